Context: an optimization exercise on an open-source flow, tuned for small area and a short achievable clock period. The choices shown serve that exercise and are no tape-out recipe. At most, simulation tests tie the RTL to the original design; equivalence was not proved. The runs stand in the order in which they began. Some may have run side by side, so a run need not build on the results above it, and the first need not be the original design. Some runs may be left out. An edit can pass the tests and still lose a function that they never use. Function not checked in runs 4, 8 to 14, 27 to 30 and 33: the RTL went through the layout flow alone.

==> flow/design.v <==
module user_logic
(
  Bus2IP_Clk,                      
  Bus2IP_Reset,                    
  Bus2IP_Data,                     
  Bus2IP_BE,                       
  Bus2IP_RdCE,                     
  Bus2IP_WrCE,                     
  IP2Bus_Data,                     
  IP2Bus_RdAck,                    
  IP2Bus_WrAck,                    
  IP2Bus_Error                     
);  
parameter C_SLV_DWIDTH                   = 32;
parameter C_NUM_REG                      = 3;
input                                     Bus2IP_Clk;
input                                     Bus2IP_Reset;
input      [0 : C_SLV_DWIDTH-1]           Bus2IP_Data;
input      [0 : C_SLV_DWIDTH/8-1]         Bus2IP_BE;
input      [0 : C_NUM_REG-1]              Bus2IP_RdCE;
input      [0 : C_NUM_REG-1]              Bus2IP_WrCE;
output     [0 : C_SLV_DWIDTH-1]           IP2Bus_Data;
output                                    IP2Bus_RdAck;
output                                    IP2Bus_WrAck;
output                                    IP2Bus_Error;
  reg        [0 : C_SLV_DWIDTH-1]           slv_reg0;
  reg        [0 : C_SLV_DWIDTH-1]           slv_reg1;
  reg        [0 : C_SLV_DWIDTH-1]           slv_reg2;
  wire       [0 : 2]                        slv_reg_write_sel;
  wire       [0 : 2]                        slv_reg_read_sel;
  reg        [0 : C_SLV_DWIDTH-1]           slv_ip2bus_data;
  wire                                      slv_read_ack;
  wire                                      slv_write_ack;
  integer                                   byte_index, bit_index;
	reg [0 : C_SLV_DWIDTH-1] tmp_reg;
	always @(posedge Bus2IP_Clk)
	  begin
	    if(Bus2IP_Reset == 1)
	      begin
		slv_reg2 <= 0;
		tmp_reg <= 0;
	      end
	    else
	      begin
		tmp_reg <= slv_reg0 * slv_reg1;
		slv_reg2 <= tmp_reg;
	      end
	  end
  assign
    slv_reg_write_sel = Bus2IP_WrCE[0:2],
    slv_reg_read_sel  = Bus2IP_RdCE[0:2],
    slv_write_ack     = Bus2IP_WrCE[0] || Bus2IP_WrCE[1] || Bus2IP_WrCE[2],
    slv_read_ack      = Bus2IP_RdCE[0] || Bus2IP_RdCE[1] || Bus2IP_RdCE[2];
  always @( posedge Bus2IP_Clk )
    begin: SLAVE_REG_WRITE_PROC
      if ( Bus2IP_Reset == 1 )
        begin
          slv_reg0 <= 0;
          slv_reg1 <= 0;
        end
      else
        case ( slv_reg_write_sel )
          3'b100 :
            for ( byte_index = 0; byte_index <= (C_SLV_DWIDTH/8)-1; byte_index = byte_index+1 )
              if ( Bus2IP_BE[byte_index] == 1 )
                for ( bit_index = byte_index*8; bit_index <= byte_index*8+7; bit_index = bit_index+1 )
                  slv_reg0[bit_index] <= Bus2IP_Data[bit_index];
          3'b010 :
            for ( byte_index = 0; byte_index <= (C_SLV_DWIDTH/8)-1; byte_index = byte_index+1 )
              if ( Bus2IP_BE[byte_index] == 1 )
                for ( bit_index = byte_index*8; bit_index <= byte_index*8+7; bit_index = bit_index+1 )
                  slv_reg1[bit_index] <= Bus2IP_Data[bit_index];
          default : ;
        endcase
    end  
  always @( slv_reg_read_sel or slv_reg0 or slv_reg1 or slv_reg2 )
    begin: SLAVE_REG_READ_PROC
      case ( slv_reg_read_sel )
        3'b100 : slv_ip2bus_data <= slv_reg0;
        3'b010 : slv_ip2bus_data <= slv_reg1;
        3'b001 : slv_ip2bus_data <= slv_reg2;
        default : slv_ip2bus_data <= 0;
      endcase
    end  
  assign IP2Bus_Data    = slv_ip2bus_data;
  assign IP2Bus_WrAck   = slv_write_ack;
  assign IP2Bus_RdAck   = slv_read_ack;
  assign IP2Bus_Error   = 0;
endmodule
==> flow/run.sh <==
#!/bin/bash
# synth_recipe.tcl (not shown) runs the flow's synth.tcl, then flattens the netlist and writes it again
# the make line also repeats each setting of config.mk as NAME=value (left out here)
make -C /OpenROAD-flow-scripts/flow DESIGN_CONFIG=/design/flow/config.mk WORK_HOME=/design/flow/orfs CLKGATE_MAP_FILE= SYNTH_SCRIPT=/design/flow/synth_recipe.tcl finish
==> flow/config.mk <==
export PLATFORM = sky130hd
export DESIGN_NAME = user_logic
export DESIGN_NICKNAME = user_logic
export VERILOG_FILES = /design/flow/design.v
export SDC_FILE = /design/flow/constraint.sdc
export NUM_CORES = 4
export LEC_CHECK = 0
export CAP_MARGIN = 20
export CORE_MARGIN = 2
export CORE_UTILIZATION = 40
export SLEW_MARGIN = 20
==> flow/constraint.sdc <==
create_clock -name core_clock -period 8.0 [get_ports {Bus2IP_Clk}]
set_input_delay 1.6000 -clock core_clock [delete_from_list [all_inputs] [get_ports {Bus2IP_Clk}]]
set_output_delay 1.6000 -clock core_clock [all_outputs]
set_load 0.01 [all_outputs]
==> summary.txt, run 1 <==
Run status
  • Status: complete, no violations

GRT
  • First-pass GRT wire length: approximately 100 mm
  • Total Routing Usage GR: 24.91%
  • Largest net degree at the start of global routing: 102
  • Global route overflow: 0
  • Antenna violations before repair: 2
  • Vias in the first global route: between 15000 and 20000

Drt
  • Post-route ant nets: 0
  • WL/cell: 20.76 microns
  • Drc violations: 0
  • DR iter-0 viols: roughly 1200
  • Via Count: between 15000 and 20000
  • Vias/cell: between 5 and 6
  • Drt pass-1 iters: 6
  • DRT Wirelength: roughly 63 mm

Yosys
  • Distinct cell type count of the synthesized netlist: 53
  • Ys flop type: dfxtp_1
  • EDFF count, synth: 0
  • Top cells by area, synth: fa_1 40%, dfxtp_1 13%, nand2_1 8.1%
  • Biggest area consumer among synthesized cells: fa_1
  • Sequential area share after synthesis: between 10% and 20%
  • Cells after synthesis: 2312
  • Post-synthesis mux area share: 0.5063%
  • Post-Synth Simple-Gate Area: 19.32%
  • Largest family of logic cells by synthesized area: adder cells
  • Synth warnings: 1
  • Synthesized cell area: 20260 sq um
  • FFs w/ async S/R, synth: 0%
  • Syn_area_per_cell: 8.765 sq um
  • Seq cells post-synth: 128
  • Syn Nets: 2887
  • Yosys top cell area share: 40.31%
  • XOR/XNOR share of the synthesized area: 3.606%
  • Compound-Gate Fraction of Synth Area: around 5.7%
  • Synthesized-area fraction occupied by adder cells: 47.90%

Floorplanning
  • # IOs: 79
  • Core Region: 50070 sq um
  • Die Ht: 229.1 microns
  • Core Rows: between 80 and 90
  • Die ar.: between 50000 and 60000 sq um
  • Die width: 229.1 microns
  • Starting Density: between 40% and 50%

STA
  • Max Clock Freq: 129.7 MHz
  • Final Hold Vio Count: 0
  • Final Skew: between 0.007 and 0.008 ns
  • Post-layout min period: ~7.7 ns
  • Setup Total Neg Slack: 0 ns
  • Unrepaired setup endpoints after global routing: false
  • Setup WS post-layout: 0.2922 ns
  • Setup violations, final: 0
  • Final Max Tran Viols: 0
  • Final worst path period share: 96.35%
  • Slew HR: 25.80%
  • Final hold slack: 0.4361 ns
  • Worst-margin pin slew: 1.113 ns

Place
  • Pre-CTS setup slack: 0.3938 ns
  • Final Wtd Congestion: between 1 and 1.5
  • IO buf count: 77
  • DP HPWL: 49.47 mm

Finish
  • Area of the multi-input gates: 15630 sq um
  • Nets: 2917
  • Filler cell count: 4964
  • Diode count: 0
  • Area growth syn-to-layout: 11.40%
  • Register area: 2564 sq um
  • Share of post-route cells with drive strength above 1: 4.968%
  • Final Core Density: 45.09%

CTS
  • CTS tree: yes
  • Hold_buf cts: 0
  • CTS H-tree lvls: 4
  • Setup Fix Bufs, Post-CTS: 0
  • CTS buffer count: 17
  • Clock slew at reported path FFs: roughly 0.070 ns
  • Sink Count: 128
  • Root Buffer: clkbuf_16
  • Max clock buf depth: 2
  • Later-pin clock latency in the skew report: around 0.44 ns

Setup path
  • CP Launch Type: register
  • WS Path Type: reg2reg
  • Critical Path End Type: register
  • Required @ worst endpoint: 8.35 ns
  • Critical path arrival: 8.06 ns
  • Crit-path max FO: 13

Job
  • Max Cap Viol: 0

Hold path
  • Worst min path class: reg2reg
==> logic make-up after synthesis <==
kind of cell / count (synthesis)
AOI/OAI and AO/OA: 194
xor gates and xnor gates: 81
adders and majority gates: 531
buffers and inverters: 547
DFF: 128
muxes: 10
other: 1
and+or+nand+nor: 820
==> area by class of cell <==
cell class / instances / area share, %
clock inverter: 15 / 1.025
multi-input combinational: 1637 / 69.25
clock buffer: 17 / 1.884
sequential: 128 / 11.36
tap: 672 / 3.724
timing repair buffer: 152 / 6.008
inverter: 406 / 6.751
==> metrics by stage <==
step,instance area [sq um],instances
3_5_place_dp,21920,2995
3_3_place_gp,21920,2995
2_1_floorplan,20260,2312
5_1_grt,22580,3027
6_report,22580,3027
4_1_cts,22570,3027
==> cells in the mapped netlist, types with 2 or more instances <==
cell type    n
nand2_1    438
fa_1       408
inv_1      406
and2_1     259
clkbuf_1   133
dfxtp_1    128
ha_1       123
a21oi_1     81
xnor2_1     56
nor2_1      43
nor2b_1     43
o21ai_0     41
a22oi_1     32
xor2_1      23
a21o_1      11
mux2i_1      8
nand3_1      8
nor3_1       8
and3_1       5
buf_2        5
o211ai_1     4
o31ai_1      4
a211oi_1     3
nand4_1      3
o21bai_1     3
or3_1        3
a2111oi_0    2
a21boi_0     2
mux2_1       2
nand2b_1     2
nor3b_1      2
nor4_1       2
==> what timing repair did <==
| action | 4_1_cts | 5_1_grt |
|---|---|---|
| endpoints found under the hold margin | 0 | 0 |
| endpoints found under the setup margin | 0 | 1 |
| resized for setup | 0 | 1 |
==> worst max-delay path, stage by stage (launching register included) <==
cell,delay (ns)
dfxtp_1,0.89
buf_4,0.29
nand2_1,0.08
fa_1,0.43
inv_1,0.08
fa_1,0.43
fa_1,0.52
inv_1,0.05
fa_1,0.48
inv_1,0.06
fa_1,0.50
inv_1,0.05
fa_1,0.56
inv_1,0.06
fa_1,0.50
fa_1,0.45
ha_1,0.40
nand3_1,0.19
nor3_1,0.27
and4_1,0.29
nor2_2,0.09
o211a_1,0.26
or4_1,0.51
a21oi_1,0.15
==> metal layers <==
metal  global-route usage [%]  vias up  part of all wire (%)  routed length (microns)
met5                        0        -                     0                        0
met4                    8.726        0                   3.2                     2017
met3                    3.723      111                   7.7                     4819
met2                    39.93      610                    45                    28570
met1                    34.41     7963                    44                    27420
li1                         -     6917                     -                        -
==> cells in the final DEF (no fill, tap or decap), types with 3 or more instances in the layout <==
cell / n
ha_1: 123
o21bai_1: 3
inv_6: 4
a211oi_1: 3
nand2_1: 438
o31ai_1: 4
fa_1: 408
clkbuf_16: 17
o211ai_1: 4
inv_1: 406
a22oi_1: 32
and3_1: 5
bufinv_16: 5
and2_1: 259
mux2i_1: 8
nor2_1: 43
dfxtp_1: 127
nor2b_1: 41
a21oi_1: 81
nand4_1: 3
a21o_1: 11
clkinv_4: 3
nor3_1: 8
xor2_1: 23
xnor2_1: 56
o21ai_0: 41
buf_4: 74
or3_1: 3
nand3_1: 8
clkdlybuf4s50_1: 76
==> worst paths after layout <==
path                                   start           end  slack [ns]  depth (start not counted)
worst max-delay path            slv_reg0[23]    tmp_reg[0]        0.29                         23
worst max register to register  slv_reg0[23]    tmp_reg[0]        0.29                         23
worst min register to register   tmp_reg[16]  slv_reg2[16]        0.44                          1
worst min-delay path             tmp_reg[16]  slv_reg2[16]        0.44                          1
Power of run 1 is not shown: the default activity estimate is doubtful for this run.
==> inputs of run 2 (changes only) <==
==> flow/design.v (replaced) <==
module user_logic
(
  Bus2IP_Clk,                      
  Bus2IP_Reset,                    
  Bus2IP_Data,                     
  Bus2IP_BE,                       
  Bus2IP_RdCE,                     
  Bus2IP_WrCE,                     
  IP2Bus_Data,                     
  IP2Bus_RdAck,                    
  IP2Bus_WrAck,                    
  IP2Bus_Error                     
);
parameter C_SLV_DWIDTH                   = 32;
parameter C_NUM_REG                      = 3;
input                                     Bus2IP_Clk;
input                                     Bus2IP_Reset;
input      [0 : C_SLV_DWIDTH-1]           Bus2IP_Data;
input      [0 : C_SLV_DWIDTH/8-1]         Bus2IP_BE;
input      [0 : C_NUM_REG-1]              Bus2IP_RdCE;
input      [0 : C_NUM_REG-1]              Bus2IP_WrCE;
output     [0 : C_SLV_DWIDTH-1]           IP2Bus_Data;
output                                    IP2Bus_RdAck;
output                                    IP2Bus_WrAck;
output                                    IP2Bus_Error;
  reg  [0:31] slv_reg0;    
  reg  [0:31] slv_reg1;    
  reg  [0:31] slv_reg2;    
  reg         rst_d;       
  reg  [31:0] p_s;         
  integer     byte_index;
  wire n1 = slv_reg1[31];
  wire n2 = slv_reg1[30] & ~slv_reg1[31];
  wire n3 = n1 & slv_reg0[31];
  wire n4 = slv_reg1[30] & ~(n1 & slv_reg0[31]);
  wire n5 = ((n1 & slv_reg0[30]) | (n2 & slv_reg0[31])) ^ slv_reg1[30];
  wire n6 = ((n1 & slv_reg0[29]) | (n2 & slv_reg0[30])) ^ slv_reg1[30];
  wire n7 = ((n1 & slv_reg0[28]) | (n2 & slv_reg0[29])) ^ slv_reg1[30];
  wire n8 = ((n1 & slv_reg0[27]) | (n2 & slv_reg0[28])) ^ slv_reg1[30];
  wire n9 = ((n1 & slv_reg0[26]) | (n2 & slv_reg0[27])) ^ slv_reg1[30];
  wire n10 = ((n1 & slv_reg0[25]) | (n2 & slv_reg0[26])) ^ slv_reg1[30];
  wire n11 = ((n1 & slv_reg0[24]) | (n2 & slv_reg0[25])) ^ slv_reg1[30];
  wire n12 = ((n1 & slv_reg0[23]) | (n2 & slv_reg0[24])) ^ slv_reg1[30];
  wire n13 = ((n1 & slv_reg0[22]) | (n2 & slv_reg0[23])) ^ slv_reg1[30];
  wire n14 = ((n1 & slv_reg0[21]) | (n2 & slv_reg0[22])) ^ slv_reg1[30];
  wire n15 = ((n1 & slv_reg0[20]) | (n2 & slv_reg0[21])) ^ slv_reg1[30];
  wire n16 = ((n1 & slv_reg0[19]) | (n2 & slv_reg0[20])) ^ slv_reg1[30];
  wire n17 = ((n1 & slv_reg0[18]) | (n2 & slv_reg0[19])) ^ slv_reg1[30];
  wire n18 = ((n1 & slv_reg0[17]) | (n2 & slv_reg0[18])) ^ slv_reg1[30];
  wire n19 = ((n1 & slv_reg0[16]) | (n2 & slv_reg0[17])) ^ slv_reg1[30];
  wire n20 = ((n1 & slv_reg0[15]) | (n2 & slv_reg0[16])) ^ slv_reg1[30];
  wire n21 = ((n1 & slv_reg0[14]) | (n2 & slv_reg0[15])) ^ slv_reg1[30];
  wire n22 = ((n1 & slv_reg0[13]) | (n2 & slv_reg0[14])) ^ slv_reg1[30];
  wire n23 = ((n1 & slv_reg0[12]) | (n2 & slv_reg0[13])) ^ slv_reg1[30];
  wire n24 = ((n1 & slv_reg0[11]) | (n2 & slv_reg0[12])) ^ slv_reg1[30];
  wire n25 = ((n1 & slv_reg0[10]) | (n2 & slv_reg0[11])) ^ slv_reg1[30];
  wire n26 = ((n1 & slv_reg0[9]) | (n2 & slv_reg0[10])) ^ slv_reg1[30];
  wire n27 = ((n1 & slv_reg0[8]) | (n2 & slv_reg0[9])) ^ slv_reg1[30];
  wire n28 = ((n1 & slv_reg0[7]) | (n2 & slv_reg0[8])) ^ slv_reg1[30];
  wire n29 = ((n1 & slv_reg0[6]) | (n2 & slv_reg0[7])) ^ slv_reg1[30];
  wire n30 = ((n1 & slv_reg0[5]) | (n2 & slv_reg0[6])) ^ slv_reg1[30];
  wire n31 = ((n1 & slv_reg0[4]) | (n2 & slv_reg0[5])) ^ slv_reg1[30];
  wire n32 = ((n1 & slv_reg0[3]) | (n2 & slv_reg0[4])) ^ slv_reg1[30];
  wire n33 = ((n1 & slv_reg0[2]) | (n2 & slv_reg0[3])) ^ slv_reg1[30];
  wire n34 = ((n1 & slv_reg0[1]) | (n2 & slv_reg0[2])) ^ slv_reg1[30];
  wire n35 = ((n1 & slv_reg0[0]) | (n2 & slv_reg0[1])) ^ slv_reg1[30];
  wire n36 = slv_reg1[29] ^ slv_reg1[30];
  wire n37 = (slv_reg1[28] & ~slv_reg1[29] & ~slv_reg1[30]) | (~slv_reg1[28] & slv_reg1[29] & slv_reg1[30]);
  wire n38 = n36 & slv_reg0[31];
  wire n39 = slv_reg1[28] & ~(n36 & slv_reg0[31]);
  wire n40 = ((n36 & slv_reg0[30]) | (n37 & slv_reg0[31])) ^ slv_reg1[28];
  wire n41 = ((n36 & slv_reg0[29]) | (n37 & slv_reg0[30])) ^ slv_reg1[28];
  wire n42 = ((n36 & slv_reg0[28]) | (n37 & slv_reg0[29])) ^ slv_reg1[28];
  wire n43 = ((n36 & slv_reg0[27]) | (n37 & slv_reg0[28])) ^ slv_reg1[28];
  wire n44 = ((n36 & slv_reg0[26]) | (n37 & slv_reg0[27])) ^ slv_reg1[28];
  wire n45 = ((n36 & slv_reg0[25]) | (n37 & slv_reg0[26])) ^ slv_reg1[28];
  wire n46 = ((n36 & slv_reg0[24]) | (n37 & slv_reg0[25])) ^ slv_reg1[28];
  wire n47 = ((n36 & slv_reg0[23]) | (n37 & slv_reg0[24])) ^ slv_reg1[28];
  wire n48 = ((n36 & slv_reg0[22]) | (n37 & slv_reg0[23])) ^ slv_reg1[28];
  wire n49 = ((n36 & slv_reg0[21]) | (n37 & slv_reg0[22])) ^ slv_reg1[28];
  wire n50 = ((n36 & slv_reg0[20]) | (n37 & slv_reg0[21])) ^ slv_reg1[28];
  wire n51 = ((n36 & slv_reg0[19]) | (n37 & slv_reg0[20])) ^ slv_reg1[28];
  wire n52 = ((n36 & slv_reg0[18]) | (n37 & slv_reg0[19])) ^ slv_reg1[28];
  wire n53 = ((n36 & slv_reg0[17]) | (n37 & slv_reg0[18])) ^ slv_reg1[28];
  wire n54 = ((n36 & slv_reg0[16]) | (n37 & slv_reg0[17])) ^ slv_reg1[28];
  wire n55 = ((n36 & slv_reg0[15]) | (n37 & slv_reg0[16])) ^ slv_reg1[28];
  wire n56 = ((n36 & slv_reg0[14]) | (n37 & slv_reg0[15])) ^ slv_reg1[28];
  wire n57 = ((n36 & slv_reg0[13]) | (n37 & slv_reg0[14])) ^ slv_reg1[28];
  wire n58 = ((n36 & slv_reg0[12]) | (n37 & slv_reg0[13])) ^ slv_reg1[28];
  wire n59 = ((n36 & slv_reg0[11]) | (n37 & slv_reg0[12])) ^ slv_reg1[28];
  wire n60 = ((n36 & slv_reg0[10]) | (n37 & slv_reg0[11])) ^ slv_reg1[28];
  wire n61 = ((n36 & slv_reg0[9]) | (n37 & slv_reg0[10])) ^ slv_reg1[28];
  wire n62 = ((n36 & slv_reg0[8]) | (n37 & slv_reg0[9])) ^ slv_reg1[28];
  wire n63 = ((n36 & slv_reg0[7]) | (n37 & slv_reg0[8])) ^ slv_reg1[28];
  wire n64 = ((n36 & slv_reg0[6]) | (n37 & slv_reg0[7])) ^ slv_reg1[28];
  wire n65 = ((n36 & slv_reg0[5]) | (n37 & slv_reg0[6])) ^ slv_reg1[28];
  wire n66 = ((n36 & slv_reg0[4]) | (n37 & slv_reg0[5])) ^ slv_reg1[28];
  wire n67 = ((n36 & slv_reg0[3]) | (n37 & slv_reg0[4])) ^ slv_reg1[28];
  wire n68 = ((n36 & slv_reg0[2]) | (n37 & slv_reg0[3])) ^ slv_reg1[28];
  wire n69 = slv_reg1[27] ^ slv_reg1[28];
  wire n70 = (slv_reg1[26] & ~slv_reg1[27] & ~slv_reg1[28]) | (~slv_reg1[26] & slv_reg1[27] & slv_reg1[28]);
  wire n71 = n69 & slv_reg0[31];
  wire n72 = slv_reg1[26] & ~(n69 & slv_reg0[31]);
  wire n73 = ((n69 & slv_reg0[30]) | (n70 & slv_reg0[31])) ^ slv_reg1[26];
  wire n74 = ((n69 & slv_reg0[29]) | (n70 & slv_reg0[30])) ^ slv_reg1[26];
  wire n75 = ((n69 & slv_reg0[28]) | (n70 & slv_reg0[29])) ^ slv_reg1[26];
  wire n76 = ((n69 & slv_reg0[27]) | (n70 & slv_reg0[28])) ^ slv_reg1[26];
  wire n77 = ((n69 & slv_reg0[26]) | (n70 & slv_reg0[27])) ^ slv_reg1[26];
  wire n78 = ((n69 & slv_reg0[25]) | (n70 & slv_reg0[26])) ^ slv_reg1[26];
  wire n79 = ((n69 & slv_reg0[24]) | (n70 & slv_reg0[25])) ^ slv_reg1[26];
  wire n80 = ((n69 & slv_reg0[23]) | (n70 & slv_reg0[24])) ^ slv_reg1[26];
  wire n81 = ((n69 & slv_reg0[22]) | (n70 & slv_reg0[23])) ^ slv_reg1[26];
  wire n82 = ((n69 & slv_reg0[21]) | (n70 & slv_reg0[22])) ^ slv_reg1[26];
  wire n83 = ((n69 & slv_reg0[20]) | (n70 & slv_reg0[21])) ^ slv_reg1[26];
  wire n84 = ((n69 & slv_reg0[19]) | (n70 & slv_reg0[20])) ^ slv_reg1[26];
  wire n85 = ((n69 & slv_reg0[18]) | (n70 & slv_reg0[19])) ^ slv_reg1[26];
  wire n86 = ((n69 & slv_reg0[17]) | (n70 & slv_reg0[18])) ^ slv_reg1[26];
  wire n87 = ((n69 & slv_reg0[16]) | (n70 & slv_reg0[17])) ^ slv_reg1[26];
  wire n88 = ((n69 & slv_reg0[15]) | (n70 & slv_reg0[16])) ^ slv_reg1[26];
  wire n89 = ((n69 & slv_reg0[14]) | (n70 & slv_reg0[15])) ^ slv_reg1[26];
  wire n90 = ((n69 & slv_reg0[13]) | (n70 & slv_reg0[14])) ^ slv_reg1[26];
  wire n91 = ((n69 & slv_reg0[12]) | (n70 & slv_reg0[13])) ^ slv_reg1[26];
  wire n92 = ((n69 & slv_reg0[11]) | (n70 & slv_reg0[12])) ^ slv_reg1[26];
  wire n93 = ((n69 & slv_reg0[10]) | (n70 & slv_reg0[11])) ^ slv_reg1[26];
  wire n94 = ((n69 & slv_reg0[9]) | (n70 & slv_reg0[10])) ^ slv_reg1[26];
  wire n95 = ((n69 & slv_reg0[8]) | (n70 & slv_reg0[9])) ^ slv_reg1[26];
  wire n96 = ((n69 & slv_reg0[7]) | (n70 & slv_reg0[8])) ^ slv_reg1[26];
  wire n97 = ((n69 & slv_reg0[6]) | (n70 & slv_reg0[7])) ^ slv_reg1[26];
  wire n98 = ((n69 & slv_reg0[5]) | (n70 & slv_reg0[6])) ^ slv_reg1[26];
  wire n99 = ((n69 & slv_reg0[4]) | (n70 & slv_reg0[5])) ^ slv_reg1[26];
  wire n100 = slv_reg1[25] ^ slv_reg1[26];
  wire n101 = (slv_reg1[24] & ~slv_reg1[25] & ~slv_reg1[26]) | (~slv_reg1[24] & slv_reg1[25] & slv_reg1[26]);
  wire n102 = n100 & slv_reg0[31];
  wire n103 = slv_reg1[24] & ~(n100 & slv_reg0[31]);
  wire n104 = ((n100 & slv_reg0[30]) | (n101 & slv_reg0[31])) ^ slv_reg1[24];
  wire n105 = ((n100 & slv_reg0[29]) | (n101 & slv_reg0[30])) ^ slv_reg1[24];
  wire n106 = ((n100 & slv_reg0[28]) | (n101 & slv_reg0[29])) ^ slv_reg1[24];
  wire n107 = ((n100 & slv_reg0[27]) | (n101 & slv_reg0[28])) ^ slv_reg1[24];
  wire n108 = ((n100 & slv_reg0[26]) | (n101 & slv_reg0[27])) ^ slv_reg1[24];
  wire n109 = ((n100 & slv_reg0[25]) | (n101 & slv_reg0[26])) ^ slv_reg1[24];
  wire n110 = ((n100 & slv_reg0[24]) | (n101 & slv_reg0[25])) ^ slv_reg1[24];
  wire n111 = ((n100 & slv_reg0[23]) | (n101 & slv_reg0[24])) ^ slv_reg1[24];
  wire n112 = ((n100 & slv_reg0[22]) | (n101 & slv_reg0[23])) ^ slv_reg1[24];
  wire n113 = ((n100 & slv_reg0[21]) | (n101 & slv_reg0[22])) ^ slv_reg1[24];
  wire n114 = ((n100 & slv_reg0[20]) | (n101 & slv_reg0[21])) ^ slv_reg1[24];
  wire n115 = ((n100 & slv_reg0[19]) | (n101 & slv_reg0[20])) ^ slv_reg1[24];
  wire n116 = ((n100 & slv_reg0[18]) | (n101 & slv_reg0[19])) ^ slv_reg1[24];
  wire n117 = ((n100 & slv_reg0[17]) | (n101 & slv_reg0[18])) ^ slv_reg1[24];
  wire n118 = ((n100 & slv_reg0[16]) | (n101 & slv_reg0[17])) ^ slv_reg1[24];
  wire n119 = ((n100 & slv_reg0[15]) | (n101 & slv_reg0[16])) ^ slv_reg1[24];
  wire n120 = ((n100 & slv_reg0[14]) | (n101 & slv_reg0[15])) ^ slv_reg1[24];
  wire n121 = ((n100 & slv_reg0[13]) | (n101 & slv_reg0[14])) ^ slv_reg1[24];
  wire n122 = ((n100 & slv_reg0[12]) | (n101 & slv_reg0[13])) ^ slv_reg1[24];
  wire n123 = ((n100 & slv_reg0[11]) | (n101 & slv_reg0[12])) ^ slv_reg1[24];
  wire n124 = ((n100 & slv_reg0[10]) | (n101 & slv_reg0[11])) ^ slv_reg1[24];
  wire n125 = ((n100 & slv_reg0[9]) | (n101 & slv_reg0[10])) ^ slv_reg1[24];
  wire n126 = ((n100 & slv_reg0[8]) | (n101 & slv_reg0[9])) ^ slv_reg1[24];
  wire n127 = ((n100 & slv_reg0[7]) | (n101 & slv_reg0[8])) ^ slv_reg1[24];
  wire n128 = ((n100 & slv_reg0[6]) | (n101 & slv_reg0[7])) ^ slv_reg1[24];
  wire n129 = slv_reg1[23] ^ slv_reg1[24];
  wire n130 = (slv_reg1[22] & ~slv_reg1[23] & ~slv_reg1[24]) | (~slv_reg1[22] & slv_reg1[23] & slv_reg1[24]);
  wire n131 = n129 & slv_reg0[31];
  wire n132 = slv_reg1[22] & ~(n129 & slv_reg0[31]);
  wire n133 = ((n129 & slv_reg0[30]) | (n130 & slv_reg0[31])) ^ slv_reg1[22];
  wire n134 = ((n129 & slv_reg0[29]) | (n130 & slv_reg0[30])) ^ slv_reg1[22];
  wire n135 = ((n129 & slv_reg0[28]) | (n130 & slv_reg0[29])) ^ slv_reg1[22];
  wire n136 = ((n129 & slv_reg0[27]) | (n130 & slv_reg0[28])) ^ slv_reg1[22];
  wire n137 = ((n129 & slv_reg0[26]) | (n130 & slv_reg0[27])) ^ slv_reg1[22];
  wire n138 = ((n129 & slv_reg0[25]) | (n130 & slv_reg0[26])) ^ slv_reg1[22];
  wire n139 = ((n129 & slv_reg0[24]) | (n130 & slv_reg0[25])) ^ slv_reg1[22];
  wire n140 = ((n129 & slv_reg0[23]) | (n130 & slv_reg0[24])) ^ slv_reg1[22];
  wire n141 = ((n129 & slv_reg0[22]) | (n130 & slv_reg0[23])) ^ slv_reg1[22];
  wire n142 = ((n129 & slv_reg0[21]) | (n130 & slv_reg0[22])) ^ slv_reg1[22];
  wire n143 = ((n129 & slv_reg0[20]) | (n130 & slv_reg0[21])) ^ slv_reg1[22];
  wire n144 = ((n129 & slv_reg0[19]) | (n130 & slv_reg0[20])) ^ slv_reg1[22];
  wire n145 = ((n129 & slv_reg0[18]) | (n130 & slv_reg0[19])) ^ slv_reg1[22];
  wire n146 = ((n129 & slv_reg0[17]) | (n130 & slv_reg0[18])) ^ slv_reg1[22];
  wire n147 = ((n129 & slv_reg0[16]) | (n130 & slv_reg0[17])) ^ slv_reg1[22];
  wire n148 = ((n129 & slv_reg0[15]) | (n130 & slv_reg0[16])) ^ slv_reg1[22];
  wire n149 = ((n129 & slv_reg0[14]) | (n130 & slv_reg0[15])) ^ slv_reg1[22];
  wire n150 = ((n129 & slv_reg0[13]) | (n130 & slv_reg0[14])) ^ slv_reg1[22];
  wire n151 = ((n129 & slv_reg0[12]) | (n130 & slv_reg0[13])) ^ slv_reg1[22];
  wire n152 = ((n129 & slv_reg0[11]) | (n130 & slv_reg0[12])) ^ slv_reg1[22];
  wire n153 = ((n129 & slv_reg0[10]) | (n130 & slv_reg0[11])) ^ slv_reg1[22];
  wire n154 = ((n129 & slv_reg0[9]) | (n130 & slv_reg0[10])) ^ slv_reg1[22];
  wire n155 = ((n129 & slv_reg0[8]) | (n130 & slv_reg0[9])) ^ slv_reg1[22];
  wire n156 = slv_reg1[21] ^ slv_reg1[22];
  wire n157 = (slv_reg1[20] & ~slv_reg1[21] & ~slv_reg1[22]) | (~slv_reg1[20] & slv_reg1[21] & slv_reg1[22]);
  wire n158 = n156 & slv_reg0[31];
  wire n159 = slv_reg1[20] & ~(n156 & slv_reg0[31]);
  wire n160 = ((n156 & slv_reg0[30]) | (n157 & slv_reg0[31])) ^ slv_reg1[20];
  wire n161 = ((n156 & slv_reg0[29]) | (n157 & slv_reg0[30])) ^ slv_reg1[20];
  wire n162 = ((n156 & slv_reg0[28]) | (n157 & slv_reg0[29])) ^ slv_reg1[20];
  wire n163 = ((n156 & slv_reg0[27]) | (n157 & slv_reg0[28])) ^ slv_reg1[20];
  wire n164 = ((n156 & slv_reg0[26]) | (n157 & slv_reg0[27])) ^ slv_reg1[20];
  wire n165 = ((n156 & slv_reg0[25]) | (n157 & slv_reg0[26])) ^ slv_reg1[20];
  wire n166 = ((n156 & slv_reg0[24]) | (n157 & slv_reg0[25])) ^ slv_reg1[20];
  wire n167 = ((n156 & slv_reg0[23]) | (n157 & slv_reg0[24])) ^ slv_reg1[20];
  wire n168 = ((n156 & slv_reg0[22]) | (n157 & slv_reg0[23])) ^ slv_reg1[20];
  wire n169 = ((n156 & slv_reg0[21]) | (n157 & slv_reg0[22])) ^ slv_reg1[20];
  wire n170 = ((n156 & slv_reg0[20]) | (n157 & slv_reg0[21])) ^ slv_reg1[20];
  wire n171 = ((n156 & slv_reg0[19]) | (n157 & slv_reg0[20])) ^ slv_reg1[20];
  wire n172 = ((n156 & slv_reg0[18]) | (n157 & slv_reg0[19])) ^ slv_reg1[20];
  wire n173 = ((n156 & slv_reg0[17]) | (n157 & slv_reg0[18])) ^ slv_reg1[20];
  wire n174 = ((n156 & slv_reg0[16]) | (n157 & slv_reg0[17])) ^ slv_reg1[20];
  wire n175 = ((n156 & slv_reg0[15]) | (n157 & slv_reg0[16])) ^ slv_reg1[20];
  wire n176 = ((n156 & slv_reg0[14]) | (n157 & slv_reg0[15])) ^ slv_reg1[20];
  wire n177 = ((n156 & slv_reg0[13]) | (n157 & slv_reg0[14])) ^ slv_reg1[20];
  wire n178 = ((n156 & slv_reg0[12]) | (n157 & slv_reg0[13])) ^ slv_reg1[20];
  wire n179 = ((n156 & slv_reg0[11]) | (n157 & slv_reg0[12])) ^ slv_reg1[20];
  wire n180 = ((n156 & slv_reg0[10]) | (n157 & slv_reg0[11])) ^ slv_reg1[20];
  wire n181 = slv_reg1[19] ^ slv_reg1[20];
  wire n182 = (slv_reg1[18] & ~slv_reg1[19] & ~slv_reg1[20]) | (~slv_reg1[18] & slv_reg1[19] & slv_reg1[20]);
  wire n183 = n181 & slv_reg0[31];
  wire n184 = slv_reg1[18] & ~(n181 & slv_reg0[31]);
  wire n185 = ((n181 & slv_reg0[30]) | (n182 & slv_reg0[31])) ^ slv_reg1[18];
  wire n186 = ((n181 & slv_reg0[29]) | (n182 & slv_reg0[30])) ^ slv_reg1[18];
  wire n187 = ((n181 & slv_reg0[28]) | (n182 & slv_reg0[29])) ^ slv_reg1[18];
  wire n188 = ((n181 & slv_reg0[27]) | (n182 & slv_reg0[28])) ^ slv_reg1[18];
  wire n189 = ((n181 & slv_reg0[26]) | (n182 & slv_reg0[27])) ^ slv_reg1[18];
  wire n190 = ((n181 & slv_reg0[25]) | (n182 & slv_reg0[26])) ^ slv_reg1[18];
  wire n191 = ((n181 & slv_reg0[24]) | (n182 & slv_reg0[25])) ^ slv_reg1[18];
  wire n192 = ((n181 & slv_reg0[23]) | (n182 & slv_reg0[24])) ^ slv_reg1[18];
  wire n193 = ((n181 & slv_reg0[22]) | (n182 & slv_reg0[23])) ^ slv_reg1[18];
  wire n194 = ((n181 & slv_reg0[21]) | (n182 & slv_reg0[22])) ^ slv_reg1[18];
  wire n195 = ((n181 & slv_reg0[20]) | (n182 & slv_reg0[21])) ^ slv_reg1[18];
  wire n196 = ((n181 & slv_reg0[19]) | (n182 & slv_reg0[20])) ^ slv_reg1[18];
  wire n197 = ((n181 & slv_reg0[18]) | (n182 & slv_reg0[19])) ^ slv_reg1[18];
  wire n198 = ((n181 & slv_reg0[17]) | (n182 & slv_reg0[18])) ^ slv_reg1[18];
  wire n199 = ((n181 & slv_reg0[16]) | (n182 & slv_reg0[17])) ^ slv_reg1[18];
  wire n200 = ((n181 & slv_reg0[15]) | (n182 & slv_reg0[16])) ^ slv_reg1[18];
  wire n201 = ((n181 & slv_reg0[14]) | (n182 & slv_reg0[15])) ^ slv_reg1[18];
  wire n202 = ((n181 & slv_reg0[13]) | (n182 & slv_reg0[14])) ^ slv_reg1[18];
  wire n203 = ((n181 & slv_reg0[12]) | (n182 & slv_reg0[13])) ^ slv_reg1[18];
  wire n204 = slv_reg1[17] ^ slv_reg1[18];
  wire n205 = (slv_reg1[16] & ~slv_reg1[17] & ~slv_reg1[18]) | (~slv_reg1[16] & slv_reg1[17] & slv_reg1[18]);
  wire n206 = n204 & slv_reg0[31];
  wire n207 = slv_reg1[16] & ~(n204 & slv_reg0[31]);
  wire n208 = ((n204 & slv_reg0[30]) | (n205 & slv_reg0[31])) ^ slv_reg1[16];
  wire n209 = ((n204 & slv_reg0[29]) | (n205 & slv_reg0[30])) ^ slv_reg1[16];
  wire n210 = ((n204 & slv_reg0[28]) | (n205 & slv_reg0[29])) ^ slv_reg1[16];
  wire n211 = ((n204 & slv_reg0[27]) | (n205 & slv_reg0[28])) ^ slv_reg1[16];
  wire n212 = ((n204 & slv_reg0[26]) | (n205 & slv_reg0[27])) ^ slv_reg1[16];
  wire n213 = ((n204 & slv_reg0[25]) | (n205 & slv_reg0[26])) ^ slv_reg1[16];
  wire n214 = ((n204 & slv_reg0[24]) | (n205 & slv_reg0[25])) ^ slv_reg1[16];
  wire n215 = ((n204 & slv_reg0[23]) | (n205 & slv_reg0[24])) ^ slv_reg1[16];
  wire n216 = ((n204 & slv_reg0[22]) | (n205 & slv_reg0[23])) ^ slv_reg1[16];
  wire n217 = ((n204 & slv_reg0[21]) | (n205 & slv_reg0[22])) ^ slv_reg1[16];
  wire n218 = ((n204 & slv_reg0[20]) | (n205 & slv_reg0[21])) ^ slv_reg1[16];
  wire n219 = ((n204 & slv_reg0[19]) | (n205 & slv_reg0[20])) ^ slv_reg1[16];
  wire n220 = ((n204 & slv_reg0[18]) | (n205 & slv_reg0[19])) ^ slv_reg1[16];
  wire n221 = ((n204 & slv_reg0[17]) | (n205 & slv_reg0[18])) ^ slv_reg1[16];
  wire n222 = ((n204 & slv_reg0[16]) | (n205 & slv_reg0[17])) ^ slv_reg1[16];
  wire n223 = ((n204 & slv_reg0[15]) | (n205 & slv_reg0[16])) ^ slv_reg1[16];
  wire n224 = ((n204 & slv_reg0[14]) | (n205 & slv_reg0[15])) ^ slv_reg1[16];
  wire n225 = slv_reg1[15] ^ slv_reg1[16];
  wire n226 = (slv_reg1[14] & ~slv_reg1[15] & ~slv_reg1[16]) | (~slv_reg1[14] & slv_reg1[15] & slv_reg1[16]);
  wire n227 = n225 & slv_reg0[31];
  wire n228 = slv_reg1[14] & ~(n225 & slv_reg0[31]);
  wire n229 = ((n225 & slv_reg0[30]) | (n226 & slv_reg0[31])) ^ slv_reg1[14];
  wire n230 = ((n225 & slv_reg0[29]) | (n226 & slv_reg0[30])) ^ slv_reg1[14];
  wire n231 = ((n225 & slv_reg0[28]) | (n226 & slv_reg0[29])) ^ slv_reg1[14];
  wire n232 = ((n225 & slv_reg0[27]) | (n226 & slv_reg0[28])) ^ slv_reg1[14];
  wire n233 = ((n225 & slv_reg0[26]) | (n226 & slv_reg0[27])) ^ slv_reg1[14];
  wire n234 = ((n225 & slv_reg0[25]) | (n226 & slv_reg0[26])) ^ slv_reg1[14];
  wire n235 = ((n225 & slv_reg0[24]) | (n226 & slv_reg0[25])) ^ slv_reg1[14];
  wire n236 = ((n225 & slv_reg0[23]) | (n226 & slv_reg0[24])) ^ slv_reg1[14];
  wire n237 = ((n225 & slv_reg0[22]) | (n226 & slv_reg0[23])) ^ slv_reg1[14];
  wire n238 = ((n225 & slv_reg0[21]) | (n226 & slv_reg0[22])) ^ slv_reg1[14];
  wire n239 = ((n225 & slv_reg0[20]) | (n226 & slv_reg0[21])) ^ slv_reg1[14];
  wire n240 = ((n225 & slv_reg0[19]) | (n226 & slv_reg0[20])) ^ slv_reg1[14];
  wire n241 = ((n225 & slv_reg0[18]) | (n226 & slv_reg0[19])) ^ slv_reg1[14];
  wire n242 = ((n225 & slv_reg0[17]) | (n226 & slv_reg0[18])) ^ slv_reg1[14];
  wire n243 = ((n225 & slv_reg0[16]) | (n226 & slv_reg0[17])) ^ slv_reg1[14];
  wire n244 = slv_reg1[13] ^ slv_reg1[14];
  wire n245 = (slv_reg1[12] & ~slv_reg1[13] & ~slv_reg1[14]) | (~slv_reg1[12] & slv_reg1[13] & slv_reg1[14]);
  wire n246 = n244 & slv_reg0[31];
  wire n247 = slv_reg1[12] & ~(n244 & slv_reg0[31]);
  wire n248 = ((n244 & slv_reg0[30]) | (n245 & slv_reg0[31])) ^ slv_reg1[12];
  wire n249 = ((n244 & slv_reg0[29]) | (n245 & slv_reg0[30])) ^ slv_reg1[12];
  wire n250 = ((n244 & slv_reg0[28]) | (n245 & slv_reg0[29])) ^ slv_reg1[12];
  wire n251 = ((n244 & slv_reg0[27]) | (n245 & slv_reg0[28])) ^ slv_reg1[12];
  wire n252 = ((n244 & slv_reg0[26]) | (n245 & slv_reg0[27])) ^ slv_reg1[12];
  wire n253 = ((n244 & slv_reg0[25]) | (n245 & slv_reg0[26])) ^ slv_reg1[12];
  wire n254 = ((n244 & slv_reg0[24]) | (n245 & slv_reg0[25])) ^ slv_reg1[12];
  wire n255 = ((n244 & slv_reg0[23]) | (n245 & slv_reg0[24])) ^ slv_reg1[12];
  wire n256 = ((n244 & slv_reg0[22]) | (n245 & slv_reg0[23])) ^ slv_reg1[12];
  wire n257 = ((n244 & slv_reg0[21]) | (n245 & slv_reg0[22])) ^ slv_reg1[12];
  wire n258 = ((n244 & slv_reg0[20]) | (n245 & slv_reg0[21])) ^ slv_reg1[12];
  wire n259 = ((n244 & slv_reg0[19]) | (n245 & slv_reg0[20])) ^ slv_reg1[12];
  wire n260 = ((n244 & slv_reg0[18]) | (n245 & slv_reg0[19])) ^ slv_reg1[12];
  wire n261 = slv_reg1[11] ^ slv_reg1[12];
  wire n262 = (slv_reg1[10] & ~slv_reg1[11] & ~slv_reg1[12]) | (~slv_reg1[10] & slv_reg1[11] & slv_reg1[12]);
  wire n263 = n261 & slv_reg0[31];
  wire n264 = slv_reg1[10] & ~(n261 & slv_reg0[31]);
  wire n265 = ((n261 & slv_reg0[30]) | (n262 & slv_reg0[31])) ^ slv_reg1[10];
  wire n266 = ((n261 & slv_reg0[29]) | (n262 & slv_reg0[30])) ^ slv_reg1[10];
  wire n267 = ((n261 & slv_reg0[28]) | (n262 & slv_reg0[29])) ^ slv_reg1[10];
  wire n268 = ((n261 & slv_reg0[27]) | (n262 & slv_reg0[28])) ^ slv_reg1[10];
  wire n269 = ((n261 & slv_reg0[26]) | (n262 & slv_reg0[27])) ^ slv_reg1[10];
  wire n270 = ((n261 & slv_reg0[25]) | (n262 & slv_reg0[26])) ^ slv_reg1[10];
  wire n271 = ((n261 & slv_reg0[24]) | (n262 & slv_reg0[25])) ^ slv_reg1[10];
  wire n272 = ((n261 & slv_reg0[23]) | (n262 & slv_reg0[24])) ^ slv_reg1[10];
  wire n273 = ((n261 & slv_reg0[22]) | (n262 & slv_reg0[23])) ^ slv_reg1[10];
  wire n274 = ((n261 & slv_reg0[21]) | (n262 & slv_reg0[22])) ^ slv_reg1[10];
  wire n275 = ((n261 & slv_reg0[20]) | (n262 & slv_reg0[21])) ^ slv_reg1[10];
  wire n276 = slv_reg1[9] ^ slv_reg1[10];
  wire n277 = (slv_reg1[8] & ~slv_reg1[9] & ~slv_reg1[10]) | (~slv_reg1[8] & slv_reg1[9] & slv_reg1[10]);
  wire n278 = n276 & slv_reg0[31];
  wire n279 = slv_reg1[8] & ~(n276 & slv_reg0[31]);
  wire n280 = ((n276 & slv_reg0[30]) | (n277 & slv_reg0[31])) ^ slv_reg1[8];
  wire n281 = ((n276 & slv_reg0[29]) | (n277 & slv_reg0[30])) ^ slv_reg1[8];
  wire n282 = ((n276 & slv_reg0[28]) | (n277 & slv_reg0[29])) ^ slv_reg1[8];
  wire n283 = ((n276 & slv_reg0[27]) | (n277 & slv_reg0[28])) ^ slv_reg1[8];
  wire n284 = ((n276 & slv_reg0[26]) | (n277 & slv_reg0[27])) ^ slv_reg1[8];
  wire n285 = ((n276 & slv_reg0[25]) | (n277 & slv_reg0[26])) ^ slv_reg1[8];
  wire n286 = ((n276 & slv_reg0[24]) | (n277 & slv_reg0[25])) ^ slv_reg1[8];
  wire n287 = ((n276 & slv_reg0[23]) | (n277 & slv_reg0[24])) ^ slv_reg1[8];
  wire n288 = ((n276 & slv_reg0[22]) | (n277 & slv_reg0[23])) ^ slv_reg1[8];
  wire n289 = slv_reg1[7] ^ slv_reg1[8];
  wire n290 = (slv_reg1[6] & ~slv_reg1[7] & ~slv_reg1[8]) | (~slv_reg1[6] & slv_reg1[7] & slv_reg1[8]);
  wire n291 = n289 & slv_reg0[31];
  wire n292 = slv_reg1[6] & ~(n289 & slv_reg0[31]);
  wire n293 = ((n289 & slv_reg0[30]) | (n290 & slv_reg0[31])) ^ slv_reg1[6];
  wire n294 = ((n289 & slv_reg0[29]) | (n290 & slv_reg0[30])) ^ slv_reg1[6];
  wire n295 = ((n289 & slv_reg0[28]) | (n290 & slv_reg0[29])) ^ slv_reg1[6];
  wire n296 = ((n289 & slv_reg0[27]) | (n290 & slv_reg0[28])) ^ slv_reg1[6];
  wire n297 = ((n289 & slv_reg0[26]) | (n290 & slv_reg0[27])) ^ slv_reg1[6];
  wire n298 = ((n289 & slv_reg0[25]) | (n290 & slv_reg0[26])) ^ slv_reg1[6];
  wire n299 = ((n289 & slv_reg0[24]) | (n290 & slv_reg0[25])) ^ slv_reg1[6];
  wire n300 = slv_reg1[5] ^ slv_reg1[6];
  wire n301 = (slv_reg1[4] & ~slv_reg1[5] & ~slv_reg1[6]) | (~slv_reg1[4] & slv_reg1[5] & slv_reg1[6]);
  wire n302 = n300 & slv_reg0[31];
  wire n303 = slv_reg1[4] & ~(n300 & slv_reg0[31]);
  wire n304 = ((n300 & slv_reg0[30]) | (n301 & slv_reg0[31])) ^ slv_reg1[4];
  wire n305 = ((n300 & slv_reg0[29]) | (n301 & slv_reg0[30])) ^ slv_reg1[4];
  wire n306 = ((n300 & slv_reg0[28]) | (n301 & slv_reg0[29])) ^ slv_reg1[4];
  wire n307 = ((n300 & slv_reg0[27]) | (n301 & slv_reg0[28])) ^ slv_reg1[4];
  wire n308 = ((n300 & slv_reg0[26]) | (n301 & slv_reg0[27])) ^ slv_reg1[4];
  wire n309 = slv_reg1[3] ^ slv_reg1[4];
  wire n310 = (slv_reg1[2] & ~slv_reg1[3] & ~slv_reg1[4]) | (~slv_reg1[2] & slv_reg1[3] & slv_reg1[4]);
  wire n311 = n309 & slv_reg0[31];
  wire n312 = slv_reg1[2] & ~(n309 & slv_reg0[31]);
  wire n313 = ((n309 & slv_reg0[30]) | (n310 & slv_reg0[31])) ^ slv_reg1[2];
  wire n314 = ((n309 & slv_reg0[29]) | (n310 & slv_reg0[30])) ^ slv_reg1[2];
  wire n315 = ((n309 & slv_reg0[28]) | (n310 & slv_reg0[29])) ^ slv_reg1[2];
  wire n316 = slv_reg1[1] ^ slv_reg1[2];
  wire n317 = (slv_reg1[0] & ~slv_reg1[1] & ~slv_reg1[2]) | (~slv_reg1[0] & slv_reg1[1] & slv_reg1[2]);
  wire n318 = n316 & slv_reg0[31];
  wire n319 = slv_reg1[0] & ~(n316 & slv_reg0[31]);
  wire n320 = ((n316 & slv_reg0[30]) | (n317 & slv_reg0[31])) ^ slv_reg1[0];
  wire n321, n322;
  mul_ha u_n321 (.a(n4), .b(n5), .s(n321), .co(n322));
  wire n323, n324;
  mul_fa u_n323 (.a(n38), .b(n6), .c(n322), .s(n323), .co(n324));
  wire n325, n326;
  mul_fa u_n325 (.a(n39), .b(n40), .c(n7), .s(n325), .co(n326));
  wire n327, n328;
  mul_ha u_n327 (.a(n324), .b(n325), .s(n327), .co(n328));
  wire n329, n330;
  mul_fa u_n329 (.a(n71), .b(n41), .c(n8), .s(n329), .co(n330));
  wire n331, n332;
  mul_fa u_n331 (.a(n326), .b(n329), .c(n328), .s(n331), .co(n332));
  wire n333, n334;
  mul_fa u_n333 (.a(n42), .b(n72), .c(n73), .s(n333), .co(n334));
  wire n335, n336;
  mul_fa u_n335 (.a(n9), .b(n330), .c(n333), .s(n335), .co(n336));
  wire n337, n338;
  mul_ha u_n337 (.a(n332), .b(n335), .s(n337), .co(n338));
  wire n339, n340;
  mul_fa u_n339 (.a(n102), .b(n10), .c(n43), .s(n339), .co(n340));
  wire n341, n342;
  mul_fa u_n341 (.a(n74), .b(n334), .c(n339), .s(n341), .co(n342));
  wire n343, n344;
  mul_fa u_n343 (.a(n336), .b(n341), .c(n338), .s(n343), .co(n344));
  wire n345, n346;
  mul_fa u_n345 (.a(n103), .b(n104), .c(n11), .s(n345), .co(n346));
  wire n347, n348;
  mul_fa u_n347 (.a(n44), .b(n75), .c(n340), .s(n347), .co(n348));
  wire n349, n350;
  mul_fa u_n349 (.a(n345), .b(n342), .c(n347), .s(n349), .co(n350));
  wire n351, n352;
  mul_fa u_n351 (.a(n131), .b(n105), .c(n12), .s(n351), .co(n352));
  wire n353, n354;
  mul_fa u_n353 (.a(n45), .b(n76), .c(n346), .s(n353), .co(n354));
  wire n355, n356;
  mul_fa u_n355 (.a(n351), .b(n348), .c(n353), .s(n355), .co(n356));
  wire n357, n358;
  mul_fa u_n357 (.a(n106), .b(n13), .c(n132), .s(n357), .co(n358));
  wire n359, n360;
  mul_fa u_n359 (.a(n133), .b(n46), .c(n77), .s(n359), .co(n360));
  wire n361, n362;
  mul_fa u_n361 (.a(n352), .b(n357), .c(n359), .s(n361), .co(n362));
  wire n363, n364;
  mul_fa u_n363 (.a(n354), .b(n361), .c(n356), .s(n363), .co(n364));
  wire n365, n366;
  mul_fa u_n365 (.a(n158), .b(n107), .c(n134), .s(n365), .co(n366));
  wire n367, n368;
  mul_fa u_n367 (.a(n14), .b(n47), .c(n78), .s(n367), .co(n368));
  wire n369, n370;
  mul_fa u_n369 (.a(n358), .b(n360), .c(n365), .s(n369), .co(n370));
  wire n371, n372;
  mul_fa u_n371 (.a(n367), .b(n362), .c(n369), .s(n371), .co(n372));
  wire n373, n374;
  mul_fa u_n373 (.a(n108), .b(n135), .c(n15), .s(n373), .co(n374));
  wire n375, n376;
  mul_fa u_n375 (.a(n159), .b(n160), .c(n48), .s(n375), .co(n376));
  wire n377, n378;
  mul_fa u_n377 (.a(n79), .b(n366), .c(n368), .s(n377), .co(n378));
  wire n379, n380;
  mul_fa u_n379 (.a(n373), .b(n375), .c(n370), .s(n379), .co(n380));
  wire n381, n382;
  mul_fa u_n381 (.a(n377), .b(n372), .c(n379), .s(n381), .co(n382));
  wire n383, n384;
  mul_fa u_n383 (.a(n183), .b(n109), .c(n136), .s(n383), .co(n384));
  wire n385, n386;
  mul_fa u_n385 (.a(n16), .b(n161), .c(n49), .s(n385), .co(n386));
  wire n387, n388;
  mul_fa u_n387 (.a(n80), .b(n374), .c(n376), .s(n387), .co(n388));
  wire n389, n390;
  mul_fa u_n389 (.a(n383), .b(n385), .c(n378), .s(n389), .co(n390));
  wire n391, n392;
  mul_fa u_n391 (.a(n387), .b(n380), .c(n389), .s(n391), .co(n392));
  wire n393, n394;
  mul_fa u_n393 (.a(n110), .b(n137), .c(n162), .s(n393), .co(n394));
  wire n395, n396;
  mul_fa u_n395 (.a(n17), .b(n184), .c(n185), .s(n395), .co(n396));
  wire n397, n398;
  mul_fa u_n397 (.a(n50), .b(n81), .c(n384), .s(n397), .co(n398));
  wire n399, n400;
  mul_fa u_n399 (.a(n386), .b(n393), .c(n395), .s(n399), .co(n400));
  wire n401, n402;
  mul_fa u_n401 (.a(n388), .b(n397), .c(n399), .s(n401), .co(n402));
  wire n403, n404;
  mul_fa u_n403 (.a(n390), .b(n401), .c(n392), .s(n403), .co(n404));
  wire n405, n406;
  mul_fa u_n405 (.a(n206), .b(n111), .c(n138), .s(n405), .co(n406));
  wire n407, n408;
  mul_fa u_n407 (.a(n163), .b(n18), .c(n186), .s(n407), .co(n408));
  wire n409, n410;
  mul_fa u_n409 (.a(n51), .b(n82), .c(n394), .s(n409), .co(n410));
  wire n411, n412;
  mul_fa u_n411 (.a(n396), .b(n405), .c(n407), .s(n411), .co(n412));
  wire n413, n414;
  mul_fa u_n413 (.a(n398), .b(n400), .c(n409), .s(n413), .co(n414));
  wire n415, n416;
  mul_fa u_n415 (.a(n411), .b(n402), .c(n413), .s(n415), .co(n416));
  wire n417, n418;
  mul_fa u_n417 (.a(n112), .b(n139), .c(n164), .s(n417), .co(n418));
  wire n419, n420;
  mul_fa u_n419 (.a(n187), .b(n19), .c(n207), .s(n419), .co(n420));
  wire n421, n422;
  mul_fa u_n421 (.a(n208), .b(n52), .c(n83), .s(n421), .co(n422));
  wire n423, n424;
  mul_fa u_n423 (.a(n406), .b(n408), .c(n417), .s(n423), .co(n424));
  wire n425, n426;
  mul_fa u_n425 (.a(n419), .b(n421), .c(n410), .s(n425), .co(n426));
  wire n427, n428;
  mul_fa u_n427 (.a(n412), .b(n423), .c(n414), .s(n427), .co(n428));
  wire n429, n430;
  mul_fa u_n429 (.a(n425), .b(n416), .c(n427), .s(n429), .co(n430));
  wire n431, n432;
  mul_fa u_n431 (.a(n227), .b(n113), .c(n140), .s(n431), .co(n432));
  wire n433, n434;
  mul_fa u_n433 (.a(n165), .b(n188), .c(n20), .s(n433), .co(n434));
  wire n435, n436;
  mul_fa u_n435 (.a(n209), .b(n53), .c(n84), .s(n435), .co(n436));
  wire n437, n438;
  mul_fa u_n437 (.a(n418), .b(n420), .c(n422), .s(n437), .co(n438));
  wire n439, n440;
  mul_fa u_n439 (.a(n431), .b(n433), .c(n435), .s(n439), .co(n440));
  wire n441, n442;
  mul_fa u_n441 (.a(n424), .b(n437), .c(n439), .s(n441), .co(n442));
  wire n443, n444;
  mul_fa u_n443 (.a(n426), .b(n441), .c(n428), .s(n443), .co(n444));
  wire n445, n446;
  mul_fa u_n445 (.a(n114), .b(n141), .c(n166), .s(n445), .co(n446));
  wire n447, n448;
  mul_fa u_n447 (.a(n189), .b(n21), .c(n210), .s(n447), .co(n448));
  wire n449, n450;
  mul_fa u_n449 (.a(n228), .b(n229), .c(n54), .s(n449), .co(n450));
  wire n451, n452;
  mul_fa u_n451 (.a(n85), .b(n432), .c(n434), .s(n451), .co(n452));
  wire n453, n454;
  mul_fa u_n453 (.a(n436), .b(n445), .c(n447), .s(n453), .co(n454));
  wire n455, n456;
  mul_fa u_n455 (.a(n449), .b(n438), .c(n440), .s(n455), .co(n456));
  wire n457, n458;
  mul_fa u_n457 (.a(n451), .b(n453), .c(n442), .s(n457), .co(n458));
  wire n459, n460;
  mul_fa u_n459 (.a(n455), .b(n457), .c(n444), .s(n459), .co(n460));
  wire n461, n462;
  mul_fa u_n461 (.a(n246), .b(n115), .c(n142), .s(n461), .co(n462));
  wire n463, n464;
  mul_fa u_n463 (.a(n167), .b(n190), .c(n211), .s(n463), .co(n464));
  wire n465, n466;
  mul_fa u_n465 (.a(n22), .b(n230), .c(n55), .s(n465), .co(n466));
  wire n467, n468;
  mul_fa u_n467 (.a(n86), .b(n446), .c(n448), .s(n467), .co(n468));
  wire n469, n470;
  mul_fa u_n469 (.a(n450), .b(n461), .c(n463), .s(n469), .co(n470));
  wire n471, n472;
  mul_fa u_n471 (.a(n465), .b(n452), .c(n454), .s(n471), .co(n472));
  wire n473, n474;
  mul_fa u_n473 (.a(n467), .b(n469), .c(n456), .s(n473), .co(n474));
  wire n475, n476;
  mul_fa u_n475 (.a(n471), .b(n458), .c(n473), .s(n475), .co(n476));
  wire n477, n478;
  mul_fa u_n477 (.a(n116), .b(n143), .c(n168), .s(n477), .co(n478));
  wire n479, n480;
  mul_fa u_n479 (.a(n191), .b(n212), .c(n23), .s(n479), .co(n480));
  wire n481, n482;
  mul_fa u_n481 (.a(n231), .b(n247), .c(n248), .s(n481), .co(n482));
  wire n483, n484;
  mul_fa u_n483 (.a(n56), .b(n87), .c(n462), .s(n483), .co(n484));
  wire n485, n486;
  mul_fa u_n485 (.a(n464), .b(n466), .c(n477), .s(n485), .co(n486));
  wire n487, n488;
  mul_fa u_n487 (.a(n479), .b(n481), .c(n468), .s(n487), .co(n488));
  wire n489, n490;
  mul_fa u_n489 (.a(n470), .b(n483), .c(n485), .s(n489), .co(n490));
  wire n491, n492;
  mul_fa u_n491 (.a(n472), .b(n487), .c(n489), .s(n491), .co(n492));
  wire n493, n494;
  mul_fa u_n493 (.a(n474), .b(n491), .c(n476), .s(n493), .co(n494));
  wire n495, n496;
  mul_fa u_n495 (.a(n263), .b(n117), .c(n144), .s(n495), .co(n496));
  wire n497, n498;
  mul_fa u_n497 (.a(n169), .b(n192), .c(n213), .s(n497), .co(n498));
  wire n499, n500;
  mul_fa u_n499 (.a(n232), .b(n24), .c(n249), .s(n499), .co(n500));
  wire n501, n502;
  mul_fa u_n501 (.a(n57), .b(n88), .c(n478), .s(n501), .co(n502));
  wire n503, n504;
  mul_fa u_n503 (.a(n480), .b(n482), .c(n495), .s(n503), .co(n504));
  wire n505, n506;
  mul_fa u_n505 (.a(n497), .b(n499), .c(n484), .s(n505), .co(n506));
  wire n507, n508;
  mul_fa u_n507 (.a(n486), .b(n501), .c(n503), .s(n507), .co(n508));
  wire n509, n510;
  mul_fa u_n509 (.a(n488), .b(n505), .c(n490), .s(n509), .co(n510));
  wire n511, n512;
  mul_fa u_n511 (.a(n507), .b(n492), .c(n509), .s(n511), .co(n512));
  wire n513, n514;
  mul_fa u_n513 (.a(n118), .b(n145), .c(n170), .s(n513), .co(n514));
  wire n515, n516;
  mul_fa u_n515 (.a(n193), .b(n214), .c(n233), .s(n515), .co(n516));
  wire n517, n518;
  mul_fa u_n517 (.a(n25), .b(n250), .c(n264), .s(n517), .co(n518));
  wire n519, n520;
  mul_fa u_n519 (.a(n265), .b(n58), .c(n89), .s(n519), .co(n520));
  wire n521, n522;
  mul_fa u_n521 (.a(n496), .b(n498), .c(n500), .s(n521), .co(n522));
  wire n523, n524;
  mul_fa u_n523 (.a(n513), .b(n515), .c(n517), .s(n523), .co(n524));
  wire n525, n526;
  mul_fa u_n525 (.a(n519), .b(n502), .c(n504), .s(n525), .co(n526));
  wire n527, n528;
  mul_fa u_n527 (.a(n521), .b(n523), .c(n506), .s(n527), .co(n528));
  wire n529, n530;
  mul_fa u_n529 (.a(n508), .b(n525), .c(n527), .s(n529), .co(n530));
  wire n531, n532;
  mul_fa u_n531 (.a(n510), .b(n529), .c(n512), .s(n531), .co(n532));
  wire n533, n534;
  mul_fa u_n533 (.a(n278), .b(n119), .c(n146), .s(n533), .co(n534));
  wire n535, n536;
  mul_fa u_n535 (.a(n171), .b(n194), .c(n215), .s(n535), .co(n536));
  wire n537, n538;
  mul_fa u_n537 (.a(n234), .b(n251), .c(n26), .s(n537), .co(n538));
  wire n539, n540;
  mul_fa u_n539 (.a(n266), .b(n59), .c(n90), .s(n539), .co(n540));
  wire n541, n542;
  mul_fa u_n541 (.a(n514), .b(n516), .c(n518), .s(n541), .co(n542));
  wire n543, n544;
  mul_fa u_n543 (.a(n520), .b(n533), .c(n535), .s(n543), .co(n544));
  wire n545, n546;
  mul_fa u_n545 (.a(n537), .b(n539), .c(n522), .s(n545), .co(n546));
  wire n547, n548;
  mul_fa u_n547 (.a(n524), .b(n541), .c(n543), .s(n547), .co(n548));
  wire n549, n550;
  mul_fa u_n549 (.a(n526), .b(n545), .c(n547), .s(n549), .co(n550));
  wire n551, n552;
  mul_fa u_n551 (.a(n528), .b(n549), .c(n530), .s(n551), .co(n552));
  wire n553, n554;
  mul_fa u_n553 (.a(n120), .b(n147), .c(n172), .s(n553), .co(n554));
  wire n555, n556;
  mul_fa u_n555 (.a(n195), .b(n216), .c(n235), .s(n555), .co(n556));
  wire n557, n558;
  mul_fa u_n557 (.a(n252), .b(n267), .c(n27), .s(n557), .co(n558));
  wire n559, n560;
  mul_fa u_n559 (.a(n279), .b(n280), .c(n60), .s(n559), .co(n560));
  wire n561, n562;
  mul_fa u_n561 (.a(n91), .b(n534), .c(n536), .s(n561), .co(n562));
  wire n563, n564;
  mul_fa u_n563 (.a(n538), .b(n540), .c(n553), .s(n563), .co(n564));
  wire n565, n566;
  mul_fa u_n565 (.a(n555), .b(n557), .c(n559), .s(n565), .co(n566));
  wire n567, n568;
  mul_fa u_n567 (.a(n542), .b(n544), .c(n561), .s(n567), .co(n568));
  wire n569, n570;
  mul_fa u_n569 (.a(n563), .b(n565), .c(n546), .s(n569), .co(n570));
  wire n571, n572;
  mul_fa u_n571 (.a(n548), .b(n567), .c(n569), .s(n571), .co(n572));
  wire n573, n574;
  mul_fa u_n573 (.a(n550), .b(n571), .c(n552), .s(n573), .co(n574));
  wire n575, n576;
  mul_fa u_n575 (.a(n291), .b(n121), .c(n148), .s(n575), .co(n576));
  wire n577, n578;
  mul_fa u_n577 (.a(n173), .b(n196), .c(n217), .s(n577), .co(n578));
  wire n579, n580;
  mul_fa u_n579 (.a(n236), .b(n253), .c(n268), .s(n579), .co(n580));
  wire n581, n582;
  mul_fa u_n581 (.a(n28), .b(n281), .c(n61), .s(n581), .co(n582));
  wire n583, n584;
  mul_fa u_n583 (.a(n92), .b(n554), .c(n556), .s(n583), .co(n584));
  wire n585, n586;
  mul_fa u_n585 (.a(n558), .b(n560), .c(n575), .s(n585), .co(n586));
  wire n587, n588;
  mul_fa u_n587 (.a(n577), .b(n579), .c(n581), .s(n587), .co(n588));
  wire n589, n590;
  mul_fa u_n589 (.a(n562), .b(n564), .c(n566), .s(n589), .co(n590));
  wire n591, n592;
  mul_fa u_n591 (.a(n583), .b(n585), .c(n587), .s(n591), .co(n592));
  wire n593, n594;
  mul_fa u_n593 (.a(n568), .b(n589), .c(n591), .s(n593), .co(n594));
  wire n595, n596;
  mul_fa u_n595 (.a(n570), .b(n593), .c(n572), .s(n595), .co(n596));
  wire n597, n598;
  mul_fa u_n597 (.a(n122), .b(n149), .c(n174), .s(n597), .co(n598));
  wire n599, n600;
  mul_fa u_n599 (.a(n197), .b(n218), .c(n237), .s(n599), .co(n600));
  wire n601, n602;
  mul_fa u_n601 (.a(n254), .b(n269), .c(n282), .s(n601), .co(n602));
  wire n603, n604;
  mul_fa u_n603 (.a(n29), .b(n292), .c(n293), .s(n603), .co(n604));
  wire n605, n606;
  mul_fa u_n605 (.a(n62), .b(n93), .c(n576), .s(n605), .co(n606));
  wire n607, n608;
  mul_fa u_n607 (.a(n578), .b(n580), .c(n582), .s(n607), .co(n608));
  wire n609, n610;
  mul_fa u_n609 (.a(n597), .b(n599), .c(n601), .s(n609), .co(n610));
  wire n611, n612;
  mul_fa u_n611 (.a(n603), .b(n584), .c(n586), .s(n611), .co(n612));
  wire n613, n614;
  mul_fa u_n613 (.a(n588), .b(n605), .c(n607), .s(n613), .co(n614));
  wire n615, n616;
  mul_fa u_n615 (.a(n609), .b(n590), .c(n592), .s(n615), .co(n616));
  wire n617, n618;
  mul_fa u_n617 (.a(n611), .b(n613), .c(n594), .s(n617), .co(n618));
  wire n619, n620;
  mul_fa u_n619 (.a(n615), .b(n617), .c(n596), .s(n619), .co(n620));
  wire n621, n622;
  mul_fa u_n621 (.a(n302), .b(n123), .c(n150), .s(n621), .co(n622));
  wire n623, n624;
  mul_fa u_n623 (.a(n175), .b(n198), .c(n219), .s(n623), .co(n624));
  wire n625, n626;
  mul_fa u_n625 (.a(n238), .b(n255), .c(n270), .s(n625), .co(n626));
  wire n627, n628;
  mul_fa u_n627 (.a(n283), .b(n294), .c(n30), .s(n627), .co(n628));
  wire n629, n630;
  mul_fa u_n629 (.a(n63), .b(n94), .c(n598), .s(n629), .co(n630));
  wire n631, n632;
  mul_fa u_n631 (.a(n600), .b(n602), .c(n604), .s(n631), .co(n632));
  wire n633, n634;
  mul_fa u_n633 (.a(n621), .b(n623), .c(n625), .s(n633), .co(n634));
  wire n635, n636;
  mul_fa u_n635 (.a(n627), .b(n606), .c(n608), .s(n635), .co(n636));
  wire n637, n638;
  mul_fa u_n637 (.a(n610), .b(n629), .c(n631), .s(n637), .co(n638));
  wire n639, n640;
  mul_fa u_n639 (.a(n633), .b(n612), .c(n614), .s(n639), .co(n640));
  wire n641, n642;
  mul_fa u_n641 (.a(n635), .b(n637), .c(n616), .s(n641), .co(n642));
  wire n643, n644;
  mul_fa u_n643 (.a(n639), .b(n618), .c(n641), .s(n643), .co(n644));
  wire n645, n646;
  mul_fa u_n645 (.a(n124), .b(n151), .c(n176), .s(n645), .co(n646));
  wire n647, n648;
  mul_fa u_n647 (.a(n199), .b(n220), .c(n239), .s(n647), .co(n648));
  wire n649, n650;
  mul_fa u_n649 (.a(n256), .b(n271), .c(n284), .s(n649), .co(n650));
  wire n651, n652;
  mul_fa u_n651 (.a(n295), .b(n303), .c(n304), .s(n651), .co(n652));
  wire n653, n654;
  mul_fa u_n653 (.a(n31), .b(n64), .c(n95), .s(n653), .co(n654));
  wire n655, n656;
  mul_fa u_n655 (.a(n622), .b(n624), .c(n626), .s(n655), .co(n656));
  wire n657, n658;
  mul_fa u_n657 (.a(n628), .b(n645), .c(n647), .s(n657), .co(n658));
  wire n659, n660;
  mul_fa u_n659 (.a(n649), .b(n651), .c(n653), .s(n659), .co(n660));
  wire n661, n662;
  mul_fa u_n661 (.a(n630), .b(n632), .c(n634), .s(n661), .co(n662));
  wire n663, n664;
  mul_fa u_n663 (.a(n655), .b(n657), .c(n659), .s(n663), .co(n664));
  wire n665, n666;
  mul_fa u_n665 (.a(n636), .b(n638), .c(n661), .s(n665), .co(n666));
  wire n667, n668;
  mul_fa u_n667 (.a(n663), .b(n640), .c(n665), .s(n667), .co(n668));
  wire n669, n670;
  mul_fa u_n669 (.a(n642), .b(n667), .c(n644), .s(n669), .co(n670));
  wire n671, n672;
  mul_fa u_n671 (.a(n311), .b(n125), .c(n152), .s(n671), .co(n672));
  wire n673, n674;
  mul_fa u_n673 (.a(n177), .b(n200), .c(n221), .s(n673), .co(n674));
  wire n675, n676;
  mul_fa u_n675 (.a(n240), .b(n257), .c(n272), .s(n675), .co(n676));
  wire n677, n678;
  mul_fa u_n677 (.a(n285), .b(n296), .c(n305), .s(n677), .co(n678));
  wire n679, n680;
  mul_fa u_n679 (.a(n32), .b(n65), .c(n96), .s(n679), .co(n680));
  wire n681, n682;
  mul_fa u_n681 (.a(n646), .b(n648), .c(n650), .s(n681), .co(n682));
  wire n683, n684;
  mul_fa u_n683 (.a(n652), .b(n654), .c(n671), .s(n683), .co(n684));
  wire n685, n686;
  mul_fa u_n685 (.a(n673), .b(n675), .c(n677), .s(n685), .co(n686));
  wire n687, n688;
  mul_fa u_n687 (.a(n679), .b(n656), .c(n658), .s(n687), .co(n688));
  wire n689, n690;
  mul_fa u_n689 (.a(n660), .b(n681), .c(n683), .s(n689), .co(n690));
  wire n691, n692;
  mul_fa u_n691 (.a(n685), .b(n662), .c(n664), .s(n691), .co(n692));
  wire n693, n694;
  mul_fa u_n693 (.a(n687), .b(n689), .c(n666), .s(n693), .co(n694));
  wire n695, n696;
  mul_fa u_n695 (.a(n691), .b(n668), .c(n693), .s(n695), .co(n696));
  wire n697, n698;
  mul_fa u_n697 (.a(n126), .b(n153), .c(n178), .s(n697), .co(n698));
  wire n699, n700;
  mul_fa u_n699 (.a(n201), .b(n222), .c(n241), .s(n699), .co(n700));
  wire n701, n702;
  mul_fa u_n701 (.a(n258), .b(n273), .c(n286), .s(n701), .co(n702));
  wire n703, n704;
  mul_fa u_n703 (.a(n297), .b(n306), .c(n312), .s(n703), .co(n704));
  wire n705, n706;
  mul_fa u_n705 (.a(n313), .b(n33), .c(n66), .s(n705), .co(n706));
  wire n707, n708;
  mul_fa u_n707 (.a(n97), .b(n672), .c(n674), .s(n707), .co(n708));
  wire n709, n710;
  mul_fa u_n709 (.a(n676), .b(n678), .c(n680), .s(n709), .co(n710));
  wire n711, n712;
  mul_fa u_n711 (.a(n697), .b(n699), .c(n701), .s(n711), .co(n712));
  wire n713, n714;
  mul_fa u_n713 (.a(n703), .b(n705), .c(n682), .s(n713), .co(n714));
  wire n715, n716;
  mul_fa u_n715 (.a(n684), .b(n686), .c(n707), .s(n715), .co(n716));
  wire n717, n718;
  mul_fa u_n717 (.a(n709), .b(n711), .c(n688), .s(n717), .co(n718));
  wire n719, n720;
  mul_fa u_n719 (.a(n713), .b(n690), .c(n715), .s(n719), .co(n720));
  wire n721, n722;
  mul_fa u_n721 (.a(n692), .b(n717), .c(n719), .s(n721), .co(n722));
  wire n723, n724;
  mul_fa u_n723 (.a(n694), .b(n721), .c(n696), .s(n723), .co(n724));
  wire n725, n726;
  mul_fa u_n725 (.a(n318), .b(n127), .c(n154), .s(n725), .co(n726));
  wire n727, n728;
  mul_fa u_n727 (.a(n179), .b(n202), .c(n223), .s(n727), .co(n728));
  wire n729, n730;
  mul_fa u_n729 (.a(n242), .b(n259), .c(n274), .s(n729), .co(n730));
  wire n731, n732;
  mul_fa u_n731 (.a(n287), .b(n298), .c(n307), .s(n731), .co(n732));
  wire n733, n734;
  mul_fa u_n733 (.a(n314), .b(n34), .c(n67), .s(n733), .co(n734));
  wire n735, n736;
  mul_fa u_n735 (.a(n98), .b(n698), .c(n700), .s(n735), .co(n736));
  wire n737, n738;
  mul_fa u_n737 (.a(n702), .b(n704), .c(n706), .s(n737), .co(n738));
  wire n739, n740;
  mul_fa u_n739 (.a(n725), .b(n727), .c(n729), .s(n739), .co(n740));
  wire n741, n742;
  mul_fa u_n741 (.a(n731), .b(n733), .c(n708), .s(n741), .co(n742));
  wire n743, n744;
  mul_fa u_n743 (.a(n710), .b(n712), .c(n735), .s(n743), .co(n744));
  wire n745, n746;
  mul_fa u_n745 (.a(n737), .b(n739), .c(n714), .s(n745), .co(n746));
  wire n747, n748;
  mul_fa u_n747 (.a(n716), .b(n741), .c(n743), .s(n747), .co(n748));
  wire n749, n750;
  mul_fa u_n749 (.a(n718), .b(n745), .c(n720), .s(n749), .co(n750));
  wire n751, n752;
  mul_fa u_n751 (.a(n747), .b(n722), .c(n749), .s(n751), .co(n752));
  wire n753 = n128 ^ n155;
  wire n754 = n180 ^ n203;
  wire n755 = n224 ^ n243;
  wire n756 = n260 ^ n275;
  wire n757 = n288 ^ n299;
  wire n758 = n308 ^ n315;
  wire n759 = n319 ^ n320;
  wire n760 = n35 ^ n68;
  wire n761 = n99 ^ n753;
  wire n762 = n754 ^ n755;
  wire n763 = n756 ^ n757;
  wire n764 = n758 ^ n759;
  wire n765 = n760 ^ n726;
  wire n766 = n728 ^ n730;
  wire n767 = n732 ^ n734;
  wire n768 = n761 ^ n762;
  wire n769 = n763 ^ n764;
  wire n770 = n765 ^ n766;
  wire n771 = n767 ^ n768;
  wire n772 = n769 ^ n736;
  wire n773 = n738 ^ n770;
  wire n774 = n740 ^ n771;
  wire n775 = n772 ^ n773;
  wire n776 = n774 ^ n742;
  wire n777 = n744 ^ n775;
  wire n778 = n776 ^ n777;
  wire n779 = n746 ^ n748;
  wire n780 = n778 ^ n779;
  wire n781 = n750 ^ n780;
  wire n782 = n781 ^ n752;
  wire [31:0] cs_s = {n782, n751, n723, n695, n669, n643, n619, n595, n573, n551, n531, n511, n493, n475, n459, n430, n429, n415, n403, n382, n381, n371, n363, n350, n349, n343, n337, n331, n327, n323, n321, n3};
  wire [31:0] cs_c = {1'b0, n724, 1'b0, n670, 1'b0, n620, 1'b0, n574, 1'b0, n532, 1'b0, n494, 1'b0, n460, 1'b0, n443, 1'b0, n404, 1'b0, n391, 1'b0, n364, 1'b0, n355, n344, 1'b0, 1'b0, 1'b0, 1'b0, 1'b0, 1'b0, 1'b0};
  reg         p_c7;
  reg         p_c8;
  reg         p_c10;
  reg         p_c12;
  reg         p_c14;
  reg         p_c16;
  reg         p_c18;
  reg         p_c20;
  reg         p_c22;
  reg         p_c24;
  reg         p_c26;
  reg         p_c28;
  reg         p_c30;
  always @(posedge Bus2IP_Clk) begin
    rst_d <= Bus2IP_Reset;
    p_s[0] <= cs_s[0];
    p_s[1] <= cs_s[1];
    p_s[2] <= cs_s[2];
    p_s[3] <= cs_s[3];
    p_s[4] <= cs_s[4];
    p_s[5] <= cs_s[5];
    p_s[6] <= cs_s[6];
    p_s[7] <= cs_s[7];
    p_c7 <= cs_c[7];
    p_s[8] <= cs_s[8];
    p_c8 <= cs_c[8];
    p_s[9] <= cs_s[9];
    p_s[10] <= cs_s[10];
    p_c10 <= cs_c[10];
    p_s[11] <= cs_s[11];
    p_s[12] <= cs_s[12];
    p_c12 <= cs_c[12];
    p_s[13] <= cs_s[13];
    p_s[14] <= cs_s[14];
    p_c14 <= cs_c[14];
    p_s[15] <= cs_s[15];
    p_s[16] <= cs_s[16];
    p_c16 <= cs_c[16];
    p_s[17] <= cs_s[17];
    p_s[18] <= cs_s[18];
    p_c18 <= cs_c[18];
    p_s[19] <= cs_s[19];
    p_s[20] <= cs_s[20];
    p_c20 <= cs_c[20];
    p_s[21] <= cs_s[21];
    p_s[22] <= cs_s[22];
    p_c22 <= cs_c[22];
    p_s[23] <= cs_s[23];
    p_s[24] <= cs_s[24];
    p_c24 <= cs_c[24];
    p_s[25] <= cs_s[25];
    p_s[26] <= cs_s[26];
    p_c26 <= cs_c[26];
    p_s[27] <= cs_s[27];
    p_s[28] <= cs_s[28];
    p_c28 <= cs_c[28];
    p_s[29] <= cs_s[29];
    p_s[30] <= cs_s[30];
    p_c30 <= cs_c[30];
    p_s[31] <= cs_s[31];
  end
  wire [31:0] prod = p_s + {1'b0, p_c30, 1'b0, p_c28, 1'b0, p_c26, 1'b0, p_c24, 1'b0, p_c22, 1'b0, p_c20, 1'b0, p_c18, 1'b0, p_c16, 1'b0, p_c14, 1'b0, p_c12, 1'b0, p_c10, 1'b0, p_c8, p_c7, 1'b0, 1'b0, 1'b0, 1'b0, 1'b0, 1'b0, 1'b0};
  always @(posedge Bus2IP_Clk) begin
    if (Bus2IP_Reset | rst_d)
      slv_reg2 <= 0;
    else
      slv_reg2 <= {prod[31], prod[30], prod[29], prod[28], prod[27], prod[26], prod[25], prod[24], prod[23], prod[22], prod[21], prod[20], prod[19], prod[18], prod[17], prod[16], prod[15], prod[14], prod[13], prod[12], prod[11], prod[10], prod[9], prod[8], prod[7], prod[6], prod[5], prod[4], prod[3], prod[2], prod[1], prod[0]};
  end
  always @(posedge Bus2IP_Clk) begin
    if (Bus2IP_Reset == 1) begin
      slv_reg0 <= 0;
      slv_reg1 <= 0;
    end else
      case (Bus2IP_WrCE)
        3'b100 :
          for (byte_index = 0; byte_index <= 3; byte_index = byte_index + 1)
            if (Bus2IP_BE[byte_index] == 1)
              slv_reg0[byte_index*8 +: 8] <= Bus2IP_Data[byte_index*8 +: 8];
        3'b010 :
          for (byte_index = 0; byte_index <= 3; byte_index = byte_index + 1)
            if (Bus2IP_BE[byte_index] == 1)
              slv_reg1[byte_index*8 +: 8] <= Bus2IP_Data[byte_index*8 +: 8];
        default : ;
      endcase
  end
  reg [0:31] slv_ip2bus_data;
  always @(*)
    case (Bus2IP_RdCE)
      3'b100  : slv_ip2bus_data = slv_reg0;
      3'b010  : slv_ip2bus_data = slv_reg1;
      3'b001  : slv_ip2bus_data = slv_reg2;
      default : slv_ip2bus_data = 0;
    endcase
  assign IP2Bus_Data  = slv_ip2bus_data;
  assign IP2Bus_WrAck = Bus2IP_WrCE[0] | Bus2IP_WrCE[1] | Bus2IP_WrCE[2];
  assign IP2Bus_RdAck = Bus2IP_RdCE[0] | Bus2IP_RdCE[1] | Bus2IP_RdCE[2];
  assign IP2Bus_Error = 1'b0;
endmodule
module mul_fa (input a, input b, input c, output s, output co);
  assign s  = a ^ b ^ c;
  assign co = (a & b) | (a & c) | (b & c);
endmodule
module mul_ha (input a, input b, output s, output co);
  assign s  = a ^ b;
  assign co = a & b;
endmodule
--- a/flow/config.mk
+++ b/flow/config.mk
@@ -5,7 +5,10 @@
 export SDC_FILE = /design/flow/constraint.sdc
 export NUM_CORES = 4
 export LEC_CHECK = 0
+export ABC_AREA = 1
 export CAP_MARGIN = 20
 export CORE_MARGIN = 2
 export CORE_UTILIZATION = 40
 export SLEW_MARGIN = 20
+export SYNTH_HIERARCHICAL = 1
+export SYNTH_MINIMUM_KEEP_SIZE = 0
==> run 2 against run 1 <==
Effect of this change: critical path type unchanged; largest cell class unchanged; still clean; synthesized cell count is 21% lower; die area is 24% lower; routed wire length shrank 12%; register-to-register slack better by 1.6 ns; synthesized area fell by 24%.
==> summary.txt, run 2 <==
Run status
  • Status: complete, no violations

STA
  • Setup violations, final: 0
  • Final Hold Vio Count: 0
  • Unrepaired setup endpoints after global routing: false
  • Final worst path period share: 76.25%
  • Final Skew: 0.01540 ns
  • Post-layout min period: 6.100 ns
  • Setup Total Neg Slack: 0 ns
  • Final Max Tran Viols: 0
  • Slew HR: 25.80%
  • Worst-margin pin slew: roughly 1.1 ns
  • Max Clock Freq: 163.9 MHz

Drt
  • Drc violations: 0
  • Vias/cell: 5.899
  • Drt pass-1 iters: 5
  • DRT Wirelength: 55.05 mm
  • WL/cell: between 20 and 25 microns
  • Via Count: 13793
  • DR iter-0 viols: 1545
  • Post-route ant nets: 0

Floorplanning
  • Core Region: 37840 sq um
  • # IOs: 79
  • Die width: 200.3 microns
  • Die ar.: 40120 sq um
  • Core Rows: ~70
  • Starting Density: 40.73%
  • Die Ht: 200.3 microns

Finish
  • Diode count: 0
  • Register area: 2848 sq um
  • Share of post-route cells with drive strength above 1: under 10%
  • Nets: approximately 2100
  • Area growth syn-to-layout: 10.38%
  • Area of the multi-input gates: 11340 sq um
  • Filler cell count: roughly 3800
  • Most common cell after layout, fill and taps aside: xor2_1
  • Commonest non-fill, non-tap cells in the layout: 247 x xor2_1, 242 x o22ai_1, 239 x nand2_1

Yosys
  • EDFF count, synth: 0
  • Distinct cell type count of the synthesized netlist: between 40 and 50
  • Sequential area share after synthesis: 18.44%
  • Top cells by area, synth: fa_1 28%, dfxtp_1 18%, xor2_1 14%
  • Synthesized cell area: 15410 sq um
  • Cells after synthesis: 1836
  • Most frequent cell after synthesis: xor2_1
  • Seq cells post-synth: 142
  • Synth warnings: 7
  • Most common library cells after synthesis: 247 x xor2_1, 242 x o22ai_1, 239 x nand2_1
  • FFs w/ async S/R, synth: 0%
  • Ys flop type: dfxtp_1
  • Yosys top cell area share: 27.79%
  • Biggest area consumer among synthesized cells: fa_1
  • Syn_area_per_cell: ~8.4 sq um
  • Syn Nets: 2110

Place
  • Final Wtd Congestion: 0.9677
  • IO buf count: 77
  • DP HPWL: 40.09 mm

CTS
  • Gates resized, CTS repair: 0
  • Sink Count: 142
  • Root Buffer: clkbuf_16
  • CTS tree: yes
  • Hold_buf cts: 0
  • Later-pin clock latency in the skew report: 0.46 ns
  • CTS H-tree lvls: 4
  • Max clock buf depth: 2
  • Clock slew at reported path FFs: 0.07 ns
  • Setup Fix Bufs, Post-CTS: 0
  • CTS buffer count: 17

GRT
  • Total Routing Usage GR: between 20% and 30%
  • First-pass GRT wire length: 83.64 mm
  • Vias in the first global route: 13662
  • Global route overflow: 0
  • Antenna violations before repair: 0
  • Largest net degree at the start of global routing: 65

Hold path
  • HP Start: p_s[3]
  • WHS Path Cells: 2
  • Worst min path class: reg2reg
  • Hold Path End: slv_reg2[28]

Setup path
  • Reg2reg path depth: 20
  • WP buf/inv: 3
  • Crit-path max FO: 24
  • Crit-path slowest cell: nand2_1
  • WS Path Type: reg2reg
  • R2R setup slack: roughly 1.9 ns
  • CP Launch Type: register
  • Most frequent cell on the critical path: nand2_1
  • Worst reg2reg endpoint: p_s[31]
  • Required @ worst endpoint: 8.35 ns
  • Critical path arrival: 6.45 ns
  • CP max stage delay: 0.82 ns
  • Critical Path End Type: register
  • Crit-path cells: buf_4 -> nand2_1 -> nand2_1 -> o22ai_1 -> xor2_1 -> fa_1 -> fa_1 -> fa_1 -> fa_1 -> fa_1 -> fa_1 -> xnor2_1 -> inv_1 -> or2_1 -> nand2_1 -> nand2_1 -> nand2_1 -> inv_1 -> nand2_1 -> nand2_1
  • Critical path's top delay family: adder cells
  • Worst reg2reg startpoint: slv_reg1[24]

Job
  • Max Cap Viol: 0
## run 2: cell type report
cell class | instances | share of cell area, %
sequential | 142 | 16.74
multi-input combinational | 1387 | 66.67
inverter | 158 | 3.493
clock buffer | 18 | 2.522
timing repair buffer | 108 | 5.897
clock inverter | 14 | 0.9265
tap | 511 | 3.758
## run 2: worst register-to-register path, delay by kind of cell, from the launching register on
family / cells / cell delay [ns]
flip-flops: 1 / 0.66
AO/OA/AOI/OAI: 1 / 0.21
XOR/XNOR: 2 / 0.36
AND/OR/NAND/NOR: 8 / 1.48
adder cells (fa/ha/maj): 6 / 2.76
buffers and inverters: 3 / 0.52
## run 2: modules after synthesis (local to each module, per instance)
| module | times used | cells |
|---|---|---|
| mul_fa | 213 | 1 |
| user_logic | 1 | 1620 |
| mul_ha | 3 | 1 |
## run 2: layer usage
layer	share of wire (%)	global-route usage [%]	vias up
met2	45	42.81	804
met4	4.3	11.98	0
li1	-	-	6088
met3	10	7.240	163
met5	0	0	-
met1	40	35.93	6738
## run 2: metrics by stage
step           worst slack [ns]  cell area [sq um]  hold WS [ns]  utilization, %  cells
6_report                  1.900              17020        0.4133           44.96   2338
3_5_place_dp              2.016              16430        0.3998           43.41   2306
2_1_floorplan             3.218              15410        0.3936               -   1836
4_1_cts                   1.971              17020        0.4111           44.96   2338
5_1_grt                   1.605              17020        0.4343           44.96   2338
3_3_place_gp              1.951              16430        0.3948           43.41   2306
## run 2: how the worst max path moves through the flow
stage          slack [ns]      end    startpoint  cells past startpoint
6_report             1.90  p_s[31]  slv_reg1[24]                     20
5_1_grt              1.61  p_s[31]  slv_reg1[24]                     20
4_1_cts              1.97  p_s[31]  slv_reg1[24]                     20
3_5_place_dp         2.02  p_s[31]  slv_reg1[24]                     20
3_3_place_gp         1.95  p_s[31]  slv_reg1[24]                     20
2_1_floorplan        3.22  p_s[31]  slv_reg1[12]                     20
## run 2: logic make-up (layout without fill, tap and decap cells)
group / after synthesis / count (layout) / share of synthesized area (%)
buf+inv: 307 / 298 / 8.003
xor+xnor: 257 / 257 / 14.60
other cells: 1 / 1 / 0.02433
flops: 142 / 142 / 18.44
fa+ha+maj: 230 / 230 / 29.09
simple gates: 415 / 415 / 11.19
compound gates: 484 / 484 / 18.64
Power of run 2 is not shown: the default activity estimate is doubtful for this run.
==> inputs of run 3 (changes only) <==
--- a/flow/config.mk
+++ b/flow/config.mk
@@ -9,6 +9,7 @@
 export CAP_MARGIN = 20
 export CORE_MARGIN = 2
 export CORE_UTILIZATION = 40
+export SETUP_SLACK_MARGIN = 3.5
 export SLEW_MARGIN = 20
 export SYNTH_HIERARCHICAL = 1
 export SYNTH_MINIMUM_KEEP_SIZE = 0
==> run 3 against run 2 <==
Effect of this change: still clean; first-iteration DRC count shrank 8.7%; synthesized cell count stayed put; die area is the same; setup slack improved by 1.3 ns; routed wire length up 9.2%; largest cell class unchanged; highest routed layer is now met5.
==> summary.txt, run 3 <==
Run status
  • Status: complete, no violations

CTS
  • Hold_buf cts: 0
  • Max clock buf depth: 2
  • Root Buffer: clkbuf_16
  • Later-pin clock latency in the skew report: 0.46 ns
  • CTS H-tree lvls: 4
  • CTS buffer count: 17
  • Clock slew at reported path FFs: 0.07 ns
  • CTS tree: yes
  • Sink Count: 142

Floorplanning
  • Core Rows: 71
  • Starting Density: 40.73%
  • Core Region: approximately 38000 sq um
  • Die Ht: ~200 microns
  • Die ar.: 40120 sq um
  • Die width: 200.3 microns
  • # IOs: 79

STA
  • Max Clock Freq: 209.2 MHz
  • Final Hold Vio Count: 0
  • Final Skew: 0.01340 ns
  • Setup violations, final: 0
  • Post-layout min period: 4.780 ns
  • Final worst path period share: 59.74%
  • Unrepaired setup endpoints after global routing: true
  • Final Max Tran Viols: 0
  • Slew HR: 41.87%
  • Setup Total Neg Slack: 0 ns
  • Worst-margin pin slew: 0.8710 ns

Finish
  • Area growth syn-to-layout: 24.07%
  • Diode count: 0
  • Area of the multi-input gates: 12130 sq um
  • Nets: 2191
  • Register area: 2915 sq um
  • Commonest non-fill, non-tap cells in the layout: 236 x xor2_1, 213 x nand2_1, 209 x o22ai_1
  • Most common cell after layout, fill and taps aside: xor2_1
  • Filler cell count: ~3600
  • Share of post-route cells with drive strength above 1: 21.25%

Yosys
  • Yosys top cell area share: 27.79%
  • Most common library cells after synthesis: 247 x xor2_1, 242 x o22ai_1, 239 x nand2_1
  • Synth warnings: 7
  • Synthesized cell area: 15410 sq um
  • EDFF count, synth: 0
  • Seq cells post-synth: 142
  • Distinct cell type count of the synthesized netlist: 42
  • Syn_area_per_cell: 8.396 sq um
  • Cells after synthesis: roughly 1800
  • Top cells by area, synth: fa_1 28%, dfxtp_1 18%, xor2_1 14%
  • Syn Nets: 2110
  • Sequential area share after synthesis: 18.44%
  • Most frequent cell after synthesis: xor2_1
  • Biggest area consumer among synthesized cells: fa_1
  • FFs w/ async S/R, synth: 0%
  • Ys flop type: dfxtp_1

Setup path
  • CP max stage delay: between 0.6 and 0.7 ns
  • Crit-path max FO: 13
  • Critical Path End Type: register
  • Most frequent cell on the critical path: fa_2
  • WS Path Type: reg2reg
  • CP Launch Type: register
  • Required @ worst endpoint: 8.36 ns
  • Critical path arrival: 5.14 ns
  • Crit-path slowest cell: inv_1
  • Crit-path cells: inv_1 -> o22ai_2 -> xor2_2 -> fa_2 -> fa_2 -> fa_2 -> fa_2 -> fa_2 -> fa_2 -> xnor2_1 -> inv_1 -> or2_1 -> nand2_1 -> nand2_1 -> nand2_1 -> inv_1 -> nand2_1 -> nand2_1

Drt
  • Drt pass-1 iters: 8
  • Post-route ant nets: 0
  • WL/cell: 24.64 microns
  • Vias/cell: 5.960
  • Via Count: 14543
  • Drc violations: 0
  • DRT Wirelength: 60.13 mm
  • DR iter-0 viols: 1410

GRT
  • Vias in the first global route: 14832
  • First-pass GRT wire length: 89.82 mm
  • Largest net degree at the start of global routing: 65
  • Antenna violations before repair: 2
  • Total Routing Usage GR: a little under 30%
  • Global route overflow: 0

Job
  • Max Cap Viol: 0

Place
  • Final Wtd Congestion: 0.9103
  • IO buf count: 77
  • DP HPWL: 39.24 mm

Hold path
  • Worst min path class: reg2reg
-- run 3: stage by stage --
stage	util [%]	instance area, sq um	std cells	setup WS (ns)	hold slack (ns)
finish	50.54	19120	2440	3.221	0.4152
floorplan	-	15550	1836	3.491	0.3936
detailed placement	43.56	16490	2304	1.956	0.4027
global route	50.54	19120	2440	3.067	0.4347
CTS	49.29	18650	2427	3.267	0.4135
global placement	43.56	16490	2304	2.050	0.3957
-- run 3: cell families after synthesis --
kind of cell    after synthesis  synth area share, %
compound gates              484                18.64
flops                       142                18.44
buf+inv                     307                8.003
simple gates                415                11.19
xor+xnor                    257                14.60
other cells                   1              0.02433
fa+ha+maj                   230                29.09
-- run 3: layout make-up --
class / instances / area share (%)
well taps: 511 / 3.343
repair buffers: 203 / 11.07
multi-input cells: 1389 / 63.40
flip-flops and latches: 142 / 15.24
inverters: 158 / 3.598
repair inverters: 6 / 0.2355
clock buffers: 18 / 2.244
clock inverters: 13 / 0.8636
-- run 3: per-module statistics from Yosys (local to each module, per instance) --
module	cell area, sq um	copies in the design	flops+latches	cells inside
mul_ha	12.51	3	0	1
user_logic	11110	1	142	1620
mul_fa	20.02	213	0	1
-- run 3: worst paths after layout --
kind,endpoint,slack [ns],cells past startpoint,start
hold / removal,slv_reg2[30],0.42,2,p_s[1]
hold reg to reg,slv_reg2[30],0.42,2,p_s[1]
setup / recovery,p_s[31],3.22,18,slv_reg0[11]
setup reg to reg,p_s[31],3.22,18,slv_reg0[11]
-- run 3: routing by layer --
metal,vias up,share of wire [%],track usage (%)
met3,210,11,9.567
li1,6305,-,-
met2,909,46,48.03
met1,7117,38,36.04
met4,2,4.7,14.18
met5,-,0.022,0
-- run 3: critical path, delay by kind of cell (launching register included) --
family | cells | cell delay [ns]
buffers and inverters | 3 | 0.71
AOI/OAI and AO/OA | 1 | 0.21
adders and majority gates | 6 | 2.56
xor gates and xnor gates | 2 | 0.35
and+or+nand+nor | 6 | 0.50
DFF | 1 | 0.32
-- run 3: repair_timing --
item,CTS,global route
pin swaps,51,54
gates cloned,16,1
setup endpoints to repair,63,49
gates resized for setup,247,139
buffers inserted,76,12
Power of run 3 is not shown: the default activity estimate is doubtful for this run.
## Run 4: large edit since run 3, in outline
flow/design.v: 921 -> 1249 lines; modules unchanged: 2
  user_logic: edited, 913 -> 1235 lines, shown in part
  mul_bs: new, 3 lines
  mul_x2: new, 3 lines
==> module user_logic, changes in run 4, first 41 of 1140 lines <==
@@ -27,328 +27,607 @@
   reg  [0:31] slv_reg1;    
   reg  [0:31] slv_reg2;    
   reg         rst_d;       
-  reg  [31:0] p_s;         
   integer     byte_index;
+  reg [0:31] a_next, b_next;
+  always @(*) begin
+    a_next = slv_reg0;
+    b_next = slv_reg1;
+    if (Bus2IP_Reset == 1) begin
+      a_next = 0;
+      b_next = 0;
+    end else
+      case (Bus2IP_WrCE)
+        3'b100 :
+          for (byte_index = 0; byte_index <= 3; byte_index = byte_index + 1)
+            if (Bus2IP_BE[byte_index] == 1)
+              a_next[byte_index*8 +: 8] = Bus2IP_Data[byte_index*8 +: 8];
+        3'b010 :
+          for (byte_index = 0; byte_index <= 3; byte_index = byte_index + 1)
+            if (Bus2IP_BE[byte_index] == 1)
+              b_next[byte_index*8 +: 8] = Bus2IP_Data[byte_index*8 +: 8];
+        default : ;
+      endcase
+  end
+  always @(posedge Bus2IP_Clk) begin
+    slv_reg0 <= a_next;
+    slv_reg1 <= b_next;
+  end
   wire n1 = slv_reg1[31];
   wire n2 = slv_reg1[30] & ~slv_reg1[31];
   wire n3 = n1 & slv_reg0[31];
   wire n4 = slv_reg1[30] & ~(n1 & slv_reg0[31]);
-  wire n5 = ((n1 & slv_reg0[30]) | (n2 & slv_reg0[31])) ^ slv_reg1[30];
-  wire n6 = ((n1 & slv_reg0[29]) | (n2 & slv_reg0[30])) ^ slv_reg1[30];
-  wire n7 = ((n1 & slv_reg0[28]) | (n2 & slv_reg0[29])) ^ slv_reg1[30];
-  wire n8 = ((n1 & slv_reg0[27]) | (n2 & slv_reg0[28])) ^ slv_reg1[30];
-  wire n9 = ((n1 & slv_reg0[26]) | (n2 & slv_reg0[27])) ^ slv_reg1[30];
-  wire n10 = ((n1 & slv_reg0[25]) | (n2 & slv_reg0[26])) ^ slv_reg1[30];
-  wire n11 = ((n1 & slv_reg0[24]) | (n2 & slv_reg0[25])) ^ slv_reg1[30];
==> module mul_bs as of run 4 <==
module mul_bs (input one, input two, input neg, input x1, input x0, output pp);
  assign pp = ((one & x1) | (two & x0)) ^ neg;
endmodule
==> module mul_x2 as of run 4 <==
module mul_x2 (input a, input b, output y);
  assign y = a ^ b;
endmodule
--- a/flow/config.mk
+++ b/flow/config.mk
@@ -5,7 +5,7 @@
 export SDC_FILE = /design/flow/constraint.sdc
 export NUM_CORES = 4
 export LEC_CHECK = 0
-export ABC_AREA = 1
+export ABC_AREA = 0
 export CAP_MARGIN = 20
 export CORE_MARGIN = 2
 export CORE_UTILIZATION = 40
==> run 4 against run 3 <==
Effect of this change: still clean; hold slack improved by 0.013 ns; core utilization rose by 1.2 points; synthesized cell count fell by 15%; global-route usage grew 0.22 points; cell count fell by 4.8%; register-to-register slack improved by 0.19 ns; sequential cell count unchanged; sequential share of layout area decreased by 1.3 points; die area increased by 6.5%; setup slack improved by 0.19 ns; highest routed layer unchanged.
==> summary.txt, run 4 <==
Run status
  • Status: complete, no violations

CTS
  • Clock slew at reported path FFs: 0.07 ns
  • Sink Count: 142
  • Later-pin clock latency in the skew report: 0.46 ns
  • CTS buffer count: 17
  • CTS H-tree lvls: 4
  • Max clock buf depth: 2
  • Root Buffer: clkbuf_16
  • CTS tree: yes

Yosys
  • Yosys top cell area share: 26.07%
  • Synth warnings: 7
  • Sequential area share after synthesis: 17.30%
  • Most frequent cell after synthesis: xnor2_1
  • Top cells by area, synth: fa_1 26%, a22oi_2 19%, dfxtp_1 17%
  • EDFF count, synth: 0
  • Cells after synthesis: 1564
  • FFs w/ async S/R, synth: 0%
  • Ys flop type: dfxtp_1
  • Synthesized cell area: 16440 sq um
  • Most common library cells after synthesis: 262 x xnor2_1, 256 x a22oi_2, 215 x nand2_1
  • Distinct cell type count of the synthesized netlist: between 50 and 60
  • Syn_area_per_cell: 10.51 sq um
  • Biggest area consumer among synthesized cells: fa_1
  • Syn Nets: 1838
  • Seq cells post-synth: ~140

Drt
  • Post-route ant nets: 0
  • DRT Wirelength: between 60 and 70 mm
  • Drc violations: 0
  • Via Count: 14025
  • Met1 wire length: roughly 25 mm
  • Vias/cell: 6.035
  • WL/cell: 26.93 microns
  • DR iter-0 viols: roughly 1200
  • Max layer used: met5
  • Routed wl met3: 5.591 mm
  • Drt pass-1 iters: 8
  • Met2 WL post-DR: between 20 and 30 mm

Setup path
  • Reg2reg path depth: 12
  • Worst reg2reg startpoint: slv_reg1[19]
  • Worst reg2reg endpoint: p29_0
  • Crit-path cells: nand2_1 -> o21ai_4 -> buf_12 -> a22oi_2 -> xnor2_1 -> fa_1 -> fa_1 -> fa_1 -> fa_1 -> fa_2 -> fa_2 -> fa_2
  • Critical Path End Type: register
  • Most frequent cell on the critical path: fa_1
  • Critical path's top delay family: adder cells
  • Crit-path slowest cell: fa_2
  • WP buf/inv: 1
  • CP Launch Type: register
  • Critical path arrival: 4.97 ns
  • CP max stage delay: around 0.57 ns
  • Required @ worst endpoint: 8.38 ns
  • WS Path Type: reg2reg
  • Crit-path max FO: 5
  • R2R setup slack: 3.41 ns

Finish
  • Non-Filler Instances: 2324
  • Commonest non-fill, non-tap cells in the layout: 256 x a22oi_2, 239 x xnor2_1, 214 x nand2_1
  • Biggest regs: slv_reg0 (32), slv_reg1 (32), slv_reg2 (32)
  • Final Core Density: 51.76%
  • Share of post-route cells with drive strength above 1: 36.52%
  • Area of the multi-input gates: 14080 sq um
  • Most common cell after layout, fill and taps aside: a22oi_2
  • Nets: 2049
  • Area growth syn-to-layout: 28.30%
  • Register area: 2945 sq um
  • Filler cell count: between 3000 and 4000

Place
  • Final Wtd Congestion: 0.9212
  • DP HPWL: 40.43 mm
  • Dpl cells: 2159
  • IO buf count: 77

GRT
  • Largest net degree at the start of global routing: 73
  • First-pass GRT wire length: just over 90 mm
  • Antenna violations before repair: 2
  • Global route overflow: 0
  • Total Routing Usage GR: 29.97%
  • Vias in the first global route: 14664

Hold path
  • HP Start: p2_0
  • Hold Path End: slv_reg2[29]
  • WHS Path Cells: 1
  • Worst min path class: reg2reg

STA
  • Setup violations, final: 0
  • Unrepaired setup endpoints after global routing: true
  • Setup Total Neg Slack: 0 ns
  • Max Clock Freq: about 220 MHz
  • Slew HR: a little over a third
  • Final Hold Vio Count: 0
  • Final Skew: roughly 0.019 ns
  • Final worst path period share: 57.34%
  • Worst-margin pin slew: around 0.98 ns
  • Final Max Tran Viols: 0
  • Post-layout min period: 4.587 ns

Floorplanning
  • Core Region: 40740 sq um
  • Die ar.: 42730 sq um
  • Die width: 206.7 microns
  • Die Ht: approximately 210 microns
  • Starting Density: 40.34%
  • Core Rows: 74
  • # IOs: 79

Job
  • Max Cap Viol: 0
## run 4: stage by stage
| stage | hold slack (ns) | worst slack [ns] | instance area [sq um] |
|---|---|---|---|
| floorplan | 0.4057 | 3.069 | 16960 |
| global placement | 0.4098 | 2.095 | 18430 |
| detailed placement | 0.4127 | 2.057 | 18430 |
| CTS | 0.4302 | 3.481 | 20720 |
| global route | 0.4470 | 3.361 | 21080 |
| finish | 0.4286 | 3.413 | 21090 |
## run 4: layout make-up
cell class | count | area share, %
multi-input cells | 1359 | 66.76
flip-flops and latches | 142 | 13.97
repair buffers | 247 | 13.13
well taps | 532 | 3.157
clock buffers | 18 | 2.136
clock inverters | 14 | 0.6645
inverters | 8 | 0.1424
diodes | 4 | 0.04747
## run 4: cells by family (layout without fill, tap and decap cells)
logic type | Yosys count | count (layout) | synth area share, %
buffers and inverters | 63 | 287 | 1.492
DFF | 142 | 142 | 17.30
other | 1 | 5 | 0.02282
and+or+nand+nor | 356 | 356 | 10.07
adders and majority gates | 230 | 230 | 27.28
muxes | 7 | 7 | 0.4339
AOI/OAI and AO/OA | 452 | 452 | 26.72
xor gates and xnor gates | 313 | 313 | 16.68
## run 4: routing by layer
metal,vias up,track usage [%]
met5,-,0
met4,2,13.93
met3,187,7.786
met2,762,48.10
met1,7107,37.87
li1,5967,-
## run 4: how the worst max path moves through the flow
stage	startpoint	endpoint	slack (ns)	cells after the start
after detailed placement	Bus2IP_RdCE[1]	IP2Bus_Data[15]	2.06	7
after global routing	slv_reg1[12]	p27_0	3.36	12
after global placement	Bus2IP_RdCE[1]	IP2Bus_Data[16]	2.10	7
after floorplan	slv_reg1[26]	p27_0	3.07	11
final	slv_reg1[19]	p29_0	3.41	12
after CTS	Bus2IP_RdCE[2]	IP2Bus_Data[8]	3.48	6
## run 4: timing repair
| item | in CTS | in global routing |
|---|---|---|
| setup buffers | 106 | 17 |
| gates cloned | 4 | 2 |
| gates resized for setup | 187 | 62 |
| setup endpoints to repair | 61 | 41 |
| hold buffers | 0 | 0 |
| pin swaps | 31 | 20 |
## run 4: modules after synthesis, one instance, submodules excluded
module / flip-flops and latches / area (sq um)
mul_x2: 0 / 8.758
mul_bs: 0 / 21.27
user_logic: 142 / 6426
mul_ha: 0 / 12.51
mul_fa: 0 / 20.02
Power of run 4 is not shown: the default activity estimate is doubtful for this run.
## Run 5: large edit since run 4, in outline
flow/design.v: 1249 -> 1013 lines; modules unchanged: 2
  user_logic: edited, 1235 -> 1005 lines, shown in part
  removed: mul_bs, mul_x2
==> module user_logic as of run 5, first 47 of 1005 lines <==
module user_logic
(
  Bus2IP_Clk,                      
  Bus2IP_Reset,                    
  Bus2IP_Data,                     
  Bus2IP_BE,                       
  Bus2IP_RdCE,                     
  Bus2IP_WrCE,                     
  IP2Bus_Data,                     
  IP2Bus_RdAck,                    
  IP2Bus_WrAck,                    
  IP2Bus_Error                     
);
parameter C_SLV_DWIDTH                   = 32;
parameter C_NUM_REG                      = 3;
input                                     Bus2IP_Clk;
input                                     Bus2IP_Reset;
input      [0 : C_SLV_DWIDTH-1]           Bus2IP_Data;
input      [0 : C_SLV_DWIDTH/8-1]         Bus2IP_BE;
input      [0 : C_NUM_REG-1]              Bus2IP_RdCE;
input      [0 : C_NUM_REG-1]              Bus2IP_WrCE;
output     [0 : C_SLV_DWIDTH-1]           IP2Bus_Data;
output                                    IP2Bus_RdAck;
output                                    IP2Bus_WrAck;
output                                    IP2Bus_Error;
  reg  [0:31] slv_reg0;    
  reg  [0:31] slv_reg1;    
  reg  [0:31] slv_reg2;    
  reg         rst_d;       
  integer     byte_index;
  reg [0:31] a_next, b_next;
  always @(*) begin
    a_next = slv_reg0;
    b_next = slv_reg1;
    if (Bus2IP_Reset == 1) begin
      a_next = 0;
      b_next = 0;
    end else
      case (Bus2IP_WrCE)
        3'b100 :
          for (byte_index = 0; byte_index <= 3; byte_index = byte_index + 1)
            if (Bus2IP_BE[byte_index] == 1)
              a_next[byte_index*8 +: 8] = Bus2IP_Data[byte_index*8 +: 8];
        3'b010 :
          for (byte_index = 0; byte_index <= 3; byte_index = byte_index + 1)
            if (Bus2IP_BE[byte_index] == 1)
              b_next[byte_index*8 +: 8] = Bus2IP_Data[byte_index*8 +: 8];
--- a/flow/config.mk
+++ b/flow/config.mk
@@ -5,7 +5,7 @@
 export SDC_FILE = /design/flow/constraint.sdc
 export NUM_CORES = 4
 export LEC_CHECK = 0
-export ABC_AREA = 0
+export ABC_AREA = 1
 export CAP_MARGIN = 20
 export CORE_MARGIN = 2
 export CORE_UTILIZATION = 40
==> run 5 against run 4 <==
Effect of this change: non-clock buffer count fell by 125; count of clock-buffer cells in the layout fell by 1; final area fell by 15%; register-to-register slack improved by 0.30 ns; sequential share of layout area rose by 5.2 points.
==> summary.txt, run 5 <==
Yosys
  • Synthesized cell area: 16090 sq um
  • Yosys top cell area share: 26.62%
  • Compound-Gate Fraction of Synth Area: 16.82%
  • EDFF count, synth: 0
  • Distinct cell type count of the synthesized netlist: 44
  • FFs w/ async S/R, synth: 0%
  • Synthesized-area fraction occupied by adder cells: 27.87%
  • Most common library cells after synthesis: 294 x nand2_1, 246 x xor2_1, 239 x o22ai_1
  • Seq cells post-synth: 170
  • Most frequent cell after synthesis: nand2_1
  • Post-synthesis mux area share: 0%
  • Synth warnings: 7
  • XOR/XNOR share of the synthesized area: 13.76%
  • Syn_area_per_cell: 8.501 sq um
  • Top cells by area, synth: fa_1 27%, dfxtp_1 21%, xor2_1 13%
  • Biggest area consumer among synthesized cells: fa_1
  • Largest family of logic cells by synthesized area: adder cells
  • Sequential area share after synthesis: 21.15%
  • Cells after synthesis: 1893
  • Ys flop type: dfxtp_1
  • Post-Synth Simple-Gate Area: 12.64%
  • Syn Nets: 2167

STA
  • Final Max Tran Viols: 0
  • Max Clock Freq: 225.2 MHz
  • Final Skew: 0.01691 ns
  • Setup Total Neg Slack: 0 ns
  • Final hold slack: around 0.41 ns
  • Worst-margin pin slew: 1.147 ns
  • Final worst path period share: 55.51%
  • Slew HR: 23.45%
  • Unrepaired setup endpoints after global routing: false
  • Setup violations, final: 0
  • Post-layout min period: roughly 4.4 ns
  • Final Hold Vio Count: 0

Floorplanning
  • Die Ht: 204.6 microns
  • Core Rows: 73
  • Core Region: 39730 sq um
  • Die width: around 200 microns
  • # IOs: 79
  • Die ar.: 41850 sq um
  • Starting Density: between 40% and 50%

Setup path
  • WS Path Type: in2out
  • Required @ worst endpoint: 6.40 ns
  • Worst reg2reg startpoint: slv_reg1[28]
  • Critical Path End Type: output pin
  • CP Launch Type: input port
  • Reg2reg path depth: 21
  • Critical path arrival: ~2.8 ns
  • Worst reg2reg endpoint: p31_0
  • R2R setup slack: 3.71 ns
  • Crit-path max FO: 5

Finish
  • Area growth syn-to-layout: 11.38%
  • Diode count: 0
  • Filler cell count: roughly 3900
  • Final Core Density: 45.11%
  • Share of post-route cells with drive strength above 1: between 8 and 9%
  • Most common cell after layout, fill and taps aside: nand2_1
  • Nets: 2165
  • Biggest regs: slv_reg0 (32), slv_reg1 (32), slv_reg2 (32)
  • Commonest non-fill, non-tap cells in the layout: 290 x nand2_1, 246 x xor2_1, 239 x o22ai_1
  • Non-Filler Instances: 2429
  • Register area: 3427 sq um
  • Area of the multi-input gates: 11510 sq um

Drt
  • Via Count: between 10000 and 15000
  • DRT Wirelength: 58.62 mm
  • Drc violations: 0
  • Vias/cell: ~6
  • Post-route ant nets: 0
  • Drt pass-1 iters: 5
  • DR iter-0 viols: 1615
  • WL/cell: 24.13 microns

CTS
  • Clock slew at reported path FFs: approximately 0.070 ns
  • Max clock buf depth: 2
  • CTS H-tree lvls: 4
  • Root Buffer: clkbuf_16
  • CTS buffer count: 17
  • Later-pin clock latency in the skew report: 0.47 ns
  • CTS tree: yes
  • Hold_buf cts: 0
  • Sink Count: 170

Hold path
  • HP Start: p4_0
  • Hold Path End: slv_reg2[27]
  • Worst min path class: reg2reg
  • WHS Path Cells: 2

Run status
  • Status: complete, no violations

GRT
  • Vias in the first global route: between 10000 and 15000
  • Largest net degree at the start of global routing: 67
  • Global route overflow: 0
  • First-pass GRT wire length: 87.77 mm
  • Antenna violations before repair: 0
  • Total Routing Usage GR: 28.16%

Place
  • IO buf count: 77
  • Dpl cells: between 2000 and 2500
  • Final Wtd Congestion: 0.8645
  • DP HPWL: 39.13 mm

Job
  • Max Cap Viol: 0
-- run 5: cell types whose count changed after synthesis, moves of 42 or more --
cell,change
xnor2_1,-257
o22ai_1,+238
xor2_1,+195
a22oi_2,-256
a211oi_1,+54
a21oi_1,-42
inv_1,+137
clkbuf_1,+61
nor2_1,+95
nand2_1,+79
-- run 5: cell families after synthesis --
kind of cell,Yosys count
AOI/OAI and AO/OA,430
xor gates and xnor gates,252
adders and majority gates,230
buffers and inverters,308
DFF,170
other,1
and+or+nand+nor,502
-- run 5: Yosys stat by module, one instance, submodules excluded --
| module | cell area, sq um | flip-flops and latches |
|---|---|---|
| mul_fa | 20.02 | 0 |
| user_logic | 11790 | 170 |
| mul_ha | 12.51 | 0 |
-- run 5: stage by stage --
step                setup WS (ns)  area, sq um
floorplan                   3.947        16090
global placement            2.465        17090
detailed placement          2.376        17090
CTS                         3.527        17780
global route                3.496        17920
finish                      3.559        17920
-- run 5: worst max-delay path by stage --
stage | from | endpoint | slack [ns] | depth (start not counted)
2_1_floorplan | Bus2IP_RdCE[2] | IP2Bus_Data[30] | 3.95 | 4
4_1_cts | slv_reg1[26] | p31_0 | 3.53 | 27
6_report | Bus2IP_WrCE[1] | IP2Bus_WrAck | 3.56 | 4
5_1_grt | slv_reg1[20] | p31_0 | 3.50 | 26
3_3_place_gp | Bus2IP_RdCE[2] | IP2Bus_Data[1] | 2.46 | 5
3_5_place_dp | Bus2IP_RdCE[2] | IP2Bus_Data[16] | 2.38 | 5
-- run 5: critical path: stages --
cell and delay [ns]:
clkdlybuf4s50_1 0.47, nor2_4 0.21, nand2_1 0.08, clkdlybuf4s50_1 0.48
-- run 5: layout make-up --
cell class / count / share of cell area [%]
Inverter: 162 / 3.504
Timing Repair Buffer: 122 / 6.213
Tap cell: 525 / 3.665
Timing Repair inverter: 2 / 0.05585
Clock buffer: 17 / 2.373
Sequential cell: 170 / 19.12
Multi-Input combinational cell: 1416 / 64.22
Clock inverter: 15 / 0.8447
-- run 5: timing repair --
item / 4_1_cts / 5_1_grt
buffers inserted: 9 / 3
cloned: 4 / 4
resized for setup: 162 / 26
pin swaps: 2 / 1
hold endpoints to repair: 0 / 0
setup endpoints to repair: 73 / 5
-- run 5: per-layer routing --
metal,wire (microns),track usage [%],part of all wire [%]
met5,0,0,0
met4,4288,18.04,7.3
met3,5214,5.218,8.9
met2,25940,43.61,44
met1,23170,36.20,40
Power of run 5 is not shown: the default activity estimate is doubtful for this run.
==> inputs of run 6 (changes only) <==
--- a/flow/config.mk
+++ b/flow/config.mk
@@ -9,7 +9,7 @@
 export CAP_MARGIN = 20
 export CORE_MARGIN = 2
 export CORE_UTILIZATION = 40
-export SETUP_SLACK_MARGIN = 3.5
+export SETUP_SLACK_MARGIN = 4.5
 export SLEW_MARGIN = 20
 export SYNTH_HIERARCHICAL = 1
 export SYNTH_MINIMUM_KEEP_SIZE = 0
==> run 6 against run 5 <==
Effect of this change: still clean on timing, DRC and antenna; non-clock buffer count increased by 130; setup slack gained 0.15 ns; global-route usage rose by 1.6 points; first-iteration DRC count grew 17%; critical path depth is 4 higher; cell count increased by 5.8%; critical path type unchanged.
==> summary.txt, run 6 <==
Run status
  • Status: complete, no violations

Finish
  • Area growth syn-to-layout: 27.21%
  • Diode count: 0
  • Biggest regs: slv_reg0 (32), slv_reg1 (32), slv_reg2 (32)
  • Filler cell count: around 3500
  • Commonest non-fill, non-tap cells in the layout: 247 x nand2_1, 233 x xor2_1, 204 x o22ai_1
  • Share of post-route cells with drive strength above 1: 24.69%
  • Nets: 2306
  • Most common cell after layout, fill and taps aside: nand2_1

Drt
  • DR iter-0 viols: 1882
  • DRT Wirelength: around 65 mm
  • WL/cell: 25.39 microns
  • Vias/cell: 6.086
  • Drt pass-1 iters: 6
  • Drc violations: 0
  • Via Count: 15642
  • Post-route ant nets: 0

Yosys
  • Ys flop type: dfxtp_1
  • Most frequent cell after synthesis: nand2_1
  • Seq cells post-synth: 170
  • Distinct cell type count of the synthesized netlist: 44
  • FFs w/ async S/R, synth: 0%
  • Top cells by area, synth: fa_1 27%, dfxtp_1 21%, xor2_1 13%
  • Most common library cells after synthesis: 294 x nand2_1, 246 x xor2_1, 239 x o22ai_1
  • Synth warnings: 7
  • Syn Nets: 2167
  • EDFF count, synth: 0
  • Synthesized cell area: 16090 sq um
  • Biggest area consumer among synthesized cells: fa_1
  • Yosys top cell area share: 26.62%
  • Sequential area share after synthesis: 21.15%
  • Syn_area_per_cell: 8.501 sq um
  • Cells after synthesis: 1893

GRT
  • Largest net degree at the start of global routing: 67
  • Antenna violations before repair: 0
  • First-pass GRT wire length: 92.26 mm
  • Global route overflow: 0
  • Vias in the first global route: approximately 15000
  • Total Routing Usage GR: just under 30%

CTS
  • CTS H-tree lvls: 4
  • CTS tree: yes
  • Sink Count: 170
  • Root Buffer: clkbuf_16
  • Clock slew at reported path FFs: about 0.07 ns
  • Later-pin clock latency in the skew report: ~0.46 ns
  • Max clock buf depth: 2
  • CTS buffer count: 17
  • Hold_buf cts: 0

STA
  • Setup WS post-layout: between 3 and 4 ns
  • Final Hold Vio Count: 0
  • Final Max Tran Viols: 0
  • Setup violations, final: 0
  • Final hold slack: 0.4149 ns
  • Setup Total Neg Slack: 0 ns
  • Max Clock Freq: about 230 MHz
  • Unrepaired setup endpoints after global routing: true
  • Post-layout min period: 4.289 ns
  • Worst-margin pin slew: between 0.7 and 0.8 ns
  • Slew HR: 48.00%
  • Final Skew: around 0.018 ns
  • Final worst path period share: 53.62%

Hold path
  • WHS Path Cells: 2
  • Worst min path class: reg2reg

Floorplanning
  • Starting Density: just over 40%
  • Die Ht: just over 200 microns
  • Die width: 204.6 microns
  • Core Rows: 73
  • # IOs: between 70 and 80
  • Die ar.: around 42000 sq um
  • Core Region: about 40000 sq um

Place
  • DP HPWL: 39.17 mm
  • Pre-CTS setup slack: 2.539 ns
  • Final Wtd Congestion: 0.8959
  • IO buf count: 77

Setup path
  • Required @ worst endpoint: approximately 6.4 ns
  • Critical Path End Type: output pin
  • Reg2reg path depth: 24
  • Critical path arrival: 2.69 ns
  • CP Launch Type: input port
  • Crit-path max FO: 6
  • R2R setup slack: around 4.3 ns
  • WS Path Type: in2out

Job
  • Max Cap Viol: 0
run 6: per-layer routing:
| layer | vias to the layer above | global-route usage, % | wire length (microns) |
|---|---|---|---|
| li1 | 6583 | - | - |
| met1 | 7590 | 38.09 | 24020 |
| met2 | 1150 | 45.42 | 28090 |
| met3 | 319 | 6.347 | 7416 |
| met4 | 0 | 19.46 | 5739 |
| met5 | - | 0 | 0 |
run 6: timing repair:
item	CTS	global route
endpoints found under the setup margin	104	72
pin swaps	40	66
resized for setup	339	206
setup buffers	76	59
cloned	17	9
run 6: area by class of cell:
type / instances / area, sq um / area share (%)
multi-input cells: 1418 / 12320 / 60.19
inverters: 162 / 748.2 / 3.655
repair inverters: 11 / 81.33 / 0.3973
clock buffers: 17 / 425.4 / 2.078
well taps: 525 / 656.9 / 3.209
repair buffers: 252 / 2589 / 12.65
clock inverters: 15 / 183.9 / 0.8985
flip-flops and latches: 170 / 3465 / 16.92
run 6: kinds of logic (layout without fill, tap and decap cells):
logic type	count (synthesis)	in the layout	share of synthesized area [%]
AO/OA/AOI/OAI	430	430	16.82
other	1	1	0.02330
flip-flops	170	170	21.15
AND/OR/NAND/NOR	502	505	12.64
XOR/XNOR	252	252	13.76
adder cells (fa/ha/maj)	230	230	27.87
buffers and inverters	308	457	7.744
run 6: Yosys stat by module, one instance, submodules excluded:
module	flops+latches	area, sq um
mul_fa	0	20.02
mul_ha	0	12.51
user_logic	170	11790
run 6: through the flow:
| step | std cells | utilization, % | instance area [sq um] |
|---|---|---|---|
| after floorplan | 1893 | - | 16200 |
| after global placement | 2376 | 43.10 | 17130 |
| after detailed placement | 2377 | 43.17 | 17150 |
| after CTS | 2502 | 48.00 | 19070 |
| after global routing | 2570 | 51.52 | 20470 |
| final | 2570 | 51.52 | 20470 |
run 6: critical path: stages:
cell and delay (ns):
buf_12 0.11, nor3_4 0.20, buf_12 0.15, buf_16 0.14, buf_8 0.14, nand2_1 0.05, o211ai_1 0.10, buf_2 0.18
run 6: path summary, 6_finish.rpt:
check | from | end
worst max-delay path | Bus2IP_RdCE[2] | IP2Bus_Data[14]
worst min-delay path | p6_0 | slv_reg2[25]
worst max register to register | slv_reg0[12] | p31_0
worst min register to register | p6_0 | slv_reg2[25]
Power of run 6 is not shown: the default activity estimate is doubtful for this run.
==> inputs of run 7 (changes only) <==
--- a/flow/config.mk
+++ b/flow/config.mk
@@ -9,7 +9,7 @@
 export CAP_MARGIN = 20
 export CORE_MARGIN = 2
 export CORE_UTILIZATION = 40
-export SETUP_SLACK_MARGIN = 4.5
+export SETUP_SLACK_MARGIN = 4.0
 export SLEW_MARGIN = 20
 export SYNTH_HIERARCHICAL = 1
 export SYNTH_MINIMUM_KEEP_SIZE = 0
==> run 7 against run 6 <==
Effect of this change: clock skew is 0.0027 ns lower; sequential cell count unchanged; register-to-register slack got worse by 0.37 ns; synthesized area is the same; fmax increased by 0.80%; synthesized cell count stayed put; global-route usage fell by 1.4 points; largest cell class unchanged; highest routed layer unchanged.
==> summary.txt, run 7 <==
CTS
  • Later-pin clock latency in the skew report: 0.46 ns
  • Sink Count: 170
  • CTS H-tree lvls: 4
  • Root Buffer: clkbuf_16
  • CTS buffer count: 17
  • Clock slew at reported path FFs: about 0.070 ns
  • Max clock buf depth: 2
  • Hold_buf cts: 0
  • CTS tree: yes

Drt
  • Drt pass-1 iters: 6
  • Via Count: 14713
  • Post-route ant nets: 0
  • Vias/cell: 5.998
  • DR iter-0 viols: 1570
  • WL/cell: 24.47 microns
  • Drc violations: 0
  • DRT Wirelength: ~60 mm

Hold path
  • WHS Path Cells: 2
  • Worst min path class: reg2reg

Finish
  • Most common cell after layout, fill and taps aside: nand2_1
  • Commonest non-fill, non-tap cells in the layout: 269 x nand2_1, 245 x xor2_1, 239 x o22ai_1
  • Cell area after layout: roughly 18000 sq um
  • Diode count: 0
  • Share of post-route cells with drive strength above 1: 11.26%
  • Nets: 2189
  • Biggest regs: slv_reg0 (32), slv_reg1 (32), slv_reg2 (32)
  • Area growth syn-to-layout: 14.17%

Floorplanning
  • Die Ht: slightly above 200 microns
  • # IOs: 79
  • Die width: between 200 and 250 microns
  • Die ar.: 41850 sq um
  • Core Rows: 73
  • Core Region: 39730 sq um
  • Starting Density: 40.50%

Yosys
  • Synth warnings: 7
  • Sequential area share after synthesis: 21.15%
  • Most common library cells after synthesis: 294 x nand2_1, 246 x xor2_1, 239 x o22ai_1
  • Syn Nets: between 2000 and 2500
  • EDFF count, synth: 0
  • Syn_area_per_cell: 8.501 sq um
  • Top cells by area, synth: fa_1 27%, dfxtp_1 21%, xor2_1 13%
  • Seq cells post-synth: 170
  • Cells after synthesis: 1893
  • Biggest area consumer among synthesized cells: fa_1
  • Yosys top cell area share: around a quarter
  • FFs w/ async S/R, synth: 0%
  • Ys flop type: dfxtp_1
  • Distinct cell type count of the synthesized netlist: 44
  • Synthesized cell area: between 15000 and 20000 sq um
  • Most frequent cell after synthesis: nand2_1

STA
  • Final hold slack: 0.4122 ns
  • Setup WS post-layout: 3.745 ns
  • Max Clock Freq: 235.0 MHz
  • Final Hold Vio Count: 0
  • Final worst path period share: 53.19%
  • Final Skew: 0.01511 ns
  • Setup violations, final: 0
  • Setup Total Neg Slack: 0 ns
  • Slew HR: 24.27%
  • Final Max Tran Viols: 0
  • Unrepaired setup endpoints after global routing: true
  • Post-layout min period: between 4 and 5 ns
  • Worst-margin pin slew: 1.135 ns

Job
  • Max Cap Viol: 0

GRT
  • Largest net degree at the start of global routing: 67
  • Met1 Use GR: 36.62%
  • M2 GR Usage: a little over two fifths
  • Total Routing Usage GR: between 20 and 30%
  • GR Util met3: 5.011%
  • Vias in the first global route: 14701
  • First-pass GRT wire length: 88.88 mm
  • Busiest grt layer: met2
  • Antenna violations before repair: 0
  • Global route overflow: 0

Place
  • DP HPWL: 39.13 mm
  • Final Wtd Congestion: 0.8645
  • Placed cell area: 17090 sq um
  • Pre-CTS setup slack: 2.376 ns
  • IO buf count: a little under 80

Setup path
  • Crit-path max FO: 8
  • Required @ worst endpoint: 6.40 ns
  • CP Launch Type: input port
  • WS Path Type: in2out
  • Critical Path End Type: output pin
  • Reg2reg path depth: 18
  • Critical path arrival: 2.66 ns
  • R2R setup slack: 3.97 ns

Run status
  • Status: complete, no violations
-- run 7: cell counts after synthesis --
No cell type changed its count.
-- run 7: timing repair --
item,CTS,global route
pin swaps,14,16
endpoints found under the setup margin,98,52
buffers inserted,18,14
cloned,6,6
gates resized for setup,225,44
-- run 7: worst paths after layout --
check | from | endpoint
worst min-delay path | p4_0 | slv_reg2[27]
worst max-delay path | Bus2IP_RdCE[0] | IP2Bus_Data[25]
worst max register to register | slv_reg1[10] | p31_0
worst min register to register | p4_0 | slv_reg2[27]
-- run 7: area by class of cell --
type                    instances  area, sq um
fillers                      3856        21360
multi-input cells            1417        11650
flip-flops and latches        170         3438
repair buffers                144         1360
inverters                     162        669.4
well taps                     525        656.9
clock buffers                  17        425.4
clock inverters                15        151.4
repair inverters                3        22.52
-- run 7: routing by layer --
| layer | wire length (microns) | share of wire (%) | up-vias |
|---|---|---|---|
| met5 | 0 | 0 | - |
| met4 | 4418 | 7.4 | 0 |
| met3 | 5853 | 9.8 | 177 |
| met2 | 26260 | 44 | 988 |
| met1 | 23500 | 39 | 7202 |
| li1 | - | - | 6346 |
-- run 7: worst max-delay path: stages --
cell	delay (ns)
buf_12	0.10
nor3_4	0.21
buf_6	0.16
buf_12	0.11
buf_16	0.15
nand2_2	0.05
o211ai_1	0.10
buf_2	0.17
-- run 7: cells by family after synthesis --
kind of cell / count (synthesis) / share of synthesized area (%)
other: 1 / 0.02330
and+or+nand+nor: 502 / 12.64
xor gates and xnor gates: 252 / 13.76
buffers and inverters: 308 / 7.744
DFF: 170 / 21.15
AOI/OAI and AO/OA: 430 / 16.82
adders and majority gates: 230 / 27.87
-- run 7: modules after synthesis (local to each module, per instance) --
module / cell area, sq um / cells inside
mul_ha: 12.51 / 1
user_logic: 11790 / 1677
mul_fa: 20.02 / 1
-- run 7: per-stage QoR --
step                      utilization (%)  cells
after CTS                           45.27   2432
after global routing                46.24   2453
after global placement              43.02   2376
final                               46.24   2453
after floorplan                         -   1893
after detailed placement            43.02   2376
Power of run 7 is not shown: the default activity estimate is doubtful for this run.
--- run 8: outline of the changes from run 7 ---
flow/design.v: 1013 -> 1561 lines; modules unchanged: 2
  user_logic: edited, 1005 -> 1544 lines, shown in part
  mul_ao22: new, 3 lines
  mul_x2: new, 3 lines
  mul_omux: new, 3 lines
==> module user_logic as of run 8, first 41 of 1544 lines <==
module user_logic
(
  Bus2IP_Clk,                      
  Bus2IP_Reset,                    
  Bus2IP_Data,                     
  Bus2IP_BE,                       
  Bus2IP_RdCE,                     
  Bus2IP_WrCE,                     
  IP2Bus_Data,                     
  IP2Bus_RdAck,                    
  IP2Bus_WrAck,                    
  IP2Bus_Error                     
);
parameter C_SLV_DWIDTH                   = 32;
parameter C_NUM_REG                      = 3;
input                                     Bus2IP_Clk;
input                                     Bus2IP_Reset;
input      [0 : C_SLV_DWIDTH-1]           Bus2IP_Data;
input      [0 : C_SLV_DWIDTH/8-1]         Bus2IP_BE;
input      [0 : C_NUM_REG-1]              Bus2IP_RdCE;
input      [0 : C_NUM_REG-1]              Bus2IP_WrCE;
output     [0 : C_SLV_DWIDTH-1]           IP2Bus_Data;
output                                    IP2Bus_RdAck;
output                                    IP2Bus_WrAck;
output                                    IP2Bus_Error;
  reg  [0:31] slv_reg0;    
  reg  [0:31] slv_reg1;    
  reg  [0:31] slv_reg2;    
  reg         rst_d;       
  integer     byte_index;
  reg [0:31] a_next, b_next;
  always @(*) begin
    a_next = slv_reg0;
    b_next = slv_reg1;
    if (Bus2IP_Reset == 1) begin
      a_next = 0;
      b_next = 0;
    end else
      case (Bus2IP_WrCE)
        3'b100 :
          for (byte_index = 0; byte_index <= 3; byte_index = byte_index + 1)
==> module mul_ao22 as of run 8 <==
module mul_ao22 (input a, input b, input c, input d, output y);
  assign y = (a & b) | (c & d);
endmodule
==> module mul_x2 as of run 8 <==
module mul_x2 (input a, input b, output y);
  assign y = a ^ b;
endmodule
==> module mul_omux as of run 8 <==
module mul_omux (input bad, input s0, input s1, input s2, input d0, input d1, input d2, output y);
  assign y = ~bad & ((s0 & d0) | (s1 & d1) | (s2 & d2));
endmodule
--- a/flow/config.mk
+++ b/flow/config.mk
@@ -5,7 +5,7 @@
 export SDC_FILE = /design/flow/constraint.sdc
 export NUM_CORES = 4
 export LEC_CHECK = 0
-export ABC_AREA = 1
+export ABC_AREA = 0
 export CAP_MARGIN = 20
 export CORE_MARGIN = 2
 export CORE_UTILIZATION = 40
==> run 8 against run 7 <==
Effect of this change: synthesized cell count decreased by 19%; hold slack improved by 0.017 ns; sequential share of layout area down 0.42 points; via count down 9.4%; largest cell class unchanged; core utilization up 2.1 points.
==> summary.txt, run 8 <==
Drt
  • Via Count: 13335
  • DRT Wirelength: 58.06 mm
  • Drt pass-1 iters: 7
  • Post-route ant nets: 0
  • Drc violations: 0
  • Vias/cell: between 6 and 7
  • WL/cell: about 26 microns
  • DR iter-0 viols: between 1500 and 2000

CTS
  • Hold_buf cts: 0
  • Sink Count: 170
  • Max clock buf depth: 2
  • Clock slew at reported path FFs: 0.07 ns
  • CTS H-tree lvls: 4
  • Later-pin clock latency in the skew report: 0.45 ns
  • Root Buffer: clkbuf_16
  • CTS tree: yes
  • CTS buffer count: 17

STA
  • Worst-margin pin slew: roughly 1.1 ns
  • Setup Total Neg Slack: 0 ns
  • Post-layout min period: 4.364 ns
  • Slew HR: 24.40%
  • Unrepaired setup endpoints after global routing: true
  • Final Max Tran Viols: 0
  • Setup violations, final: 0
  • Final Skew: roughly 0.018 ns
  • Max Clock Freq: roughly 230 MHz
  • Final Hold Vio Count: 0
  • Final worst path period share: 54.55%

Hold path
  • Worst min path class: reg2reg
  • WHS Path Cells: 1
  • HP Start: p0_0

Setup path
  • Crit-path cells: buf_8 -> buf_12 -> xor2_4 -> o21ai_4 -> buf_6 -> buf_12 -> buf_16 -> nor2_1 -> buf_2
  • CP max stage delay: 0.19 ns
  • Reg2reg path depth: 8
  • Crit-path max FO: 5
  • Crit-path slowest cell: o21ai_4
  • CP startpoint: Bus2IP_RdCE[0]
  • Required @ worst endpoint: 6.40 ns
  • WS Path Type: in2out
  • Worst reg2reg startpoint: slv_reg1[30]
  • Most frequent cell on the critical path: buf_12
  • Critical path arrival: 2.76 ns
  • Critical Path End Type: output pin
  • CP Launch Type: input port

Yosys
  • Syn Nets: between 1500 and 2000
  • Distinct cell type count of the synthesized netlist: 53
  • Sequential area share after synthesis: 21.57%
  • Top cells by area, synth: fa_1 27%, dfxtp_1 22%, xor2_1 17%
  • Syn_area_per_cell: 10.33 sq um
  • EDFF count, synth: 0
  • Biggest area consumer among synthesized cells: fa_1
  • Most frequent cell after synthesis: xor2_1
  • FFs w/ async S/R, synth: 0%
  • Ys flop type: dfxtp_1
  • Most common library cells after synthesis: 303 x xor2_1, 257 x a22o_1, 214 x fa_1
  • Seq cells post-synth: 170
  • Yosys top cell area share: 27.15%
  • Synth warnings: 7
  • Cells after synthesis: around 1500
  • Synthesized cell area: 15780 sq um

Place
  • IO buf count: 77
  • DP HPWL: 37.02 mm
  • Final Wtd Congestion: 0.8908

Finish
  • Filler cell count: 3553
  • Commonest non-fill, non-tap cells in the layout: 294 x xor2_1, 257 x a22o_1, 214 x fa_1
  • Area growth syn-to-layout: 18.95%
  • Share of post-route cells with drive strength above 1: 12.93%
  • Nets: 1947
  • Most common cell after layout, fill and taps aside: xor2_1
  • Biggest regs: slv_reg0 (32), slv_reg1 (32), slv_reg2 (32)

GRT
  • Largest net degree at the start of global routing: 69
  • Vias in the first global route: 13672
  • Total Routing Usage GR: 28.34%
  • Global route overflow: 0
  • Antenna violations before repair: 0
  • First-pass GRT wire length: 86.22 mm

Floorplanning
  • Die Ht: 202.6 microns
  • # IOs: 79
  • Starting Density: 40.64%
  • Core Rows: 72
  • Die ar.: 41050 sq um
  • Die width: 202.6 microns
  • Core Region: roughly 39000 sq um

Job
  • Max Cap Viol: 0

Run status
  • Status: complete, no violations
## run 8: per-stage QoR
step / cells / hold WS, ns / cell area [sq um] / worst slack [ns] / util [%]
finish: 2205 / 0.4291 / 18770 / 3.636 / 48.34
global route: 2204 / 0.4448 / 18770 / 3.620 / 48.34
CTS: 2193 / 0.4314 / 18520 / 3.631 / 47.71
detailed placement: 2136 / 0.4135 / 17540 / 2.360 / 45.16
global placement: 2136 / 0.4099 / 17530 / 2.426 / 45.15
floorplan: 1527 / 0.4057 / 15890 / 3.970 / -
## run 8: cell families (layout without fill, tap and decap cells)
kind of cell | Yosys count | count (layout) | share of synthesized area (%)
adder cells (fa/ha/maj) | 230 | 230 | 28.42
flip-flops | 170 | 170 | 21.57
XOR/XNOR | 313 | 313 | 17.37
other | 1 | 2 | 0.02376
AND/OR/NAND/NOR | 346 | 347 | 9.903
AO/OA/AOI/OAI | 430 | 431 | 21.65
multiplexers | 3 | 3 | 0.1982
buffers and inverters | 34 | 191 | 0.8643
## run 8: final cells by class
cell class                 count  area, sq um  share of cell area [%]
inverter                       7        26.28                  0.1400
clock buffer                  18        439.2                   2.340
sequential                   170         3433                   18.29
clock inverter                14        126.4                  0.6732
timing repair buffer         152         1560                   8.312
antenna                        1        2.502                 0.01333
multi-input combinational   1325        12530                   66.78
tap                          518        648.1                   3.453
## run 8: Yosys stat by module (local to each module, per instance)
module | cell area, sq um | times used | flops+latches
mul_ao22 | 8.758 | 256 | 0
mul_fa | 20.02 | 213 | 0
mul_ha | 12.51 | 3 | 0
mul_x2 | 8.758 | 286 | 0
user_logic | 6291 | 1 | 170
mul_omux | 13.76 | 32 | 0
## run 8: critical path: cells and delay by family
family                 cells  cell delay [ns]
AND/OR/NAND/NOR            1             0.05
buffers and inverters      6             0.76
XOR/XNOR                   1             0.15
AO/OA/AOI/OAI              1             0.19
## run 8: repair_timing
item                       4_1_cts  5_1_grt
setup endpoints to repair       79       50
pin swaps                       13       14
cloned                           8        1
hold endpoints to repair         0        0
resized for setup              207       29
buffers inserted                17       10
## run 8: layer usage
metal  track usage, %  share of wire (%)
met5            2.143               0.21
met4            11.05                3.5
met3            9.053                 13
met2            43.24                 44
met1            37.23                 40
## run 8: worst paths after layout
path / slack [ns] / to
setup / recovery: 3.64 / IP2Bus_Data[15]
hold / removal: 0.43 / slv_reg2[31]
setup reg to reg: 4.10 / p29_2
hold reg to reg: 0.43 / slv_reg2[31]
Power of run 8 is not shown: the default activity estimate is doubtful for this run.
==> inputs of run 9 (changes only) <==
--- a/flow/design.v
+++ b/flow/design.v
@@ -1532,10 +1532,15 @@
     else
       slv_reg2 <= {prod[31], prod[30], prod[29], prod[28], prod[27], prod[26], prod[25], prod[24], prod[23], prod[22], prod[21], prod[20], prod[19], prod[18], prod[17], prod[16], prod[15], prod[14], prod[13], prod[12], prod[11], prod[10], prod[9], prod[8], prod[7], prod[6], prod[5], prod[4], prod[3], prod[2], prod[1], prod[0]};
   end
-  wire rd_bad = ~((Bus2IP_RdCE == 3'b100) | (Bus2IP_RdCE == 3'b010) | (Bus2IP_RdCE == 3'b001));
   genvar gi;
   generate for (gi = 0; gi < 32; gi = gi + 1) begin : g_rd
-    mul_omux u_omux (.bad(rd_bad), .s0(Bus2IP_RdCE[0]), .s1(Bus2IP_RdCE[1]), .s2(Bus2IP_RdCE[2]),
+    wire many;
+    if (gi % 8 == 0) begin : g_dec
+      mul_maj3 u_many (.a(Bus2IP_RdCE[0]), .b(Bus2IP_RdCE[1]), .c(Bus2IP_RdCE[2]), .y(many));
+    end else begin : g_use
+      assign many = g_rd[gi - gi % 8].many;
+    end
+    mul_omux u_omux (.many(many), .s0(Bus2IP_RdCE[0]), .s1(Bus2IP_RdCE[1]), .s2(Bus2IP_RdCE[2]),
                      .d0(slv_reg0[gi]), .d1(slv_reg1[gi]), .d2(slv_reg2[gi]), .y(IP2Bus_Data[gi]));
   end endgenerate
   assign IP2Bus_WrAck = Bus2IP_WrCE[0] | Bus2IP_WrCE[1] | Bus2IP_WrCE[2];
@@ -1556,6 +1561,9 @@
 module mul_x2 (input a, input b, output y);
   assign y = a ^ b;
 endmodule
-module mul_omux (input bad, input s0, input s1, input s2, input d0, input d1, input d2, output y);
-  assign y = ~bad & ((s0 & d0) | (s1 & d1) | (s2 & d2));
+module mul_maj3 (input a, input b, input c, output y);
+  assign y = (a & b) | (a & c) | (b & c);
+endmodule
+module mul_omux (input many, input s0, input s1, input s2, input d0, input d1, input d2, output y);
+  assign y = ~many & ((s0 & d0) | (s1 & d1) | (s2 & d2));
 endmodule
==> run 9 against run 8 <==
Effect of this change: synthesized cell count shrank 1.1%; critical endpoint unchanged; final area fell by 0.39%; clock skew down 0.0033 ns; largest cell class unchanged; sequential cell count unchanged; still clean on timing, DRC and antenna; critical path depth down 3; fmax up 3.6%; routed wire length decreased by 2.1%.
==> summary.txt, run 9 <==
Yosys
  • Biggest area consumer among synthesized cells: fa_1
  • Syn Nets: 1784
  • Synthesized cell area: ~16000 sq um
  • Seq cells post-synth: 170
  • Ys flop type: dfxtp_1
  • Cells after synthesis: 1510
  • FFs w/ async S/R, synth: 0%
  • Distinct cell type count of the synthesized netlist: 54
  • Most common library cells after synthesis: 309 x xor2_1, 256 x a22o_1, 214 x fa_1
  • Yosys top cell area share: 27.26%
  • Top cells by area, synth: fa_1 27%, dfxtp_1 22%, xor2_1 17%
  • Syn_area_per_cell: 10.41 sq um
  • EDFF count, synth: 0
  • Most frequent cell after synthesis: xor2_1
  • Sequential area share after synthesis: 21.65%
  • Synth warnings: 7

Floorplanning
  • Core Region: 38740 sq um
  • Die Ht: 202.2 microns
  • Starting Density: 40.57%
  • # IOs: 79
  • Die ar.: 40900 sq um
  • Core Rows: 72
  • Die width: 202.2 microns

Drt
  • WL/cell: 25.92 microns
  • Post-route ant nets: 0
  • Met1 wire length: 22.70 mm
  • Met2 WL post-DR: between 20 and 30 mm
  • Vias/cell: 6.086
  • Drt pass-1 iters: 9
  • DRT Wirelength: about 57 mm
  • Routed wl met3: 5.800 mm
  • Via Count: 13341
  • Drc violations: 0
  • DR iter-0 viols: 1439
  • Max layer used: met4

GRT
  • Total Routing Usage GR: 27.85%
  • Antenna violations before repair: 0
  • Largest net degree at the start of global routing: just over 70
  • Global route overflow: 0
  • First-pass GRT wire length: between 80 and 90 mm
  • Vias in the first global route: 13691

Finish
  • Area growth syn-to-layout: 18.96%
  • Most common cell after layout, fill and taps aside: xor2_1
  • Biggest regs: slv_reg0 (32), slv_reg1 (32), slv_reg2 (32)
  • Nets: just under 2000
  • Share of post-route cells with drive strength above 1: 12.31%
  • Cell area after layout: 18700 sq um
  • Commonest non-fill, non-tap cells in the layout: 300 x xor2_1, 256 x a22o_1, 214 x fa_1

CTS
  • CTS H-tree lvls: 4
  • Later-pin clock latency in the skew report: about 0.45 ns
  • Sink Count: 170
  • CTS tree: yes
  • Max clock buf depth: 2
  • Root Buffer: clkbuf_16
  • Clock slew at reported path FFs: 0.07 ns
  • CTS buffer count: 17

Place
  • Final Wtd Congestion: between 0.8 and 0.9
  • Placed cell area: 17460 sq um
  • DP HPWL: 37.20 mm
  • Pre-CTS setup slack: ~2.5 ns
  • IO buf count: just under 80

Setup path
  • Critical path arrival: 2.61 ns
  • Critical Path End Type: output pin
  • Worst reg2reg endpoint: p31_1
  • Worst reg2reg startpoint: slv_reg1[24]
  • Required @ worst endpoint: roughly 6.4 ns
  • Reg2reg path depth: 11
  • R2R setup slack: roughly 4.1 ns
  • CP startpoint: Bus2IP_RdCE[1]
  • Setup crit end: IP2Bus_Data[15]
  • Crit-path max FO: 8
  • CP Launch Type: input port
  • WS Path Type: in2out

STA
  • Final Max Tran Viols: 0
  • Max Clock Freq: 237.4 MHz
  • Slew HR: 23.30%
  • Setup Total Neg Slack: 0 ns
  • Setup violations, final: 0
  • Setup WS post-layout: 3.788 ns
  • Final hold slack: 0.4270 ns
  • Unrepaired setup endpoints after global routing: true
  • Final Skew: 0.01433 ns
  • Final worst path period share: 52.65%
  • Worst-margin pin slew: about 1.1 ns
  • Post-layout min period: approximately 4.2 ns
  • Final Hold Vio Count: 0

Job
  • Max Cap Viol: 0

Run status
  • Status: complete, no violations

Hold path
  • HP Start: p2_0
  • Worst min path class: reg2reg
==> run 9: cell count changes in the layout (fill, tap and decap cells not counted), moves of 5 or more <==
cell	change
a21oi_1	-6
o21ai_4	-5
xor2_1	+6
buf_4	-5
nor3_1	-5
==> run 9: worst min-delay path by stage <==
stage                         to  slack, ns  depth (start not counted)
finish              slv_reg2[29]       0.43                          1
global route        slv_reg2[27]       0.45                          1
CTS                 slv_reg2[29]       0.43                          1
detailed placement  slv_reg2[29]       0.41                          1
global placement    slv_reg2[29]       0.41                          1
floorplan           slv_reg2[25]       0.41                          1
==> run 9: layout make-up <==
cell class / instances / area, sq um
diodes: 1 / 2.502
clock buffers: 20 / 446.7
clock inverters: 12 / 102.6
fillers: 3661 / 20040
inverters: 6 / 22.52
multi-input cells: 1313 / 12470
flip-flops and latches: 170 / 3432
well taps: 518 / 648.1
repair buffers: 152 / 1573
==> run 9: Yosys stat by module, one instance, submodules excluded <==
module      cells  copies in the design  flops+latches
mul_ha          1                     3              0
mul_ao22        1                   256              0
mul_omux        2                    32              0
mul_fa          1                   213              0
mul_x2          1                   286              0
user_logic    684                     1            170
mul_maj3        1                     4              0
==> run 9: cell families after synthesis <==
kind of cell | after synthesis | share of synthesized area, %
and+or+nand+nor | 335 | 9.553
AOI/OAI and AO/OA | 423 | 21.43
buffers and inverters | 28 | 0.7085
xor gates and xnor gates | 315 | 17.55
other | 1 | 0.02386
muxes | 4 | 0.2627
DFF | 170 | 21.65
adders and majority gates | 234 | 28.82
==> run 9: critical path, cell delays in order <==
cell,delay [ns]
buf_12,0.11
buf_12,0.14
maj3_4,0.37
buf_12,0.15
nor2_2,0.08
buf_2,0.15
==> run 9: stage by stage <==
stage / cells / utilization [%]
after floorplan: 1510 / -
after global placement: 2120 / 45.05
after detailed placement: 2120 / 45.06
after CTS: 2183 / 47.80
after global routing: 2191 / 48.26
final: 2192 / 48.27
==> run 9: repair_timing <==
action / CTS / global route
hold buffers: 0 / 0
cloned: 7 / 0
gates resized for setup: 226 / 16
endpoints found under the setup margin: 72 / 43
pin swaps: 49 / 18
buffers inserted: 24 / 8
==> run 9: metal layers <==
metal / vias to the layer above / track usage [%]
met5: - / 0
met4: 0 / 13.22
met3: 149 / 6.998
met1: 6698 / 35.91
li1: 5722 / -
met2: 772 / 43.90
Power of run 9 is not shown: the default activity estimate is doubtful for this run.
==> inputs of run 10 (changes only) <==
--- a/flow/design.v
+++ b/flow/design.v
@@ -907,419 +907,377 @@
   wire n597, n598;
   mul_fa u_n597 (.a(n78), .b(n590), .c(n595), .s(n597), .co(n598));
   wire n599, n600;
-  mul_fa u_n599 (.a(n592), .b(n597), .c(n594), .s(n599), .co(n600));
+  mul_fa u_n599 (.a(n138), .b(n18), .c(n190), .s(n599), .co(n600));
   wire n601, n602;
-  mul_fa u_n601 (.a(n138), .b(n18), .c(n190), .s(n601), .co(n602));
+  mul_fa u_n601 (.a(n192), .b(n80), .c(n596), .s(n601), .co(n602));
   wire n603, n604;
-  mul_fa u_n603 (.a(n192), .b(n80), .c(n596), .s(n603), .co(n604));
+  mul_fa u_n603 (.a(n599), .b(n598), .c(n601), .s(n603), .co(n604));
   wire n605, n606;
-  mul_fa u_n605 (.a(n601), .b(n598), .c(n603), .s(n605), .co(n606));
+  mul_fa u_n605 (.a(n243), .b(n140), .c(n194), .s(n605), .co(n606));
   wire n607, n608;
-  mul_fa u_n607 (.a(n243), .b(n140), .c(n194), .s(n607), .co(n608));
+  mul_fa u_n607 (.a(n20), .b(n82), .c(n600), .s(n607), .co(n608));
   wire n609, n610;
-  mul_fa u_n609 (.a(n20), .b(n82), .c(n602), .s(n609), .co(n610));
+  mul_fa u_n609 (.a(n605), .b(n602), .c(n607), .s(n609), .co(n610));
   wire n611, n612;
-  mul_fa u_n611 (.a(n607), .b(n604), .c(n609), .s(n611), .co(n612));
+  mul_fa u_n611 (.a(n142), .b(n196), .c(n22), .s(n611), .co(n612));
   wire n613, n614;
-  mul_fa u_n613 (.a(n142), .b(n196), .c(n22), .s(n613), .co(n614));
+  mul_fa u_n613 (.a(n244), .b(n246), .c(n84), .s(n613), .co(n614));
   wire n615, n616;
-  mul_fa u_n615 (.a(n244), .b(n246), .c(n84), .s(n615), .co(n616));
+  mul_fa u_n615 (.a(n606), .b(n611), .c(n613), .s(n615), .co(n616));
   wire n617, n618;
-  mul_fa u_n617 (.a(n608), .b(n613), .c(n615), .s(n617), .co(n618));
+  mul_fa u_n617 (.a(n293), .b(n144), .c(n198), .s(n617), .co(n618));
   wire n619, n620;
-  mul_fa u_n619 (.a(n610), .b(n617), .c(n612), .s(n619), .co(n620));
+  mul_fa u_n619 (.a(n24), .b(n248), .c(n86), .s(n619), .co(n620));
   wire n621, n622;
-  mul_fa u_n621 (.a(n293), .b(n144), .c(n198), .s(n621), .co(n622));
+  mul_fa u_n621 (.a(n612), .b(n614), .c(n617), .s(n621), .co(n622));
   wire n623, n624;
-  mul_fa u_n623 (.a(n24), .b(n248), .c(n86), .s(n623), .co(n624));
+  mul_fa u_n623 (.a(n619), .b(n616), .c(n621), .s(n623), .co(n624));
   wire n625, n626;
-  mul_fa u_n625 (.a(n614), .b(n616), .c(n621), .s(n625), .co(n626));
+  mul_fa u_n625 (.a(n146), .b(n200), .c(n250), .s(n625), .co(n626));
   wire n627, n628;
-  mul_fa u_n627 (.a(n623), .b(n618), .c(n625), .s(n627), .co(n628));
+  mul_fa u_n627 (.a(n26), .b(n294), .c(n296), .s(n627), .co(n628));
   wire n629, n630;
-  mul_fa u_n629 (.a(n146), .b(n200), .c(n250), .s(n629), .co(n630));
+  mul_fa u_n629 (.a(n88), .b(n618), .c(n620), .s(n629), .co(n630));
   wire n631, n632;
-  mul_fa u_n631 (.a(n26), .b(n294), .c(n296), .s(n631), .co(n632));
+  mul_fa u_n631 (.a(n625), .b(n627), .c(n622), .s(n631), .co(n632));
   wire n633, n634;
-  mul_fa u_n633 (.a(n88), .b(n622), .c(n624), .s(n633), .co(n634));
+  mul_fa u_n633 (.a(n339), .b(n148), .c(n202), .s(n633), .co(n634));
   wire n635, n636;
-  mul_fa u_n635 (.a(n629), .b(n631), .c(n626), .s(n635), .co(n636));
+  mul_fa u_n635 (.a(n252), .b(n28), .c(n298), .s(n635), .co(n636));
   wire n637, n638;
-  mul_fa u_n637 (.a(n633), .b(n628), .c(n635), .s(n637), .co(n638));
+  mul_fa u_n637 (.a(n90), .b(n626), .c(n628), .s(n637), .co(n638));
   wire n639, n640;
-  mul_fa u_n639 (.a(n339), .b(n148), .c(n202), .s(n639), .co(n640));
+  mul_fa u_n639 (.a(n633), .b(n635), .c(n630), .s(n639), .co(n640));
   wire n641, n642;
-  mul_fa u_n641 (.a(n252), .b(n28), .c(n298), .s(n641), .co(n642));
+  mul_fa u_n641 (.a(n150), .b(n204), .c(n254), .s(n641), .co(n642));
   wire n643, n644;
-  mul_fa u_n643 (.a(n90), .b(n630), .c(n632), .s(n643), .co(n644));
+  mul_fa u_n643 (.a(n30), .b(n300), .c(n340), .s(n643), .co(n644));
   wire n645, n646;
-  mul_fa u_n645 (.a(n639), .b(n641), .c(n634), .s(n645), .co(n646));
+  mul_fa u_n645 (.a(n342), .b(n92), .c(n634), .s(n645), .co(n646));
   wire n647, n648;
-  mul_fa u_n647 (.a(n643), .b(n636), .c(n645), .s(n647), .co(n648));
+  mul_fa u_n647 (.a(n636), .b(n641), .c(n643), .s(n647), .co(n648));
   wire n649, n650;
-  mul_fa u_n649 (.a(n150), .b(n204), .c(n254), .s(n649), .co(n650));
+  mul_fa u_n649 (.a(n638), .b(n645), .c(n647), .s(n649), .co(n650));
   wire n651, n652;
-  mul_fa u_n651 (.a(n30), .b(n300), .c(n340), .s(n651), .co(n652));
+  mul_fa u_n651 (.a(n381), .b(n152), .c(n206), .s(n651), .co(n652));
   wire n653, n654;
-  mul_fa u_n653 (.a(n342), .b(n92), .c(n640), .s(n653), .co(n654));
+  mul_fa u_n653 (.a(n256), .b(n302), .c(n32), .s(n653), .co(n654));
   wire n655, n656;
-  mul_fa u_n655 (.a(n642), .b(n649), .c(n651), .s(n655), .co(n656));
+  mul_fa u_n655 (.a(n344), .b(n94), .c(n642), .s(n655), .co(n656));
   wire n657, n658;
-  mul_fa u_n657 (.a(n644), .b(n653), .c(n655), .s(n657), .co(n658));
+  mul_fa u_n657 (.a(n644), .b(n651), .c(n653), .s(n657), .co(n658));
   wire n659, n660;
-  mul_fa u_n659 (.a(n381), .b(n152), .c(n206), .s(n659), .co(n660));
+  mul_fa u_n659 (.a(n646), .b(n648), .c(n655), .s(n659), .co(n660));
   wire n661, n662;
-  mul_fa u_n661 (.a(n256), .b(n302), .c(n32), .s(n661), .co(n662));
+  mul_fa u_n661 (.a(n154), .b(n208), .c(n258), .s(n661), .co(n662));
   wire n663, n664;
-  mul_fa u_n663 (.a(n344), .b(n94), .c(n650), .s(n663), .co(n664));
+  mul_fa u_n663 (.a(n304), .b(n34), .c(n346), .s(n663), .co(n664));
   wire n665, n666;
-  mul_fa u_n665 (.a(n652), .b(n659), .c(n661), .s(n665), .co(n666));
+  mul_fa u_n665 (.a(n382), .b(n384), .c(n96), .s(n665), .co(n666));
   wire n667, n668;
-  mul_fa u_n667 (.a(n654), .b(n656), .c(n663), .s(n667), .co(n668));
+  mul_fa u_n667 (.a(n652), .b(n654), .c(n661), .s(n667), .co(n668));
   wire n669, n670;
-  mul_fa u_n669 (.a(n665), .b(n658), .c(n667), .s(n669), .co(n670));
+  mul_fa u_n669 (.a(n663), .b(n665), .c(n656), .s(n669), .co(n670));
   wire n671, n672;
-  mul_fa u_n671 (.a(n154), .b(n208), .c(n258), .s(n671), .co(n672));
+  mul_fa u_n671 (.a(n419), .b(n156), .c(n210), .s(n671), .co(n672));
   wire n673, n674;
-  mul_fa u_n673 (.a(n304), .b(n34), .c(n346), .s(n673), .co(n674));
+  mul_fa u_n673 (.a(n260), .b(n306), .c(n348), .s(n673), .co(n674));
   wire n675, n676;
-  mul_fa u_n675 (.a(n382), .b(n384), .c(n96), .s(n675), .co(n676));
+  mul_fa u_n675 (.a(n36), .b(n386), .c(n98), .s(n675), .co(n676));
   wire n677, n678;
-  mul_fa u_n677 (.a(n660), .b(n662), .c(n671), .s(n677), .co(n678));
+  mul_fa u_n677 (.a(n662), .b(n664), .c(n666), .s(n677), .co(n678));
   wire n679, n680;
-  mul_fa u_n679 (.a(n673), .b(n675), .c(n664), .s(n679), .co(n680));
+  mul_fa u_n679 (.a(n671), .b(n673), .c(n675), .s(n679), .co(n680));
   wire n681, n682;
-  mul_fa u_n681 (.a(n666), .b(n677), .c(n668), .s(n681), .co(n682));
+  mul_fa u_n681 (.a(n668), .b(n677), .c(n679), .s(n681), .co(n682));
   wire n683, n684;
-  mul_fa u_n683 (.a(n419), .b(n156), .c(n210), .s(n683), .co(n684));
+  mul_fa u_n683 (.a(n100), .b(n158), .c(n212), .s(n683), .co(n684));
   wire n685, n686;
-  mul_fa u_n685 (.a(n260), .b(n306), .c(n348), .s(n685), .co(n686));
+  mul_fa u_n685 (.a(n262), .b(n308), .c(n350), .s(n685), .co(n686));
   wire n687, n688;
-  mul_fa u_n687 (.a(n36), .b(n386), .c(n98), .s(n687), .co(n688));
+  mul_fa u_n687 (.a(n38), .b(n388), .c(n420), .s(n687), .co(n688));
   wire n689, n690;
-  mul_fa u_n689 (.a(n672), .b(n674), .c(n676), .s(n689), .co(n690));
+  mul_fa u_n689 (.a(n422), .b(n672), .c(n674), .s(n689), .co(n690));
   wire n691, n692;
-  mul_fa u_n691 (.a(n683), .b(n685), .c(n687), .s(n691), .co(n692));
+  mul_fa u_n691 (.a(n676), .b(n683), .c(n685), .s(n691), .co(n692));
   wire n693, n694;
-  mul_fa u_n693 (.a(n678), .b(n689), .c(n691), .s(n693), .co(n694));
+  mul_fa u_n693 (.a(n687), .b(n678), .c(n680), .s(n693), .co(n694));
   wire n695, n696;
-  mul_fa u_n695 (.a(n100), .b(n158), .c(n212), .s(n695), .co(n696));
+  mul_fa u_n695 (.a(n453), .b(n102), .c(n160), .s(n695), .co(n696));
   wire n697, n698;
-  mul_fa u_n697 (.a(n262), .b(n308), .c(n350), .s(n697), .co(n698));
+  mul_fa u_n697 (.a(n214), .b(n264), .c(n310), .s(n697), .co(n698));
   wire n699, n700;
-  mul_fa u_n699 (.a(n38), .b(n388), .c(n420), .s(n699), .co(n700));
+  mul_fa u_n699 (.a(n352), .b(n390), .c(n40), .s(n699), .co(n700));
   wire n701, n702;
-  mul_fa u_n701 (.a(n422), .b(n684), .c(n686), .s(n701), .co(n702));
+  mul_fa u_n701 (.a(n424), .b(n684), .c(n686), .s(n701), .co(n702));
   wire n703, n704;
   mul_fa u_n703 (.a(n688), .b(n695), .c(n697), .s(n703), .co(n704));
   wire n705, n706;
   mul_fa u_n705 (.a(n699), .b(n690), .c(n692), .s(n705), .co(n706));
   wire n707, n708;
-  mul_fa u_n707 (.a(n701), .b(n703), .c(n694), .s(n707), .co(n708));
+  mul_fa u_n707 (.a(n104), .b(n162), .c(n216), .s(n707), .co(n708));
   wire n709, n710;
-  mul_fa u_n709 (.a(n453), .b(n102), .c(n160), .s(n709), .co(n710));
+  mul_fa u_n709 (.a(n266), .b(n312), .c(n354), .s(n709), .co(n710));
   wire n711, n712;
-  mul_fa u_n711 (.a(n214), .b(n264), .c(n310), .s(n711), .co(n712));
+  mul_fa u_n711 (.a(n392), .b(n42), .c(n426), .s(n711), .co(n712));
   wire n713, n714;
-  mul_fa u_n713 (.a(n352), .b(n390), .c(n40), .s(n713), .co(n714));
+  mul_fa u_n713 (.a(n454), .b(n456), .c(n696), .s(n713), .co(n714));
   wire n715, n716;
-  mul_fa u_n715 (.a(n424), .b(n696), .c(n698), .s(n715), .co(n716));
+  mul_fa u_n715 (.a(n698), .b(n700), .c(n707), .s(n715), .co(n716));
   wire n717, n718;
-  mul_fa u_n717 (.a(n700), .b(n709), .c(n711), .s(n717), .co(n718));
+  mul_fa u_n717 (.a(n709), .b(n711), .c(n702), .s(n717), .co(n718));
   wire n719, n720;
-  mul_fa u_n719 (.a(n713), .b(n702), .c(n704), .s(n719), .co(n720));
+  mul_fa u_n719 (.a(n704), .b(n713), .c(n715), .s(n719), .co(n720));
   wire n721, n722;
-  mul_fa u_n721 (.a(n715), .b(n717), .c(n706), .s(n721), .co(n722));
+  mul_fa u_n721 (.a(n483), .b(n106), .c(n164), .s(n721), .co(n722));
   wire n723, n724;
-  mul_fa u_n723 (.a(n104), .b(n162), .c(n216), .s(n723), .co(n724));
+  mul_fa u_n723 (.a(n218), .b(n268), .c(n314), .s(n723), .co(n724));
   wire n725, n726;
-  mul_fa u_n725 (.a(n266), .b(n312), .c(n354), .s(n725), .co(n726));
+  mul_fa u_n725 (.a(n356), .b(n394), .c(n428), .s(n725), .co(n726));
   wire n727, n728;
-  mul_fa u_n727 (.a(n392), .b(n42), .c(n426), .s(n727), .co(n728));
+  mul_fa u_n727 (.a(n44), .b(n458), .c(n708), .s(n727), .co(n728));
   wire n729, n730;
-  mul_fa u_n729 (.a(n454), .b(n456), .c(n710), .s(n729), .co(n730));
+  mul_fa u_n729 (.a(n710), .b(n712), .c(n721), .s(n729), .co(n730));
   wire n731, n732;
-  mul_fa u_n731 (.a(n712), .b(n714), .c(n723), .s(n731), .co(n732));
+  mul_fa u_n731 (.a(n723), .b(n725), .c(n714), .s(n731), .co(n732));
   wire n733, n734;
-  mul_fa u_n733 (.a(n725), .b(n727), .c(n716), .s(n733), .co(n734));
+  mul_fa u_n733 (.a(n716), .b(n727), .c(n729), .s(n733), .co(n734));
   wire n735, n736;
-  mul_fa u_n735 (.a(n718), .b(n729), .c(n731), .s(n735), .co(n736));
+  mul_fa u_n735 (.a(n108), .b(n166), .c(n220), .s(n735), .co(n736));
   wire n737, n738;
-  mul_fa u_n737 (.a(n720), .b(n733), .c(n735), .s(n737), .co(n738));
+  mul_fa u_n737 (.a(n270), .b(n316), .c(n358), .s(n737), .co(n738));
   wire n739, n740;
-  mul_fa u_n739 (.a(n483), .b(n106), .c(n164), .s(n739), .co(n740));
+  mul_fa u_n739 (.a(n396), .b(n430), .c(n46), .s(n739), .co(n740));
   wire n741, n742;
-  mul_fa u_n741 (.a(n218), .b(n268), .c(n314), .s(n741), .co(n742));
+  mul_fa u_n741 (.a(n460), .b(n484), .c(n486), .s(n741), .co(n742));
   wire n743, n744;
-  mul_fa u_n743 (.a(n356), .b(n394), .c(n428), .s(n743), .co(n744));
+  mul_fa u_n743 (.a(n722), .b(n724), .c(n726), .s(n743), .co(n744));
   wire n745, n746;
-  mul_fa u_n745 (.a(n44), .b(n458), .c(n724), .s(n745), .co(n746));
+  mul_fa u_n745 (.a(n735), .b(n737), .c(n739), .s(n745), .co(n746));
   wire n747, n748;
-  mul_fa u_n747 (.a(n726), .b(n728), .c(n739), .s(n747), .co(n748));
+  mul_fa u_n747 (.a(n741), .b(n728), .c(n730), .s(n747), .co(n748));
   wire n749, n750;
-  mul_fa u_n749 (.a(n741), .b(n743), .c(n730), .s(n749), .co(n750));
+  mul_fa u_n749 (.a(n743), .b(n745), .c(n732), .s(n749), .co(n750));
   wire n751, n752;
-  mul_fa u_n751 (.a(n732), .b(n745), .c(n747), .s(n751), .co(n752));
+  mul_fa u_n751 (.a(n509), .b(n110), .c(n168), .s(n751), .co(n752));
   wire n753, n754;
-  mul_fa u_n753 (.a(n734), .b(n749), .c(n736), .s(n753), .co(n754));
+  mul_fa u_n753 (.a(n222), .b(n272), .c(n318), .s(n753), .co(n754));
   wire n755, n756;
-  mul_fa u_n755 (.a(n108), .b(n166), .c(n220), .s(n755), .co(n756));
+  mul_fa u_n755 (.a(n360), .b(n398), .c(n432), .s(n755), .co(n756));
   wire n757, n758;
-  mul_fa u_n757 (.a(n270), .b(n316), .c(n358), .s(n757), .co(n758));
+  mul_fa u_n757 (.a(n462), .b(n48), .c(n488), .s(n757), .co(n758));
   wire n759, n760;
-  mul_fa u_n759 (.a(n396), .b(n430), .c(n46), .s(n759), .co(n760));
+  mul_fa u_n759 (.a(n736), .b(n738), .c(n740), .s(n759), .co(n760));
   wire n761, n762;
-  mul_fa u_n761 (.a(n460), .b(n484), .c(n486), .s(n761), .co(n762));
+  mul_fa u_n761 (.a(n742), .b(n751), .c(n753), .s(n761), .co(n762));
   wire n763, n764;
-  mul_fa u_n763 (.a(n740), .b(n742), .c(n744), .s(n763), .co(n764));
+  mul_fa u_n763 (.a(n755), .b(n757), .c(n744), .s(n763), .co(n764));
   wire n765, n766;
-  mul_fa u_n765 (.a(n755), .b(n757), .c(n759), .s(n765), .co(n766));
+  mul_fa u_n765 (.a(n746), .b(n759), .c(n761), .s(n765), .co(n766));
   wire n767, n768;
-  mul_fa u_n767 (.a(n761), .b(n746), .c(n748), .s(n767), .co(n768));
+  mul_fa u_n767 (.a(n112), .b(n170), .c(n224), .s(n767), .co(n768));
   wire n769, n770;
-  mul_fa u_n769 (.a(n763), .b(n765), .c(n750), .s(n769), .co(n770));
+  mul_fa u_n769 (.a(n274), .b(n320), .c(n362), .s(n769), .co(n770));
   wire n771, n772;
-  mul_fa u_n771 (.a(n509), .b(n110), .c(n168), .s(n771), .co(n772));
+  mul_fa u_n771 (.a(n400), .b(n434), .c(n464), .s(n771), .co(n772));
   wire n773, n774;
-  mul_fa u_n773 (.a(n222), .b(n272), .c(n318), .s(n773), .co(n774));
+  mul_fa u_n773 (.a(n490), .b(n50), .c(n510), .s(n773), .co(n774));
   wire n775, n776;
-  mul_fa u_n775 (.a(n360), .b(n398), .c(n432), .s(n775), .co(n776));
+  mul_fa u_n775 (.a(n512), .b(n752), .c(n754), .s(n775), .co(n776));
   wire n777, n778;
-  mul_fa u_n777 (.a(n462), .b(n48), .c(n488), .s(n777), .co(n778));
+  mul_fa u_n777 (.a(n756), .b(n758), .c(n767), .s(n777), .co(n778));
   wire n779, n780;
-  mul_fa u_n779 (.a(n756), .b(n758), .c(n760), .s(n779), .co(n780));
+  mul_fa u_n779 (.a(n769), .b(n771), .c(n773), .s(n779), .co(n780));
   wire n781, n782;
-  mul_fa u_n781 (.a(n762), .b(n771), .c(n773), .s(n781), .co(n782));
+  mul_fa u_n781 (.a(n760), .b(n762), .c(n775), .s(n781), .co(n782));
   wire n783, n784;
-  mul_fa u_n783 (.a(n775), .b(n777), .c(n764), .s(n783), .co(n784));
+  mul_fa u_n783 (.a(n777), .b(n779), .c(n764), .s(n783), .co(n784));
   wire n785, n786;
-  mul_fa u_n785 (.a(n766), .b(n779), .c(n781), .s(n785), .co(n786));
+  mul_fa u_n785 (.a(n531), .b(n114), .c(n172), .s(n785), .co(n786));
   wire n787, n788;
-  mul_fa u_n787 (.a(n768), .b(n783), .c(n785), .s(n787), .co(n788));
+  mul_fa u_n787 (.a(n226), .b(n276), .c(n322), .s(n787), .co(n788));
   wire n789, n790;
-  mul_fa u_n789 (.a(n112), .b(n170), .c(n224), .s(n789), .co(n790));
+  mul_fa u_n789 (.a(n364), .b(n402), .c(n436), .s(n789), .co(n790));
   wire n791, n792;
-  mul_fa u_n791 (.a(n274), .b(n320), .c(n362), .s(n791), .co(n792));
+  mul_fa u_n791 (.a(n466), .b(n492), .c(n514), .s(n791), .co(n792));
   wire n793, n794;
-  mul_fa u_n793 (.a(n400), .b(n434), .c(n464), .s(n793), .co(n794));
+  mul_fa u_n793 (.a(n52), .b(n768), .c(n770), .s(n793), .co(n794));
   wire n795, n796;
-  mul_fa u_n795 (.a(n490), .b(n50), .c(n510), .s(n795), .co(n796));
+  mul_fa u_n795 (.a(n772), .b(n774), .c(n785), .s(n795), .co(n796));
   wire n797, n798;
-  mul_fa u_n797 (.a(n512), .b(n772), .c(n774), .s(n797), .co(n798));
+  mul_fa u_n797 (.a(n787), .b(n789), .c(n791), .s(n797), .co(n798));
   wire n799, n800;
-  mul_fa u_n799 (.a(n776), .b(n778), .c(n789), .s(n799), .co(n800));
+  mul_fa u_n799 (.a(n776), .b(n778), .c(n780), .s(n799), .co(n800));
   wire n801, n802;
-  mul_fa u_n801 (.a(n791), .b(n793), .c(n795), .s(n801), .co(n802));
+  mul_fa u_n801 (.a(n793), .b(n795), .c(n797), .s(n801), .co(n802));
   wire n803, n804;
-  mul_fa u_n803 (.a(n780), .b(n782), .c(n797), .s(n803), .co(n804));
+  mul_fa u_n803 (.a(n116), .b(n174), .c(n228), .s(n803), .co(n804));
   wire n805, n806;
-  mul_fa u_n805 (.a(n799), .b(n801), .c(n784), .s(n805), .co(n806));
+  mul_fa u_n805 (.a(n278), .b(n324), .c(n366), .s(n805), .co(n806));
   wire n807, n808;
-  mul_fa u_n807 (.a(n531), .b(n114), .c(n172), .s(n807), .co(n808));
+  mul_fa u_n807 (.a(n404), .b(n438), .c(n468), .s(n807), .co(n808));
   wire n809, n810;
-  mul_fa u_n809 (.a(n226), .b(n276), .c(n322), .s(n809), .co(n810));
+  mul_fa u_n809 (.a(n494), .b(n516), .c(n532), .s(n809), .co(n810));
   wire n811, n812;
-  mul_fa u_n811 (.a(n364), .b(n402), .c(n436), .s(n811), .co(n812));
+  mul_fa u_n811 (.a(n534), .b(n54), .c(n786), .s(n811), .co(n812));
   wire n813, n814;
-  mul_fa u_n813 (.a(n466), .b(n492), .c(n514), .s(n813), .co(n814));
+  mul_fa u_n813 (.a(n788), .b(n790), .c(n792), .s(n813), .co(n814));
   wire n815, n816;
-  mul_fa u_n815 (.a(n52), .b(n790), .c(n792), .s(n815), .co(n816));
+  mul_fa u_n815 (.a(n803), .b(n805), .c(n807), .s(n815), .co(n816));
   wire n817, n818;
-  mul_fa u_n817 (.a(n794), .b(n796), .c(n807), .s(n817), .co(n818));
+  mul_fa u_n817 (.a(n809), .b(n794), .c(n796), .s(n817), .co(n818));
   wire n819, n820;
-  mul_fa u_n819 (.a(n809), .b(n811), .c(n813), .s(n819), .co(n820));
+  mul_fa u_n819 (.a(n798), .b(n811), .c(n813), .s(n819), .co(n820));
   wire n821, n822;
-  mul_fa u_n821 (.a(n798), .b(n800), .c(n802), .s(n821), .co(n822));
+  mul_fa u_n821 (.a(n549), .b(n118), .c(n176), .s(n821), .co(n822));
   wire n823, n824;
-  mul_fa u_n823 (.a(n815), .b(n817), .c(n819), .s(n823), .co(n824));
+  mul_fa u_n823 (.a(n230), .b(n280), .c(n326), .s(n823), .co(n824));
   wire n825, n826;
-  mul_fa u_n825 (.a(n804), .b(n821), .c(n823), .s(n825), .co(n826));
+  mul_fa u_n825 (.a(n368), .b(n406), .c(n440), .s(n825), .co(n826));
   wire n827, n828;
-  mul_fa u_n827 (.a(n116), .b(n174), .c(n228), .s(n827), .co(n828));
+  mul_fa u_n827 (.a(n470), .b(n496), .c(n518), .s(n827), .co(n828));
   wire n829, n830;
-  mul_fa u_n829 (.a(n278), .b(n324), .c(n366), .s(n829), .co(n830));
+  mul_fa u_n829 (.a(n536), .b(n56), .c(n804), .s(n829), .co(n830));
   wire n831, n832;
-  mul_fa u_n831 (.a(n404), .b(n438), .c(n468), .s(n831), .co(n832));
+  mul_fa u_n831 (.a(n806), .b(n808), .c(n810), .s(n831), .co(n832));
   wire n833, n834;
-  mul_fa u_n833 (.a(n494), .b(n516), .c(n532), .s(n833), .co(n834));
+  mul_fa u_n833 (.a(n821), .b(n823), .c(n825), .s(n833), .co(n834));
   wire n835, n836;
-  mul_fa u_n835 (.a(n534), .b(n54), .c(n808), .s(n835), .co(n836));
+  mul_fa u_n835 (.a(n827), .b(n812), .c(n814), .s(n835), .co(n836));
   wire n837, n838;
-  mul_fa u_n837 (.a(n810), .b(n812), .c(n814), .s(n837), .co(n838));
+  mul_fa u_n837 (.a(n816), .b(n829), .c(n831), .s(n837), .co(n838));
   wire n839, n840;
-  mul_fa u_n839 (.a(n827), .b(n829), .c(n831), .s(n839), .co(n840));
+  mul_fa u_n839 (.a(n120), .b(n178), .c(n232), .s(n839), .co(n840));
   wire n841, n842;
-  mul_fa u_n841 (.a(n833), .b(n816), .c(n818), .s(n841), .co(n842));
+  mul_fa u_n841 (.a(n282), .b(n328), .c(n370), .s(n841), .co(n842));
   wire n843, n844;
-  mul_fa u_n843 (.a(n820), .b(n835), .c(n837), .s(n843), .co(n844));
+  mul_fa u_n843 (.a(n408), .b(n442), .c(n472), .s(n843), .co(n844));
   wire n845, n846;
-  mul_fa u_n845 (.a(n839), .b(n822), .c(n824), .s(n845), .co(n846));
+  mul_fa u_n845 (.a(n498), .b(n520), .c(n538), .s(n845), .co(n846));
   wire n847, n848;
-  mul_fa u_n847 (.a(n549), .b(n118), .c(n176), .s(n847), .co(n848));
+  mul_fa u_n847 (.a(n550), .b(n552), .c(n58), .s(n847), .co(n848));
   wire n849, n850;
-  mul_fa u_n849 (.a(n230), .b(n280), .c(n326), .s(n849), .co(n850));
+  mul_fa u_n849 (.a(n822), .b(n824), .c(n826), .s(n849), .co(n850));
   wire n851, n852;
-  mul_fa u_n851 (.a(n368), .b(n406), .c(n440), .s(n851), .co(n852));
+  mul_fa u_n851 (.a(n828), .b(n839), .c(n841), .s(n851), .co(n852));
   wire n853, n854;
-  mul_fa u_n853 (.a(n470), .b(n496), .c(n518), .s(n853), .co(n854));
+  mul_fa u_n853 (.a(n843), .b(n845), .c(n847), .s(n853), .co(n854));
   wire n855, n856;
-  mul_fa u_n855 (.a(n536), .b(n56), .c(n828), .s(n855), .co(n856));
+  mul_fa u_n855 (.a(n830), .b(n832), .c(n834), .s(n855), .co(n856));
   wire n857, n858;
-  mul_fa u_n857 (.a(n830), .b(n832), .c(n834), .s(n857), .co(n858));
+  mul_fa u_n857 (.a(n849), .b(n851), .c(n853), .s(n857), .co(n858));
   wire n859, n860;
-  mul_fa u_n859 (.a(n847), .b(n849), .c(n851), .s(n859), .co(n860));
+  mul_fa u_n859 (.a(n563), .b(n122), .c(n180), .s(n859), .co(n860));
   wire n861, n862;
-  mul_fa u_n861 (.a(n853), .b(n836), .c(n838), .s(n861), .co(n862));
+  mul_fa u_n861 (.a(n234), .b(n284), .c(n330), .s(n861), .co(n862));
   wire n863, n864;
-  mul_fa u_n863 (.a(n840), .b(n855), .c(n857), .s(n863), .co(n864));
+  mul_fa u_n863 (.a(n372), .b(n410), .c(n444), .s(n863), .co(n864));
   wire n865, n866;
-  mul_fa u_n865 (.a(n859), .b(n842), .c(n844), .s(n865), .co(n866));
+  mul_fa u_n865 (.a(n474), .b(n500), .c(n522), .s(n865), .co(n866));
   wire n867, n868;
-  mul_fa u_n867 (.a(n120), .b(n178), .c(n232), .s(n867), .co(n868));
+  mul_fa u_n867 (.a(n540), .b(n554), .c(n60), .s(n867), .co(n868));
   wire n869, n870;
-  mul_fa u_n869 (.a(n282), .b(n328), .c(n370), .s(n869), .co(n870));
+  mul_fa u_n869 (.a(n840), .b(n842), .c(n844), .s(n869), .co(n870));
   wire n871, n872;
-  mul_fa u_n871 (.a(n408), .b(n442), .c(n472), .s(n871), .co(n872));
+  mul_fa u_n871 (.a(n846), .b(n848), .c(n859), .s(n871), .co(n872));
   wire n873, n874;
-  mul_fa u_n873 (.a(n498), .b(n520), .c(n538), .s(n873), .co(n874));
+  mul_fa u_n873 (.a(n861), .b(n863), .c(n865), .s(n873), .co(n874));
   wire n875, n876;
-  mul_fa u_n875 (.a(n550), .b(n552), .c(n58), .s(n875), .co(n876));
+  mul_fa u_n875 (.a(n867), .b(n850), .c(n852), .s(n875), .co(n876));
   wire n877, n878;
-  mul_fa u_n877 (.a(n848), .b(n850), .c(n852), .s(n877), .co(n878));
+  mul_fa u_n877 (.a(n854), .b(n869), .c(n871), .s(n877), .co(n878));
   wire n879, n880;
-  mul_fa u_n879 (.a(n854), .b(n867), .c(n869), .s(n879), .co(n880));
+  mul_fa u_n879 (.a(n124), .b(n182), .c(n236), .s(n879), .co(n880));
   wire n881, n882;
-  mul_fa u_n881 (.a(n871), .b(n873), .c(n875), .s(n881), .co(n882));
+  mul_fa u_n881 (.a(n286), .b(n332), .c(n374), .s(n881), .co(n882));
   wire n883, n884;
-  mul_fa u_n883 (.a(n856), .b(n858), .c(n860), .s(n883), .co(n884));
+  mul_fa u_n883 (.a(n412), .b(n446), .c(n476), .s(n883), .co(n884));
   wire n885, n886;
-  mul_fa u_n885 (.a(n877), .b(n879), .c(n881), .s(n885), .co(n886));
+  mul_fa u_n885 (.a(n502), .b(n524), .c(n542), .s(n885), .co(n886));
   wire n887, n888;
-  mul_fa u_n887 (.a(n862), .b(n864), .c(n883), .s(n887), .co(n888));
+  mul_fa u_n887 (.a(n556), .b(n564), .c(n566), .s(n887), .co(n888));
   wire n889, n890;
-  mul_fa u_n889 (.a(n563), .b(n122), .c(n180), .s(n889), .co(n890));
+  mul_fa u_n889 (.a(n62), .b(n860), .c(n862), .s(n889), .co(n890));
   wire n891, n892;
-  mul_fa u_n891 (.a(n234), .b(n284), .c(n330), .s(n891), .co(n892));
+  mul_fa u_n891 (.a(n864), .b(n866), .c(n868), .s(n891), .co(n892));
   wire n893, n894;
-  mul_fa u_n893 (.a(n372), .b(n410), .c(n444), .s(n893), .co(n894));
+  mul_fa u_n893 (.a(n879), .b(n881), .c(n883), .s(n893), .co(n894));
   wire n895, n896;
-  mul_fa u_n895 (.a(n474), .b(n500), .c(n522), .s(n895), .co(n896));
+  mul_fa u_n895 (.a(n885), .b(n887), .c(n870), .s(n895), .co(n896));
   wire n897, n898;
-  mul_fa u_n897 (.a(n540), .b(n554), .c(n60), .s(n897), .co(n898));
+  mul_fa u_n897 (.a(n872), .b(n874), .c(n889), .s(n897), .co(n898));
   wire n899, n900;
-  mul_fa u_n899 (.a(n868), .b(n870), .c(n872), .s(n899), .co(n900));
+  mul_fa u_n899 (.a(n573), .b(n126), .c(n184), .s(n899), .co(n900));
   wire n901, n902;
-  mul_fa u_n901 (.a(n874), .b(n876), .c(n889), .s(n901), .co(n902));
+  mul_fa u_n901 (.a(n238), .b(n288), .c(n334), .s(n901), .co(n902));
   wire n903, n904;
-  mul_fa u_n903 (.a(n891), .b(n893), .c(n895), .s(n903), .co(n904));
+  mul_fa u_n903 (.a(n376), .b(n414), .c(n448), .s(n903), .co(n904));
   wire n905, n906;
-  mul_fa u_n905 (.a(n897), .b(n878), .c(n880), .s(n905), .co(n906));
+  mul_fa u_n905 (.a(n478), .b(n504), .c(n526), .s(n905), .co(n906));
   wire n907, n908;
-  mul_fa u_n907 (.a(n882), .b(n899), .c(n901), .s(n907), .co(n908));
+  mul_fa u_n907 (.a(n544), .b(n558), .c(n568), .s(n907), .co(n908));
   wire n909, n910;
-  mul_fa u_n909 (.a(n903), .b(n884), .c(n886), .s(n909), .co(n910));
+  mul_fa u_n909 (.a(n64), .b(n880), .c(n882), .s(n909), .co(n910));
   wire n911, n912;
-  mul_fa u_n911 (.a(n124), .b(n182), .c(n236), .s(n911), .co(n912));
+  mul_fa u_n911 (.a(n884), .b(n886), .c(n888), .s(n911), .co(n912));
   wire n913, n914;
-  mul_fa u_n913 (.a(n286), .b(n332), .c(n374), .s(n913), .co(n914));
+  mul_fa u_n913 (.a(n899), .b(n901), .c(n903), .s(n913), .co(n914));
   wire n915, n916;
-  mul_fa u_n915 (.a(n412), .b(n446), .c(n476), .s(n915), .co(n916));
+  mul_fa u_n915 (.a(n905), .b(n907), .c(n890), .s(n915), .co(n916));
   wire n917, n918;
-  mul_fa u_n917 (.a(n502), .b(n524), .c(n542), .s(n917), .co(n918));
+  mul_fa u_n917 (.a(n892), .b(n894), .c(n909), .s(n917), .co(n918));
   wire n919, n920;
-  mul_fa u_n919 (.a(n556), .b(n564), .c(n566), .s(n919), .co(n920));
-  wire n921, n922;
-  mul_fa u_n921 (.a(n62), .b(n890), .c(n892), .s(n921), .co(n922));
-  wire n923, n924;
-  mul_fa u_n923 (.a(n894), .b(n896), .c(n898), .s(n923), .co(n924));
-  wire n925, n926;
-  mul_fa u_n925 (.a(n911), .b(n913), .c(n915), .s(n925), .co(n926));
-  wire n927, n928;
-  mul_fa u_n927 (.a(n917), .b(n919), .c(n900), .s(n927), .co(n928));
-  wire n929, n930;
-  mul_fa u_n929 (.a(n902), .b(n904), .c(n921), .s(n929), .co(n930));
-  wire n931, n932;
-  mul_fa u_n931 (.a(n923), .b(n925), .c(n906), .s(n931), .co(n932));
-  wire n933, n934;
-  mul_fa u_n933 (.a(n927), .b(n908), .c(n929), .s(n933), .co(n934));
-  wire n935, n936;
-  mul_fa u_n935 (.a(n573), .b(n126), .c(n184), .s(n935), .co(n936));
-  wire n937, n938;
-  mul_fa u_n937 (.a(n238), .b(n288), .c(n334), .s(n937), .co(n938));
-  wire n939, n940;
-  mul_fa u_n939 (.a(n376), .b(n414), .c(n448), .s(n939), .co(n940));
-  wire n941, n942;
-  mul_fa u_n941 (.a(n478), .b(n504), .c(n526), .s(n941), .co(n942));
-  wire n943, n944;
-  mul_fa u_n943 (.a(n544), .b(n558), .c(n568), .s(n943), .co(n944));
-  wire n945, n946;
-  mul_fa u_n945 (.a(n64), .b(n912), .c(n914), .s(n945), .co(n946));
-  wire n947, n948;
-  mul_fa u_n947 (.a(n916), .b(n918), .c(n920), .s(n947), .co(n948));
-  wire n949, n950;
-  mul_fa u_n949 (.a(n935), .b(n937), .c(n939), .s(n949), .co(n950));
-  wire n951, n952;
-  mul_fa u_n951 (.a(n941), .b(n943), .c(n922), .s(n951), .co(n952));
-  wire n953, n954;
-  mul_fa u_n953 (.a(n924), .b(n926), .c(n945), .s(n953), .co(n954));
-  wire n955, n956;
-  mul_fa u_n955 (.a(n947), .b(n949), .c(n928), .s(n955), .co(n956));
-  wire n957, n958;
-  mul_fa u_n957 (.a(n930), .b(n951), .c(n953), .s(n957), .co(n958));
-  wire n959;
-  mul_x2 u_n959 (.a(n128), .b(n186), .y(n959));
-  wire n960;
-  mul_x2 u_n960 (.a(n240), .b(n290), .y(n960));
-  wire n961;
-  mul_x2 u_n961 (.a(n336), .b(n378), .y(n961));
-  wire n962;
-  mul_x2 u_n962 (.a(n416), .b(n450), .y(n962));
-  wire n963;
-  mul_x2 u_n963 (.a(n480), .b(n506), .y(n963));
-  wire n964;
-  mul_x2 u_n964 (.a(n528), .b(n546), .y(n964));
-  wire n965;
-  mul_x2 u_n965 (.a(n560), .b(n570), .y(n965));
-  wire n966;
-  mul_x2 u_n966 (.a(n574), .b(n576), .y(n966));
-  wire n967;
-  mul_x2 u_n967 (.a(n66), .b(n959), .y(n967));
-  wire n968;
-  mul_x2 u_n968 (.a(n960), .b(n961), .y(n968));
-  wire n969;
-  mul_x2 u_n969 (.a(n962), .b(n963), .y(n969));
-  wire n970;
-  mul_x2 u_n970 (.a(n964), .b(n965), .y(n970));
-  wire n971;
-  mul_x2 u_n971 (.a(n966), .b(n936), .y(n971));
-  wire n972;
-  mul_x2 u_n972 (.a(n938), .b(n940), .y(n972));
-  wire n973;
-  mul_x2 u_n973 (.a(n942), .b(n944), .y(n973));
-  wire n974;
-  mul_x2 u_n974 (.a(n967), .b(n968), .y(n974));
-  wire n975;
-  mul_x2 u_n975 (.a(n969), .b(n970), .y(n975));
-  wire n976;
-  mul_x2 u_n976 (.a(n971), .b(n972), .y(n976));
-  wire n977;
-  mul_x2 u_n977 (.a(n973), .b(n974), .y(n977));
-  wire n978;
-  mul_x2 u_n978 (.a(n975), .b(n946), .y(n978));
-  wire n979;
-  mul_x2 u_n979 (.a(n948), .b(n976), .y(n979));
-  wire n980;
-  mul_x2 u_n980 (.a(n950), .b(n977), .y(n980));
-  wire n981;
-  mul_x2 u_n981 (.a(n978), .b(n979), .y(n981));
-  wire n982;
-  mul_x2 u_n982 (.a(n980), .b(n952), .y(n982));
-  wire n983;
-  mul_x2 u_n983 (.a(n954), .b(n981), .y(n983));
-  wire n984;
-  mul_x2 u_n984 (.a(n982), .b(n983), .y(n984));
-  wire n985;
-  mul_x2 u_n985 (.a(n956), .b(n958), .y(n985));
+  mul_fa u_n919 (.a(n911), .b(n913), .c(n896), .s(n919), .co(n920));
+  wire n921;
+  mul_x2 u_n921 (.a(n128), .b(n186), .y(n921));
+  wire n922;
+  mul_x2 u_n922 (.a(n240), .b(n290), .y(n922));
+  wire n923;
+  mul_x2 u_n923 (.a(n336), .b(n378), .y(n923));
+  wire n924;
+  mul_x2 u_n924 (.a(n416), .b(n450), .y(n924));
+  wire n925;
+  mul_x2 u_n925 (.a(n480), .b(n506), .y(n925));
+  wire n926;
+  mul_x2 u_n926 (.a(n528), .b(n546), .y(n926));
+  wire n927;
+  mul_x2 u_n927 (.a(n560), .b(n570), .y(n927));
+  wire n928;
+  mul_x2 u_n928 (.a(n574), .b(n576), .y(n928));
+  wire n929;
+  mul_x2 u_n929 (.a(n66), .b(n921), .y(n929));
+  wire n930;
+  mul_x2 u_n930 (.a(n922), .b(n923), .y(n930));
+  wire n931;
+  mul_x2 u_n931 (.a(n924), .b(n925), .y(n931));
+  wire n932;
+  mul_x2 u_n932 (.a(n926), .b(n927), .y(n932));
+  wire n933;
+  mul_x2 u_n933 (.a(n928), .b(n900), .y(n933));
+  wire n934;
+  mul_x2 u_n934 (.a(n902), .b(n904), .y(n934));
+  wire n935;
+  mul_x2 u_n935 (.a(n906), .b(n908), .y(n935));
+  wire n936;
+  mul_x2 u_n936 (.a(n929), .b(n930), .y(n936));
+  wire n937;
+  mul_x2 u_n937 (.a(n931), .b(n932), .y(n937));
+  wire n938;
+  mul_x2 u_n938 (.a(n933), .b(n934), .y(n938));
+  wire n939;
+  mul_x2 u_n939 (.a(n935), .b(n936), .y(n939));
+  wire n940;
+  mul_x2 u_n940 (.a(n937), .b(n910), .y(n940));
+  wire n941;
+  mul_x2 u_n941 (.a(n912), .b(n938), .y(n941));
+  wire n942;
+  mul_x2 u_n942 (.a(n914), .b(n939), .y(n942));
+  wire n943;
+  mul_x2 u_n943 (.a(n940), .b(n941), .y(n943));
+  wire n944;
+  mul_x2 u_n944 (.a(n942), .b(n916), .y(n944));
+  wire n945;
+  mul_x2 u_n945 (.a(n918), .b(n943), .y(n945));
   reg         p0_0;
   reg         p1_0;
   reg         p2_0;
@@ -1327,72 +1285,93 @@
   reg         p4_0;
   reg         p5_0;
   reg         p6_0;
+  reg         p6_1;
+  reg         p6_2;
   reg         p7_0;
-  reg         p7_1;
   reg         p8_0;
   reg         p8_1;
   reg         p9_0;
+  reg         p9_1;
+  reg         p9_2;
   reg         p10_0;
-  reg         p10_1;
   reg         p11_0;
+  reg         p11_1;
+  reg         p11_2;
   reg         p12_0;
   reg         p12_1;
+  reg         p12_2;
   reg         p13_0;
   reg         p13_1;
-  reg         p13_2;
   reg         p14_0;
+  reg         p14_1;
+  reg         p14_2;
   reg         p15_0;
   reg         p15_1;
   reg         p15_2;
+  reg         p15_3;
   reg         p16_0;
   reg         p16_1;
-  reg         p16_2;
   reg         p17_0;
   reg         p17_1;
+  reg         p17_2;
+  reg         p17_3;
   reg         p18_0;
   reg         p18_1;
   reg         p18_2;
+  reg         p18_3;
   reg         p19_0;
   reg         p19_1;
+  reg         p19_2;
   reg         p20_0;
   reg         p20_1;
   reg         p20_2;
+  reg         p20_3;
   reg         p21_0;
   reg         p21_1;
   reg         p21_2;
-  reg         p21_3;
   reg         p22_0;
   reg         p22_1;
+  reg         p22_2;
+  reg         p22_3;
   reg         p23_0;
   reg         p23_1;
   reg         p23_2;
-  reg         p23_3;
   reg         p24_0;
   reg         p24_1;
+  reg         p24_2;
+  reg         p24_3;
   reg         p25_0;
   reg         p25_1;
   reg         p25_2;
   reg         p25_3;
+  reg         p25_4;
   reg         p26_0;
   reg         p26_1;
   reg         p26_2;
   reg         p26_3;
+  reg         p26_4;
   reg         p27_0;
   reg         p27_1;
   reg         p27_2;
+  reg         p27_3;
   reg         p28_0;
   reg         p28_1;
   reg         p28_2;
   reg         p28_3;
+  reg         p28_4;
   reg         p29_0;
   reg         p29_1;
   reg         p29_2;
+  reg         p29_3;
+  reg         p29_4;
+  reg         p29_5;
   reg         p30_0;
   reg         p30_1;
   reg         p30_2;
   reg         p30_3;
   reg         p31_0;
   reg         p31_1;
+  reg         p31_2;
   always @(posedge Bus2IP_Clk) begin
     rst_d <= Bus2IP_Reset;
     p0_0 <= n3;
@@ -1401,131 +1380,194 @@
     p3_0 <= n583;
     p4_0 <= n587;
     p5_0 <= n593;
-    p6_0 <= n599;
-    p7_0 <= n605;
-    p7_1 <= n600;
-    p8_0 <= n606;
-    p8_1 <= n611;
-    p9_0 <= n619;
-    p10_0 <= n627;
-    p10_1 <= n620;
-    p11_0 <= n637;
-    p12_0 <= n638;
-    p12_1 <= n647;
-    p13_0 <= n646;
-    p13_1 <= n657;
-    p13_2 <= n648;
-    p14_0 <= n669;
-    p15_0 <= n679;
-    p15_1 <= n670;
-    p15_2 <= n681;
-    p16_0 <= n680;
-    p16_1 <= n693;
-    p16_2 <= n682;
-    p17_0 <= n705;
-    p17_1 <= n707;
-    p18_0 <= n719;
-    p18_1 <= n708;
-    p18_2 <= n721;
-    p19_0 <= n722;
-    p19_1 <= n737;
-    p20_0 <= n751;
-    p20_1 <= n738;
-    p20_2 <= n753;
-    p21_0 <= n752;
-    p21_1 <= n767;
-    p21_2 <= n769;
-    p21_3 <= n754;
-    p22_0 <= n770;
-    p22_1 <= n787;
-    p23_0 <= n786;
-    p23_1 <= n803;
-    p23_2 <= n805;
-    p23_3 <= n788;
-    p24_0 <= n806;
-    p24_1 <= n825;
-    p25_0 <= n841;
-    p25_1 <= n843;
-    p25_2 <= n826;
-    p25_3 <= n845;
-    p26_0 <= n861;
-    p26_1 <= n863;
-    p26_2 <= n846;
-    p26_3 <= n865;
-    p27_0 <= n885;
-    p27_1 <= n866;
-    p27_2 <= n887;
-    p28_0 <= n905;
-    p28_1 <= n907;
-    p28_2 <= n888;
-    p28_3 <= n909;
-    p29_0 <= n910;
-    p29_1 <= n931;
-    p29_2 <= n933;
-    p30_0 <= n932;
-    p30_1 <= n955;
-    p30_2 <= n934;
-    p30_3 <= n957;
-    p31_0 <= n984;
-    p31_1 <= n985;
+    p6_0 <= n592;
+    p6_1 <= n597;
+    p6_2 <= n594;
+    p7_0 <= n603;
+    p8_0 <= n604;
+    p8_1 <= n609;
+    p9_0 <= n608;
+    p9_1 <= n615;
+    p9_2 <= n610;
+    p10_0 <= n623;
+    p11_0 <= n629;
+    p11_1 <= n624;
+    p11_2 <= n631;
+    p12_0 <= n637;
+    p12_1 <= n632;
+    p12_2 <= n639;
+    p13_0 <= n640;
+    p13_1 <= n649;
+    p14_0 <= n657;
+    p14_1 <= n650;
+    p14_2 <= n659;
+    p15_0 <= n658;
+    p15_1 <= n667;
+    p15_2 <= n660;
+    p15_3 <= n669;
+    p16_0 <= n670;
+    p16_1 <= n681;
+    p17_0 <= n689;
+    p17_1 <= n691;
+    p17_2 <= n682;
+    p17_3 <= n693;
+    p18_0 <= n701;
+    p18_1 <= n703;
+    p18_2 <= n694;
+    p18_3 <= n705;
+    p19_0 <= n706;
+    p19_1 <= n717;
+    p19_2 <= n719;
+    p20_0 <= n718;
+    p20_1 <= n731;
+    p20_2 <= n720;
+    p20_3 <= n733;
+    p21_0 <= n734;
+    p21_1 <= n747;
+    p21_2 <= n749;
+    p22_0 <= n748;
+    p22_1 <= n763;
+    p22_2 <= n765;
+    p22_3 <= n750;
+    p23_0 <= n766;
+    p23_1 <= n781;
+    p23_2 <= n783;
+    p24_0 <= n782;
+    p24_1 <= n799;
+    p24_2 <= n801;
+    p24_3 <= n784;
+    p25_0 <= n815;
+    p25_1 <= n800;
+    p25_2 <= n802;
+    p25_3 <= n817;
+    p25_4 <= n819;
+    p26_0 <= n833;
+    p26_1 <= n818;
+    p26_2 <= n820;
+    p26_3 <= n835;
+    p26_4 <= n837;
+    p27_0 <= n836;
+    p27_1 <= n838;
+    p27_2 <= n855;
+    p27_3 <= n857;
+    p28_0 <= n873;
+    p28_1 <= n856;
+    p28_2 <= n858;
+    p28_3 <= n875;
+    p28_4 <= n877;
+    p29_0 <= n891;
+    p29_1 <= n893;
+    p29_2 <= n876;
+    p29_3 <= n895;
+    p29_4 <= n878;
+    p29_5 <= n897;
+    p30_0 <= n898;
+    p30_1 <= n915;
+    p30_2 <= n917;
+    p30_3 <= n919;
+    p31_0 <= n944;
+    p31_1 <= n945;
+    p31_2 <= n920;
   end
+  wire n946, n947;
+  mul_fa u_n946 (.a(p6_0), .b(p6_1), .c(p6_2), .s(n946), .co(n947));
+  wire n948, n949;
+  mul_fa u_n948 (.a(p9_0), .b(p9_1), .c(p9_2), .s(n948), .co(n949));
+  wire n950, n951;
+  mul_fa u_n950 (.a(p11_0), .b(p11_1), .c(p11_2), .s(n950), .co(n951));
+  wire n952, n953;
+  mul_fa u_n952 (.a(p12_0), .b(p12_1), .c(p12_2), .s(n952), .co(n953));
+  wire n954, n955;
+  mul_fa u_n954 (.a(p13_0), .b(p13_1), .c(n953), .s(n954), .co(n955));
+  wire n956, n957;
+  mul_fa u_n956 (.a(p14_0), .b(p14_1), .c(p14_2), .s(n956), .co(n957));
+  wire n958, n959;
+  mul_fa u_n958 (.a(p15_0), .b(p15_1), .c(p15_2), .s(n958), .co(n959));
+  wire n960, n961;
+  mul_fa u_n960 (.a(p15_3), .b(n957), .c(n958), .s(n960), .co(n961));
+  wire n962, n963;
+  mul_fa u_n962 (.a(p16_0), .b(p16_1), .c(n959), .s(n962), .co(n963));
+  wire n964, n965;
+  mul_fa u_n964 (.a(p17_0), .b(p17_1), .c(p17_2), .s(n964), .co(n965));
+  wire n966, n967;
+  mul_fa u_n966 (.a(p17_3), .b(n964), .c(n963), .s(n966), .co(n967));
+  wire n968, n969;
+  mul_fa u_n968 (.a(p18_0), .b(p18_1), .c(p18_2), .s(n968), .co(n969));
+  wire n970, n971;
+  mul_fa u_n970 (.a(p18_3), .b(n965), .c(n968), .s(n970), .co(n971));
+  wire n972, n973;
+  mul_fa u_n972 (.a(p19_0), .b(p19_1), .c(p19_2), .s(n972), .co(n973));
+  wire n974, n975;
+  mul_fa u_n974 (.a(n969), .b(n972), .c(n971), .s(n974), .co(n975));
+  wire n976, n977;
+  mul_fa u_n976 (.a(p20_0), .b(p20_1), .c(p20_2), .s(n976), .co(n977));
+  wire n978, n979;
+  mul_fa u_n978 (.a(p20_3), .b(n973), .c(n976), .s(n978), .co(n979));
+  wire n980, n981;
+  mul_fa u_n980 (.a(p21_0), .b(p21_1), .c(p21_2), .s(n980), .co(n981));
+  wire n982, n983;
+  mul_fa u_n982 (.a(n977), .b(n980), .c(n979), .s(n982), .co(n983));
+  wire n984, n985;
+  mul_fa u_n984 (.a(p22_0), .b(p22_1), .c(p22_2), .s(n984), .co(n985));
   wire n986, n987;
-  mul_fa u_n986 (.a(p13_0), .b(p13_1), .c(p13_2), .s(n986), .co(n987));
+  mul_fa u_n986 (.a(p22_3), .b(n981), .c(n984), .s(n986), .co(n987));
   wire n988, n989;
-  mul_fa u_n988 (.a(p15_0), .b(p15_1), .c(p15_2), .s(n988), .co(n989));
+  mul_fa u_n988 (.a(p23_0), .b(p23_1), .c(p23_2), .s(n988), .co(n989));
   wire n990, n991;
-  mul_fa u_n990 (.a(p16_0), .b(p16_1), .c(p16_2), .s(n990), .co(n991));
+  mul_fa u_n990 (.a(n985), .b(n988), .c(n987), .s(n990), .co(n991));
   wire n992, n993;
-  mul_fa u_n992 (.a(p17_0), .b(p17_1), .c(n991), .s(n992), .co(n993));
+  mul_fa u_n992 (.a(p24_0), .b(p24_1), .c(p24_2), .s(n992), .co(n993));
   wire n994, n995;
-  mul_fa u_n994 (.a(p18_0), .b(p18_1), .c(p18_2), .s(n994), .co(n995));
+  mul_fa u_n994 (.a(p24_3), .b(n989), .c(n992), .s(n994), .co(n995));
   wire n996, n997;
-  mul_fa u_n996 (.a(p19_0), .b(p19_1), .c(n995), .s(n996), .co(n997));
+  mul_fa u_n996 (.a(p25_0), .b(p25_1), .c(p25_2), .s(n996), .co(n997));
   wire n998, n999;
-  mul_fa u_n998 (.a(p20_0), .b(p20_1), .c(p20_2), .s(n998), .co(n999));
+  mul_fa u_n998 (.a(p25_3), .b(p25_4), .c(n993), .s(n998), .co(n999));
   wire n1000, n1001;
-  mul_fa u_n1000 (.a(p21_0), .b(p21_1), .c(p21_2), .s(n1000), .co(n1001));
+  mul_fa u_n1000 (.a(n996), .b(n995), .c(n998), .s(n1000), .co(n1001));
   wire n1002, n1003;
-  mul_fa u_n1002 (.a(p21_3), .b(n999), .c(n1000), .s(n1002), .co(n1003));
+  mul_fa u_n1002 (.a(p26_0), .b(p26_1), .c(p26_2), .s(n1002), .co(n1003));
   wire n1004, n1005;
-  mul_fa u_n1004 (.a(p22_0), .b(p22_1), .c(n1001), .s(n1004), .co(n1005));
+  mul_fa u_n1004 (.a(p26_3), .b(p26_4), .c(n997), .s(n1004), .co(n1005));
   wire n1006, n1007;
-  mul_fa u_n1006 (.a(p23_0), .b(p23_1), .c(p23_2), .s(n1006), .co(n1007));
+  mul_fa u_n1006 (.a(n1002), .b(n999), .c(n1004), .s(n1006), .co(n1007));
   wire n1008, n1009;
-  mul_fa u_n1008 (.a(p23_3), .b(n1006), .c(n1005), .s(n1008), .co(n1009));
+  mul_fa u_n1008 (.a(p27_0), .b(p27_1), .c(p27_2), .s(n1008), .co(n1009));
   wire n1010, n1011;
-  mul_fa u_n1010 (.a(p24_0), .b(p24_1), .c(n1007), .s(n1010), .co(n1011));
+  mul_fa u_n1010 (.a(p27_3), .b(n1003), .c(n1008), .s(n1010), .co(n1011));
   wire n1012, n1013;
-  mul_fa u_n1012 (.a(p25_0), .b(p25_1), .c(p25_2), .s(n1012), .co(n1013));
+  mul_fa u_n1012 (.a(n1005), .b(n1010), .c(n1007), .s(n1012), .co(n1013));
   wire n1014, n1015;
-  mul_fa u_n1014 (.a(p25_3), .b(n1012), .c(n1011), .s(n1014), .co(n1015));
+  mul_fa u_n1014 (.a(p28_0), .b(p28_1), .c(p28_2), .s(n1014), .co(n1015));
   wire n1016, n1017;
-  mul_fa u_n1016 (.a(p26_0), .b(p26_1), .c(p26_2), .s(n1016), .co(n1017));
+  mul_fa u_n1016 (.a(p28_3), .b(p28_4), .c(n1009), .s(n1016), .co(n1017));
   wire n1018, n1019;
-  mul_fa u_n1018 (.a(p26_3), .b(n1013), .c(n1016), .s(n1018), .co(n1019));
+  mul_fa u_n1018 (.a(n1014), .b(n1011), .c(n1016), .s(n1018), .co(n1019));
   wire n1020, n1021;
-  mul_fa u_n1020 (.a(p27_0), .b(p27_1), .c(p27_2), .s(n1020), .co(n1021));
+  mul_fa u_n1020 (.a(p29_0), .b(p29_1), .c(p29_2), .s(n1020), .co(n1021));
   wire n1022, n1023;
-  mul_fa u_n1022 (.a(n1017), .b(n1020), .c(n1019), .s(n1022), .co(n1023));
+  mul_fa u_n1022 (.a(p29_3), .b(p29_4), .c(p29_5), .s(n1022), .co(n1023));
   wire n1024, n1025;
-  mul_fa u_n1024 (.a(p28_0), .b(p28_1), .c(p28_2), .s(n1024), .co(n1025));
+  mul_fa u_n1024 (.a(n1015), .b(n1020), .c(n1022), .s(n1024), .co(n1025));
   wire n1026, n1027;
-  mul_fa u_n1026 (.a(p28_3), .b(n1021), .c(n1024), .s(n1026), .co(n1027));
+  mul_fa u_n1026 (.a(n1017), .b(n1024), .c(n1019), .s(n1026), .co(n1027));
   wire n1028, n1029;
-  mul_fa u_n1028 (.a(p29_0), .b(p29_1), .c(p29_2), .s(n1028), .co(n1029));
+  mul_fa u_n1028 (.a(p30_0), .b(p30_1), .c(p30_2), .s(n1028), .co(n1029));
   wire n1030, n1031;
-  mul_fa u_n1030 (.a(n1025), .b(n1028), .c(n1027), .s(n1030), .co(n1031));
+  mul_fa u_n1030 (.a(p30_3), .b(n1021), .c(n1023), .s(n1030), .co(n1031));
   wire n1032, n1033;
-  mul_fa u_n1032 (.a(p30_0), .b(p30_1), .c(p30_2), .s(n1032), .co(n1033));
-  wire n1034, n1035;
-  mul_fa u_n1034 (.a(p30_3), .b(n1029), .c(n1032), .s(n1034), .co(n1035));
+  mul_fa u_n1032 (.a(n1028), .b(n1025), .c(n1030), .s(n1032), .co(n1033));
+  wire n1034;
+  mul_x2 u_n1034 (.a(p31_0), .b(p31_1), .y(n1034));
+  wire n1035;
+  mul_x2 u_n1035 (.a(p31_2), .b(n1034), .y(n1035));
   wire n1036;
-  mul_x2 u_n1036 (.a(p31_0), .b(p31_1), .y(n1036));
+  mul_x2 u_n1036 (.a(n1029), .b(n1035), .y(n1036));
   wire n1037;
-  mul_x2 u_n1037 (.a(n1036), .b(n1033), .y(n1037));
+  mul_x2 u_n1037 (.a(n1036), .b(n1031), .y(n1037));
   wire n1038;
-  mul_x2 u_n1038 (.a(n1037), .b(n1035), .y(n1038));
-  wire [31:0] prod = {n1038, n1034, n1030, n1026, n1022, n1018, n1014, n1010, n1008, n1003, n1002, n998, n996, n994, n992, n989, n988, p14_0, n986, p12_0, p11_0, p10_0, p9_0, p8_0, p7_0, p6_0, p5_0, p4_0, p3_0, p2_0, p1_0, p0_0} + {1'b0, n1031, 1'b0, n1023, 1'b0, n1015, 1'b0, n1009, 1'b0, n1004, 1'b0, n997, 1'b0, n993, 1'b0, n990, 1'b0, n987, 1'b0, p12_1, 1'b0, p10_1, 1'b0, p8_1, p7_1, 1'b0, 1'b0, 1'b0, 1'b0, 1'b0, 1'b0, 1'b0};
+  mul_x2 u_n1038 (.a(n1037), .b(n1033), .y(n1038));
+  wire [31:0] prod = {n1038, n1032, n1026, n1018, n1012, n1001, n1000, n994, n990, n986, n982, n978, n974, n970, n966, n961, n960, n956, n954, n951, n950, p10_0, n948, p8_0, p7_0, n946, p5_0, p4_0, p3_0, p2_0, p1_0, p0_0} + {1'b0, n1027, 1'b0, n1013, 1'b0, n1006, 1'b0, n991, 1'b0, n983, 1'b0, n975, 1'b0, n967, 1'b0, n962, 1'b0, n955, 1'b0, n952, 1'b0, n949, 1'b0, p8_1, n947, 1'b0, 1'b0, 1'b0, 1'b0, 1'b0, 1'b0, 1'b0};
   always @(posedge Bus2IP_Clk) begin
     if (Bus2IP_Reset | rst_d)
       slv_reg2 <= 0;
==> run 10 against run 9 <==
Effect of this change: via count rose by 0.16%; highest routed layer unchanged; global-route usage fell by 0.23 points; critical path depth did not move; largest cell class unchanged.
==> summary.txt, run 10 <==
STA
  • Max Clock Freq: 230.0 MHz
  • Final worst path period share: 54.35%
  • Setup Total Neg Slack: 0 ns
  • Final Hold Vio Count: 0
  • Final Skew: 0.02073 ns
  • Unrepaired setup endpoints after global routing: true
  • Setup violations, final: 0
  • Slew HR: 28.57%
  • Worst-margin pin slew: 1.060 ns
  • Final Max Tran Viols: 0
  • Post-layout min period: 4.348 ns

Drt
  • DRT Wirelength: ~57 mm
  • WL/cell: 25.52 microns
  • Drt pass-1 iters: 7
  • Vias/cell: 6.036
  • Post-route ant nets: 0
  • DR iter-0 viols: about 1600
  • Drc violations: 0
  • Via Count: 13363

Floorplanning
  • Die width: 204.9 microns
  • # IOs: between 70 and 80
  • Die ar.: 41970 sq um
  • Die Ht: between 200 and 250 microns
  • Core Region: 39820 sq um
  • Starting Density: 40.52%
  • Core Rows: 73

Yosys
  • Most common library cells after synthesis: 309 x xor2_1, 256 x a22o_1, 214 x fa_1
  • Syn Nets: 1805
  • Yosys top cell area share: 26.55%
  • Ys flop type: dfxtp_1
  • Syn_area_per_cell: 10.54 sq um
  • Cells after synthesis: between 1500 and 2000
  • Top cells by area, synth: fa_1 27%, dfxtp_1 24%, xor2_1 17%
  • Synthesized cell area: 16140 sq um
  • Distinct cell type count of the synthesized netlist: 54
  • FFs w/ async S/R, synth: 0%
  • Synth warnings: 7
  • Biggest area consumer among synthesized cells: fa_1
  • Most frequent cell after synthesis: xor2_1
  • Sequential area share after synthesis: 23.69%
  • Seq cells post-synth: about 190
  • EDFF count, synth: 0

Finish
  • Nets: 1949
  • Area growth syn-to-layout: 17.69%
  • Commonest non-fill, non-tap cells in the layout: 301 x xor2_1, 256 x a22o_1, 214 x fa_1
  • Filler cell count: 3770
  • Biggest regs: slv_reg0 (32), slv_reg1 (32), slv_reg2 (32)
  • Area of the multi-input gates: 12430 sq um
  • Share of post-route cells with drive strength above 1: 11.67%
  • Most common cell after layout, fill and taps aside: xor2_1
  • Register area: 3840 sq um

CTS
  • Sink Count: 191
  • Hold_buf cts: 0
  • CTS tree: yes
  • CTS H-tree lvls: 4
  • CTS buffer count: 17
  • Root Buffer: clkbuf_16
  • Later-pin clock latency in the skew report: 0.47 ns
  • Max clock buf depth: 2
  • Clock slew at reported path FFs: 0.08 ns

Hold path
  • Worst min path class: reg2reg

Setup path
  • WP buf/inv: 4
  • Critical Path End Type: output pin
  • Crit-path slowest cell: a222oi_1
  • Critical path's top delay family: buffers and inverters
  • Critical path arrival: ~2.8 ns
  • CP max stage delay: 0.54 ns
  • Crit-path cells: buf_12 -> buf_4 -> buf_16 -> a222oi_1 -> nor2_4 -> buf_6
  • WS Path Type: in2out
  • CP Launch Type: input port
  • Crit-path max FO: 18
  • Required @ worst endpoint: about 6.4 ns

GRT
  • Largest net degree at the start of global routing: 71
  • Total Routing Usage GR: between 20 and 30%
  • Vias in the first global route: around 14000
  • Global route overflow: 0
  • First-pass GRT wire length: 86.41 mm
  • Antenna violations before repair: 1

Place
  • IO buf count: between 70 and 80
  • DP HPWL: 38.11 mm
  • Final Wtd Congestion: slightly below 0.9

Run status
  • Status: complete, no violations

Job
  • Max Cap Viol: 0
-- run 10: cell type report --
class                   count  share of cell area (%)
well taps                 525                   3.459
repair buffers            147                   7.411
diodes                      1                 0.01318
inverters                   6                  0.1186
clock inverters            13                   1.008
clock buffers              19                   2.332
multi-input cells        1312                   65.44
flip-flops and latches    191                   20.22
-- run 10: worst reg2reg max path, stage by stage (launching register included) --
cell,delay (ns)
dfxtp_1,0.65
nand2b_1,0.32
o21ai_0,0.85
a22o_1,0.29
xor2_1,0.10
fa_1,0.51
fa_1,0.42
fa_1,0.44
xor2_1,0.15
-- run 10: final timing paths --
| path | start | slack [ns] | cells past startpoint | endpoint |
|---|---|---|---|---|
| worst max-delay path | Bus2IP_RdCE[0] | 3.65 | 6 | IP2Bus_Data[12] |
| worst min-delay path | p3_0 | 0.43 | 1 | slv_reg2[28] |
| worst max register to register | slv_reg1[8] | 4.16 | 8 | p31_1 |
| worst min register to register | p3_0 | 0.43 | 1 | slv_reg2[28] |
-- run 10: metrics by stage --
| stage | instance area [sq um] | setup WS, ns | std cells | util (%) | hold slack (ns) |
|---|---|---|---|---|---|
| finish | 18990 | 3.652 | 2214 | 47.69 | 0.4302 |
| global route | 18990 | 3.649 | 2213 | 47.69 | 0.4522 |
| CTS | 18840 | 3.705 | 2208 | 47.31 | 0.4316 |
| detailed placement | 17910 | 2.352 | 2159 | 44.98 | 0.4129 |
| global placement | 17910 | 2.358 | 2159 | 44.98 | 0.4097 |
| floorplan | 16190 | 4.025 | 1531 | - | 0.4057 |
-- run 10: per-module statistics from Yosys (local to each module, per instance) --
module / cells inside / cell area, sq um / copies in the design
user_logic: 705 / 6604 / 1
mul_fa: 1 / 20.02 / 213
mul_omux: 2 / 13.76 / 32
mul_ha: 1 / 12.51 / 3
mul_maj3: 1 / 11.26 / 4
mul_ao22: 1 / 8.758 / 256
mul_x2: 1 / 8.758 / 286
-- run 10: logic make-up after synthesis --
group           after synthesis  share of synthesized area [%]
simple gates                335                          9.304
flops                       191                          23.69
mux                           4                         0.2559
fa+ha+maj                   234                          28.07
buf+inv                      28                         0.6900
compound gates              423                          20.87
other cells                   1                        0.02324
xor+xnor                    315                          17.10
-- run 10: per-layer routing --
layer | vias to the layer above | wire [microns] | global-route usage, % | share of wire, %
li1 | 5765 | - | - | -
met1 | 6721 | 23220 | 36.80 | 41
met2 | 739 | 26210 | 44.12 | 46
met3 | 138 | 5159 | 5.425 | 9.1
met4 | 0 | 1910 | 11.02 | 3.4
met5 | - | 0 | 0 | 0
-- run 10: timing repair --
action	CTS	global route
gates cloned	4	2
buffers inserted	13	3
setup endpoints to repair	57	40
endpoints found under the hold margin	0	0
resized for setup	220	17
pin swaps	35	15
Power of run 10 is not shown: the default activity estimate is doubtful for this run.
## Run 11: large edit since run 10, in outline
flow/design.v: 1611 -> 1573 lines; modules unchanged: 6
  user_logic: edited, 1591 -> 1553 lines, shown in part
==> module user_logic, changes in run 11, first 52 of 2354 lines <==
@@ -48,1236 +48,1340 @@
         default : ;
       endcase
   end
+  reg         two_r0;
+  reg         one_r1;
+  reg         two_r1;
+  reg         one_r2;
+  reg         two_r2;
+  reg         one_r3;
+  reg         two_r3;
+  reg         one_r4;
+  reg         two_r4;
+  reg         one_r5;
+  reg         two_r5;
+  reg         one_r6;
+  reg         two_r6;
+  reg         one_r7;
+  reg         two_r7;
+  reg         one_r8;
+  reg         two_r8;
+  reg         one_r9;
+  reg         two_r9;
+  reg         one_r10;
+  reg         two_r10;
+  reg         one_r11;
+  reg         two_r11;
+  reg         one_r12;
+  reg         two_r12;
+  reg         one_r13;
+  reg         two_r13;
+  reg         one_r14;
+  reg         two_r14;
+  reg         one_r15;
+  reg         two_r15;
   always @(posedge Bus2IP_Clk) begin
     slv_reg0 <= a_next;
     slv_reg1 <= b_next;
+    two_r0 <= b_next[30] & ~b_next[31];
+    one_r1 <= b_next[29] ^ b_next[30];
+    two_r1 <= (b_next[28] & ~b_next[29] & ~b_next[30]) | (~b_next[28] & b_next[29] & b_next[30]);
+    one_r2 <= b_next[27] ^ b_next[28];
+    two_r2 <= (b_next[26] & ~b_next[27] & ~b_next[28]) | (~b_next[26] & b_next[27] & b_next[28]);
+    one_r3 <= b_next[25] ^ b_next[26];
+    two_r3 <= (b_next[24] & ~b_next[25] & ~b_next[26]) | (~b_next[24] & b_next[25] & b_next[26]);
+    one_r4 <= b_next[23] ^ b_next[24];
+    two_r4 <= (b_next[22] & ~b_next[23] & ~b_next[24]) | (~b_next[22] & b_next[23] & b_next[24]);
+    one_r5 <= b_next[21] ^ b_next[22];
+    two_r5 <= (b_next[20] & ~b_next[21] & ~b_next[22]) | (~b_next[20] & b_next[21] & b_next[22]);
+    one_r6 <= b_next[19] ^ b_next[20];
+    two_r6 <= (b_next[18] & ~b_next[19] & ~b_next[20]) | (~b_next[18] & b_next[19] & b_next[20]);
+    one_r7 <= b_next[17] ^ b_next[18];
==> run 11 against run 10 <==
Effect of this change: critical path type unchanged; non-clock buffer count down 15; synthesized cell count down 4.1%; core utilization down 0.70 points; synthesized area up 0.51%; setup slack better by 0.026 ns; cell count down 4.0%; count of clock-buffer cells in the layout up 2; highest routed layer is now met5; sequential share of layout area down 0.19 points.
==> summary.txt, run 11 <==
Run status
  • Status: complete, no violations

GRT
  • Antenna violations before repair: 5
  • Largest net degree at the start of global routing: between 60 and 70
  • Total Routing Usage GR: 27.64%
  • First-pass GRT wire length: 84.56 mm
  • Global route overflow: 0
  • Vias in the first global route: 13178

Floorplanning
  • Starting Density: about two fifths
  • Die width: 205.4 microns
  • # IOs: 79
  • Die ar.: about 42000 sq um
  • Core Region: approximately 40000 sq um
  • Die Ht: roughly 210 microns
  • Core Rows: 73

Drt
  • Via Count: 12973
  • Drt pass-1 iters: 7
  • Post-route ant nets: 0
  • WL/cell: approximately 27 microns
  • DR iter-0 viols: 1517
  • DRT Wirelength: 57.36 mm
  • Drc violations: 0
  • Vias/cell: 6.102

Finish
  • Filler cell count: ~3600
  • Commonest non-fill, non-tap cells in the layout: 308 x xor2_1, 256 x a22o_1, 215 x fa_1
  • Most common cell after layout, fill and taps aside: xor2_1
  • Area of the multi-input gates: 12410 sq um
  • Cell area after layout: 18760 sq um
  • Register area: 3757 sq um
  • Share of post-route cells with drive strength above 1: 13.12%
  • Nets: 1863
  • Area growth syn-to-layout: 15.64%
  • Diode count: 0
  • Biggest regs: slv_reg0 (32), slv_reg1 (32), slv_reg2 (32)

STA
  • Post-layout min period: 4.322 ns
  • Final Hold Vio Count: 0
  • Unrepaired setup endpoints after global routing: true
  • Final Max Tran Viols: 0
  • Setup violations, final: 0
  • Setup Total Neg Slack: 0 ns
  • Max Clock Freq: 231.4 MHz
  • Worst-margin pin slew: 1.075 ns
  • Final hold slack: 0.4310 ns
  • Slew HR: around 28%
  • Final worst path period share: 54.03%
  • Final Skew: 0.01683 ns

Yosys
  • Most common library cells after synthesis: 308 x xor2_1, 256 x a22o_1, 215 x fa_1
  • Post-Synth Simple-Gate Area: 8.454%
  • Sequential area share after synthesis: a little under a quarter
  • Yosys top cell area share: 26.54%
  • Top cells by area, synth: fa_1 27%, dfxtp_1 23%, xor2_1 17%
  • Ys flop type: dfxtp_1
  • Seq cells post-synth: 186
  • Largest family of logic cells by synthesized area: adder cells
  • FFs w/ async S/R, synth: 0%
  • Distinct cell type count of the synthesized netlist: 58
  • Syn Nets: 1743
  • XOR/XNOR share of the synthesized area: 16.90%
  • Compound-Gate Fraction of Synth Area: 20.31%
  • Post-synthesis mux area share: 2.222%
  • Most frequent cell after synthesis: xor2_1
  • Synthesized-area fraction occupied by adder cells: between 20 and 30%
  • Biggest area consumer among synthesized cells: fa_1
  • Synth warnings: 7
  • Syn_area_per_cell: 11.05 sq um
  • EDFF count, synth: 0
  • Cells after synthesis: 1468
  • Synthesized cell area: ~16000 sq um

Setup path
  • Required @ worst endpoint: around 6.4 ns
  • Critical path arrival: 2.72 ns
  • Critical Path End Type: output pin
  • CP Launch Type: input port
  • Crit-path max FO: 8
  • Reg2reg path depth: 8
  • WS Path Type: in2out

CTS
  • Hold_buf cts: 0
  • Later-pin clock latency in the skew report: about 0.47 ns
  • CTS buffer count: 17
  • Root Buffer: clkbuf_16
  • CTS H-tree lvls: 4
  • Sink Count: 186
  • Max clock buf depth: 2
  • Clock slew at reported path FFs: 0.07 ns
  • CTS tree: yes

Place
  • DP HPWL: 37.50 mm
  • Final Wtd Congestion: 0.8862
  • IO buf count: 77
  • Placed cell area: 17740 sq um

Job
  • Max Cap Viol: 0

Hold path
  • WHS Path Cells: 1
  • Worst min path class: reg2reg
==> run 11: modules after synthesis, one instance, submodules excluded <==
module | cells inside | cell area (sq um)
user_logic | 640 | 6654
mul_ha | 1 | 12.51
mul_x2 | 1 | 8.758
mul_ao22 | 1 | 8.758
mul_omux | 2 | 13.76
mul_fa | 1 | 20.02
mul_maj3 | 1 | 11.26
==> run 11: cell type report <==
type | count | share of cell area, %
clock buffers | 21 | 2.508
multi-input cells | 1245 | 66.18
well taps | 525 | 3.502
flip-flops and latches | 186 | 20.03
repair buffers | 132 | 6.844
inverters | 6 | 0.1201
clock inverters | 11 | 0.8138
==> run 11: cell families after synthesis <==
logic type	Yosys count
multiplexers	36
AND/OR/NAND/NOR	281
AO/OA/AOI/OAI	379
adder cells (fa/ha/maj)	235
flip-flops	186
buffers and inverters	37
other	1
XOR/XNOR	313
==> run 11: timing repair <==
| action | in CTS | in global routing |
|---|---|---|
| gates cloned | 4 | 3 |
| setup endpoints to repair | 37 | 49 |
| pin swaps | 44 | 21 |
| setup buffers | 14 | 1 |
| resized for setup | 208 | 33 |
==> run 11: critical path, stage by stage <==
cell	delay, ns
buf_12	0.12
buf_12	0.15
maj3_4	0.41
buf_6	0.16
nor2_4	0.14
buf_6	0.12
==> run 11: layer usage <==
layer | track usage (%) | share of wire, %
met5 | 0 | 0.047
met4 | 9.301 | 2.9
met3 | 8.299 | 12
met2 | 43.13 | 46
met1 | 36.58 | 40
==> run 11: final timing paths <==
kind,to,start,slack [ns]
setup / recovery,IP2Bus_Data[12],Bus2IP_RdCE[0],3.68
hold / removal,slv_reg2[25],p6_0,0.43
setup reg to reg,p15_0,two_r0,4.09
hold reg to reg,slv_reg2[25],p6_0,0.43
==> run 11: per-stage QoR <==
step / setup slack, ns / cells / util [%]
finish: 3.678 / 2126 / 47.00
global route: 3.664 / 2126 / 47.00
CTS: 3.693 / 2122 / 46.68
detailed placement: 2.756 / 2072 / 44.46
global placement: 2.768 / 2072 / 44.46
floorplan: 4.135 / 1468 / -
Power of run 11 is not shown: the default activity estimate is doubtful for this run.
==> run 12: too many edits to list; what changed since run 11 <==
flow/design.v: 1573 -> 1513 lines; modules unchanged: 6
  user_logic: edited, 1553 -> 1493 lines, shown in part
==> module user_logic as of run 12, first 47 of 1493 lines <==
module user_logic
(
  Bus2IP_Clk,                      
  Bus2IP_Reset,                    
  Bus2IP_Data,                     
  Bus2IP_BE,                       
  Bus2IP_RdCE,                     
  Bus2IP_WrCE,                     
  IP2Bus_Data,                     
  IP2Bus_RdAck,                    
  IP2Bus_WrAck,                    
  IP2Bus_Error                     
);
parameter C_SLV_DWIDTH                   = 32;
parameter C_NUM_REG                      = 3;
input                                     Bus2IP_Clk;
input                                     Bus2IP_Reset;
input      [0 : C_SLV_DWIDTH-1]           Bus2IP_Data;
input      [0 : C_SLV_DWIDTH/8-1]         Bus2IP_BE;
input      [0 : C_NUM_REG-1]              Bus2IP_RdCE;
input      [0 : C_NUM_REG-1]              Bus2IP_WrCE;
output     [0 : C_SLV_DWIDTH-1]           IP2Bus_Data;
output                                    IP2Bus_RdAck;
output                                    IP2Bus_WrAck;
output                                    IP2Bus_Error;
  reg  [0:31] slv_reg0;    
  reg  [0:31] slv_reg1;    
  reg  [0:31] slv_reg2;    
  reg         rst_d;       
  integer     byte_index;
  reg [0:31] a_next, b_next;
  always @(*) begin
    a_next = slv_reg0;
    b_next = slv_reg1;
    if (Bus2IP_Reset == 1) begin
      a_next = 0;
      b_next = 0;
    end else
      case (Bus2IP_WrCE)
        3'b100 :
          for (byte_index = 0; byte_index <= 3; byte_index = byte_index + 1)
            if (Bus2IP_BE[byte_index] == 1)
              a_next[byte_index*8 +: 8] = Bus2IP_Data[byte_index*8 +: 8];
        3'b010 :
          for (byte_index = 0; byte_index <= 3; byte_index = byte_index + 1)
            if (Bus2IP_BE[byte_index] == 1)
              b_next[byte_index*8 +: 8] = Bus2IP_Data[byte_index*8 +: 8];
==> run 12 against run 11 <==
Effect of this change: cell count up 7.0%; hold slack lost 0.0026 ns; sequential share of layout area decreased by 5.6 points; count of clock-buffer cells in the layout is 3 lower; setup slack got worse by 0.15 ns; sequential cell count down 44; critical endpoint is now p27_0.
==> summary.txt, run 12 <==
Drt
  • Met2 WL post-DR: 26.57 mm
  • Via Count: 14068
  • Max layer used: met4
  • Post-route ant nets: 0
  • Drc violations: 0
  • Drt pass-1 iters: 9
  • DR iter-0 viols: 1630
  • Vias/cell: 6.186
  • WL/cell: ~27 microns
  • DRT Wirelength: about 60 mm
  • Routed wl met3: around 7 mm
  • Met1 wire length: 22.97 mm

Setup path
  • CP Launch Type: register
  • Worst reg2reg startpoint: slv_reg1[26]
  • WS Path Type: reg2reg
  • Critical path arrival: 4.78 ns
  • Critical Path End Type: register
  • Crit-path max FO: 5
  • R2R setup slack: 3.53 ns
  • Reg2reg path depth: 13
  • CP startpoint: slv_reg1[26]
  • Worst reg2reg endpoint: p27_0
  • Setup crit end: p27_0
  • Required @ worst endpoint: around 8.3 ns

Yosys
  • Yosys top cell area share: approximately 28%
  • Seq cells post-synth: 142
  • Syn Nets: 1763
  • Synthesized cell area: 15190 sq um
  • Most common library cells after synthesis: 308 x xor2_1, 256 x a22o_1, 214 x fa_1
  • Syn_area_per_cell: just over 10 sq um
  • Top cells by area, synth: fa_1 28%, dfxtp_1 19%, xor2_1 18%
  • Synth warnings: 7
  • Ys flop type: dfxtp_1
  • Distinct cell type count of the synthesized netlist: 59
  • EDFF count, synth: 0
  • Most frequent cell after synthesis: xor2_1
  • Biggest area consumer among synthesized cells: fa_1
  • FFs w/ async S/R, synth: 0%
  • Cells after synthesis: about 1500
  • Sequential area share after synthesis: 18.72%

Floorplanning
  • Core Region: 37490 sq um
  • Die width: 198.9 microns
  • # IOs: 79
  • Die ar.: 39540 sq um
  • Die Ht: 198.9 microns
  • Core Rows: a little over 70
  • Starting Density: between 40% and 50%

Place
  • DP HPWL: 36.80 mm
  • IO buf count: 77
  • Final Wtd Congestion: 0.9033

STA
  • Max Clock Freq: 223.8 MHz
  • Final Hold Vio Count: 0
  • Slew HR: 32.51%
  • Final Skew: 0.01763 ns
  • Setup Total Neg Slack: 0 ns
  • Setup violations, final: 0
  • Final worst path period share: 55.86%
  • Worst-margin pin slew: around 1 ns
  • Post-layout min period: 4.469 ns
  • Final Max Tran Viols: 0
  • Unrepaired setup endpoints after global routing: true

GRT
  • Vias in the first global route: around 14000
  • Total Routing Usage GR: 30.89%
  • First-pass GRT wire length: roughly 89 mm
  • Largest net degree at the start of global routing: 70
  • Global route overflow: 0
  • Antenna violations before repair: 0

Hold path
  • Worst min path class: reg2reg

CTS
  • Root Buffer: clkbuf_16
  • CTS buffer count: 17
  • Hold_buf cts: 0
  • Later-pin clock latency in the skew report: around 0.45 ns
  • Sink Count: 142
  • CTS H-tree lvls: 4
  • Max clock buf depth: 2
  • CTS tree: yes
  • Clock slew at reported path FFs: 0.07 ns

Finish
  • Commonest non-fill, non-tap cells in the layout: 266 x xor2_1, 254 x a22o_1, 166 x nand2_1
  • Biggest regs: slv_reg0 (32), slv_reg1 (32), slv_reg2 (32)
  • Most common cell after layout, fill and taps aside: xor2_1
  • Area growth syn-to-layout: 33.85%
  • Share of post-route cells with drive strength above 1: 26.92%
  • Nets: 2022

Run status
  • Status: complete, no violations

Job
  • Max Cap Viol: 0
[run 12: cell count changes after synthesis, sizes merged, moves of 14 or more]
cell | previous run | this run
nand2 | 87 | 175
dfxtp | 186 | 142
mux2i | 36 | 2
a21oi | 39 | 70
o21ai | 5 | 28
buf | 27 | 7
nor2 | 88 | 69
clkbuf | 4 | 18
o22ai | 14 | 0
[run 12: modules after synthesis (local to each module, per instance)]
module / area (sq um) / cells inside / flops+latches
user_logic: 5653 / 663 / 142
mul_fa: 20.02 / 1 / 0
mul_omux: 13.76 / 2 / 0
mul_ha: 12.51 / 1 / 0
mul_maj3: 11.26 / 1 / 0
mul_ao22: 8.758 / 1 / 0
mul_x2: 8.758 / 1 / 0
[run 12: metal layers]
| metal | vias to the layer above | global-route usage [%] |
|---|---|---|
| met5 | - | 0 |
| met4 | 0 | 15.59 |
| met3 | 231 | 8.766 |
| met2 | 1006 | 47.80 |
| met1 | 6948 | 39.49 |
| li1 | 5883 | - |
[run 12: repair_timing]
action	in CTS	in global routing
hold endpoints to repair	0	0
resized for setup	349	67
gates cloned	12	1
setup buffers	130	13
pin swaps	79	47
setup endpoints to repair	66	53
[run 12: worst max-delay path, stage by stage, from the launching register on]
cell and delay (ns):
dfxtp_4 0.40, buf_6 0.13, nand2_4 0.06, o21ai_4 0.21, buf_12 0.16, a22o_1 0.17
xor2_2 0.16, fa_2 0.49, fa_2 0.59, fa_2 0.44, fa_2 0.36, fa_2 0.35
fa_2 0.37, fa_1 0.44
[run 12: cells by family after synthesis]
logic type | share of synthesized area [%]
flip-flops | 18.72
adder cells (fa/ha/maj) | 29.82
buffers and inverters | 0.8073
AO/OA/AOI/OAI | 22.10
other | 0.02469
AND/OR/NAND/NOR | 10.18
XOR/XNOR | 18.11
multiplexers | 0.2307
[run 12: through the flow]
stage          hold WS, ns  area, sq um  cells  setup WS [ns]  utilization (%)
2_1_floorplan       0.4057        15550   1489          3.365                -
3_3_place_gp        0.4080        17100   2084          2.291            45.60
3_5_place_dp        0.4161        17100   2084          2.270            45.60
4_1_cts             0.4342        19870   2258          3.598            52.99
5_1_grt             0.4469        20320   2272          3.441            54.21
6_report            0.4284        20330   2274          3.531            54.23
[run 12: final cells by class]
class | instances | area [sq um]
fill | 3272 | 17160
multi-input combinational | 1323 | 13240
sequential | 142 | 2938
timing repair buffer | 259 | 2893
tap | 511 | 639.4
clock buffer | 18 | 450.4
clock inverter | 14 | 141.4
inverter | 5 | 18.77
antenna | 2 | 5.005
[run 12: worst min-delay path by stage]
| stage | depth (start not counted) | slack, ns | end | startpoint |
|---|---|---|---|---|
| global route | 1 | 0.45 | slv_reg2[30] | p1_0 |
| global placement | 1 | 0.41 | slv_reg2[27] | p4_0 |
| CTS | 1 | 0.43 | slv_reg2[31] | p0_0 |
| floorplan | 1 | 0.41 | slv_reg2[25] | p6_0 |
| detailed placement | 1 | 0.42 | slv_reg2[31] | p0_0 |
| finish | 1 | 0.43 | slv_reg2[31] | p0_0 |
Power of run 12 is not shown: the default activity estimate is doubtful for this run.
## Run 13: large edit since run 12, in outline
flow/design.v: 1513 -> 1615 lines; modules unchanged: 6
  user_logic: edited, 1493 -> 1583 lines, not shown
  mul_o22ai: new, 3 lines
  mul_a22oi: new, 3 lines
  mul_nand2: new, 3 lines
  mul_a21oi: new, 3 lines
==> module mul_o22ai as of run 13 <==
module mul_o22ai (input a, input b, input c, input d, output y);
  assign y = ~((a | b) & (c | d));
endmodule
==> module mul_a22oi as of run 13 <==
module mul_a22oi (input a, input b, input c, input d, output y);
  assign y = ~((a & b) | (c & d));
endmodule
==> module mul_nand2 as of run 13 <==
module mul_nand2 (input a, input b, output y);
  assign y = ~(a & b);
endmodule
==> module mul_a21oi as of run 13 <==
module mul_a21oi (input a, input b, input c, output y);
  assign y = ~((a & b) | c);
endmodule
==> run 13 against run 12 <==
Effect of this change: synthesized area up 3.9%; via count up 1.0%; sequential share of layout area up 3.8 points; sequential cell count up 28; still clean; routed wire length down 3.5%; die area up 3.9%; hold slack better by 0.0050 ns; cell count up 1.6%; final area down 7.5%; setup slack better by 0.24 ns; core utilization down 5.8 points.
==> summary.txt, run 13 <==
Run status
  • Status: complete, no violations

Drt
  • WL/cell: 25.21 microns
  • Vias/cell: 6.150
  • DR iter-0 viols: 1638
  • Drt pass-1 iters: 8
  • Via Count: 14212
  • Drc violations: 0
  • DRT Wirelength: around 60 mm
  • Post-route ant nets: 0

Setup path
  • Worst reg2reg endpoint: p17_1
  • Worst reg2reg startpoint: slv_reg1[28]
  • Critical Path End Type: output pin
  • CP Launch Type: input port
  • Reg2reg path depth: 8
  • Crit-path max FO: 5
  • R2R setup slack: 4.05 ns
  • WS Path Type: in2out
  • Required @ worst endpoint: 6.40 ns
  • Critical path arrival: 2.63 ns

CTS
  • Clock slew at reported path FFs: 0.08 ns
  • Max clock buf depth: 2
  • Sink Count: 170
  • CTS buffer count: 17
  • Root Buffer: clkbuf_16
  • Later-pin clock latency in the skew report: around 0.46 ns
  • CTS tree: yes
  • Hold_buf cts: 0
  • CTS H-tree lvls: 4

Yosys
  • Most common library cells after synthesis: 303 x xor2_1, 256 x o22ai_1, 214 x fa_1
  • Sequential area share after synthesis: 21.56%
  • Synth warnings: 7
  • Syn_area_per_cell: about 10 sq um
  • Syn Nets: 1898
  • Synthesized cell area: 15780 sq um
  • Distinct cell type count of the synthesized netlist: 68
  • Most frequent cell after synthesis: xor2_1
  • Yosys top cell area share: 27.14%
  • FFs w/ async S/R, synth: 0%
  • Ys flop type: dfxtp_1
  • Seq cells post-synth: 170
  • EDFF count, synth: 0
  • Cells after synthesis: 1623
  • Biggest area consumer among synthesized cells: fa_1
  • Top cells by area, synth: fa_1 27%, dfxtp_1 22%, xor2_1 17%

Hold path
  • WHS Path Cells: 1
  • Worst min path class: reg2reg
  • Hold Path End: slv_reg2[25]
  • HP Start: p6_0

Floorplanning
  • Core Region: 38830 sq um
  • Starting Density: 40.65%
  • Core Rows: 72
  • Die ar.: a little over 40000 sq um
  • Die width: 202.6 microns
  • # IOs: 79
  • Die Ht: 202.6 microns

Place
  • Pre-CTS setup slack: roughly 2.5 ns
  • IO buf count: 77
  • DP HPWL: between 30 and 40 mm
  • Final Wtd Congestion: between 0.9 and 1
  • Placed cell area: ~17000 sq um

STA
  • Setup Total Neg Slack: 0 ns
  • Final Hold Vio Count: 0
  • Worst-margin pin slew: around 1.2 ns
  • Setup WS post-layout: about 3.8 ns
  • Final Max Tran Viols: 0
  • Unrepaired setup endpoints after global routing: true
  • Max Clock Freq: 236.4 MHz
  • Final Skew: 0.01762 ns
  • Setup violations, final: 0
  • Slew HR: 20.99%
  • Post-layout min period: ~4.2 ns
  • Final worst path period share: 52.87%

GRT
  • Global route overflow: 0
  • Total Routing Usage GR: 28.37%
  • Antenna violations before repair: 0
  • First-pass GRT wire length: 87.91 mm
  • Vias in the first global route: 14357
  • Largest net degree at the start of global routing: 68

Finish
  • Area growth syn-to-layout: 19.13%
  • Share of post-route cells with drive strength above 1: 15.79%
  • Final Core Density: 48.43%
  • Cell area after layout: 18800 sq um
  • Area of the multi-input gates: about 12000 sq um
  • Nets: 2054
  • Filler cell count: 3586
  • Biggest regs: slv_reg0 (32), slv_reg1 (32), slv_reg2 (32)
  • Register area: 3436 sq um
  • Commonest non-fill, non-tap cells in the layout: 299 x xor2_1, 256 x o22ai_1, 214 x fa_1
  • Most common cell after layout, fill and taps aside: xor2_1

Job
  • Max Cap Viol: 0
==> run 13: repair_timing <==
item / 4_1_cts / 5_1_grt
setup endpoints to repair: 75 / 54
cloned: 9 / 0
pin swaps: 5 / 6
gates resized for setup: 201 / 10
setup buffers: 36 / 26
==> run 13: how the worst max path moves through the flow <==
stage | to | cells past startpoint | from
floorplan | p31_1 | 9 | slv_reg1[14]
global placement | IP2Bus_Data[9] | 5 | Bus2IP_RdCE[2]
detailed placement | IP2Bus_Data[15] | 5 | Bus2IP_RdCE[2]
CTS | IP2Bus_Data[10] | 6 | Bus2IP_RdCE[2]
global route | IP2Bus_Data[9] | 6 | Bus2IP_RdCE[2]
finish | IP2Bus_Data[11] | 6 | Bus2IP_RdCE[2]
==> run 13: Yosys stat by module, one instance, submodules excluded <==
module	flops+latches	area, sq um	times used	cells inside
mul_a21oi	0	8.758	32	1
mul_maj3	0	11.26	4	1
mul_ha	0	12.51	3	1
user_logic	170	6530	1	765
mul_a22oi	0	12.51	32	1
mul_x2	0	8.758	286	1
mul_fa	0	20.02	213	1
mul_o22ai	0	6.256	256	1
mul_nand2	0	3.754	32	1
==> run 13: final cells by class <==
type                    count  share of cell area (%)
repair buffers            170                   9.023
clock inverters            14                  0.9249
well taps                 518                   3.447
flip-flops and latches    170                   18.27
clock buffers              18                   2.336
diodes                      1                 0.01331
multi-input cells        1364                   64.67
repair inverters            4                  0.1597
inverters                  52                   1.158
==> run 13: critical path: stages <==
cell and delay [ns]:
buf_12 0.10, buf_12 0.12, maj3_4 0.41, buf_6 0.16, a21oi_2 0.09, buf_2 0.13
==> run 13: cell families (layout without fill, tap and decap cells) <==
logic type,count (synthesis),in the layout,synth area share [%]
buf+inv,91,258,2.283
flops,170,170,21.56
simple gates,355,355,10.30
xor+xnor,310,310,17.20
compound gates,461,463,19.86
other cells,1,2,0.02376
fa+ha+maj,235,235,28.78
==> run 13: metrics by stage <==
step                hold WS, ns  std cells
floorplan                0.4057       1623
global placement         0.4097       2207
detailed placement       0.4176       2207
CTS                      0.4370       2284
global route             0.4552       2310
finish                   0.4334       2311
==> run 13: routing by layer <==
metal	vias up	GRT usage (%)	routed length [microns]
met5	-	0	0
met4	0	12.96	3003
met3	258	8.909	7018
met2	1014	43.41	25490
met1	6892	36.70	22750
li1	6048	-	-
Power of run 13 is not shown: the default activity estimate is doubtful for this run.
==> inputs of run 14 (changes only) <==
--- a/flow/design.v
+++ b/flow/design.v
@@ -1572,10 +1572,8 @@
     end else begin : g_use
       assign many = g_rd[gi - gi % 8].many;
     end
-    wire t01, t2;
-    mul_a22oi u_t01 (.a(Bus2IP_RdCE[0]), .b(slv_reg0[gi]), .c(Bus2IP_RdCE[1]), .d(slv_reg1[gi]), .y(t01));
-    mul_nand2 u_t2 (.a(Bus2IP_RdCE[2]), .b(slv_reg2[gi]), .y(t2));
-    mul_a21oi u_y (.a(t01), .b(t2), .c(many), .y(IP2Bus_Data[gi]));
+    mul_omux u_omux (.many(many), .s0(Bus2IP_RdCE[0]), .s1(Bus2IP_RdCE[1]), .s2(Bus2IP_RdCE[2]),
+                     .d0(slv_reg0[gi]), .d1(slv_reg1[gi]), .d2(slv_reg2[gi]), .y(IP2Bus_Data[gi]));
   end endgenerate
   assign IP2Bus_WrAck = Bus2IP_WrCE[0] | Bus2IP_WrCE[1] | Bus2IP_WrCE[2];
   assign IP2Bus_RdAck = Bus2IP_RdCE[0] | Bus2IP_RdCE[1] | Bus2IP_RdCE[2];
@@ -1598,15 +1596,6 @@
 module mul_x2 (input a, input b, output y);
   assign y = a ^ b;
 endmodule
-module mul_a22oi (input a, input b, input c, input d, output y);
-  assign y = ~((a & b) | (c & d));
-endmodule
-module mul_nand2 (input a, input b, output y);
-  assign y = ~(a & b);
-endmodule
-module mul_a21oi (input a, input b, input c, output y);
-  assign y = ~((a & b) | c);
-endmodule
 module mul_maj3 (input a, input b, input c, output y);
   assign y = (a & b) | (a & c) | (b & c);
 endmodule
==> run 14 against run 13 <==
Effect of this change: final area down 2.3%; still clean; critical path type unchanged; highest routed layer is now met5; clock skew about the same; critical endpoint is now IP2Bus_Data[14]; via count down 2.2%.
==> summary.txt, run 14 <==
Drt
  • Drt pass-1 iters: 9
  • WL/cell: between 20 and 30 microns
  • DR iter-0 viols: 2103
  • Vias/cell: 6.194
  • Drc violations: 0
  • Post-route ant nets: 0
  • DRT Wirelength: roughly 60 mm
  • Via Count: 13900

Yosys
  • Top cells by area, synth: fa_1 28%, dfxtp_1 23%, xor2_1 18%
  • FFs w/ async S/R, synth: 0%
  • Syn_area_per_cell: 9.726 sq um
  • EDFF count, synth: 0
  • Yosys top cell area share: ~28%
  • Syn Nets: approximately 1800
  • Biggest area consumer among synthesized cells: fa_1
  • Sequential area share after synthesis: a little under a quarter
  • Most frequent cell after synthesis: xor2_1
  • Distinct cell type count of the synthesized netlist: 46
  • Cells after synthesis: 1555
  • Synth warnings: 7
  • Synthesized cell area: approximately 15000 sq um
  • Seq cells post-synth: 170
  • Ys flop type: dfxtp_1
  • Most common library cells after synthesis: 308 x xor2_1, 258 x o22ai_1, 214 x fa_1

Place
  • IO buf count: 77
  • DP HPWL: between 30 and 40 mm
  • Final Wtd Congestion: 0.8851
  • Placed cell area: approximately 17000 sq um

STA
  • Final worst path period share: a little over half
  • Final Hold Vio Count: 0
  • Setup violations, final: 0
  • Setup Total Neg Slack: 0 ns
  • Final Max Tran Viols: 0
  • Slew HR: 24.86%
  • Final Skew: 0.01747 ns
  • Final hold slack: 0.4258 ns
  • Post-layout min period: 4.309 ns
  • Worst-margin pin slew: between 1 and 1.5 ns
  • Unrepaired setup endpoints after global routing: true
  • Max Clock Freq: around 230 MHz

Floorplanning
  • Core Region: 37490 sq um
  • Die ar.: 39380 sq um
  • Die Ht: slightly below 200 microns
  • # IOs: 79
  • Starting Density: between 40% and 50%
  • Die width: about 200 microns
  • Core Rows: 71

Setup path
  • Critical path arrival: 2.71 ns
  • Required @ worst endpoint: 6.40 ns
  • Crit-path max FO: 5
  • WS Path Type: in2out
  • Critical Path End Type: output pin
  • CP Launch Type: input port

CTS
  • CTS H-tree lvls: 4
  • Hold_buf cts: 0
  • Clock slew at reported path FFs: 0.07 ns
  • Root Buffer: clkbuf_16
  • Sink Count: 170
  • CTS buffer count: 17
  • Max clock buf depth: 2
  • CTS tree: yes
  • Later-pin clock latency in the skew report: 0.47 ns

Finish
  • Area growth syn-to-layout: 21.51%
  • Biggest regs: slv_reg0 (32), slv_reg1 (32), slv_reg2 (32)
  • Register area: 3427 sq um
  • Filler cell count: around 3600
  • Most common cell after layout, fill and taps aside: xor2_1
  • Nets: about 2000
  • Area of the multi-input gates: 11630 sq um
  • Share of post-route cells with drive strength above 1: 13.05%
  • Commonest non-fill, non-tap cells in the layout: 304 x xor2_1, 258 x o22ai_1, 214 x fa_1
  • Cell area after layout: 18380 sq um

Job
  • Max Cap Viol: 0

GRT
  • First-pass GRT wire length: 86.31 mm
  • Total Routing Usage GR: 29.77%
  • Vias in the first global route: 14154
  • Antenna violations before repair: 2
  • Largest net degree at the start of global routing: 68
  • Global route overflow: 0

Hold path
  • Worst min path class: reg2reg

Run status
  • Status: complete, no violations
-- run 14: final timing paths --
path,startpoint,to,slack (ns),cells past startpoint
worst max-delay path,Bus2IP_RdCE[0],IP2Bus_Data[14],3.69,6
worst min-delay path,p5_0,slv_reg2[26],0.43,1
worst max register to register,slv_reg1[28],p11_0,4.03,8
worst min register to register,p5_0,slv_reg2[26],0.43,1
-- run 14: critical path: stages --
cell and delay (ns):
buf_12 0.12, buf_12 0.14, buf_16 0.13, a222oi_1 0.52, nor2_4 0.06, buf_6 0.13
-- run 14: what timing repair did --
action,4_1_cts,5_1_grt
cloned,15,3
pin swaps,35,31
gates resized for setup,221,33
buffers inserted,35,19
setup endpoints to repair,75,65
-- run 14: cell type report --
cell class                 instances  share of cell area (%)
sequential                       170                   18.65
antenna                            1                 0.01362
clock inverter                    14                  0.6468
inverter                          54                   1.226
clock buffer                      18                   2.335
timing repair inverter             4                  0.1634
tap                              511                   3.479
timing repair buffer             171                   10.21
multi-input combinational       1301                   63.27
-- run 14: per-module statistics from Yosys (local to each module, per instance) --
| module | times used | flip-flops and latches | cells inside |
|---|---|---|---|
| mul_maj3 | 4 | 0 | 1 |
| mul_o22ai | 256 | 0 | 1 |
| mul_omux | 32 | 0 | 2 |
| mul_ha | 3 | 0 | 1 |
| user_logic | 1 | 170 | 729 |
| mul_fa | 213 | 0 | 1 |
| mul_x2 | 286 | 0 | 1 |
-- run 14: cells by family (layout without fill, tap and decap cells) --
| logic type | count (synthesis) | in the layout | synth area share (%) |
|---|---|---|---|
| AOI/OAI and AO/OA | 409 | 412 | 17.31 |
| xor gates and xnor gates | 319 | 319 | 18.47 |
| adders and majority gates | 235 | 235 | 30.03 |
| buffers and inverters | 87 | 261 | 2.225 |
| DFF | 170 | 170 | 22.50 |
| other | 1 | 2 | 0.02480 |
| and+or+nand+nor | 334 | 334 | 9.432 |
-- run 14: metal layers --
layer | up-vias | GRT usage (%) | wire, microns
li1 | 5823 | - | -
met4 | 2 | 14.76 | 3313
met5 | - | 0 | 13
met1 | 6730 | 38.24 | 21720
met2 | 1098 | 44.96 | 25620
met3 | 247 | 9.969 | 7786
-- run 14: stage by stage --
| stage | util (%) | worst slack, ns | cells |
|---|---|---|---|
| floorplan | - | 4.033 | 1555 |
| CTS | 47.92 | 3.712 | 2221 |
| detailed placement | 44.50 | 2.377 | 2139 |
| finish | 49.02 | 3.691 | 2244 |
| global placement | 44.50 | 2.392 | 2139 |
| global route | 49.01 | 3.659 | 2243 |
Power of run 14 is not shown: the default activity estimate is doubtful for this run.
==> inputs of run 15 (changes only) <==
--- a/flow/design.v
+++ b/flow/design.v
@@ -1568,12 +1568,17 @@
   generate for (gi = 0; gi < 32; gi = gi + 1) begin : g_rd
     wire many;
     if (gi % 8 == 0) begin : g_dec
-      mul_maj3 u_many (.a(Bus2IP_RdCE[0]), .b(Bus2IP_RdCE[1]), .c(Bus2IP_RdCE[2]), .y(many));
+      wire n01, n2x;
+      mul_nand2 u_n01 (.a(Bus2IP_RdCE[0]), .b(Bus2IP_RdCE[1]), .y(n01));
+      mul_o21ai u_n2x (.a(Bus2IP_RdCE[0]), .b(Bus2IP_RdCE[1]), .c(Bus2IP_RdCE[2]), .y(n2x));
+      mul_nand2 u_many (.a(n01), .b(n2x), .y(many));
     end else begin : g_use
       assign many = g_rd[gi - gi % 8].many;
     end
-    mul_omux u_omux (.many(many), .s0(Bus2IP_RdCE[0]), .s1(Bus2IP_RdCE[1]), .s2(Bus2IP_RdCE[2]),
-                     .d0(slv_reg0[gi]), .d1(slv_reg1[gi]), .d2(slv_reg2[gi]), .y(IP2Bus_Data[gi]));
+    wire t01, t2;
+    mul_a22oi u_t01 (.a(Bus2IP_RdCE[0]), .b(slv_reg0[gi]), .c(Bus2IP_RdCE[1]), .d(slv_reg1[gi]), .y(t01));
+    mul_nand2 u_t2 (.a(Bus2IP_RdCE[2]), .b(slv_reg2[gi]), .y(t2));
+    mul_a21oi u_y (.a(t01), .b(t2), .c(many), .y(IP2Bus_Data[gi]));
   end endgenerate
   assign IP2Bus_WrAck = Bus2IP_WrCE[0] | Bus2IP_WrCE[1] | Bus2IP_WrCE[2];
   assign IP2Bus_RdAck = Bus2IP_RdCE[0] | Bus2IP_RdCE[1] | Bus2IP_RdCE[2];
@@ -1596,6 +1601,18 @@
 module mul_x2 (input a, input b, output y);
   assign y = a ^ b;
 endmodule
+module mul_o21ai (input a, input b, input c, output y);
+  assign y = ~((a | b) & c);
+endmodule
+module mul_a22oi (input a, input b, input c, input d, output y);
+  assign y = ~((a & b) | (c & d));
+endmodule
+module mul_nand2 (input a, input b, output y);
+  assign y = ~(a & b);
+endmodule
+module mul_a21oi (input a, input b, input c, output y);
+  assign y = ~((a & b) | c);
+endmodule
 module mul_maj3 (input a, input b, input c, output y);
   assign y = (a & b) | (a & c) | (b & c);
 endmodule
==> run 15 against run 14 <==
Effect of this change: still clean; final area increased by 2.8%; sequential cell count unchanged; sequential share of layout area decreased by 0.49 points; fmax increased by 2.9%; global-route usage decreased by 0.75 points; setup slack improved by 0.12 ns; synthesized area increased by 3.1%.
==> summary.txt, run 15 <==
Run status
  • Status: complete, no violations

Yosys
  • Syn Nets: 1835
  • Synth warnings: 7
  • Synthesized-area fraction occupied by adder cells: 28.83%
  • Seq cells post-synth: 170
  • Distinct cell type count of the synthesized netlist: 54
  • Compound-Gate Fraction of Synth Area: a little under a fifth
  • Biggest area consumer among synthesized cells: fa_1
  • XOR/XNOR share of the synthesized area: about 18%
  • Ys flop type: dfxtp_1
  • Cells after synthesis: 1560
  • Post-synthesis mux area share: 2.182%
  • Post-Synth Simple-Gate Area: 8.608%
  • Most frequent cell after synthesis: xor2_1
  • Syn_area_per_cell: approximately 10 sq um
  • Top cells by area, synth: fa_1 27%, dfxtp_1 22%, xor2_1 17%
  • FFs w/ async S/R, synth: 0%
  • Most common library cells after synthesis: 311 x xor2_1, 257 x o22ai_1, 214 x fa_1
  • Sequential area share after synthesis: 21.82%
  • Yosys top cell area share: 27.47%
  • Largest family of logic cells by synthesized area: adder cells
  • Synthesized cell area: 15600 sq um
  • EDFF count, synth: 0

Setup path
  • WP buf/inv: 4
  • WS Path Type: in2out
  • Required @ worst endpoint: between 6 and 7 ns
  • Reg2reg path depth: 9
  • CP max stage delay: 0.19 ns
  • Crit-path cells: buf_16 -> buf_12 -> o21ai_4 -> nand2_4 -> buf_6 -> a21oi_4 -> buf_6
  • Crit-path slowest cell: a21oi_4
  • Crit-path max FO: 5
  • Worst reg2reg endpoint: p22_1
  • R2R setup slack: 3.97 ns
  • CP Launch Type: input port
  • Worst reg2reg startpoint: slv_reg1[14]
  • Critical Path End Type: output pin
  • Critical path's top delay family: buffers and inverters
  • Most frequent cell on the critical path: buf_6
  • Critical path arrival: 2.59 ns

Finish
  • Share of post-route cells with drive strength above 1: between 15 and 20%
  • Most common cell after layout, fill and taps aside: xor2_1
  • Area growth syn-to-layout: 21.13%
  • Biggest regs: slv_reg0 (32), slv_reg1 (32), slv_reg2 (32)
  • Nets: 2003
  • Commonest non-fill, non-tap cells in the layout: 307 x xor2_1, 257 x o22ai_1, 214 x fa_1
  • Filler cell count: 3622
  • Diode count: 0

STA
  • Slew HR: 16.71%
  • Max Clock Freq: between 200 and 250 MHz
  • Final Max Tran Viols: 0
  • Worst-margin pin slew: 1.248 ns
  • Setup violations, final: 0
  • Setup Total Neg Slack: 0 ns
  • Post-layout min period: 4.188 ns
  • Unrepaired setup endpoints after global routing: true
  • Final Hold Vio Count: 0
  • Final Skew: just over 0.02 ns
  • Final worst path period share: 52.35%

GRT
  • First-pass GRT wire length: 88.02 mm
  • Met1 Use GR: 37.33%
  • Total Routing Usage GR: between 20% and 30%
  • Global route overflow: 0
  • GR Util met3: 8.520%
  • Antenna violations before repair: 0
  • Largest net degree at the start of global routing: 71
  • M2 GR Usage: a little under half
  • Vias in the first global route: 14136
  • Busiest grt layer: met2

Job
  • Max Cap Viol: 0

Hold path
  • WHS Path Cells: 1
  • Hold Path End: slv_reg2[26]
  • Worst min path class: reg2reg
  • HP Start: p5_0

Drt
  • WL/cell: roughly 26 microns
  • Drt pass-1 iters: 6
  • Drc violations: 0
  • Post-route ant nets: 0
  • Via Count: ~14000
  • DRT Wirelength: 58.30 mm
  • DR iter-0 viols: between 2000 and 2500
  • Vias/cell: 6.134

CTS
  • CTS tree: yes
  • CTS H-tree lvls: 4
  • Sink Count: 170
  • Hold_buf cts: 0
  • Later-pin clock latency in the skew report: 0.47 ns
  • Root Buffer: clkbuf_16
  • Max clock buf depth: 2
  • CTS buffer count: 17
  • Clock slew at reported path FFs: around 0.080 ns

Place
  • Final Wtd Congestion: 0.9604
  • DP HPWL: 36.24 mm
  • IO buf count: just under 80

Floorplanning
  • Die width: 201.5 microns
  • # IOs: 79
  • Core Rows: between 70 and 80
  • Core Region: 38560 sq um
  • Starting Density: 40.45%
  • Die Ht: ~200 microns
  • Die ar.: 40590 sq um
run 15: changes by cell type in the layout (fill, tap and decap cells not counted), moves of 6 or more:
cell / before / now
nor3_1: 9 / 2
mux2i_1: 0 / 34
nor2_2: 13 / 3
and2_1: 17 / 11
a21oi_1: 79 / 45
a21oi_2: 5 / 31
a222oi_1: 32 / 0
a22oi_2: 0 / 32
nor2_1: 84 / 101
nand2_1: 161 / 127
buf_4: 54 / 60
run 15: final cells by class:
cell class / count / area (sq um) / share of cell area [%]
inverters: 53 / 221.5 / 1.172
clock buffers: 18 / 429.2 / 2.272
flip-flops and latches: 170 / 3431 / 18.16
repair inverters: 4 / 30.03 / 0.1590
well taps: 518 / 648.1 / 3.431
repair buffers: 171 / 1753 / 9.279
clock inverters: 14 / 198.9 / 1.053
multi-input cells: 1311 / 12180 / 64.47
run 15: worst max path at each step:
stage / startpoint / end / depth (start not counted) / slack [ns]
4_1_cts: Bus2IP_RdCE[0] / IP2Bus_Data[12] / 7 / 3.84
3_5_place_dp: Bus2IP_RdCE[2] / IP2Bus_Data[16] / 6 / 2.38
2_1_floorplan: slv_reg1[14] / p31_1 / 9 / 4.03
6_report: Bus2IP_RdCE[0] / IP2Bus_Data[12] / 7 / 3.81
3_3_place_gp: Bus2IP_RdCE[2] / IP2Bus_Data[12] / 5 / 2.46
5_1_grt: Bus2IP_RdCE[0] / IP2Bus_Data[12] / 7 / 3.80
run 15: stage by stage:
stage	setup slack [ns]	area (sq um)	hold slack, ns	utilization [%]	instances
after global placement	2.459	17160	0.4148	44.52	2155
after CTS	3.841	18640	0.4304	48.34	2241
final	3.812	18890	0.4355	49.00	2259
after floorplan	4.031	15660	0.4057	-	1560
after detailed placement	2.375	17160	0.4123	44.52	2155
after global routing	3.798	18890	0.4468	49.00	2259
run 15: repair_timing:
action / CTS / global route
setup endpoints to repair: 77 / 58
buffers inserted: 43 / 18
pin swaps: 12 / 1
cloned: 11 / 0
gates resized for setup: 235 / 13
run 15: layer usage:
layer | share of wire (%) | vias up
met1 | 38 | 6831
met5 | 0 | -
met3 | 12 | 205
met2 | 45 | 991
met4 | 4.5 | 0
li1 | - | 5830
run 15: logic make-up after synthesis:
group                    count (synthesis)
multiplexers                            34
XOR/XNOR                               320
adder cells (fa/ha/maj)                231
AND/OR/NAND/NOR                        306
other                                    1
AO/OA/AOI/OAI                          417
buffers and inverters                   81
flip-flops                             170
run 15: Yosys stat by module (local to each module, per instance):
module	flip-flops and latches	cells inside	cell area (sq um)
mul_a21oi	0	1	8.758
mul_a22oi	0	1	12.51
mul_fa	0	1	20.02
mul_ha	0	1	12.51
mul_nand2	0	1	3.754
mul_o21ai	0	1	5.005
mul_o22ai	0	1	6.256
mul_x2	0	1	8.758
user_logic	170	694	6337
Power of run 15 is not shown: the default activity estimate is doubtful for this run.
==> inputs of run 16 (changes only) <==
==> flow/design.v: back to that of run 5 <==
--- a/flow/config.mk
+++ b/flow/config.mk
@@ -5,11 +5,11 @@
 export SDC_FILE = /design/flow/constraint.sdc
 export NUM_CORES = 4
 export LEC_CHECK = 0
-export ABC_AREA = 0
+export ABC_AREA = 1
 export CAP_MARGIN = 20
 export CORE_MARGIN = 2
 export CORE_UTILIZATION = 40
-export SETUP_SLACK_MARGIN = 4.0
+export SETUP_SLACK_MARGIN = 3.85
 export SLEW_MARGIN = 20
 export SYNTH_HIERARCHICAL = 1
 export SYNTH_MINIMUM_KEEP_SIZE = 0
==> run 16 against run 15 <==
Effect of this change: core utilization decreased by 2.9 points; global-route usage decreased by 0.68 points; final area decreased by 3.0%; sequential cell count unchanged; routed wire length increased by 2.4%; clock skew decreased by 0.0045 ns; non-clock buffer count decreased by 26; via count increased by 5.3%; still clean; synthesized cell count increased by 21%; hold slack got worse by 0.023 ns; count of clock-buffer cells in the layout decreased by 1.
==> summary.txt, run 16 <==
Finish
  • Register area: 3438 sq um
  • Commonest non-fill, non-tap cells in the layout: 274 x nand2_1, 245 x xor2_1, 239 x o22ai_1
  • Biggest regs: slv_reg0 (32), slv_reg1 (32), slv_reg2 (32)
  • Nets: around 2200
  • Most common cell after layout, fill and taps aside: nand2_1
  • Filler cell count: 3854
  • Share of post-route cells with drive strength above 1: a little over a tenth
  • Diode count: 0
  • Area of the multi-input gates: 11590 sq um
  • Area growth syn-to-layout: 13.87%

Yosys
  • Synth warnings: 7
  • Sequential area share after synthesis: 21.15%
  • Top cells by area, synth: fa_1 27%, dfxtp_1 21%, xor2_1 13%
  • FFs w/ async S/R, synth: 0%
  • Syn Nets: 2167
  • EDFF count, synth: 0
  • Synthesized cell area: 16090 sq um
  • Most frequent cell after synthesis: nand2_1
  • Syn_area_per_cell: between 8 and 9 sq um
  • Most common library cells after synthesis: 294 x nand2_1, 246 x xor2_1, 239 x o22ai_1
  • Distinct cell type count of the synthesized netlist: 44
  • Seq cells post-synth: 170
  • Yosys top cell area share: 26.62%
  • Cells after synthesis: ~1900
  • Ys flop type: dfxtp_1
  • Biggest area consumer among synthesized cells: fa_1

STA
  • Post-layout min period: about 4.3 ns
  • Final worst path period share: 53.24%
  • Setup Total Neg Slack: 0 ns
  • Setup violations, final: 0
  • Final Skew: 0.01610 ns
  • Final Hold Vio Count: 0
  • Unrepaired setup endpoints after global routing: true
  • Max Clock Freq: 234.8 MHz
  • Worst-margin pin slew: ~1.1 ns
  • Final Max Tran Viols: 0
  • Slew HR: 24.56%

Setup path
  • Crit-path slowest cell: nor3_4
  • Crit-path cells: buf_12 -> nor3_4 -> buf_6 -> buf_12 -> buf_16 -> nand2_1 -> o211ai_1 -> buf_2
  • CP Launch Type: input port
  • WP buf/inv: 5
  • Critical path's top delay family: buffers and inverters
  • WS Path Type: in2out
  • Crit-path max FO: 8
  • CP max stage delay: approximately 0.21 ns
  • Required @ worst endpoint: 6.40 ns
  • Most frequent cell on the critical path: buf_12
  • Critical Path End Type: output pin
  • Reg2reg path depth: 8
  • Critical path arrival: 2.66 ns
  • Stages on the worst setup path: 8

Place
  • Final Wtd Congestion: around 0.86
  • IO buf count: 77
  • DP HPWL: 39.13 mm

GRT
  • Antenna violations before repair: 0
  • Global route overflow: 0
  • Met1 Use GR: 36.77%
  • Total Routing Usage GR: 28.35%
  • M2 GR Usage: 43.83%
  • GR Util met3: 4.932%
  • Vias in the first global route: 14640
  • First-pass GRT wire length: about 90 mm
  • Largest net degree at the start of global routing: 67
  • Busiest grt layer: met2

CTS
  • Root Buffer: clkbuf_16
  • CTS H-tree lvls: 4
  • Max clock buf depth: 2
  • Later-pin clock latency in the skew report: 0.46 ns
  • CTS buffer count: 17
  • Sink Count: 170
  • Clock slew at reported path FFs: approximately 0.070 ns
  • CTS tree: yes
  • Hold_buf cts: 0

Floorplanning
  • Core Rows: 73
  • Die width: 204.6 microns
  • Die Ht: 204.6 microns
  • Core Region: a little under 40000 sq um
  • Die ar.: 41850 sq um
  • # IOs: 79
  • Starting Density: between 40 and 50%

Drt
  • Vias/cell: between 5 and 6
  • DRT Wirelength: 59.70 mm
  • Drc violations: 0
  • WL/cell: between 20 and 25 microns
  • Post-route ant nets: 0
  • Via Count: about 15000
  • DR iter-0 viols: 1545
  • Drt pass-1 iters: 6

Hold path
  • WHS Path Cells: 2
  • Worst min path class: reg2reg

Job
  • Max Cap Viol: 0

Run status
  • Status: complete, no violations
-- run 16: cell count changes in the layout (fill, tap and decap cells not counted), moves of 42 or more --
cell,delta
a211oi_1,+54
o21ai_0,+43
nand2_1,+147
inv_1,+89
nand3_1,+42
xor2_1,-62
-- run 16: worst min-delay path, stage by stage, from the launching register on --
cell	delay, ns
dfxtp_1	0.30
inv_1	0.04
nor2_1	0.03
-- run 16: modules after synthesis (local to each module, per instance) --
module      cells  flops+latches
user_logic   1677            170
mul_fa          1              0
mul_ha          1              0
-- run 16: metrics by stage --
step | instances | hold WS, ns | area (sq um) | setup slack, ns | util (%)
floorplan | 1893 | 0.3936 | 16090 | 3.947 | -
global placement | 2376 | 0.4021 | 17090 | 2.465 | 43.02
detailed placement | 2376 | 0.4034 | 17090 | 2.376 | 43.02
CTS | 2430 | 0.4157 | 17950 | 3.769 | 45.19
global route | 2454 | 0.4320 | 18320 | 3.709 | 46.12
finish | 2454 | 0.4122 | 18320 | 3.741 | 46.12
-- run 16: area by class of cell --
class	instances	area share [%]
repair inverters	3	0.1093
well taps	525	3.585
multi-input cells	1417	63.26
clock buffers	17	2.322
repair buffers	145	7.484
flip-flops and latches	170	18.76
inverters	162	3.646
clock inverters	15	0.8262
-- run 16: cell families after synthesis --
kind of cell | synth area share (%)
adder cells (fa/ha/maj) | 27.87
buffers and inverters | 7.744
AO/OA/AOI/OAI | 16.82
XOR/XNOR | 13.76
AND/OR/NAND/NOR | 12.64
flip-flops | 21.15
other | 0.02330
-- run 16: path summary, 6_finish.rpt --
| path | from | endpoint | slack, ns |
|---|---|---|---|
| max reg2reg | slv_reg1[19] | p22_1 | 3.91 |
| min reg2reg | p4_0 | slv_reg2[27] | 0.41 |
| max | Bus2IP_RdCE[0] | IP2Bus_Data[19] | 3.74 |
| min | p4_0 | slv_reg2[27] | 0.41 |
-- run 16: repair_timing --
item / CTS / global route
buffers inserted: 16 / 17
cloned: 6 / 6
endpoints found under the setup margin: 93 / 46
resized for setup: 217 / 35
hold endpoints to repair: 0 / 0
pin swaps: 13 / 5
-- run 16: per-layer routing --
metal | part of all wire (%) | wire [microns] | up-vias
met2 | 44 | 26450 | 869
met1 | 40 | 23590 | 7187
met5 | 0 | 0 | -
li1 | - | - | 6352
met4 | 7.1 | 4244 | 0
met3 | 9.1 | 5415 | 181
Power of run 16 is not shown: the default activity estimate is doubtful for this run.
==> inputs of run 17 (changes only) <==
==> flow/design.v: back to that of run 15 <==
--- a/flow/config.mk
+++ b/flow/config.mk
@@ -5,7 +5,7 @@
 export SDC_FILE = /design/flow/constraint.sdc
 export NUM_CORES = 4
 export LEC_CHECK = 0
-export ABC_AREA = 1
+export ABC_AREA = 0
 export CAP_MARGIN = 20
 export CORE_MARGIN = 2
 export CORE_UTILIZATION = 40
==> run 17 against run 16 <==
Effect of this change: clock skew rose by 0.0050 ns; highest routed layer unchanged; still clean; count of clock-buffer cells in the layout rose by 1; critical path depth fell by 1.
==> summary.txt, run 17 <==
Run status
  • Status: complete, no violations

Yosys
  • Yosys top cell area share: a little over a quarter
  • Syn_area_per_cell: 9.998 sq um
  • FFs w/ async S/R, synth: 0%
  • Most frequent cell after synthesis: xor2_1
  • Cells after synthesis: about 1600
  • Ys flop type: dfxtp_1
  • Top cells by area, synth: fa_1 27%, dfxtp_1 22%, xor2_1 17%
  • Distinct cell type count of the synthesized netlist: 54
  • Biggest area consumer among synthesized cells: fa_1
  • Syn Nets: 1835
  • Sequential area share after synthesis: 21.82%
  • Synthesized cell area: approximately 16000 sq um
  • Most common library cells after synthesis: 311 x xor2_1, 257 x o22ai_1, 214 x fa_1
  • EDFF count, synth: 0
  • Seq cells post-synth: 170
  • Synth warnings: 7

STA
  • Slew HR: 34.61%
  • Final Max Tran Viols: 0
  • Unrepaired setup endpoints after global routing: true
  • Max Clock Freq: between 200 and 250 MHz
  • Setup WS post-layout: between 3 and 4 ns
  • Final Skew: 0.02113 ns
  • Setup Total Neg Slack: 0 ns
  • Final Hold Vio Count: 0
  • Post-layout min period: 4.212 ns
  • Worst-margin pin slew: between 0.9 and 1 ns
  • Final worst path period share: 52.65%
  • Setup violations, final: 0

Finish
  • Diode count: 0
  • Commonest non-fill, non-tap cells in the layout: 308 x xor2_1, 257 x o22ai_1, 214 x fa_1
  • Biggest regs: slv_reg0 (32), slv_reg1 (32), slv_reg2 (32)
  • Share of post-route cells with drive strength above 1: 14.33%
  • Most common cell after layout, fill and taps aside: xor2_1
  • Area growth syn-to-layout: 19.55%
  • Nets: 1986

Setup path
  • Reg2reg path depth: 10
  • Worst reg2reg endpoint: p31_1
  • Critical path's top delay family: buffers and inverters
  • Critical path arrival: 2.61 ns
  • Required @ worst endpoint: 6.40 ns
  • R2R setup slack: 3.84 ns
  • Crit-path cells: buf_16 -> buf_12 -> o21ai_4 -> nand2_4 -> buf_6 -> a21oi_4 -> buf_2
  • Crit-path slowest cell: a21oi_4
  • WS Path Type: in2out
  • CP max stage delay: 0.17 ns
  • CP startpoint: Bus2IP_RdCE[1]
  • Critical Path End Type: output pin
  • WP buf/inv: 4
  • Crit-path max FO: 6
  • CP Launch Type: input port
  • Worst reg2reg startpoint: slv_reg1[14]

CTS
  • CTS H-tree lvls: 4
  • Later-pin clock latency in the skew report: 0.47 ns
  • CTS tree: yes
  • Clock slew at reported path FFs: 0.07 ns
  • CTS buffer count: 17
  • Hold_buf cts: 0
  • Sink Count: 170
  • Root Buffer: clkbuf_16
  • Max clock buf depth: 2

Floorplanning
  • Core Rows: 72
  • # IOs: 79
  • Core Region: 38560 sq um
  • Die ar.: between 40000 and 50000 sq um
  • Die width: between 200 and 250 microns
  • Starting Density: 40.45%
  • Die Ht: between 200 and 250 microns

GRT
  • Largest net degree at the start of global routing: 71
  • Vias in the first global route: 14393
  • Global route overflow: 0
  • First-pass GRT wire length: approximately 88 mm
  • Antenna violations before repair: 0
  • Total Routing Usage GR: 28.85%

Hold path
  • Worst min path class: reg2reg
  • HP Start: p0_0
  • WHS Path Cells: 1
  • Hold Path End: slv_reg2[31]

Place
  • IO buf count: 77
  • Pre-CTS setup slack: 2.340 ns
  • Final Wtd Congestion: 0.9514
  • DP HPWL: 36.98 mm

Drt
  • Drt pass-1 iters: 5
  • DRT Wirelength: 57.82 mm
  • Vias/cell: 6.138
  • Post-route ant nets: 0
  • WL/cell: 25.79 microns
  • DR iter-0 viols: 1479
  • Drc violations: 0
  • Via Count: around 14000

Job
  • Max Cap Viol: 0
[run 17: cell types whose count changed after synthesis, moves of 34 or more]
cell      change
nand3_1      -43
a211oi_1     -54
nand2_1     -160
inv_1        -93
xor2_1       +65
mux2i_1      +34
clkbuf_1     -89
o21ai_0      -44
[run 17: layout make-up]
class                      instances  area, sq um
fill                            3685        19910
multi-input combinational       1311        12150
sequential                       170         3417
timing repair buffer             154         1599
tap                              518        648.1
clock buffer                      18        429.2
inverter                          53        217.7
clock inverter                    14        152.6
timing repair inverter             4        30.03
[run 17: worst max-delay path by stage]
stage                      end  slack [ns]  cells past startpoint
5_1_grt                  p31_1        3.73                     10
6_report       IP2Bus_Data[12]        3.79                      7
3_5_place_dp   IP2Bus_Data[21]        2.34                      6
4_1_cts        IP2Bus_Data[18]        3.75                      5
3_3_place_gp   IP2Bus_Data[22]        2.44                      6
2_1_floorplan            p31_1        3.89                     10
[run 17: timing repair]
action                                  in CTS  in global routing
endpoints found under the setup margin      75                 44
resized for setup                          142                 30
pin swaps                                   12                  8
endpoints found under the hold margin        0                  0
cloned                                      11                  0
buffers inserted                            36                  2
[run 17: routing by layer]
layer | part of all wire (%) | vias to the layer above | track usage [%]
met4 | 4.6 | 0 | 13.21
met1 | 38 | 6800 | 37.17
met3 | 12 | 220 | 8.714
li1 | - | 5786 | -
met2 | 45 | 955 | 44.61
met5 | 0 | - | 0
[run 17: metrics by stage]
stage | utilization [%] | hold WS [ns] | instance area, sq um | std cells
2_1_floorplan | - | 0.4057 | 15650 | 1560
3_3_place_gp | 44.61 | 0.4128 | 17200 | 2161
3_5_place_dp | 44.61 | 0.4159 | 17200 | 2161
4_1_cts | 48.06 | 0.4369 | 18530 | 2240
5_1_grt | 48.36 | 0.4570 | 18650 | 2242
6_report | 48.36 | 0.4341 | 18650 | 2242
[run 17: cell families (layout without fill, tap and decap cells)]
kind of cell	after synthesis	count (layout)	synth area share, %
other	1	1	0.02404
muxes	34	34	2.182
AOI/OAI and AO/OA	417	419	18.56
buffers and inverters	81	243	2.006
and+or+nand+nor	306	306	8.608
adders and majority gates	231	231	28.83
DFF	170	170	21.82
xor gates and xnor gates	320	320	17.97
[run 17: per-module statistics from Yosys, one instance, submodules excluded, excerpt]
module	copies in the design	area, sq um
mul_x2	286	8.758
mul_o21ai	4	5.005
user_logic	1	6337
mul_a21oi	32	8.758
mul_o22ai	256	6.256
mul_fa	213	20.02
mul_ha	3	12.51
Power of run 17 is not shown: the default activity estimate is doubtful for this run.
==> inputs of run 18 (changes only) <==
--- a/flow/config.mk
+++ b/flow/config.mk
@@ -8,8 +8,8 @@
 export ABC_AREA = 0
 export CAP_MARGIN = 20
 export CORE_MARGIN = 2
-export CORE_UTILIZATION = 40
-export SETUP_SLACK_MARGIN = 3.85
+export CORE_UTILIZATION = 60
+export SETUP_SLACK_MARGIN = 4.0
 export SLEW_MARGIN = 20
 export SYNTH_HIERARCHICAL = 1
 export SYNTH_MINIMUM_KEEP_SIZE = 0
==> run 18 against run 17 <==
Effect of this change: core utilization increased by 24 points; routed wire length is 1.9% higher; count of clock-buffer cells in the layout is 1 lower; die area down 33%; largest cell class unchanged.
==> summary.txt, run 18 <==
Place
  • Final Wtd Congestion: 0.9333
  • Pre-CTS setup slack: 2.424 ns
  • Placed cell area: 16970 sq um
  • DP HPWL: around 35 mm
  • IO buf count: just under 80

CTS
  • CTS tree: yes
  • Sink Count: 170
  • Clock slew at reported path FFs: roughly 0.090 ns
  • Root Buffer: clkbuf_16
  • Max clock buf depth: 2
  • CTS buffer count: 17
  • CTS H-tree lvls: 4
  • Hold_buf cts: 0
  • Later-pin clock latency in the skew report: around 0.46 ns

Yosys
  • Most frequent cell after synthesis: xor2_1
  • Post-Synth Simple-Gate Area: under 10%
  • Most common library cells after synthesis: 311 x xor2_1, 257 x o22ai_1, 214 x fa_1
  • Seq cells post-synth: 170
  • Biggest area consumer among synthesized cells: fa_1
  • Post-synthesis mux area share: under 10%
  • Ys flop type: dfxtp_1
  • Distinct cell type count of the synthesized netlist: between 50 and 60
  • Cells after synthesis: 1560
  • Synth warnings: 7
  • FFs w/ async S/R, synth: 0%
  • Top cells by area, synth: fa_1 27%, dfxtp_1 22%, xor2_1 17%
  • Syn Nets: roughly 1800
  • Compound-Gate Fraction of Synth Area: 18.56%
  • Largest family of logic cells by synthesized area: adder cells
  • EDFF count, synth: 0
  • Sequential area share after synthesis: a little over a fifth
  • Synthesized cell area: 15600 sq um
  • Syn_area_per_cell: between 9 and 10 sq um
  • Synthesized-area fraction occupied by adder cells: 28.83%
  • XOR/XNOR share of the synthesized area: 17.97%
  • Yosys top cell area share: 27.47%

Finish
  • Nets: a little over 2000
  • Commonest non-fill, non-tap cells in the layout: 307 x xor2_1, 257 x o22ai_1, 214 x fa_1
  • Share of post-route cells with drive strength above 1: 17.20%
  • Area growth syn-to-layout: 20.06%
  • Biggest regs: slv_reg0 (32), slv_reg1 (32), slv_reg2 (32)
  • Diode count: 0
  • Most common cell after layout, fill and taps aside: xor2_1
  • Final Core Density: 72.68%
  • Cell area after layout: 18720 sq um

STA
  • Final Max Tran Viols: 0
  • Setup Total Neg Slack: 0 ns
  • Final worst path period share: 52.71%
  • Unrepaired setup endpoints after global routing: true
  • Final Skew: 0.02163 ns
  • Final Hold Vio Count: 0
  • Setup WS post-layout: 3.783 ns
  • Max Clock Freq: 237.2 MHz
  • Post-layout min period: 4.217 ns
  • Worst-margin pin slew: roughly 1.2 ns
  • Slew HR: 18.03%
  • Setup violations, final: 0

Floorplanning
  • Die Ht: 165.2 microns
  • Die width: approximately 170 microns
  • Starting Density: roughly 61%
  • # IOs: 79
  • Core Rows: 59
  • Core Region: 25760 sq um
  • Die ar.: 27300 sq um

Drt
  • WL/cell: 28.26 microns
  • Drt pass-1 iters: 6
  • Vias/cell: ~6.8
  • DR iter-0 viols: 2043
  • Via Count: 14210
  • Post-route ant nets: 0
  • Drc violations: 0
  • DRT Wirelength: slightly below 60 mm

Setup path
  • Crit-path max FO: 7
  • Critical path arrival: 2.62 ns
  • Required @ worst endpoint: 6.40 ns
  • Critical Path End Type: output pin
  • Reg2reg path depth: 10
  • WS Path Type: in2out
  • CP Launch Type: input port

Run status
  • Status: complete, no violations

GRT
  • First-pass GRT wire length: 87.33 mm
  • Vias in the first global route: 14452
  • Antenna violations before repair: 1
  • Total Routing Usage GR: 43.80%
  • Global route overflow: 0
  • Largest net degree at the start of global routing: just over 70

Hold path
  • WHS Path Cells: 1
  • Worst min path class: reg2reg

Job
  • Max Cap Viol: 0
==> run 18: cell families (layout without fill, tap and decap cells) <==
kind of cell,Yosys count,count (layout)
adder cells (fa/ha/maj),231,231
multiplexers,34,34
flip-flops,170,170
AND/OR/NAND/NOR,306,306
AO/OA/AOI/OAI,417,419
XOR/XNOR,320,320
other,1,1
buffers and inverters,81,269
==> run 18: per-stage QoR <==
| step | hold WS [ns] | instances |
|---|---|---|
| 2_1_floorplan | 0.4057 | 1560 |
| 3_3_place_gp | 0.4071 | 1976 |
| 3_5_place_dp | 0.4144 | 1976 |
| 4_1_cts | 0.4354 | 2074 |
| 5_1_grt | 0.4534 | 2085 |
| 6_report | 0.4347 | 2085 |
==> run 18: area by class of cell <==
cell class | count | area (sq um)
clock buffer | 17 | 425.4
multi-input combinational | 1311 | 12160
fill | 1905 | 7039
sequential | 170 | 3430
timing repair buffer | 180 | 1826
inverter | 53 | 221.5
tap | 335 | 419.2
clock inverter | 15 | 209.0
timing repair inverter | 4 | 30.03
==> run 18: critical path: stages <==
cell	delay, ns
buf_16	0.12
buf_12	0.14
o21ai_4	0.16
nand2_4	0.11
buf_4	0.16
a21oi_4	0.19
buf_6	0.13
==> run 18: final timing paths <==
path	from	endpoint	slack, ns
max reg2reg	slv_reg1[14]	p31_1	4.02
max	Bus2IP_RdCE[1]	IP2Bus_Data[11]	3.78
min	p1_0	slv_reg2[30]	0.43
min reg2reg	p1_0	slv_reg2[30]	0.43
==> run 18: per-layer routing <==
| metal | track usage, % | share of wire, % |
|---|---|---|
| met5 | 0 | 0 |
| met2 | 65.55 | 42 |
| met3 | 14.14 | 14 |
| met1 | 55.68 | 36 |
| met4 | 25.49 | 7.4 |
==> run 18: per-module statistics from Yosys (local to each module, per instance) <==
module	area, sq um	flip-flops and latches
mul_o22ai	6.256	0
mul_o21ai	5.005	0
mul_x2	8.758	0
mul_nand2	3.754	0
mul_fa	20.02	0
mul_a22oi	12.51	0
user_logic	6337	170
mul_ha	12.51	0
mul_a21oi	8.758	0
==> run 18: timing repair <==
| item | 4_1_cts | 5_1_grt |
|---|---|---|
| pin swaps | 13 | 7 |
| resized for setup | 209 | 26 |
| buffers inserted | 56 | 11 |
| cloned | 10 | 0 |
| endpoints found under the setup margin | 75 | 44 |
Power of run 18 is not shown: the default activity estimate is doubtful for this run.
==> inputs of run 19 (changes only) <==
--- a/flow/config.mk
+++ b/flow/config.mk
@@ -8,8 +8,8 @@
 export ABC_AREA = 0
 export CAP_MARGIN = 20
 export CORE_MARGIN = 2
-export CORE_UTILIZATION = 60
-export SETUP_SLACK_MARGIN = 4.0
+export CORE_UTILIZATION = 40
+export SETUP_SLACK_MARGIN = 3.7
 export SLEW_MARGIN = 20
 export SYNTH_HIERARCHICAL = 1
 export SYNTH_MINIMUM_KEEP_SIZE = 0
==> run 19 against run 18 <==
Effect of this change: clock skew is 0.0027 ns lower; via count is 5.4% lower; hold slack worse by 0.0055 ns; non-clock buffer count is 37 lower; final area is 2.0% lower; register-to-register slack worse by 0.25 ns; still clean on timing, DRC and antenna; setup slack worse by 0.057 ns; first-iteration DRC count is 28% lower; core utilization is 25 points lower.
==> summary.txt, run 19 <==
Run status
  • Status: complete, no violations

Drt
  • WL/cell: 24.55 microns
  • Via Count: 13437
  • DRT Wirelength: 54.70 mm
  • Drt pass-1 iters: 5
  • Vias/cell: 6.031
  • DR iter-0 viols: around 1500
  • Post-route ant nets: 0
  • Drc violations: 0

Hold path
  • Worst min path class: reg2reg

Floorplanning
  • Die ar.: just over 40000 sq um
  • Die width: around 200 microns
  • # IOs: 79
  • Starting Density: between 40 and 50%
  • Core Rows: 72
  • Core Region: 38560 sq um
  • Die Ht: 201.5 microns

GRT
  • Largest net degree at the start of global routing: 71
  • Global route overflow: 0
  • Vias in the first global route: 13797
  • First-pass GRT wire length: 82.81 mm
  • Total Routing Usage GR: between 20% and 30%
  • Antenna violations before repair: 0

Setup path
  • Critical Path End Type: output pin
  • Required @ worst endpoint: 6.40 ns
  • Critical path arrival: 2.67 ns
  • CP Launch Type: input port
  • WS Path Type: in2out
  • Crit-path max FO: 24

Yosys
  • Biggest area consumer among synthesized cells: fa_1
  • Syn Nets: ~1800
  • Top cells by area, synth: fa_1 27%, dfxtp_1 22%, xor2_1 17%
  • Most frequent cell after synthesis: xor2_1
  • Distinct cell type count of the synthesized netlist: 54
  • Most common library cells after synthesis: 311 x xor2_1, 257 x o22ai_1, 214 x fa_1
  • Ys flop type: dfxtp_1
  • Sequential area share after synthesis: 21.82%
  • Synth warnings: 7
  • Cells after synthesis: roughly 1600
  • Syn_area_per_cell: 9.998 sq um
  • Synthesized cell area: 15600 sq um
  • Yosys top cell area share: a little over a quarter
  • EDFF count, synth: 0
  • Seq cells post-synth: 170
  • FFs w/ async S/R, synth: 0%

CTS
  • Sink Count: between 150 and 200
  • CTS H-tree lvls: 4
  • Root Buffer: clkbuf_16
  • CTS buffer count: 17
  • Later-pin clock latency in the skew report: between 0.4 and 0.5 ns
  • CTS tree: yes
  • Clock slew at reported path FFs: 0.08 ns
  • Max clock buf depth: 2

Place
  • DP HPWL: 36.41 mm
  • Final Wtd Congestion: 0.9444
  • Pre-CTS setup slack: about 2.4 ns
  • IO buf count: 77

Finish
  • Commonest non-fill, non-tap cells in the layout: 310 x xor2_1, 257 x o22ai_1, 214 x fa_1
  • Nets: 1972
  • Filler cell count: 3666
  • Most common cell after layout, fill and taps aside: xor2_1
  • Area growth syn-to-layout: 17.64%
  • Diode count: 0
  • Biggest regs: slv_reg0 (32), slv_reg1 (32), slv_reg2 (32)
  • Share of post-route cells with drive strength above 1: 12.57%

STA
  • Setup Total Neg Slack: 0 ns
  • Final worst path period share: 53.42%
  • Final Hold Vio Count: 0
  • Post-layout min period: around 4.3 ns
  • Setup WS post-layout: 3.726 ns
  • Slew HR: 23.69%
  • Worst-margin pin slew: about 1.1 ns
  • Max Clock Freq: 234.0 MHz
  • Final Max Tran Viols: 0
  • Setup violations, final: 0
  • Final Skew: about 0.019 ns
  • Unrepaired setup endpoints after global routing: true

Job
  • Max Cap Viol: 0
run 19: final timing paths:
| kind | end | start | slack, ns | cells after the start |
|---|---|---|---|---|
| max | IP2Bus_Data[19] | Bus2IP_RdCE[1] | 3.73 | 7 |
| min | slv_reg2[26] | p5_0 | 0.43 | 1 |
| max reg2reg | p22_1 | slv_reg1[30] | 3.77 | 9 |
| min reg2reg | slv_reg2[26] | p5_0 | 0.43 | 1 |
run 19: timing repair:
item / 4_1_cts / 5_1_grt
cloned: 3 / 1
endpoints found under the setup margin: 64 / 26
pin swaps: 5 / 4
setup buffers: 17 / 12
resized for setup: 95 / 18
hold buffers: 0 / 0
run 19: cell type report:
type / instances / area (sq um) / area share (%)
repair inverters: 1 / 7.507 / 0.04092
inverters: 53 / 206.4 / 1.125
multi-input cells: 1311 / 12060 / 65.72
flip-flops and latches: 170 / 3413 / 18.60
clock buffers: 17 / 425.4 / 2.319
well taps: 518 / 648.1 / 3.532
clock inverters: 15 / 222.7 / 1.214
repair buffers: 143 / 1366 / 7.447
run 19: cells by family (layout without fill, tap and decap cells):
| kind of cell | after synthesis | after routing | share of synthesized area (%) |
|---|---|---|---|
| AO/OA/AOI/OAI | 417 | 419 | 18.56 |
| flip-flops | 170 | 170 | 21.82 |
| other | 1 | 1 | 0.02404 |
| multiplexers | 34 | 34 | 2.182 |
| XOR/XNOR | 320 | 320 | 17.97 |
| adder cells (fa/ha/maj) | 231 | 231 | 28.83 |
| AND/OR/NAND/NOR | 306 | 306 | 8.608 |
| buffers and inverters | 81 | 229 | 2.006 |
run 19: stage by stage:
stage          hold slack, ns  instance area (sq um)  cells  utilization, %
6_report               0.4293                  18350   2228           47.59
5_1_grt                0.4517                  18350   2228           47.59
4_1_cts                0.4372                  18200   2215           47.19
3_5_place_dp           0.4130                  17210   2163           44.63
3_3_place_gp           0.4124                  17210   2163           44.63
2_1_floorplan          0.4057                  15630   1560               -
run 19: metal layers:
metal | global-route usage, % | share of wire, % | vias up
met3 | 7.337 | 11 | 182
li1 | - | - | 5758
met2 | 42.16 | 45 | 856
met1 | 34.87 | 40 | 6641
met4 | 12.53 | 4.2 | 0
met5 | 0 | 0 | -
run 19: per-module statistics from Yosys (local to each module, per instance):
module	cells inside	flip-flops and latches
mul_fa	1	0
mul_x2	1	0
mul_a22oi	1	0
mul_o22ai	1	0
mul_ha	1	0
user_logic	694	170
mul_o21ai	1	0
mul_nand2	1	0
mul_a21oi	1	0
run 19: critical path: stages:
cell,delay [ns]
buf_16,0.16
buf_12,0.16
o21ai_4,0.16
nand2_4,0.09
buf_4,0.15
a21oi_2,0.10
clkdlybuf4s15_1,0.24
Power of run 19 is not shown: the default activity estimate is doubtful for this run.
==> inputs of run 20 (changes only) <==
==> flow/flow/run.sh (new file) <==
#!/bin/bash
set -euo pipefail
bash standard.sh "BUFFER_PORTS_ARGS=-buffer_cell sky130_fd_sc_hd__buf_2" finish > make.log 2>&1
==> flow/standard.sh (new file) <==
#!/bin/bash
# synth_recipe.tcl (not shown) runs the flow's synth.tcl, then flattens the netlist and writes it again
# the make line also repeats each setting of config.mk as NAME=value (left out here)
make -C /OpenROAD-flow-scripts/flow DESIGN_CONFIG=/design/flow/config.mk WORK_HOME=/design/flow/orfs CLKGATE_MAP_FILE= SYNTH_SCRIPT=/design/flow/synth_recipe.tcl "${@:-finish}"
--- a/flow/config.mk
+++ b/flow/config.mk
@@ -9,7 +9,7 @@
 export CAP_MARGIN = 20
 export CORE_MARGIN = 2
 export CORE_UTILIZATION = 40
-export SETUP_SLACK_MARGIN = 3.7
+export SETUP_SLACK_MARGIN = 4.0
 export SLEW_MARGIN = 20
 export SYNTH_HIERARCHICAL = 1
 export SYNTH_MINIMUM_KEEP_SIZE = 0
removed: flow/run.sh
==> run 20 against run 19 <==
Effect of this change: still clean; count of clock-buffer cells in the layout is 1 higher; clock skew rose by 0.012 ns; setup slack better by 0.15 ns; non-clock buffer count grew 12; fmax grew 3.5%; die area unchanged; core utilization is 0.51 points higher; final area increased by 1.1%; first-iteration DRC count is 15% higher; critical path depth is 1 lower; synthesized area unchanged; critical path type unchanged.
==> summary.txt, run 20 <==
Run status
  • Status: complete, no violations

Finish
  • Share of post-route cells with drive strength above 1: roughly 18%
  • Most common cell after layout, fill and taps aside: xor2_1
  • Area of the multi-input gates: ~12000 sq um
  • Final Core Density: 48.10%
  • Biggest regs: slv_reg0 (32), slv_reg1 (32), slv_reg2 (32)
  • Register area: 3430 sq um
  • Filler cell count: 3617
  • Commonest non-fill, non-tap cells in the layout: 307 x xor2_1, 257 x o22ai_1, 214 x fa_1
  • Area growth syn-to-layout: 18.91%
  • Nets: 1988
  • Non-Filler Instances: ~2200

Place
  • DP HPWL: between 30 and 40 mm
  • Dpl cells: between 2000 and 2500
  • IO buf count: 77
  • Final Wtd Congestion: roughly 0.88

Job
  • Max Cap Viol: 0

Drt
  • DR iter-0 viols: approximately 1700
  • Drt pass-1 iters: 5
  • Vias/cell: 6.105
  • Drc violations: 0
  • Post-route ant nets: 0
  • Via Count: around 14000
  • WL/cell: 25.60 microns
  • DRT Wirelength: 57.49 mm

GRT
  • Total Routing Usage GR: 27.92%
  • Largest net degree at the start of global routing: 71
  • Antenna violations before repair: 2
  • Global route overflow: 0
  • First-pass GRT wire length: 85.17 mm
  • Vias in the first global route: around 14000

Yosys
  • Most common library cells after synthesis: 311 x xor2_1, 257 x o22ai_1, 214 x fa_1
  • Biggest area consumer among synthesized cells: fa_1
  • Synthesized cell area: roughly 16000 sq um
  • Seq cells post-synth: 170
  • Synth warnings: 7
  • EDFF count, synth: 0
  • Syn Nets: between 1500 and 2000
  • Ys flop type: dfxtp_1
  • Sequential area share after synthesis: 21.82%
  • Top cells by area, synth: fa_1 27%, dfxtp_1 22%, xor2_1 17%
  • Yosys top cell area share: 27.47%
  • Most frequent cell after synthesis: xor2_1
  • Cells after synthesis: 1560
  • Distinct cell type count of the synthesized netlist: 54
  • FFs w/ async S/R, synth: 0%
  • Syn_area_per_cell: 9.998 sq um

Setup path
  • Crit-path max FO: 5
  • Critical Path End Type: output pin
  • WS Path Type: in2out
  • Required @ worst endpoint: between 6 and 7 ns
  • CP Launch Type: input port
  • Critical path arrival: approximately 2.5 ns

STA
  • Final Skew: 0.03069 ns
  • Unrepaired setup endpoints after global routing: true
  • Final worst path period share: 51.61%
  • Final Hold Vio Count: 0
  • Slew HR: 33.60%
  • Max Clock Freq: 242.2 MHz
  • Setup violations, final: 0
  • Setup Total Neg Slack: 0 ns
  • Final Max Tran Viols: 0
  • Post-layout min period: ~4.1 ns
  • Worst-margin pin slew: slightly below 1 ns

Hold path
  • Worst min path class: reg2reg

CTS
  • CTS tree: yes
  • Sink Count: 170
  • Later-pin clock latency in the skew report: 0.48 ns
  • Root Buffer: clkbuf_16
  • CTS buffer count: 17
  • CTS H-tree lvls: 4
  • Max clock buf depth: 2
  • Clock slew at reported path FFs: roughly 0.080 ns

Floorplanning
  • # IOs: 79
  • Die width: 201.5 microns
  • Die ar.: 40590 sq um
  • Starting Density: 40.45%
  • Core Region: 38560 sq um
  • Die Ht: 201.5 microns
  • Core Rows: 72
[run 20: cell count changes in the layout (fill, tap and decap cells not counted), sizes merged]
cell | previous run | this run
buf | 74 | 154
clkdlybuf4s50 | 37 | 0
dlygate4sd2 | 25 | 0
clkinvlp | 4 | 11
clkdlybuf4s15 | 4 | 0
inv | 56 | 52
bufinv | 2 | 0
diode | 0 | 2
a21oi | 89 | 90
bufbuf | 1 | 0
clkinv | 7 | 8
[run 20: what timing repair did]
action | in CTS | in global routing
buffers inserted | 24 | 19
gates resized for setup | 76 | 19
pin swaps | 27 | 15
hold buffers | 0 | 0
cloned | 13 | 1
endpoints found under the setup margin | 77 | 63
[run 20: cells by family (layout without fill, tap and decap cells)]
logic type | count (synthesis) | in the layout | synth area share (%)
AOI/OAI and AO/OA | 417 | 420 | 18.56
xor gates and xnor gates | 320 | 320 | 17.97
adders and majority gates | 231 | 231 | 28.83
buffers and inverters | 81 | 244 | 2.006
DFF | 170 | 170 | 21.82
muxes | 34 | 34 | 2.182
other | 1 | 3 | 0.02404
and+or+nand+nor | 306 | 306 | 8.608
[run 20: per-layer routing]
metal	track usage (%)	vias up	share of wire (%)
met3	8.050	216	11
met4	12.97	0	4.6
met5	0	-	0
met2	43.37	932	45
met1	35.96	6769	39
li1	-	5795	-
[run 20: worst paths after layout]
check                               startpoint               to  slack, ns  cells past startpoint
worst max register to register    slv_reg1[20]            p31_1       4.04                      9
worst min-delay path                      p1_0     slv_reg2[30]       0.44                      1
worst min register to register            p1_0     slv_reg2[30]       0.44                      1
worst max-delay path            Bus2IP_RdCE[1]  IP2Bus_Data[14]       3.87                      6
[run 20: stage by stage]
step | cell area [sq um] | hold slack (ns) | worst slack, ns
6_report | 18550 | 0.4377 | 3.872
5_1_grt | 18540 | 0.4534 | 3.854
4_1_cts | 18210 | 0.4371 | 3.877
3_5_place_dp | 16790 | 0.4209 | 3.100
3_3_place_gp | 16790 | 0.4070 | 3.144
2_1_floorplan | 15660 | 0.4057 | 4.031
[run 20: critical path: stages]
cell,delay (ns)
buf_16,0.12
buf_12,0.14
buf_12,0.12
a22oi_2,0.29
a21oi_4,0.10
buf_2,0.15
[run 20: modules after synthesis (local to each module, per instance)]
module      cells inside  flops+latches  copies in the design  cell area [sq um]
mul_a22oi              1              0                    32              12.51
mul_o22ai              1              0                   256              6.256
mul_ha                 1              0                     3              12.51
mul_x2                 1              0                   286              8.758
mul_o21ai              1              0                     4              5.005
mul_nand2              1              0                    40              3.754
mul_fa                 1              0                   213              20.02
mul_a21oi              1              0                    32              8.758
user_logic           694            170                     1               6337
[run 20: area by class of cell]
class,instances,share of cell area (%)
diodes,2,0.02699
repair buffers,155,7.496
multi-input cells,1312,65.91
repair inverters,4,0.1619
clock inverters,14,0.8568
flip-flops and latches,170,18.49
inverters,53,1.194
clock buffers,18,2.368
well taps,518,3.495
Power of run 20 is not shown: the default activity estimate is doubtful for this run.
==> inputs of run 21 (changes only) <==
==> flow/flow/run.sh (replaced) <==
#!/bin/bash
set -euo pipefail
bash standard.sh "BUFFER_PORTS_ARGS=-buffer_cell sky130_fd_sc_hd__buf_1" finish > make.log 2>&1
==> run 21 against run 20 <==
Effect of this change: synthesized cell count unchanged; synthesized area unchanged; fmax fell by 0.67%; critical endpoint unchanged; register-to-register slack better by 0.02 ns; final area is 0.31% lower; highest routed layer is now met5.
==> summary.txt, run 21 <==
STA
  • Final worst path period share: between 50% and 60%
  • Max Clock Freq: 240.6 MHz
  • Setup violations, final: 0
  • Final Skew: 0.02980 ns
  • Final Max Tran Viols: 0
  • Post-layout min period: 4.156 ns
  • Slew HR: a little under a third
  • Worst-margin pin slew: 1.045 ns
  • Unrepaired setup endpoints after global routing: true
  • Final Hold Vio Count: 0
  • Setup Total Neg Slack: 0 ns

Drt
  • DRT Wirelength: 57.23 mm
  • Post-route ant nets: 0
  • WL/cell: approximately 26 microns
  • DR iter-0 viols: 1610
  • Drc violations: 0
  • Drt pass-1 iters: 6
  • Via Count: 13757
  • Vias/cell: 6.136

CTS
  • CTS buffer count: 17
  • Hold_buf cts: 0
  • Root Buffer: clkbuf_16
  • Max clock buf depth: 2
  • Clock slew at reported path FFs: 0.08 ns
  • CTS tree: yes
  • Later-pin clock latency in the skew report: 0.47 ns
  • CTS H-tree lvls: 4
  • Sink Count: 170

Setup path
  • CP max stage delay: around 0.2 ns
  • Required @ worst endpoint: between 6 and 7 ns
  • Critical path arrival: 2.56 ns
  • Critical Path End Type: output pin
  • Reg2reg path depth: 10
  • Worst reg2reg endpoint: p31_1
  • CP Launch Type: input port
  • Crit-path slowest cell: o21ai_4
  • Crit-path max FO: 8
  • Worst reg2reg startpoint: slv_reg1[14]
  • Crit-path cells: clkbuf_16 -> buf_16 -> o21ai_4 -> nand2_8 -> a21oi_4 -> buf_6
  • Critical path's top delay family: buffers and inverters
  • WP buf/inv: 3
  • WS Path Type: in2out
  • Stages on the worst setup path: 6
  • R2R setup slack: between 4 and 5 ns

Hold path
  • WHS Path Cells: 1
  • Worst min path class: reg2reg
  • Hold Path End: slv_reg2[25]
  • HP Start: p6_0

Floorplanning
  • Starting Density: 40.45%
  • Die width: 201.5 microns
  • # IOs: 79
  • Die Ht: 201.5 microns
  • Core Rows: 72
  • Core Region: 38560 sq um
  • Die ar.: 40590 sq um

Finish
  • Commonest non-fill, non-tap cells in the layout: 308 x xor2_1, 257 x o22ai_1, 214 x fa_1
  • Nets: between 1500 and 2000
  • Non-Filler Instances: 2242
  • Area growth syn-to-layout: 18.54%
  • Share of post-route cells with drive strength above 1: 15.03%
  • Most common cell after layout, fill and taps aside: xor2_1
  • Biggest regs: slv_reg0 (32), slv_reg1 (32), slv_reg2 (32)
  • Cell area after layout: approximately 18000 sq um
  • Final Core Density: 47.95%

Yosys
  • Top cells by area, synth: fa_1 27%, dfxtp_1 22%, xor2_1 17%
  • Most common library cells after synthesis: 311 x xor2_1, 257 x o22ai_1, 214 x fa_1
  • Synthesized cell area: about 16000 sq um
  • EDFF count, synth: 0
  • Distinct cell type count of the synthesized netlist: 54
  • Sequential area share after synthesis: a little over a fifth
  • Syn Nets: around 1800
  • Ys flop type: dfxtp_1
  • Biggest area consumer among synthesized cells: fa_1
  • Yosys top cell area share: 27.47%
  • Synth warnings: 7
  • Seq cells post-synth: 170
  • Cells after synthesis: 1560
  • Syn_area_per_cell: about 10 sq um
  • Most frequent cell after synthesis: xor2_1
  • FFs w/ async S/R, synth: 0%

Run status
  • Status: complete, no violations

Place
  • DP HPWL: 36.05 mm
  • Dpl cells: 2155
  • IO buf count: 77
  • Final Wtd Congestion: 0.8919
  • Placed cell area: 16700 sq um

GRT
  • Global route overflow: 0
  • First-pass GRT wire length: 84.99 mm
  • Vias in the first global route: 13787
  • Largest net degree at the start of global routing: 71
  • Antenna violations before repair: 4
  • Total Routing Usage GR: 27.86%

Job
  • Max Cap Viol: 0
## run 21: worst reg2reg max path, cell delays in order (launching register included)
cell	delay [ns]
dfxtp_2	0.53
buf_4	0.34
nor2_1	0.13
a21oi_4	0.45
o22ai_1	0.15
xor2_1	0.22
fa_1	0.51
fa_1	0.42
fa_1	0.44
fa_1	0.46
xor2_1	0.17
## run 21: cells by family after synthesis
kind of cell,Yosys count,share of synthesized area [%]
fa+ha+maj,231,28.83
flops,170,21.82
buf+inv,81,2.006
xor+xnor,320,17.97
simple gates,306,8.608
other cells,1,0.02404
compound gates,417,18.56
mux,34,2.182
## run 21: metal layers
metal / wire length [microns] / vias up / GRT usage (%)
met4: 2949 / 2 / 11.95
li1: - / 5810 / -
met5: 13 / - / 0
met3: 6433 / 258 / 7.807
met2: 25790 / 910 / 44.16
met1: 22040 / 6777 / 35.70
## run 21: layout make-up
cell class                 instances  area (sq um)
fill                            3618         20070
antenna                            1         2.502
inverter                          53         221.5
tap                              518         648.1
timing repair inverter             3         22.52
clock inverter                    14         181.4
timing repair buffer             154          1383
clock buffer                      17         425.4
sequential                       170          3431
multi-input combinational       1312         12170
## run 21: per-module statistics from Yosys, one instance, submodules excluded
module      flip-flops and latches  cells  copies in the design
mul_o21ai                        0      1                     4
mul_ha                           0      1                     3
mul_fa                           0      1                   213
mul_nand2                        0      1                    40
user_logic                     170    694                     1
mul_o22ai                        0      1                   256
mul_a21oi                        0      1                    32
mul_a22oi                        0      1                    32
mul_x2                           0      1                   286
## run 21: worst max path at each step
stage                               from         endpoint  slack, ns
after global routing      Bus2IP_RdCE[1]  IP2Bus_Data[12]       3.81
after detailed placement  Bus2IP_RdCE[1]  IP2Bus_Data[14]       3.10
after floorplan             slv_reg1[14]            p31_1       4.03
final                     Bus2IP_RdCE[1]  IP2Bus_Data[14]       3.84
after CTS                 Bus2IP_RdCE[0]  IP2Bus_Data[14]       3.87
after global placement    Bus2IP_RdCE[0]  IP2Bus_Data[12]       3.12
## run 21: repair_timing
action | in CTS | in global routing
endpoints found under the hold margin | 0 | 0
resized for setup | 77 | 25
endpoints found under the setup margin | 77 | 62
pin swaps | 11 | 13
gates cloned | 11 | 1
buffers inserted | 26 | 17
## run 21: through the flow
step                      setup WS [ns]  hold slack (ns)
final                             3.844           0.4205
after global routing              3.810           0.4344
after CTS                         3.866           0.4289
after detailed placement          3.099           0.4152
after global placement            3.125           0.4111
after floorplan                   4.031           0.4057
Power of run 21 is not shown: the default activity estimate is doubtful for this run.
==> inputs of run 22 (changes only) <==
==> flow/flow/run.sh (replaced) <==
#!/bin/bash
set -euo pipefail
bash standard.sh "BUFFER_PORTS_ARGS=-buffer_cell sky130_fd_sc_hd__buf_2" \
  "CTS_ARGS=-sink_clustering_enable -repair_clock_nets -dont_use_dummy_load -sink_clustering_size 14 -buf_list sky130_fd_sc_hd__clkbuf_8 -root_buf sky130_fd_sc_hd__clkbuf_16" \
  finish > make.log 2>&1
==> run 22 against run 21 <==
Effect of this change: hold slack gained 0.024 ns; synthesized area stayed put; fmax up 0.78%; setup slack better by 0.032 ns; critical path depth unchanged.
==> summary.txt, run 22 <==
Run status
  • Status: complete, no violations

CTS
  • CTS tree: yes
  • CTS H-tree lvls: 4
  • Sink Count: 170
  • Clock slew at reported path FFs: 0.10 ns
  • CTS buffer count: 17
  • Root Buffer: clkbuf_16
  • Max clock buf depth: 2
  • Later-pin clock latency in the skew report: around 0.43 ns

Yosys
  • FFs w/ async S/R, synth: 0%
  • Seq cells post-synth: 170
  • EDFF count, synth: 0
  • Yosys top cell area share: about 27%
  • Sequential area share after synthesis: a little over a fifth
  • Cells after synthesis: 1560
  • Most frequent cell after synthesis: xor2_1
  • Biggest area consumer among synthesized cells: fa_1
  • Top cells by area, synth: fa_1 27%, dfxtp_1 22%, xor2_1 17%
  • Distinct cell type count of the synthesized netlist: 54
  • Ys flop type: dfxtp_1
  • Syn_area_per_cell: ~10 sq um
  • Most common library cells after synthesis: 311 x xor2_1, 257 x o22ai_1, 214 x fa_1
  • Synth warnings: 7
  • Synthesized cell area: 15600 sq um
  • Syn Nets: 1835

Setup path
  • Crit-path max FO: 8
  • CP Launch Type: input port
  • WS Path Type: in2out
  • Most frequent cell on the critical path: buf_12
  • Required @ worst endpoint: 6.40 ns
  • CP max stage delay: 0.28 ns
  • R2R setup slack: ~4.1 ns
  • Worst reg2reg endpoint: p19_1
  • Critical Path End Type: output pin
  • Worst reg2reg startpoint: slv_reg1[28]
  • Reg2reg path depth: 8
  • Crit-path cells: buf_16 -> buf_12 -> buf_12 -> a22oi_2 -> a21oi_4 -> buf_6
  • Critical path's top delay family: buffers and inverters
  • Critical path arrival: 2.52 ns
  • Crit-path slowest cell: a22oi_2
  • WP buf/inv: 4

Place
  • IO buf count: 77
  • DP HPWL: between 30 and 40 mm
  • Final Wtd Congestion: between 0.8 and 0.9

GRT
  • Global route overflow: 0
  • First-pass GRT wire length: 84.48 mm
  • Vias in the first global route: roughly 14000
  • GR Util met3: 7.953%
  • Busiest grt layer: met2
  • Met1 Use GR: 35.71%
  • M2 GR Usage: 43.09%
  • Antenna violations before repair: 1
  • Largest net degree at the start of global routing: 71
  • Total Routing Usage GR: between 20% and 30%

Finish
  • Biggest regs: slv_reg0 (32), slv_reg1 (32), slv_reg2 (32)
  • Commonest non-fill, non-tap cells in the layout: 307 x xor2_1, 257 x o22ai_1, 214 x fa_1
  • Diode count: 0
  • Area of the multi-input gates: 12180 sq um
  • Most common cell after layout, fill and taps aside: xor2_1
  • Filler cell count: about 3700
  • Share of post-route cells with drive strength above 1: approximately 17%
  • Area growth syn-to-layout: 16.13%
  • Register area: 3432 sq um
  • Nets: ~2000

STA
  • Final worst path period share: approximately half
  • Unrepaired setup endpoints after global routing: true
  • Setup Total Neg Slack: 0 ns
  • Post-layout min period: 4.124 ns
  • Setup violations, final: 0
  • Worst-margin pin slew: 0.9708 ns
  • Final Hold Vio Count: 0
  • Slew HR: 35.21%
  • Max Clock Freq: 242.5 MHz
  • Final Skew: 0.06057 ns
  • Final Max Tran Viols: 0

Drt
  • Drt pass-1 iters: 8
  • Drc violations: 0
  • Post-route ant nets: 0
  • Via Count: 13637
  • WL/cell: 25.51 microns
  • DRT Wirelength: 56.71 mm
  • DR iter-0 viols: 1682
  • Vias/cell: between 6 and 7

Job
  • Max Cap Viol: 0

Floorplanning
  • # IOs: between 70 and 80
  • Core Region: 38560 sq um
  • Core Rows: 72
  • Die Ht: 201.5 microns
  • Die ar.: 40590 sq um
  • Die width: 201.5 microns
  • Starting Density: 40.45%

Hold path
  • Hold Path End: slv_reg2[30]
  • HP Start: p1_0
  • WHS Path Cells: 1
  • Worst min path class: reg2reg
[run 22: cell count changes in the layout (fill, tap and decap cells not counted), sizes merged]
cell,before,now
diode,1,0
clkinv,8,1
clkbuf,24,19
inv,52,46
clkinvlp,9,10
buf,144,146
bufbuf,3,1
bufinv,1,0
[run 22: how the worst max path moves through the flow]
stage | from | endpoint | slack (ns) | cells past startpoint
floorplan | slv_reg1[14] | p31_1 | 4.03 | 9
global placement | Bus2IP_RdCE[1] | IP2Bus_Data[12] | 3.14 | 6
detailed placement | Bus2IP_RdCE[1] | IP2Bus_Data[10] | 3.10 | 6
CTS | Bus2IP_RdCE[0] | IP2Bus_Data[14] | 3.89 | 6
global route | Bus2IP_RdCE[1] | IP2Bus_Data[10] | 3.84 | 6
finish | Bus2IP_RdCE[1] | IP2Bus_Data[14] | 3.88 | 6
[run 22: per-module statistics from Yosys, one instance, submodules excluded]
| module | cell area [sq um] | cells inside | copies in the design | flops+latches |
|---|---|---|---|---|
| mul_a21oi | 8.758 | 1 | 32 | 0 |
| mul_a22oi | 12.51 | 1 | 32 | 0 |
| mul_fa | 20.02 | 1 | 213 | 0 |
| mul_ha | 12.51 | 1 | 3 | 0 |
| mul_nand2 | 3.754 | 1 | 40 | 0 |
| mul_o21ai | 5.005 | 1 | 4 | 0 |
| mul_o22ai | 6.256 | 1 | 256 | 0 |
| mul_x2 | 8.758 | 1 | 286 | 0 |
| user_logic | 6337 | 694 | 1 | 170 |
[run 22: routing by layer]
metal / share of wire (%) / vias up
li1: - / 5767
met2: 45 / 931
met3: 11 / 217
met4: 4.7 / 0
met5: 0 / -
met1: 39 / 6722
[run 22: per-stage QoR]
step	hold WS (ns)	instance area [sq um]	instances	setup slack, ns	util (%)
6_report	0.4444	18110	2223	3.876	46.97
5_1_grt	0.4593	18110	2223	3.843	46.97
4_1_cts	0.4294	17780	2206	3.891	46.12
3_5_place_dp	0.4209	16790	2155	3.100	43.55
3_3_place_gp	0.4070	16790	2155	3.144	43.55
2_1_floorplan	0.4057	15660	1560	4.031	-
[run 22: repair_timing]
action / CTS / global route
cloned: 12 / 1
hold buffers: 0 / 0
resized for setup: 62 / 24
pin swaps: 15 / 13
setup buffers: 22 / 16
setup endpoints to repair: 78 / 63
[run 22: kinds of logic after synthesis]
group | after synthesis | synth area share (%)
buffers and inverters | 81 | 2.006
other | 1 | 0.02404
XOR/XNOR | 320 | 17.97
multiplexers | 34 | 2.182
AND/OR/NAND/NOR | 306 | 8.608
adder cells (fa/ha/maj) | 231 | 28.83
AO/OA/AOI/OAI | 417 | 18.56
flip-flops | 170 | 21.82
[run 22: worst reg2reg max path: cells and delay by family (launching register included)]
family          cells  cell delay (ns)
fa+ha+maj           4             1.90
xor+xnor            1             0.21
simple gates        1             0.31
flops               1             0.66
compound gates      2             0.72
[run 22: final cells by class]
cell class / instances / share of cell area (%)
clock buffers: 17 / 1.354
multi-input cells: 1312 / 67.27
repair inverters: 4 / 0.1658
well taps: 518 / 3.579
repair buffers: 149 / 7.454
inverters: 53 / 1.223
flip-flops and latches: 170 / 18.95
Power of run 22 is not shown: the default activity estimate is doubtful for this run.
==> inputs of run 23 (changes only) <==
==> flow/flow/run.sh (replaced) <==
#!/bin/bash
set -euo pipefail
bash standard.sh "BUFFER_PORTS_ARGS=-buffer_cell sky130_fd_sc_hd__buf_2" \
  "CTS_ARGS=-sink_clustering_enable -repair_clock_nets -dont_use_dummy_load -sink_clustering_size 20" \
  finish > make.log 2>&1
==> run 23 against run 22 <==
Effect of this change: synthesized cell count is the same; sequential cell count is the same; count of clock-buffer cells in the layout is the same; register-to-register slack lost 0.06 ns; die area is the same; first-iteration DRC count shrank 2.3%; critical endpoint unchanged.
==> summary.txt, run 23 <==
Finish
  • Most common cell after layout, fill and taps aside: xor2_1
  • Commonest non-fill, non-tap cells in the layout: 307 x xor2_1, 257 x o22ai_1, 214 x fa_1
  • Area growth syn-to-layout: 16.73%
  • Diode count: 0
  • Biggest regs: slv_reg0 (32), slv_reg1 (32), slv_reg2 (32)
  • Filler cell count: 3651
  • Area of the multi-input gates: 12150 sq um
  • Register area: 3430 sq um
  • Share of post-route cells with drive strength above 1: 17.00%
  • Nets: 1983

Yosys
  • Yosys top cell area share: 27.47%
  • Synthesized cell area: 15600 sq um
  • FFs w/ async S/R, synth: 0%
  • Seq cells post-synth: 170
  • Syn Nets: approximately 1800
  • Sequential area share after synthesis: 21.82%
  • Ys flop type: dfxtp_1
  • Syn_area_per_cell: 9.998 sq um
  • Most frequent cell after synthesis: xor2_1
  • Most common library cells after synthesis: 311 x xor2_1, 257 x o22ai_1, 214 x fa_1
  • Cells after synthesis: about 1600
  • Top cells by area, synth: fa_1 27%, dfxtp_1 22%, xor2_1 17%
  • Biggest area consumer among synthesized cells: fa_1
  • Synth warnings: 7
  • EDFF count, synth: 0
  • Distinct cell type count of the synthesized netlist: 54

STA
  • Unrepaired setup endpoints after global routing: true
  • Setup Total Neg Slack: 0 ns
  • Worst-margin pin slew: 1.012 ns
  • Setup violations, final: 0
  • Final Skew: about 0.04 ns
  • Post-layout min period: 4.129 ns
  • Final Max Tran Viols: 0
  • Max Clock Freq: 242.2 MHz
  • Slew HR: about 32%
  • Final Hold Vio Count: 0
  • Final worst path period share: around 52%

Job
  • Max Cap Viol: 0

CTS
  • CTS tree: yes
  • Root Buffer: clkbuf_16
  • Sink Count: 170
  • Clock slew at reported path FFs: 0.07 ns
  • CTS buffer count: 17
  • CTS H-tree lvls: 4
  • Later-pin clock latency in the skew report: 0.47 ns
  • Max clock buf depth: 2
  • Hold_buf cts: 0

Drt
  • Drt pass-1 iters: 6
  • Drc violations: 0
  • Via Count: 13662
  • Vias/cell: 6.143
  • Post-route ant nets: 0
  • WL/cell: 25.50 microns
  • DRT Wirelength: 56.71 mm
  • DR iter-0 viols: roughly 1600

GRT
  • Antenna violations before repair: 3
  • Largest net degree at the start of global routing: slightly above 70
  • Global route overflow: 0
  • M2 GR Usage: 43.13%
  • Met1 Use GR: 35.61%
  • GR Util met3: 8.714%
  • First-pass GRT wire length: roughly 85 mm
  • Busiest grt layer: met2
  • Vias in the first global route: 13826
  • Total Routing Usage GR: 27.87%

Place
  • Final Wtd Congestion: ~0.9
  • IO buf count: 77
  • DP HPWL: about 36 mm

Setup path
  • Critical path arrival: 2.53 ns
  • CP max stage delay: roughly 0.29 ns
  • Stages on the worst setup path: 5
  • Crit-path max FO: 5
  • CP Launch Type: input port
  • Required @ worst endpoint: 6.40 ns
  • Crit-path slowest cell: a22oi_2
  • WS Path Type: in2out
  • WP buf/inv: 3
  • Critical path's top delay family: buffers and inverters
  • Crit-path cells: buf_12 -> bufbuf_16 -> a22oi_2 -> a21oi_4 -> buf_6
  • Critical Path End Type: output pin
  • Reg2reg path depth: 9

Floorplanning
  • Starting Density: between 40 and 50%
  • Die Ht: slightly above 200 microns
  • Die ar.: 40590 sq um
  • Die width: 201.5 microns
  • Core Region: around 39000 sq um
  • # IOs: 79
  • Core Rows: 72

Hold path
  • WHS Path Cells: 1
  • Worst min path class: reg2reg

Run status
  • Status: complete, no violations
-- run 23: timing repair --
item / in CTS / in global routing
gates resized for setup: 62 / 16
gates cloned: 12 / 0
pin swaps: 16 / 4
setup buffers: 24 / 16
endpoints found under the setup margin: 77 / 64
-- run 23: logic make-up after synthesis --
group | synth area share (%)
multiplexers | 2.182
XOR/XNOR | 17.97
flip-flops | 21.82
AO/OA/AOI/OAI | 18.56
buffers and inverters | 2.006
adder cells (fa/ha/maj) | 28.83
AND/OR/NAND/NOR | 8.608
other | 0.02404
-- run 23: worst paths after layout --
check	from	end	slack, ns
worst min-delay path	p1_0	slv_reg2[30]	0.44
worst min register to register	p1_0	slv_reg2[30]	0.44
worst max register to register	slv_reg1[16]	p31_1	4.02
worst max-delay path	Bus2IP_RdCE[0]	IP2Bus_Data[14]	3.87
-- run 23: modules after synthesis (local to each module, per instance) --
module      cell area, sq um  times used  cells  flip-flops and latches
mul_a21oi              8.758          32      1                       0
mul_o21ai              5.005           4      1                       0
mul_fa                 20.02         213      1                       0
mul_x2                 8.758         286      1                       0
mul_nand2              3.754          40      1                       0
mul_ha                 12.51           3      1                       0
mul_a22oi              12.51          32      1                       0
user_logic              6337           1    694                     170
mul_o22ai              6.256         256      1                       0
-- run 23: layout make-up --
class	instances	area share, %
flip-flops and latches	170	18.84
well taps	518	3.560
multi-input cells	1312	66.76
repair buffers	150	7.147
inverters	53	1.196
repair inverters	4	0.1649
clock buffers	17	2.337
-- run 23: routing by layer --
layer	part of all wire, %	up-vias
li1	-	5774
met1	39	6763
met2	45	932
met3	12	193
met4	4.2	0
met5	0	-
-- run 23: per-stage QoR --
step | area, sq um | setup WS [ns] | instances | hold slack [ns] | utilization, %
3_5_place_dp | 16790 | 3.100 | 2155 | 0.4209 | 43.55
2_1_floorplan | 15660 | 4.031 | 1560 | 0.4057 | -
4_1_cts | 17950 | 3.891 | 2208 | 0.4306 | 46.56
5_1_grt | 18210 | 3.843 | 2224 | 0.4476 | 47.22
6_report | 18210 | 3.871 | 2224 | 0.4366 | 47.22
3_3_place_gp | 16790 | 3.144 | 2155 | 0.4070 | 43.55
Power of run 23 is not shown: the default activity estimate is doubtful for this run.
==> inputs of run 24 (changes only) <==
--- a/flow/design.v
+++ b/flow/design.v
@@ -1575,10 +1575,11 @@
     end else begin : g_use
       assign many = g_rd[gi - gi % 8].many;
     end
-    wire t01, t2;
-    mul_a22oi u_t01 (.a(Bus2IP_RdCE[0]), .b(slv_reg0[gi]), .c(Bus2IP_RdCE[1]), .d(slv_reg1[gi]), .y(t01));
-    mul_nand2 u_t2 (.a(Bus2IP_RdCE[2]), .b(slv_reg2[gi]), .y(t2));
-    mul_a21oi u_y (.a(t01), .b(t2), .c(many), .y(IP2Bus_Data[gi]));
+    wire n0, n1, n2;
+    mul_nand2 u_n0 (.a(Bus2IP_RdCE[0]), .b(slv_reg0[gi]), .y(n0));
+    mul_nand2 u_n1 (.a(Bus2IP_RdCE[1]), .b(slv_reg1[gi]), .y(n1));
+    mul_nand2 u_n2 (.a(Bus2IP_RdCE[2]), .b(slv_reg2[gi]), .y(n2));
+    mul_a31oi u_y (.a(n0), .b(n1), .c(n2), .d(many), .y(IP2Bus_Data[gi]));
   end endgenerate
   assign IP2Bus_WrAck = Bus2IP_WrCE[0] | Bus2IP_WrCE[1] | Bus2IP_WrCE[2];
   assign IP2Bus_RdAck = Bus2IP_RdCE[0] | Bus2IP_RdCE[1] | Bus2IP_RdCE[2];
@@ -1604,14 +1605,11 @@
 module mul_o21ai (input a, input b, input c, output y);
   assign y = ~((a | b) & c);
 endmodule
-module mul_a22oi (input a, input b, input c, input d, output y);
-  assign y = ~((a & b) | (c & d));
-endmodule
 module mul_nand2 (input a, input b, output y);
   assign y = ~(a & b);
 endmodule
-module mul_a21oi (input a, input b, input c, output y);
-  assign y = ~((a & b) | c);
+module mul_a31oi (input a, input b, input c, input d, output y);
+  assign y = ~((a & b & c) | d);
 endmodule
 module mul_maj3 (input a, input b, input c, output y);
   assign y = (a & b) | (a & c) | (b & c);
--- a/flow/config.mk
+++ b/flow/config.mk
@@ -9,6 +9,7 @@
 export CAP_MARGIN = 20
 export CORE_MARGIN = 2
 export CORE_UTILIZATION = 40
+export PLACE_DENSITY = 0.75
 export SETUP_SLACK_MARGIN = 4.0
 export SLEW_MARGIN = 20
 export SYNTH_HIERARCHICAL = 1
==> run 24 against run 23 <==
Effect of this change: core utilization is 0.91 points higher; count of clock-buffer cells in the layout is the same; via count is 6.4% higher; global-route usage up 1.1 points; critical path type unchanged; hold slack worse by 0.0079 ns; largest cell class unchanged; register-to-register slack lost 0.10 ns; fmax grew 1.1%; sequential share of layout area rose by 0.056 points; clock skew shrank 0.0092 ns.
==> summary.txt, run 24 <==
Setup path
  • WS Path Type: in2out
  • Required @ worst endpoint: ~6.4 ns
  • Critical path arrival: 2.48 ns
  • Crit-path max FO: 8
  • Critical Path End Type: output pin
  • CP Launch Type: input port

Yosys
  • Most frequent cell after synthesis: xor2_1
  • Post-synthesis mux area share: 2.217%
  • EDFF count, synth: 0
  • Largest family of logic cells by synthesized area: adder cells
  • Biggest area consumer among synthesized cells: fa_1
  • Synthesized-area fraction occupied by adder cells: 29.29%
  • XOR/XNOR share of the synthesized area: between 10% and 20%
  • Ys flop type: dfxtp_1
  • Top cells by area, synth: fa_1 28%, dfxtp_1 22%, xor2_1 18%
  • FFs w/ async S/R, synth: 0%
  • Most common library cells after synthesis: 311 x xor2_1, 257 x o22ai_1, 214 x fa_1
  • Compound-Gate Fraction of Synth Area: between 15 and 20%
  • Syn_area_per_cell: 9.649 sq um
  • Synthesized cell area: 15350 sq um
  • Sequential area share after synthesis: roughly 22%
  • Post-Synth Simple-Gate Area: ~10%
  • Syn Nets: 1866
  • Seq cells post-synth: 170
  • Cells after synthesis: 1591
  • Synth warnings: 7
  • Distinct cell type count of the synthesized netlist: 52
  • Yosys top cell area share: 27.91%

Floorplanning
  • # IOs: between 70 and 80
  • Die Ht: 199.9 microns
  • Core Rows: between 70 and 80
  • Die width: 199.9 microns
  • Core Region: 37760 sq um
  • Starting Density: 40.66%
  • Die ar.: 39960 sq um

CTS
  • Later-pin clock latency in the skew report: 0.46 ns
  • Root Buffer: clkbuf_16
  • Hold_buf cts: 0
  • CTS buffer count: 17
  • Clock slew at reported path FFs: 0.08 ns
  • Max clock buf depth: 2
  • Sink Count: 170
  • CTS H-tree lvls: 4
  • CTS tree: yes

Finish
  • Biggest regs: slv_reg0 (32), slv_reg1 (32), slv_reg2 (32)
  • Diode count: 0
  • Final Core Density: about half
  • Most common cell after layout, fill and taps aside: xor2_1
  • Area growth syn-to-layout: 18.37%
  • Non-Filler Instances: around 2200
  • Commonest non-fill, non-tap cells in the layout: 306 x xor2_1, 257 x o22ai_1, 214 x fa_1
  • Nets: 2015
  • Share of post-route cells with drive strength above 1: 14.33%
  • Filler cell count: 3381

GRT
  • First-pass GRT wire length: 85.75 mm
  • GR Util met3: 11.04%
  • Busiest grt layer: met2
  • Global route overflow: 0
  • Met1 Use GR: 36.10%
  • M2 GR Usage: 43.42%
  • Antenna violations before repair: 1
  • Vias in the first global route: 14565
  • Largest net degree at the start of global routing: 71
  • Total Routing Usage GR: 28.97%

STA
  • Setup violations, final: 0
  • Worst-margin pin slew: between 1 and 1.5 ns
  • Final Max Tran Viols: 0
  • Final Hold Vio Count: 0
  • Post-layout min period: a little over 4 ns
  • Final worst path period share: 51.03%
  • Final Skew: 0.03159 ns
  • Setup Total Neg Slack: 0 ns
  • Max Clock Freq: 244.9 MHz
  • Setup WS post-layout: between 3 and 4 ns
  • Slew HR: 13.84%
  • Unrepaired setup endpoints after global routing: true

Drt
  • Post-route ant nets: 0
  • Drt pass-1 iters: 8
  • DRT Wirelength: 57.66 mm
  • Drc violations: 0
  • Vias/cell: 6.465
  • DR iter-0 viols: 2432
  • WL/cell: roughly 26 microns
  • Via Count: 14540

Hold path
  • Worst min path class: reg2reg

Place
  • Pre-CTS setup slack: 3.152 ns
  • Final Wtd Congestion: 0.9788
  • DP HPWL: 34.75 mm
  • Dpl cells: 2169
  • IO buf count: 77

Run status
  • Status: complete, no violations

Job
  • Max Cap Viol: 0
-- run 24: changes by cell type after synthesis, sizes merged --
cell and change:
a22oi -32, a21oi -32, nand2 +63, a31oi +32
-- run 24: logic make-up (layout without fill, tap and decap cells) --
kind of cell / after synthesis / after routing
buf+inv: 81 / 224
mux: 34 / 34
flops: 170 / 170
fa+ha+maj: 231 / 231
other cells: 1 / 1
simple gates: 369 / 369
xor+xnor: 320 / 320
compound gates: 385 / 389
-- run 24: path summary, 6_finish.rpt --
check | start | end | slack, ns | cells past startpoint
max | Bus2IP_RdCE[1] | IP2Bus_Data[29] | 3.92 | 6
min | p6_0 | slv_reg2[25] | 0.43 | 1
max reg2reg | slv_reg1[22] | p17_1 | 3.92 | 9
min reg2reg | p6_0 | slv_reg2[25] | 0.43 | 1
-- run 24: area by class of cell --
type / instances / area [sq um] / share of cell area, %
Sequential cell: 170 / 3433 / 18.89
Timing Repair Buffer: 149 / 1286 / 7.078
Inverter: 53 / 221.5 / 1.219
Clock buffer: 17 / 425.4 / 2.341
Timing Repair inverter: 5 / 37.54 / 0.2066
Multi-Input combinational cell: 1344 / 12130 / 66.74
Tap cell: 511 / 639.4 / 3.518
-- run 24: worst max-delay path, cell delays in order --
cell	delay (ns)
buf_16	0.13
buf_8	0.14
nand2_1	0.10
nand2_4	0.13
a31oi_2	0.21
buf_2	0.17
-- run 24: timing repair --
item,4_1_cts,5_1_grt
hold endpoints to repair,0,0
pin swaps,9,10
endpoints found under the setup margin,93,68
gates resized for setup,64,37
gates cloned,13,0
buffers inserted,21,29
-- run 24: Yosys stat by module (local to each module, per instance) --
module,times used,area (sq um),cells inside,flops+latches
mul_ha,3,12.51,1,0
mul_a31oi,32,6.256,1,0
user_logic,1,6334,693,170
mul_x2,286,8.758,1,0
mul_o21ai,4,5.005,1,0
mul_o22ai,256,6.256,1,0
mul_nand2,104,3.754,1,0
mul_fa,213,20.02,1,0
-- run 24: metal layers --
metal | routed length, microns | vias to the layer above
li1 | - | 5841
met1 | 20580 | 6859
met2 | 24340 | 1394
met3 | 8620 | 446
met4 | 4124 | 0
met5 | 0 | -
-- run 24: through the flow --
stage,cell area [sq um],hold WS [ns]
after global placement,16460,0.4107
after floorplan,15420,0.4057
after CTS,17620,0.4310
after global routing,18170,0.4558
after detailed placement,16470,0.4122
final,18170,0.4286
Power of run 24 is not shown: the default activity estimate is doubtful for this run.
==> inputs of run 25 (changes only) <==
--- a/flow/config.mk
+++ b/flow/config.mk
@@ -9,7 +9,6 @@
 export CAP_MARGIN = 20
 export CORE_MARGIN = 2
 export CORE_UTILIZATION = 40
-export PLACE_DENSITY = 0.75
 export SETUP_SLACK_MARGIN = 4.0
 export SLEW_MARGIN = 20
 export SYNTH_HIERARCHICAL = 1
==> run 25 against run 24 <==
Effect of this change: global-route usage increased by 0.48 points; synthesized area is the same; synthesized cell count stayed put; via count shrank 5.3%; clock skew increased by 0.0046 ns; count of clock-buffer cells in the layout did not move; core utilization shrank 0.71 points; sequential share of layout area up 0.29 points; cell count is 0.53% lower; critical path type unchanged.
==> summary.txt, run 25 <==
Run status
  • Status: complete, no violations

Yosys
  • Syn_area_per_cell: 9.649 sq um
  • Yosys top cell area share: 27.91%
  • Syn Nets: 1866
  • EDFF count, synth: 0
  • Synthesized cell area: 15350 sq um
  • Biggest area consumer among synthesized cells: fa_1
  • Post-Synth Simple-Gate Area: 10.29%
  • Post-synthesis mux area share: between 2 and 2.5%
  • Seq cells post-synth: 170
  • Cells after synthesis: 1591
  • Synthesized-area fraction occupied by adder cells: 29.29%
  • Most frequent cell after synthesis: xor2_1
  • Distinct cell type count of the synthesized netlist: 52
  • Most common library cells after synthesis: 311 x xor2_1, 257 x o22ai_1, 214 x fa_1
  • Top cells by area, synth: fa_1 28%, dfxtp_1 22%, xor2_1 18%
  • Sequential area share after synthesis: about 22%
  • Compound-Gate Fraction of Synth Area: 15.72%
  • Largest family of logic cells by synthesized area: adder cells
  • FFs w/ async S/R, synth: 0%
  • XOR/XNOR share of the synthesized area: a little under a fifth
  • Ys flop type: dfxtp_1
  • Synth warnings: 7

Floorplanning
  • Die ar.: 39960 sq um
  • Starting Density: 40.66%
  • Die width: 199.9 microns
  • Die Ht: roughly 200 microns
  • Core Rows: between 70 and 80
  • # IOs: 79
  • Core Region: 37760 sq um

Drt
  • Drc violations: 0
  • Max layer used: met4
  • DRT Wirelength: slightly below 60 mm
  • Met2 WL post-DR: 25.69 mm
  • Met1 wire length: 22.96 mm
  • Drt pass-1 iters: 6
  • Post-route ant nets: 0
  • Vias/cell: 6.155
  • Via Count: 13769
  • Routed wl met3: approximately 6.4 mm
  • DR iter-0 viols: 1633
  • WL/cell: 25.99 microns

Finish
  • Commonest non-fill, non-tap cells in the layout: 308 x xor2_1, 257 x o22ai_1, 214 x fa_1
  • Area of the multi-input gates: 11920 sq um
  • Most common cell after layout, fill and taps aside: xor2_1
  • Diode count: 0
  • Share of post-route cells with drive strength above 1: 13.04%
  • Register area: 3435 sq um
  • Nets: 2003
  • Biggest regs: slv_reg0 (32), slv_reg1 (32), slv_reg2 (32)
  • Area growth syn-to-layout: 16.63%
  • Filler cell count: between 3000 and 4000

Setup path
  • Crit-path max FO: 8
  • Critical path arrival: 2.38 ns
  • CP Launch Type: input port
  • WS Path Type: in2out
  • Critical Path End Type: output pin
  • Required @ worst endpoint: 6.40 ns

GRT
  • Total Routing Usage GR: 29.45%
  • Antenna violations before repair: 0
  • Largest net degree at the start of global routing: 71
  • Vias in the first global route: around 14000
  • Global route overflow: 0
  • First-pass GRT wire length: 85.69 mm

STA
  • Final Max Tran Viols: 0
  • Worst-margin pin slew: 1.198 ns
  • Post-layout min period: around 4 ns
  • Final worst path period share: 49.75%
  • Unrepaired setup endpoints after global routing: true
  • Setup violations, final: 0
  • Setup Total Neg Slack: 0 ns
  • Slew HR: 20.02%
  • Final Skew: around 0.036 ns
  • Final Hold Vio Count: 0
  • Max Clock Freq: 251.2 MHz

CTS
  • Root Buffer: clkbuf_16
  • CTS H-tree lvls: 4
  • CTS tree: yes
  • CTS buffer count: 17
  • Max clock buf depth: 2
  • Clock slew at reported path FFs: 0.07 ns
  • Later-pin clock latency in the skew report: roughly 0.46 ns
  • Sink Count: 170

Hold path
  • Worst min path class: reg2reg

Place
  • Final Wtd Congestion: 0.9123
  • DP HPWL: approximately 36 mm
  • IO buf count: 77

Job
  • Max Cap Viol: 0
[run 25: per-module statistics from Yosys (local to each module, per instance)]
module      cells  cell area, sq um  times used
mul_ha          1             12.51           3
user_logic    693              6334           1
mul_nand2       1             3.754         104
mul_o22ai       1             6.256         256
mul_a31oi       1             6.256          32
mul_x2          1             8.758         286
mul_o21ai       1             5.005           4
mul_fa          1             20.02         213
[run 25: cell type report]
type,count,area share (%)
multi-input combinational,1342,66.58
tap,511,3.571
clock buffer,17,2.376
sequential,170,19.18
timing repair inverter,3,0.1258
timing repair buffer,141,6.953
inverter,53,1.216
[run 25: critical path, stage by stage]
cell and delay, ns:
buf_16 0.13, o21ai_4 0.16, nand2_4 0.15, a31oi_1 0.18
buf_2 0.15
[run 25: final timing paths]
check / startpoint / to / slack (ns) / cells after the start
worst max register to register: slv_reg1[22] / p31_1 / 4.05 / 10
worst min-delay path: p0_0 / slv_reg2[31] / 0.44 / 1
worst max-delay path: Bus2IP_RdCE[1] / IP2Bus_Data[13] / 4.02 / 5
worst min register to register: p0_0 / slv_reg2[31] / 0.44 / 1
[run 25: repair_timing]
item,in CTS,in global routing
setup buffers,13,21
setup endpoints to repair,74,47
cloned,6,4
hold buffers,0,0
pin swaps,7,5
resized for setup,48,25
[run 25: per-stage QoR]
stage | instance area [sq um] | setup WS, ns | cells | hold slack (ns) | util (%)
finish | 17910 | 4.020 | 2237 | 0.4411 | 47.43
global route | 17910 | 3.977 | 2237 | 0.4645 | 47.43
CTS | 17440 | 3.999 | 2212 | 0.4411 | 46.20
detailed placement | 16520 | 3.376 | 2176 | 0.4199 | 43.75
global placement | 16510 | 3.383 | 2176 | 0.4120 | 43.74
floorplan | 15420 | 4.046 | 1591 | 0.4057 | -
[run 25: per-layer routing]
layer	vias to the layer above	track usage, %
met1	6737	39.09
li1	5809	-
met4	0	15.06
met2	1006	45.31
met3	217	6.519
met5	-	0
[run 25: kinds of logic (layout without fill, tap and decap cells)]
kind of cell    count (synthesis)  in the layout
xor+xnor                      320            320
flops                         170            170
fa+ha+maj                     231            231
simple gates                  369            369
compound gates                385            387
mux                            34             34
buf+inv                        81            214
other cells                     1              1
Power of run 25 is not shown: the default activity estimate is doubtful for this run.
==> inputs of run 26 (changes only) <==
--- a/flow/config.mk
+++ b/flow/config.mk
@@ -9,7 +9,7 @@
 export CAP_MARGIN = 20
 export CORE_MARGIN = 2
 export CORE_UTILIZATION = 40
-export SETUP_SLACK_MARGIN = 4.0
+export SETUP_SLACK_MARGIN = 4.25
 export SLEW_MARGIN = 20
 export SYNTH_HIERARCHICAL = 1
 export SYNTH_MINIMUM_KEEP_SIZE = 0
==> run 26 against run 25 <==
Effect of this change: setup slack got worse by 0.048 ns; fmax fell by 1.2%; still clean on timing, DRC and antenna; synthesized cell count did not move; critical path type unchanged; final area rose by 5.5%; first-iteration DRC count rose by 17%; global-route usage rose by 1.1 points; via count rose by 2.4%; register-to-register slack improved by 0.30 ns; sequential cell count did not move; count of clock-buffer cells in the layout did not move; sequential share of layout area fell by 0.94 points; routed wire length rose by 3.6%.
==> summary.txt, run 26 <==
Floorplanning
  • Die ar.: 39960 sq um
  • Die width: 199.9 microns
  • Starting Density: 40.66%
  • Core Region: 37760 sq um
  • Core Rows: 71
  • # IOs: 79
  • Die Ht: 199.9 microns

CTS
  • CTS H-tree lvls: 4
  • Hold_buf cts: 0
  • Sink Count: 170
  • Root Buffer: clkbuf_16
  • Max clock buf depth: 2
  • Clock slew at reported path FFs: 0.07 ns
  • CTS buffer count: 17
  • CTS tree: yes
  • Later-pin clock latency in the skew report: roughly 0.47 ns

Setup path
  • CP Launch Type: input port
  • Critical path arrival: 2.43 ns
  • Required @ worst endpoint: 6.40 ns
  • Crit-path cells: buf_16 -> o21ai_4 -> nand2_8 -> a31oi_4 -> buf_2
  • Crit-path max FO: 8
  • WS Path Type: in2out
  • Critical Path End Type: output pin
  • Crit-path slowest cell: o21ai_4
  • CP max stage delay: 0.21 ns

Drt
  • Drc violations: 0
  • Vias/cell: slightly above 6
  • WL/cell: 26.38 microns
  • DR iter-0 viols: 1913
  • DRT Wirelength: 60.23 mm
  • Via Count: between 10000 and 15000
  • Drt pass-1 iters: 6
  • Post-route ant nets: 0

Yosys
  • Biggest area consumer among synthesized cells: fa_1
  • Most common library cells after synthesis: 311 x xor2_1, 257 x o22ai_1, 214 x fa_1
  • Cells after synthesis: 1591
  • FFs w/ async S/R, synth: 0%
  • Most frequent cell after synthesis: xor2_1
  • Sequential area share after synthesis: 22.17%
  • EDFF count, synth: 0
  • Syn_area_per_cell: between 9 and 10 sq um
  • Synth warnings: 7
  • Yosys top cell area share: 27.91%
  • Ys flop type: dfxtp_1
  • Distinct cell type count of the synthesized netlist: 52
  • Syn Nets: 1866
  • Top cells by area, synth: fa_1 28%, dfxtp_1 22%, xor2_1 18%
  • Seq cells post-synth: 170
  • Synthesized cell area: 15350 sq um

STA
  • Final Max Tran Viols: 0
  • Final Skew: approximately 0.032 ns
  • Final Hold Vio Count: 0
  • Setup violations, final: 0
  • Max Clock Freq: roughly 250 MHz
  • Slew HR: between 30% and 40%
  • Unrepaired setup endpoints after global routing: true
  • Worst-margin pin slew: 0.9742 ns
  • Post-layout min period: 4.028 ns
  • Final worst path period share: a little over 50%
  • Setup Total Neg Slack: 0 ns

GRT
  • Antenna violations before repair: 3
  • Vias in the first global route: ~14000
  • First-pass GRT wire length: between 80 and 90 mm
  • Largest net degree at the start of global routing: 71
  • Total Routing Usage GR: 30.58%
  • Global route overflow: 0

Place
  • IO buf count: 77
  • DP HPWL: ~36 mm
  • Final Wtd Congestion: ~0.88

Run status
  • Status: complete, no violations

Finish
  • Share of post-route cells with drive strength above 1: 17.12%
  • Register area: 3447 sq um
  • Most common cell after layout, fill and taps aside: xor2_1
  • Biggest regs: slv_reg0 (32), slv_reg1 (32), slv_reg2 (32)
  • Filler cell count: 3428
  • Area growth syn-to-layout: 23.10%
  • Commonest non-fill, non-tap cells in the layout: 308 x xor2_1, 256 x o22ai_1, 214 x fa_1
  • Area of the multi-input gates: 12340 sq um
  • Nets: 2047

Job
  • Max Cap Viol: 0

Hold path
  • Worst min path class: reg2reg
## run 26: cell types whose count changed in the layout (fill, tap and decap cells not counted), sizes merged
| cell | before | now |
|---|---|---|
| buf | 135 | 175 |
| bufbuf | 2 | 6 |
| a21oi | 57 | 60 |
| clkbuf | 21 | 18 |
| diode | 0 | 2 |
| clkinvlp | 8 | 9 |
| inv | 47 | 46 |
## run 26: worst paths after layout
check        slack [ns]        endpoint            from  cells after the start
max                3.97  IP2Bus_Data[0]  Bus2IP_RdCE[0]                      5
min                0.43    slv_reg2[30]            p1_0                      1
max reg2reg        4.35           p19_1    slv_reg1[22]                      8
min reg2reg        0.43    slv_reg2[30]            p1_0                      1
## run 26: layout make-up
type | instances | area share, %
Multi-Input combinational cell | 1345 | 65.29
Inverter | 53 | 1.185
Timing Repair Buffer | 182 | 9.501
Antenna cell | 2 | 0.02648
Tap cell | 511 | 3.383
Timing Repair inverter | 3 | 0.1192
Sequential cell | 170 | 18.24
Clock buffer | 17 | 2.251
## run 26: worst max-delay path: cells and delay by family
kind	cells	cell delay (ns)
simple gates	1	0.14
buf+inv	2	0.29
compound gates	2	0.40
## run 26: per-layer routing
| metal | up-vias | GRT usage (%) | wire length (microns) |
|---|---|---|---|
| met2 | 1052 | 46.09 | 26210 |
| met4 | 2 | 16.08 | 3496 |
| met1 | 6888 | 39.45 | 23060 |
| met3 | 241 | 9.493 | 7449 |
| li1 | 5913 | - | - |
| met5 | - | 0 | 13 |
## run 26: Yosys stat by module (local to each module, per instance)
module	cells	copies in the design	flip-flops and latches	area, sq um
mul_a31oi	1	32	0	6.256
mul_o22ai	1	256	0	6.256
mul_nand2	1	104	0	3.754
mul_o21ai	1	4	0	5.005
user_logic	693	1	170	6334
mul_fa	1	213	0	20.02
mul_ha	1	3	0	12.51
mul_x2	1	286	0	8.758
## run 26: cells by family after synthesis
logic type               after synthesis  share of synthesized area, %
flip-flops                           170                         22.17
AO/OA/AOI/OAI                        385                         15.72
XOR/XNOR                             320                         18.26
multiplexers                          34                         2.217
buffers and inverters                 81                         2.037
other                                  1                       0.02443
AND/OR/NAND/NOR                      369                         10.29
adder cells (fa/ha/maj)              231                         29.29
## run 26: repair_timing
| action | 4_1_cts | 5_1_grt |
|---|---|---|
| setup endpoints to repair | 88 | 61 |
| pin swaps | 17 | 8 |
| gates cloned | 14 | 1 |
| resized for setup | 98 | 42 |
| buffers inserted | 50 | 30 |
## run 26: stage by stage
stage | area, sq um | hold WS [ns] | util (%) | setup WS, ns | std cells
finish | 18900 | 0.4321 | 50.05 | 3.972 | 2283
global route | 18890 | 0.4471 | 50.04 | 3.960 | 2281
CTS | 18300 | 0.4316 | 48.46 | 4.014 | 2250
detailed placement | 16510 | 0.4152 | 43.73 | 3.437 | 2169
global placement | 16510 | 0.4129 | 43.73 | 3.421 | 2169
floorplan | 15470 | 0.4057 | - | 4.224 | 1591
Power of run 26 is not shown: the default activity estimate is doubtful for this run.
==> run 27: too many edits to list; what changed since run 26 <==
flow/design.v: 1619 -> 1623 lines; modules unchanged: 10
  user_logic: edited, 1587 -> 1591 lines, shown in part
==> module user_logic, changes in run 27, first 52 of 2350 lines <==
@@ -48,1310 +48,1372 @@
         default : ;
       endcase
   end
+  reg         two_r0;
+  reg         one_r1;
+  reg         two_r1;
+  reg         one_r2;
+  reg         two_r2;
+  reg         one_r3;
+  reg         two_r3;
+  reg         one_r4;
+  reg         two_r4;
+  reg         one_r5;
+  reg         two_r5;
+  reg         one_r6;
+  reg         two_r6;
+  reg         one_r7;
+  reg         two_r7;
+  reg         one_r8;
+  reg         two_r8;
+  reg         one_r9;
+  reg         two_r9;
+  reg         one_r10;
+  reg         two_r10;
+  reg         one_r11;
+  reg         two_r11;
+  reg         one_r12;
+  reg         two_r12;
+  reg         one_r13;
+  reg         two_r13;
+  reg         one_r14;
+  reg         two_r14;
+  reg         one_r15;
+  reg         two_r15;
   always @(posedge Bus2IP_Clk) begin
     slv_reg0 <= a_next;
     slv_reg1 <= b_next;
+    two_r0 <= b_next[30] & ~b_next[31];
+    one_r1 <= b_next[29] ^ b_next[30];
+    two_r1 <= (b_next[28] & ~b_next[29] & ~b_next[30]) | (~b_next[28] & b_next[29] & b_next[30]);
+    one_r2 <= b_next[27] ^ b_next[28];
+    two_r2 <= (b_next[26] & ~b_next[27] & ~b_next[28]) | (~b_next[26] & b_next[27] & b_next[28]);
+    one_r3 <= b_next[25] ^ b_next[26];
+    two_r3 <= (b_next[24] & ~b_next[25] & ~b_next[26]) | (~b_next[24] & b_next[25] & b_next[26]);
+    one_r4 <= b_next[23] ^ b_next[24];
+    two_r4 <= (b_next[22] & ~b_next[23] & ~b_next[24]) | (~b_next[22] & b_next[23] & b_next[24]);
+    one_r5 <= b_next[21] ^ b_next[22];
+    two_r5 <= (b_next[20] & ~b_next[21] & ~b_next[22]) | (~b_next[20] & b_next[21] & b_next[22]);
+    one_r6 <= b_next[19] ^ b_next[20];
+    two_r6 <= (b_next[18] & ~b_next[19] & ~b_next[20]) | (~b_next[18] & b_next[19] & b_next[20]);
+    one_r7 <= b_next[17] ^ b_next[18];
--- a/flow/config.mk
+++ b/flow/config.mk
@@ -9,7 +9,7 @@
 export CAP_MARGIN = 20
 export CORE_MARGIN = 2
 export CORE_UTILIZATION = 40
-export SETUP_SLACK_MARGIN = 4.25
+export SETUP_SLACK_MARGIN = 4.0
 export SLEW_MARGIN = 20
 export SYNTH_HIERARCHICAL = 1
 export SYNTH_MINIMUM_KEEP_SIZE = 0
==> run 27 against run 26 <==
Effect of this change: die area up 3.2%; cell count down 0.18%; critical path depth unchanged; global-route usage down 3.8 points; synthesized cell count up 2.7%; core utilization down 3.6 points; routed wire length down 4.2%; synthesized area up 3.3%.
==> summary.txt, run 27 <==
Drt
  • Post-route ant nets: 0
  • Drt pass-1 iters: 6
  • WL/cell: 25.32 microns
  • Drc violations: 0
  • Vias/cell: 6.081
  • Via Count: around 14000
  • DR iter-0 viols: 1610
  • DRT Wirelength: 57.70 mm

Floorplanning
  • Core Rows: 72
  • Die ar.: 41260 sq um
  • # IOs: 79
  • Starting Density: around two fifths
  • Die width: 203.1 microns
  • Die Ht: 203.1 microns
  • Core Region: 38920 sq um

Yosys
  • EDFF count, synth: 0
  • Distinct cell type count of the synthesized netlist: 53
  • Synth warnings: 7
  • Top cells by area, synth: fa_1 27%, dfxtp_1 23%, xor2_1 17%
  • FFs w/ async S/R, synth: 0%
  • Most frequent cell after synthesis: xor2_1
  • Biggest area consumer among synthesized cells: fa_1
  • Cells after synthesis: 1634
  • Ys flop type: dfxtp_1
  • Synthesized cell area: about 16000 sq um
  • Syn Nets: roughly 1900
  • Sequential area share after synthesis: 23.48%
  • Yosys top cell area share: 27.14%
  • Syn_area_per_cell: 9.707 sq um
  • Seq cells post-synth: 186
  • Most common library cells after synthesis: 308 x xor2_1, 270 x o22ai_1, 215 x fa_1

STA
  • Final Skew: about 0.034 ns
  • Final Hold Vio Count: 0
  • Post-layout min period: 3.994 ns
  • Final Max Tran Viols: 0
  • Setup violations, final: 0
  • Worst-margin pin slew: 1.063 ns
  • Max Clock Freq: 250.4 MHz
  • Final worst path period share: 49.93%
  • Unrepaired setup endpoints after global routing: true
  • Setup Total Neg Slack: 0 ns
  • Slew HR: about 30%

Setup path
  • CP max stage delay: 0.18 ns
  • Reg2reg path depth: 8
  • R2R setup slack: 4.06 ns
  • Worst reg2reg startpoint: one_r5
  • Crit-path cells: buf_16 -> o21ai_4 -> nand2_4 -> a31oi_2 -> buf_2
  • Worst reg2reg endpoint: p27_1
  • Critical path arrival: 2.39 ns
  • Crit-path max FO: 8
  • Crit-path slowest cell: a31oi_2
  • Critical Path End Type: output pin
  • WS Path Type: in2out
  • CP Launch Type: input port
  • Required @ worst endpoint: ~6.4 ns

GRT
  • Vias in the first global route: about 14000
  • Largest net degree at the start of global routing: 67
  • Global route overflow: 0
  • Total Routing Usage GR: 26.73%
  • First-pass GRT wire length: a little over 80 mm
  • Antenna violations before repair: 2

CTS
  • CTS H-tree lvls: 4
  • Root Buffer: clkbuf_16
  • Hold_buf cts: 0
  • CTS buffer count: 17
  • Max clock buf depth: 2
  • Clock slew at reported path FFs: 0.08 ns
  • Later-pin clock latency in the skew report: around 0.47 ns
  • CTS tree: yes
  • Sink Count: 186

Place
  • DP HPWL: 37.27 mm
  • Final Wtd Congestion: 0.8802
  • IO buf count: 77

Finish
  • Commonest non-fill, non-tap cells in the layout: 308 x xor2_1, 270 x o22ai_1, 215 x fa_1
  • Nets: 2036
  • Share of post-route cells with drive strength above 1: 11.37%
  • Biggest regs: slv_reg0 (32), slv_reg1 (32), slv_reg2 (32)
  • Most common cell after layout, fill and taps aside: xor2_1
  • Area growth syn-to-layout: 13.99%
  • Filler cell count: about 3700

Hold path
  • HP Start: p5_0
  • WHS Path Cells: 1
  • Worst min path class: reg2reg
  • Hold Path End: slv_reg2[26]

Job
  • Max Cap Viol: 0

Run status
  • Status: complete, no violations
==> run 27: cell count changes after synthesis, moves of 10 or more <==
cell,previous run,this run
nor2_1,104,81
dfxtp_1,170,186
inv_1,52,67
a21oi_1,55,42
o22ai_1,257,270
nand2b_1,2,12
==> run 27: area by class of cell <==
cell class | count | area (sq um) | area share [%]
sequential | 186 | 3727 | 20.62
tap | 518 | 648.1 | 3.585
inverter | 68 | 296.5 | 1.640
timing repair buffer | 129 | 1013 | 5.606
clock buffer | 17 | 425.4 | 2.353
antenna | 2 | 5.005 | 0.02768
multi-input combinational | 1348 | 11880 | 65.72
timing repair inverter | 11 | 82.58 | 0.4567
==> run 27: layer usage <==
layer  share of wire [%]  routed length (microns)  global-route usage [%]
met4                 4.9                     2816                   12.17
met5               0.023                       13                       0
met2                  44                    25370                   40.88
met1                  40                    23040                   36.13
met3                  11                     6454                   6.120
==> run 27: repair_timing <==
action	4_1_cts	5_1_grt
endpoints found under the setup margin	45	48
buffers inserted	3	14
gates cloned	4	12
pin swaps	6	3
hold endpoints to repair	0	0
gates resized for setup	33	23
==> run 27: critical path, delay by kind of cell <==
kind	cells	cell delay (ns)
compound gates	2	0.35
buf+inv	2	0.30
simple gates	1	0.14
==> run 27: modules after synthesis, one instance, submodules excluded <==
module      times used  cells inside  area [sq um]
user_logic           1           734          6810
mul_fa             214             1         20.02
mul_ha               4             1         12.51
mul_x2             286             1         8.758
mul_a31oi           32             1         6.256
mul_o22ai          256             1         6.256
mul_o21ai            4             1         5.005
mul_nand2          104             1         3.754
==> run 27: how the worst max path moves through the flow <==
| stage | start | endpoint | slack (ns) | depth (start not counted) |
|---|---|---|---|---|
| 6_report | Bus2IP_RdCE[1] | IP2Bus_Data[8] | 4.01 | 5 |
| 5_1_grt | Bus2IP_RdCE[1] | IP2Bus_Data[8] | 3.98 | 5 |
| 4_1_cts | Bus2IP_RdCE[1] | IP2Bus_Data[28] | 4.00 | 5 |
| 3_5_place_dp | Bus2IP_RdCE[1] | IP2Bus_Data[13] | 3.40 | 5 |
| 3_3_place_gp | Bus2IP_RdCE[1] | IP2Bus_Data[8] | 3.45 | 5 |
| 2_1_floorplan | slv_reg1[28] | p27_1 | 4.13 | 6 |
==> run 27: logic make-up (layout without fill, tap and decap cells) <==
group	Yosys count	after routing	synth area share (%)
AND/OR/NAND/NOR	380	380	10.78
other	1	3	0.02364
buffers and inverters	100	225	2.485
adder cells (fa/ha/maj)	231	231	28.40
multiplexers	34	34	2.146
flip-flops	186	186	23.48
XOR/XNOR	311	311	17.17
AO/OA/AOI/OAI	391	391	15.52
==> run 27: metrics by stage <==
| stage | std cells | worst slack [ns] | cell area (sq um) | hold slack (ns) | utilization [%] |
|---|---|---|---|---|---|
| CTS | 2251 | 3.998 | 17650 | 0.4192 | 45.35 |
| finish | 2279 | 4.006 | 18080 | 0.4189 | 46.46 |
| detailed placement | 2227 | 3.400 | 16990 | 0.4122 | 43.66 |
| global route | 2277 | 3.980 | 18070 | 0.4367 | 46.44 |
| global placement | 2227 | 3.447 | 16990 | 0.4107 | 43.66 |
| floorplan | 1634 | 4.135 | 15860 | 0.4057 | - |
Power of run 27 is not shown: the default activity estimate is doubtful for this run.
==> run 28: too many edits to list; what changed since run 27 <==
flow/design.v: 1623 -> 1623 lines; modules unchanged: 10
  user_logic: edited, 1591 -> 1588 lines, shown in part
  mul_nand2b: new, 3 lines
==> module user_logic as of run 28, first 47 of 1588 lines <==
module user_logic
(
  Bus2IP_Clk,                      
  Bus2IP_Reset,                    
  Bus2IP_Data,                     
  Bus2IP_BE,                       
  Bus2IP_RdCE,                     
  Bus2IP_WrCE,                     
  IP2Bus_Data,                     
  IP2Bus_RdAck,                    
  IP2Bus_WrAck,                    
  IP2Bus_Error                     
);
parameter C_SLV_DWIDTH                   = 32;
parameter C_NUM_REG                      = 3;
input                                     Bus2IP_Clk;
input                                     Bus2IP_Reset;
input      [0 : C_SLV_DWIDTH-1]           Bus2IP_Data;
input      [0 : C_SLV_DWIDTH/8-1]         Bus2IP_BE;
input      [0 : C_NUM_REG-1]              Bus2IP_RdCE;
input      [0 : C_NUM_REG-1]              Bus2IP_WrCE;
output     [0 : C_SLV_DWIDTH-1]           IP2Bus_Data;
output                                    IP2Bus_RdAck;
output                                    IP2Bus_WrAck;
output                                    IP2Bus_Error;
  reg  [0:31] slv_reg0_n;  
  wire [0:31] slv_reg0 = ~slv_reg0_n;
  reg  [0:31] slv_reg1;    
  reg  [0:31] slv_reg2;    
  reg         rst_d;       
  integer     byte_index;
  reg [0:31] a_next, b_next;
  always @(*) begin
    a_next = slv_reg0;
    b_next = slv_reg1;
    if (Bus2IP_Reset == 1) begin
      a_next = 0;
      b_next = 0;
    end else
      case (Bus2IP_WrCE)
        3'b100 :
          for (byte_index = 0; byte_index <= 3; byte_index = byte_index + 1)
            if (Bus2IP_BE[byte_index] == 1)
              a_next[byte_index*8 +: 8] = Bus2IP_Data[byte_index*8 +: 8];
        3'b010 :
          for (byte_index = 0; byte_index <= 3; byte_index = byte_index + 1)
            if (Bus2IP_BE[byte_index] == 1)
==> module mul_nand2b as of run 28 <==
module mul_nand2b (input a, input bn, output y);
  assign y = ~(a & ~bn);
endmodule
==> run 28 against run 27 <==
Effect of this change: critical path depth is the same; via count is 0.86% lower; core utilization up 1.5 points; still clean; fmax decreased by 3.1%; final area decreased by 0.15%; critical endpoint is now IP2Bus_Data[11]; register-to-register slack better by 0.03 ns.
==> summary.txt, run 28 <==
Setup path
  • Required @ worst endpoint: 6.40 ns
  • WP buf/inv: 2
  • Crit-path cells: buf_12 -> o21ai_4 -> nand2_8 -> a31oi_4 -> buf_6
  • Critical path arrival: about 2.5 ns
  • CP Launch Type: input port
  • CP max stage delay: roughly 0.26 ns
  • Crit-path slowest cell: a31oi_4
  • Critical path's top delay family: compound AO/OA/AOI/OAI gates
  • Crit-path max FO: 37
  • WS Path Type: in2out
  • Critical Path End Type: output pin

GRT
  • Vias in the first global route: between 10000 and 15000
  • First-pass GRT wire length: 84.03 mm
  • Global route overflow: 0
  • Total Routing Usage GR: around 29%
  • Antenna violations before repair: 0
  • Largest net degree at the start of global routing: between 70 and 80

CTS
  • Root Buffer: clkbuf_16
  • Clock slew at reported path FFs: 0.08 ns
  • Hold_buf cts: 0
  • CTS buffer count: 17
  • Later-pin clock latency in the skew report: 0.47 ns
  • Max clock buf depth: 2
  • CTS tree: yes
  • Sink Count: 170
  • CTS H-tree lvls: 4

Yosys
  • Distinct cell type count of the synthesized netlist: 54
  • Top cells by area, synth: fa_1 28%, dfxtp_1 22%, xor2_1 16%
  • Biggest area consumer among synthesized cells: fa_1
  • EDFF count, synth: 0
  • Synth warnings: 7
  • Yosys top cell area share: about 28%
  • Most common library cells after synthesis: 288 x xor2_1, 256 x o22ai_1, 214 x fa_1
  • Syn_area_per_cell: roughly 10 sq um
  • Seq cells post-synth: between 150 and 200
  • Syn Nets: 1842
  • Cells after synthesis: 1568
  • Synthesized cell area: 15310 sq um
  • FFs w/ async S/R, synth: 0%
  • Ys flop type: dfxtp_1
  • Sequential area share after synthesis: 22.22%
  • Most frequent cell after synthesis: xor2_1

Finish
  • Biggest regs: slv_reg0_n (32), slv_reg1 (32), slv_reg2 (32)
  • Commonest non-fill, non-tap cells in the layout: 288 x xor2_1, 256 x o22ai_1, 214 x fa_1
  • Area growth syn-to-layout: 17.88%
  • Most common cell after layout, fill and taps aside: xor2_1
  • Nets: 1972
  • Filler cell count: 3583
  • Share of post-route cells with drive strength above 1: 14.03%

Drt
  • DR iter-0 viols: 1616
  • Drt pass-1 iters: 5
  • DRT Wirelength: 56.33 mm
  • Vias/cell: 6.214
  • Via Count: between 10000 and 15000
  • Drc violations: 0
  • Post-route ant nets: 0
  • WL/cell: 25.48 microns

Hold path
  • Worst min path class: reg2reg

Place
  • IO buf count: 77
  • Pre-CTS setup slack: about 3.1 ns
  • Final Wtd Congestion: 0.9141
  • DP HPWL: 36.71 mm

STA
  • Unrepaired setup endpoints after global routing: true
  • Setup violations, final: 0
  • Setup Total Neg Slack: 0 ns
  • Final worst path period share: 51.50%
  • Post-layout min period: 4.120 ns
  • Final hold slack: approximately 0.41 ns
  • Setup WS post-layout: 3.880 ns
  • Final Max Tran Viols: 0
  • Final Skew: 0.03558 ns
  • Slew HR: 19.53%
  • Worst-margin pin slew: 1.205 ns
  • Final Hold Vio Count: 0
  • Max Clock Freq: 242.7 MHz

Run status
  • Status: complete, no violations

Floorplanning
  • Die width: 199.7 microns
  • Die ar.: 39870 sq um
  • Die Ht: 199.7 microns
  • # IOs: 79
  • Starting Density: 40.66%
  • Core Rows: 71
  • Core Region: 37670 sq um

Job
  • Max Cap Viol: 0
## run 28: cell types whose count changed after synthesis, moves of 15 or more
cell      delta
inv_1       -62
a211o_1     +32
mux2i_1     -26
nand2b_1    +21
xnor2_1     +21
xor2_1      -20
nand2_1     -19
clkbuf_1    +17
dfxtp_1     -16
nor2_1      +15
## run 28: routing by layer
metal | vias up | GRT usage (%) | share of wire (%)
li1 | 5817 | - | -
met1 | 6860 | 40.59 | 41
met2 | 930 | 42.10 | 43
met3 | 133 | 8.034 | 12
met4 | 0 | 10.70 | 3.4
met5 | - | 0 | 0
## run 28: area by class of cell
class	count	area (sq um)	share of cell area, %
diodes	4	10.01	0.05545
multi-input cells	1359	12240	67.81
well taps	511	639.4	3.542
repair buffers	145	1285	7.118
inverters	5	18.77	0.1040
flip-flops and latches	170	3433	19.02
clock buffers	17	425.4	2.357
## run 28: repair_timing
| item | 4_1_cts | 5_1_grt |
|---|---|---|
| gates resized for setup | 60 | 36 |
| buffers inserted | 20 | 6 |
| gates cloned | 10 | 1 |
| setup endpoints to repair | 77 | 63 |
| pin swaps | 14 | 7 |
## run 28: path summary, 6_finish.rpt
| path | start | to | slack [ns] | cells past startpoint |
|---|---|---|---|---|
| worst max register to register | slv_reg1[28] | p19_1 | 4.09 | 8 |
| worst min register to register | p2_0 | slv_reg2[29] | 0.41 | 1 |
| worst max-delay path | Bus2IP_RdCE[2] | IP2Bus_Data[11] | 3.88 | 5 |
| worst min-delay path | p2_0 | slv_reg2[29] | 0.41 | 1 |
## run 28: per-module statistics from Yosys (local to each module, per instance)
module	cells inside	flops+latches	copies in the design	area (sq um)
mul_x2	1	0	286	8.758
mul_o22ai	1	0	256	6.256
mul_nand2	1	0	72	3.754
mul_o21ai	1	0	4	5.005
mul_ha	1	0	3	12.51
mul_a31oi	1	0	32	6.256
user_logic	670	170	1	6216
mul_fa	1	0	213	20.02
mul_nand2b	1	0	32	6.256
## run 28: per-stage QoR
stage / util [%] / cell area (sq um) / cells
2_1_floorplan: - / 15440 / 1568
3_3_place_gp: 44.10 / 16610 / 2153
3_5_place_dp: 44.11 / 16620 / 2153
4_1_cts: 47.15 / 17760 / 2200
5_1_grt: 47.90 / 18040 / 2207
6_report: 47.93 / 18050 / 2211
## run 28: worst reg2reg max path, cell delays in order (launching register included)
cell	delay, ns
dfxtp_4	0.66
nor2_1	0.27
a21oi_4	0.58
o22ai_1	0.17
xor2_1	0.22
fa_1	0.48
fa_1	0.47
fa_1	0.53
fa_1	0.42
## run 28: logic make-up (layout without fill, tap and decap cells)
| group | count (synthesis) | after routing | synth area share (%) |
|---|---|---|---|
| buf+inv | 44 | 167 | 1.127 |
| flops | 170 | 170 | 22.22 |
| simple gates | 385 | 385 | 11.30 |
| mux | 9 | 9 | 0.6209 |
| xor+xnor | 312 | 313 | 17.84 |
| fa+ha+maj | 230 | 230 | 29.28 |
| compound gates | 417 | 421 | 17.58 |
| other cells | 1 | 5 | 0.02449 |
Power of run 28 is not shown: the default activity estimate is doubtful for this run.
==> run 29: too many edits to list; what changed since run 28 <==
flow/design.v: 1623 -> 1591 lines; modules unchanged: 10
  user_logic: edited, 1588 -> 1559 lines, shown in part
  removed: mul_nand2b
==> module user_logic, changes in run 29, first 40 of 1977 lines <==
@@ -23,8 +23,7 @@
 output                                    IP2Bus_RdAck;
 output                                    IP2Bus_WrAck;
 output                                    IP2Bus_Error;
-  reg  [0:31] slv_reg0_n;  
-  wire [0:31] slv_reg0 = ~slv_reg0_n;
+  reg  [0:31] slv_reg0;    
   reg  [0:31] slv_reg1;    
   reg  [0:31] slv_reg2;    
   reg         rst_d;       
@@ -50,7 +49,7 @@
       endcase
   end
   always @(posedge Bus2IP_Clk) begin
-    slv_reg0_n <= ~a_next;
+    slv_reg0 <= a_next;
     slv_reg1 <= b_next;
   end
   wire n1 = slv_reg1[31];
@@ -60,97 +59,97 @@
   wire n5 = n1 & slv_reg0[31];
   wire n6 = slv_reg1[30] & ~(n1 & slv_reg0[31]);
   wire n7, n8;
-  mul_o22ai u_n7 (.a(n3), .b(slv_reg0_n[30]), .c(n4), .d(slv_reg0_n[31]), .y(n7));
+  mul_o22ai u_n7 (.a(n3), .b(~slv_reg0[30]), .c(n4), .d(~slv_reg0[31]), .y(n7));
   mul_x2 u_n8 (.a(n7), .b(slv_reg1[30]), .y(n8));
   wire n9, n10;
-  mul_o22ai u_n9 (.a(n3), .b(slv_reg0_n[29]), .c(n4), .d(slv_reg0_n[30]), .y(n9));
+  mul_o22ai u_n9 (.a(n3), .b(~slv_reg0[29]), .c(n4), .d(~slv_reg0[30]), .y(n9));
   mul_x2 u_n10 (.a(n9), .b(slv_reg1[30]), .y(n10));
   wire n11, n12;
-  mul_o22ai u_n11 (.a(n3), .b(slv_reg0_n[28]), .c(n4), .d(slv_reg0_n[29]), .y(n11));
+  mul_o22ai u_n11 (.a(n3), .b(~slv_reg0[28]), .c(n4), .d(~slv_reg0[29]), .y(n11));
   mul_x2 u_n12 (.a(n11), .b(slv_reg1[30]), .y(n12));
   wire n13, n14;
-  mul_o22ai u_n13 (.a(n3), .b(slv_reg0_n[27]), .c(n4), .d(slv_reg0_n[28]), .y(n13));
+  mul_o22ai u_n13 (.a(n3), .b(~slv_reg0[27]), .c(n4), .d(~slv_reg0[28]), .y(n13));
   mul_x2 u_n14 (.a(n13), .b(slv_reg1[30]), .y(n14));
   wire n15, n16;
-  mul_o22ai u_n15 (.a(n3), .b(slv_reg0_n[26]), .c(n4), .d(slv_reg0_n[27]), .y(n15));
==> run 29 against run 28 <==
Effect of this change: setup slack gained 0.063 ns; fmax grew 1.6%; still clean on timing, DRC and antenna; highest routed layer is now met5; critical endpoint is now p20_0; sequential cell count shrank 14.
==> summary.txt, run 29 <==
Drt
  • Post-route ant nets: 0
  • WL/cell: approximately 27 microns
  • Drt pass-1 iters: 13
  • Routed wl met3: about 8 mm
  • Met1 wire length: 23.41 mm
  • Max layer used: met5
  • DRT Wirelength: a little over 60 mm
  • Met2 WL post-DR: roughly 26 mm
  • Vias/cell: 6.297
  • Via Count: 14584
  • Drc violations: 0
  • DR iter-0 viols: 2104

Finish
  • Share of post-route cells with drive strength above 1: 19.51%
  • Area growth syn-to-layout: 23.87%
  • Final Core Density: between 50% and 60%
  • Register area: 3186 sq um
  • Nets: ~2100
  • Cell area after layout: 18850 sq um
  • Biggest regs: slv_reg0 (32), slv_reg1 (32), slv_reg2 (32)
  • Filler cell count: 3400
  • Commonest non-fill, non-tap cells in the layout: 299 x xor2_1, 251 x o22ai_1, 206 x fa_1
  • Area of the multi-input gates: 12420 sq um
  • Most common cell after layout, fill and taps aside: xor2_1

Setup path
  • Reg2reg path depth: 10
  • Most frequent cell on the critical path: fa_1
  • CP max stage delay: 0.52 ns
  • Critical path's top delay family: adder cells
  • Worst reg2reg startpoint: slv_reg1[22]
  • R2R setup slack: 3.94 ns
  • Required @ worst endpoint: 8.32 ns
  • CP Launch Type: register
  • Critical Path End Type: register
  • Worst reg2reg endpoint: p20_0
  • Crit-path max FO: 9
  • Crit-path slowest cell: fa_1
  • WS Path Type: reg2reg
  • WP buf/inv: 2
  • Crit-path cells: xor2_4 -> buf_4 -> clkinvlp_4 -> o22ai_1 -> xor2_1 -> fa_1 -> fa_1 -> fa_1 -> fa_1 -> fa_1
  • Critical path arrival: 4.37 ns

Hold path
  • WHS Path Cells: 1
  • HP Start: p6_0
  • Hold Path End: slv_reg2[25]
  • Worst min path class: reg2reg

Yosys
  • Synth warnings: 7
  • Yosys top cell area share: 28.15%
  • EDFF count, synth: 0
  • Ys flop type: dfxtp_1
  • Seq cells post-synth: 156
  • Distinct cell type count of the synthesized netlist: 57
  • Syn Nets: 1881
  • FFs w/ async S/R, synth: 0%
  • Most common library cells after synthesis: 305 x xor2_1, 258 x o22ai_1, 214 x fa_1
  • Syn_area_per_cell: between 9 and 10 sq um
  • Biggest area consumer among synthesized cells: fa_1
  • Most frequent cell after synthesis: xor2_1
  • Synthesized cell area: 15220 sq um
  • Top cells by area, synth: fa_1 28%, dfxtp_1 21%, xor2_1 18%
  • Sequential area share after synthesis: 20.52%
  • Cells after synthesis: 1607

STA
  • Final Hold Vio Count: 0
  • Final worst path period share: 50.71%
  • Slew HR: 35.70%
  • Post-layout min period: 4.057 ns
  • Max Clock Freq: between 200 and 250 MHz
  • Worst-margin pin slew: approximately 0.96 ns
  • Setup Total Neg Slack: 0 ns
  • Final Skew: around 0.032 ns
  • Final Max Tran Viols: 0
  • Unrepaired setup endpoints after global routing: true
  • Setup violations, final: 0

Floorplanning
  • # IOs: 79
  • Core Region: 37580 sq um
  • Starting Density: 40.50%
  • Die ar.: between 30000 and 40000 sq um
  • Die Ht: 199.1 microns
  • Core Rows: 71
  • Die width: 199.1 microns

GRT
  • Antenna violations before repair: 4
  • Vias in the first global route: 14443
  • Global route overflow: 0
  • Total Routing Usage GR: a little under a third
  • First-pass GRT wire length: between 90 and 100 mm
  • Largest net degree at the start of global routing: 70

Job
  • Max Cap Viol: 0

CTS
  • CTS tree: yes
  • Clock slew at reported path FFs: approximately 0.07 ns
  • CTS H-tree lvls: 4
  • Sink Count: 156
  • Root Buffer: clkbuf_16
  • CTS buffer count: 17
  • Max clock buf depth: 2
  • Later-pin clock latency in the skew report: 0.46 ns

Place
  • Placed cell area: 16380 sq um
  • Final Wtd Congestion: 0.8863
  • DP HPWL: between 30 and 40 mm
  • IO buf count: 77

Run status
  • Status: complete, no violations
==> run 29: cell types whose count changed after synthesis, moves of 7 or more <==
cell,change
dfxtp_1,-14
a211o_1,-32
nand2b_1,-31
inv_1,+49
nand2_1,+15
nor3_1,+8
xnor2_1,-20
nor2_1,-8
xor2_1,+17
mux2i_1,+27
and3_1,+14
or3_1,-7
==> run 29: logic make-up (layout without fill, tap and decap cells) <==
logic type	count (synthesis)	count (layout)	synth area share, %
adder cells (fa/ha/maj)	230	230	29.47
multiplexers	35	35	2.302
AO/OA/AOI/OAI	400	405	16.25
flip-flops	156	156	20.52
AND/OR/NAND/NOR	389	389	11.46
XOR/XNOR	309	309	17.78
other	1	2	0.02464
buffers and inverters	87	279	2.187
==> run 29: through the flow <==
stage | hold WS (ns) | cells | setup WS (ns)
3_5_place_dp | 0.4146 | 2175 | 3.352
6_report | 0.4292 | 2316 | 3.943
2_1_floorplan | 0.4057 | 1607 | 3.950
3_3_place_gp | 0.4084 | 2175 | 3.353
5_1_grt | 0.4401 | 2315 | 3.936
4_1_cts | 0.4316 | 2279 | 3.985
==> run 29: per-module statistics from Yosys, one instance, submodules excluded <==
module / cells inside / flip-flops and latches / cell area, sq um
user_logic: 709 / 156 / 6200
mul_o22ai: 1 / 0 / 6.256
mul_nand2: 1 / 0 / 3.754
mul_o21ai: 1 / 0 / 5.005
mul_a31oi: 1 / 0 / 6.256
mul_x2: 1 / 0 / 8.758
mul_ha: 1 / 0 / 12.51
mul_fa: 1 / 0 / 20.02
==> run 29: per-layer routing <==
| layer | GRT usage, % | vias up |
|---|---|---|
| li1 | - | 6052 |
| met1 | 39.70 | 7042 |
| met2 | 46.33 | 1151 |
| met3 | 9.603 | 337 |
| met4 | 18.19 | 2 |
| met5 | 0 | - |
==> run 29: worst register-to-register path, delay by kind of cell (launching register included) <==
family / cells / cell delay (ns)
compound gates: 1 / 0.27
xor+xnor: 2 / 0.53
fa+ha+maj: 5 / 2.29
buf+inv: 2 / 0.36
flops: 1 / 0.46
==> run 29: worst max-delay path by stage <==
stage / from / endpoint / slack [ns] / depth (start not counted)
2_1_floorplan: slv_reg1[26] / p27_1 / 3.95 / 10
3_3_place_gp: Bus2IP_RdCE[1] / IP2Bus_Data[10] / 3.35 / 5
3_5_place_dp: Bus2IP_RdCE[1] / IP2Bus_Data[14] / 3.35 / 5
4_1_cts: Bus2IP_RdCE[0] / IP2Bus_Data[8] / 3.99 / 5
5_1_grt: Bus2IP_RdCE[0] / IP2Bus_Data[12] / 3.94 / 5
6_report: slv_reg1[22] / p20_0 / 3.94 / 10
==> run 29: layout make-up <==
class                      instances  area share [%]
timing repair buffer             198           9.823
sequential                       156           16.90
antenna                            1         0.01327
tap                              511           3.392
multi-input combinational       1369           65.88
inverter                          55           1.381
clock buffer                      17           2.257
timing repair inverter             9          0.3584
==> run 29: what timing repair did <==
item / 4_1_cts / 5_1_grt
endpoints found under the setup margin: 78 / 45
setup buffers: 71 / 33
hold buffers: 0 / 0
cloned: 16 / 3
hold endpoints to repair: 0 / 0
pin swaps: 12 / 16
resized for setup: 89 / 53
Power of run 29 is not shown: the default activity estimate is doubtful for this run.
==> inputs of run 30 (changes only) <==
--- a/flow/design.v
+++ b/flow/design.v
@@ -939,351 +939,351 @@
   wire n629, n630;
   mul_fa u_n629 (.a(n82), .b(n622), .c(n627), .s(n629), .co(n630));
   wire n631, n632;
-  mul_fa u_n631 (.a(n624), .b(n629), .c(n626), .s(n631), .co(n632));
+  mul_fa u_n631 (.a(n144), .b(n198), .c(n20), .s(n631), .co(n632));
   wire n633, n634;
-  mul_fa u_n633 (.a(n144), .b(n198), .c(n20), .s(n633), .co(n634));
+  mul_fa u_n633 (.a(n200), .b(n84), .c(n628), .s(n633), .co(n634));
   wire n635, n636;
-  mul_fa u_n635 (.a(n200), .b(n84), .c(n628), .s(n635), .co(n636));
+  mul_fa u_n635 (.a(n631), .b(n630), .c(n633), .s(n635), .co(n636));
   wire n637, n638;
-  mul_fa u_n637 (.a(n633), .b(n630), .c(n635), .s(n637), .co(n638));
+  mul_fa u_n637 (.a(n253), .b(n146), .c(n202), .s(n637), .co(n638));
   wire n639, n640;
-  mul_fa u_n639 (.a(n253), .b(n146), .c(n202), .s(n639), .co(n640));
+  mul_fa u_n639 (.a(n22), .b(n86), .c(n632), .s(n639), .co(n640));
   wire n641, n642;
-  mul_fa u_n641 (.a(n22), .b(n86), .c(n634), .s(n641), .co(n642));
+  mul_fa u_n641 (.a(n637), .b(n634), .c(n639), .s(n641), .co(n642));
   wire n643, n644;
-  mul_fa u_n643 (.a(n639), .b(n636), .c(n641), .s(n643), .co(n644));
+  mul_fa u_n643 (.a(n148), .b(n204), .c(n24), .s(n643), .co(n644));
   wire n645, n646;
-  mul_fa u_n645 (.a(n148), .b(n204), .c(n24), .s(n645), .co(n646));
+  mul_fa u_n645 (.a(n254), .b(n256), .c(n88), .s(n645), .co(n646));
   wire n647, n648;
-  mul_fa u_n647 (.a(n254), .b(n256), .c(n88), .s(n647), .co(n648));
+  mul_fa u_n647 (.a(n638), .b(n643), .c(n645), .s(n647), .co(n648));
   wire n649, n650;
-  mul_fa u_n649 (.a(n640), .b(n645), .c(n647), .s(n649), .co(n650));
+  mul_fa u_n649 (.a(n640), .b(n647), .c(n642), .s(n649), .co(n650));
   wire n651, n652;
-  mul_fa u_n651 (.a(n642), .b(n649), .c(n644), .s(n651), .co(n652));
+  mul_fa u_n651 (.a(n305), .b(n150), .c(n206), .s(n651), .co(n652));
   wire n653, n654;
-  mul_fa u_n653 (.a(n305), .b(n150), .c(n206), .s(n653), .co(n654));
+  mul_fa u_n653 (.a(n258), .b(n26), .c(n90), .s(n653), .co(n654));
   wire n655, n656;
-  mul_fa u_n655 (.a(n258), .b(n26), .c(n90), .s(n655), .co(n656));
+  mul_fa u_n655 (.a(n644), .b(n646), .c(n651), .s(n655), .co(n656));
   wire n657, n658;
-  mul_fa u_n657 (.a(n646), .b(n648), .c(n653), .s(n657), .co(n658));
+  mul_fa u_n657 (.a(n653), .b(n648), .c(n655), .s(n657), .co(n658));
   wire n659, n660;
-  mul_fa u_n659 (.a(n655), .b(n650), .c(n657), .s(n659), .co(n660));
+  mul_fa u_n659 (.a(n152), .b(n208), .c(n260), .s(n659), .co(n660));
   wire n661, n662;
-  mul_fa u_n661 (.a(n152), .b(n208), .c(n260), .s(n661), .co(n662));
+  mul_fa u_n661 (.a(n28), .b(n306), .c(n308), .s(n661), .co(n662));
   wire n663, n664;
-  mul_fa u_n663 (.a(n28), .b(n306), .c(n308), .s(n663), .co(n664));
+  mul_fa u_n663 (.a(n92), .b(n652), .c(n654), .s(n663), .co(n664));
   wire n665, n666;
-  mul_fa u_n665 (.a(n92), .b(n654), .c(n656), .s(n665), .co(n666));
+  mul_fa u_n665 (.a(n659), .b(n661), .c(n656), .s(n665), .co(n666));
   wire n667, n668;
-  mul_fa u_n667 (.a(n661), .b(n663), .c(n658), .s(n667), .co(n668));
+  mul_fa u_n667 (.a(n663), .b(n658), .c(n665), .s(n667), .co(n668));
   wire n669, n670;
-  mul_fa u_n669 (.a(n665), .b(n660), .c(n667), .s(n669), .co(n670));
+  mul_fa u_n669 (.a(n353), .b(n154), .c(n210), .s(n669), .co(n670));
   wire n671, n672;
-  mul_fa u_n671 (.a(n353), .b(n154), .c(n210), .s(n671), .co(n672));
+  mul_fa u_n671 (.a(n262), .b(n30), .c(n310), .s(n671), .co(n672));
   wire n673, n674;
-  mul_fa u_n673 (.a(n262), .b(n30), .c(n310), .s(n673), .co(n674));
+  mul_fa u_n673 (.a(n94), .b(n660), .c(n662), .s(n673), .co(n674));
   wire n675, n676;
-  mul_fa u_n675 (.a(n94), .b(n662), .c(n664), .s(n675), .co(n676));
+  mul_fa u_n675 (.a(n669), .b(n671), .c(n664), .s(n675), .co(n676));
   wire n677, n678;
-  mul_fa u_n677 (.a(n671), .b(n673), .c(n666), .s(n677), .co(n678));
+  mul_fa u_n677 (.a(n673), .b(n666), .c(n675), .s(n677), .co(n678));
   wire n679, n680;
-  mul_fa u_n679 (.a(n675), .b(n668), .c(n677), .s(n679), .co(n680));
+  mul_fa u_n679 (.a(n156), .b(n212), .c(n264), .s(n679), .co(n680));
   wire n681, n682;
-  mul_fa u_n681 (.a(n156), .b(n212), .c(n264), .s(n681), .co(n682));
+  mul_fa u_n681 (.a(n312), .b(n32), .c(n354), .s(n681), .co(n682));
   wire n683, n684;
-  mul_fa u_n683 (.a(n312), .b(n32), .c(n354), .s(n683), .co(n684));
+  mul_fa u_n683 (.a(n356), .b(n96), .c(n670), .s(n683), .co(n684));
   wire n685, n686;
-  mul_fa u_n685 (.a(n356), .b(n96), .c(n672), .s(n685), .co(n686));
+  mul_fa u_n685 (.a(n672), .b(n679), .c(n681), .s(n685), .co(n686));
   wire n687, n688;
-  mul_fa u_n687 (.a(n674), .b(n681), .c(n683), .s(n687), .co(n688));
+  mul_fa u_n687 (.a(n674), .b(n683), .c(n685), .s(n687), .co(n688));
   wire n689, n690;
-  mul_fa u_n689 (.a(n676), .b(n685), .c(n687), .s(n689), .co(n690));
+  mul_fa u_n689 (.a(n397), .b(n158), .c(n214), .s(n689), .co(n690));
   wire n691, n692;
-  mul_fa u_n691 (.a(n678), .b(n689), .c(n680), .s(n691), .co(n692));
+  mul_fa u_n691 (.a(n266), .b(n314), .c(n34), .s(n691), .co(n692));
   wire n693, n694;
-  mul_fa u_n693 (.a(n397), .b(n158), .c(n214), .s(n693), .co(n694));
+  mul_fa u_n693 (.a(n358), .b(n98), .c(n680), .s(n693), .co(n694));
   wire n695, n696;
-  mul_fa u_n695 (.a(n266), .b(n314), .c(n34), .s(n695), .co(n696));
+  mul_fa u_n695 (.a(n682), .b(n689), .c(n691), .s(n695), .co(n696));
   wire n697, n698;
-  mul_fa u_n697 (.a(n358), .b(n98), .c(n682), .s(n697), .co(n698));
+  mul_fa u_n697 (.a(n684), .b(n686), .c(n693), .s(n697), .co(n698));
   wire n699, n700;
-  mul_fa u_n699 (.a(n684), .b(n693), .c(n695), .s(n699), .co(n700));
+  mul_fa u_n699 (.a(n695), .b(n688), .c(n697), .s(n699), .co(n700));
   wire n701, n702;
-  mul_fa u_n701 (.a(n686), .b(n688), .c(n697), .s(n701), .co(n702));
+  mul_fa u_n701 (.a(n100), .b(n160), .c(n216), .s(n701), .co(n702));
   wire n703, n704;
-  mul_fa u_n703 (.a(n699), .b(n690), .c(n701), .s(n703), .co(n704));
+  mul_fa u_n703 (.a(n268), .b(n316), .c(n36), .s(n703), .co(n704));
   wire n705, n706;
-  mul_fa u_n705 (.a(n100), .b(n160), .c(n216), .s(n705), .co(n706));
+  mul_fa u_n705 (.a(n360), .b(n398), .c(n400), .s(n705), .co(n706));
   wire n707, n708;
-  mul_fa u_n707 (.a(n268), .b(n316), .c(n36), .s(n707), .co(n708));
+  mul_fa u_n707 (.a(n690), .b(n692), .c(n701), .s(n707), .co(n708));
   wire n709, n710;
-  mul_fa u_n709 (.a(n360), .b(n398), .c(n400), .s(n709), .co(n710));
+  mul_fa u_n709 (.a(n703), .b(n705), .c(n694), .s(n709), .co(n710));
   wire n711, n712;
-  mul_fa u_n711 (.a(n694), .b(n696), .c(n705), .s(n711), .co(n712));
+  mul_fa u_n711 (.a(n696), .b(n707), .c(n698), .s(n711), .co(n712));
   wire n713, n714;
-  mul_fa u_n713 (.a(n707), .b(n709), .c(n698), .s(n713), .co(n714));
+  mul_fa u_n713 (.a(n437), .b(n102), .c(n162), .s(n713), .co(n714));
   wire n715, n716;
-  mul_fa u_n715 (.a(n700), .b(n711), .c(n702), .s(n715), .co(n716));
+  mul_fa u_n715 (.a(n218), .b(n270), .c(n318), .s(n715), .co(n716));
   wire n717, n718;
-  mul_fa u_n717 (.a(n713), .b(n704), .c(n715), .s(n717), .co(n718));
+  mul_fa u_n717 (.a(n362), .b(n38), .c(n402), .s(n717), .co(n718));
   wire n719, n720;
-  mul_fa u_n719 (.a(n437), .b(n102), .c(n162), .s(n719), .co(n720));
+  mul_fa u_n719 (.a(n702), .b(n704), .c(n706), .s(n719), .co(n720));
   wire n721, n722;
-  mul_fa u_n721 (.a(n218), .b(n270), .c(n318), .s(n721), .co(n722));
+  mul_fa u_n721 (.a(n713), .b(n715), .c(n717), .s(n721), .co(n722));
   wire n723, n724;
-  mul_fa u_n723 (.a(n362), .b(n38), .c(n402), .s(n723), .co(n724));
+  mul_fa u_n723 (.a(n708), .b(n719), .c(n721), .s(n723), .co(n724));
   wire n725, n726;
-  mul_fa u_n725 (.a(n706), .b(n708), .c(n710), .s(n725), .co(n726));
+  mul_fa u_n725 (.a(n104), .b(n164), .c(n220), .s(n725), .co(n726));
   wire n727, n728;
-  mul_fa u_n727 (.a(n719), .b(n721), .c(n723), .s(n727), .co(n728));
+  mul_fa u_n727 (.a(n272), .b(n320), .c(n364), .s(n727), .co(n728));
   wire n729, n730;
-  mul_fa u_n729 (.a(n712), .b(n725), .c(n727), .s(n729), .co(n730));
+  mul_fa u_n729 (.a(n40), .b(n404), .c(n438), .s(n729), .co(n730));
   wire n731, n732;
-  mul_fa u_n731 (.a(n714), .b(n729), .c(n716), .s(n731), .co(n732));
+  mul_fa u_n731 (.a(n440), .b(n714), .c(n716), .s(n731), .co(n732));
   wire n733, n734;
-  mul_fa u_n733 (.a(n104), .b(n164), .c(n220), .s(n733), .co(n734));
+  mul_fa u_n733 (.a(n718), .b(n725), .c(n727), .s(n733), .co(n734));
   wire n735, n736;
-  mul_fa u_n735 (.a(n272), .b(n320), .c(n364), .s(n735), .co(n736));
+  mul_fa u_n735 (.a(n729), .b(n720), .c(n722), .s(n735), .co(n736));
   wire n737, n738;
-  mul_fa u_n737 (.a(n40), .b(n404), .c(n438), .s(n737), .co(n738));
+  mul_fa u_n737 (.a(n731), .b(n733), .c(n724), .s(n737), .co(n738));
   wire n739, n740;
-  mul_fa u_n739 (.a(n440), .b(n720), .c(n722), .s(n739), .co(n740));
+  mul_fa u_n739 (.a(n473), .b(n106), .c(n166), .s(n739), .co(n740));
   wire n741, n742;
-  mul_fa u_n741 (.a(n724), .b(n733), .c(n735), .s(n741), .co(n742));
+  mul_fa u_n741 (.a(n222), .b(n274), .c(n322), .s(n741), .co(n742));
   wire n743, n744;
-  mul_fa u_n743 (.a(n737), .b(n726), .c(n728), .s(n743), .co(n744));
+  mul_fa u_n743 (.a(n366), .b(n406), .c(n42), .s(n743), .co(n744));
   wire n745, n746;
-  mul_fa u_n745 (.a(n739), .b(n741), .c(n730), .s(n745), .co(n746));
+  mul_fa u_n745 (.a(n442), .b(n726), .c(n728), .s(n745), .co(n746));
   wire n747, n748;
-  mul_fa u_n747 (.a(n473), .b(n106), .c(n166), .s(n747), .co(n748));
+  mul_fa u_n747 (.a(n730), .b(n739), .c(n741), .s(n747), .co(n748));
   wire n749, n750;
-  mul_fa u_n749 (.a(n222), .b(n274), .c(n322), .s(n749), .co(n750));
+  mul_fa u_n749 (.a(n743), .b(n732), .c(n734), .s(n749), .co(n750));
   wire n751, n752;
-  mul_fa u_n751 (.a(n366), .b(n406), .c(n42), .s(n751), .co(n752));
+  mul_fa u_n751 (.a(n745), .b(n747), .c(n736), .s(n751), .co(n752));
   wire n753, n754;
-  mul_fa u_n753 (.a(n442), .b(n734), .c(n736), .s(n753), .co(n754));
+  mul_fa u_n753 (.a(n108), .b(n168), .c(n224), .s(n753), .co(n754));
   wire n755, n756;
-  mul_fa u_n755 (.a(n738), .b(n747), .c(n749), .s(n755), .co(n756));
+  mul_fa u_n755 (.a(n276), .b(n324), .c(n368), .s(n755), .co(n756));
   wire n757, n758;
-  mul_fa u_n757 (.a(n751), .b(n740), .c(n742), .s(n757), .co(n758));
+  mul_fa u_n757 (.a(n408), .b(n44), .c(n444), .s(n757), .co(n758));
   wire n759, n760;
-  mul_fa u_n759 (.a(n753), .b(n755), .c(n744), .s(n759), .co(n760));
+  mul_fa u_n759 (.a(n474), .b(n476), .c(n740), .s(n759), .co(n760));
   wire n761, n762;
-  mul_fa u_n761 (.a(n757), .b(n746), .c(n759), .s(n761), .co(n762));
+  mul_fa u_n761 (.a(n742), .b(n744), .c(n753), .s(n761), .co(n762));
   wire n763, n764;
-  mul_fa u_n763 (.a(n108), .b(n168), .c(n224), .s(n763), .co(n764));
+  mul_fa u_n763 (.a(n755), .b(n757), .c(n746), .s(n763), .co(n764));
   wire n765, n766;
-  mul_fa u_n765 (.a(n276), .b(n324), .c(n368), .s(n765), .co(n766));
+  mul_fa u_n765 (.a(n748), .b(n759), .c(n761), .s(n765), .co(n766));
   wire n767, n768;
-  mul_fa u_n767 (.a(n408), .b(n44), .c(n444), .s(n767), .co(n768));
+  mul_fa u_n767 (.a(n750), .b(n763), .c(n765), .s(n767), .co(n768));
   wire n769, n770;
-  mul_fa u_n769 (.a(n474), .b(n476), .c(n748), .s(n769), .co(n770));
+  mul_fa u_n769 (.a(n505), .b(n110), .c(n170), .s(n769), .co(n770));
   wire n771, n772;
-  mul_fa u_n771 (.a(n750), .b(n752), .c(n763), .s(n771), .co(n772));
+  mul_fa u_n771 (.a(n226), .b(n278), .c(n326), .s(n771), .co(n772));
   wire n773, n774;
-  mul_fa u_n773 (.a(n765), .b(n767), .c(n754), .s(n773), .co(n774));
+  mul_fa u_n773 (.a(n370), .b(n410), .c(n446), .s(n773), .co(n774));
   wire n775, n776;
-  mul_fa u_n775 (.a(n756), .b(n769), .c(n771), .s(n775), .co(n776));
+  mul_fa u_n775 (.a(n46), .b(n478), .c(n754), .s(n775), .co(n776));
   wire n777, n778;
-  mul_fa u_n777 (.a(n758), .b(n773), .c(n775), .s(n777), .co(n778));
+  mul_fa u_n777 (.a(n756), .b(n758), .c(n769), .s(n777), .co(n778));
   wire n779, n780;
-  mul_fa u_n779 (.a(n505), .b(n110), .c(n170), .s(n779), .co(n780));
+  mul_fa u_n779 (.a(n771), .b(n773), .c(n760), .s(n779), .co(n780));
   wire n781, n782;
-  mul_fa u_n781 (.a(n226), .b(n278), .c(n326), .s(n781), .co(n782));
+  mul_fa u_n781 (.a(n762), .b(n775), .c(n777), .s(n781), .co(n782));
   wire n783, n784;
-  mul_fa u_n783 (.a(n370), .b(n410), .c(n446), .s(n783), .co(n784));
+  mul_fa u_n783 (.a(n764), .b(n779), .c(n766), .s(n783), .co(n784));
   wire n785, n786;
-  mul_fa u_n785 (.a(n46), .b(n478), .c(n764), .s(n785), .co(n786));
+  mul_fa u_n785 (.a(n112), .b(n172), .c(n228), .s(n785), .co(n786));
   wire n787, n788;
-  mul_fa u_n787 (.a(n766), .b(n768), .c(n779), .s(n787), .co(n788));
+  mul_fa u_n787 (.a(n280), .b(n328), .c(n372), .s(n787), .co(n788));
   wire n789, n790;
-  mul_fa u_n789 (.a(n781), .b(n783), .c(n770), .s(n789), .co(n790));
+  mul_fa u_n789 (.a(n412), .b(n448), .c(n48), .s(n789), .co(n790));
   wire n791, n792;
-  mul_fa u_n791 (.a(n772), .b(n785), .c(n787), .s(n791), .co(n792));
+  mul_fa u_n791 (.a(n480), .b(n506), .c(n508), .s(n791), .co(n792));
   wire n793, n794;
-  mul_fa u_n793 (.a(n774), .b(n789), .c(n776), .s(n793), .co(n794));
+  mul_fa u_n793 (.a(n770), .b(n772), .c(n774), .s(n793), .co(n794));
   wire n795, n796;
-  mul_fa u_n795 (.a(n791), .b(n778), .c(n793), .s(n795), .co(n796));
+  mul_fa u_n795 (.a(n785), .b(n787), .c(n789), .s(n795), .co(n796));
   wire n797, n798;
-  mul_fa u_n797 (.a(n112), .b(n172), .c(n228), .s(n797), .co(n798));
+  mul_fa u_n797 (.a(n791), .b(n776), .c(n778), .s(n797), .co(n798));
   wire n799, n800;
-  mul_fa u_n799 (.a(n280), .b(n328), .c(n372), .s(n799), .co(n800));
+  mul_fa u_n799 (.a(n793), .b(n795), .c(n780), .s(n799), .co(n800));
   wire n801, n802;
-  mul_fa u_n801 (.a(n412), .b(n448), .c(n48), .s(n801), .co(n802));
+  mul_fa u_n801 (.a(n533), .b(n114), .c(n174), .s(n801), .co(n802));
   wire n803, n804;
-  mul_fa u_n803 (.a(n480), .b(n506), .c(n508), .s(n803), .co(n804));
+  mul_fa u_n803 (.a(n230), .b(n282), .c(n330), .s(n803), .co(n804));
   wire n805, n806;
-  mul_fa u_n805 (.a(n780), .b(n782), .c(n784), .s(n805), .co(n806));
+  mul_fa u_n805 (.a(n374), .b(n414), .c(n450), .s(n805), .co(n806));
   wire n807, n808;
-  mul_fa u_n807 (.a(n797), .b(n799), .c(n801), .s(n807), .co(n808));
+  mul_fa u_n807 (.a(n482), .b(n50), .c(n510), .s(n807), .co(n808));
   wire n809, n810;
-  mul_fa u_n809 (.a(n803), .b(n786), .c(n788), .s(n809), .co(n810));
+  mul_fa u_n809 (.a(n786), .b(n788), .c(n790), .s(n809), .co(n810));
   wire n811, n812;
-  mul_fa u_n811 (.a(n805), .b(n807), .c(n790), .s(n811), .co(n812));
+  mul_fa u_n811 (.a(n792), .b(n801), .c(n803), .s(n811), .co(n812));
   wire n813, n814;
-  mul_fa u_n813 (.a(n792), .b(n809), .c(n811), .s(n813), .co(n814));
+  mul_fa u_n813 (.a(n805), .b(n807), .c(n794), .s(n813), .co(n814));
   wire n815, n816;
-  mul_fa u_n815 (.a(n533), .b(n114), .c(n174), .s(n815), .co(n816));
+  mul_fa u_n815 (.a(n796), .b(n809), .c(n811), .s(n815), .co(n816));
   wire n817, n818;
-  mul_fa u_n817 (.a(n230), .b(n282), .c(n330), .s(n817), .co(n818));
+  mul_fa u_n817 (.a(n798), .b(n813), .c(n815), .s(n817), .co(n818));
   wire n819, n820;
-  mul_fa u_n819 (.a(n374), .b(n414), .c(n450), .s(n819), .co(n820));
+  mul_fa u_n819 (.a(n116), .b(n176), .c(n232), .s(n819), .co(n820));
   wire n821, n822;
-  mul_fa u_n821 (.a(n482), .b(n50), .c(n510), .s(n821), .co(n822));
+  mul_fa u_n821 (.a(n284), .b(n332), .c(n376), .s(n821), .co(n822));
   wire n823, n824;
-  mul_fa u_n823 (.a(n798), .b(n800), .c(n802), .s(n823), .co(n824));
+  mul_fa u_n823 (.a(n416), .b(n452), .c(n484), .s(n823), .co(n824));
   wire n825, n826;
-  mul_fa u_n825 (.a(n804), .b(n815), .c(n817), .s(n825), .co(n826));
+  mul_fa u_n825 (.a(n512), .b(n52), .c(n534), .s(n825), .co(n826));
   wire n827, n828;
-  mul_fa u_n827 (.a(n819), .b(n821), .c(n806), .s(n827), .co(n828));
+  mul_fa u_n827 (.a(n536), .b(n802), .c(n804), .s(n827), .co(n828));
   wire n829, n830;
-  mul_fa u_n829 (.a(n808), .b(n823), .c(n825), .s(n829), .co(n830));
+  mul_fa u_n829 (.a(n806), .b(n808), .c(n819), .s(n829), .co(n830));
   wire n831, n832;
-  mul_fa u_n831 (.a(n810), .b(n827), .c(n829), .s(n831), .co(n832));
+  mul_fa u_n831 (.a(n821), .b(n823), .c(n825), .s(n831), .co(n832));
   wire n833, n834;
-  mul_fa u_n833 (.a(n116), .b(n176), .c(n232), .s(n833), .co(n834));
+  mul_fa u_n833 (.a(n810), .b(n812), .c(n827), .s(n833), .co(n834));
   wire n835, n836;
-  mul_fa u_n835 (.a(n284), .b(n332), .c(n376), .s(n835), .co(n836));
+  mul_fa u_n835 (.a(n829), .b(n831), .c(n814), .s(n835), .co(n836));
   wire n837, n838;
-  mul_fa u_n837 (.a(n416), .b(n452), .c(n484), .s(n837), .co(n838));
+  mul_fa u_n837 (.a(n557), .b(n118), .c(n178), .s(n837), .co(n838));
   wire n839, n840;
-  mul_fa u_n839 (.a(n512), .b(n52), .c(n534), .s(n839), .co(n840));
+  mul_fa u_n839 (.a(n234), .b(n286), .c(n334), .s(n839), .co(n840));
   wire n841, n842;
-  mul_fa u_n841 (.a(n536), .b(n816), .c(n818), .s(n841), .co(n842));
+  mul_fa u_n841 (.a(n378), .b(n418), .c(n454), .s(n841), .co(n842));
   wire n843, n844;
-  mul_fa u_n843 (.a(n820), .b(n822), .c(n833), .s(n843), .co(n844));
+  mul_fa u_n843 (.a(n486), .b(n514), .c(n538), .s(n843), .co(n844));
   wire n845, n846;
-  mul_fa u_n845 (.a(n835), .b(n837), .c(n839), .s(n845), .co(n846));
+  mul_fa u_n845 (.a(n54), .b(n820), .c(n822), .s(n845), .co(n846));
   wire n847, n848;
-  mul_fa u_n847 (.a(n824), .b(n826), .c(n841), .s(n847), .co(n848));
+  mul_fa u_n847 (.a(n824), .b(n826), .c(n837), .s(n847), .co(n848));
   wire n849, n850;
-  mul_fa u_n849 (.a(n843), .b(n845), .c(n828), .s(n849), .co(n850));
+  mul_fa u_n849 (.a(n839), .b(n841), .c(n843), .s(n849), .co(n850));
   wire n851, n852;
-  mul_fa u_n851 (.a(n830), .b(n847), .c(n849), .s(n851), .co(n852));
+  mul_fa u_n851 (.a(n828), .b(n830), .c(n832), .s(n851), .co(n852));
   wire n853, n854;
-  mul_fa u_n853 (.a(n557), .b(n118), .c(n178), .s(n853), .co(n854));
+  mul_fa u_n853 (.a(n845), .b(n847), .c(n849), .s(n853), .co(n854));
   wire n855, n856;
-  mul_fa u_n855 (.a(n234), .b(n286), .c(n334), .s(n855), .co(n856));
+  mul_fa u_n855 (.a(n834), .b(n851), .c(n853), .s(n855), .co(n856));
   wire n857, n858;
-  mul_fa u_n857 (.a(n378), .b(n418), .c(n454), .s(n857), .co(n858));
+  mul_fa u_n857 (.a(n120), .b(n180), .c(n236), .s(n857), .co(n858));
   wire n859, n860;
-  mul_fa u_n859 (.a(n486), .b(n514), .c(n538), .s(n859), .co(n860));
+  mul_fa u_n859 (.a(n288), .b(n336), .c(n380), .s(n859), .co(n860));
   wire n861, n862;
-  mul_fa u_n861 (.a(n54), .b(n834), .c(n836), .s(n861), .co(n862));
+  mul_fa u_n861 (.a(n420), .b(n456), .c(n488), .s(n861), .co(n862));
   wire n863, n864;
-  mul_fa u_n863 (.a(n838), .b(n840), .c(n853), .s(n863), .co(n864));
+  mul_fa u_n863 (.a(n516), .b(n540), .c(n558), .s(n863), .co(n864));
   wire n865, n866;
-  mul_fa u_n865 (.a(n855), .b(n857), .c(n859), .s(n865), .co(n866));
+  mul_fa u_n865 (.a(n56), .b(n560), .c(n838), .s(n865), .co(n866));
   wire n867, n868;
-  mul_fa u_n867 (.a(n842), .b(n844), .c(n846), .s(n867), .co(n868));
+  mul_fa u_n867 (.a(n840), .b(n842), .c(n844), .s(n867), .co(n868));
   wire n869, n870;
-  mul_fa u_n869 (.a(n861), .b(n863), .c(n865), .s(n869), .co(n870));
+  mul_fa u_n869 (.a(n857), .b(n859), .c(n861), .s(n869), .co(n870));
   wire n871, n872;
-  mul_fa u_n871 (.a(n848), .b(n867), .c(n869), .s(n871), .co(n872));
+  mul_fa u_n871 (.a(n863), .b(n846), .c(n848), .s(n871), .co(n872));
   wire n873, n874;
-  mul_fa u_n873 (.a(n120), .b(n180), .c(n236), .s(n873), .co(n874));
+  mul_fa u_n873 (.a(n850), .b(n865), .c(n867), .s(n873), .co(n874));
   wire n875, n876;
-  mul_fa u_n875 (.a(n288), .b(n336), .c(n380), .s(n875), .co(n876));
+  mul_fa u_n875 (.a(n869), .b(n852), .c(n854), .s(n875), .co(n876));
   wire n877, n878;
-  mul_fa u_n877 (.a(n420), .b(n456), .c(n488), .s(n877), .co(n878));
+  mul_fa u_n877 (.a(n577), .b(n122), .c(n182), .s(n877), .co(n878));
   wire n879, n880;
-  mul_fa u_n879 (.a(n516), .b(n540), .c(n558), .s(n879), .co(n880));
+  mul_fa u_n879 (.a(n238), .b(n290), .c(n338), .s(n879), .co(n880));
   wire n881, n882;
-  mul_fa u_n881 (.a(n56), .b(n560), .c(n854), .s(n881), .co(n882));
+  mul_fa u_n881 (.a(n382), .b(n422), .c(n458), .s(n881), .co(n882));
   wire n883, n884;
-  mul_fa u_n883 (.a(n856), .b(n858), .c(n860), .s(n883), .co(n884));
+  mul_fa u_n883 (.a(n490), .b(n518), .c(n542), .s(n883), .co(n884));
   wire n885, n886;
-  mul_fa u_n885 (.a(n873), .b(n875), .c(n877), .s(n885), .co(n886));
+  mul_fa u_n885 (.a(n562), .b(n58), .c(n858), .s(n885), .co(n886));
   wire n887, n888;
-  mul_fa u_n887 (.a(n879), .b(n862), .c(n864), .s(n887), .co(n888));
+  mul_fa u_n887 (.a(n860), .b(n862), .c(n864), .s(n887), .co(n888));
   wire n889, n890;
-  mul_fa u_n889 (.a(n866), .b(n881), .c(n883), .s(n889), .co(n890));
+  mul_fa u_n889 (.a(n877), .b(n879), .c(n881), .s(n889), .co(n890));
   wire n891, n892;
-  mul_fa u_n891 (.a(n885), .b(n868), .c(n870), .s(n891), .co(n892));
+  mul_fa u_n891 (.a(n883), .b(n866), .c(n868), .s(n891), .co(n892));
   wire n893, n894;
-  mul_fa u_n893 (.a(n887), .b(n889), .c(n872), .s(n893), .co(n894));
+  mul_fa u_n893 (.a(n870), .b(n885), .c(n887), .s(n893), .co(n894));
   wire n895, n896;
-  mul_fa u_n895 (.a(n577), .b(n122), .c(n182), .s(n895), .co(n896));
+  mul_fa u_n895 (.a(n889), .b(n872), .c(n874), .s(n895), .co(n896));
   wire n897, n898;
-  mul_fa u_n897 (.a(n238), .b(n290), .c(n338), .s(n897), .co(n898));
+  mul_fa u_n897 (.a(n124), .b(n184), .c(n240), .s(n897), .co(n898));
   wire n899, n900;
-  mul_fa u_n899 (.a(n382), .b(n422), .c(n458), .s(n899), .co(n900));
+  mul_fa u_n899 (.a(n292), .b(n340), .c(n384), .s(n899), .co(n900));
   wire n901, n902;
-  mul_fa u_n901 (.a(n490), .b(n518), .c(n542), .s(n901), .co(n902));
+  mul_fa u_n901 (.a(n424), .b(n460), .c(n492), .s(n901), .co(n902));
   wire n903, n904;
-  mul_fa u_n903 (.a(n562), .b(n58), .c(n874), .s(n903), .co(n904));
+  mul_fa u_n903 (.a(n520), .b(n544), .c(n564), .s(n903), .co(n904));
   wire n905, n906;
-  mul_fa u_n905 (.a(n876), .b(n878), .c(n880), .s(n905), .co(n906));
+  mul_fa u_n905 (.a(n578), .b(n580), .c(n60), .s(n905), .co(n906));
   wire n907, n908;
-  mul_fa u_n907 (.a(n895), .b(n897), .c(n899), .s(n907), .co(n908));
+  mul_fa u_n907 (.a(n878), .b(n880), .c(n882), .s(n907), .co(n908));
   wire n909, n910;
-  mul_fa u_n909 (.a(n901), .b(n882), .c(n884), .s(n909), .co(n910));
+  mul_fa u_n909 (.a(n884), .b(n897), .c(n899), .s(n909), .co(n910));
   wire n911, n912;
-  mul_fa u_n911 (.a(n886), .b(n903), .c(n905), .s(n911), .co(n912));
+  mul_fa u_n911 (.a(n901), .b(n903), .c(n905), .s(n911), .co(n912));
   wire n913, n914;
-  mul_fa u_n913 (.a(n907), .b(n888), .c(n890), .s(n913), .co(n914));
+  mul_fa u_n913 (.a(n886), .b(n888), .c(n890), .s(n913), .co(n914));
   wire n915, n916;
-  mul_fa u_n915 (.a(n909), .b(n911), .c(n892), .s(n915), .co(n916));
+  mul_fa u_n915 (.a(n907), .b(n909), .c(n911), .s(n915), .co(n916));
   wire n917, n918;
-  mul_fa u_n917 (.a(n124), .b(n184), .c(n240), .s(n917), .co(n918));
+  mul_fa u_n917 (.a(n892), .b(n894), .c(n913), .s(n917), .co(n918));
   wire n919, n920;
-  mul_fa u_n919 (.a(n292), .b(n340), .c(n384), .s(n919), .co(n920));
+  mul_fa u_n919 (.a(n593), .b(n126), .c(n186), .s(n919), .co(n920));
   wire n921, n922;
-  mul_fa u_n921 (.a(n424), .b(n460), .c(n492), .s(n921), .co(n922));
+  mul_fa u_n921 (.a(n242), .b(n294), .c(n342), .s(n921), .co(n922));
   wire n923, n924;
-  mul_fa u_n923 (.a(n520), .b(n544), .c(n564), .s(n923), .co(n924));
+  mul_fa u_n923 (.a(n386), .b(n426), .c(n462), .s(n923), .co(n924));
   wire n925, n926;
-  mul_fa u_n925 (.a(n578), .b(n580), .c(n60), .s(n925), .co(n926));
+  mul_fa u_n925 (.a(n494), .b(n522), .c(n546), .s(n925), .co(n926));
   wire n927, n928;
-  mul_fa u_n927 (.a(n896), .b(n898), .c(n900), .s(n927), .co(n928));
+  mul_fa u_n927 (.a(n566), .b(n582), .c(n62), .s(n927), .co(n928));
   wire n929, n930;
-  mul_fa u_n929 (.a(n902), .b(n917), .c(n919), .s(n929), .co(n930));
+  mul_fa u_n929 (.a(n898), .b(n900), .c(n902), .s(n929), .co(n930));
   wire n931, n932;
-  mul_fa u_n931 (.a(n921), .b(n923), .c(n925), .s(n931), .co(n932));
+  mul_fa u_n931 (.a(n904), .b(n906), .c(n919), .s(n931), .co(n932));
   wire n933, n934;
-  mul_fa u_n933 (.a(n904), .b(n906), .c(n908), .s(n933), .co(n934));
+  mul_fa u_n933 (.a(n921), .b(n923), .c(n925), .s(n933), .co(n934));
   wire n935, n936;
-  mul_fa u_n935 (.a(n927), .b(n929), .c(n931), .s(n935), .co(n936));
+  mul_fa u_n935 (.a(n927), .b(n908), .c(n910), .s(n935), .co(n936));
   wire n937, n938;
-  mul_fa u_n937 (.a(n910), .b(n912), .c(n933), .s(n937), .co(n938));
+  mul_fa u_n937 (.a(n912), .b(n929), .c(n931), .s(n937), .co(n938));
   wire n939, n940;
-  mul_fa u_n939 (.a(n935), .b(n914), .c(n937), .s(n939), .co(n940));
+  mul_fa u_n939 (.a(n933), .b(n914), .c(n916), .s(n939), .co(n940));
   wire n941, n942;
-  mul_fa u_n941 (.a(n593), .b(n126), .c(n186), .s(n941), .co(n942));
+  mul_fa u_n941 (.a(n128), .b(n188), .c(n244), .s(n941), .co(n942));
   wire n943, n944;
-  mul_fa u_n943 (.a(n242), .b(n294), .c(n342), .s(n943), .co(n944));
+  mul_fa u_n943 (.a(n296), .b(n344), .c(n388), .s(n943), .co(n944));
   wire n945, n946;
-  mul_fa u_n945 (.a(n386), .b(n426), .c(n462), .s(n945), .co(n946));
+  mul_fa u_n945 (.a(n428), .b(n464), .c(n496), .s(n945), .co(n946));
   wire n947, n948;
-  mul_fa u_n947 (.a(n494), .b(n522), .c(n546), .s(n947), .co(n948));
+  mul_fa u_n947 (.a(n524), .b(n548), .c(n568), .s(n947), .co(n948));
   wire n949, n950;
-  mul_fa u_n949 (.a(n566), .b(n582), .c(n62), .s(n949), .co(n950));
+  mul_fa u_n949 (.a(n584), .b(n594), .c(n596), .s(n949), .co(n950));
   wire n951, n952;
-  mul_fa u_n951 (.a(n918), .b(n920), .c(n922), .s(n951), .co(n952));
+  mul_fa u_n951 (.a(n64), .b(n920), .c(n922), .s(n951), .co(n952));
   wire n953, n954;
-  mul_fa u_n953 (.a(n924), .b(n926), .c(n941), .s(n953), .co(n954));
+  mul_fa u_n953 (.a(n924), .b(n926), .c(n928), .s(n953), .co(n954));
   wire n955, n956;
-  mul_fa u_n955 (.a(n943), .b(n945), .c(n947), .s(n955), .co(n956));
+  mul_fa u_n955 (.a(n941), .b(n943), .c(n945), .s(n955), .co(n956));
   wire n957, n958;
-  mul_fa u_n957 (.a(n949), .b(n928), .c(n930), .s(n957), .co(n958));
+  mul_fa u_n957 (.a(n947), .b(n949), .c(n930), .s(n957), .co(n958));
   wire n959, n960;
-  mul_fa u_n959 (.a(n932), .b(n951), .c(n953), .s(n959), .co(n960));
+  mul_fa u_n959 (.a(n932), .b(n934), .c(n951), .s(n959), .co(n960));
   wire n961, n962;
-  mul_fa u_n961 (.a(n955), .b(n934), .c(n936), .s(n961), .co(n962));
+  mul_fa u_n961 (.a(n953), .b(n955), .c(n936), .s(n961), .co(n962));
   wire n963, n964;
-  mul_fa u_n963 (.a(n957), .b(n959), .c(n938), .s(n963), .co(n964));
+  mul_fa u_n963 (.a(n957), .b(n938), .c(n959), .s(n963), .co(n964));
   wire n965, n966;
-  mul_fa u_n965 (.a(n128), .b(n188), .c(n244), .s(n965), .co(n966));
+  mul_fa u_n965 (.a(n605), .b(n130), .c(n190), .s(n965), .co(n966));
   wire n967, n968;
-  mul_fa u_n967 (.a(n296), .b(n344), .c(n388), .s(n967), .co(n968));
+  mul_fa u_n967 (.a(n246), .b(n298), .c(n346), .s(n967), .co(n968));
   wire n969, n970;
-  mul_fa u_n969 (.a(n428), .b(n464), .c(n496), .s(n969), .co(n970));
+  mul_fa u_n969 (.a(n390), .b(n430), .c(n466), .s(n969), .co(n970));
   wire n971, n972;
-  mul_fa u_n971 (.a(n524), .b(n548), .c(n568), .s(n971), .co(n972));
+  mul_fa u_n971 (.a(n498), .b(n526), .c(n550), .s(n971), .co(n972));
   wire n973, n974;
-  mul_fa u_n973 (.a(n584), .b(n594), .c(n596), .s(n973), .co(n974));
+  mul_fa u_n973 (.a(n570), .b(n586), .c(n598), .s(n973), .co(n974));
   wire n975, n976;
-  mul_fa u_n975 (.a(n64), .b(n942), .c(n944), .s(n975), .co(n976));
+  mul_fa u_n975 (.a(n66), .b(n942), .c(n944), .s(n975), .co(n976));
   wire n977, n978;
   mul_fa u_n977 (.a(n946), .b(n948), .c(n950), .s(n977), .co(n978));
   wire n979, n980;
@@ -1295,91 +1295,59 @@
   wire n985, n986;
   mul_fa u_n985 (.a(n977), .b(n979), .c(n958), .s(n985), .co(n986));
   wire n987, n988;
-  mul_fa u_n987 (.a(n981), .b(n960), .c(n983), .s(n987), .co(n988));
-  wire n989, n990;
-  mul_fa u_n989 (.a(n962), .b(n985), .c(n987), .s(n989), .co(n990));
-  wire n991, n992;
-  mul_fa u_n991 (.a(n605), .b(n130), .c(n190), .s(n991), .co(n992));
-  wire n993, n994;
-  mul_fa u_n993 (.a(n246), .b(n298), .c(n346), .s(n993), .co(n994));
-  wire n995, n996;
-  mul_fa u_n995 (.a(n390), .b(n430), .c(n466), .s(n995), .co(n996));
-  wire n997, n998;
-  mul_fa u_n997 (.a(n498), .b(n526), .c(n550), .s(n997), .co(n998));
-  wire n999, n1000;
-  mul_fa u_n999 (.a(n570), .b(n586), .c(n598), .s(n999), .co(n1000));
-  wire n1001, n1002;
-  mul_fa u_n1001 (.a(n66), .b(n966), .c(n968), .s(n1001), .co(n1002));
-  wire n1003, n1004;
-  mul_fa u_n1003 (.a(n970), .b(n972), .c(n974), .s(n1003), .co(n1004));
-  wire n1005, n1006;
-  mul_fa u_n1005 (.a(n991), .b(n993), .c(n995), .s(n1005), .co(n1006));
-  wire n1007, n1008;
-  mul_fa u_n1007 (.a(n997), .b(n999), .c(n976), .s(n1007), .co(n1008));
-  wire n1009, n1010;
-  mul_fa u_n1009 (.a(n978), .b(n1001), .c(n1003), .s(n1009), .co(n1010));
-  wire n1011, n1012;
-  mul_fa u_n1011 (.a(n980), .b(n1005), .c(n982), .s(n1011), .co(n1012));
-  wire n1013, n1014;
-  mul_fa u_n1013 (.a(n1007), .b(n984), .c(n1009), .s(n1013), .co(n1014));
-  wire n1015, n1016;
-  mul_fa u_n1015 (.a(n1011), .b(n986), .c(n988), .s(n1015), .co(n1016));
-  wire n1017;
-  mul_x2 u_n1017 (.a(n132), .b(n192), .y(n1017));
-  wire n1018;
-  mul_x2 u_n1018 (.a(n248), .b(n300), .y(n1018));
-  wire n1019;
-  mul_x2 u_n1019 (.a(n348), .b(n392), .y(n1019));
-  wire n1020;
-  mul_x2 u_n1020 (.a(n432), .b(n468), .y(n1020));
-  wire n1021;
-  mul_x2 u_n1021 (.a(n500), .b(n528), .y(n1021));
-  wire n1022;
-  mul_x2 u_n1022 (.a(n552), .b(n572), .y(n1022));
-  wire n1023;
-  mul_x2 u_n1023 (.a(n588), .b(n600), .y(n1023));
-  wire n1024;
-  mul_x2 u_n1024 (.a(n606), .b(n608), .y(n1024));
-  wire n1025;
-  mul_x2 u_n1025 (.a(n68), .b(n1017), .y(n1025));
-  wire n1026;
-  mul_x2 u_n1026 (.a(n1018), .b(n1019), .y(n1026));
-  wire n1027;
-  mul_x2 u_n1027 (.a(n1020), .b(n1021), .y(n1027));
-  wire n1028;
-  mul_x2 u_n1028 (.a(n1022), .b(n1023), .y(n1028));
-  wire n1029;
-  mul_x2 u_n1029 (.a(n1024), .b(n1000), .y(n1029));
-  wire n1030;
-  mul_x2 u_n1030 (.a(n992), .b(n994), .y(n1030));
-  wire n1031;
-  mul_x2 u_n1031 (.a(n996), .b(n998), .y(n1031));
-  wire n1032;
-  mul_x2 u_n1032 (.a(n1025), .b(n1026), .y(n1032));
-  wire n1033;
-  mul_x2 u_n1033 (.a(n1027), .b(n1028), .y(n1033));
-  wire n1034;
-  mul_x2 u_n1034 (.a(n1029), .b(n1030), .y(n1034));
-  wire n1035;
-  mul_x2 u_n1035 (.a(n1031), .b(n1032), .y(n1035));
-  wire n1036;
-  mul_x2 u_n1036 (.a(n1033), .b(n1002), .y(n1036));
-  wire n1037;
-  mul_x2 u_n1037 (.a(n1004), .b(n1034), .y(n1037));
-  wire n1038;
-  mul_x2 u_n1038 (.a(n1006), .b(n1035), .y(n1038));
-  wire n1039;
-  mul_x2 u_n1039 (.a(n1036), .b(n1037), .y(n1039));
-  wire n1040;
-  mul_x2 u_n1040 (.a(n1038), .b(n1008), .y(n1040));
-  wire n1041;
-  mul_x2 u_n1041 (.a(n1010), .b(n1039), .y(n1041));
-  wire n1042;
-  mul_x2 u_n1042 (.a(n1040), .b(n1041), .y(n1042));
-  wire n1043;
-  mul_x2 u_n1043 (.a(n1012), .b(n1014), .y(n1043));
-  wire n1044;
-  mul_x2 u_n1044 (.a(n1042), .b(n1043), .y(n1044));
+  mul_fa u_n987 (.a(n960), .b(n981), .c(n983), .s(n987), .co(n988));
+  wire n989;
+  mul_x2 u_n989 (.a(n132), .b(n192), .y(n989));
+  wire n990;
+  mul_x2 u_n990 (.a(n248), .b(n300), .y(n990));
+  wire n991;
+  mul_x2 u_n991 (.a(n348), .b(n392), .y(n991));
+  wire n992;
+  mul_x2 u_n992 (.a(n432), .b(n468), .y(n992));
+  wire n993;
+  mul_x2 u_n993 (.a(n500), .b(n528), .y(n993));
+  wire n994;
+  mul_x2 u_n994 (.a(n552), .b(n572), .y(n994));
+  wire n995;
+  mul_x2 u_n995 (.a(n588), .b(n600), .y(n995));
+  wire n996;
+  mul_x2 u_n996 (.a(n606), .b(n608), .y(n996));
+  wire n997;
+  mul_x2 u_n997 (.a(n68), .b(n989), .y(n997));
+  wire n998;
+  mul_x2 u_n998 (.a(n990), .b(n991), .y(n998));
+  wire n999;
+  mul_x2 u_n999 (.a(n992), .b(n993), .y(n999));
+  wire n1000;
+  mul_x2 u_n1000 (.a(n994), .b(n995), .y(n1000));
+  wire n1001;
+  mul_x2 u_n1001 (.a(n996), .b(n966), .y(n1001));
+  wire n1002;
+  mul_x2 u_n1002 (.a(n968), .b(n970), .y(n1002));
+  wire n1003;
+  mul_x2 u_n1003 (.a(n972), .b(n974), .y(n1003));
+  wire n1004;
+  mul_x2 u_n1004 (.a(n1000), .b(n997), .y(n1004));
+  wire n1005;
+  mul_x2 u_n1005 (.a(n998), .b(n999), .y(n1005));
+  wire n1006;
+  mul_x2 u_n1006 (.a(n1001), .b(n1002), .y(n1006));
+  wire n1007;
+  mul_x2 u_n1007 (.a(n1003), .b(n1004), .y(n1007));
+  wire n1008;
+  mul_x2 u_n1008 (.a(n1005), .b(n976), .y(n1008));
+  wire n1009;
+  mul_x2 u_n1009 (.a(n978), .b(n1006), .y(n1009));
+  wire n1010;
+  mul_x2 u_n1010 (.a(n980), .b(n1007), .y(n1010));
+  wire n1011;
+  mul_x2 u_n1011 (.a(n1008), .b(n1009), .y(n1011));
+  wire n1012;
+  mul_x2 u_n1012 (.a(n1010), .b(n982), .y(n1012));
+  wire n1013;
+  mul_x2 u_n1013 (.a(n984), .b(n1011), .y(n1013));
+  wire n1014;
+  mul_x2 u_n1014 (.a(n1012), .b(n1013), .y(n1014));
   reg         p0_0;
   reg         p1_0;
   reg         p2_0;
@@ -1387,8 +1355,9 @@
   reg         p4_0;
   reg         p5_0;
   reg         p6_0;
+  reg         p6_1;
+  reg         p6_2;
   reg         p7_0;
-  reg         p7_1;
   reg         p8_0;
   reg         p8_1;
   reg         p9_0;
@@ -1398,47 +1367,62 @@
   reg         p12_0;
   reg         p12_1;
   reg         p13_0;
+  reg         p13_1;
+  reg         p13_2;
   reg         p14_0;
-  reg         p14_1;
   reg         p15_0;
+  reg         p15_1;
+  reg         p15_2;
   reg         p16_0;
   reg         p16_1;
+  reg         p16_2;
   reg         p17_0;
   reg         p17_1;
-  reg         p17_2;
   reg         p18_0;
+  reg         p18_1;
+  reg         p18_2;
   reg         p19_0;
   reg         p19_1;
-  reg         p19_2;
   reg         p20_0;
+  reg         p20_1;
+  reg         p20_2;
   reg         p21_0;
   reg         p21_1;
   reg         p21_2;
+  reg         p21_3;
   reg         p22_0;
   reg         p22_1;
-  reg         p22_2;
   reg         p23_0;
   reg         p23_1;
+  reg         p23_2;
+  reg         p23_3;
   reg         p24_0;
   reg         p24_1;
-  reg         p24_2;
   reg         p25_0;
   reg         p25_1;
+  reg         p25_2;
+  reg         p25_3;
   reg         p26_0;
   reg         p26_1;
   reg         p26_2;
+  reg         p26_3;
   reg         p27_0;
   reg         p27_1;
+  reg         p27_2;
   reg         p28_0;
   reg         p28_1;
   reg         p28_2;
+  reg         p28_3;
   reg         p29_0;
   reg         p29_1;
+  reg         p29_2;
   reg         p30_0;
   reg         p30_1;
   reg         p30_2;
+  reg         p30_3;
   reg         p31_0;
   reg         p31_1;
+  reg         p31_2;
   always @(posedge Bus2IP_Clk) begin
     rst_d <= Bus2IP_Reset;
     p0_0 <= n5;
@@ -1447,89 +1431,137 @@
     p3_0 <= n615;
     p4_0 <= n619;
     p5_0 <= n625;
-    p6_0 <= n631;
-    p7_0 <= n637;
-    p7_1 <= n632;
-    p8_0 <= n638;
-    p8_1 <= n643;
-    p9_0 <= n651;
-    p10_0 <= n659;
-    p10_1 <= n652;
-    p11_0 <= n669;
-    p12_0 <= n670;
-    p12_1 <= n679;
-    p13_0 <= n691;
-    p14_0 <= n703;
-    p14_1 <= n692;
-    p15_0 <= n717;
-    p16_0 <= n718;
-    p16_1 <= n731;
-    p17_0 <= n743;
-    p17_1 <= n745;
-    p17_2 <= n732;
-    p18_0 <= n761;
-    p19_0 <= n760;
-    p19_1 <= n777;
-    p19_2 <= n762;
-    p20_0 <= n795;
-    p21_0 <= n794;
-    p21_1 <= n813;
-    p21_2 <= n796;
-    p22_0 <= n812;
-    p22_1 <= n831;
-    p22_2 <= n814;
-    p23_0 <= n832;
-    p23_1 <= n851;
-    p24_0 <= n850;
-    p24_1 <= n871;
-    p24_2 <= n852;
-    p25_0 <= n891;
-    p25_1 <= n893;
-    p26_0 <= n913;
-    p26_1 <= n894;
-    p26_2 <= n915;
-    p27_0 <= n916;
-    p27_1 <= n939;
-    p28_0 <= n961;
-    p28_1 <= n940;
-    p28_2 <= n963;
-    p29_0 <= n964;
-    p29_1 <= n989;
-    p30_0 <= n1013;
-    p30_1 <= n1015;
-    p30_2 <= n990;
-    p31_0 <= n1016;
-    p31_1 <= n1044;
+    p6_0 <= n624;
+    p6_1 <= n629;
+    p6_2 <= n626;
+    p7_0 <= n635;
+    p8_0 <= n636;
+    p8_1 <= n641;
+    p9_0 <= n649;
+    p10_0 <= n657;
+    p10_1 <= n650;
+    p11_0 <= n667;
+    p12_0 <= n668;
+    p12_1 <= n677;
+    p13_0 <= n676;
+    p13_1 <= n687;
+    p13_2 <= n678;
+    p14_0 <= n699;
+    p15_0 <= n709;
+    p15_1 <= n700;
+    p15_2 <= n711;
+    p16_0 <= n710;
+    p16_1 <= n723;
+    p16_2 <= n712;
+    p17_0 <= n735;
+    p17_1 <= n737;
+    p18_0 <= n749;
+    p18_1 <= n738;
+    p18_2 <= n751;
+    p19_0 <= n752;
+    p19_1 <= n767;
+    p20_0 <= n781;
+    p20_1 <= n768;
+    p20_2 <= n783;
+    p21_0 <= n782;
+    p21_1 <= n797;
+    p21_2 <= n799;
+    p21_3 <= n784;
+    p22_0 <= n800;
+    p22_1 <= n817;
+    p23_0 <= n816;
+    p23_1 <= n833;
+    p23_2 <= n835;
+    p23_3 <= n818;
+    p24_0 <= n836;
+    p24_1 <= n855;
+    p25_0 <= n871;
+    p25_1 <= n873;
+    p25_2 <= n856;
+    p25_3 <= n875;
+    p26_0 <= n891;
+    p26_1 <= n893;
+    p26_2 <= n876;
+    p26_3 <= n895;
+    p27_0 <= n915;
+    p27_1 <= n896;
+    p27_2 <= n917;
+    p28_0 <= n935;
+    p28_1 <= n937;
+    p28_2 <= n918;
+    p28_3 <= n939;
+    p29_0 <= n940;
+    p29_1 <= n961;
+    p29_2 <= n963;
+    p30_0 <= n962;
+    p30_1 <= n985;
+    p30_2 <= n964;
+    p30_3 <= n987;
+    p31_0 <= n986;
+    p31_1 <= n988;
+    p31_2 <= n1014;
   end
+  wire n1015, n1016;
+  mul_fa u_n1015 (.a(p6_0), .b(p6_1), .c(p6_2), .s(n1015), .co(n1016));
+  wire n1017, n1018;
+  mul_fa u_n1017 (.a(p13_0), .b(p13_1), .c(p13_2), .s(n1017), .co(n1018));
+  wire n1019, n1020;
+  mul_fa u_n1019 (.a(p15_0), .b(p15_1), .c(p15_2), .s(n1019), .co(n1020));
+  wire n1021, n1022;
+  mul_fa u_n1021 (.a(p16_0), .b(p16_1), .c(p16_2), .s(n1021), .co(n1022));
+  wire n1023, n1024;
+  mul_fa u_n1023 (.a(p17_0), .b(p17_1), .c(n1022), .s(n1023), .co(n1024));
+  wire n1025, n1026;
+  mul_fa u_n1025 (.a(p18_0), .b(p18_1), .c(p18_2), .s(n1025), .co(n1026));
+  wire n1027, n1028;
+  mul_fa u_n1027 (.a(p19_0), .b(p19_1), .c(n1026), .s(n1027), .co(n1028));
+  wire n1029, n1030;
+  mul_fa u_n1029 (.a(p20_0), .b(p20_1), .c(p20_2), .s(n1029), .co(n1030));
+  wire n1031, n1032;
+  mul_fa u_n1031 (.a(p21_0), .b(p21_1), .c(p21_2), .s(n1031), .co(n1032));
+  wire n1033, n1034;
+  mul_fa u_n1033 (.a(p21_3), .b(n1030), .c(n1031), .s(n1033), .co(n1034));
+  wire n1035, n1036;
+  mul_fa u_n1035 (.a(p22_0), .b(p22_1), .c(n1032), .s(n1035), .co(n1036));
+  wire n1037, n1038;
+  mul_fa u_n1037 (.a(p23_0), .b(p23_1), .c(p23_2), .s(n1037), .co(n1038));
+  wire n1039, n1040;
+  mul_fa u_n1039 (.a(p23_3), .b(n1037), .c(n1036), .s(n1039), .co(n1040));
+  wire n1041, n1042;
+  mul_fa u_n1041 (.a(p24_0), .b(p24_1), .c(n1038), .s(n1041), .co(n1042));
+  wire n1043, n1044;
+  mul_fa u_n1043 (.a(p25_0), .b(p25_1), .c(p25_2), .s(n1043), .co(n1044));
   wire n1045, n1046;
-  mul_fa u_n1045 (.a(p17_0), .b(p17_1), .c(p17_2), .s(n1045), .co(n1046));
+  mul_fa u_n1045 (.a(p25_3), .b(n1043), .c(n1042), .s(n1045), .co(n1046));
   wire n1047, n1048;
-  mul_fa u_n1047 (.a(p19_0), .b(p19_1), .c(p19_2), .s(n1047), .co(n1048));
+  mul_fa u_n1047 (.a(p26_0), .b(p26_1), .c(p26_2), .s(n1047), .co(n1048));
   wire n1049, n1050;
-  mul_fa u_n1049 (.a(p21_0), .b(p21_1), .c(p21_2), .s(n1049), .co(n1050));
+  mul_fa u_n1049 (.a(p26_3), .b(n1044), .c(n1047), .s(n1049), .co(n1050));
   wire n1051, n1052;
-  mul_fa u_n1051 (.a(p22_0), .b(p22_1), .c(p22_2), .s(n1051), .co(n1052));
+  mul_fa u_n1051 (.a(p27_0), .b(p27_1), .c(p27_2), .s(n1051), .co(n1052));
   wire n1053, n1054;
-  mul_fa u_n1053 (.a(p23_0), .b(p23_1), .c(n1052), .s(n1053), .co(n1054));
+  mul_fa u_n1053 (.a(n1048), .b(n1051), .c(n1050), .s(n1053), .co(n1054));
   wire n1055, n1056;
-  mul_fa u_n1055 (.a(p24_0), .b(p24_1), .c(p24_2), .s(n1055), .co(n1056));
+  mul_fa u_n1055 (.a(p28_0), .b(p28_1), .c(p28_2), .s(n1055), .co(n1056));
   wire n1057, n1058;
-  mul_fa u_n1057 (.a(p25_0), .b(p25_1), .c(n1056), .s(n1057), .co(n1058));
+  mul_fa u_n1057 (.a(p28_3), .b(n1052), .c(n1055), .s(n1057), .co(n1058));
   wire n1059, n1060;
-  mul_fa u_n1059 (.a(p26_0), .b(p26_1), .c(p26_2), .s(n1059), .co(n1060));
+  mul_fa u_n1059 (.a(p29_0), .b(p29_1), .c(p29_2), .s(n1059), .co(n1060));
   wire n1061, n1062;
-  mul_fa u_n1061 (.a(p27_0), .b(p27_1), .c(n1060), .s(n1061), .co(n1062));
+  mul_fa u_n1061 (.a(n1056), .b(n1059), .c(n1058), .s(n1061), .co(n1062));
   wire n1063, n1064;
-  mul_fa u_n1063 (.a(p28_0), .b(p28_1), .c(p28_2), .s(n1063), .co(n1064));
+  mul_fa u_n1063 (.a(p30_0), .b(p30_1), .c(p30_2), .s(n1063), .co(n1064));
   wire n1065, n1066;
-  mul_fa u_n1065 (.a(p29_0), .b(p29_1), .c(n1064), .s(n1065), .co(n1066));
-  wire n1067, n1068;
-  mul_fa u_n1067 (.a(p30_0), .b(p30_1), .c(p30_2), .s(n1067), .co(n1068));
+  mul_fa u_n1065 (.a(p30_3), .b(n1060), .c(n1063), .s(n1065), .co(n1066));
+  wire n1067;
+  mul_x2 u_n1067 (.a(p31_0), .b(p31_1), .y(n1067));
+  wire n1068;
+  mul_x2 u_n1068 (.a(p31_2), .b(n1067), .y(n1068));
   wire n1069;
-  mul_x2 u_n1069 (.a(p31_0), .b(p31_1), .y(n1069));
+  mul_x2 u_n1069 (.a(n1064), .b(n1068), .y(n1069));
   wire n1070;
-  mul_x2 u_n1070 (.a(n1069), .b(n1068), .y(n1070));
-  wire [31:0] prod = {n1070, n1067, n1065, n1063, n1061, n1059, n1057, n1055, n1053, n1050, n1049, p20_0, n1047, p18_0, n1045, p16_0, p15_0, p14_0, p13_0, p12_0, p11_0, p10_0, p9_0, p8_0, p7_0, p6_0, p5_0, p4_0, p3_0, p2_0, p1_0, p0_0} + {1'b0, n1066, 1'b0, n1062, 1'b0, n1058, 1'b0, n1054, 1'b0, n1051, 1'b0, n1048, 1'b0, n1046, 1'b0, p16_1, 1'b0, p14_1, 1'b0, p12_1, 1'b0, p10_1, 1'b0, p8_1, p7_1, 1'b0, 1'b0, 1'b0, 1'b0, 1'b0, 1'b0, 1'b0};
+  mul_x2 u_n1070 (.a(n1069), .b(n1066), .y(n1070));
+  wire [31:0] prod = {n1070, n1065, n1061, n1057, n1053, n1049, n1045, n1041, n1039, n1034, n1033, n1029, n1027, n1025, n1023, n1020, n1019, p14_0, n1017, p12_0, p11_0, p10_0, p9_0, p8_0, p7_0, n1015, p5_0, p4_0, p3_0, p2_0, p1_0, p0_0} + {1'b0, n1062, 1'b0, n1054, 1'b0, n1046, 1'b0, n1040, 1'b0, n1035, 1'b0, n1028, 1'b0, n1024, 1'b0, n1021, 1'b0, n1018, 1'b0, p12_1, 1'b0, p10_1, 1'b0, p8_1, n1016, 1'b0, 1'b0, 1'b0, 1'b0, 1'b0, 1'b0, 1'b0};
   always @(posedge Bus2IP_Clk) begin
     if (Bus2IP_Reset | rst_d)
       slv_reg2 <= 0;
==> run 30 against run 29 <==
Effect of this change: hold slack gained 0.0010 ns; sequential share of layout area grew 2.5 points; still clean; clock skew shrank 0.0034 ns; synthesized cell count grew 0.44%.
==> summary.txt, run 30 <==
Place
  • Final Wtd Congestion: approximately 0.92
  • Pre-CTS setup slack: 3.362 ns
  • IO buf count: 77
  • DP HPWL: 36.19 mm

STA
  • Setup Total Neg Slack: 0 ns
  • Final Hold Vio Count: 0
  • Worst-margin pin slew: between 1 and 1.5 ns
  • Post-layout min period: 4.047 ns
  • Final hold slack: approximately 0.43 ns
  • Setup violations, final: 0
  • Final worst path period share: 50.58%
  • Slew HR: 21.68%
  • Unrepaired setup endpoints after global routing: true
  • Final Skew: 0.02854 ns
  • Final Max Tran Viols: 0
  • Max Clock Freq: 247.1 MHz
  • Setup WS post-layout: 3.953 ns

Floorplanning
  • Die width: 200.5 microns
  • Die ar.: 40190 sq um
  • Die Ht: between 200 and 250 microns
  • Starting Density: between 40 and 50%
  • Core Region: 37840 sq um
  • Core Rows: 71
  • # IOs: roughly 80

Yosys
  • Top cells by area, synth: fa_1 28%, dfxtp_1 22%, xor2_1 17%
  • Sequential area share after synthesis: roughly 22%
  • Most common library cells after synthesis: 307 x xor2_1, 256 x o22ai_1, 214 x fa_1
  • Syn_area_per_cell: 9.567 sq um
  • FFs w/ async S/R, synth: 0%
  • Synth warnings: 7
  • Most frequent cell after synthesis: xor2_1
  • Yosys top cell area share: roughly 28%
  • Cells after synthesis: roughly 1600
  • Ys flop type: dfxtp_1
  • Seq cells post-synth: ~170
  • EDFF count, synth: 0
  • Distinct cell type count of the synthesized netlist: 51
  • Synthesized cell area: 15440 sq um
  • Syn Nets: 1888
  • Biggest area consumer among synthesized cells: fa_1

GRT
  • Total Routing Usage GR: 27.04%
  • Antenna violations before repair: 0
  • Vias in the first global route: 13550
  • First-pass GRT wire length: 82.61 mm
  • Global route overflow: 0
  • Largest net degree at the start of global routing: 73

Drt
  • Post-route ant nets: 0
  • Drc violations: 0
  • WL/cell: approximately 25 microns
  • DRT Wirelength: 55.28 mm
  • Drt pass-1 iters: 6
  • DR iter-0 viols: about 1600
  • Vias/cell: 6.118
  • Via Count: 13699

Setup path
  • Critical path arrival: approximately 2.5 ns
  • Critical Path End Type: output pin
  • Required @ worst endpoint: roughly 6.4 ns
  • Crit-path max FO: 8
  • CP Launch Type: input port
  • WS Path Type: in2out

CTS
  • CTS buffer count: 17
  • Max clock buf depth: 2
  • Clock slew at reported path FFs: 0.07 ns
  • CTS tree: yes
  • Root Buffer: clkbuf_16
  • CTS H-tree lvls: 4
  • Sink Count: 172
  • Later-pin clock latency in the skew report: 0.46 ns
  • Hold_buf cts: 0

Finish
  • Share of post-route cells with drive strength above 1: between 10% and 20%
  • Diode count: 0
  • Biggest regs: slv_reg0 (32), slv_reg1 (32), slv_reg2 (32)
  • Final Core Density: a little under half
  • Filler cell count: 3653
  • Commonest non-fill, non-tap cells in the layout: 305 x xor2_1, 256 x o22ai_1, 214 x fa_1
  • Nets: around 2000
  • Most common cell after layout, fill and taps aside: xor2_1
  • Area growth syn-to-layout: 15.57%

Run status
  • Status: complete, no violations

Job
  • Max Cap Viol: 0

Hold path
  • Worst min path class: reg2reg
## run 30: changes by cell type after synthesis, moves of 4 or more
cell and delta:
nand2_1 +9, nor2_1 +13, mux2i_1 +4, inv_1 -4, o21a_1 -5, and3_1 -6, nand4_1 -4, nor3_1 -7
a211oi_1 +4, dfxtp_1 +16
## run 30: logic make-up (layout without fill, tap and decap cells)
logic type | count (synthesis) | count (layout) | share of synthesized area (%)
compound gates | 396 | 399 | 15.83
mux | 39 | 39 | 2.528
fa+ha+maj | 230 | 230 | 29.04
flops | 172 | 172 | 22.30
simple gates | 381 | 381 | 10.51
xor+xnor | 312 | 312 | 17.70
other cells | 1 | 1 | 0.02429
buf+inv | 83 | 194 | 2.074
## run 30: timing repair
action | 4_1_cts | 5_1_grt
pin swaps | 8 | 4
gates cloned | 8 | 2
buffers inserted | 8 | 8
hold endpoints to repair | 0 | 0
resized for setup | 54 | 38
endpoints found under the setup margin | 84 | 51
## run 30: layout make-up
cell class | instances | area (sq um) | share of cell area [%]
sequential | 172 | 3466 | 19.42
timing repair buffer | 123 | 1020 | 5.715
timing repair inverter | 2 | 15.01 | 0.08414
inverter | 52 | 206.4 | 1.157
multi-input combinational | 1362 | 12070 | 67.66
clock buffer | 17 | 425.4 | 2.384
tap | 511 | 639.4 | 3.583
## run 30: modules after synthesis (local to each module, per instance)
module	area, sq um	cells	copies in the design
mul_o22ai	6.256	1	256
mul_a31oi	6.256	1	32
mul_x2	8.758	1	286
mul_fa	20.02	1	213
user_logic	6422	716	1
mul_nand2	3.754	1	104
mul_o21ai	5.005	1	4
mul_ha	12.51	1	3
## run 30: worst paths after layout
| kind | startpoint | end | slack (ns) | cells after the start |
|---|---|---|---|---|
| hold reg to reg | p5_0 | slv_reg2[26] | 0.43 | 1 |
| setup / recovery | Bus2IP_RdCE[0] | IP2Bus_Data[6] | 3.95 | 5 |
| setup reg to reg | p23_0 | slv_reg2[3] | 4.07 | 9 |
| hold / removal | p5_0 | slv_reg2[26] | 0.43 | 1 |
## run 30: critical path, cell delays in order
cell	delay [ns]
buf_16	0.13
o21ai_4	0.18
nand2_4	0.15
a31oi_1	0.21
buf_2	0.17
## run 30: layer usage
layer  share of wire [%]  vias up  global-route usage [%]
li1                    -     5859                       -
met1                  40     6708                   35.75
met2                  44      935                   41.77
met3                  12      197                   7.500
met4                 4.5        0                   11.32
met5                   0        -                       0
## run 30: per-stage QoR
step	std cells	area, sq um
final	2239	17840
after global routing	2239	17840
after CTS	2229	17520
after floorplan	1614	15500
after detailed placement	2196	16590
after global placement	2196	16590
Power of run 30 is not shown: the default activity estimate is doubtful for this run.
==> inputs of run 31 (changes only) <==
==> flow/design.v: back to that of run 24 <==
==> flow/flow/run.sh (replaced) <==
#!/bin/bash
set -euo pipefail
bash standard.sh "BUFFER_PORTS_ARGS=-buffer_cell sky130_fd_sc_hd__buf_2" \
  "CTS_ARGS=-sink_clustering_enable -repair_clock_nets -dont_use_dummy_load -sink_clustering_size 40 -sink_clustering_max_diameter 150" \
  finish > make.log 2>&1
==> run 31 against run 30 <==
Effect of this change: synthesized cell count fell by 1.4%; routed wire length is 5.1% higher; critical path type unchanged; global-route usage grew 2.4 points; register-to-register slack got worse by 0.02 ns; setup slack gained 0.066 ns; first-iteration DRC count rose by 5.2%; fmax increased by 1.7%; still clean on timing, DRC and antenna; cell count about the same; final area rose by 0.34%; sequential cell count down 2.
==> summary.txt, run 31 <==
Drt
  • Vias/cell: between 6 and 7
  • DRT Wirelength: 58.13 mm
  • Via Count: 13769
  • Drt pass-1 iters: 6
  • Drc violations: 0
  • Post-route ant nets: 0
  • DR iter-0 viols: between 1500 and 2000
  • WL/cell: 25.99 microns

CTS
  • CTS buffer count: 17
  • CTS H-tree lvls: 4
  • Max clock buf depth: 2
  • CTS tree: yes
  • Sink Count: 170
  • Root Buffer: clkbuf_16
  • Clock slew at reported path FFs: 0.07 ns
  • Later-pin clock latency in the skew report: 0.46 ns

Yosys
  • Seq cells post-synth: 170
  • FFs w/ async S/R, synth: 0%
  • Syn_area_per_cell: 9.649 sq um
  • Most common library cells after synthesis: 311 x xor2_1, 257 x o22ai_1, 214 x fa_1
  • Compound-Gate Fraction of Synth Area: 15.72%
  • Largest family of logic cells by synthesized area: adder cells
  • Biggest area consumer among synthesized cells: fa_1
  • Syn Nets: ~1900
  • Most frequent cell after synthesis: xor2_1
  • Yosys top cell area share: 27.91%
  • Top cells by area, synth: fa_1 28%, dfxtp_1 22%, xor2_1 18%
  • Sequential area share after synthesis: 22.17%
  • Synthesized-area fraction occupied by adder cells: 29.29%
  • Synth warnings: 7
  • Distinct cell type count of the synthesized netlist: 52
  • XOR/XNOR share of the synthesized area: 18.26%
  • Ys flop type: dfxtp_1
  • Post-Synth Simple-Gate Area: 10.29%
  • Cells after synthesis: about 1600
  • Post-synthesis mux area share: around 2.2%
  • EDFF count, synth: 0
  • Synthesized cell area: 15350 sq um

GRT
  • Largest net degree at the start of global routing: 71
  • Antenna violations before repair: 0
  • Vias in the first global route: 13989
  • Total Routing Usage GR: 29.45%
  • First-pass GRT wire length: 85.69 mm
  • Global route overflow: 0

Setup path
  • Critical path arrival: 2.38 ns
  • Crit-path cells: buf_16 -> o21ai_4 -> nand2_4 -> a31oi_1 -> buf_2
  • CP Launch Type: input port
  • Critical Path End Type: output pin
  • Crit-path max FO: 8
  • WS Path Type: in2out
  • CP max stage delay: 0.18 ns
  • Crit-path slowest cell: a31oi_1
  • Required @ worst endpoint: 6.40 ns

Finish
  • Filler cell count: 3579
  • Biggest regs: slv_reg0 (32), slv_reg1 (32), slv_reg2 (32)
  • Share of post-route cells with drive strength above 1: between 10% and 20%
  • Most common cell after layout, fill and taps aside: xor2_1
  • Diode count: 0
  • Commonest non-fill, non-tap cells in the layout: 308 x xor2_1, 257 x o22ai_1, 214 x fa_1
  • Area growth syn-to-layout: 16.63%
  • Nets: roughly 2000

STA
  • Unrepaired setup endpoints after global routing: true
  • Post-layout min period: 3.980 ns
  • Final Skew: 0.03618 ns
  • Final Max Tran Viols: 0
  • Final worst path period share: about half
  • Worst-margin pin slew: about 1.2 ns
  • Slew HR: 20.02%
  • Setup Total Neg Slack: 0 ns
  • Setup violations, final: 0
  • Max Clock Freq: 251.2 MHz
  • Final Hold Vio Count: 0

Floorplanning
  • Starting Density: 40.66%
  • Die width: 199.9 microns
  • Core Rows: 71
  • Core Region: 37760 sq um
  • Die ar.: between 30000 and 40000 sq um
  • Die Ht: 199.9 microns
  • # IOs: 79

Job
  • Max Cap Viol: 0

Place
  • DP HPWL: approximately 36 mm
  • Final Wtd Congestion: 0.9123
  • IO buf count: 77

Run status
  • Status: complete, no violations

Hold path
  • Worst min path class: reg2reg
## run 31: what timing repair did
action / 4_1_cts / 5_1_grt
gates resized for setup: 48 / 25
buffers inserted: 13 / 21
hold buffers: 0 / 0
setup endpoints to repair: 74 / 47
cloned: 6 / 4
pin swaps: 7 / 5
hold endpoints to repair: 0 / 0
## run 31: final cells by class
cell class                      count  area, sq um  area share, %
Clock buffer                       17        425.4          2.376
Inverter                           53        217.7          1.216
Multi-Input combinational cell   1342        11920          66.58
Sequential cell                   170         3435          19.18
Tap cell                          511        639.4          3.571
Timing Repair Buffer              141         1245          6.953
Timing Repair inverter              3        22.52         0.1258
## run 31: logic make-up after synthesis
group | count (synthesis)
muxes | 34
xor gates and xnor gates | 320
and+or+nand+nor | 369
adders and majority gates | 231
buffers and inverters | 81
AOI/OAI and AO/OA | 385
other | 1
DFF | 170
## run 31: path summary, 6_finish.rpt
check / startpoint / endpoint / slack (ns) / cells after the start
setup / recovery: Bus2IP_RdCE[1] / IP2Bus_Data[13] / 4.02 / 5
hold reg to reg: p0_0 / slv_reg2[31] / 0.44 / 1
setup reg to reg: slv_reg1[22] / p31_1 / 4.05 / 10
hold / removal: p0_0 / slv_reg2[31] / 0.44 / 1
## run 31: per-layer routing
| layer | GRT usage, % | vias to the layer above | wire length (microns) |
|---|---|---|---|
| met5 | 0 | - | 0 |
| met4 | 15.06 | 0 | 3119 |
| met3 | 6.519 | 217 | 6356 |
| met2 | 45.31 | 1006 | 25690 |
| met1 | 39.09 | 6737 | 22960 |
| li1 | - | 5809 | - |
## run 31: metrics by stage
step	instances	hold WS, ns	util [%]	area [sq um]	setup slack (ns)
floorplan	1591	0.4057	-	15420	4.046
global placement	2176	0.4120	43.74	16510	3.383
detailed placement	2176	0.4199	43.75	16520	3.376
CTS	2212	0.4411	46.20	17440	3.999
global route	2237	0.4645	47.43	17910	3.977
finish	2237	0.4411	47.43	17910	4.020
## run 31: modules after synthesis, one instance, submodules excluded
module / cells inside / flops+latches
mul_o22ai: 1 / 0
mul_x2: 1 / 0
mul_a31oi: 1 / 0
mul_nand2: 1 / 0
mul_o21ai: 1 / 0
user_logic: 693 / 170
mul_fa: 1 / 0
mul_ha: 1 / 0
## run 31: worst max-delay path: cells and delay by family
kind | cells | cell delay (ns)
compound gates | 2 | 0.34
buf+inv | 2 | 0.28
simple gates | 1 | 0.15
Power of run 31 is not shown: the default activity estimate is doubtful for this run.
==> inputs of run 32 (changes only) <==
==> flow/flow/run.sh (replaced) <==
#!/bin/bash
set -euo pipefail
bash standard.sh "BUFFER_PORTS_ARGS=-buffer_cell sky130_fd_sc_hd__buf_2" \
  "CTS_ARGS=-sink_clustering_enable -repair_clock_nets -dont_use_dummy_load -sink_clustering_size 10 -buf_list sky130_fd_sc_hd__clkbuf_8 -root_buf sky130_fd_sc_hd__clkbuf_16" \
  finish > make.log 2>&1
==> run 32 against run 31 <==
Effect of this change: synthesized area unchanged; highest routed layer unchanged; fmax decreased by 0.29%; global-route usage decreased by 0.064 points; cell count about the same; routed wire length about the same; still clean; setup slack got worse by 0.011 ns; largest cell class unchanged.
==> summary.txt, run 32 <==
GRT
  • Global route overflow: 0
  • First-pass GRT wire length: ~85 mm
  • Total Routing Usage GR: 29.38%
  • Largest net degree at the start of global routing: 71
  • Antenna violations before repair: 0
  • Vias in the first global route: 13899

Yosys
  • Top cells by area, synth: fa_1 28%, dfxtp_1 22%, xor2_1 18%
  • Distinct cell type count of the synthesized netlist: 52
  • Ys flop type: dfxtp_1
  • Yosys top cell area share: 27.91%
  • Biggest area consumer among synthesized cells: fa_1
  • Syn Nets: 1866
  • Seq cells post-synth: 170
  • Most common library cells after synthesis: 311 x xor2_1, 257 x o22ai_1, 214 x fa_1
  • Sequential area share after synthesis: 22.17%
  • Synthesized cell area: ~15000 sq um
  • Synth warnings: 7
  • Syn_area_per_cell: 9.649 sq um
  • Cells after synthesis: ~1600
  • Most frequent cell after synthesis: xor2_1
  • EDFF count, synth: 0
  • FFs w/ async S/R, synth: 0%

Finish
  • Nets: 2002
  • Share of post-route cells with drive strength above 1: 12.99%
  • Non-Filler Instances: 2236
  • Commonest non-fill, non-tap cells in the layout: 308 x xor2_1, 257 x o22ai_1, 214 x fa_1
  • Diode count: 0
  • Biggest regs: slv_reg0 (32), slv_reg1 (32), slv_reg2 (32)
  • Area growth syn-to-layout: 15.52%
  • Most common cell after layout, fill and taps aside: xor2_1

Drt
  • Via Count: 13740
  • DR iter-0 viols: around 1700
  • DRT Wirelength: 58.17 mm
  • Drt pass-1 iters: 5
  • Vias/cell: 6.145
  • WL/cell: 26.02 microns
  • Post-route ant nets: 0
  • Drc violations: 0

Place
  • IO buf count: 77
  • DP HPWL: 36.02 mm
  • Final Wtd Congestion: 0.9123
  • Dpl cells: 2176
  • Pre-CTS setup slack: 3.376 ns

Setup path
  • Critical Path End Type: output pin
  • WS Path Type: in2out
  • R2R setup slack: 4.02 ns
  • CP Launch Type: input port
  • Critical path arrival: around 2.4 ns
  • Reg2reg path depth: 10
  • Required @ worst endpoint: 6.40 ns
  • Crit-path max FO: 8
  • Worst reg2reg endpoint: p31_1
  • Worst reg2reg startpoint: slv_reg1[22]

STA
  • Post-layout min period: 3.992 ns
  • Slew HR: 21.83%
  • Setup WS post-layout: approximately 4 ns
  • Setup violations, final: 0
  • Final worst path period share: 49.90%
  • Final Hold Vio Count: 0
  • Final Skew: 0.04746 ns
  • Setup Total Neg Slack: 0 ns
  • Max Clock Freq: 250.5 MHz
  • Final Max Tran Viols: 0
  • Unrepaired setup endpoints after global routing: true
  • Worst-margin pin slew: about 1.2 ns

CTS
  • CTS buffer count: 17
  • Clock slew at reported path FFs: about 0.10 ns
  • CTS H-tree lvls: 4
  • Hold_buf cts: 0
  • CTS tree: yes
  • Root Buffer: clkbuf_16
  • Sink Count: 170
  • Max clock buf depth: 2
  • Later-pin clock latency in the skew report: 0.43 ns

Hold path
  • Hold Path End: slv_reg2[31]
  • WHS Path Cells: 1
  • Worst min path class: reg2reg
  • HP Start: p0_0

Job
  • Max Cap Viol: 0

Floorplanning
  • # IOs: 79
  • Starting Density: about 40%
  • Core Region: 37760 sq um
  • Core Rows: just over 70
  • Die width: 199.9 microns
  • Die ar.: 39960 sq um
  • Die Ht: roughly 200 microns

Run status
  • Status: complete, no violations
==> run 32: cell count changes in the layout (fill, tap and decap cells not counted) <==
cell | previous run | this run
clkbuf_8 | 0 | 16
clkbuf_16 | 21 | 5
buf_2 | 73 | 71
buf_6 | 3 | 5
buf_8 | 1 | 2
buf_4 | 42 | 41
a31oi_2 | 8 | 7
buf_12 | 12 | 11
a31oi_4 | 3 | 4
==> run 32: how the worst max path moves through the flow <==
stage	startpoint	endpoint	depth (start not counted)
6_report	Bus2IP_RdCE[1]	IP2Bus_Data[13]	5
2_1_floorplan	slv_reg1[14]	p31_1	9
5_1_grt	slv_reg1[20]	p31_1	10
3_5_place_dp	Bus2IP_RdCE[1]	IP2Bus_Data[8]	5
3_3_place_gp	Bus2IP_RdCE[1]	IP2Bus_Data[8]	5
4_1_cts	slv_reg1[26]	p31_1	11
==> run 32: critical path, stage by stage <==
cell and delay [ns]:
buf_16 0.13, o21ai_4 0.16, nand2_4 0.15, a31oi_1 0.19
buf_2 0.15
==> run 32: routing by layer <==
metal	up-vias	part of all wire (%)	global-route usage [%]
met1	6696	39	39.06
li1	5793	-	-
met4	0	5.7	15.56
met3	233	11	6.620
met5	-	0	0
met2	1018	44	44.80
==> run 32: what timing repair did <==
item | in CTS | in global routing
pin swaps | 7 | 5
setup buffers | 13 | 20
endpoints found under the hold margin | 0 | 0
endpoints found under the setup margin | 75 | 51
gates resized for setup | 48 | 28
gates cloned | 6 | 4
==> run 32: kinds of logic (layout without fill, tap and decap cells) <==
logic type	count (synthesis)	after routing	synth area share (%)
other	1	1	0.02443
muxes	34	34	2.217
adders and majority gates	231	231	29.29
DFF	170	170	22.17
AOI/OAI and AO/OA	385	387	15.72
buffers and inverters	81	213	2.037
xor gates and xnor gates	320	320	18.26
and+or+nand+nor	369	369	10.29
==> run 32: cell type report <==
class | count | area, sq um
timing repair buffer | 140 | 1245
multi-input combinational | 1342 | 11930
fill | 3595 | 20020
timing repair inverter | 3 | 22.52
clock buffer | 17 | 245.2
sequential | 170 | 3435
tap | 511 | 639.4
inverter | 53 | 217.7
==> run 32: Yosys stat by module (local to each module, per instance) <==
| module | area [sq um] | times used | flip-flops and latches |
|---|---|---|---|
| mul_o22ai | 6.256 | 256 | 0 |
| mul_fa | 20.02 | 213 | 0 |
| mul_a31oi | 6.256 | 32 | 0 |
| mul_o21ai | 5.005 | 4 | 0 |
| mul_ha | 12.51 | 3 | 0 |
| user_logic | 6334 | 1 | 170 |
| mul_x2 | 8.758 | 286 | 0 |
| mul_nand2 | 3.754 | 104 | 0 |
==> run 32: stage by stage <==
stage / cell area [sq um] / utilization [%] / hold slack (ns)
global route: 17730 / 46.97 / 0.4728
floorplan: 15420 / - / 0.4057
detailed placement: 16520 / 43.75 / 0.4199
global placement: 16510 / 43.74 / 0.4120
finish: 17730 / 46.97 / 0.4502
CTS: 17270 / 45.75 / 0.4478
Power of run 32 is not shown: the default activity estimate is doubtful for this run.
==> inputs of run 33 (changes only) <==
--- a/flow/design.v
+++ b/flow/design.v
@@ -1567,13 +1567,13 @@
   genvar gi;
   generate for (gi = 0; gi < 32; gi = gi + 1) begin : g_rd
     wire many;
-    if (gi % 8 == 0) begin : g_dec
+    if (gi % 4 == 0) begin : g_dec
       wire n01, n2x;
       mul_nand2 u_n01 (.a(Bus2IP_RdCE[0]), .b(Bus2IP_RdCE[1]), .y(n01));
       mul_o21ai u_n2x (.a(Bus2IP_RdCE[0]), .b(Bus2IP_RdCE[1]), .c(Bus2IP_RdCE[2]), .y(n2x));
       mul_nand2 u_many (.a(n01), .b(n2x), .y(many));
     end else begin : g_use
-      assign many = g_rd[gi - gi % 8].many;
+      assign many = g_rd[gi - gi % 4].many;
     end
     wire n0, n1, n2;
     mul_nand2 u_n0 (.a(Bus2IP_RdCE[0]), .b(slv_reg0[gi]), .y(n0));
==> flow/flow/run.sh (replaced) <==
#!/bin/bash
set -euo pipefail
bash standard.sh "BUFFER_PORTS_ARGS=-buffer_cell sky130_fd_sc_hd__buf_2" \
  "CTS_ARGS=-sink_clustering_enable -repair_clock_nets -dont_use_dummy_load -sink_clustering_size 20" \
  finish > make.log 2>&1
==> run 33 against run 32 <==
Effect of this change: largest cell class unchanged; sequential cell count stayed put; routed wire length is 2.8% lower; still clean; critical path type unchanged; synthesized cell count is 0.75% higher.
==> summary.txt, run 33 <==
Floorplanning
  • Die width: 200.2 microns
  • Die Ht: 200.2 microns
  • # IOs: 79
  • Core Region: 37760 sq um
  • Starting Density: just over 40%
  • Core Rows: 71
  • Die ar.: 40090 sq um

Drt
  • DR iter-0 viols: 1771
  • Post-route ant nets: 0
  • Vias/cell: 6.065
  • Drc violations: 0
  • Via Count: between 10000 and 15000
  • Drt pass-1 iters: 5
  • DRT Wirelength: 56.52 mm
  • WL/cell: 25.21 microns

Place
  • DP HPWL: approximately 35 mm
  • Final Wtd Congestion: 0.8711
  • IO buf count: 77
  • Pre-CTS setup slack: 3.371 ns

Yosys
  • Largest family of logic cells by synthesized area: adder cells
  • EDFF count, synth: 0
  • Post-Synth Simple-Gate Area: a little over a tenth
  • Cells after synthesis: 1603
  • Top cells by area, synth: fa_1 28%, dfxtp_1 22%, xor2_1 18%
  • Ys flop type: dfxtp_1
  • XOR/XNOR share of the synthesized area: 18.20%
  • Syn_area_per_cell: 9.608 sq um
  • FFs w/ async S/R, synth: 0%
  • Synth warnings: 7
  • Distinct cell type count of the synthesized netlist: 52
  • Synthesized-area fraction occupied by adder cells: roughly 30%
  • Most common library cells after synthesis: 311 x xor2_1, 257 x o22ai_1, 214 x fa_1
  • Biggest area consumer among synthesized cells: fa_1
  • Syn Nets: 1878
  • Sequential area share after synthesis: 22.10%
  • Seq cells post-synth: 170
  • Post-synthesis mux area share: between 2 and 2.5%
  • Yosys top cell area share: approximately 28%
  • Most frequent cell after synthesis: xor2_1
  • Synthesized cell area: around 15000 sq um
  • Compound-Gate Fraction of Synth Area: 15.80%

CTS
  • Hold_buf cts: 0
  • Clock slew at reported path FFs: approximately 0.070 ns
  • Max clock buf depth: 2
  • Sink Count: 170
  • CTS tree: yes
  • Root Buffer: clkbuf_16
  • CTS H-tree lvls: 4
  • Later-pin clock latency in the skew report: 0.46 ns
  • CTS buffer count: 17

Setup path
  • CP max stage delay: 0.23 ns
  • WP buf/inv: 2
  • CP Launch Type: input port
  • Worst reg2reg endpoint: p31_1
  • Stages on the worst setup path: 5
  • WS Path Type: in2out
  • Crit-path cells: buf_16 -> o21ai_4 -> nand2_4 -> a31oi_4 -> buf_2
  • Required @ worst endpoint: between 6 and 7 ns
  • Worst reg2reg startpoint: slv_reg1[14]
  • Setup crit end: IP2Bus_Data[12]
  • Crit-path max FO: 7
  • Critical path's top delay family: compound AO/OA/AOI/OAI gates
  • CP startpoint: Bus2IP_RdCE[0]
  • R2R setup slack: 4.12 ns
  • Crit-path slowest cell: a31oi_4
  • Critical Path End Type: output pin
  • Critical path arrival: 2.43 ns
  • Reg2reg path depth: 10

Finish
  • Filler cell count: 3566
  • Most common cell after layout, fill and taps aside: xor2_1
  • Final Core Density: 47.39%
  • Commonest non-fill, non-tap cells in the layout: 309 x xor2_1, 257 x o22ai_1, 214 x fa_1
  • Biggest regs: slv_reg0 (32), slv_reg1 (32), slv_reg2 (32)
  • Nets: 2006
  • Area growth syn-to-layout: 16.17%
  • Share of post-route cells with drive strength above 1: 12.72%

STA
  • Final hold slack: 0.4278 ns
  • Final Skew: 0.03295 ns
  • Max Clock Freq: 247.8 MHz
  • Post-layout min period: approximately 4 ns
  • Setup Total Neg Slack: 0 ns
  • Slew HR: around a quarter
  • Final Hold Vio Count: 0
  • Setup violations, final: 0
  • Final worst path period share: 50.43%
  • Worst-margin pin slew: 1.127 ns
  • Setup WS post-layout: between 3 and 4 ns
  • Unrepaired setup endpoints after global routing: true
  • Final Max Tran Viols: 0

Run status
  • Status: complete, no violations

GRT
  • Largest net degree at the start of global routing: 71
  • Total Routing Usage GR: 28.12%
  • Antenna violations before repair: 3
  • Global route overflow: 0
  • First-pass GRT wire length: 84.90 mm
  • Vias in the first global route: 13894

Job
  • Max Cap Viol: 0

Hold path
  • Worst min path class: reg2reg
-- run 33: cell types whose count changed after synthesis, sizes merged --
cell,delta
nand2,+8
o21ai,+4
-- run 33: layer usage --
| layer | global-route usage, % | part of all wire (%) | up-vias |
|---|---|---|---|
| li1 | - | - | 5831 |
| met1 | 37.27 | 40 | 6634 |
| met2 | 41.82 | 43 | 935 |
| met3 | 7.956 | 11 | 196 |
| met4 | 14.50 | 5.2 | 2 |
| met5 | 0.4762 | 0.012 | - |
-- run 33: repair_timing --
action	CTS	global route
resized for setup	58	21
endpoints found under the setup margin	77	53
cloned	9	1
setup buffers	7	14
pin swaps	7	8
-- run 33: logic make-up (layout without fill, tap and decap cells) --
family                   count (synthesis)  after routing
AO/OA/AOI/OAI                          389            391
AND/OR/NAND/NOR                        377            377
XOR/XNOR                               320            320
adder cells (fa/ha/maj)                231            231
flip-flops                             170            170
buffers and inverters                   81            205
multiplexers                            34             34
other                                    1              3
-- run 33: worst min-delay path by stage --
stage | start | endpoint | slack (ns) | depth (start not counted)
5_1_grt | p0_0 | slv_reg2[31] | 0.45 | 1
4_1_cts | p0_0 | slv_reg2[31] | 0.43 | 1
3_3_place_gp | p1_0 | slv_reg2[30] | 0.41 | 1
2_1_floorplan | p6_0 | slv_reg2[25] | 0.41 | 1
3_5_place_dp | p0_0 | slv_reg2[31] | 0.41 | 1
6_report | p0_0 | slv_reg2[31] | 0.43 | 1
-- run 33: modules after synthesis, one instance, submodules excluded, excerpt --
module     cells inside  flops+latches  times used
mul_x2                1              0         286
mul_a31oi             1              0          32
mul_o21ai             1              0           8
mul_fa                1              0         213
mul_ha                1              0           3
mul_nand2             1              0         112
-- run 33: metrics by stage --
step	cell area, sq um	instances
2_1_floorplan	15470	1603
3_3_place_gp	16590	2192
3_5_place_dp	16590	2192
4_1_cts	17630	2225
5_1_grt	17890	2241
6_report	17890	2242
-- run 33: final cells by class --
type                            instances  area [sq um]  area share [%]
Multi-Input combinational cell       1354         12030           67.23
Sequential cell                       170          3431           19.17
Timing Repair Buffer                  133          1135           6.342
Tap cell                              511         639.4           3.573
Clock buffer                           17         425.4           2.377
Inverter                               53         214.0           1.196
Timing Repair inverter                  2         15.01         0.08391
Antenna cell                            2         5.005         0.02797
Power of run 33 is not shown: the default activity estimate is doubtful for this run.

## static timing again, ports no longer ideal
The flow's constraints put no driver on any port. The routed layouts listed below were extracted and timed again, unchanged, in two steps. Step 1 sets driving cells, clkbuf_16 on the clock port and buf_2 on the other inputs (assumed; they add their load-dependent delay and slew). Step 2 also shifts input and output timing later by t, the mid clock arrival at the registers, as if the neighbouring blocks saw the same clock. a / b / c = ideal / step 1 / step 2; a / b = the first two.
run	shift t [ns]	slack for setup (ns)	worst setup path after step 2
run 1	0.490	0.292 / 0.292 / 0.292	register to register
run 2	0.504	1.900 / 1.900 / 1.900	register to register
run 3	0.507	3.221 / 3.221 / 3.221	register to register
run 4	0.502	3.413 / 3.413 / 3.413	register to register
run 5	0.513	3.559 / 3.528 / 3.528	input to output
run 6	0.506	3.711 / 3.664 / 3.664	input to output
run 7	0.508	3.745 / 3.694 / 3.694	input to output
run 8	0.495	3.636 / 3.593 / 3.593	input to output
run 9	0.495	3.788 / 3.666 / 3.666	input to output
run 10	0.512	3.652 / 3.606 / 3.606	input to output
run 11	0.514	3.678 / 3.629 / 3.629	input to output
run 12	0.488	3.531 / 3.531 / 3.531	register to register
run 13	0.502	3.770 / 3.725 / 3.725	input to output
run 14	0.510	3.691 / 3.643 / 3.643	input to output
run 15	0.514	3.812 / 3.752 / 3.752	input to output
run 16	0.509	3.741 / 3.690 / 3.690	input to output
run 17	0.514	3.788 / 3.634 / 3.634	input to output
run 18	0.499	3.783 / 3.694 / 3.694	input to output
run 19	0.516	3.726 / 3.651 / 3.651	input to output
run 20	0.514	3.872 / 3.813 / 3.813	input to output
run 21	0.514	3.844 / 3.763 / 3.763	input to output
run 22	0.454	3.876 / 3.817 / 3.817	input to output
run 23	0.499	3.871 / 3.822 / 3.822	input to output
run 24	0.495	3.917 / 3.761 / 3.761	input to output
run 25	0.502	4.020 / 3.879 / 3.879	input to output
run 26	0.504	3.972 / 3.848 / 3.848	input to output
run 27	0.505	4.006 / 3.833 / 3.833	input to output
run 28	0.506	3.880 / 3.774 / 3.774	input to output
run 29	0.497	3.943 / 3.815 / 3.815	input to output
run 30	0.506	3.953 / 3.814 / 3.814	input to output
run 31	0.502	4.020 / 3.879 / 3.879	input to output
run 32	0.457	4.008 / 3.871 / 3.871	input to output
run 33	0.497	3.965 / 3.782 / 3.782	input to output
After both steps every run listed still meets setup and hold. For run 33, which loses most, drivers alone change the setup slack by -0.183 ns; drivers and shift together by -0.183 ns.
